This is an optimization exercise on Yosys and OpenROAD, whose aim is small area, not a production implementation. Where RTL was checked, it was by simulation tests only, not by an equivalence proof against the original. The runs stand in the order in which they began. Some may have run side by side, so a run need not build on the results above it, and the first need not be the original design. Some runs may be left out. An edit can pass the tests and still lose a function that they never use. The RTL of runs 2 to 4 was laid out without a check of its function. No driver is modelled on the clock port, so clocking that relies on it looks cheaper here than on a real chip. Power figures rest on the tool's default switching activity, not on a simulated workload.

`design/flow/design.v`:
```
`timescale 1ns / 1ps
module instruction_decode(input wire[31:0] instruction, output wire[1:0] opcode, output wire[3:0] fcode, output wire[4:0] rs, output wire[4:0] rt, output wire[15:0] imm, output wire[15:0] sh, output wire[25:0] j);
		assign opcode = instruction[31:30];
		assign fcode = instruction[29:26];
		assign rs = instruction[25:21];
		assign rt = instruction[20:16];
		assign imm = instruction[15:0];
		assign sh = instruction[15:0];
		assign j = instruction[25:0];
endmodule
`timescale 1ns / 1ps
module control_unit(input wire clk, input wire rst, input wire[1:0] opcode, input wire[3:0] fcode, 
output reg[5:0] alu_control, 
output reg branch, regWrite, memWrite, const_src, memRead, regData, reg2PC, regWriteSelect );
always@(opcode or fcode or rst)
begin	
	if(rst)
	begin
		alu_control <= 0;
		branch <= 0;
		regWrite <= 0;
		memWrite <= 0;
		memRead <= 0;
		regData <= 0;
		reg2PC <= 0;
		regWriteSelect <= 0;
		const_src <= 0;
	end
	else begin
		alu_control <= 0;
		branch <= 0;
		regWrite <= 0;
		memWrite <= 0;
		memRead <= 0;
		regData <= 0;
		reg2PC <= 0;
		regWriteSelect <= 0;
		const_src <= 0;
		case(opcode)
			2'd0: begin
						case(fcode)
							4'd0: begin
										alu_control <= 6'd0;
										branch <= 0;
										regWrite <= 1;
										memWrite <= 0;
										memRead <= 1;
										const_src <= 0;
										regData <= 0;
										reg2PC <= 0;
										regWriteSelect <= 0;	
									end
							4'd1: begin
										alu_control <= 6'd0;
										branch <= 0;
										regWrite <= 0;
										memWrite <= 1;
										memRead <= 0;
										const_src <= 0;
										regData <= 0;
										reg2PC <= 0;
										regWriteSelect <= 0;	
									end
							default: begin
										end
						endcase	
					end
			2'd1: begin
						case(fcode)
							4'd0: begin
										alu_control <= 6'b010000;
										branch <= 0;
										regWrite <= 1;
										memWrite <= 0;
										memRead <= 0;
										const_src <= 0;
										regData <= 1;
										reg2PC <= 0;
										regWriteSelect <= 0;	
									end
							4'd1: begin
										alu_control <= 6'b010001;
										branch <= 0;
										regWrite <= 1;
										memWrite <= 0;
										memRead <= 0;
										const_src <= 0;
										regData <= 1;
										reg2PC <= 0;
										regWriteSelect <= 0;	
									end
							4'd2: begin
										alu_control <= 6'b010010;
										branch <= 0;
										regWrite <= 1;
										memWrite <= 0;
										memRead <= 0;
										const_src <= 0;
										regData <= 1;
										reg2PC <= 0;
										regWriteSelect <= 0;	
									end
							4'd3: begin
										alu_control <= 6'b010011;
										branch <= 0;
										regWrite <= 1;
										memWrite <= 0;
										memRead <= 0;
										const_src <= 0;
										regData <= 1;
										reg2PC <= 0;
										regWriteSelect <= 0;	
									end
							4'd4: begin
										alu_control <= 6'b010100;
										branch <= 0;
										regWrite <= 1;
										memWrite <= 0;
										memRead <= 0;
										const_src <= 0;
										regData <= 1;
										reg2PC <= 0;
										regWriteSelect <= 0;	
									end
							4'd5: begin
										alu_control <= 6'b010101;
										branch <= 0;
										regWrite <= 1;
										memWrite <= 0;
										memRead <= 0;
										const_src <= 0;
										regData <= 1;
										reg2PC <= 0;
										regWriteSelect <= 0;	
									end
							4'd6: begin
										alu_control <= 6'b010110;
										branch <= 0;
										regWrite <= 1;
										memWrite <= 0;
										memRead <= 0;
										const_src <= 0;
										regData <= 1;
										reg2PC <= 0;
										regWriteSelect <= 0;	
									end
							4'd7: begin
										alu_control <= 6'b010111;
										branch <= 0;
										regWrite <= 1;
										memWrite <= 0;
										memRead <= 0;
										const_src <= 0;
										regData <= 1;
										reg2PC <= 0;
										regWriteSelect <= 0;	
									end
							4'd8: begin
										alu_control <= 6'b011000;
										branch <= 0;
										regWrite <= 1;
										memWrite <= 0;
										memRead <= 0;
										const_src <= 0;
										regData <= 1;
										reg2PC <= 0;
										regWriteSelect <= 0;	
									end	
							default: begin
										end
						endcase
					end
			2'd2: begin
						case(fcode)
							4'd0: begin
											alu_control <= 6'b100000;
											branch <= 0;
											regWrite <= 1;
											memWrite <= 0;
											const_src <= 0;
											memRead <= 0;
											regData <= 1;
											reg2PC <= 0;
											regWriteSelect <= 0;	
										end
							4'd1: begin
											alu_control <= 6'b100001;
											branch <= 0;
											regWrite <= 1;
											memWrite <= 0;
											const_src <= 0;
											memRead <= 0;
											regData <= 1;
											reg2PC <= 0;
											regWriteSelect <= 0;	
										end
							4'd2: begin
											alu_control <= 6'b100010;
											branch <= 0;
											regWrite <= 1;
											memWrite <= 0;
											const_src <= 1;
											memRead <= 0;
											regData <= 1;
											reg2PC <= 0;
											regWriteSelect <= 0;	
										end
							4'd3: begin
											alu_control <= 6'b100011;
											branch <= 0;
											regWrite <= 1;
											memWrite <= 0;
											const_src <= 1;
											memRead <= 0;
											regData <= 1;
											reg2PC <= 0;
											regWriteSelect <= 0;	
										end
							4'd4: begin
											alu_control <= 6'b100100;
											branch <= 0;
											regWrite <= 1;
											memWrite <= 0;
											const_src <= 1;
											memRead <= 0;
											regData <= 1;
											reg2PC <= 0;
											regWriteSelect <= 0;	
										end
							default: begin
										end
						endcase
					end
			2'd3: begin
						case(fcode)
							4'd0: begin
											alu_control <= 6'b110000;
											branch <= 1;
											regWrite <= 0;
											memWrite <= 0;
											const_src <= 0;
											memRead <= 0;
											regData <= 0;
											reg2PC <= 1;
											regWriteSelect <= 0;	
										end
							4'd1: begin
											alu_control <= 6'b110001;
											branch <= 1;
											regWrite <= 0;
											memWrite <= 0;
											const_src <= 0;
											memRead <= 0;
											regData <= 0;
											reg2PC <= 0;
											regWriteSelect <= 0;	
										end
							4'd2: begin
											alu_control <= 6'b110010;
											branch <= 1;
											regWrite <= 0;
											memWrite <= 0;
											const_src <= 0;
											memRead <= 0;
											regData <= 0;
											reg2PC <= 0;
											regWriteSelect <= 0;	
										end
							4'd3: begin
											alu_control <= 6'b110011;
											branch <= 1;
											regWrite <= 0;
											memWrite <= 0;
											memRead <= 0;
											const_src <= 0;
											regData <= 0;
											reg2PC <= 0;
											regWriteSelect <= 0;	
										end
							4'd4: begin
											alu_control <= 6'b110100;
											branch <= 1;
											regWrite <= 0;
											memWrite <= 0;
											memRead <= 0;
											const_src <= 0;
											regData <= 0;
											reg2PC <= 0;
											regWriteSelect <= 0;	
										end
							4'd5: begin
											alu_control <= 6'b110101;
											branch <= 1;
											regWrite <= 0;
											memWrite <= 0;
											memRead <= 0;
											const_src <= 0;
											regData <= 0;
											reg2PC <= 0;
											regWriteSelect <= 0;	
										end
							4'd6: begin
											alu_control <= 6'b110110;
											branch <= 1;
											regWrite <= 0;
											memWrite <= 0;
											memRead <= 0;
											const_src <= 0;
											regData <= 0;
											reg2PC <= 0;
											regWriteSelect <= 0;	
										end
							4'd7: begin
											alu_control <= 6'b110111;
											branch <= 1;
											regWrite <= 0;
											memWrite <= 0;
											memRead <= 0;
											const_src <= 0;
											regData <= 0;
											reg2PC <= 0;
											regWriteSelect <= 0;	
										end
							4'd8: begin
											alu_control <= 6'b111000;
											branch <= 1;
											regWrite <= 0;
											memWrite <= 0;
											memRead <= 0;
											const_src <= 0;
											regData <= 0;
											reg2PC <= 0;
											regWriteSelect <= 0;	
										end
							4'd9: begin
											alu_control <= 6'b111001;
											branch <= 1;
											regWrite <= 0;
											memWrite <= 0;
											memRead <= 0;
											const_src <= 0;
											regData <= 0;
											reg2PC <= 0;
											regWriteSelect <= 0;	
										end
							4'd10: begin
											alu_control <= 6'b111010;
											branch <= 1;
											regWrite <= 0;
											memWrite <= 0;
											memRead <= 0;
											const_src <= 0;
											regData <= 0;
											reg2PC <= 0;
											regWriteSelect <= 0;	
										end
							4'd11: begin
											alu_control <= 6'b111011;
											branch <= 1;
											regWrite <= 1;
											memWrite <= 0;
											memRead <= 0;
											const_src <= 0;
											regData <= 0;
											reg2PC <= 1;
											regWriteSelect <= 0;	
										end
							default: begin
										end
						endcase
					end
			default: begin
						end
		endcase
	end
end
endmodule
`timescale 1ns / 1ps
module branch(input wire clk, input wire rst, input wire[1:0] opcode, input wire[3:0] fcode, input wire[25:0] offset_in, input wire[31:0] reg_val, input wire z_flag, input wire c_flag, input wire s_flag, input wire o_flag, output reg[25:0] offset_out, output reg branch );
	wire z_flag_c, c_flag_c, o_flag_c, s_flag_c;
	d_flip_flop z_flag_ff(clk, rst, z_flag, z_flag_c),
				 c_flag_ff(clk, rst, c_flag, c_flag_c),
				 s_flag_ff(clk, rst, s_flag, s_flag_c),
				 o_flag_ff(clk, rst, o_flag, o_flag_c);
	always @(opcode or fcode or reg_val or offset_in or z_flag_c or c_flag_c or s_flag_c or o_flag_c or rst)
	begin
		if (rst) begin
			offset_out = 0;
			branch = 0;
		end
		else begin
			if (opcode == 2'b11) begin
				branch = 1;
				case(fcode)
					4'b0010: begin  
									offset_out = offset_in;
								end
					4'b0001: begin  
									offset_out = reg_val[25:0];
								end
					4'b0011: begin  
									if (z_flag_c) offset_out = offset_in;
									else begin
										branch = 0;
										offset_out = 0;
									end
								end
					4'b0100: begin  
									if (!z_flag_c) offset_out = offset_in;
									else begin
										branch = 0;
										offset_out = 0;
									end
								end
					4'b0101: begin  
									if (c_flag_c) offset_out = offset_in;
									else begin
										branch = 0;
										offset_out = 0;
									end
								end
					4'b0110: begin  
									if (!c_flag_c) offset_out = offset_in;
									else begin
										branch = 0;
										offset_out = 0;
									end
								end
					4'b0111: begin  
									if (s_flag_c) offset_out = offset_in;
									else begin
										branch = 0;
										offset_out = 0;
									end
								end
					4'b1000: begin  
									if (!s_flag_c) offset_out = offset_in;
									else begin
										branch = 0;
										offset_out = 0;
									end
								end
					4'b1001: begin  
									if (o_flag_c) offset_out = offset_in;
									else begin
										branch = 0;
										offset_out = 0;
									end
								end
					4'b1010: begin  
									if (!o_flag_c) offset_out = offset_in;
									else begin
										branch = 0;
										offset_out = 0;
									end
								end
					4'b1011: begin  
									offset_out = offset_in;
								end
					4'b0000: begin  
									offset_out = reg_val[25:0];
								end
					default: begin
									branch = 0;
									offset_out = 0;
								end
					endcase
			end
			else begin 
				offset_out = 0;
				branch = 0;
			end
		end
	end
endmodule
`timescale 1ns / 1ps
module d_flip_flop(input wire clk, input wire rst, input wire in, output reg out);
	always @(posedge clk or posedge rst)
	begin
		if(rst)
			out <= 0;
		else
			out <= in;
	end
endmodule
`timescale 1ns / 1ps
module Mux_32b_2x1(input wire [31:0] a, input wire [31:0] b, input wire select, output reg[31:0] out);
	always @(*)
	begin 
		if(select)
			out = b;
		else out = a;
	end
endmodule
`timescale 1ns / 1ps
module Mux_5b_2x1(input wire [4:0] a, input wire [4:0] b, input wire select, output reg[4:0] out);
	always @(*)
		begin 
			if(select)
				out = b;
			else out = a;
		end
endmodule
`timescale 1ns / 1ps
module register_bank(input wire clk,input wire rst,input wire regWriteEnable, input wire [4:0] regAddr_write, input wire [31:0] regWriteData, input wire [4:0] regAddr_1, output wire [31:0] regReadData_1,input wire [4:0] regAddr_2, output wire [31:0] regReadData_2, input wire flag);
	reg [31:0] regArray [31:0];
	integer i; 
	always @ (posedge clk or posedge rst )
	begin
		if(rst)
		begin
			for(i=0;i<32;i=i+1) 
				regArray[i] <= 32'd0;
		end
		else
		begin
			if(regWriteEnable) 
			begin
				regArray[regAddr_write] <= regWriteData;
			end
		end
	end
	assign regReadData_1 = regArray[regAddr_1];  
	assign regReadData_2 = flag?regArray[regAddr_2]:32'd0;  
endmodule
`timescale 1ns / 1ps
module alu(input wire[31:0] a, input wire[31:0] b, input wire[15:0] imm, input wire[5:0] control, output reg[31:0] res, output reg[31:0] res_mult, output reg c_flag, output reg z_flag, output reg s_flag, output reg o_flag);
	wire [31:0] multu_l, multu_u, mult_l, mult_u, addi;
	wire [31:0] addn, shift, shif_i;
	wire cn, ci;
	always@(a or b or imm or control)
	begin
		c_flag = 0;  
		z_flag = 0;  
		s_flag = 0;  
		o_flag = 0;  
		res_mult = 32'd0;
		case(control)
			6'b010000: res = a & b;
			6'b010001: res = a ^ b;
			6'b010010: begin
							{c_flag,res} = a+b;
						  end 
			6'b010011: begin
							res = a * b;  
						  end
			6'b010100: begin
							res = a * b;  
						  end
			6'b010101: res = ~b + 1;
			6'b010110: res = a>>b;
			6'b010111: res = a<<b;
			6'b011000: res = $signed(a)>>>b;
			6'b100000: begin
							{c_flag,res} = a+imm;
						  end
			6'b100001: res = ~imm + 1;
			6'b100010: res = a>>imm;
			6'b100011: res = a<<imm;
			6'b100100: res = $signed(a)>>>imm; 
			6'b000000: res = a+imm;
			6'b110000: res = a;
			6'b110001: res = b;
			default: res = 32'd0;
		endcase
		if(res==32'd0) begin
			z_flag = 1;  
		end
		s_flag = res[31];  
		o_flag = c_flag^(res[31]^(a[31]^b[31]));  
	end
endmodule
`timescale 1ns / 1ps
module l_s_memory( input wire clk, input wire rst, input wire [9:0] addr, input wire [31:0] data_in, input wire MemRead, MemWrite, 
	output wire [31:0] data_out,
	output wire [9:0] mem_addr, output wire [31:0] mem_wdata, output wire mem_we, output wire mem_re, input wire [31:0] mem_rdata);
	wire ena;
	wire [9:0] address;
	assign ena = (MemRead)? 1'b1 : MemWrite;
	assign address = (ena)? addr : 10'd0;
	assign mem_addr = address;
	assign mem_wdata = data_in;
	assign mem_we = MemWrite;
	assign mem_re = MemRead;
	assign data_out = mem_rdata;
endmodule
`timescale 1ns / 1ps
module data_path( input wire clk, input wire rst, input wire regWriteEnable, input wire[4:0] regAddr_1, input wire[4:0] regAddr_2,  input wire [15:0] shift_amount,
					  input wire [31:0] npc, input wire reg_to_pc, input wire regWrite_select,
					  input wire MemRead, input wire MemWrite, input wire [5:0] alu_control, input wire const_src, input wire reg_data,
					  input wire [15:0] imm, output wire [31:0] alu_result, alu_result_mult, output wire zero_flag, output wire carry_flag,
					  output wire sign_flag, output wire overflow_flag,
					  output wire [9:0] dmem_addr, output wire [31:0] dmem_wdata, output wire dmem_we, output wire dmem_re, input wire [31:0] dmem_rdata);
	wire[31:0] memDataOut; 
	wire[31:0] alu_result_temp, alu_result_temp_mult;  
	wire[31:0] regWriteData, regReadData_1, regReadData_2;  
	wire[31:0] regWriteData_temp;    
		l_s_memory l_s_mem(.clk(clk), .rst(rst),.addr(alu_result_temp[9:0]),.data_in(regReadData_2),.MemRead(MemRead),
						.MemWrite(MemWrite),.data_out(memDataOut),
						.mem_addr(dmem_addr),.mem_wdata(dmem_wdata),.mem_we(dmem_we),.mem_re(dmem_re),.mem_rdata(dmem_rdata));  
	Mux_32b_2x1 reg_input(.a(memDataOut),.b(alu_result_temp),.select(reg_data),.out(regWriteData_temp));
	Mux_32b_2x1 regBank_pc_input(.a(regWriteData_temp),.b(npc),.select(reg_to_pc),.out(regWriteData));   
	wire [4:0] reg_Addr_1_final;  
	Mux_5b_2x1 regBank_addr_input (.a(regAddr_1),.b(5'b11111),.select(reg_to_pc),.out(reg_Addr_1_final));  
	wire [4:0] regWriteAddr;
	Mux_5b_2x1 regWriteAddr_select (.a(reg_Addr_1_final),.b(regAddr_2),.select(regWrite_select),.out(regWriteAddr));
	register_bank Reg_Bank(.clk(clk),.rst(rst),.regWriteEnable(regWriteEnable),.regWriteData(regWriteData), .regAddr_write(regWriteAddr),
					 .regAddr_1(reg_Addr_1_final),.regAddr_2(regAddr_2),.regReadData_1(regReadData_1),.regReadData_2(regReadData_2), .flag(1'b1));
	wire [31:0] alu_input_3, alu_const_input;
	Mux_32b_2x1 alu_input_imm (.a({{16{imm[15]}},imm}),.b({16'b0,shift_amount}),.select(const_src),.out(alu_input_3)); 
	alu ALU(.a(regReadData_1),.b(regReadData_2),.imm(alu_input_3[15:0]),.control(alu_control),.res(alu_result_temp),.res_mult(alu_result_temp_mult),.z_flag(zero_flag),
				.c_flag(carry_flag),.s_flag(sign_flag),.o_flag(overflow_flag));
	assign alu_result = alu_result_temp;
	assign alu_result_mult = alu_result_temp_mult;	
endmodule
`timescale 1ns / 1ps
module kgp_risc( input wire clk, input wire rst,
	output wire [31:0] imem_addr, input wire [31:0] imem_data,
	output wire [9:0] dmem_addr, output wire [31:0] dmem_wdata, output wire dmem_we, output wire dmem_re, input wire [31:0] dmem_rdata );
	wire [31:0] pc;
	wire [31:0] instruction;
	wire [31:0] alu_result, alu_result_mult;
	wire[25:0] jump_offset;
	assign imem_addr = pc;
	assign instruction = imem_data;
	wire [1:0] opcode; 
	wire [4:0] reg_addr_1, reg_addr_2; 
	wire [3:0] fcode; 
	wire [15:0] imm, shift_amount; 
	wire [25:0] offset; 
	wire [5:0] alu_control;  
	wire Branch, regWrite, MemWrite,MemRead,const_src,reg_data,reg_to_pc,regWrite_select;  
	wire zero_flag, carry_flag, sign_flag, overflow_flag;  
	instruction_decode ID(.instruction(instruction),.opcode(opcode), .rs(reg_addr_1),.rt(reg_addr_2),.sh(shift_amount),
									.fcode(fcode),.imm(imm),.j(offset));  
	control_unit CU (.opcode(opcode),.fcode(fcode),.clk(clk),.rst(rst),.alu_control(alu_control),
					 .branch(Branch),.regWrite(regWrite),.memRead(MemRead),.memWrite(MemWrite),.regWriteSelect(regWrite_select),
					 .const_src(const_src),.regData(reg_data),.reg2PC(reg_to_pc));
	wire branch_success;  
	branch BL(.clk(clk),.rst(rst),.opcode(opcode),.fcode(fcode),.offset_in(offset),.reg_val(alu_result),.z_flag(zero_flag),
				  .c_flag(carry_flag),.o_flag(overflow_flag),.s_flag(sign_flag),.branch(branch_success),.offset_out(jump_offset));  
	data_path DP (.clk(clk),.rst(rst),.regWriteEnable(regWrite),.regAddr_1(reg_addr_1),.regAddr_2(reg_addr_2),.shift_amount(shift_amount), 
					 .npc(pc),.reg_to_pc(reg_to_pc), .regWrite_select(regWrite_select),
					 .MemRead(MemRead),.MemWrite(MemWrite),.alu_control(alu_control),.const_src(const_src),.reg_data(reg_data),
					 .imm(imm),.alu_result(alu_result),.alu_result_mult(alu_result_mult),.zero_flag(zero_flag),.carry_flag(carry_flag),
					 .sign_flag(sign_flag),.overflow_flag(overflow_flag),
					 .dmem_addr(dmem_addr),.dmem_wdata(dmem_wdata),.dmem_we(dmem_we),.dmem_re(dmem_re),.dmem_rdata(dmem_rdata)); 
	PC_next PCN(.clk(clk),.rst(rst),.offset(jump_offset),.branch(branch_success),.pc(pc));
endmodule
`timescale 1ns / 1ps
`default_nettype none
module PC_next(input wire clk,input wire [25:0] offset,input wire branch, output reg [31:0] pc,input wire rst);
	wire [31:0] pc_next, pc_non_jump, pc_jump;
	always @(posedge clk or posedge rst)
	begin
		if(rst)
		begin
			pc <= 32'd0; 		 
		end
		else
			pc <= pc_next; 	 
	end
	assign pc_non_jump = pc + 32'd4; 								 
	assign pc_jump = pc + 32'd4 + {{6{offset[25]}},offset}; 	 
	assign pc_next = (branch)? pc_jump: pc_non_jump; 			 
endmodule
```
`design/flow/run.sh`:
```
#!/bin/bash
# synth_recipe.tcl (not shown) runs the flow's synth.tcl, then flattens the netlist and writes it again
# the make line also repeats each setting of config.mk as NAME=value (left out here)
make -C /OpenROAD-flow-scripts/flow DESIGN_CONFIG=/design/flow/config.mk WORK_HOME=/design/flow/orfs CLKGATE_MAP_FILE= SYNTH_SCRIPT=/design/flow/synth_recipe.tcl finish
```
`design/flow/config.mk`:
```
export PLATFORM = sky130hd
export DESIGN_NAME = kgp_risc
export DESIGN_NICKNAME = kgp_risc
export VERILOG_FILES = /design/flow/design.v
export SDC_FILE = /design/flow/constraint.sdc
export NUM_CORES = 4
export LEC_CHECK = 0
export CAP_MARGIN = 20
export CORE_MARGIN = 2
export CORE_UTILIZATION = 30
export SLEW_MARGIN = 20
```
`design/flow/constraint.sdc`:
```
create_clock -name core_clock -period 25.0 [get_ports {clk}]
set_input_delay 5.0000 -clock core_clock [delete_from_list [all_inputs] [get_ports {clk}]]
set_output_delay 5.0000 -clock core_clock [all_outputs]
set_load 0.01 [all_outputs]
```
==> impl_metrics.ini, run 1 <==
[grt]
grt_pass1_vias = 85930
grt_max_degree = 163
grt_usage = 0.3622
grt_overflow = 0
antenna_found_initial = 63
grt_pass1_wl_um = 726800

[hold_path]
hold_path_class = flip-flop to flip-flop

[worst_setup_path]
slowest_delay_ns = 0.97
cp_common_cell = fa_1
endpoint_kind = output pin
worstSetupPathType = input port to output pin
required_ns = 20.00
cp_slowest_cell = a2111oi_0
worstSetupStartpointType = input port
cpLargestDelayFamily = adder cells
critPathArrivalTime_ns = 16.44
cp_max_fo = 31
worstPathBufferInverterCount = 8

[synth]
synthFlopType = dfrtp_1
synth_common_cells = 1704 x nand2_1, 1242 x o21ai_0, 1060 x dfrtp_1, 685 x nand3_1, 654 x clkbuf_1
synth_edf_count = 0
synth_fa_ha_area_frac = 0.1271
synth_cells = 10489
synth_cell_types = 114
postSynth.asyncResetShare = 1.000
synthesis.area_um2 = 85220
yosysSeqAreaShare = 0.3113
synth_xor_area_frac = 0.01973
synth_area_leaders = dfrtp_1 31%, fa_1 9.7%, nand2_1 7.5%, o21ai_0 7.3%, nand3_1 4.0%
ys_warn_count = 9
synth_top_area_frac = 0.3113
synth.largest_area_cell = dfrtp_1
yosys.area_share.simple = 0.2231
synth_compound_area_frac = 0.2068
synth_most_common_cell = nand2_1
synth_area_per_cell_um2 = 8.124
synth_top_family_by_area = simple AND/OR/NAND/NOR gates
synth_seq_cells = 1060
synth_mux_area_frac = 0.04064

[timing]
period_minus_slack_ns = 21.44
setup_tns_ns = 0
clock.fmax_mhz = 46.64
finalHoldViolations = 0
finalClockSkew_ns = 0.1256
maxSlewHeadroom = 0.1226
worst_pin_slew_ns = 1.316
slew_viol_final = 0
hold_ws_ns = 0.4875
fin_crit_sh = 0.8577
setup_viol = 0
grt_setup_unrepaired = no

[clock_network]
clock_latency_ns = 0.90
cts_resized = 0
numCtsBuffers = 113
cts_tree = yes
clockRootBuffer = clkbuf_16
ctsHoldBuffers = 0
cts_buffer_depth = 3
cts_sinks = 1060
path_clk_slew_ns = 0.07
cts_setup_buffers = 0
cts-htree-levels = 3

[final_layout]
drive_gt1_frac = 0.09387
area.growth.synth_to_final_pct = 12.64
fin_util = 0.3400
final_nets = 10941
design_area_um2 = 95990

[power]
switching_share = 0.4026
peakVddDrop_mv = 0.06216
powerDensity_nw_per_um2 = 57.90
clkPwrFrac = 0.329
pwr-share-comb = 0.299
pwr-share-seq = 0.372
p_switching_mw = 2.238
leakagePower_nw = 41.11
power_mw = 5.558
p_int_mw = 3.320

[placed_design]
gp_congestion = 1.101
placedInstanceArea_um2 = 91720
io_buffers = 141
dp_hpwl_um = 374900

[detailed_routing]
drt-total-wl_um = 535300
drt_iter0_markers = 15078
ant_nets = 0
drc_errors = 0
viasPerCell = 6.491
dr.pass1.iters = 13
vias = 91828
wl_per_cell_um = 37.84

[floorplan]
die_area_um2 = 288300
die_y_um = 537.0
core_um2 = 282300
rows = 195
die_x_um = 537.0
start_util = 0.3019
ioPinCount = 142

[status]
status = finished clean

[job]
drv_cap = 0
## power by group through the flow
stage	Clock (mW)	Combinational, mW	Sequential, mW
3_3_place_gp	0	1.57	2.08
3_5_place_dp	0	1.57	2.08
2_1_floorplan	0	0.893	1.98
5_1_grt	1.90	1.72	2.07
4_1_cts	1.83	1.58	2.05
6_report	1.83	1.66	2.07
## layer usage
metal / global-route usage / vias up / wire [um]
met5: 0.005921 / - / 482
met4: 0.2888 / 44 / 53200
met3: 0.1555 / 2562 / 73610
met2: 0.5026 / 7880 / 213100
met1: 0.4342 / 44717 / 194900
li1: - / 36625 / -
## path summary, 6_finish.rpt
check,endpoint,slack [ns],startpoint,cells past startpoint
setup reg to reg,PCN.pc[31]$_DFF_PP0_,10.61,DP.Reg_Bank.regArray[28][5]$_DFFE_PP0P_,53
max in group asynchronous,DP.Reg_Bank.regArray[16][17]$_DFFE_PP0P_,16.13,rst,6
hold / removal,DP.Reg_Bank.regArray[11][19]$_DFFE_PP0P_,0.49,DP.Reg_Bank.regArray[11][19]$_DFFE_PP0P_,2
setup / recovery,dmem_addr[9],3.56,imem_data[27],32
min in group asynchronous,PCN.pc[2]$_DFF_PP0_,4.90,rst,2
hold reg to reg,DP.Reg_Bank.regArray[11][19]$_DFFE_PP0P_,0.49,DP.Reg_Bank.regArray[11][19]$_DFFE_PP0P_,2
## cell type report
type | instances | area, um^2
Antenna cell | 50 | 125.1
Fill cell | 29870 | 186300
Multi-Input combinational cell | 7940 | 53800
Clock buffer | 147 | 3127
Sequential cell | 1060 | 26530
Timing Repair Buffer | 575 | 4815
Tap cell | 3743 | 4683
Clock inverter | 67 | 783.3
Inverter | 566 | 2131
## layout by cell type (no fill, tap or decap), types with 80 or more instances in the layout
cell	count
nor2_1	504
xnor2_1	138
nand3_1	678
nor3_1	203
a22o_1	80
clkbuf_16	114
ha_1	208
a21oi_1	254
dfrtp_1	1060
and3_1	175
fa_1	411
a211oi_1	107
buf_4	424
nand2_1	1677
and2_1	172
inv_1	556
clkdlybuf4s50_1	131
a22oi_1	254
nand4_1	184
o21ai_0	1231
mux2i_1	256
## worst reg2reg max path, delay by kind of cell, from the launching register on
family          cells  cell delay (ns)
compound gates     21             4.59
buf+inv             6             0.95
simple gates       12             3.38
flops               1             0.48
xor+xnor            3             0.62
fa+ha+maj          11             4.34
## logic make-up after synthesis
family | Yosys count
xor+xnor | 192
simple gates | 4049
mux | 325
flops | 1060
fa+ha+maj | 619
buf+inv | 1489
compound gates | 2755
## per-stage QoR
stage | instances | worst slack (ns)
finish | 14148 | 3.558
global route | 14105 | 3.430
CTS | 14088 | 3.819
detailed placement | 13874 | 3.841
global placement | 13873 | 3.937
floorplan | 10489 | -4.163
## state kept, by name, summed over array words and instances (netlist names)
register,count
DP.Reg_Bank.regArray,1024
PCN.pc,32
BL.c_flag_ff.out,1
BL.o_flag_ff.out,1
BL.s_flag_ff.out,1
BL.z_flag_ff.out,1
==> run 2: changes to the inputs <==
==> design/flow/design.v (replaced) <==
`timescale 1ns / 1ps
module mul32(input wire [31:0] a, input wire [31:0] b, output wire [31:0] p);
	wire bo0 = b[0] ^ 1'b0;
	wire bt0 = (b[1] & ~b[0] & ~1'b0) | (~b[1] & b[0] & 1'b0);
	wire bn0 = b[1];
	wire m_0; mbpp pm_0(.one(bo0), .two(bt0), .neg(bn0), .x(a[0]), .y(1'b0), .p(m_0));
	wire m_1; mbpp pm_1(.one(bo0), .two(bt0), .neg(bn0), .x(a[1]), .y(a[0]), .p(m_1));
	wire m_2; mbpp pm_2(.one(bo0), .two(bt0), .neg(bn0), .x(a[2]), .y(a[1]), .p(m_2));
	wire m_3; mbpp pm_3(.one(bo0), .two(bt0), .neg(bn0), .x(a[3]), .y(a[2]), .p(m_3));
	wire m_4; mbpp pm_4(.one(bo0), .two(bt0), .neg(bn0), .x(a[4]), .y(a[3]), .p(m_4));
	wire m_5; mbpp pm_5(.one(bo0), .two(bt0), .neg(bn0), .x(a[5]), .y(a[4]), .p(m_5));
	wire m_6; mbpp pm_6(.one(bo0), .two(bt0), .neg(bn0), .x(a[6]), .y(a[5]), .p(m_6));
	wire m_7; mbpp pm_7(.one(bo0), .two(bt0), .neg(bn0), .x(a[7]), .y(a[6]), .p(m_7));
	wire m_8; mbpp pm_8(.one(bo0), .two(bt0), .neg(bn0), .x(a[8]), .y(a[7]), .p(m_8));
	wire m_9; mbpp pm_9(.one(bo0), .two(bt0), .neg(bn0), .x(a[9]), .y(a[8]), .p(m_9));
	wire m_10; mbpp pm_10(.one(bo0), .two(bt0), .neg(bn0), .x(a[10]), .y(a[9]), .p(m_10));
	wire m_11; mbpp pm_11(.one(bo0), .two(bt0), .neg(bn0), .x(a[11]), .y(a[10]), .p(m_11));
	wire m_12; mbpp pm_12(.one(bo0), .two(bt0), .neg(bn0), .x(a[12]), .y(a[11]), .p(m_12));
	wire m_13; mbpp pm_13(.one(bo0), .two(bt0), .neg(bn0), .x(a[13]), .y(a[12]), .p(m_13));
	wire m_14; mbpp pm_14(.one(bo0), .two(bt0), .neg(bn0), .x(a[14]), .y(a[13]), .p(m_14));
	wire m_15; mbpp pm_15(.one(bo0), .two(bt0), .neg(bn0), .x(a[15]), .y(a[14]), .p(m_15));
	wire m_16; mbpp pm_16(.one(bo0), .two(bt0), .neg(bn0), .x(a[16]), .y(a[15]), .p(m_16));
	wire m_17; mbpp pm_17(.one(bo0), .two(bt0), .neg(bn0), .x(a[17]), .y(a[16]), .p(m_17));
	wire m_18; mbpp pm_18(.one(bo0), .two(bt0), .neg(bn0), .x(a[18]), .y(a[17]), .p(m_18));
	wire m_19; mbpp pm_19(.one(bo0), .two(bt0), .neg(bn0), .x(a[19]), .y(a[18]), .p(m_19));
	wire m_20; mbpp pm_20(.one(bo0), .two(bt0), .neg(bn0), .x(a[20]), .y(a[19]), .p(m_20));
	wire m_21; mbpp pm_21(.one(bo0), .two(bt0), .neg(bn0), .x(a[21]), .y(a[20]), .p(m_21));
	wire m_22; mbpp pm_22(.one(bo0), .two(bt0), .neg(bn0), .x(a[22]), .y(a[21]), .p(m_22));
	wire m_23; mbpp pm_23(.one(bo0), .two(bt0), .neg(bn0), .x(a[23]), .y(a[22]), .p(m_23));
	wire m_24; mbpp pm_24(.one(bo0), .two(bt0), .neg(bn0), .x(a[24]), .y(a[23]), .p(m_24));
	wire m_25; mbpp pm_25(.one(bo0), .two(bt0), .neg(bn0), .x(a[25]), .y(a[24]), .p(m_25));
	wire m_26; mbpp pm_26(.one(bo0), .two(bt0), .neg(bn0), .x(a[26]), .y(a[25]), .p(m_26));
	wire m_27; mbpp pm_27(.one(bo0), .two(bt0), .neg(bn0), .x(a[27]), .y(a[26]), .p(m_27));
	wire m_28; mbpp pm_28(.one(bo0), .two(bt0), .neg(bn0), .x(a[28]), .y(a[27]), .p(m_28));
	wire m_29; mbpp pm_29(.one(bo0), .two(bt0), .neg(bn0), .x(a[29]), .y(a[28]), .p(m_29));
	wire m_30; mbpp pm_30(.one(bo0), .two(bt0), .neg(bn0), .x(a[30]), .y(a[29]), .p(m_30));
	wire m_31; mbpp pm_31(.one(bo0), .two(bt0), .neg(bn0), .x(a[31]), .y(a[30]), .p(m_31));
	wire bo1 = b[2] ^ b[1];
	wire bt1 = (b[3] & ~b[2] & ~b[1]) | (~b[3] & b[2] & b[1]);
	wire bn1 = b[3];
	wire m_32; mbpp pm_32(.one(bo1), .two(bt1), .neg(bn1), .x(a[0]), .y(1'b0), .p(m_32));
	wire m_33; mbpp pm_33(.one(bo1), .two(bt1), .neg(bn1), .x(a[1]), .y(a[0]), .p(m_33));
	wire m_34; mbpp pm_34(.one(bo1), .two(bt1), .neg(bn1), .x(a[2]), .y(a[1]), .p(m_34));
	wire m_35; mbpp pm_35(.one(bo1), .two(bt1), .neg(bn1), .x(a[3]), .y(a[2]), .p(m_35));
	wire m_36; mbpp pm_36(.one(bo1), .two(bt1), .neg(bn1), .x(a[4]), .y(a[3]), .p(m_36));
	wire m_37; mbpp pm_37(.one(bo1), .two(bt1), .neg(bn1), .x(a[5]), .y(a[4]), .p(m_37));
	wire m_38; mbpp pm_38(.one(bo1), .two(bt1), .neg(bn1), .x(a[6]), .y(a[5]), .p(m_38));
	wire m_39; mbpp pm_39(.one(bo1), .two(bt1), .neg(bn1), .x(a[7]), .y(a[6]), .p(m_39));
	wire m_40; mbpp pm_40(.one(bo1), .two(bt1), .neg(bn1), .x(a[8]), .y(a[7]), .p(m_40));
	wire m_41; mbpp pm_41(.one(bo1), .two(bt1), .neg(bn1), .x(a[9]), .y(a[8]), .p(m_41));
	wire m_42; mbpp pm_42(.one(bo1), .two(bt1), .neg(bn1), .x(a[10]), .y(a[9]), .p(m_42));
	wire m_43; mbpp pm_43(.one(bo1), .two(bt1), .neg(bn1), .x(a[11]), .y(a[10]), .p(m_43));
	wire m_44; mbpp pm_44(.one(bo1), .two(bt1), .neg(bn1), .x(a[12]), .y(a[11]), .p(m_44));
	wire m_45; mbpp pm_45(.one(bo1), .two(bt1), .neg(bn1), .x(a[13]), .y(a[12]), .p(m_45));
	wire m_46; mbpp pm_46(.one(bo1), .two(bt1), .neg(bn1), .x(a[14]), .y(a[13]), .p(m_46));
	wire m_47; mbpp pm_47(.one(bo1), .two(bt1), .neg(bn1), .x(a[15]), .y(a[14]), .p(m_47));
	wire m_48; mbpp pm_48(.one(bo1), .two(bt1), .neg(bn1), .x(a[16]), .y(a[15]), .p(m_48));
	wire m_49; mbpp pm_49(.one(bo1), .two(bt1), .neg(bn1), .x(a[17]), .y(a[16]), .p(m_49));
	wire m_50; mbpp pm_50(.one(bo1), .two(bt1), .neg(bn1), .x(a[18]), .y(a[17]), .p(m_50));
	wire m_51; mbpp pm_51(.one(bo1), .two(bt1), .neg(bn1), .x(a[19]), .y(a[18]), .p(m_51));
	wire m_52; mbpp pm_52(.one(bo1), .two(bt1), .neg(bn1), .x(a[20]), .y(a[19]), .p(m_52));
	wire m_53; mbpp pm_53(.one(bo1), .two(bt1), .neg(bn1), .x(a[21]), .y(a[20]), .p(m_53));
	wire m_54; mbpp pm_54(.one(bo1), .two(bt1), .neg(bn1), .x(a[22]), .y(a[21]), .p(m_54));
	wire m_55; mbpp pm_55(.one(bo1), .two(bt1), .neg(bn1), .x(a[23]), .y(a[22]), .p(m_55));
	wire m_56; mbpp pm_56(.one(bo1), .two(bt1), .neg(bn1), .x(a[24]), .y(a[23]), .p(m_56));
	wire m_57; mbpp pm_57(.one(bo1), .two(bt1), .neg(bn1), .x(a[25]), .y(a[24]), .p(m_57));
	wire m_58; mbpp pm_58(.one(bo1), .two(bt1), .neg(bn1), .x(a[26]), .y(a[25]), .p(m_58));
	wire m_59; mbpp pm_59(.one(bo1), .two(bt1), .neg(bn1), .x(a[27]), .y(a[26]), .p(m_59));
	wire m_60; mbpp pm_60(.one(bo1), .two(bt1), .neg(bn1), .x(a[28]), .y(a[27]), .p(m_60));
	wire m_61; mbpp pm_61(.one(bo1), .two(bt1), .neg(bn1), .x(a[29]), .y(a[28]), .p(m_61));
	wire bo2 = b[4] ^ b[3];
	wire bt2 = (b[5] & ~b[4] & ~b[3]) | (~b[5] & b[4] & b[3]);
	wire bn2 = b[5];
	wire m_62; mbpp pm_62(.one(bo2), .two(bt2), .neg(bn2), .x(a[0]), .y(1'b0), .p(m_62));
	wire m_63; mbpp pm_63(.one(bo2), .two(bt2), .neg(bn2), .x(a[1]), .y(a[0]), .p(m_63));
	wire m_64; mbpp pm_64(.one(bo2), .two(bt2), .neg(bn2), .x(a[2]), .y(a[1]), .p(m_64));
	wire m_65; mbpp pm_65(.one(bo2), .two(bt2), .neg(bn2), .x(a[3]), .y(a[2]), .p(m_65));
	wire m_66; mbpp pm_66(.one(bo2), .two(bt2), .neg(bn2), .x(a[4]), .y(a[3]), .p(m_66));
	wire m_67; mbpp pm_67(.one(bo2), .two(bt2), .neg(bn2), .x(a[5]), .y(a[4]), .p(m_67));
	wire m_68; mbpp pm_68(.one(bo2), .two(bt2), .neg(bn2), .x(a[6]), .y(a[5]), .p(m_68));
	wire m_69; mbpp pm_69(.one(bo2), .two(bt2), .neg(bn2), .x(a[7]), .y(a[6]), .p(m_69));
	wire m_70; mbpp pm_70(.one(bo2), .two(bt2), .neg(bn2), .x(a[8]), .y(a[7]), .p(m_70));
	wire m_71; mbpp pm_71(.one(bo2), .two(bt2), .neg(bn2), .x(a[9]), .y(a[8]), .p(m_71));
	wire m_72; mbpp pm_72(.one(bo2), .two(bt2), .neg(bn2), .x(a[10]), .y(a[9]), .p(m_72));
	wire m_73; mbpp pm_73(.one(bo2), .two(bt2), .neg(bn2), .x(a[11]), .y(a[10]), .p(m_73));
	wire m_74; mbpp pm_74(.one(bo2), .two(bt2), .neg(bn2), .x(a[12]), .y(a[11]), .p(m_74));
	wire m_75; mbpp pm_75(.one(bo2), .two(bt2), .neg(bn2), .x(a[13]), .y(a[12]), .p(m_75));
	wire m_76; mbpp pm_76(.one(bo2), .two(bt2), .neg(bn2), .x(a[14]), .y(a[13]), .p(m_76));
	wire m_77; mbpp pm_77(.one(bo2), .two(bt2), .neg(bn2), .x(a[15]), .y(a[14]), .p(m_77));
	wire m_78; mbpp pm_78(.one(bo2), .two(bt2), .neg(bn2), .x(a[16]), .y(a[15]), .p(m_78));
	wire m_79; mbpp pm_79(.one(bo2), .two(bt2), .neg(bn2), .x(a[17]), .y(a[16]), .p(m_79));
	wire m_80; mbpp pm_80(.one(bo2), .two(bt2), .neg(bn2), .x(a[18]), .y(a[17]), .p(m_80));
	wire m_81; mbpp pm_81(.one(bo2), .two(bt2), .neg(bn2), .x(a[19]), .y(a[18]), .p(m_81));
	wire m_82; mbpp pm_82(.one(bo2), .two(bt2), .neg(bn2), .x(a[20]), .y(a[19]), .p(m_82));
	wire m_83; mbpp pm_83(.one(bo2), .two(bt2), .neg(bn2), .x(a[21]), .y(a[20]), .p(m_83));
	wire m_84; mbpp pm_84(.one(bo2), .two(bt2), .neg(bn2), .x(a[22]), .y(a[21]), .p(m_84));
	wire m_85; mbpp pm_85(.one(bo2), .two(bt2), .neg(bn2), .x(a[23]), .y(a[22]), .p(m_85));
	wire m_86; mbpp pm_86(.one(bo2), .two(bt2), .neg(bn2), .x(a[24]), .y(a[23]), .p(m_86));
	wire m_87; mbpp pm_87(.one(bo2), .two(bt2), .neg(bn2), .x(a[25]), .y(a[24]), .p(m_87));
	wire m_88; mbpp pm_88(.one(bo2), .two(bt2), .neg(bn2), .x(a[26]), .y(a[25]), .p(m_88));
	wire m_89; mbpp pm_89(.one(bo2), .two(bt2), .neg(bn2), .x(a[27]), .y(a[26]), .p(m_89));
	wire bo3 = b[6] ^ b[5];
	wire bt3 = (b[7] & ~b[6] & ~b[5]) | (~b[7] & b[6] & b[5]);
	wire bn3 = b[7];
	wire m_90; mbpp pm_90(.one(bo3), .two(bt3), .neg(bn3), .x(a[0]), .y(1'b0), .p(m_90));
	wire m_91; mbpp pm_91(.one(bo3), .two(bt3), .neg(bn3), .x(a[1]), .y(a[0]), .p(m_91));
	wire m_92; mbpp pm_92(.one(bo3), .two(bt3), .neg(bn3), .x(a[2]), .y(a[1]), .p(m_92));
	wire m_93; mbpp pm_93(.one(bo3), .two(bt3), .neg(bn3), .x(a[3]), .y(a[2]), .p(m_93));
	wire m_94; mbpp pm_94(.one(bo3), .two(bt3), .neg(bn3), .x(a[4]), .y(a[3]), .p(m_94));
	wire m_95; mbpp pm_95(.one(bo3), .two(bt3), .neg(bn3), .x(a[5]), .y(a[4]), .p(m_95));
	wire m_96; mbpp pm_96(.one(bo3), .two(bt3), .neg(bn3), .x(a[6]), .y(a[5]), .p(m_96));
	wire m_97; mbpp pm_97(.one(bo3), .two(bt3), .neg(bn3), .x(a[7]), .y(a[6]), .p(m_97));
	wire m_98; mbpp pm_98(.one(bo3), .two(bt3), .neg(bn3), .x(a[8]), .y(a[7]), .p(m_98));
	wire m_99; mbpp pm_99(.one(bo3), .two(bt3), .neg(bn3), .x(a[9]), .y(a[8]), .p(m_99));
	wire m_100; mbpp pm_100(.one(bo3), .two(bt3), .neg(bn3), .x(a[10]), .y(a[9]), .p(m_100));
	wire m_101; mbpp pm_101(.one(bo3), .two(bt3), .neg(bn3), .x(a[11]), .y(a[10]), .p(m_101));
	wire m_102; mbpp pm_102(.one(bo3), .two(bt3), .neg(bn3), .x(a[12]), .y(a[11]), .p(m_102));
	wire m_103; mbpp pm_103(.one(bo3), .two(bt3), .neg(bn3), .x(a[13]), .y(a[12]), .p(m_103));
	wire m_104; mbpp pm_104(.one(bo3), .two(bt3), .neg(bn3), .x(a[14]), .y(a[13]), .p(m_104));
	wire m_105; mbpp pm_105(.one(bo3), .two(bt3), .neg(bn3), .x(a[15]), .y(a[14]), .p(m_105));
	wire m_106; mbpp pm_106(.one(bo3), .two(bt3), .neg(bn3), .x(a[16]), .y(a[15]), .p(m_106));
	wire m_107; mbpp pm_107(.one(bo3), .two(bt3), .neg(bn3), .x(a[17]), .y(a[16]), .p(m_107));
	wire m_108; mbpp pm_108(.one(bo3), .two(bt3), .neg(bn3), .x(a[18]), .y(a[17]), .p(m_108));
	wire m_109; mbpp pm_109(.one(bo3), .two(bt3), .neg(bn3), .x(a[19]), .y(a[18]), .p(m_109));
	wire m_110; mbpp pm_110(.one(bo3), .two(bt3), .neg(bn3), .x(a[20]), .y(a[19]), .p(m_110));
	wire m_111; mbpp pm_111(.one(bo3), .two(bt3), .neg(bn3), .x(a[21]), .y(a[20]), .p(m_111));
	wire m_112; mbpp pm_112(.one(bo3), .two(bt3), .neg(bn3), .x(a[22]), .y(a[21]), .p(m_112));
	wire m_113; mbpp pm_113(.one(bo3), .two(bt3), .neg(bn3), .x(a[23]), .y(a[22]), .p(m_113));
	wire m_114; mbpp pm_114(.one(bo3), .two(bt3), .neg(bn3), .x(a[24]), .y(a[23]), .p(m_114));
	wire m_115; mbpp pm_115(.one(bo3), .two(bt3), .neg(bn3), .x(a[25]), .y(a[24]), .p(m_115));
	wire bo4 = b[8] ^ b[7];
	wire bt4 = (b[9] & ~b[8] & ~b[7]) | (~b[9] & b[8] & b[7]);
	wire bn4 = b[9];
	wire m_116; mbpp pm_116(.one(bo4), .two(bt4), .neg(bn4), .x(a[0]), .y(1'b0), .p(m_116));
	wire m_117; mbpp pm_117(.one(bo4), .two(bt4), .neg(bn4), .x(a[1]), .y(a[0]), .p(m_117));
	wire m_118; mbpp pm_118(.one(bo4), .two(bt4), .neg(bn4), .x(a[2]), .y(a[1]), .p(m_118));
	wire m_119; mbpp pm_119(.one(bo4), .two(bt4), .neg(bn4), .x(a[3]), .y(a[2]), .p(m_119));
	wire m_120; mbpp pm_120(.one(bo4), .two(bt4), .neg(bn4), .x(a[4]), .y(a[3]), .p(m_120));
	wire m_121; mbpp pm_121(.one(bo4), .two(bt4), .neg(bn4), .x(a[5]), .y(a[4]), .p(m_121));
	wire m_122; mbpp pm_122(.one(bo4), .two(bt4), .neg(bn4), .x(a[6]), .y(a[5]), .p(m_122));
	wire m_123; mbpp pm_123(.one(bo4), .two(bt4), .neg(bn4), .x(a[7]), .y(a[6]), .p(m_123));
	wire m_124; mbpp pm_124(.one(bo4), .two(bt4), .neg(bn4), .x(a[8]), .y(a[7]), .p(m_124));
	wire m_125; mbpp pm_125(.one(bo4), .two(bt4), .neg(bn4), .x(a[9]), .y(a[8]), .p(m_125));
	wire m_126; mbpp pm_126(.one(bo4), .two(bt4), .neg(bn4), .x(a[10]), .y(a[9]), .p(m_126));
	wire m_127; mbpp pm_127(.one(bo4), .two(bt4), .neg(bn4), .x(a[11]), .y(a[10]), .p(m_127));
	wire m_128; mbpp pm_128(.one(bo4), .two(bt4), .neg(bn4), .x(a[12]), .y(a[11]), .p(m_128));
	wire m_129; mbpp pm_129(.one(bo4), .two(bt4), .neg(bn4), .x(a[13]), .y(a[12]), .p(m_129));
	wire m_130; mbpp pm_130(.one(bo4), .two(bt4), .neg(bn4), .x(a[14]), .y(a[13]), .p(m_130));
	wire m_131; mbpp pm_131(.one(bo4), .two(bt4), .neg(bn4), .x(a[15]), .y(a[14]), .p(m_131));
	wire m_132; mbpp pm_132(.one(bo4), .two(bt4), .neg(bn4), .x(a[16]), .y(a[15]), .p(m_132));
	wire m_133; mbpp pm_133(.one(bo4), .two(bt4), .neg(bn4), .x(a[17]), .y(a[16]), .p(m_133));
	wire m_134; mbpp pm_134(.one(bo4), .two(bt4), .neg(bn4), .x(a[18]), .y(a[17]), .p(m_134));
	wire m_135; mbpp pm_135(.one(bo4), .two(bt4), .neg(bn4), .x(a[19]), .y(a[18]), .p(m_135));
	wire m_136; mbpp pm_136(.one(bo4), .two(bt4), .neg(bn4), .x(a[20]), .y(a[19]), .p(m_136));
	wire m_137; mbpp pm_137(.one(bo4), .two(bt4), .neg(bn4), .x(a[21]), .y(a[20]), .p(m_137));
	wire m_138; mbpp pm_138(.one(bo4), .two(bt4), .neg(bn4), .x(a[22]), .y(a[21]), .p(m_138));
	wire m_139; mbpp pm_139(.one(bo4), .two(bt4), .neg(bn4), .x(a[23]), .y(a[22]), .p(m_139));
	wire bo5 = b[10] ^ b[9];
	wire bt5 = (b[11] & ~b[10] & ~b[9]) | (~b[11] & b[10] & b[9]);
	wire bn5 = b[11];
	wire m_140; mbpp pm_140(.one(bo5), .two(bt5), .neg(bn5), .x(a[0]), .y(1'b0), .p(m_140));
	wire m_141; mbpp pm_141(.one(bo5), .two(bt5), .neg(bn5), .x(a[1]), .y(a[0]), .p(m_141));
	wire m_142; mbpp pm_142(.one(bo5), .two(bt5), .neg(bn5), .x(a[2]), .y(a[1]), .p(m_142));
	wire m_143; mbpp pm_143(.one(bo5), .two(bt5), .neg(bn5), .x(a[3]), .y(a[2]), .p(m_143));
	wire m_144; mbpp pm_144(.one(bo5), .two(bt5), .neg(bn5), .x(a[4]), .y(a[3]), .p(m_144));
	wire m_145; mbpp pm_145(.one(bo5), .two(bt5), .neg(bn5), .x(a[5]), .y(a[4]), .p(m_145));
	wire m_146; mbpp pm_146(.one(bo5), .two(bt5), .neg(bn5), .x(a[6]), .y(a[5]), .p(m_146));
	wire m_147; mbpp pm_147(.one(bo5), .two(bt5), .neg(bn5), .x(a[7]), .y(a[6]), .p(m_147));
	wire m_148; mbpp pm_148(.one(bo5), .two(bt5), .neg(bn5), .x(a[8]), .y(a[7]), .p(m_148));
	wire m_149; mbpp pm_149(.one(bo5), .two(bt5), .neg(bn5), .x(a[9]), .y(a[8]), .p(m_149));
	wire m_150; mbpp pm_150(.one(bo5), .two(bt5), .neg(bn5), .x(a[10]), .y(a[9]), .p(m_150));
	wire m_151; mbpp pm_151(.one(bo5), .two(bt5), .neg(bn5), .x(a[11]), .y(a[10]), .p(m_151));
	wire m_152; mbpp pm_152(.one(bo5), .two(bt5), .neg(bn5), .x(a[12]), .y(a[11]), .p(m_152));
	wire m_153; mbpp pm_153(.one(bo5), .two(bt5), .neg(bn5), .x(a[13]), .y(a[12]), .p(m_153));
	wire m_154; mbpp pm_154(.one(bo5), .two(bt5), .neg(bn5), .x(a[14]), .y(a[13]), .p(m_154));
	wire m_155; mbpp pm_155(.one(bo5), .two(bt5), .neg(bn5), .x(a[15]), .y(a[14]), .p(m_155));
	wire m_156; mbpp pm_156(.one(bo5), .two(bt5), .neg(bn5), .x(a[16]), .y(a[15]), .p(m_156));
	wire m_157; mbpp pm_157(.one(bo5), .two(bt5), .neg(bn5), .x(a[17]), .y(a[16]), .p(m_157));
	wire m_158; mbpp pm_158(.one(bo5), .two(bt5), .neg(bn5), .x(a[18]), .y(a[17]), .p(m_158));
	wire m_159; mbpp pm_159(.one(bo5), .two(bt5), .neg(bn5), .x(a[19]), .y(a[18]), .p(m_159));
	wire m_160; mbpp pm_160(.one(bo5), .two(bt5), .neg(bn5), .x(a[20]), .y(a[19]), .p(m_160));
	wire m_161; mbpp pm_161(.one(bo5), .two(bt5), .neg(bn5), .x(a[21]), .y(a[20]), .p(m_161));
	wire bo6 = b[12] ^ b[11];
	wire bt6 = (b[13] & ~b[12] & ~b[11]) | (~b[13] & b[12] & b[11]);
	wire bn6 = b[13];
	wire m_162; mbpp pm_162(.one(bo6), .two(bt6), .neg(bn6), .x(a[0]), .y(1'b0), .p(m_162));
	wire m_163; mbpp pm_163(.one(bo6), .two(bt6), .neg(bn6), .x(a[1]), .y(a[0]), .p(m_163));
	wire m_164; mbpp pm_164(.one(bo6), .two(bt6), .neg(bn6), .x(a[2]), .y(a[1]), .p(m_164));
	wire m_165; mbpp pm_165(.one(bo6), .two(bt6), .neg(bn6), .x(a[3]), .y(a[2]), .p(m_165));
	wire m_166; mbpp pm_166(.one(bo6), .two(bt6), .neg(bn6), .x(a[4]), .y(a[3]), .p(m_166));
	wire m_167; mbpp pm_167(.one(bo6), .two(bt6), .neg(bn6), .x(a[5]), .y(a[4]), .p(m_167));
	wire m_168; mbpp pm_168(.one(bo6), .two(bt6), .neg(bn6), .x(a[6]), .y(a[5]), .p(m_168));
	wire m_169; mbpp pm_169(.one(bo6), .two(bt6), .neg(bn6), .x(a[7]), .y(a[6]), .p(m_169));
	wire m_170; mbpp pm_170(.one(bo6), .two(bt6), .neg(bn6), .x(a[8]), .y(a[7]), .p(m_170));
	wire m_171; mbpp pm_171(.one(bo6), .two(bt6), .neg(bn6), .x(a[9]), .y(a[8]), .p(m_171));
	wire m_172; mbpp pm_172(.one(bo6), .two(bt6), .neg(bn6), .x(a[10]), .y(a[9]), .p(m_172));
	wire m_173; mbpp pm_173(.one(bo6), .two(bt6), .neg(bn6), .x(a[11]), .y(a[10]), .p(m_173));
	wire m_174; mbpp pm_174(.one(bo6), .two(bt6), .neg(bn6), .x(a[12]), .y(a[11]), .p(m_174));
	wire m_175; mbpp pm_175(.one(bo6), .two(bt6), .neg(bn6), .x(a[13]), .y(a[12]), .p(m_175));
	wire m_176; mbpp pm_176(.one(bo6), .two(bt6), .neg(bn6), .x(a[14]), .y(a[13]), .p(m_176));
	wire m_177; mbpp pm_177(.one(bo6), .two(bt6), .neg(bn6), .x(a[15]), .y(a[14]), .p(m_177));
	wire m_178; mbpp pm_178(.one(bo6), .two(bt6), .neg(bn6), .x(a[16]), .y(a[15]), .p(m_178));
	wire m_179; mbpp pm_179(.one(bo6), .two(bt6), .neg(bn6), .x(a[17]), .y(a[16]), .p(m_179));
	wire m_180; mbpp pm_180(.one(bo6), .two(bt6), .neg(bn6), .x(a[18]), .y(a[17]), .p(m_180));
	wire m_181; mbpp pm_181(.one(bo6), .two(bt6), .neg(bn6), .x(a[19]), .y(a[18]), .p(m_181));
	wire bo7 = b[14] ^ b[13];
	wire bt7 = (b[15] & ~b[14] & ~b[13]) | (~b[15] & b[14] & b[13]);
	wire bn7 = b[15];
	wire m_182; mbpp pm_182(.one(bo7), .two(bt7), .neg(bn7), .x(a[0]), .y(1'b0), .p(m_182));
	wire m_183; mbpp pm_183(.one(bo7), .two(bt7), .neg(bn7), .x(a[1]), .y(a[0]), .p(m_183));
	wire m_184; mbpp pm_184(.one(bo7), .two(bt7), .neg(bn7), .x(a[2]), .y(a[1]), .p(m_184));
	wire m_185; mbpp pm_185(.one(bo7), .two(bt7), .neg(bn7), .x(a[3]), .y(a[2]), .p(m_185));
	wire m_186; mbpp pm_186(.one(bo7), .two(bt7), .neg(bn7), .x(a[4]), .y(a[3]), .p(m_186));
	wire m_187; mbpp pm_187(.one(bo7), .two(bt7), .neg(bn7), .x(a[5]), .y(a[4]), .p(m_187));
	wire m_188; mbpp pm_188(.one(bo7), .two(bt7), .neg(bn7), .x(a[6]), .y(a[5]), .p(m_188));
	wire m_189; mbpp pm_189(.one(bo7), .two(bt7), .neg(bn7), .x(a[7]), .y(a[6]), .p(m_189));
	wire m_190; mbpp pm_190(.one(bo7), .two(bt7), .neg(bn7), .x(a[8]), .y(a[7]), .p(m_190));
	wire m_191; mbpp pm_191(.one(bo7), .two(bt7), .neg(bn7), .x(a[9]), .y(a[8]), .p(m_191));
	wire m_192; mbpp pm_192(.one(bo7), .two(bt7), .neg(bn7), .x(a[10]), .y(a[9]), .p(m_192));
	wire m_193; mbpp pm_193(.one(bo7), .two(bt7), .neg(bn7), .x(a[11]), .y(a[10]), .p(m_193));
	wire m_194; mbpp pm_194(.one(bo7), .two(bt7), .neg(bn7), .x(a[12]), .y(a[11]), .p(m_194));
	wire m_195; mbpp pm_195(.one(bo7), .two(bt7), .neg(bn7), .x(a[13]), .y(a[12]), .p(m_195));
	wire m_196; mbpp pm_196(.one(bo7), .two(bt7), .neg(bn7), .x(a[14]), .y(a[13]), .p(m_196));
	wire m_197; mbpp pm_197(.one(bo7), .two(bt7), .neg(bn7), .x(a[15]), .y(a[14]), .p(m_197));
	wire m_198; mbpp pm_198(.one(bo7), .two(bt7), .neg(bn7), .x(a[16]), .y(a[15]), .p(m_198));
	wire m_199; mbpp pm_199(.one(bo7), .two(bt7), .neg(bn7), .x(a[17]), .y(a[16]), .p(m_199));
	wire bo8 = b[16] ^ b[15];
	wire bt8 = (b[17] & ~b[16] & ~b[15]) | (~b[17] & b[16] & b[15]);
	wire bn8 = b[17];
	wire m_200; mbpp pm_200(.one(bo8), .two(bt8), .neg(bn8), .x(a[0]), .y(1'b0), .p(m_200));
	wire m_201; mbpp pm_201(.one(bo8), .two(bt8), .neg(bn8), .x(a[1]), .y(a[0]), .p(m_201));
	wire m_202; mbpp pm_202(.one(bo8), .two(bt8), .neg(bn8), .x(a[2]), .y(a[1]), .p(m_202));
	wire m_203; mbpp pm_203(.one(bo8), .two(bt8), .neg(bn8), .x(a[3]), .y(a[2]), .p(m_203));
	wire m_204; mbpp pm_204(.one(bo8), .two(bt8), .neg(bn8), .x(a[4]), .y(a[3]), .p(m_204));
	wire m_205; mbpp pm_205(.one(bo8), .two(bt8), .neg(bn8), .x(a[5]), .y(a[4]), .p(m_205));
	wire m_206; mbpp pm_206(.one(bo8), .two(bt8), .neg(bn8), .x(a[6]), .y(a[5]), .p(m_206));
	wire m_207; mbpp pm_207(.one(bo8), .two(bt8), .neg(bn8), .x(a[7]), .y(a[6]), .p(m_207));
	wire m_208; mbpp pm_208(.one(bo8), .two(bt8), .neg(bn8), .x(a[8]), .y(a[7]), .p(m_208));
	wire m_209; mbpp pm_209(.one(bo8), .two(bt8), .neg(bn8), .x(a[9]), .y(a[8]), .p(m_209));
	wire m_210; mbpp pm_210(.one(bo8), .two(bt8), .neg(bn8), .x(a[10]), .y(a[9]), .p(m_210));
	wire m_211; mbpp pm_211(.one(bo8), .two(bt8), .neg(bn8), .x(a[11]), .y(a[10]), .p(m_211));
	wire m_212; mbpp pm_212(.one(bo8), .two(bt8), .neg(bn8), .x(a[12]), .y(a[11]), .p(m_212));
	wire m_213; mbpp pm_213(.one(bo8), .two(bt8), .neg(bn8), .x(a[13]), .y(a[12]), .p(m_213));
	wire m_214; mbpp pm_214(.one(bo8), .two(bt8), .neg(bn8), .x(a[14]), .y(a[13]), .p(m_214));
	wire m_215; mbpp pm_215(.one(bo8), .two(bt8), .neg(bn8), .x(a[15]), .y(a[14]), .p(m_215));
	wire bo9 = b[18] ^ b[17];
	wire bt9 = (b[19] & ~b[18] & ~b[17]) | (~b[19] & b[18] & b[17]);
	wire bn9 = b[19];
	wire m_216; mbpp pm_216(.one(bo9), .two(bt9), .neg(bn9), .x(a[0]), .y(1'b0), .p(m_216));
	wire m_217; mbpp pm_217(.one(bo9), .two(bt9), .neg(bn9), .x(a[1]), .y(a[0]), .p(m_217));
	wire m_218; mbpp pm_218(.one(bo9), .two(bt9), .neg(bn9), .x(a[2]), .y(a[1]), .p(m_218));
	wire m_219; mbpp pm_219(.one(bo9), .two(bt9), .neg(bn9), .x(a[3]), .y(a[2]), .p(m_219));
	wire m_220; mbpp pm_220(.one(bo9), .two(bt9), .neg(bn9), .x(a[4]), .y(a[3]), .p(m_220));
	wire m_221; mbpp pm_221(.one(bo9), .two(bt9), .neg(bn9), .x(a[5]), .y(a[4]), .p(m_221));
	wire m_222; mbpp pm_222(.one(bo9), .two(bt9), .neg(bn9), .x(a[6]), .y(a[5]), .p(m_222));
	wire m_223; mbpp pm_223(.one(bo9), .two(bt9), .neg(bn9), .x(a[7]), .y(a[6]), .p(m_223));
	wire m_224; mbpp pm_224(.one(bo9), .two(bt9), .neg(bn9), .x(a[8]), .y(a[7]), .p(m_224));
	wire m_225; mbpp pm_225(.one(bo9), .two(bt9), .neg(bn9), .x(a[9]), .y(a[8]), .p(m_225));
	wire m_226; mbpp pm_226(.one(bo9), .two(bt9), .neg(bn9), .x(a[10]), .y(a[9]), .p(m_226));
	wire m_227; mbpp pm_227(.one(bo9), .two(bt9), .neg(bn9), .x(a[11]), .y(a[10]), .p(m_227));
	wire m_228; mbpp pm_228(.one(bo9), .two(bt9), .neg(bn9), .x(a[12]), .y(a[11]), .p(m_228));
	wire m_229; mbpp pm_229(.one(bo9), .two(bt9), .neg(bn9), .x(a[13]), .y(a[12]), .p(m_229));
	wire bo10 = b[20] ^ b[19];
	wire bt10 = (b[21] & ~b[20] & ~b[19]) | (~b[21] & b[20] & b[19]);
	wire bn10 = b[21];
	wire m_230; mbpp pm_230(.one(bo10), .two(bt10), .neg(bn10), .x(a[0]), .y(1'b0), .p(m_230));
	wire m_231; mbpp pm_231(.one(bo10), .two(bt10), .neg(bn10), .x(a[1]), .y(a[0]), .p(m_231));
	wire m_232; mbpp pm_232(.one(bo10), .two(bt10), .neg(bn10), .x(a[2]), .y(a[1]), .p(m_232));
	wire m_233; mbpp pm_233(.one(bo10), .two(bt10), .neg(bn10), .x(a[3]), .y(a[2]), .p(m_233));
	wire m_234; mbpp pm_234(.one(bo10), .two(bt10), .neg(bn10), .x(a[4]), .y(a[3]), .p(m_234));
	wire m_235; mbpp pm_235(.one(bo10), .two(bt10), .neg(bn10), .x(a[5]), .y(a[4]), .p(m_235));
	wire m_236; mbpp pm_236(.one(bo10), .two(bt10), .neg(bn10), .x(a[6]), .y(a[5]), .p(m_236));
	wire m_237; mbpp pm_237(.one(bo10), .two(bt10), .neg(bn10), .x(a[7]), .y(a[6]), .p(m_237));
	wire m_238; mbpp pm_238(.one(bo10), .two(bt10), .neg(bn10), .x(a[8]), .y(a[7]), .p(m_238));
	wire m_239; mbpp pm_239(.one(bo10), .two(bt10), .neg(bn10), .x(a[9]), .y(a[8]), .p(m_239));
	wire m_240; mbpp pm_240(.one(bo10), .two(bt10), .neg(bn10), .x(a[10]), .y(a[9]), .p(m_240));
	wire m_241; mbpp pm_241(.one(bo10), .two(bt10), .neg(bn10), .x(a[11]), .y(a[10]), .p(m_241));
	wire bo11 = b[22] ^ b[21];
	wire bt11 = (b[23] & ~b[22] & ~b[21]) | (~b[23] & b[22] & b[21]);
	wire bn11 = b[23];
	wire m_242; mbpp pm_242(.one(bo11), .two(bt11), .neg(bn11), .x(a[0]), .y(1'b0), .p(m_242));
	wire m_243; mbpp pm_243(.one(bo11), .two(bt11), .neg(bn11), .x(a[1]), .y(a[0]), .p(m_243));
	wire m_244; mbpp pm_244(.one(bo11), .two(bt11), .neg(bn11), .x(a[2]), .y(a[1]), .p(m_244));
	wire m_245; mbpp pm_245(.one(bo11), .two(bt11), .neg(bn11), .x(a[3]), .y(a[2]), .p(m_245));
	wire m_246; mbpp pm_246(.one(bo11), .two(bt11), .neg(bn11), .x(a[4]), .y(a[3]), .p(m_246));
	wire m_247; mbpp pm_247(.one(bo11), .two(bt11), .neg(bn11), .x(a[5]), .y(a[4]), .p(m_247));
	wire m_248; mbpp pm_248(.one(bo11), .two(bt11), .neg(bn11), .x(a[6]), .y(a[5]), .p(m_248));
	wire m_249; mbpp pm_249(.one(bo11), .two(bt11), .neg(bn11), .x(a[7]), .y(a[6]), .p(m_249));
	wire m_250; mbpp pm_250(.one(bo11), .two(bt11), .neg(bn11), .x(a[8]), .y(a[7]), .p(m_250));
	wire m_251; mbpp pm_251(.one(bo11), .two(bt11), .neg(bn11), .x(a[9]), .y(a[8]), .p(m_251));
	wire bo12 = b[24] ^ b[23];
	wire bt12 = (b[25] & ~b[24] & ~b[23]) | (~b[25] & b[24] & b[23]);
	wire bn12 = b[25];
	wire m_252; mbpp pm_252(.one(bo12), .two(bt12), .neg(bn12), .x(a[0]), .y(1'b0), .p(m_252));
	wire m_253; mbpp pm_253(.one(bo12), .two(bt12), .neg(bn12), .x(a[1]), .y(a[0]), .p(m_253));
	wire m_254; mbpp pm_254(.one(bo12), .two(bt12), .neg(bn12), .x(a[2]), .y(a[1]), .p(m_254));
	wire m_255; mbpp pm_255(.one(bo12), .two(bt12), .neg(bn12), .x(a[3]), .y(a[2]), .p(m_255));
	wire m_256; mbpp pm_256(.one(bo12), .two(bt12), .neg(bn12), .x(a[4]), .y(a[3]), .p(m_256));
	wire m_257; mbpp pm_257(.one(bo12), .two(bt12), .neg(bn12), .x(a[5]), .y(a[4]), .p(m_257));
	wire m_258; mbpp pm_258(.one(bo12), .two(bt12), .neg(bn12), .x(a[6]), .y(a[5]), .p(m_258));
	wire m_259; mbpp pm_259(.one(bo12), .two(bt12), .neg(bn12), .x(a[7]), .y(a[6]), .p(m_259));
	wire bo13 = b[26] ^ b[25];
	wire bt13 = (b[27] & ~b[26] & ~b[25]) | (~b[27] & b[26] & b[25]);
	wire bn13 = b[27];
	wire m_260; mbpp pm_260(.one(bo13), .two(bt13), .neg(bn13), .x(a[0]), .y(1'b0), .p(m_260));
	wire m_261; mbpp pm_261(.one(bo13), .two(bt13), .neg(bn13), .x(a[1]), .y(a[0]), .p(m_261));
	wire m_262; mbpp pm_262(.one(bo13), .two(bt13), .neg(bn13), .x(a[2]), .y(a[1]), .p(m_262));
	wire m_263; mbpp pm_263(.one(bo13), .two(bt13), .neg(bn13), .x(a[3]), .y(a[2]), .p(m_263));
	wire m_264; mbpp pm_264(.one(bo13), .two(bt13), .neg(bn13), .x(a[4]), .y(a[3]), .p(m_264));
	wire m_265; mbpp pm_265(.one(bo13), .two(bt13), .neg(bn13), .x(a[5]), .y(a[4]), .p(m_265));
	wire bo14 = b[28] ^ b[27];
	wire bt14 = (b[29] & ~b[28] & ~b[27]) | (~b[29] & b[28] & b[27]);
	wire bn14 = b[29];
	wire m_266; mbpp pm_266(.one(bo14), .two(bt14), .neg(bn14), .x(a[0]), .y(1'b0), .p(m_266));
	wire m_267; mbpp pm_267(.one(bo14), .two(bt14), .neg(bn14), .x(a[1]), .y(a[0]), .p(m_267));
	wire m_268; mbpp pm_268(.one(bo14), .two(bt14), .neg(bn14), .x(a[2]), .y(a[1]), .p(m_268));
	wire m_269; mbpp pm_269(.one(bo14), .two(bt14), .neg(bn14), .x(a[3]), .y(a[2]), .p(m_269));
	wire bo15 = b[30] ^ b[29];
	wire bt15 = (b[31] & ~b[30] & ~b[29]) | (~b[31] & b[30] & b[29]);
	wire bn15 = b[31];
	wire m_270; mbpp pm_270(.one(bo15), .two(bt15), .neg(bn15), .x(a[0]), .y(1'b0), .p(m_270));
	wire m_271; mbpp pm_271(.one(bo15), .two(bt15), .neg(bn15), .x(a[1]), .y(a[0]), .p(m_271));
	wire m_272, m_273; mha hm_272(.x(bn0), .y(m_0), .s(m_272), .c(m_273));
	wire m_274, m_275; mha hm_274(.x(m_1), .y(m_273), .s(m_274), .c(m_275));
	wire m_276, m_277; mfa fm_276(.x(bn1), .y(m_2), .z(m_32), .s(m_276), .c(m_277));
	wire m_278, m_279; mha hm_278(.x(m_276), .y(m_275), .s(m_278), .c(m_279));
	wire m_280, m_281; mfa fm_280(.x(m_3), .y(m_33), .z(m_277), .s(m_280), .c(m_281));
	wire m_282, m_283; mha hm_282(.x(m_279), .y(m_280), .s(m_282), .c(m_283));
	wire m_284, m_285; mfa fm_284(.x(bn2), .y(m_4), .z(m_34), .s(m_284), .c(m_285));
	wire m_286, m_287; mfa fm_286(.x(m_62), .y(m_284), .z(m_281), .s(m_286), .c(m_287));
	wire m_288, m_289; mha hm_288(.x(m_283), .y(m_286), .s(m_288), .c(m_289));
	wire m_290, m_291; mfa fm_290(.x(m_5), .y(m_35), .z(m_63), .s(m_290), .c(m_291));
	wire m_292, m_293; mfa fm_292(.x(m_285), .y(m_290), .z(m_287), .s(m_292), .c(m_293));
	wire m_294, m_295; mha hm_294(.x(m_289), .y(m_292), .s(m_294), .c(m_295));
	wire m_296, m_297; mfa fm_296(.x(bn3), .y(m_6), .z(m_36), .s(m_296), .c(m_297));
	wire m_298, m_299; mfa fm_298(.x(m_64), .y(m_90), .z(m_291), .s(m_298), .c(m_299));
	wire m_300, m_301; mfa fm_300(.x(m_296), .y(m_298), .z(m_293), .s(m_300), .c(m_301));
	wire m_302, m_303; mha hm_302(.x(m_295), .y(m_300), .s(m_302), .c(m_303));
	wire m_304, m_305; mfa fm_304(.x(m_7), .y(m_37), .z(m_65), .s(m_304), .c(m_305));
	wire m_306, m_307; mfa fm_306(.x(m_91), .y(m_297), .z(m_304), .s(m_306), .c(m_307));
	wire m_308, m_309; mfa fm_308(.x(m_299), .y(m_306), .z(m_301), .s(m_308), .c(m_309));
	wire m_310, m_311; mha hm_310(.x(m_303), .y(m_308), .s(m_310), .c(m_311));
	wire m_312, m_313; mfa fm_312(.x(bn4), .y(m_8), .z(m_38), .s(m_312), .c(m_313));
	wire m_314, m_315; mfa fm_314(.x(m_66), .y(m_92), .z(m_116), .s(m_314), .c(m_315));
	wire m_316, m_317; mfa fm_316(.x(m_305), .y(m_312), .z(m_314), .s(m_316), .c(m_317));
	wire m_318, m_319; mfa fm_318(.x(m_307), .y(m_316), .z(m_309), .s(m_318), .c(m_319));
	wire m_320, m_321; mha hm_320(.x(m_311), .y(m_318), .s(m_320), .c(m_321));
	wire m_322, m_323; mfa fm_322(.x(m_9), .y(m_39), .z(m_67), .s(m_322), .c(m_323));
	wire m_324, m_325; mfa fm_324(.x(m_93), .y(m_117), .z(m_313), .s(m_324), .c(m_325));
	wire m_326, m_327; mfa fm_326(.x(m_315), .y(m_322), .z(m_317), .s(m_326), .c(m_327));
	wire m_328, m_329; mfa fm_328(.x(m_324), .y(m_326), .z(m_319), .s(m_328), .c(m_329));
	wire m_330, m_331; mha hm_330(.x(m_321), .y(m_328), .s(m_330), .c(m_331));
	wire m_332, m_333; mfa fm_332(.x(bn5), .y(m_10), .z(m_40), .s(m_332), .c(m_333));
	wire m_334, m_335; mfa fm_334(.x(m_68), .y(m_94), .z(m_118), .s(m_334), .c(m_335));
	wire m_336, m_337; mfa fm_336(.x(m_140), .y(m_323), .z(m_332), .s(m_336), .c(m_337));
	wire m_338, m_339; mfa fm_338(.x(m_334), .y(m_325), .z(m_336), .s(m_338), .c(m_339));
	wire m_340, m_341; mfa fm_340(.x(m_327), .y(m_338), .z(m_329), .s(m_340), .c(m_341));
	wire m_342, m_343; mha hm_342(.x(m_331), .y(m_340), .s(m_342), .c(m_343));
	wire m_344, m_345; mfa fm_344(.x(m_11), .y(m_41), .z(m_69), .s(m_344), .c(m_345));
	wire m_346, m_347; mfa fm_346(.x(m_95), .y(m_119), .z(m_141), .s(m_346), .c(m_347));
	wire m_348, m_349; mfa fm_348(.x(m_333), .y(m_335), .z(m_344), .s(m_348), .c(m_349));
	wire m_350, m_351; mfa fm_350(.x(m_346), .y(m_337), .z(m_348), .s(m_350), .c(m_351));
	wire m_352, m_353; mfa fm_352(.x(m_339), .y(m_350), .z(m_341), .s(m_352), .c(m_353));
	wire m_354, m_355; mha hm_354(.x(m_343), .y(m_352), .s(m_354), .c(m_355));
	wire m_356, m_357; mfa fm_356(.x(bn6), .y(m_12), .z(m_42), .s(m_356), .c(m_357));
	wire m_358, m_359; mfa fm_358(.x(m_70), .y(m_96), .z(m_120), .s(m_358), .c(m_359));
	wire m_360, m_361; mfa fm_360(.x(m_142), .y(m_162), .z(m_345), .s(m_360), .c(m_361));
	wire m_362, m_363; mfa fm_362(.x(m_347), .y(m_356), .z(m_358), .s(m_362), .c(m_363));
	wire m_364, m_365; mfa fm_364(.x(m_349), .y(m_360), .z(m_362), .s(m_364), .c(m_365));
	wire m_366, m_367; mfa fm_366(.x(m_351), .y(m_364), .z(m_353), .s(m_366), .c(m_367));
	wire m_368, m_369; mha hm_368(.x(m_355), .y(m_366), .s(m_368), .c(m_369));
	wire m_370, m_371; mfa fm_370(.x(m_13), .y(m_43), .z(m_71), .s(m_370), .c(m_371));
	wire m_372, m_373; mfa fm_372(.x(m_97), .y(m_121), .z(m_143), .s(m_372), .c(m_373));
	wire m_374, m_375; mfa fm_374(.x(m_163), .y(m_357), .z(m_359), .s(m_374), .c(m_375));
	wire m_376, m_377; mfa fm_376(.x(m_370), .y(m_372), .z(m_361), .s(m_376), .c(m_377));
	wire m_378, m_379; mfa fm_378(.x(m_363), .y(m_374), .z(m_365), .s(m_378), .c(m_379));
	wire m_380, m_381; mfa fm_380(.x(m_376), .y(m_378), .z(m_367), .s(m_380), .c(m_381));
	wire m_382, m_383; mha hm_382(.x(m_369), .y(m_380), .s(m_382), .c(m_383));
	wire m_384, m_385; mfa fm_384(.x(bn7), .y(m_14), .z(m_44), .s(m_384), .c(m_385));
	wire m_386, m_387; mfa fm_386(.x(m_72), .y(m_98), .z(m_122), .s(m_386), .c(m_387));
	wire m_388, m_389; mfa fm_388(.x(m_144), .y(m_164), .z(m_182), .s(m_388), .c(m_389));
	wire m_390, m_391; mfa fm_390(.x(m_371), .y(m_373), .z(m_384), .s(m_390), .c(m_391));
	wire m_392, m_393; mfa fm_392(.x(m_386), .y(m_388), .z(m_375), .s(m_392), .c(m_393));
	wire m_394, m_395; mfa fm_394(.x(m_390), .y(m_377), .z(m_392), .s(m_394), .c(m_395));
	wire m_396, m_397; mfa fm_396(.x(m_379), .y(m_394), .z(m_381), .s(m_396), .c(m_397));
	wire m_398, m_399; mha hm_398(.x(m_383), .y(m_396), .s(m_398), .c(m_399));
	wire m_400, m_401; mfa fm_400(.x(m_15), .y(m_45), .z(m_73), .s(m_400), .c(m_401));
	wire m_402, m_403; mfa fm_402(.x(m_99), .y(m_123), .z(m_145), .s(m_402), .c(m_403));
	wire m_404, m_405; mfa fm_404(.x(m_165), .y(m_183), .z(m_385), .s(m_404), .c(m_405));
	wire m_406, m_407; mfa fm_406(.x(m_387), .y(m_389), .z(m_400), .s(m_406), .c(m_407));
	wire m_408, m_409; mfa fm_408(.x(m_402), .y(m_391), .z(m_404), .s(m_408), .c(m_409));
	wire m_410, m_411; mfa fm_410(.x(m_406), .y(m_393), .z(m_408), .s(m_410), .c(m_411));
	wire m_412, m_413; mfa fm_412(.x(m_395), .y(m_410), .z(m_397), .s(m_412), .c(m_413));
	wire m_414, m_415; mha hm_414(.x(m_399), .y(m_412), .s(m_414), .c(m_415));
	wire m_416, m_417; mfa fm_416(.x(bn8), .y(m_16), .z(m_46), .s(m_416), .c(m_417));
	wire m_418, m_419; mfa fm_418(.x(m_74), .y(m_100), .z(m_124), .s(m_418), .c(m_419));
	wire m_420, m_421; mfa fm_420(.x(m_146), .y(m_166), .z(m_184), .s(m_420), .c(m_421));
	wire m_422, m_423; mfa fm_422(.x(m_200), .y(m_401), .z(m_403), .s(m_422), .c(m_423));
	wire m_424, m_425; mfa fm_424(.x(m_416), .y(m_418), .z(m_420), .s(m_424), .c(m_425));
	wire m_426, m_427; mfa fm_426(.x(m_405), .y(m_407), .z(m_422), .s(m_426), .c(m_427));
	wire m_428, m_429; mfa fm_428(.x(m_424), .y(m_409), .z(m_426), .s(m_428), .c(m_429));
	wire m_430, m_431; mfa fm_430(.x(m_411), .y(m_428), .z(m_413), .s(m_430), .c(m_431));
	wire m_432, m_433; mha hm_432(.x(m_415), .y(m_430), .s(m_432), .c(m_433));
	wire m_434, m_435; mfa fm_434(.x(m_17), .y(m_47), .z(m_75), .s(m_434), .c(m_435));
	wire m_436, m_437; mfa fm_436(.x(m_101), .y(m_125), .z(m_147), .s(m_436), .c(m_437));
	wire m_438, m_439; mfa fm_438(.x(m_167), .y(m_185), .z(m_201), .s(m_438), .c(m_439));
	wire m_440, m_441; mfa fm_440(.x(m_417), .y(m_419), .z(m_421), .s(m_440), .c(m_441));
	wire m_442, m_443; mfa fm_442(.x(m_434), .y(m_436), .z(m_438), .s(m_442), .c(m_443));
	wire m_444, m_445; mfa fm_444(.x(m_423), .y(m_425), .z(m_440), .s(m_444), .c(m_445));
	wire m_446, m_447; mfa fm_446(.x(m_442), .y(m_427), .z(m_444), .s(m_446), .c(m_447));
	wire m_448, m_449; mfa fm_448(.x(m_429), .y(m_446), .z(m_431), .s(m_448), .c(m_449));
	wire m_450, m_451; mha hm_450(.x(m_433), .y(m_448), .s(m_450), .c(m_451));
	wire m_452, m_453; mfa fm_452(.x(bn9), .y(m_18), .z(m_48), .s(m_452), .c(m_453));
	wire m_454, m_455; mfa fm_454(.x(m_76), .y(m_102), .z(m_126), .s(m_454), .c(m_455));
	wire m_456, m_457; mfa fm_456(.x(m_148), .y(m_168), .z(m_186), .s(m_456), .c(m_457));
	wire m_458, m_459; mfa fm_458(.x(m_202), .y(m_216), .z(m_435), .s(m_458), .c(m_459));
	wire m_460, m_461; mfa fm_460(.x(m_437), .y(m_439), .z(m_452), .s(m_460), .c(m_461));
	wire m_462, m_463; mfa fm_462(.x(m_454), .y(m_456), .z(m_441), .s(m_462), .c(m_463));
	wire m_464, m_465; mfa fm_464(.x(m_443), .y(m_458), .z(m_460), .s(m_464), .c(m_465));
	wire m_466, m_467; mfa fm_466(.x(m_445), .y(m_462), .z(m_464), .s(m_466), .c(m_467));
	wire m_468, m_469; mfa fm_468(.x(m_447), .y(m_466), .z(m_449), .s(m_468), .c(m_469));
	wire m_470, m_471; mha hm_470(.x(m_451), .y(m_468), .s(m_470), .c(m_471));
	wire m_472, m_473; mfa fm_472(.x(m_19), .y(m_49), .z(m_77), .s(m_472), .c(m_473));
	wire m_474, m_475; mfa fm_474(.x(m_103), .y(m_127), .z(m_149), .s(m_474), .c(m_475));
	wire m_476, m_477; mfa fm_476(.x(m_169), .y(m_187), .z(m_203), .s(m_476), .c(m_477));
	wire m_478, m_479; mfa fm_478(.x(m_217), .y(m_453), .z(m_455), .s(m_478), .c(m_479));
	wire m_480, m_481; mfa fm_480(.x(m_457), .y(m_472), .z(m_474), .s(m_480), .c(m_481));
	wire m_482, m_483; mfa fm_482(.x(m_476), .y(m_459), .z(m_461), .s(m_482), .c(m_483));
	wire m_484, m_485; mfa fm_484(.x(m_478), .y(m_480), .z(m_463), .s(m_484), .c(m_485));
	wire m_486, m_487; mfa fm_486(.x(m_465), .y(m_482), .z(m_467), .s(m_486), .c(m_487));
	wire m_488, m_489; mfa fm_488(.x(m_484), .y(m_486), .z(m_469), .s(m_488), .c(m_489));
	wire m_490, m_491; mha hm_490(.x(m_471), .y(m_488), .s(m_490), .c(m_491));
	wire m_492, m_493; mfa fm_492(.x(bn10), .y(m_20), .z(m_50), .s(m_492), .c(m_493));
	wire m_494, m_495; mfa fm_494(.x(m_78), .y(m_104), .z(m_128), .s(m_494), .c(m_495));
	wire m_496, m_497; mfa fm_496(.x(m_150), .y(m_170), .z(m_188), .s(m_496), .c(m_497));
	wire m_498, m_499; mfa fm_498(.x(m_204), .y(m_218), .z(m_230), .s(m_498), .c(m_499));
	wire m_500, m_501; mfa fm_500(.x(m_473), .y(m_475), .z(m_477), .s(m_500), .c(m_501));
	wire m_502, m_503; mfa fm_502(.x(m_492), .y(m_494), .z(m_496), .s(m_502), .c(m_503));
	wire m_504, m_505; mfa fm_504(.x(m_498), .y(m_479), .z(m_481), .s(m_504), .c(m_505));
	wire m_506, m_507; mfa fm_506(.x(m_500), .y(m_502), .z(m_483), .s(m_506), .c(m_507));
	wire m_508, m_509; mfa fm_508(.x(m_504), .y(m_485), .z(m_506), .s(m_508), .c(m_509));
	wire m_510, m_511; mfa fm_510(.x(m_487), .y(m_508), .z(m_489), .s(m_510), .c(m_511));
	wire m_512, m_513; mha hm_512(.x(m_491), .y(m_510), .s(m_512), .c(m_513));
	wire m_514, m_515; mfa fm_514(.x(m_21), .y(m_51), .z(m_79), .s(m_514), .c(m_515));
	wire m_516, m_517; mfa fm_516(.x(m_105), .y(m_129), .z(m_151), .s(m_516), .c(m_517));
	wire m_518, m_519; mfa fm_518(.x(m_171), .y(m_189), .z(m_205), .s(m_518), .c(m_519));
	wire m_520, m_521; mfa fm_520(.x(m_219), .y(m_231), .z(m_493), .s(m_520), .c(m_521));
	wire m_522, m_523; mfa fm_522(.x(m_495), .y(m_497), .z(m_499), .s(m_522), .c(m_523));
	wire m_524, m_525; mfa fm_524(.x(m_514), .y(m_516), .z(m_518), .s(m_524), .c(m_525));
	wire m_526, m_527; mfa fm_526(.x(m_501), .y(m_503), .z(m_520), .s(m_526), .c(m_527));
	wire m_528, m_529; mfa fm_528(.x(m_522), .y(m_524), .z(m_505), .s(m_528), .c(m_529));
	wire m_530, m_531; mfa fm_530(.x(m_526), .y(m_507), .z(m_528), .s(m_530), .c(m_531));
	wire m_532, m_533; mfa fm_532(.x(m_509), .y(m_530), .z(m_511), .s(m_532), .c(m_533));
	wire m_534, m_535; mha hm_534(.x(m_513), .y(m_532), .s(m_534), .c(m_535));
	wire m_536, m_537; mfa fm_536(.x(bn11), .y(m_22), .z(m_52), .s(m_536), .c(m_537));
	wire m_538, m_539; mfa fm_538(.x(m_80), .y(m_106), .z(m_130), .s(m_538), .c(m_539));
	wire m_540, m_541; mfa fm_540(.x(m_152), .y(m_172), .z(m_190), .s(m_540), .c(m_541));
	wire m_542, m_543; mfa fm_542(.x(m_206), .y(m_220), .z(m_232), .s(m_542), .c(m_543));
	wire m_544, m_545; mfa fm_544(.x(m_242), .y(m_515), .z(m_517), .s(m_544), .c(m_545));
	wire m_546, m_547; mfa fm_546(.x(m_519), .y(m_536), .z(m_538), .s(m_546), .c(m_547));
	wire m_548, m_549; mfa fm_548(.x(m_540), .y(m_542), .z(m_521), .s(m_548), .c(m_549));
	wire m_550, m_551; mfa fm_550(.x(m_523), .y(m_525), .z(m_544), .s(m_550), .c(m_551));
	wire m_552, m_553; mfa fm_552(.x(m_546), .y(m_527), .z(m_548), .s(m_552), .c(m_553));
	wire m_554, m_555; mfa fm_554(.x(m_550), .y(m_529), .z(m_552), .s(m_554), .c(m_555));
	wire m_556, m_557; mfa fm_556(.x(m_531), .y(m_554), .z(m_533), .s(m_556), .c(m_557));
	wire m_558, m_559; mha hm_558(.x(m_535), .y(m_556), .s(m_558), .c(m_559));
	wire m_560, m_561; mfa fm_560(.x(m_23), .y(m_53), .z(m_81), .s(m_560), .c(m_561));
	wire m_562, m_563; mfa fm_562(.x(m_107), .y(m_131), .z(m_153), .s(m_562), .c(m_563));
	wire m_564, m_565; mfa fm_564(.x(m_173), .y(m_191), .z(m_207), .s(m_564), .c(m_565));
	wire m_566, m_567; mfa fm_566(.x(m_221), .y(m_233), .z(m_243), .s(m_566), .c(m_567));
	wire m_568, m_569; mfa fm_568(.x(m_537), .y(m_539), .z(m_541), .s(m_568), .c(m_569));
	wire m_570, m_571; mfa fm_570(.x(m_543), .y(m_560), .z(m_562), .s(m_570), .c(m_571));
	wire m_572, m_573; mfa fm_572(.x(m_564), .y(m_566), .z(m_545), .s(m_572), .c(m_573));
	wire m_574, m_575; mfa fm_574(.x(m_547), .y(m_568), .z(m_570), .s(m_574), .c(m_575));
	wire m_576, m_577; mfa fm_576(.x(m_549), .y(m_551), .z(m_572), .s(m_576), .c(m_577));
	wire m_578, m_579; mfa fm_578(.x(m_574), .y(m_553), .z(m_576), .s(m_578), .c(m_579));
	wire m_580, m_581; mfa fm_580(.x(m_555), .y(m_578), .z(m_557), .s(m_580), .c(m_581));
	wire m_582, m_583; mha hm_582(.x(m_559), .y(m_580), .s(m_582), .c(m_583));
	wire m_584, m_585; mfa fm_584(.x(bn12), .y(m_24), .z(m_54), .s(m_584), .c(m_585));
	wire m_586, m_587; mfa fm_586(.x(m_82), .y(m_108), .z(m_132), .s(m_586), .c(m_587));
	wire m_588, m_589; mfa fm_588(.x(m_154), .y(m_174), .z(m_192), .s(m_588), .c(m_589));
	wire m_590, m_591; mfa fm_590(.x(m_208), .y(m_222), .z(m_234), .s(m_590), .c(m_591));
	wire m_592, m_593; mfa fm_592(.x(m_244), .y(m_252), .z(m_561), .s(m_592), .c(m_593));
	wire m_594, m_595; mfa fm_594(.x(m_563), .y(m_565), .z(m_567), .s(m_594), .c(m_595));
	wire m_596, m_597; mfa fm_596(.x(m_584), .y(m_586), .z(m_588), .s(m_596), .c(m_597));
	wire m_598, m_599; mfa fm_598(.x(m_590), .y(m_569), .z(m_571), .s(m_598), .c(m_599));
	wire m_600, m_601; mfa fm_600(.x(m_592), .y(m_594), .z(m_596), .s(m_600), .c(m_601));
	wire m_602, m_603; mfa fm_602(.x(m_573), .y(m_575), .z(m_598), .s(m_602), .c(m_603));
	wire m_604, m_605; mfa fm_604(.x(m_600), .y(m_577), .z(m_602), .s(m_604), .c(m_605));
	wire m_606, m_607; mfa fm_606(.x(m_579), .y(m_604), .z(m_581), .s(m_606), .c(m_607));
	wire m_608, m_609; mha hm_608(.x(m_583), .y(m_606), .s(m_608), .c(m_609));
	wire m_610, m_611; mfa fm_610(.x(m_25), .y(m_55), .z(m_83), .s(m_610), .c(m_611));
	wire m_612, m_613; mfa fm_612(.x(m_109), .y(m_133), .z(m_155), .s(m_612), .c(m_613));
	wire m_614, m_615; mfa fm_614(.x(m_175), .y(m_193), .z(m_209), .s(m_614), .c(m_615));
	wire m_616, m_617; mfa fm_616(.x(m_223), .y(m_235), .z(m_245), .s(m_616), .c(m_617));
	wire m_618, m_619; mfa fm_618(.x(m_253), .y(m_585), .z(m_587), .s(m_618), .c(m_619));
	wire m_620, m_621; mfa fm_620(.x(m_589), .y(m_591), .z(m_610), .s(m_620), .c(m_621));
	wire m_622, m_623; mfa fm_622(.x(m_612), .y(m_614), .z(m_616), .s(m_622), .c(m_623));
	wire m_624, m_625; mfa fm_624(.x(m_593), .y(m_595), .z(m_597), .s(m_624), .c(m_625));
	wire m_626, m_627; mfa fm_626(.x(m_618), .y(m_620), .z(m_622), .s(m_626), .c(m_627));
	wire m_628, m_629; mfa fm_628(.x(m_599), .y(m_601), .z(m_624), .s(m_628), .c(m_629));
	wire m_630, m_631; mfa fm_630(.x(m_626), .y(m_603), .z(m_628), .s(m_630), .c(m_631));
	wire m_632, m_633; mfa fm_632(.x(m_605), .y(m_630), .z(m_607), .s(m_632), .c(m_633));
	wire m_634, m_635; mha hm_634(.x(m_609), .y(m_632), .s(m_634), .c(m_635));
	wire m_636, m_637; mfa fm_636(.x(bn13), .y(m_26), .z(m_56), .s(m_636), .c(m_637));
	wire m_638, m_639; mfa fm_638(.x(m_84), .y(m_110), .z(m_134), .s(m_638), .c(m_639));
	wire m_640, m_641; mfa fm_640(.x(m_156), .y(m_176), .z(m_194), .s(m_640), .c(m_641));
	wire m_642, m_643; mfa fm_642(.x(m_210), .y(m_224), .z(m_236), .s(m_642), .c(m_643));
	wire m_644, m_645; mfa fm_644(.x(m_246), .y(m_254), .z(m_260), .s(m_644), .c(m_645));
	wire m_646, m_647; mfa fm_646(.x(m_611), .y(m_613), .z(m_615), .s(m_646), .c(m_647));
	wire m_648, m_649; mfa fm_648(.x(m_617), .y(m_636), .z(m_638), .s(m_648), .c(m_649));
	wire m_650, m_651; mfa fm_650(.x(m_640), .y(m_642), .z(m_644), .s(m_650), .c(m_651));
	wire m_652, m_653; mfa fm_652(.x(m_619), .y(m_621), .z(m_623), .s(m_652), .c(m_653));
	wire m_654, m_655; mfa fm_654(.x(m_646), .y(m_648), .z(m_650), .s(m_654), .c(m_655));
	wire m_656, m_657; mfa fm_656(.x(m_625), .y(m_627), .z(m_652), .s(m_656), .c(m_657));
	wire m_658, m_659; mfa fm_658(.x(m_654), .y(m_629), .z(m_656), .s(m_658), .c(m_659));
	wire m_660, m_661; mfa fm_660(.x(m_631), .y(m_658), .z(m_633), .s(m_660), .c(m_661));
	wire m_662, m_663; mha hm_662(.x(m_635), .y(m_660), .s(m_662), .c(m_663));
	wire m_664, m_665; mfa fm_664(.x(m_27), .y(m_57), .z(m_85), .s(m_664), .c(m_665));
	wire m_666, m_667; mfa fm_666(.x(m_111), .y(m_135), .z(m_157), .s(m_666), .c(m_667));
	wire m_668, m_669; mfa fm_668(.x(m_177), .y(m_195), .z(m_211), .s(m_668), .c(m_669));
	wire m_670, m_671; mfa fm_670(.x(m_225), .y(m_237), .z(m_247), .s(m_670), .c(m_671));
	wire m_672, m_673; mfa fm_672(.x(m_255), .y(m_261), .z(m_637), .s(m_672), .c(m_673));
	wire m_674, m_675; mfa fm_674(.x(m_639), .y(m_641), .z(m_643), .s(m_674), .c(m_675));
	wire m_676, m_677; mfa fm_676(.x(m_645), .y(m_664), .z(m_666), .s(m_676), .c(m_677));
	wire m_678, m_679; mfa fm_678(.x(m_668), .y(m_670), .z(m_647), .s(m_678), .c(m_679));
	wire m_680, m_681; mfa fm_680(.x(m_649), .y(m_651), .z(m_672), .s(m_680), .c(m_681));
	wire m_682, m_683; mfa fm_682(.x(m_674), .y(m_676), .z(m_653), .s(m_682), .c(m_683));
	wire m_684, m_685; mfa fm_684(.x(m_655), .y(m_678), .z(m_680), .s(m_684), .c(m_685));
	wire m_686, m_687; mfa fm_686(.x(m_657), .y(m_682), .z(m_684), .s(m_686), .c(m_687));
	wire m_688, m_689; mfa fm_688(.x(m_659), .y(m_686), .z(m_661), .s(m_688), .c(m_689));
	wire m_690, m_691; mha hm_690(.x(m_663), .y(m_688), .s(m_690), .c(m_691));
	wire m_692, m_693; mfa fm_692(.x(bn14), .y(m_28), .z(m_58), .s(m_692), .c(m_693));
	wire m_694, m_695; mfa fm_694(.x(m_86), .y(m_112), .z(m_136), .s(m_694), .c(m_695));
	wire m_696, m_697; mfa fm_696(.x(m_158), .y(m_178), .z(m_196), .s(m_696), .c(m_697));
	wire m_698, m_699; mfa fm_698(.x(m_212), .y(m_226), .z(m_238), .s(m_698), .c(m_699));
	wire m_700, m_701; mfa fm_700(.x(m_248), .y(m_256), .z(m_262), .s(m_700), .c(m_701));
	wire m_702, m_703; mfa fm_702(.x(m_266), .y(m_665), .z(m_667), .s(m_702), .c(m_703));
	wire m_704, m_705; mfa fm_704(.x(m_669), .y(m_671), .z(m_692), .s(m_704), .c(m_705));
	wire m_706, m_707; mfa fm_706(.x(m_694), .y(m_696), .z(m_698), .s(m_706), .c(m_707));
	wire m_708, m_709; mfa fm_708(.x(m_700), .y(m_673), .z(m_675), .s(m_708), .c(m_709));
	wire m_710, m_711; mfa fm_710(.x(m_677), .y(m_702), .z(m_704), .s(m_710), .c(m_711));
	wire m_712, m_713; mfa fm_712(.x(m_706), .y(m_679), .z(m_681), .s(m_712), .c(m_713));
	wire m_714, m_715; mfa fm_714(.x(m_708), .y(m_710), .z(m_683), .s(m_714), .c(m_715));
	wire m_716, m_717; mfa fm_716(.x(m_685), .y(m_712), .z(m_687), .s(m_716), .c(m_717));
	wire m_718, m_719; mfa fm_718(.x(m_714), .y(m_716), .z(m_689), .s(m_718), .c(m_719));
	wire m_720, m_721; mha hm_720(.x(m_691), .y(m_718), .s(m_720), .c(m_721));
	wire m_722, m_723; mfa fm_722(.x(m_29), .y(m_59), .z(m_87), .s(m_722), .c(m_723));
	wire m_724, m_725; mfa fm_724(.x(m_113), .y(m_137), .z(m_159), .s(m_724), .c(m_725));
	wire m_726, m_727; mfa fm_726(.x(m_179), .y(m_197), .z(m_213), .s(m_726), .c(m_727));
	wire m_728, m_729; mfa fm_728(.x(m_227), .y(m_239), .z(m_249), .s(m_728), .c(m_729));
	wire m_730, m_731; mfa fm_730(.x(m_257), .y(m_263), .z(m_267), .s(m_730), .c(m_731));
	wire m_732, m_733; mfa fm_732(.x(m_693), .y(m_695), .z(m_697), .s(m_732), .c(m_733));
	wire m_734, m_735; mfa fm_734(.x(m_699), .y(m_701), .z(m_722), .s(m_734), .c(m_735));
	wire m_736, m_737; mfa fm_736(.x(m_724), .y(m_726), .z(m_728), .s(m_736), .c(m_737));
	wire m_738, m_739; mfa fm_738(.x(m_730), .y(m_703), .z(m_705), .s(m_738), .c(m_739));
	wire m_740, m_741; mfa fm_740(.x(m_707), .y(m_732), .z(m_734), .s(m_740), .c(m_741));
	wire m_742, m_743; mfa fm_742(.x(m_736), .y(m_709), .z(m_711), .s(m_742), .c(m_743));
	wire m_744, m_745; mfa fm_744(.x(m_738), .y(m_740), .z(m_713), .s(m_744), .c(m_745));
	wire m_746, m_747; mfa fm_746(.x(m_742), .y(m_715), .z(m_744), .s(m_746), .c(m_747));
	wire m_748, m_749; mfa fm_748(.x(m_717), .y(m_746), .z(m_719), .s(m_748), .c(m_749));
	wire m_750, m_751; mha hm_750(.x(m_721), .y(m_748), .s(m_750), .c(m_751));
	wire m_752, m_753; mfa fm_752(.x(bn15), .y(m_30), .z(m_60), .s(m_752), .c(m_753));
	wire m_754, m_755; mfa fm_754(.x(m_88), .y(m_114), .z(m_138), .s(m_754), .c(m_755));
	wire m_756, m_757; mfa fm_756(.x(m_160), .y(m_180), .z(m_198), .s(m_756), .c(m_757));
	wire m_758, m_759; mfa fm_758(.x(m_214), .y(m_228), .z(m_240), .s(m_758), .c(m_759));
	wire m_760, m_761; mfa fm_760(.x(m_250), .y(m_258), .z(m_264), .s(m_760), .c(m_761));
	wire m_762, m_763; mfa fm_762(.x(m_268), .y(m_270), .z(m_723), .s(m_762), .c(m_763));
	wire m_764, m_765; mfa fm_764(.x(m_725), .y(m_727), .z(m_729), .s(m_764), .c(m_765));
	wire m_766, m_767; mfa fm_766(.x(m_731), .y(m_752), .z(m_754), .s(m_766), .c(m_767));
	wire m_768, m_769; mfa fm_768(.x(m_756), .y(m_758), .z(m_760), .s(m_768), .c(m_769));
	wire m_770, m_771; mfa fm_770(.x(m_733), .y(m_735), .z(m_737), .s(m_770), .c(m_771));
	wire m_772, m_773; mfa fm_772(.x(m_762), .y(m_764), .z(m_766), .s(m_772), .c(m_773));
	wire m_774, m_775; mfa fm_774(.x(m_768), .y(m_739), .z(m_741), .s(m_774), .c(m_775));
	wire m_776, m_777; mfa fm_776(.x(m_770), .y(m_772), .z(m_743), .s(m_776), .c(m_777));
	wire m_778, m_779; mfa fm_778(.x(m_774), .y(m_745), .z(m_776), .s(m_778), .c(m_779));
	wire m_780, m_781; mfa fm_780(.x(m_747), .y(m_778), .z(m_749), .s(m_780), .c(m_781));
	wire m_782, m_783; mha hm_782(.x(m_751), .y(m_780), .s(m_782), .c(m_783));
	wire m_784 = m_31 ^ m_61;
	wire m_785 = m_89 ^ m_115;
	wire m_786 = m_139 ^ m_161;
	wire m_787 = m_181 ^ m_199;
	wire m_788 = m_215 ^ m_229;
	wire m_789 = m_241 ^ m_251;
	wire m_790 = m_259 ^ m_265;
	wire m_791 = m_269 ^ m_271;
	wire m_792 = m_784 ^ m_785;
	wire m_793 = m_786 ^ m_787;
	wire m_794 = m_788 ^ m_789;
	wire m_795 = m_790 ^ m_791;
	wire m_796 = m_753 ^ m_755;
	wire m_797 = m_757 ^ m_759;
	wire m_798 = m_761 ^ m_792;
	wire m_799 = m_793 ^ m_794;
	wire m_800 = m_795 ^ m_796;
	wire m_801 = m_797 ^ m_798;
	wire m_802 = m_799 ^ m_763;
	wire m_803 = m_765 ^ m_767;
	wire m_804 = m_769 ^ m_800;
	wire m_805 = m_801 ^ m_802;
	wire m_806 = m_803 ^ m_804;
	wire m_807 = m_771 ^ m_773;
	wire m_808 = m_805 ^ m_806;
	wire m_809 = m_807 ^ m_808;
	wire m_810 = m_775 ^ m_809;
	wire m_811 = m_810 ^ m_777;
	wire m_812 = m_811 ^ m_779;
	wire m_813 = m_812 ^ m_781;
	wire m_814 = m_813 ^ m_783;
	assign p = {m_814, m_782, m_750, m_720, m_690, m_662, m_634, m_608, m_582, m_558, m_534, m_512, m_490, m_470, m_450, m_432, m_414, m_398, m_382, m_368, m_354, m_342, m_330, m_320, m_310, m_302, m_294, m_288, m_282, m_278, m_274, m_272};
endmodule
`timescale 1ns / 1ps
module kgp_risc( input wire clk, input wire rst,
	output wire [31:0] imem_addr, input wire [31:0] imem_data,
	output wire [9:0] dmem_addr, output wire [31:0] dmem_wdata, output wire dmem_we, output wire dmem_re, input wire [31:0] dmem_rdata );
	wire [1:0]  op  = imem_data[31:30];
	wire [3:0]  fc  = imem_data[29:26];
	wire [4:0]  rs  = imem_data[25:21];
	wire [4:0]  rt  = imem_data[20:16];
	wire [15:0] imm = imem_data[15:0];
	wire [25:0] off = imem_data[25:0];
	wire op0 = (op == 2'd0), op1 = (op == 2'd1), op2 = (op == 2'd2), op3 = (op == 2'd3);
	wire is_ld  = op0 & (fc == 4'd0);
	wire is_st  = op0 & (fc == 4'd1);
	wire r_and  = op1 & (fc == 4'd0);
	wire r_xor  = op1 & (fc == 4'd1);
	wire r_add  = op1 & (fc == 4'd2);
	wire r_mul  = op1 & ((fc == 4'd3) | (fc == 4'd4));
	wire r_neg  = op1 & (fc == 4'd5);
	wire r_srl  = op1 & (fc == 4'd6);
	wire r_sll  = op1 & (fc == 4'd7);
	wire r_sra  = op1 & (fc == 4'd8);
	wire i_add  = op2 & (fc == 4'd0);
	wire i_neg  = op2 & (fc == 4'd1);
	wire i_srl  = op2 & (fc == 4'd2);
	wire i_sll  = op2 & (fc == 4'd3);
	wire i_sra  = op2 & (fc == 4'd4);
	wire b_ret  = op3 & (fc == 4'd0);
	wire b_reg  = op3 & (fc == 4'd1);
	wire b_call = op3 & (fc == 4'd11);
	wire b_zero = op3 & (fc >= 4'd2) & (fc <= 4'd11);
	wire r_ok   = op1 & (fc <= 4'd8);
	wire i_ok   = op2 & (fc <= 4'd4);
	wire rpc    = b_ret | b_call;
	wire s_shift = r_srl | r_sll | r_sra | i_srl | i_sll | i_sra;
	wire s_add   = ~(r_and | r_xor | r_mul | s_shift | b_ret | b_reg | b_zero);
	reg [31:0] pc;
	reg zf, cf, sf, vf;
	reg [31:0] vld;                
	wire [4:0] a1 = rpc ? 5'd31 : rs;
	wire we = (is_ld | r_ok | i_ok | b_call) & ~rst;
	wire [31:0] wd;
	wire [31:0] sel1 = (32'd1 << a1) & vld;
	wire [31:0] sel2 = (32'd1 << rt) & vld;
	wire [31:0] wsel = (32'd1 << a1) & {32{we}};
	wire [31:0] col [0:31];        
	genvar g, i;
	generate for (g = 0; g < 32; g = g + 1) begin : R
		reg [31:0] r;
		wire [31:0] nx;
		wire en = wsel[g];
		wire enn = ~wsel[g];
		for (i = 0; i < 32; i = i + 1) begin : B
			wmux u (.en(en), .enn(enn), .d(wd[i]), .q(r[i]), .y(nx[i]));
			assign col[i][g] = r[i];
		end
		always @(posedge clk) r <= nx;
	end endgenerate
	wire [31:0] a, b;
	generate for (i = 0; i < 32; i = i + 1) begin : RD
		rdbit u1 (.s(sel1), .d(col[i]), .y(a[i]));
		rdbit u2 (.s(sel2), .d(col[i]), .y(b[i]));
	end endgenerate
	wire neg = r_neg | i_neg;
	wire [31:0] opnd = (r_add | r_neg) ? b : {16'd0, imm};
	wire [31:0] sum;
	wire cout;
	add32 ADD (.a(a & {32{~neg}}), .b(opnd ^ {32{neg}}), .ci(neg), .s(sum), .co(cout));
	wire [31:0] samt = op1 ? b : {16'd0, imm};
	wire big = |samt[31:5];
	wire left = r_sll | i_sll;
	wire fill = (r_sra | i_sra) & a[31];
	wire [31:0] shres;
	shifter SH (.a(a), .n(samt[4:0]), .big(big), .left(left), .fill(fill), .y(shres));
	wire [31:0] prod;
	mul32 MUL (.a(a), .b(b), .p(prod));
	wire [31:0] res = ({32{r_and}} & (a & b)) | ({32{r_xor}} & (a ^ b)) | ({32{r_mul}} & prod)
	                | ({32{s_shift}} & shres) | ({32{b_ret}} & a) | ({32{b_reg}} & b)
	                | ({32{s_add}} & sum);
	wire c_n = (r_add | i_add) & cout;
	wire z_n = ~|res;
	wire s_n = res[31];
	wire v_n = c_n ^ res[31] ^ a[31] ^ b[31];
	wire take = op3 & ( (fc == 4'd0) | (fc == 4'd1) | (fc == 4'd2) | (fc == 4'd11)
	                  | ((fc == 4'd3) & zf) | ((fc == 4'd4) & ~zf)
	                  | ((fc == 4'd5) & cf) | ((fc == 4'd6) & ~cf)
	                  | ((fc == 4'd7) & sf) | ((fc == 4'd8) & ~sf)
	                  | ((fc == 4'd9) & vf) | ((fc == 4'd10) & ~vf) );
	wire [25:0] x = (b_ret | b_reg) ? res[25:0] : off;
	wire [31:0] pcn;
	pcnext PCN (.pc(pc), .y({{6{x[25]}}, x} & {32{take}}), .n(pcn));
	assign wd = b_call ? pc : (is_ld ? dmem_rdata : res);
	always @(posedge clk or posedge rst) begin
		if (rst) begin
			pc <= 32'd0;
			zf <= 1'b0; cf <= 1'b0; sf <= 1'b0; vf <= 1'b0;
			vld <= 32'd0;
		end else begin
			pc <= pcn;
			zf <= z_n; cf <= c_n; sf <= s_n; vf <= v_n;
			vld <= vld | wsel;
		end
	end
	assign imem_addr  = pc;
	assign dmem_re    = is_ld & ~rst;
	assign dmem_we    = is_st & ~rst;
	assign dmem_addr  = (is_ld | is_st) ? sum[9:0] : 10'd0;
	assign dmem_wdata = b;
endmodule
module wmux(input wire en, input wire enn, input wire d, input wire q, output wire y);
	assign y = (en & d) | (enn & q);
endmodule
module rdbit(input wire [31:0] s, input wire [31:0] d, output wire y);
	assign y = |(s & d);
endmodule
module mfa(input wire x, input wire y, input wire z, output wire s, output wire c);
	assign s = x ^ y ^ z;
	assign c = (x & y) | (x & z) | (y & z);
endmodule
module mha(input wire x, input wire y, output wire s, output wire c);
	assign s = x ^ y;
	assign c = x & y;
endmodule
module mbpp(input wire one, input wire two, input wire neg, input wire x, input wire y, output wire p);
	assign p = ((one & x) | (two & y)) ^ neg;
endmodule
module add32(input wire [31:0] a, input wire [31:0] b, input wire ci, output wire [31:0] s, output wire co);
	wire [32:0] c;
	assign c[0] = ci;
	genvar k;
	generate for (k = 0; k < 32; k = k + 1) begin : F
		mfa u (.x(a[k]), .y(b[k]), .z(c[k]), .s(s[k]), .c(c[k+1]));
	end endgenerate
	assign co = c[32];
endmodule
module pcnext(input wire [31:0] pc, input wire [31:0] y, output wire [31:0] n);
	wire [31:0] p4;
	wire [32:2] ic;
	assign p4[1:0] = pc[1:0];
	assign p4[2] = ~pc[2];
	assign ic[3] = pc[2];
	genvar k;
	generate for (k = 3; k < 32; k = k + 1) begin : I
		mha u (.x(pc[k]), .y(ic[k]), .s(p4[k]), .c(ic[k+1]));
	end endgenerate
	wire [32:0] c;
	assign c[0] = 1'b0;
	generate for (k = 0; k < 32; k = k + 1) begin : F
		mfa u (.x(p4[k]), .y(y[k]), .z(c[k]), .s(n[k]), .c(c[k+1]));
	end endgenerate
endmodule
module shifter(input wire [31:0] a, input wire [4:0] n, input wire big, input wire left, input wire fill, output wire [31:0] y);
	wire [31:0] arev, sin, sr, srrev;
	genvar k;
	generate for (k = 0; k < 32; k = k + 1) begin : REV
		assign arev[k] = a[31-k];
		assign srrev[k] = sr[31-k];
	end endgenerate
	assign sin = left ? arev : a;
	wire [32:0] sx = $signed({fill, sin}) >>> n;
	assign sr = big ? {32{fill}} : sx[31:0];
	assign y = left ? srrev : sr;
endmodule
--- a/design/flow/config.mk
+++ b/design/flow/config.mk
@@ -7,5 +7,7 @@
 export LEC_CHECK = 0
 export CAP_MARGIN = 20
 export CORE_MARGIN = 2
-export CORE_UTILIZATION = 30
+export CORE_UTILIZATION = 45
 export SLEW_MARGIN = 20
+export SYNTH_HIERARCHICAL = 1
+export SYNTH_MINIMUM_KEEP_SIZE = 0
==> run 2 against run 1 <==
Compared with the run above: maximum frequency shrank 13%; cell area is 19% lower; core utilization rose by 21 points; clock power is essentially flat; first-iteration DRC count is 42% lower; total power shrank 20%.
==> impl_metrics.ini, run 2 <==
[power]
powerDensity_nw_per_um2 = 57.01
power_mw = 4.431
peakVddDrop_mv = 0.05809
leakagePower_nw = 30.51

[timing]
finalClockSkew_ns = 0.08382
clock.fmax_mhz = 40.58
period_minus_slack_ns = 24.64
setup_ws_ns = 0.3595
finalHoldViolations = 0
worst_pin_slew_ns = 1.172
maxSlewHeadroom = 0.2170
setup_viol = 0
fin_crit_sh = 0.9856
grt_setup_unrepaired = no
slew_viol_final = 0

[synth]
synth_top_area_frac = 0.3207
synth_common_cells = 1024 x a22o_1, 1024 x dfxtp_1, 960 x a22oi_1, 337 x a22oi_2, 334 x xnor2_1
yosysSeqAreaShare = 0.3473
ys_warn_count = 7
synth_area_leaders = dfxtp_1 32%, a22o_1 14%, a22oi_1 11%, fa_1 9.1%, a22oi_2 6.6%
synth_cell_types = 83
synth.largest_area_cell = dfxtp_1
synth_edf_count = 0
synthFlopType = dfxtp_1
synth_cells = 5738
postSynth.asyncResetShare = 0.06227
synth_seq_cells = 1092
synth_area_per_cell_um2 = 11.14
synthesis.area_um2 = 63920

[worst_setup_path]
critPathArrivalTime_ns = 25.23
worstSetupStartpointType = input port
required_ns = 25.59
cp_slowest_cell = or4_4
endpoint_kind = flip-flop
cp_common_cell = fa_1
cp_max_fo = 10
worstSetupPathType = input port to flip-flop
slowest_delay_ns = 0.72

[status]
status = finished clean

[final_layout]
drive_gt1_frac = 0.2159
regMostFlops = R.r
area.growth.synth_to_final_pct = 21.58
reg_top3 = R.r x1024, pc x32, vld x32
largest_reg_flops = 1024
final_nets = 6987
layout_common_cells = 1024 x dfxtp_1, 1024 x a22o_1, 960 x a22oi_1
nFillCells = 12339

[floorplan]
die_x_um = 380.9
die_y_um = 380.9
ioPinCount = 142
die_area_um2 = 145100
core_um2 = 141200
start_util = 0.4526
rows = 138

[placed_design]
dp_hpwl_um = 218800
pre_cts_ws_ns = -0.3359
gp_congestion = 1.062
io_buffers = 141

[detailed_routing]
vias = 62297
drt-total-wl_um = 321100
wl_per_cell_um = 37.51
dr.pass1.iters = 8
ant_nets = 0
drt_iter0_markers = 8795
viasPerCell = 7.278
drc_errors = 0

[clock_network]
clock_latency_ns = 0.80
numCtsBuffers = 115
clockRootBuffer = clkbuf_16
cts_sinks = 1092
cts_setup_buffers = 0
cts_buffer_depth = 3
cts_tree = yes
path_clk_slew_ns = 0.06
cts-htree-levels = 3

[grt]
grt_max_degree = 65
grt_overflow = 0
grt_pass1_vias = 59535
grt_usage = 0.4288
antenna_found_initial = 35
grt_pass1_wl_um = 454700

[hold_path]
hold_path_class = flip-flop to flip-flop

[job]
drv_cap = 0
## run 2: per-stage QoR
stage                 util  instance area [um^2]  setup TNS (ns)  instances  hold WS (ns)
detailed placement  0.5201                 73460         -0.3359       8310        0.4520
global placement    0.5200                 73440         -0.4659       8309        0.4466
global route        0.5497                 77640               0       8530        0.4921
floorplan                -                 63990               0       5753        0.4332
CTS                 0.5490                 77540               0       8525        0.4657
finish              0.5502                 77720               0       8560        0.4656
## run 2: where the power goes
part	total, mW	switching (mW)	internal, mW
clock network	1.86	0.790	1.07
logic	0.596	0.353	0.243
registers	1.97	0.119	1.85
## run 2: modules after synthesis (local to each module, per instance), excerpt
module | times used | cells inside
wmux | 1024 | 1
rdbit | 64 | 21
shifter | 1 | 395
mul32 | 1 | 126
mfa | 289 | 1
kgp_risc | 1 | 1954
mbpp | 272 | 2
pcnext | 1 | 2
mha | 60 | 1
## run 2: metal layers
layer | GRT usage | vias to the layer above | wire, um
li1 | - | 25375 | -
met1 | 0.5605 | 31277 | 123000
met5 | 0.001984 | - | 338
met2 | 0.6118 | 4635 | 132200
met3 | 0.1366 | 988 | 41360
met4 | 0.2658 | 22 | 24150
## run 2: repair_timing
item                                    CTS  global route
hold buffers                              0             0
gates resized for setup                   0             4
endpoints found under the setup margin    0             1
## run 2: critical path, delay by kind of cell
kind | cells | cell delay [ns]
AO/OA/AOI/OAI | 4 | 0.83
adder cells (fa/ha/maj) | 32 | 13.99
buffers and inverters | 3 | 0.86
multiplexers | 2 | 1.08
AND/OR/NAND/NOR | 12 | 3.45
## run 2: cell families (layout without fill, tap and decap cells)
logic type                 after synthesis  in the layout  synth area share
other                                    2             49         0.0001175
and+or+nand+nor                        931            931           0.08117
adders and majority gates              381            381            0.1085
AOI/OAI and AO/OA                     2547           2547            0.3464
buffers and inverters                  180           1065           0.01583
xor gates and xnor gates               354            354           0.04850
DFF                                   1092           1092            0.3473
muxes                                  251            251           0.05216
## run 2: cell type report
cell class                      count  area, um^2  share of cell area
Inverter                           32       121.4            0.001562
Multi-Input combinational cell   4481       41190              0.5300
Antenna cell                       32       80.08            0.001030
Tap cell                         1890        2365             0.03043
Timing Repair Buffer              818        7680             0.09882
Clock buffer                      148        3152             0.04056
Sequential cell                  1092       22200              0.2857
Clock inverter                     67       927.1             0.01193
## run 2: path summary, 6_finish.rpt
path / endpoint / depth (start not counted) / start / slack, ns
max: pc[31]$_DFF_PP0_ / 53 / imem_data[27] / 0.36
min: vld[7]$_DFF_PP0_ / 1 / vld[7]$_DFF_PP0_ / 0.47
max reg2reg: pc[31]$_DFF_PP0_ / 51 / vld[5]$_DFF_PP0_ / 5.67
min reg2reg: vld[7]$_DFF_PP0_ / 1 / vld[7]$_DFF_PP0_ / 0.47
max in group asynchronous: pc[31]$_DFF_PP0_ / 3 / rst / 18.86
min in group asynchronous: vld[0]$_DFF_PP0_ / 2 / rst / 5.11
==> run 3: changes to the inputs <==
==> design/flow/design.v (replaced) <==
`timescale 1ns / 1ps
module mul32(input wire [31:0] a, input wire [31:0] b, output wire [31:0] p);
	wire bo0 = b[0] ^ 1'b0;
	wire bt0 = (b[1] & ~b[0] & ~1'b0) | (~b[1] & b[0] & 1'b0);
	wire bn0 = b[1] & ~(b[0] & 1'b0);
	wire x0_0; xr ux0_0(.a(a[0]), .b(bn0), .y(x0_0));
	wire x0_1; xr ux0_1(.a(a[1]), .b(bn0), .y(x0_1));
	wire x0_2; xr ux0_2(.a(a[2]), .b(bn0), .y(x0_2));
	wire x0_3; xr ux0_3(.a(a[3]), .b(bn0), .y(x0_3));
	wire x0_4; xr ux0_4(.a(a[4]), .b(bn0), .y(x0_4));
	wire x0_5; xr ux0_5(.a(a[5]), .b(bn0), .y(x0_5));
	wire x0_6; xr ux0_6(.a(a[6]), .b(bn0), .y(x0_6));
	wire x0_7; xr ux0_7(.a(a[7]), .b(bn0), .y(x0_7));
	wire x0_8; xr ux0_8(.a(a[8]), .b(bn0), .y(x0_8));
	wire x0_9; xr ux0_9(.a(a[9]), .b(bn0), .y(x0_9));
	wire x0_10; xr ux0_10(.a(a[10]), .b(bn0), .y(x0_10));
	wire x0_11; xr ux0_11(.a(a[11]), .b(bn0), .y(x0_11));
	wire x0_12; xr ux0_12(.a(a[12]), .b(bn0), .y(x0_12));
	wire x0_13; xr ux0_13(.a(a[13]), .b(bn0), .y(x0_13));
	wire x0_14; xr ux0_14(.a(a[14]), .b(bn0), .y(x0_14));
	wire x0_15; xr ux0_15(.a(a[15]), .b(bn0), .y(x0_15));
	wire x0_16; xr ux0_16(.a(a[16]), .b(bn0), .y(x0_16));
	wire x0_17; xr ux0_17(.a(a[17]), .b(bn0), .y(x0_17));
	wire x0_18; xr ux0_18(.a(a[18]), .b(bn0), .y(x0_18));
	wire x0_19; xr ux0_19(.a(a[19]), .b(bn0), .y(x0_19));
	wire x0_20; xr ux0_20(.a(a[20]), .b(bn0), .y(x0_20));
	wire x0_21; xr ux0_21(.a(a[21]), .b(bn0), .y(x0_21));
	wire x0_22; xr ux0_22(.a(a[22]), .b(bn0), .y(x0_22));
	wire x0_23; xr ux0_23(.a(a[23]), .b(bn0), .y(x0_23));
	wire x0_24; xr ux0_24(.a(a[24]), .b(bn0), .y(x0_24));
	wire x0_25; xr ux0_25(.a(a[25]), .b(bn0), .y(x0_25));
	wire x0_26; xr ux0_26(.a(a[26]), .b(bn0), .y(x0_26));
	wire x0_27; xr ux0_27(.a(a[27]), .b(bn0), .y(x0_27));
	wire x0_28; xr ux0_28(.a(a[28]), .b(bn0), .y(x0_28));
	wire x0_29; xr ux0_29(.a(a[29]), .b(bn0), .y(x0_29));
	wire x0_30; xr ux0_30(.a(a[30]), .b(bn0), .y(x0_30));
	wire x0_31; xr ux0_31(.a(a[31]), .b(bn0), .y(x0_31));
	wire m_1; ao22 pm_1(.a(bo0), .b(x0_0), .c(bt0), .d(bn0), .y(m_1));
	wire m_2; ao22 pm_2(.a(bo0), .b(x0_1), .c(bt0), .d(x0_0), .y(m_2));
	wire m_3; ao22 pm_3(.a(bo0), .b(x0_2), .c(bt0), .d(x0_1), .y(m_3));
	wire m_4; ao22 pm_4(.a(bo0), .b(x0_3), .c(bt0), .d(x0_2), .y(m_4));
	wire m_5; ao22 pm_5(.a(bo0), .b(x0_4), .c(bt0), .d(x0_3), .y(m_5));
	wire m_6; ao22 pm_6(.a(bo0), .b(x0_5), .c(bt0), .d(x0_4), .y(m_6));
	wire m_7; ao22 pm_7(.a(bo0), .b(x0_6), .c(bt0), .d(x0_5), .y(m_7));
	wire m_8; ao22 pm_8(.a(bo0), .b(x0_7), .c(bt0), .d(x0_6), .y(m_8));
	wire m_9; ao22 pm_9(.a(bo0), .b(x0_8), .c(bt0), .d(x0_7), .y(m_9));
	wire m_10; ao22 pm_10(.a(bo0), .b(x0_9), .c(bt0), .d(x0_8), .y(m_10));
	wire m_11; ao22 pm_11(.a(bo0), .b(x0_10), .c(bt0), .d(x0_9), .y(m_11));
	wire m_12; ao22 pm_12(.a(bo0), .b(x0_11), .c(bt0), .d(x0_10), .y(m_12));
	wire m_13; ao22 pm_13(.a(bo0), .b(x0_12), .c(bt0), .d(x0_11), .y(m_13));
	wire m_14; ao22 pm_14(.a(bo0), .b(x0_13), .c(bt0), .d(x0_12), .y(m_14));
	wire m_15; ao22 pm_15(.a(bo0), .b(x0_14), .c(bt0), .d(x0_13), .y(m_15));
	wire m_16; ao22 pm_16(.a(bo0), .b(x0_15), .c(bt0), .d(x0_14), .y(m_16));
	wire m_17; ao22 pm_17(.a(bo0), .b(x0_16), .c(bt0), .d(x0_15), .y(m_17));
	wire m_18; ao22 pm_18(.a(bo0), .b(x0_17), .c(bt0), .d(x0_16), .y(m_18));
	wire m_19; ao22 pm_19(.a(bo0), .b(x0_18), .c(bt0), .d(x0_17), .y(m_19));
	wire m_20; ao22 pm_20(.a(bo0), .b(x0_19), .c(bt0), .d(x0_18), .y(m_20));
	wire m_21; ao22 pm_21(.a(bo0), .b(x0_20), .c(bt0), .d(x0_19), .y(m_21));
	wire m_22; ao22 pm_22(.a(bo0), .b(x0_21), .c(bt0), .d(x0_20), .y(m_22));
	wire m_23; ao22 pm_23(.a(bo0), .b(x0_22), .c(bt0), .d(x0_21), .y(m_23));
	wire m_24; ao22 pm_24(.a(bo0), .b(x0_23), .c(bt0), .d(x0_22), .y(m_24));
	wire m_25; ao22 pm_25(.a(bo0), .b(x0_24), .c(bt0), .d(x0_23), .y(m_25));
	wire m_26; ao22 pm_26(.a(bo0), .b(x0_25), .c(bt0), .d(x0_24), .y(m_26));
	wire m_27; ao22 pm_27(.a(bo0), .b(x0_26), .c(bt0), .d(x0_25), .y(m_27));
	wire m_28; ao22 pm_28(.a(bo0), .b(x0_27), .c(bt0), .d(x0_26), .y(m_28));
	wire m_29; ao22 pm_29(.a(bo0), .b(x0_28), .c(bt0), .d(x0_27), .y(m_29));
	wire m_30; ao22 pm_30(.a(bo0), .b(x0_29), .c(bt0), .d(x0_28), .y(m_30));
	wire m_31; ao22 pm_31(.a(bo0), .b(x0_30), .c(bt0), .d(x0_29), .y(m_31));
	wire m_32; ao22 pm_32(.a(bo0), .b(x0_31), .c(bt0), .d(x0_30), .y(m_32));
	wire bo1 = b[2] ^ b[1];
	wire bt1 = (b[3] & ~b[2] & ~b[1]) | (~b[3] & b[2] & b[1]);
	wire bn1 = b[3] & ~(b[2] & b[1]);
	wire x1_0; xr ux1_0(.a(a[0]), .b(bn1), .y(x1_0));
	wire x1_1; xr ux1_1(.a(a[1]), .b(bn1), .y(x1_1));
	wire x1_2; xr ux1_2(.a(a[2]), .b(bn1), .y(x1_2));
	wire x1_3; xr ux1_3(.a(a[3]), .b(bn1), .y(x1_3));
	wire x1_4; xr ux1_4(.a(a[4]), .b(bn1), .y(x1_4));
	wire x1_5; xr ux1_5(.a(a[5]), .b(bn1), .y(x1_5));
	wire x1_6; xr ux1_6(.a(a[6]), .b(bn1), .y(x1_6));
	wire x1_7; xr ux1_7(.a(a[7]), .b(bn1), .y(x1_7));
	wire x1_8; xr ux1_8(.a(a[8]), .b(bn1), .y(x1_8));
	wire x1_9; xr ux1_9(.a(a[9]), .b(bn1), .y(x1_9));
	wire x1_10; xr ux1_10(.a(a[10]), .b(bn1), .y(x1_10));
	wire x1_11; xr ux1_11(.a(a[11]), .b(bn1), .y(x1_11));
	wire x1_12; xr ux1_12(.a(a[12]), .b(bn1), .y(x1_12));
	wire x1_13; xr ux1_13(.a(a[13]), .b(bn1), .y(x1_13));
	wire x1_14; xr ux1_14(.a(a[14]), .b(bn1), .y(x1_14));
	wire x1_15; xr ux1_15(.a(a[15]), .b(bn1), .y(x1_15));
	wire x1_16; xr ux1_16(.a(a[16]), .b(bn1), .y(x1_16));
	wire x1_17; xr ux1_17(.a(a[17]), .b(bn1), .y(x1_17));
	wire x1_18; xr ux1_18(.a(a[18]), .b(bn1), .y(x1_18));
	wire x1_19; xr ux1_19(.a(a[19]), .b(bn1), .y(x1_19));
	wire x1_20; xr ux1_20(.a(a[20]), .b(bn1), .y(x1_20));
	wire x1_21; xr ux1_21(.a(a[21]), .b(bn1), .y(x1_21));
	wire x1_22; xr ux1_22(.a(a[22]), .b(bn1), .y(x1_22));
	wire x1_23; xr ux1_23(.a(a[23]), .b(bn1), .y(x1_23));
	wire x1_24; xr ux1_24(.a(a[24]), .b(bn1), .y(x1_24));
	wire x1_25; xr ux1_25(.a(a[25]), .b(bn1), .y(x1_25));
	wire x1_26; xr ux1_26(.a(a[26]), .b(bn1), .y(x1_26));
	wire x1_27; xr ux1_27(.a(a[27]), .b(bn1), .y(x1_27));
	wire x1_28; xr ux1_28(.a(a[28]), .b(bn1), .y(x1_28));
	wire x1_29; xr ux1_29(.a(a[29]), .b(bn1), .y(x1_29));
	wire m_33; ao22 pm_33(.a(bo1), .b(x1_0), .c(bt1), .d(bn1), .y(m_33));
	wire m_34; ao22 pm_34(.a(bo1), .b(x1_1), .c(bt1), .d(x1_0), .y(m_34));
	wire m_35; ao22 pm_35(.a(bo1), .b(x1_2), .c(bt1), .d(x1_1), .y(m_35));
	wire m_36; ao22 pm_36(.a(bo1), .b(x1_3), .c(bt1), .d(x1_2), .y(m_36));
	wire m_37; ao22 pm_37(.a(bo1), .b(x1_4), .c(bt1), .d(x1_3), .y(m_37));
	wire m_38; ao22 pm_38(.a(bo1), .b(x1_5), .c(bt1), .d(x1_4), .y(m_38));
	wire m_39; ao22 pm_39(.a(bo1), .b(x1_6), .c(bt1), .d(x1_5), .y(m_39));
	wire m_40; ao22 pm_40(.a(bo1), .b(x1_7), .c(bt1), .d(x1_6), .y(m_40));
	wire m_41; ao22 pm_41(.a(bo1), .b(x1_8), .c(bt1), .d(x1_7), .y(m_41));
	wire m_42; ao22 pm_42(.a(bo1), .b(x1_9), .c(bt1), .d(x1_8), .y(m_42));
	wire m_43; ao22 pm_43(.a(bo1), .b(x1_10), .c(bt1), .d(x1_9), .y(m_43));
	wire m_44; ao22 pm_44(.a(bo1), .b(x1_11), .c(bt1), .d(x1_10), .y(m_44));
	wire m_45; ao22 pm_45(.a(bo1), .b(x1_12), .c(bt1), .d(x1_11), .y(m_45));
	wire m_46; ao22 pm_46(.a(bo1), .b(x1_13), .c(bt1), .d(x1_12), .y(m_46));
	wire m_47; ao22 pm_47(.a(bo1), .b(x1_14), .c(bt1), .d(x1_13), .y(m_47));
	wire m_48; ao22 pm_48(.a(bo1), .b(x1_15), .c(bt1), .d(x1_14), .y(m_48));
	wire m_49; ao22 pm_49(.a(bo1), .b(x1_16), .c(bt1), .d(x1_15), .y(m_49));
	wire m_50; ao22 pm_50(.a(bo1), .b(x1_17), .c(bt1), .d(x1_16), .y(m_50));
	wire m_51; ao22 pm_51(.a(bo1), .b(x1_18), .c(bt1), .d(x1_17), .y(m_51));
	wire m_52; ao22 pm_52(.a(bo1), .b(x1_19), .c(bt1), .d(x1_18), .y(m_52));
	wire m_53; ao22 pm_53(.a(bo1), .b(x1_20), .c(bt1), .d(x1_19), .y(m_53));
	wire m_54; ao22 pm_54(.a(bo1), .b(x1_21), .c(bt1), .d(x1_20), .y(m_54));
	wire m_55; ao22 pm_55(.a(bo1), .b(x1_22), .c(bt1), .d(x1_21), .y(m_55));
	wire m_56; ao22 pm_56(.a(bo1), .b(x1_23), .c(bt1), .d(x1_22), .y(m_56));
	wire m_57; ao22 pm_57(.a(bo1), .b(x1_24), .c(bt1), .d(x1_23), .y(m_57));
	wire m_58; ao22 pm_58(.a(bo1), .b(x1_25), .c(bt1), .d(x1_24), .y(m_58));
	wire m_59; ao22 pm_59(.a(bo1), .b(x1_26), .c(bt1), .d(x1_25), .y(m_59));
	wire m_60; ao22 pm_60(.a(bo1), .b(x1_27), .c(bt1), .d(x1_26), .y(m_60));
	wire m_61; ao22 pm_61(.a(bo1), .b(x1_28), .c(bt1), .d(x1_27), .y(m_61));
	wire m_62; ao22 pm_62(.a(bo1), .b(x1_29), .c(bt1), .d(x1_28), .y(m_62));
	wire bo2 = b[4] ^ b[3];
	wire bt2 = (b[5] & ~b[4] & ~b[3]) | (~b[5] & b[4] & b[3]);
	wire bn2 = b[5] & ~(b[4] & b[3]);
	wire x2_0; xr ux2_0(.a(a[0]), .b(bn2), .y(x2_0));
	wire x2_1; xr ux2_1(.a(a[1]), .b(bn2), .y(x2_1));
	wire x2_2; xr ux2_2(.a(a[2]), .b(bn2), .y(x2_2));
	wire x2_3; xr ux2_3(.a(a[3]), .b(bn2), .y(x2_3));
	wire x2_4; xr ux2_4(.a(a[4]), .b(bn2), .y(x2_4));
	wire x2_5; xr ux2_5(.a(a[5]), .b(bn2), .y(x2_5));
	wire x2_6; xr ux2_6(.a(a[6]), .b(bn2), .y(x2_6));
	wire x2_7; xr ux2_7(.a(a[7]), .b(bn2), .y(x2_7));
	wire x2_8; xr ux2_8(.a(a[8]), .b(bn2), .y(x2_8));
	wire x2_9; xr ux2_9(.a(a[9]), .b(bn2), .y(x2_9));
	wire x2_10; xr ux2_10(.a(a[10]), .b(bn2), .y(x2_10));
	wire x2_11; xr ux2_11(.a(a[11]), .b(bn2), .y(x2_11));
	wire x2_12; xr ux2_12(.a(a[12]), .b(bn2), .y(x2_12));
	wire x2_13; xr ux2_13(.a(a[13]), .b(bn2), .y(x2_13));
	wire x2_14; xr ux2_14(.a(a[14]), .b(bn2), .y(x2_14));
	wire x2_15; xr ux2_15(.a(a[15]), .b(bn2), .y(x2_15));
	wire x2_16; xr ux2_16(.a(a[16]), .b(bn2), .y(x2_16));
	wire x2_17; xr ux2_17(.a(a[17]), .b(bn2), .y(x2_17));
	wire x2_18; xr ux2_18(.a(a[18]), .b(bn2), .y(x2_18));
	wire x2_19; xr ux2_19(.a(a[19]), .b(bn2), .y(x2_19));
	wire x2_20; xr ux2_20(.a(a[20]), .b(bn2), .y(x2_20));
	wire x2_21; xr ux2_21(.a(a[21]), .b(bn2), .y(x2_21));
	wire x2_22; xr ux2_22(.a(a[22]), .b(bn2), .y(x2_22));
	wire x2_23; xr ux2_23(.a(a[23]), .b(bn2), .y(x2_23));
	wire x2_24; xr ux2_24(.a(a[24]), .b(bn2), .y(x2_24));
	wire x2_25; xr ux2_25(.a(a[25]), .b(bn2), .y(x2_25));
	wire x2_26; xr ux2_26(.a(a[26]), .b(bn2), .y(x2_26));
	wire x2_27; xr ux2_27(.a(a[27]), .b(bn2), .y(x2_27));
	wire m_63; ao22 pm_63(.a(bo2), .b(x2_0), .c(bt2), .d(bn2), .y(m_63));
	wire m_64; ao22 pm_64(.a(bo2), .b(x2_1), .c(bt2), .d(x2_0), .y(m_64));
	wire m_65; ao22 pm_65(.a(bo2), .b(x2_2), .c(bt2), .d(x2_1), .y(m_65));
	wire m_66; ao22 pm_66(.a(bo2), .b(x2_3), .c(bt2), .d(x2_2), .y(m_66));
	wire m_67; ao22 pm_67(.a(bo2), .b(x2_4), .c(bt2), .d(x2_3), .y(m_67));
	wire m_68; ao22 pm_68(.a(bo2), .b(x2_5), .c(bt2), .d(x2_4), .y(m_68));
	wire m_69; ao22 pm_69(.a(bo2), .b(x2_6), .c(bt2), .d(x2_5), .y(m_69));
	wire m_70; ao22 pm_70(.a(bo2), .b(x2_7), .c(bt2), .d(x2_6), .y(m_70));
	wire m_71; ao22 pm_71(.a(bo2), .b(x2_8), .c(bt2), .d(x2_7), .y(m_71));
	wire m_72; ao22 pm_72(.a(bo2), .b(x2_9), .c(bt2), .d(x2_8), .y(m_72));
	wire m_73; ao22 pm_73(.a(bo2), .b(x2_10), .c(bt2), .d(x2_9), .y(m_73));
	wire m_74; ao22 pm_74(.a(bo2), .b(x2_11), .c(bt2), .d(x2_10), .y(m_74));
	wire m_75; ao22 pm_75(.a(bo2), .b(x2_12), .c(bt2), .d(x2_11), .y(m_75));
	wire m_76; ao22 pm_76(.a(bo2), .b(x2_13), .c(bt2), .d(x2_12), .y(m_76));
	wire m_77; ao22 pm_77(.a(bo2), .b(x2_14), .c(bt2), .d(x2_13), .y(m_77));
	wire m_78; ao22 pm_78(.a(bo2), .b(x2_15), .c(bt2), .d(x2_14), .y(m_78));
	wire m_79; ao22 pm_79(.a(bo2), .b(x2_16), .c(bt2), .d(x2_15), .y(m_79));
	wire m_80; ao22 pm_80(.a(bo2), .b(x2_17), .c(bt2), .d(x2_16), .y(m_80));
	wire m_81; ao22 pm_81(.a(bo2), .b(x2_18), .c(bt2), .d(x2_17), .y(m_81));
	wire m_82; ao22 pm_82(.a(bo2), .b(x2_19), .c(bt2), .d(x2_18), .y(m_82));
	wire m_83; ao22 pm_83(.a(bo2), .b(x2_20), .c(bt2), .d(x2_19), .y(m_83));
	wire m_84; ao22 pm_84(.a(bo2), .b(x2_21), .c(bt2), .d(x2_20), .y(m_84));
	wire m_85; ao22 pm_85(.a(bo2), .b(x2_22), .c(bt2), .d(x2_21), .y(m_85));
	wire m_86; ao22 pm_86(.a(bo2), .b(x2_23), .c(bt2), .d(x2_22), .y(m_86));
	wire m_87; ao22 pm_87(.a(bo2), .b(x2_24), .c(bt2), .d(x2_23), .y(m_87));
	wire m_88; ao22 pm_88(.a(bo2), .b(x2_25), .c(bt2), .d(x2_24), .y(m_88));
	wire m_89; ao22 pm_89(.a(bo2), .b(x2_26), .c(bt2), .d(x2_25), .y(m_89));
	wire m_90; ao22 pm_90(.a(bo2), .b(x2_27), .c(bt2), .d(x2_26), .y(m_90));
	wire bo3 = b[6] ^ b[5];
	wire bt3 = (b[7] & ~b[6] & ~b[5]) | (~b[7] & b[6] & b[5]);
	wire bn3 = b[7] & ~(b[6] & b[5]);
	wire x3_0; xr ux3_0(.a(a[0]), .b(bn3), .y(x3_0));
	wire x3_1; xr ux3_1(.a(a[1]), .b(bn3), .y(x3_1));
	wire x3_2; xr ux3_2(.a(a[2]), .b(bn3), .y(x3_2));
	wire x3_3; xr ux3_3(.a(a[3]), .b(bn3), .y(x3_3));
	wire x3_4; xr ux3_4(.a(a[4]), .b(bn3), .y(x3_4));
	wire x3_5; xr ux3_5(.a(a[5]), .b(bn3), .y(x3_5));
	wire x3_6; xr ux3_6(.a(a[6]), .b(bn3), .y(x3_6));
	wire x3_7; xr ux3_7(.a(a[7]), .b(bn3), .y(x3_7));
	wire x3_8; xr ux3_8(.a(a[8]), .b(bn3), .y(x3_8));
	wire x3_9; xr ux3_9(.a(a[9]), .b(bn3), .y(x3_9));
	wire x3_10; xr ux3_10(.a(a[10]), .b(bn3), .y(x3_10));
	wire x3_11; xr ux3_11(.a(a[11]), .b(bn3), .y(x3_11));
	wire x3_12; xr ux3_12(.a(a[12]), .b(bn3), .y(x3_12));
	wire x3_13; xr ux3_13(.a(a[13]), .b(bn3), .y(x3_13));
	wire x3_14; xr ux3_14(.a(a[14]), .b(bn3), .y(x3_14));
	wire x3_15; xr ux3_15(.a(a[15]), .b(bn3), .y(x3_15));
	wire x3_16; xr ux3_16(.a(a[16]), .b(bn3), .y(x3_16));
	wire x3_17; xr ux3_17(.a(a[17]), .b(bn3), .y(x3_17));
	wire x3_18; xr ux3_18(.a(a[18]), .b(bn3), .y(x3_18));
	wire x3_19; xr ux3_19(.a(a[19]), .b(bn3), .y(x3_19));
	wire x3_20; xr ux3_20(.a(a[20]), .b(bn3), .y(x3_20));
	wire x3_21; xr ux3_21(.a(a[21]), .b(bn3), .y(x3_21));
	wire x3_22; xr ux3_22(.a(a[22]), .b(bn3), .y(x3_22));
	wire x3_23; xr ux3_23(.a(a[23]), .b(bn3), .y(x3_23));
	wire x3_24; xr ux3_24(.a(a[24]), .b(bn3), .y(x3_24));
	wire x3_25; xr ux3_25(.a(a[25]), .b(bn3), .y(x3_25));
	wire m_91; ao22 pm_91(.a(bo3), .b(x3_0), .c(bt3), .d(bn3), .y(m_91));
	wire m_92; ao22 pm_92(.a(bo3), .b(x3_1), .c(bt3), .d(x3_0), .y(m_92));
	wire m_93; ao22 pm_93(.a(bo3), .b(x3_2), .c(bt3), .d(x3_1), .y(m_93));
	wire m_94; ao22 pm_94(.a(bo3), .b(x3_3), .c(bt3), .d(x3_2), .y(m_94));
	wire m_95; ao22 pm_95(.a(bo3), .b(x3_4), .c(bt3), .d(x3_3), .y(m_95));
	wire m_96; ao22 pm_96(.a(bo3), .b(x3_5), .c(bt3), .d(x3_4), .y(m_96));
	wire m_97; ao22 pm_97(.a(bo3), .b(x3_6), .c(bt3), .d(x3_5), .y(m_97));
	wire m_98; ao22 pm_98(.a(bo3), .b(x3_7), .c(bt3), .d(x3_6), .y(m_98));
	wire m_99; ao22 pm_99(.a(bo3), .b(x3_8), .c(bt3), .d(x3_7), .y(m_99));
	wire m_100; ao22 pm_100(.a(bo3), .b(x3_9), .c(bt3), .d(x3_8), .y(m_100));
	wire m_101; ao22 pm_101(.a(bo3), .b(x3_10), .c(bt3), .d(x3_9), .y(m_101));
	wire m_102; ao22 pm_102(.a(bo3), .b(x3_11), .c(bt3), .d(x3_10), .y(m_102));
	wire m_103; ao22 pm_103(.a(bo3), .b(x3_12), .c(bt3), .d(x3_11), .y(m_103));
	wire m_104; ao22 pm_104(.a(bo3), .b(x3_13), .c(bt3), .d(x3_12), .y(m_104));
	wire m_105; ao22 pm_105(.a(bo3), .b(x3_14), .c(bt3), .d(x3_13), .y(m_105));
	wire m_106; ao22 pm_106(.a(bo3), .b(x3_15), .c(bt3), .d(x3_14), .y(m_106));
	wire m_107; ao22 pm_107(.a(bo3), .b(x3_16), .c(bt3), .d(x3_15), .y(m_107));
	wire m_108; ao22 pm_108(.a(bo3), .b(x3_17), .c(bt3), .d(x3_16), .y(m_108));
	wire m_109; ao22 pm_109(.a(bo3), .b(x3_18), .c(bt3), .d(x3_17), .y(m_109));
	wire m_110; ao22 pm_110(.a(bo3), .b(x3_19), .c(bt3), .d(x3_18), .y(m_110));
	wire m_111; ao22 pm_111(.a(bo3), .b(x3_20), .c(bt3), .d(x3_19), .y(m_111));
	wire m_112; ao22 pm_112(.a(bo3), .b(x3_21), .c(bt3), .d(x3_20), .y(m_112));
	wire m_113; ao22 pm_113(.a(bo3), .b(x3_22), .c(bt3), .d(x3_21), .y(m_113));
	wire m_114; ao22 pm_114(.a(bo3), .b(x3_23), .c(bt3), .d(x3_22), .y(m_114));
	wire m_115; ao22 pm_115(.a(bo3), .b(x3_24), .c(bt3), .d(x3_23), .y(m_115));
	wire m_116; ao22 pm_116(.a(bo3), .b(x3_25), .c(bt3), .d(x3_24), .y(m_116));
	wire bo4 = b[8] ^ b[7];
	wire bt4 = (b[9] & ~b[8] & ~b[7]) | (~b[9] & b[8] & b[7]);
	wire bn4 = b[9] & ~(b[8] & b[7]);
	wire x4_0; xr ux4_0(.a(a[0]), .b(bn4), .y(x4_0));
	wire x4_1; xr ux4_1(.a(a[1]), .b(bn4), .y(x4_1));
	wire x4_2; xr ux4_2(.a(a[2]), .b(bn4), .y(x4_2));
	wire x4_3; xr ux4_3(.a(a[3]), .b(bn4), .y(x4_3));
	wire x4_4; xr ux4_4(.a(a[4]), .b(bn4), .y(x4_4));
	wire x4_5; xr ux4_5(.a(a[5]), .b(bn4), .y(x4_5));
	wire x4_6; xr ux4_6(.a(a[6]), .b(bn4), .y(x4_6));
	wire x4_7; xr ux4_7(.a(a[7]), .b(bn4), .y(x4_7));
	wire x4_8; xr ux4_8(.a(a[8]), .b(bn4), .y(x4_8));
	wire x4_9; xr ux4_9(.a(a[9]), .b(bn4), .y(x4_9));
	wire x4_10; xr ux4_10(.a(a[10]), .b(bn4), .y(x4_10));
	wire x4_11; xr ux4_11(.a(a[11]), .b(bn4), .y(x4_11));
	wire x4_12; xr ux4_12(.a(a[12]), .b(bn4), .y(x4_12));
	wire x4_13; xr ux4_13(.a(a[13]), .b(bn4), .y(x4_13));
	wire x4_14; xr ux4_14(.a(a[14]), .b(bn4), .y(x4_14));
	wire x4_15; xr ux4_15(.a(a[15]), .b(bn4), .y(x4_15));
	wire x4_16; xr ux4_16(.a(a[16]), .b(bn4), .y(x4_16));
	wire x4_17; xr ux4_17(.a(a[17]), .b(bn4), .y(x4_17));
	wire x4_18; xr ux4_18(.a(a[18]), .b(bn4), .y(x4_18));
	wire x4_19; xr ux4_19(.a(a[19]), .b(bn4), .y(x4_19));
	wire x4_20; xr ux4_20(.a(a[20]), .b(bn4), .y(x4_20));
	wire x4_21; xr ux4_21(.a(a[21]), .b(bn4), .y(x4_21));
	wire x4_22; xr ux4_22(.a(a[22]), .b(bn4), .y(x4_22));
	wire x4_23; xr ux4_23(.a(a[23]), .b(bn4), .y(x4_23));
	wire m_117; ao22 pm_117(.a(bo4), .b(x4_0), .c(bt4), .d(bn4), .y(m_117));
	wire m_118; ao22 pm_118(.a(bo4), .b(x4_1), .c(bt4), .d(x4_0), .y(m_118));
	wire m_119; ao22 pm_119(.a(bo4), .b(x4_2), .c(bt4), .d(x4_1), .y(m_119));
	wire m_120; ao22 pm_120(.a(bo4), .b(x4_3), .c(bt4), .d(x4_2), .y(m_120));
	wire m_121; ao22 pm_121(.a(bo4), .b(x4_4), .c(bt4), .d(x4_3), .y(m_121));
	wire m_122; ao22 pm_122(.a(bo4), .b(x4_5), .c(bt4), .d(x4_4), .y(m_122));
	wire m_123; ao22 pm_123(.a(bo4), .b(x4_6), .c(bt4), .d(x4_5), .y(m_123));
	wire m_124; ao22 pm_124(.a(bo4), .b(x4_7), .c(bt4), .d(x4_6), .y(m_124));
	wire m_125; ao22 pm_125(.a(bo4), .b(x4_8), .c(bt4), .d(x4_7), .y(m_125));
	wire m_126; ao22 pm_126(.a(bo4), .b(x4_9), .c(bt4), .d(x4_8), .y(m_126));
	wire m_127; ao22 pm_127(.a(bo4), .b(x4_10), .c(bt4), .d(x4_9), .y(m_127));
	wire m_128; ao22 pm_128(.a(bo4), .b(x4_11), .c(bt4), .d(x4_10), .y(m_128));
	wire m_129; ao22 pm_129(.a(bo4), .b(x4_12), .c(bt4), .d(x4_11), .y(m_129));
	wire m_130; ao22 pm_130(.a(bo4), .b(x4_13), .c(bt4), .d(x4_12), .y(m_130));
	wire m_131; ao22 pm_131(.a(bo4), .b(x4_14), .c(bt4), .d(x4_13), .y(m_131));
	wire m_132; ao22 pm_132(.a(bo4), .b(x4_15), .c(bt4), .d(x4_14), .y(m_132));
	wire m_133; ao22 pm_133(.a(bo4), .b(x4_16), .c(bt4), .d(x4_15), .y(m_133));
	wire m_134; ao22 pm_134(.a(bo4), .b(x4_17), .c(bt4), .d(x4_16), .y(m_134));
	wire m_135; ao22 pm_135(.a(bo4), .b(x4_18), .c(bt4), .d(x4_17), .y(m_135));
	wire m_136; ao22 pm_136(.a(bo4), .b(x4_19), .c(bt4), .d(x4_18), .y(m_136));
	wire m_137; ao22 pm_137(.a(bo4), .b(x4_20), .c(bt4), .d(x4_19), .y(m_137));
	wire m_138; ao22 pm_138(.a(bo4), .b(x4_21), .c(bt4), .d(x4_20), .y(m_138));
	wire m_139; ao22 pm_139(.a(bo4), .b(x4_22), .c(bt4), .d(x4_21), .y(m_139));
	wire m_140; ao22 pm_140(.a(bo4), .b(x4_23), .c(bt4), .d(x4_22), .y(m_140));
	wire bo5 = b[10] ^ b[9];
	wire bt5 = (b[11] & ~b[10] & ~b[9]) | (~b[11] & b[10] & b[9]);
	wire bn5 = b[11] & ~(b[10] & b[9]);
	wire x5_0; xr ux5_0(.a(a[0]), .b(bn5), .y(x5_0));
	wire x5_1; xr ux5_1(.a(a[1]), .b(bn5), .y(x5_1));
	wire x5_2; xr ux5_2(.a(a[2]), .b(bn5), .y(x5_2));
	wire x5_3; xr ux5_3(.a(a[3]), .b(bn5), .y(x5_3));
	wire x5_4; xr ux5_4(.a(a[4]), .b(bn5), .y(x5_4));
	wire x5_5; xr ux5_5(.a(a[5]), .b(bn5), .y(x5_5));
	wire x5_6; xr ux5_6(.a(a[6]), .b(bn5), .y(x5_6));
	wire x5_7; xr ux5_7(.a(a[7]), .b(bn5), .y(x5_7));
	wire x5_8; xr ux5_8(.a(a[8]), .b(bn5), .y(x5_8));
	wire x5_9; xr ux5_9(.a(a[9]), .b(bn5), .y(x5_9));
	wire x5_10; xr ux5_10(.a(a[10]), .b(bn5), .y(x5_10));
	wire x5_11; xr ux5_11(.a(a[11]), .b(bn5), .y(x5_11));
	wire x5_12; xr ux5_12(.a(a[12]), .b(bn5), .y(x5_12));
	wire x5_13; xr ux5_13(.a(a[13]), .b(bn5), .y(x5_13));
	wire x5_14; xr ux5_14(.a(a[14]), .b(bn5), .y(x5_14));
	wire x5_15; xr ux5_15(.a(a[15]), .b(bn5), .y(x5_15));
	wire x5_16; xr ux5_16(.a(a[16]), .b(bn5), .y(x5_16));
	wire x5_17; xr ux5_17(.a(a[17]), .b(bn5), .y(x5_17));
	wire x5_18; xr ux5_18(.a(a[18]), .b(bn5), .y(x5_18));
	wire x5_19; xr ux5_19(.a(a[19]), .b(bn5), .y(x5_19));
	wire x5_20; xr ux5_20(.a(a[20]), .b(bn5), .y(x5_20));
	wire x5_21; xr ux5_21(.a(a[21]), .b(bn5), .y(x5_21));
	wire m_141; ao22 pm_141(.a(bo5), .b(x5_0), .c(bt5), .d(bn5), .y(m_141));
	wire m_142; ao22 pm_142(.a(bo5), .b(x5_1), .c(bt5), .d(x5_0), .y(m_142));
	wire m_143; ao22 pm_143(.a(bo5), .b(x5_2), .c(bt5), .d(x5_1), .y(m_143));
	wire m_144; ao22 pm_144(.a(bo5), .b(x5_3), .c(bt5), .d(x5_2), .y(m_144));
	wire m_145; ao22 pm_145(.a(bo5), .b(x5_4), .c(bt5), .d(x5_3), .y(m_145));
	wire m_146; ao22 pm_146(.a(bo5), .b(x5_5), .c(bt5), .d(x5_4), .y(m_146));
	wire m_147; ao22 pm_147(.a(bo5), .b(x5_6), .c(bt5), .d(x5_5), .y(m_147));
	wire m_148; ao22 pm_148(.a(bo5), .b(x5_7), .c(bt5), .d(x5_6), .y(m_148));
	wire m_149; ao22 pm_149(.a(bo5), .b(x5_8), .c(bt5), .d(x5_7), .y(m_149));
	wire m_150; ao22 pm_150(.a(bo5), .b(x5_9), .c(bt5), .d(x5_8), .y(m_150));
	wire m_151; ao22 pm_151(.a(bo5), .b(x5_10), .c(bt5), .d(x5_9), .y(m_151));
	wire m_152; ao22 pm_152(.a(bo5), .b(x5_11), .c(bt5), .d(x5_10), .y(m_152));
	wire m_153; ao22 pm_153(.a(bo5), .b(x5_12), .c(bt5), .d(x5_11), .y(m_153));
	wire m_154; ao22 pm_154(.a(bo5), .b(x5_13), .c(bt5), .d(x5_12), .y(m_154));
	wire m_155; ao22 pm_155(.a(bo5), .b(x5_14), .c(bt5), .d(x5_13), .y(m_155));
	wire m_156; ao22 pm_156(.a(bo5), .b(x5_15), .c(bt5), .d(x5_14), .y(m_156));
	wire m_157; ao22 pm_157(.a(bo5), .b(x5_16), .c(bt5), .d(x5_15), .y(m_157));
	wire m_158; ao22 pm_158(.a(bo5), .b(x5_17), .c(bt5), .d(x5_16), .y(m_158));
	wire m_159; ao22 pm_159(.a(bo5), .b(x5_18), .c(bt5), .d(x5_17), .y(m_159));
	wire m_160; ao22 pm_160(.a(bo5), .b(x5_19), .c(bt5), .d(x5_18), .y(m_160));
	wire m_161; ao22 pm_161(.a(bo5), .b(x5_20), .c(bt5), .d(x5_19), .y(m_161));
	wire m_162; ao22 pm_162(.a(bo5), .b(x5_21), .c(bt5), .d(x5_20), .y(m_162));
	wire bo6 = b[12] ^ b[11];
	wire bt6 = (b[13] & ~b[12] & ~b[11]) | (~b[13] & b[12] & b[11]);
	wire bn6 = b[13] & ~(b[12] & b[11]);
	wire x6_0; xr ux6_0(.a(a[0]), .b(bn6), .y(x6_0));
	wire x6_1; xr ux6_1(.a(a[1]), .b(bn6), .y(x6_1));
	wire x6_2; xr ux6_2(.a(a[2]), .b(bn6), .y(x6_2));
	wire x6_3; xr ux6_3(.a(a[3]), .b(bn6), .y(x6_3));
	wire x6_4; xr ux6_4(.a(a[4]), .b(bn6), .y(x6_4));
	wire x6_5; xr ux6_5(.a(a[5]), .b(bn6), .y(x6_5));
	wire x6_6; xr ux6_6(.a(a[6]), .b(bn6), .y(x6_6));
	wire x6_7; xr ux6_7(.a(a[7]), .b(bn6), .y(x6_7));
	wire x6_8; xr ux6_8(.a(a[8]), .b(bn6), .y(x6_8));
	wire x6_9; xr ux6_9(.a(a[9]), .b(bn6), .y(x6_9));
	wire x6_10; xr ux6_10(.a(a[10]), .b(bn6), .y(x6_10));
	wire x6_11; xr ux6_11(.a(a[11]), .b(bn6), .y(x6_11));
	wire x6_12; xr ux6_12(.a(a[12]), .b(bn6), .y(x6_12));
	wire x6_13; xr ux6_13(.a(a[13]), .b(bn6), .y(x6_13));
	wire x6_14; xr ux6_14(.a(a[14]), .b(bn6), .y(x6_14));
	wire x6_15; xr ux6_15(.a(a[15]), .b(bn6), .y(x6_15));
	wire x6_16; xr ux6_16(.a(a[16]), .b(bn6), .y(x6_16));
	wire x6_17; xr ux6_17(.a(a[17]), .b(bn6), .y(x6_17));
	wire x6_18; xr ux6_18(.a(a[18]), .b(bn6), .y(x6_18));
	wire x6_19; xr ux6_19(.a(a[19]), .b(bn6), .y(x6_19));
	wire m_163; ao22 pm_163(.a(bo6), .b(x6_0), .c(bt6), .d(bn6), .y(m_163));
	wire m_164; ao22 pm_164(.a(bo6), .b(x6_1), .c(bt6), .d(x6_0), .y(m_164));
	wire m_165; ao22 pm_165(.a(bo6), .b(x6_2), .c(bt6), .d(x6_1), .y(m_165));
	wire m_166; ao22 pm_166(.a(bo6), .b(x6_3), .c(bt6), .d(x6_2), .y(m_166));
	wire m_167; ao22 pm_167(.a(bo6), .b(x6_4), .c(bt6), .d(x6_3), .y(m_167));
	wire m_168; ao22 pm_168(.a(bo6), .b(x6_5), .c(bt6), .d(x6_4), .y(m_168));
	wire m_169; ao22 pm_169(.a(bo6), .b(x6_6), .c(bt6), .d(x6_5), .y(m_169));
	wire m_170; ao22 pm_170(.a(bo6), .b(x6_7), .c(bt6), .d(x6_6), .y(m_170));
	wire m_171; ao22 pm_171(.a(bo6), .b(x6_8), .c(bt6), .d(x6_7), .y(m_171));
	wire m_172; ao22 pm_172(.a(bo6), .b(x6_9), .c(bt6), .d(x6_8), .y(m_172));
	wire m_173; ao22 pm_173(.a(bo6), .b(x6_10), .c(bt6), .d(x6_9), .y(m_173));
	wire m_174; ao22 pm_174(.a(bo6), .b(x6_11), .c(bt6), .d(x6_10), .y(m_174));
	wire m_175; ao22 pm_175(.a(bo6), .b(x6_12), .c(bt6), .d(x6_11), .y(m_175));
	wire m_176; ao22 pm_176(.a(bo6), .b(x6_13), .c(bt6), .d(x6_12), .y(m_176));
	wire m_177; ao22 pm_177(.a(bo6), .b(x6_14), .c(bt6), .d(x6_13), .y(m_177));
	wire m_178; ao22 pm_178(.a(bo6), .b(x6_15), .c(bt6), .d(x6_14), .y(m_178));
	wire m_179; ao22 pm_179(.a(bo6), .b(x6_16), .c(bt6), .d(x6_15), .y(m_179));
	wire m_180; ao22 pm_180(.a(bo6), .b(x6_17), .c(bt6), .d(x6_16), .y(m_180));
	wire m_181; ao22 pm_181(.a(bo6), .b(x6_18), .c(bt6), .d(x6_17), .y(m_181));
	wire m_182; ao22 pm_182(.a(bo6), .b(x6_19), .c(bt6), .d(x6_18), .y(m_182));
	wire bo7 = b[14] ^ b[13];
	wire bt7 = (b[15] & ~b[14] & ~b[13]) | (~b[15] & b[14] & b[13]);
	wire bn7 = b[15] & ~(b[14] & b[13]);
	wire x7_0; xr ux7_0(.a(a[0]), .b(bn7), .y(x7_0));
	wire x7_1; xr ux7_1(.a(a[1]), .b(bn7), .y(x7_1));
	wire x7_2; xr ux7_2(.a(a[2]), .b(bn7), .y(x7_2));
	wire x7_3; xr ux7_3(.a(a[3]), .b(bn7), .y(x7_3));
	wire x7_4; xr ux7_4(.a(a[4]), .b(bn7), .y(x7_4));
	wire x7_5; xr ux7_5(.a(a[5]), .b(bn7), .y(x7_5));
	wire x7_6; xr ux7_6(.a(a[6]), .b(bn7), .y(x7_6));
	wire x7_7; xr ux7_7(.a(a[7]), .b(bn7), .y(x7_7));
	wire x7_8; xr ux7_8(.a(a[8]), .b(bn7), .y(x7_8));
	wire x7_9; xr ux7_9(.a(a[9]), .b(bn7), .y(x7_9));
	wire x7_10; xr ux7_10(.a(a[10]), .b(bn7), .y(x7_10));
	wire x7_11; xr ux7_11(.a(a[11]), .b(bn7), .y(x7_11));
	wire x7_12; xr ux7_12(.a(a[12]), .b(bn7), .y(x7_12));
	wire x7_13; xr ux7_13(.a(a[13]), .b(bn7), .y(x7_13));
	wire x7_14; xr ux7_14(.a(a[14]), .b(bn7), .y(x7_14));
	wire x7_15; xr ux7_15(.a(a[15]), .b(bn7), .y(x7_15));
	wire x7_16; xr ux7_16(.a(a[16]), .b(bn7), .y(x7_16));
	wire x7_17; xr ux7_17(.a(a[17]), .b(bn7), .y(x7_17));
	wire m_183; ao22 pm_183(.a(bo7), .b(x7_0), .c(bt7), .d(bn7), .y(m_183));
	wire m_184; ao22 pm_184(.a(bo7), .b(x7_1), .c(bt7), .d(x7_0), .y(m_184));
	wire m_185; ao22 pm_185(.a(bo7), .b(x7_2), .c(bt7), .d(x7_1), .y(m_185));
	wire m_186; ao22 pm_186(.a(bo7), .b(x7_3), .c(bt7), .d(x7_2), .y(m_186));
	wire m_187; ao22 pm_187(.a(bo7), .b(x7_4), .c(bt7), .d(x7_3), .y(m_187));
	wire m_188; ao22 pm_188(.a(bo7), .b(x7_5), .c(bt7), .d(x7_4), .y(m_188));
	wire m_189; ao22 pm_189(.a(bo7), .b(x7_6), .c(bt7), .d(x7_5), .y(m_189));
	wire m_190; ao22 pm_190(.a(bo7), .b(x7_7), .c(bt7), .d(x7_6), .y(m_190));
	wire m_191; ao22 pm_191(.a(bo7), .b(x7_8), .c(bt7), .d(x7_7), .y(m_191));
	wire m_192; ao22 pm_192(.a(bo7), .b(x7_9), .c(bt7), .d(x7_8), .y(m_192));
	wire m_193; ao22 pm_193(.a(bo7), .b(x7_10), .c(bt7), .d(x7_9), .y(m_193));
	wire m_194; ao22 pm_194(.a(bo7), .b(x7_11), .c(bt7), .d(x7_10), .y(m_194));
	wire m_195; ao22 pm_195(.a(bo7), .b(x7_12), .c(bt7), .d(x7_11), .y(m_195));
	wire m_196; ao22 pm_196(.a(bo7), .b(x7_13), .c(bt7), .d(x7_12), .y(m_196));
	wire m_197; ao22 pm_197(.a(bo7), .b(x7_14), .c(bt7), .d(x7_13), .y(m_197));
	wire m_198; ao22 pm_198(.a(bo7), .b(x7_15), .c(bt7), .d(x7_14), .y(m_198));
	wire m_199; ao22 pm_199(.a(bo7), .b(x7_16), .c(bt7), .d(x7_15), .y(m_199));
	wire m_200; ao22 pm_200(.a(bo7), .b(x7_17), .c(bt7), .d(x7_16), .y(m_200));
	wire bo8 = b[16] ^ b[15];
	wire bt8 = (b[17] & ~b[16] & ~b[15]) | (~b[17] & b[16] & b[15]);
	wire bn8 = b[17] & ~(b[16] & b[15]);
	wire x8_0; xr ux8_0(.a(a[0]), .b(bn8), .y(x8_0));
	wire x8_1; xr ux8_1(.a(a[1]), .b(bn8), .y(x8_1));
	wire x8_2; xr ux8_2(.a(a[2]), .b(bn8), .y(x8_2));
	wire x8_3; xr ux8_3(.a(a[3]), .b(bn8), .y(x8_3));
	wire x8_4; xr ux8_4(.a(a[4]), .b(bn8), .y(x8_4));
	wire x8_5; xr ux8_5(.a(a[5]), .b(bn8), .y(x8_5));
	wire x8_6; xr ux8_6(.a(a[6]), .b(bn8), .y(x8_6));
	wire x8_7; xr ux8_7(.a(a[7]), .b(bn8), .y(x8_7));
	wire x8_8; xr ux8_8(.a(a[8]), .b(bn8), .y(x8_8));
	wire x8_9; xr ux8_9(.a(a[9]), .b(bn8), .y(x8_9));
	wire x8_10; xr ux8_10(.a(a[10]), .b(bn8), .y(x8_10));
	wire x8_11; xr ux8_11(.a(a[11]), .b(bn8), .y(x8_11));
	wire x8_12; xr ux8_12(.a(a[12]), .b(bn8), .y(x8_12));
	wire x8_13; xr ux8_13(.a(a[13]), .b(bn8), .y(x8_13));
	wire x8_14; xr ux8_14(.a(a[14]), .b(bn8), .y(x8_14));
	wire x8_15; xr ux8_15(.a(a[15]), .b(bn8), .y(x8_15));
	wire m_201; ao22 pm_201(.a(bo8), .b(x8_0), .c(bt8), .d(bn8), .y(m_201));
	wire m_202; ao22 pm_202(.a(bo8), .b(x8_1), .c(bt8), .d(x8_0), .y(m_202));
	wire m_203; ao22 pm_203(.a(bo8), .b(x8_2), .c(bt8), .d(x8_1), .y(m_203));
	wire m_204; ao22 pm_204(.a(bo8), .b(x8_3), .c(bt8), .d(x8_2), .y(m_204));
	wire m_205; ao22 pm_205(.a(bo8), .b(x8_4), .c(bt8), .d(x8_3), .y(m_205));
	wire m_206; ao22 pm_206(.a(bo8), .b(x8_5), .c(bt8), .d(x8_4), .y(m_206));
	wire m_207; ao22 pm_207(.a(bo8), .b(x8_6), .c(bt8), .d(x8_5), .y(m_207));
	wire m_208; ao22 pm_208(.a(bo8), .b(x8_7), .c(bt8), .d(x8_6), .y(m_208));
	wire m_209; ao22 pm_209(.a(bo8), .b(x8_8), .c(bt8), .d(x8_7), .y(m_209));
	wire m_210; ao22 pm_210(.a(bo8), .b(x8_9), .c(bt8), .d(x8_8), .y(m_210));
	wire m_211; ao22 pm_211(.a(bo8), .b(x8_10), .c(bt8), .d(x8_9), .y(m_211));
	wire m_212; ao22 pm_212(.a(bo8), .b(x8_11), .c(bt8), .d(x8_10), .y(m_212));
	wire m_213; ao22 pm_213(.a(bo8), .b(x8_12), .c(bt8), .d(x8_11), .y(m_213));
	wire m_214; ao22 pm_214(.a(bo8), .b(x8_13), .c(bt8), .d(x8_12), .y(m_214));
	wire m_215; ao22 pm_215(.a(bo8), .b(x8_14), .c(bt8), .d(x8_13), .y(m_215));
	wire m_216; ao22 pm_216(.a(bo8), .b(x8_15), .c(bt8), .d(x8_14), .y(m_216));
	wire bo9 = b[18] ^ b[17];
	wire bt9 = (b[19] & ~b[18] & ~b[17]) | (~b[19] & b[18] & b[17]);
	wire bn9 = b[19] & ~(b[18] & b[17]);
	wire x9_0; xr ux9_0(.a(a[0]), .b(bn9), .y(x9_0));
	wire x9_1; xr ux9_1(.a(a[1]), .b(bn9), .y(x9_1));
	wire x9_2; xr ux9_2(.a(a[2]), .b(bn9), .y(x9_2));
	wire x9_3; xr ux9_3(.a(a[3]), .b(bn9), .y(x9_3));
	wire x9_4; xr ux9_4(.a(a[4]), .b(bn9), .y(x9_4));
	wire x9_5; xr ux9_5(.a(a[5]), .b(bn9), .y(x9_5));
	wire x9_6; xr ux9_6(.a(a[6]), .b(bn9), .y(x9_6));
	wire x9_7; xr ux9_7(.a(a[7]), .b(bn9), .y(x9_7));
	wire x9_8; xr ux9_8(.a(a[8]), .b(bn9), .y(x9_8));
	wire x9_9; xr ux9_9(.a(a[9]), .b(bn9), .y(x9_9));
	wire x9_10; xr ux9_10(.a(a[10]), .b(bn9), .y(x9_10));
	wire x9_11; xr ux9_11(.a(a[11]), .b(bn9), .y(x9_11));
	wire x9_12; xr ux9_12(.a(a[12]), .b(bn9), .y(x9_12));
	wire x9_13; xr ux9_13(.a(a[13]), .b(bn9), .y(x9_13));
	wire m_217; ao22 pm_217(.a(bo9), .b(x9_0), .c(bt9), .d(bn9), .y(m_217));
	wire m_218; ao22 pm_218(.a(bo9), .b(x9_1), .c(bt9), .d(x9_0), .y(m_218));
	wire m_219; ao22 pm_219(.a(bo9), .b(x9_2), .c(bt9), .d(x9_1), .y(m_219));
	wire m_220; ao22 pm_220(.a(bo9), .b(x9_3), .c(bt9), .d(x9_2), .y(m_220));
	wire m_221; ao22 pm_221(.a(bo9), .b(x9_4), .c(bt9), .d(x9_3), .y(m_221));
	wire m_222; ao22 pm_222(.a(bo9), .b(x9_5), .c(bt9), .d(x9_4), .y(m_222));
	wire m_223; ao22 pm_223(.a(bo9), .b(x9_6), .c(bt9), .d(x9_5), .y(m_223));
	wire m_224; ao22 pm_224(.a(bo9), .b(x9_7), .c(bt9), .d(x9_6), .y(m_224));
	wire m_225; ao22 pm_225(.a(bo9), .b(x9_8), .c(bt9), .d(x9_7), .y(m_225));
	wire m_226; ao22 pm_226(.a(bo9), .b(x9_9), .c(bt9), .d(x9_8), .y(m_226));
	wire m_227; ao22 pm_227(.a(bo9), .b(x9_10), .c(bt9), .d(x9_9), .y(m_227));
	wire m_228; ao22 pm_228(.a(bo9), .b(x9_11), .c(bt9), .d(x9_10), .y(m_228));
	wire m_229; ao22 pm_229(.a(bo9), .b(x9_12), .c(bt9), .d(x9_11), .y(m_229));
	wire m_230; ao22 pm_230(.a(bo9), .b(x9_13), .c(bt9), .d(x9_12), .y(m_230));
	wire bo10 = b[20] ^ b[19];
	wire bt10 = (b[21] & ~b[20] & ~b[19]) | (~b[21] & b[20] & b[19]);
	wire bn10 = b[21] & ~(b[20] & b[19]);
	wire x10_0; xr ux10_0(.a(a[0]), .b(bn10), .y(x10_0));
	wire x10_1; xr ux10_1(.a(a[1]), .b(bn10), .y(x10_1));
	wire x10_2; xr ux10_2(.a(a[2]), .b(bn10), .y(x10_2));
	wire x10_3; xr ux10_3(.a(a[3]), .b(bn10), .y(x10_3));
	wire x10_4; xr ux10_4(.a(a[4]), .b(bn10), .y(x10_4));
	wire x10_5; xr ux10_5(.a(a[5]), .b(bn10), .y(x10_5));
	wire x10_6; xr ux10_6(.a(a[6]), .b(bn10), .y(x10_6));
	wire x10_7; xr ux10_7(.a(a[7]), .b(bn10), .y(x10_7));
	wire x10_8; xr ux10_8(.a(a[8]), .b(bn10), .y(x10_8));
	wire x10_9; xr ux10_9(.a(a[9]), .b(bn10), .y(x10_9));
	wire x10_10; xr ux10_10(.a(a[10]), .b(bn10), .y(x10_10));
	wire x10_11; xr ux10_11(.a(a[11]), .b(bn10), .y(x10_11));
	wire m_231; ao22 pm_231(.a(bo10), .b(x10_0), .c(bt10), .d(bn10), .y(m_231));
	wire m_232; ao22 pm_232(.a(bo10), .b(x10_1), .c(bt10), .d(x10_0), .y(m_232));
	wire m_233; ao22 pm_233(.a(bo10), .b(x10_2), .c(bt10), .d(x10_1), .y(m_233));
	wire m_234; ao22 pm_234(.a(bo10), .b(x10_3), .c(bt10), .d(x10_2), .y(m_234));
	wire m_235; ao22 pm_235(.a(bo10), .b(x10_4), .c(bt10), .d(x10_3), .y(m_235));
	wire m_236; ao22 pm_236(.a(bo10), .b(x10_5), .c(bt10), .d(x10_4), .y(m_236));
	wire m_237; ao22 pm_237(.a(bo10), .b(x10_6), .c(bt10), .d(x10_5), .y(m_237));
	wire m_238; ao22 pm_238(.a(bo10), .b(x10_7), .c(bt10), .d(x10_6), .y(m_238));
	wire m_239; ao22 pm_239(.a(bo10), .b(x10_8), .c(bt10), .d(x10_7), .y(m_239));
	wire m_240; ao22 pm_240(.a(bo10), .b(x10_9), .c(bt10), .d(x10_8), .y(m_240));
	wire m_241; ao22 pm_241(.a(bo10), .b(x10_10), .c(bt10), .d(x10_9), .y(m_241));
	wire m_242; ao22 pm_242(.a(bo10), .b(x10_11), .c(bt10), .d(x10_10), .y(m_242));
	wire bo11 = b[22] ^ b[21];
	wire bt11 = (b[23] & ~b[22] & ~b[21]) | (~b[23] & b[22] & b[21]);
	wire bn11 = b[23] & ~(b[22] & b[21]);
	wire x11_0; xr ux11_0(.a(a[0]), .b(bn11), .y(x11_0));
	wire x11_1; xr ux11_1(.a(a[1]), .b(bn11), .y(x11_1));
	wire x11_2; xr ux11_2(.a(a[2]), .b(bn11), .y(x11_2));
	wire x11_3; xr ux11_3(.a(a[3]), .b(bn11), .y(x11_3));
	wire x11_4; xr ux11_4(.a(a[4]), .b(bn11), .y(x11_4));
	wire x11_5; xr ux11_5(.a(a[5]), .b(bn11), .y(x11_5));
	wire x11_6; xr ux11_6(.a(a[6]), .b(bn11), .y(x11_6));
	wire x11_7; xr ux11_7(.a(a[7]), .b(bn11), .y(x11_7));
	wire x11_8; xr ux11_8(.a(a[8]), .b(bn11), .y(x11_8));
	wire x11_9; xr ux11_9(.a(a[9]), .b(bn11), .y(x11_9));
	wire m_243; ao22 pm_243(.a(bo11), .b(x11_0), .c(bt11), .d(bn11), .y(m_243));
	wire m_244; ao22 pm_244(.a(bo11), .b(x11_1), .c(bt11), .d(x11_0), .y(m_244));
	wire m_245; ao22 pm_245(.a(bo11), .b(x11_2), .c(bt11), .d(x11_1), .y(m_245));
	wire m_246; ao22 pm_246(.a(bo11), .b(x11_3), .c(bt11), .d(x11_2), .y(m_246));
	wire m_247; ao22 pm_247(.a(bo11), .b(x11_4), .c(bt11), .d(x11_3), .y(m_247));
	wire m_248; ao22 pm_248(.a(bo11), .b(x11_5), .c(bt11), .d(x11_4), .y(m_248));
	wire m_249; ao22 pm_249(.a(bo11), .b(x11_6), .c(bt11), .d(x11_5), .y(m_249));
	wire m_250; ao22 pm_250(.a(bo11), .b(x11_7), .c(bt11), .d(x11_6), .y(m_250));
	wire m_251; ao22 pm_251(.a(bo11), .b(x11_8), .c(bt11), .d(x11_7), .y(m_251));
	wire m_252; ao22 pm_252(.a(bo11), .b(x11_9), .c(bt11), .d(x11_8), .y(m_252));
	wire bo12 = b[24] ^ b[23];
	wire bt12 = (b[25] & ~b[24] & ~b[23]) | (~b[25] & b[24] & b[23]);
	wire bn12 = b[25] & ~(b[24] & b[23]);
	wire x12_0; xr ux12_0(.a(a[0]), .b(bn12), .y(x12_0));
	wire x12_1; xr ux12_1(.a(a[1]), .b(bn12), .y(x12_1));
	wire x12_2; xr ux12_2(.a(a[2]), .b(bn12), .y(x12_2));
	wire x12_3; xr ux12_3(.a(a[3]), .b(bn12), .y(x12_3));
	wire x12_4; xr ux12_4(.a(a[4]), .b(bn12), .y(x12_4));
	wire x12_5; xr ux12_5(.a(a[5]), .b(bn12), .y(x12_5));
	wire x12_6; xr ux12_6(.a(a[6]), .b(bn12), .y(x12_6));
	wire x12_7; xr ux12_7(.a(a[7]), .b(bn12), .y(x12_7));
	wire m_253; ao22 pm_253(.a(bo12), .b(x12_0), .c(bt12), .d(bn12), .y(m_253));
	wire m_254; ao22 pm_254(.a(bo12), .b(x12_1), .c(bt12), .d(x12_0), .y(m_254));
	wire m_255; ao22 pm_255(.a(bo12), .b(x12_2), .c(bt12), .d(x12_1), .y(m_255));
	wire m_256; ao22 pm_256(.a(bo12), .b(x12_3), .c(bt12), .d(x12_2), .y(m_256));
	wire m_257; ao22 pm_257(.a(bo12), .b(x12_4), .c(bt12), .d(x12_3), .y(m_257));
	wire m_258; ao22 pm_258(.a(bo12), .b(x12_5), .c(bt12), .d(x12_4), .y(m_258));
	wire m_259; ao22 pm_259(.a(bo12), .b(x12_6), .c(bt12), .d(x12_5), .y(m_259));
	wire m_260; ao22 pm_260(.a(bo12), .b(x12_7), .c(bt12), .d(x12_6), .y(m_260));
	wire bo13 = b[26] ^ b[25];
	wire bt13 = (b[27] & ~b[26] & ~b[25]) | (~b[27] & b[26] & b[25]);
	wire bn13 = b[27] & ~(b[26] & b[25]);
	wire x13_0; xr ux13_0(.a(a[0]), .b(bn13), .y(x13_0));
	wire x13_1; xr ux13_1(.a(a[1]), .b(bn13), .y(x13_1));
	wire x13_2; xr ux13_2(.a(a[2]), .b(bn13), .y(x13_2));
	wire x13_3; xr ux13_3(.a(a[3]), .b(bn13), .y(x13_3));
	wire x13_4; xr ux13_4(.a(a[4]), .b(bn13), .y(x13_4));
	wire x13_5; xr ux13_5(.a(a[5]), .b(bn13), .y(x13_5));
	wire m_261; ao22 pm_261(.a(bo13), .b(x13_0), .c(bt13), .d(bn13), .y(m_261));
	wire m_262; ao22 pm_262(.a(bo13), .b(x13_1), .c(bt13), .d(x13_0), .y(m_262));
	wire m_263; ao22 pm_263(.a(bo13), .b(x13_2), .c(bt13), .d(x13_1), .y(m_263));
	wire m_264; ao22 pm_264(.a(bo13), .b(x13_3), .c(bt13), .d(x13_2), .y(m_264));
	wire m_265; ao22 pm_265(.a(bo13), .b(x13_4), .c(bt13), .d(x13_3), .y(m_265));
	wire m_266; ao22 pm_266(.a(bo13), .b(x13_5), .c(bt13), .d(x13_4), .y(m_266));
	wire bo14 = b[28] ^ b[27];
	wire bt14 = (b[29] & ~b[28] & ~b[27]) | (~b[29] & b[28] & b[27]);
	wire bn14 = b[29] & ~(b[28] & b[27]);
	wire x14_0; xr ux14_0(.a(a[0]), .b(bn14), .y(x14_0));
	wire x14_1; xr ux14_1(.a(a[1]), .b(bn14), .y(x14_1));
	wire x14_2; xr ux14_2(.a(a[2]), .b(bn14), .y(x14_2));
	wire x14_3; xr ux14_3(.a(a[3]), .b(bn14), .y(x14_3));
	wire m_267; ao22 pm_267(.a(bo14), .b(x14_0), .c(bt14), .d(bn14), .y(m_267));
	wire m_268; ao22 pm_268(.a(bo14), .b(x14_1), .c(bt14), .d(x14_0), .y(m_268));
	wire m_269; ao22 pm_269(.a(bo14), .b(x14_2), .c(bt14), .d(x14_1), .y(m_269));
	wire m_270; ao22 pm_270(.a(bo14), .b(x14_3), .c(bt14), .d(x14_2), .y(m_270));
	wire bo15 = b[30] ^ b[29];
	wire bt15 = (b[31] & ~b[30] & ~b[29]) | (~b[31] & b[30] & b[29]);
	wire bn15 = b[31] & ~(b[30] & b[29]);
	wire x15_0; xr ux15_0(.a(a[0]), .b(bn15), .y(x15_0));
	wire x15_1; xr ux15_1(.a(a[1]), .b(bn15), .y(x15_1));
	wire m_271; ao22 pm_271(.a(bo15), .b(x15_0), .c(bt15), .d(bn15), .y(m_271));
	wire m_272; ao22 pm_272(.a(bo15), .b(x15_1), .c(bt15), .d(x15_0), .y(m_272));
	wire m_273, m_274; mha hm_273(.x(m_25), .y(m_55), .s(m_273), .c(m_274));
	wire m_275, m_276; mha hm_275(.x(m_26), .y(m_56), .s(m_275), .c(m_276));
	wire m_277, m_278; mfa fm_277(.x(m_27), .y(m_57), .z(m_85), .s(m_277), .c(m_278));
	wire m_279, m_280; mha hm_279(.x(m_111), .y(m_135), .s(m_279), .c(m_280));
	wire m_281, m_282; mfa fm_281(.x(m_28), .y(m_58), .z(m_86), .s(m_281), .c(m_282));
	wire m_283, m_284; mha hm_283(.x(m_112), .y(m_136), .s(m_283), .c(m_284));
	wire m_285, m_286; mfa fm_285(.x(m_29), .y(m_59), .z(m_87), .s(m_285), .c(m_286));
	wire m_287, m_288; mfa fm_287(.x(m_113), .y(m_137), .z(m_159), .s(m_287), .c(m_288));
	wire m_289, m_290; mha hm_289(.x(m_179), .y(m_197), .s(m_289), .c(m_290));
	wire m_291, m_292; mfa fm_291(.x(m_30), .y(m_60), .z(m_88), .s(m_291), .c(m_292));
	wire m_293, m_294; mfa fm_293(.x(m_114), .y(m_138), .z(m_160), .s(m_293), .c(m_294));
	wire m_295, m_296; mha hm_295(.x(m_180), .y(m_198), .s(m_295), .c(m_296));
	wire m_297, m_298; mfa fm_297(.x(m_31), .y(m_61), .z(m_89), .s(m_297), .c(m_298));
	wire m_299, m_300; mfa fm_299(.x(m_115), .y(m_139), .z(m_161), .s(m_299), .c(m_300));
	wire m_301, m_302; mfa fm_301(.x(m_181), .y(m_199), .z(m_215), .s(m_301), .c(m_302));
	wire m_303, m_304; mha hm_303(.x(m_229), .y(m_241), .s(m_303), .c(m_304));
	wire m_305 = m_32 ^ m_62;
	wire m_306 = m_90 ^ m_116;
	wire m_307 = m_140 ^ m_162;
	wire m_308 = m_182 ^ m_200;
	wire m_309 = m_216 ^ m_230;
	wire m_310 = m_242 ^ m_252;
	wire m_311 = m_260 ^ m_266;
	wire m_312, m_313; mha hm_312(.x(m_17), .y(m_47), .s(m_312), .c(m_313));
	wire m_314, m_315; mha hm_314(.x(m_18), .y(m_48), .s(m_314), .c(m_315));
	wire m_316, m_317; mfa fm_316(.x(m_19), .y(m_49), .z(m_77), .s(m_316), .c(m_317));
	wire m_318, m_319; mha hm_318(.x(m_103), .y(m_127), .s(m_318), .c(m_319));
	wire m_320, m_321; mfa fm_320(.x(m_20), .y(m_50), .z(m_78), .s(m_320), .c(m_321));
	wire m_322, m_323; mha hm_322(.x(m_104), .y(m_128), .s(m_322), .c(m_323));
	wire m_324, m_325; mfa fm_324(.x(m_21), .y(m_51), .z(m_79), .s(m_324), .c(m_325));
	wire m_326, m_327; mfa fm_326(.x(m_105), .y(m_129), .z(m_151), .s(m_326), .c(m_327));
	wire m_328, m_329; mha hm_328(.x(m_171), .y(m_189), .s(m_328), .c(m_329));
	wire m_330, m_331; mfa fm_330(.x(m_22), .y(m_52), .z(m_80), .s(m_330), .c(m_331));
	wire m_332, m_333; mfa fm_332(.x(m_106), .y(m_130), .z(m_152), .s(m_332), .c(m_333));
	wire m_334, m_335; mha hm_334(.x(m_172), .y(m_190), .s(m_334), .c(m_335));
	wire m_336, m_337; mfa fm_336(.x(m_23), .y(m_53), .z(m_81), .s(m_336), .c(m_337));
	wire m_338, m_339; mfa fm_338(.x(m_107), .y(m_131), .z(m_153), .s(m_338), .c(m_339));
	wire m_340, m_341; mfa fm_340(.x(m_173), .y(m_191), .z(m_207), .s(m_340), .c(m_341));
	wire m_342, m_343; mha hm_342(.x(m_221), .y(m_233), .s(m_342), .c(m_343));
	wire m_344, m_345; mfa fm_344(.x(m_24), .y(m_54), .z(m_82), .s(m_344), .c(m_345));
	wire m_346, m_347; mfa fm_346(.x(m_108), .y(m_132), .z(m_154), .s(m_346), .c(m_347));
	wire m_348, m_349; mfa fm_348(.x(m_174), .y(m_192), .z(m_208), .s(m_348), .c(m_349));
	wire m_350, m_351; mha hm_350(.x(m_222), .y(m_234), .s(m_350), .c(m_351));
	wire m_352, m_353; mfa fm_352(.x(m_273), .y(m_83), .z(m_109), .s(m_352), .c(m_353));
	wire m_354, m_355; mfa fm_354(.x(m_133), .y(m_155), .z(m_175), .s(m_354), .c(m_355));
	wire m_356, m_357; mfa fm_356(.x(m_193), .y(m_209), .z(m_223), .s(m_356), .c(m_357));
	wire m_358, m_359; mfa fm_358(.x(m_235), .y(m_245), .z(m_253), .s(m_358), .c(m_359));
	wire m_360, m_361; mfa fm_360(.x(m_274), .y(m_275), .z(m_84), .s(m_360), .c(m_361));
	wire m_362, m_363; mfa fm_362(.x(m_110), .y(m_134), .z(m_156), .s(m_362), .c(m_363));
	wire m_364, m_365; mfa fm_364(.x(m_176), .y(m_194), .z(m_210), .s(m_364), .c(m_365));
	wire m_366, m_367; mfa fm_366(.x(m_224), .y(m_236), .z(m_246), .s(m_366), .c(m_367));
	wire m_368, m_369; mfa fm_368(.x(m_276), .y(m_277), .z(m_279), .s(m_368), .c(m_369));
	wire m_370, m_371; mfa fm_370(.x(m_157), .y(m_177), .z(m_195), .s(m_370), .c(m_371));
	wire m_372, m_373; mfa fm_372(.x(m_211), .y(m_225), .z(m_237), .s(m_372), .c(m_373));
	wire m_374, m_375; mfa fm_374(.x(m_247), .y(m_255), .z(m_261), .s(m_374), .c(m_375));
	wire m_376, m_377; mfa fm_376(.x(m_278), .y(m_280), .z(m_281), .s(m_376), .c(m_377));
	wire m_378, m_379; mfa fm_378(.x(m_283), .y(m_158), .z(m_178), .s(m_378), .c(m_379));
	wire m_380, m_381; mfa fm_380(.x(m_196), .y(m_212), .z(m_226), .s(m_380), .c(m_381));
	wire m_382, m_383; mfa fm_382(.x(m_238), .y(m_248), .z(m_256), .s(m_382), .c(m_383));
	wire m_384, m_385; mfa fm_384(.x(m_282), .y(m_284), .z(m_285), .s(m_384), .c(m_385));
	wire m_386, m_387; mfa fm_386(.x(m_287), .y(m_289), .z(m_213), .s(m_386), .c(m_387));
	wire m_388, m_389; mfa fm_388(.x(m_227), .y(m_239), .z(m_249), .s(m_388), .c(m_389));
	wire m_390, m_391; mfa fm_390(.x(m_257), .y(m_263), .z(m_267), .s(m_390), .c(m_391));
	wire m_392, m_393; mfa fm_392(.x(m_286), .y(m_288), .z(m_290), .s(m_392), .c(m_393));
	wire m_394, m_395; mfa fm_394(.x(m_291), .y(m_293), .z(m_295), .s(m_394), .c(m_395));
	wire m_396, m_397; mfa fm_396(.x(m_214), .y(m_228), .z(m_240), .s(m_396), .c(m_397));
	wire m_398, m_399; mfa fm_398(.x(m_250), .y(m_258), .z(m_264), .s(m_398), .c(m_399));
	wire m_400, m_401; mfa fm_400(.x(m_292), .y(m_294), .z(m_296), .s(m_400), .c(m_401));
	wire m_402, m_403; mfa fm_402(.x(m_297), .y(m_299), .z(m_301), .s(m_402), .c(m_403));
	wire m_404, m_405; mfa fm_404(.x(m_303), .y(m_251), .z(m_259), .s(m_404), .c(m_405));
	wire m_406, m_407; mfa fm_406(.x(m_265), .y(m_269), .z(m_271), .s(m_406), .c(m_407));
	wire m_408 = m_298 ^ m_300;
	wire m_409 = m_302 ^ m_304;
	wire m_410 = m_305 ^ m_306;
	wire m_411 = m_307 ^ m_308;
	wire m_412 = m_309 ^ m_310;
	wire m_413 = m_311 ^ m_270;
	wire m_414, m_415; mha hm_414(.x(m_11), .y(m_41), .s(m_414), .c(m_415));
	wire m_416, m_417; mha hm_416(.x(m_12), .y(m_42), .s(m_416), .c(m_417));
	wire m_418, m_419; mfa fm_418(.x(m_13), .y(m_43), .z(m_71), .s(m_418), .c(m_419));
	wire m_420, m_421; mha hm_420(.x(m_97), .y(m_121), .s(m_420), .c(m_421));
	wire m_422, m_423; mfa fm_422(.x(m_14), .y(m_44), .z(m_72), .s(m_422), .c(m_423));
	wire m_424, m_425; mha hm_424(.x(m_98), .y(m_122), .s(m_424), .c(m_425));
	wire m_426, m_427; mfa fm_426(.x(m_15), .y(m_45), .z(m_73), .s(m_426), .c(m_427));
	wire m_428, m_429; mfa fm_428(.x(m_99), .y(m_123), .z(m_145), .s(m_428), .c(m_429));
	wire m_430, m_431; mha hm_430(.x(m_165), .y(m_183), .s(m_430), .c(m_431));
	wire m_432, m_433; mfa fm_432(.x(m_16), .y(m_46), .z(m_74), .s(m_432), .c(m_433));
	wire m_434, m_435; mfa fm_434(.x(m_100), .y(m_124), .z(m_146), .s(m_434), .c(m_435));
	wire m_436, m_437; mha hm_436(.x(m_166), .y(m_184), .s(m_436), .c(m_437));
	wire m_438, m_439; mfa fm_438(.x(m_312), .y(m_75), .z(m_101), .s(m_438), .c(m_439));
	wire m_440, m_441; mfa fm_440(.x(m_125), .y(m_147), .z(m_167), .s(m_440), .c(m_441));
	wire m_442, m_443; mfa fm_442(.x(m_185), .y(m_201), .z(bn8), .s(m_442), .c(m_443));
	wire m_444, m_445; mfa fm_444(.x(m_313), .y(m_314), .z(m_76), .s(m_444), .c(m_445));
	wire m_446, m_447; mfa fm_446(.x(m_102), .y(m_126), .z(m_148), .s(m_446), .c(m_447));
	wire m_448, m_449; mfa fm_448(.x(m_168), .y(m_186), .z(m_202), .s(m_448), .c(m_449));
	wire m_450, m_451; mfa fm_450(.x(m_315), .y(m_316), .z(m_318), .s(m_450), .c(m_451));
	wire m_452, m_453; mfa fm_452(.x(m_149), .y(m_169), .z(m_187), .s(m_452), .c(m_453));
	wire m_454, m_455; mfa fm_454(.x(m_203), .y(m_217), .z(bn9), .s(m_454), .c(m_455));
	wire m_456, m_457; mfa fm_456(.x(m_317), .y(m_319), .z(m_320), .s(m_456), .c(m_457));
	wire m_458, m_459; mfa fm_458(.x(m_322), .y(m_150), .z(m_170), .s(m_458), .c(m_459));
	wire m_460, m_461; mfa fm_460(.x(m_188), .y(m_204), .z(m_218), .s(m_460), .c(m_461));
	wire m_462, m_463; mfa fm_462(.x(m_321), .y(m_323), .z(m_324), .s(m_462), .c(m_463));
	wire m_464, m_465; mfa fm_464(.x(m_326), .y(m_328), .z(m_205), .s(m_464), .c(m_465));
	wire m_466, m_467; mfa fm_466(.x(m_219), .y(m_231), .z(bn10), .s(m_466), .c(m_467));
	wire m_468, m_469; mfa fm_468(.x(m_325), .y(m_327), .z(m_329), .s(m_468), .c(m_469));
	wire m_470, m_471; mfa fm_470(.x(m_330), .y(m_332), .z(m_334), .s(m_470), .c(m_471));
	wire m_472, m_473; mfa fm_472(.x(m_206), .y(m_220), .z(m_232), .s(m_472), .c(m_473));
	wire m_474, m_475; mfa fm_474(.x(m_331), .y(m_333), .z(m_335), .s(m_474), .c(m_475));
	wire m_476, m_477; mfa fm_476(.x(m_336), .y(m_338), .z(m_340), .s(m_476), .c(m_477));
	wire m_478, m_479; mfa fm_478(.x(m_342), .y(m_243), .z(bn11), .s(m_478), .c(m_479));
	wire m_480, m_481; mfa fm_480(.x(m_337), .y(m_339), .z(m_341), .s(m_480), .c(m_481));
	wire m_482, m_483; mfa fm_482(.x(m_343), .y(m_344), .z(m_346), .s(m_482), .c(m_483));
	wire m_484, m_485; mfa fm_484(.x(m_348), .y(m_350), .z(m_244), .s(m_484), .c(m_485));
	wire m_486, m_487; mfa fm_486(.x(m_345), .y(m_347), .z(m_349), .s(m_486), .c(m_487));
	wire m_488, m_489; mfa fm_488(.x(m_351), .y(m_352), .z(m_354), .s(m_488), .c(m_489));
	wire m_490, m_491; mfa fm_490(.x(m_356), .y(m_358), .z(bn12), .s(m_490), .c(m_491));
	wire m_492, m_493; mfa fm_492(.x(m_353), .y(m_355), .z(m_357), .s(m_492), .c(m_493));
	wire m_494, m_495; mfa fm_494(.x(m_359), .y(m_360), .z(m_362), .s(m_494), .c(m_495));
	wire m_496, m_497; mfa fm_496(.x(m_364), .y(m_366), .z(m_254), .s(m_496), .c(m_497));
	wire m_498, m_499; mfa fm_498(.x(m_361), .y(m_363), .z(m_365), .s(m_498), .c(m_499));
	wire m_500, m_501; mfa fm_500(.x(m_367), .y(m_368), .z(m_370), .s(m_500), .c(m_501));
	wire m_502, m_503; mfa fm_502(.x(m_372), .y(m_374), .z(bn13), .s(m_502), .c(m_503));
	wire m_504, m_505; mfa fm_504(.x(m_369), .y(m_371), .z(m_373), .s(m_504), .c(m_505));
	wire m_506, m_507; mfa fm_506(.x(m_375), .y(m_376), .z(m_378), .s(m_506), .c(m_507));
	wire m_508, m_509; mfa fm_508(.x(m_380), .y(m_382), .z(m_262), .s(m_508), .c(m_509));
	wire m_510, m_511; mfa fm_510(.x(m_377), .y(m_379), .z(m_381), .s(m_510), .c(m_511));
	wire m_512, m_513; mfa fm_512(.x(m_383), .y(m_384), .z(m_386), .s(m_512), .c(m_513));
	wire m_514, m_515; mfa fm_514(.x(m_388), .y(m_390), .z(bn14), .s(m_514), .c(m_515));
	wire m_516, m_517; mfa fm_516(.x(m_385), .y(m_387), .z(m_389), .s(m_516), .c(m_517));
	wire m_518, m_519; mfa fm_518(.x(m_391), .y(m_392), .z(m_394), .s(m_518), .c(m_519));
	wire m_520, m_521; mfa fm_520(.x(m_396), .y(m_398), .z(m_268), .s(m_520), .c(m_521));
	wire m_522, m_523; mfa fm_522(.x(m_393), .y(m_395), .z(m_397), .s(m_522), .c(m_523));
	wire m_524, m_525; mfa fm_524(.x(m_399), .y(m_400), .z(m_402), .s(m_524), .c(m_525));
	wire m_526, m_527; mfa fm_526(.x(m_404), .y(m_406), .z(bn15), .s(m_526), .c(m_527));
	wire m_528 = m_401 ^ m_403;
	wire m_529 = m_405 ^ m_407;
	wire m_530 = m_408 ^ m_409;
	wire m_531 = m_410 ^ m_411;
	wire m_532 = m_412 ^ m_413;
	wire m_533, m_534; mha hm_533(.x(m_7), .y(m_37), .s(m_533), .c(m_534));
	wire m_535, m_536; mha hm_535(.x(m_8), .y(m_38), .s(m_535), .c(m_536));
	wire m_537, m_538; mfa fm_537(.x(m_9), .y(m_39), .z(m_67), .s(m_537), .c(m_538));
	wire m_539, m_540; mha hm_539(.x(m_93), .y(m_117), .s(m_539), .c(m_540));
	wire m_541, m_542; mfa fm_541(.x(m_10), .y(m_40), .z(m_68), .s(m_541), .c(m_542));
	wire m_543, m_544; mha hm_543(.x(m_94), .y(m_118), .s(m_543), .c(m_544));
	wire m_545, m_546; mfa fm_545(.x(m_414), .y(m_69), .z(m_95), .s(m_545), .c(m_546));
	wire m_547, m_548; mfa fm_547(.x(m_119), .y(m_141), .z(bn5), .s(m_547), .c(m_548));
	wire m_549, m_550; mfa fm_549(.x(m_415), .y(m_416), .z(m_70), .s(m_549), .c(m_550));
	wire m_551, m_552; mfa fm_551(.x(m_96), .y(m_120), .z(m_142), .s(m_551), .c(m_552));
	wire m_553, m_554; mfa fm_553(.x(m_417), .y(m_418), .z(m_420), .s(m_553), .c(m_554));
	wire m_555, m_556; mfa fm_555(.x(m_143), .y(m_163), .z(bn6), .s(m_555), .c(m_556));
	wire m_557, m_558; mfa fm_557(.x(m_419), .y(m_421), .z(m_422), .s(m_557), .c(m_558));
	wire m_559, m_560; mfa fm_559(.x(m_424), .y(m_144), .z(m_164), .s(m_559), .c(m_560));
	wire m_561, m_562; mfa fm_561(.x(m_423), .y(m_425), .z(m_426), .s(m_561), .c(m_562));
	wire m_563, m_564; mfa fm_563(.x(m_428), .y(m_430), .z(bn7), .s(m_563), .c(m_564));
	wire m_565, m_566; mfa fm_565(.x(m_427), .y(m_429), .z(m_431), .s(m_565), .c(m_566));
	wire m_567, m_568; mfa fm_567(.x(m_432), .y(m_434), .z(m_436), .s(m_567), .c(m_568));
	wire m_569, m_570; mfa fm_569(.x(m_433), .y(m_435), .z(m_437), .s(m_569), .c(m_570));
	wire m_571, m_572; mfa fm_571(.x(m_438), .y(m_440), .z(m_442), .s(m_571), .c(m_572));
	wire m_573, m_574; mfa fm_573(.x(m_439), .y(m_441), .z(m_443), .s(m_573), .c(m_574));
	wire m_575, m_576; mfa fm_575(.x(m_444), .y(m_446), .z(m_448), .s(m_575), .c(m_576));
	wire m_577, m_578; mfa fm_577(.x(m_445), .y(m_447), .z(m_449), .s(m_577), .c(m_578));
	wire m_579, m_580; mfa fm_579(.x(m_450), .y(m_452), .z(m_454), .s(m_579), .c(m_580));
	wire m_581, m_582; mfa fm_581(.x(m_451), .y(m_453), .z(m_455), .s(m_581), .c(m_582));
	wire m_583, m_584; mfa fm_583(.x(m_456), .y(m_458), .z(m_460), .s(m_583), .c(m_584));
	wire m_585, m_586; mfa fm_585(.x(m_457), .y(m_459), .z(m_461), .s(m_585), .c(m_586));
	wire m_587, m_588; mfa fm_587(.x(m_462), .y(m_464), .z(m_466), .s(m_587), .c(m_588));
	wire m_589, m_590; mfa fm_589(.x(m_463), .y(m_465), .z(m_467), .s(m_589), .c(m_590));
	wire m_591, m_592; mfa fm_591(.x(m_468), .y(m_470), .z(m_472), .s(m_591), .c(m_592));
	wire m_593, m_594; mfa fm_593(.x(m_469), .y(m_471), .z(m_473), .s(m_593), .c(m_594));
	wire m_595, m_596; mfa fm_595(.x(m_474), .y(m_476), .z(m_478), .s(m_595), .c(m_596));
	wire m_597, m_598; mfa fm_597(.x(m_475), .y(m_477), .z(m_479), .s(m_597), .c(m_598));
	wire m_599, m_600; mfa fm_599(.x(m_480), .y(m_482), .z(m_484), .s(m_599), .c(m_600));
	wire m_601, m_602; mfa fm_601(.x(m_481), .y(m_483), .z(m_485), .s(m_601), .c(m_602));
	wire m_603, m_604; mfa fm_603(.x(m_486), .y(m_488), .z(m_490), .s(m_603), .c(m_604));
	wire m_605, m_606; mfa fm_605(.x(m_487), .y(m_489), .z(m_491), .s(m_605), .c(m_606));
	wire m_607, m_608; mfa fm_607(.x(m_492), .y(m_494), .z(m_496), .s(m_607), .c(m_608));
	wire m_609, m_610; mfa fm_609(.x(m_493), .y(m_495), .z(m_497), .s(m_609), .c(m_610));
	wire m_611, m_612; mfa fm_611(.x(m_498), .y(m_500), .z(m_502), .s(m_611), .c(m_612));
	wire m_613, m_614; mfa fm_613(.x(m_499), .y(m_501), .z(m_503), .s(m_613), .c(m_614));
	wire m_615, m_616; mfa fm_615(.x(m_504), .y(m_506), .z(m_508), .s(m_615), .c(m_616));
	wire m_617, m_618; mfa fm_617(.x(m_505), .y(m_507), .z(m_509), .s(m_617), .c(m_618));
	wire m_619, m_620; mfa fm_619(.x(m_510), .y(m_512), .z(m_514), .s(m_619), .c(m_620));
	wire m_621, m_622; mfa fm_621(.x(m_511), .y(m_513), .z(m_515), .s(m_621), .c(m_622));
	wire m_623, m_624; mfa fm_623(.x(m_516), .y(m_518), .z(m_520), .s(m_623), .c(m_624));
	wire m_625, m_626; mfa fm_625(.x(m_517), .y(m_519), .z(m_521), .s(m_625), .c(m_626));
	wire m_627, m_628; mfa fm_627(.x(m_522), .y(m_524), .z(m_526), .s(m_627), .c(m_628));
	wire m_629 = m_523 ^ m_525;
	wire m_630 = m_527 ^ m_528;
	wire m_631 = m_529 ^ m_530;
	wire m_632 = m_531 ^ m_532;
	wire m_633, m_634; mha hm_633(.x(m_5), .y(m_35), .s(m_633), .c(m_634));
	wire m_635, m_636; mha hm_635(.x(m_6), .y(m_36), .s(m_635), .c(m_636));
	wire m_637, m_638; mfa fm_637(.x(m_533), .y(m_65), .z(m_91), .s(m_637), .c(m_638));
	wire m_639, m_640; mfa fm_639(.x(m_534), .y(m_535), .z(m_66), .s(m_639), .c(m_640));
	wire m_641, m_642; mfa fm_641(.x(m_536), .y(m_537), .z(m_539), .s(m_641), .c(m_642));
	wire m_643, m_644; mfa fm_643(.x(m_538), .y(m_540), .z(m_541), .s(m_643), .c(m_644));
	wire m_645, m_646; mfa fm_645(.x(m_542), .y(m_544), .z(m_545), .s(m_645), .c(m_646));
	wire m_647, m_648; mfa fm_647(.x(m_546), .y(m_548), .z(m_549), .s(m_647), .c(m_648));
	wire m_649, m_650; mfa fm_649(.x(m_550), .y(m_552), .z(m_553), .s(m_649), .c(m_650));
	wire m_651, m_652; mfa fm_651(.x(m_554), .y(m_556), .z(m_557), .s(m_651), .c(m_652));
	wire m_653, m_654; mfa fm_653(.x(m_558), .y(m_560), .z(m_561), .s(m_653), .c(m_654));
	wire m_655, m_656; mfa fm_655(.x(m_562), .y(m_564), .z(m_565), .s(m_655), .c(m_656));
	wire m_657, m_658; mfa fm_657(.x(m_566), .y(m_568), .z(m_569), .s(m_657), .c(m_658));
	wire m_659, m_660; mfa fm_659(.x(m_570), .y(m_572), .z(m_573), .s(m_659), .c(m_660));
	wire m_661, m_662; mfa fm_661(.x(m_574), .y(m_576), .z(m_577), .s(m_661), .c(m_662));
	wire m_663, m_664; mfa fm_663(.x(m_578), .y(m_580), .z(m_581), .s(m_663), .c(m_664));
	wire m_665, m_666; mfa fm_665(.x(m_582), .y(m_584), .z(m_585), .s(m_665), .c(m_666));
	wire m_667, m_668; mfa fm_667(.x(m_586), .y(m_588), .z(m_589), .s(m_667), .c(m_668));
	wire m_669, m_670; mfa fm_669(.x(m_590), .y(m_592), .z(m_593), .s(m_669), .c(m_670));
	wire m_671, m_672; mfa fm_671(.x(m_594), .y(m_596), .z(m_597), .s(m_671), .c(m_672));
	wire m_673, m_674; mfa fm_673(.x(m_598), .y(m_600), .z(m_601), .s(m_673), .c(m_674));
	wire m_675, m_676; mfa fm_675(.x(m_602), .y(m_604), .z(m_605), .s(m_675), .c(m_676));
	wire m_677, m_678; mfa fm_677(.x(m_606), .y(m_608), .z(m_609), .s(m_677), .c(m_678));
	wire m_679, m_680; mfa fm_679(.x(m_610), .y(m_612), .z(m_613), .s(m_679), .c(m_680));
	wire m_681, m_682; mfa fm_681(.x(m_614), .y(m_616), .z(m_617), .s(m_681), .c(m_682));
	wire m_683, m_684; mfa fm_683(.x(m_618), .y(m_620), .z(m_621), .s(m_683), .c(m_684));
	wire m_685, m_686; mfa fm_685(.x(m_622), .y(m_624), .z(m_625), .s(m_685), .c(m_686));
	wire m_687 = m_626 ^ m_628;
	wire m_688 = m_629 ^ m_630;
	wire m_689 = m_631 ^ m_632;
	wire m_690, m_691; mha hm_690(.x(m_3), .y(m_33), .s(m_690), .c(m_691));
	wire m_692, m_693; mha hm_692(.x(m_4), .y(m_34), .s(m_692), .c(m_693));
	wire m_694, m_695; mfa fm_694(.x(m_633), .y(m_63), .z(bn2), .s(m_694), .c(m_695));
	wire m_696, m_697; mfa fm_696(.x(m_634), .y(m_635), .z(m_64), .s(m_696), .c(m_697));
	wire m_698, m_699; mfa fm_698(.x(m_636), .y(m_637), .z(bn3), .s(m_698), .c(m_699));
	wire m_700, m_701; mfa fm_700(.x(m_638), .y(m_639), .z(m_92), .s(m_700), .c(m_701));
	wire m_702, m_703; mfa fm_702(.x(m_640), .y(m_641), .z(bn4), .s(m_702), .c(m_703));
	wire m_704, m_705; mfa fm_704(.x(m_642), .y(m_643), .z(m_543), .s(m_704), .c(m_705));
	wire m_706, m_707; mfa fm_706(.x(m_644), .y(m_645), .z(m_547), .s(m_706), .c(m_707));
	wire m_708, m_709; mfa fm_708(.x(m_646), .y(m_647), .z(m_551), .s(m_708), .c(m_709));
	wire m_710, m_711; mfa fm_710(.x(m_648), .y(m_649), .z(m_555), .s(m_710), .c(m_711));
	wire m_712, m_713; mfa fm_712(.x(m_650), .y(m_651), .z(m_559), .s(m_712), .c(m_713));
	wire m_714, m_715; mfa fm_714(.x(m_652), .y(m_653), .z(m_563), .s(m_714), .c(m_715));
	wire m_716, m_717; mfa fm_716(.x(m_654), .y(m_655), .z(m_567), .s(m_716), .c(m_717));
	wire m_718, m_719; mfa fm_718(.x(m_656), .y(m_657), .z(m_571), .s(m_718), .c(m_719));
	wire m_720, m_721; mfa fm_720(.x(m_658), .y(m_659), .z(m_575), .s(m_720), .c(m_721));
	wire m_722, m_723; mfa fm_722(.x(m_660), .y(m_661), .z(m_579), .s(m_722), .c(m_723));
	wire m_724, m_725; mfa fm_724(.x(m_662), .y(m_663), .z(m_583), .s(m_724), .c(m_725));
	wire m_726, m_727; mfa fm_726(.x(m_664), .y(m_665), .z(m_587), .s(m_726), .c(m_727));
	wire m_728, m_729; mfa fm_728(.x(m_666), .y(m_667), .z(m_591), .s(m_728), .c(m_729));
	wire m_730, m_731; mfa fm_730(.x(m_668), .y(m_669), .z(m_595), .s(m_730), .c(m_731));
	wire m_732, m_733; mfa fm_732(.x(m_670), .y(m_671), .z(m_599), .s(m_732), .c(m_733));
	wire m_734, m_735; mfa fm_734(.x(m_672), .y(m_673), .z(m_603), .s(m_734), .c(m_735));
	wire m_736, m_737; mfa fm_736(.x(m_674), .y(m_675), .z(m_607), .s(m_736), .c(m_737));
	wire m_738, m_739; mfa fm_738(.x(m_676), .y(m_677), .z(m_611), .s(m_738), .c(m_739));
	wire m_740, m_741; mfa fm_740(.x(m_678), .y(m_679), .z(m_615), .s(m_740), .c(m_741));
	wire m_742, m_743; mfa fm_742(.x(m_680), .y(m_681), .z(m_619), .s(m_742), .c(m_743));
	wire m_744, m_745; mfa fm_744(.x(m_682), .y(m_683), .z(m_623), .s(m_744), .c(m_745));
	wire m_746, m_747; mfa fm_746(.x(m_684), .y(m_685), .z(m_627), .s(m_746), .c(m_747));
	wire m_748 = m_686 ^ m_687;
	wire m_749 = m_688 ^ m_689;
	wire m_750 = m_747 ^ m_748;
	wire m_751 = m_749 ^ m_272;
	wire m_752 = m_750 ^ m_751;
	wire m_753, m_754; mha hm_753(.x(m_1), .y(bn0), .s(m_753), .c(m_754));
	wire m_755, m_756; rce rm_755(.a(m_2), .b(1'b0), .c(m_754), .s(m_755), .cn(m_756));
	wire m_757, m_758; rco rm_757(.a(m_690), .b(bn1), .cn(m_756), .s(m_757), .c(m_758));
	wire m_759, m_760; rce rm_759(.a(m_691), .b(m_692), .c(m_758), .s(m_759), .cn(m_760));
	wire m_761, m_762; rco rm_761(.a(m_693), .b(m_694), .cn(m_760), .s(m_761), .c(m_762));
	wire m_763, m_764; rce rm_763(.a(m_695), .b(m_696), .c(m_762), .s(m_763), .cn(m_764));
	wire m_765, m_766; rco rm_765(.a(m_697), .b(m_698), .cn(m_764), .s(m_765), .c(m_766));
	wire m_767, m_768; rce rm_767(.a(m_699), .b(m_700), .c(m_766), .s(m_767), .cn(m_768));
	wire m_769, m_770; rco rm_769(.a(m_701), .b(m_702), .cn(m_768), .s(m_769), .c(m_770));
	wire m_771, m_772; rce rm_771(.a(m_703), .b(m_704), .c(m_770), .s(m_771), .cn(m_772));
	wire m_773, m_774; rco rm_773(.a(m_705), .b(m_706), .cn(m_772), .s(m_773), .c(m_774));
	wire m_775, m_776; rce rm_775(.a(m_707), .b(m_708), .c(m_774), .s(m_775), .cn(m_776));
	wire m_777, m_778; rco rm_777(.a(m_709), .b(m_710), .cn(m_776), .s(m_777), .c(m_778));
	wire m_779, m_780; rce rm_779(.a(m_711), .b(m_712), .c(m_778), .s(m_779), .cn(m_780));
	wire m_781, m_782; rco rm_781(.a(m_713), .b(m_714), .cn(m_780), .s(m_781), .c(m_782));
	wire m_783, m_784; rce rm_783(.a(m_715), .b(m_716), .c(m_782), .s(m_783), .cn(m_784));
	wire m_785, m_786; rco rm_785(.a(m_717), .b(m_718), .cn(m_784), .s(m_785), .c(m_786));
	wire m_787, m_788; rce rm_787(.a(m_719), .b(m_720), .c(m_786), .s(m_787), .cn(m_788));
	wire m_789, m_790; rco rm_789(.a(m_721), .b(m_722), .cn(m_788), .s(m_789), .c(m_790));
	wire m_791, m_792; rce rm_791(.a(m_723), .b(m_724), .c(m_790), .s(m_791), .cn(m_792));
	wire m_793, m_794; rco rm_793(.a(m_725), .b(m_726), .cn(m_792), .s(m_793), .c(m_794));
	wire m_795, m_796; rce rm_795(.a(m_727), .b(m_728), .c(m_794), .s(m_795), .cn(m_796));
	wire m_797, m_798; rco rm_797(.a(m_729), .b(m_730), .cn(m_796), .s(m_797), .c(m_798));
	wire m_799, m_800; rce rm_799(.a(m_731), .b(m_732), .c(m_798), .s(m_799), .cn(m_800));
	wire m_801, m_802; rco rm_801(.a(m_733), .b(m_734), .cn(m_800), .s(m_801), .c(m_802));
	wire m_803, m_804; rce rm_803(.a(m_735), .b(m_736), .c(m_802), .s(m_803), .cn(m_804));
	wire m_805, m_806; rco rm_805(.a(m_737), .b(m_738), .cn(m_804), .s(m_805), .c(m_806));
	wire m_807, m_808; rce rm_807(.a(m_739), .b(m_740), .c(m_806), .s(m_807), .cn(m_808));
	wire m_809, m_810; rco rm_809(.a(m_741), .b(m_742), .cn(m_808), .s(m_809), .c(m_810));
	wire m_811, m_812; rce rm_811(.a(m_743), .b(m_744), .c(m_810), .s(m_811), .cn(m_812));
	wire m_813, m_814; rco rm_813(.a(m_745), .b(m_746), .cn(m_812), .s(m_813), .c(m_814));
	wire m_815 = m_752 ^ m_814;
	assign p = {m_815, m_813, m_811, m_809, m_807, m_805, m_803, m_801, m_799, m_797, m_795, m_793, m_791, m_789, m_787, m_785, m_783, m_781, m_779, m_777, m_775, m_773, m_771, m_769, m_767, m_765, m_763, m_761, m_759, m_757, m_755, m_753};
endmodule
`timescale 1ns / 1ps
module kgp_risc( input wire clk, input wire rst,
	output wire [31:0] imem_addr, input wire [31:0] imem_data,
	output wire [9:0] dmem_addr, output wire [31:0] dmem_wdata, output wire dmem_we, output wire dmem_re, input wire [31:0] dmem_rdata );
	wire [1:0]  op  = imem_data[31:30];
	wire [3:0]  fc  = imem_data[29:26];
	wire [4:0]  rs  = imem_data[25:21];
	wire [4:0]  rt  = imem_data[20:16];
	wire [15:0] imm = imem_data[15:0];
	wire [25:0] off = imem_data[25:0];
	wire op0 = (op == 2'd0), op1 = (op == 2'd1), op2 = (op == 2'd2), op3 = (op == 2'd3);
	wire is_ld  = op0 & (fc == 4'd0);
	wire is_st  = op0 & (fc == 4'd1);
	wire r_and  = op1 & (fc == 4'd0);
	wire r_xor  = op1 & (fc == 4'd1);
	wire r_add  = op1 & (fc == 4'd2);
	wire r_mul  = op1 & ((fc == 4'd3) | (fc == 4'd4));
	wire r_neg  = op1 & (fc == 4'd5);
	wire r_srl  = op1 & (fc == 4'd6);
	wire r_sll  = op1 & (fc == 4'd7);
	wire r_sra  = op1 & (fc == 4'd8);
	wire i_add  = op2 & (fc == 4'd0);
	wire i_neg  = op2 & (fc == 4'd1);
	wire i_srl  = op2 & (fc == 4'd2);
	wire i_sll  = op2 & (fc == 4'd3);
	wire i_sra  = op2 & (fc == 4'd4);
	wire b_ret  = op3 & (fc == 4'd0);
	wire b_reg  = op3 & (fc == 4'd1);
	wire b_call = op3 & (fc == 4'd11);
	wire b_zero = op3 & (fc >= 4'd2) & (fc <= 4'd11);
	wire r_ok   = op1 & (fc <= 4'd8);
	wire i_ok   = op2 & (fc <= 4'd4);
	wire rpc    = b_ret | b_call;
	wire s_shift = r_srl | r_sll | r_sra | i_srl | i_sll | i_sra;
	wire s_add   = ~(r_and | r_xor | r_mul | s_shift | b_ret | b_reg | b_zero);
	reg [31:0] pc;
	reg zf, cf, sf, vf;
	reg [31:0] vld;                
	wire [4:0] a1 = rpc ? 5'd31 : rs;
	wire we = (is_ld | r_ok | i_ok | b_call) & ~rst;
	wire [31:0] wd;
	wire [31:0] sel1 = (32'd1 << a1) & vld;
	wire [31:0] sel2 = (32'd1 << rt) & vld;
	wire [31:0] wsel = (32'd1 << a1) & {32{we}};
	wire [31:0] col [0:31];        
	genvar g, i;
	generate for (g = 0; g < 32; g = g + 1) begin : R
		reg [31:0] r;
		wire [31:0] nx;
		wire en = wsel[g];
		wire enn = ~wsel[g];
		for (i = 0; i < 32; i = i + 1) begin : B
			wmux u (.en(en), .enn(enn), .d(wd[i]), .q(r[i]), .y(nx[i]));
			assign col[i][g] = r[i];
		end
		always @(posedge clk) r <= nx;
	end endgenerate
	wire [31:0] a, b;
	generate for (i = 0; i < 32; i = i + 1) begin : RD
		rdbit u1 (.s(sel1), .d(col[i]), .y(a[i]));
		rdbit u2 (.s(sel2), .d(col[i]), .y(b[i]));
	end endgenerate
	wire neg = r_neg | i_neg;
	wire [31:0] opnd = (r_add | r_neg) ? b : {16'd0, imm};
	wire [31:0] sum;
	wire cout;
	add32 ADD (.a(a & {32{~neg}}), .b(opnd ^ {32{neg}}), .ci(neg), .s(sum), .co(cout));
	wire [31:0] samt = op1 ? b : {16'd0, imm};
	wire big = |samt[31:5];
	wire left = r_sll | i_sll;
	wire fill = (r_sra | i_sra) & a[31];
	wire [31:0] shres;
	shifter SH (.a(a), .n(samt[4:0]), .big(big), .left(left), .fill(fill), .y(shres));
	wire [31:0] prod;
	mul32 MUL (.a(a), .b(b), .p(prod));
	wire [31:0] res = ({32{r_and}} & (a & b)) | ({32{r_xor}} & (a ^ b)) | ({32{r_mul}} & prod)
	                | ({32{s_shift}} & shres) | ({32{b_ret}} & a) | ({32{b_reg}} & b)
	                | ({32{s_add}} & sum);
	wire c_n = (r_add | i_add) & cout;
	wire z_n = ~|res;
	wire s_n = res[31];
	wire v_n = c_n ^ res[31] ^ a[31] ^ b[31];
	wire take = op3 & ( (fc == 4'd0) | (fc == 4'd1) | (fc == 4'd2) | (fc == 4'd11)
	                  | ((fc == 4'd3) & zf) | ((fc == 4'd4) & ~zf)
	                  | ((fc == 4'd5) & cf) | ((fc == 4'd6) & ~cf)
	                  | ((fc == 4'd7) & sf) | ((fc == 4'd8) & ~sf)
	                  | ((fc == 4'd9) & vf) | ((fc == 4'd10) & ~vf) );
	wire [25:0] x = b_ret ? a[25:0] : (b_reg ? b[25:0] : off);
	wire [31:0] pcn;
	pcnext PCN (.pc(pc), .y({{6{x[25]}}, x} & {32{take}}), .n(pcn));
	assign wd = b_call ? pc : (is_ld ? dmem_rdata : res);
	always @(posedge clk or posedge rst) begin
		if (rst) begin
			pc <= 32'd0;
			zf <= 1'b0; cf <= 1'b0; sf <= 1'b0; vf <= 1'b0;
			vld <= 32'd0;
		end else begin
			pc <= pcn;
			zf <= z_n; cf <= c_n; sf <= s_n; vf <= v_n;
			vld <= vld | wsel;
		end
	end
	assign imem_addr  = pc;
	assign dmem_re    = is_ld & ~rst;
	assign dmem_we    = is_st & ~rst;
	assign dmem_addr  = (is_ld | is_st) ? sum[9:0] : 10'd0;
	assign dmem_wdata = b;
endmodule
module wmux(input wire en, input wire enn, input wire d, input wire q, output wire y);
	assign y = (en & d) | (enn & q);
endmodule
module ao22(input wire a, input wire b, input wire c, input wire d, output wire y);
	assign y = (a & b) | (c & d);
endmodule
module ao3(input wire s0, input wire d0, input wire s1, input wire d1, input wire s2, input wire d2, output wire y);
	assign y = ~((s0 & d0) | (s1 & d1) | (s2 & d2));
endmodule
module xr(input wire a, input wire b, output wire y);
	assign y = a ^ b;
endmodule
module xn(input wire a, input wire b, output wire y);
	assign y = ~(a ^ b);
endmodule
module nd(input wire a, input wire b, output wire y);
	assign y = ~(a & b);
endmodule
module cge(input wire a, input wire b, input wire p, input wire c, output wire cn);
	assign cn = ~((a & b) | (p & c));
endmodule
module cgo(input wire nab, input wire pn, input wire cn, output wire c);
	assign c = ~(nab & (pn | cn));
endmodule
module mxi(input wire s, input wire a, input wire b, output wire y);
	assign y = ~(s ? b : a);
endmodule
module mfa(input wire x, input wire y, input wire z, output wire s, output wire c);
	assign s = x ^ y ^ z;
	assign c = (x & y) | (x & z) | (y & z);
endmodule
module mha(input wire x, input wire y, output wire s, output wire c);
	assign s = x ^ y;
	assign c = x & y;
endmodule
module rdbit(input wire [31:0] s, input wire [31:0] d, output wire y);
	wire [9:0] t;
	wire u;
	genvar k;
	generate for (k = 0; k < 10; k = k + 1) begin : A
		ao3 u (.s0(s[3*k]), .d0(d[3*k]), .s1(s[3*k+1]), .d1(d[3*k+1]), .s2(s[3*k+2]), .d2(d[3*k+2]), .y(t[k]));
	end endgenerate
	ao22 u10 (.a(s[30]), .b(d[30]), .c(s[31]), .d(d[31]), .y(u));
	assign y = ~&t | u;
endmodule
module rce(input wire a, input wire b, input wire c, output wire s, output wire cn);
	wire p;
	xr u0 (.a(a), .b(b), .y(p));
	xr u1 (.a(p), .b(c), .y(s));
	cge u2 (.a(a), .b(b), .p(p), .c(c), .cn(cn));
endmodule
module rco(input wire a, input wire b, input wire cn, output wire s, output wire c);
	wire pn, nab;
	xn u0 (.a(a), .b(b), .y(pn));
	xr u1 (.a(pn), .b(cn), .y(s));
	nd u2 (.a(a), .b(b), .y(nab));
	cgo u3 (.nab(nab), .pn(pn), .cn(cn), .c(c));
endmodule
module add32(input wire [31:0] a, input wire [31:0] b, input wire ci, output wire [31:0] s, output wire co);
	wire [32:0] c;                 
	assign c[0] = ci;
	genvar k;
	generate for (k = 0; k < 32; k = k + 2) begin : F
		rce u0 (.a(a[k]), .b(b[k]), .c(c[k]), .s(s[k]), .cn(c[k+1]));
		rco u1 (.a(a[k+1]), .b(b[k+1]), .cn(c[k+1]), .s(s[k+1]), .c(c[k+2]));
	end endgenerate
	assign co = c[32];
endmodule
module pcnext(input wire [31:0] pc, input wire [31:0] y, output wire [31:0] n);
	wire [31:0] p4;
	wire [32:2] ic;
	assign p4[1:0] = pc[1:0];
	assign p4[2] = ~pc[2];
	assign ic[3] = pc[2];
	genvar k;
	generate for (k = 3; k < 32; k = k + 1) begin : I
		mha u (.x(pc[k]), .y(ic[k]), .s(p4[k]), .c(ic[k+1]));
	end endgenerate
	wire co;
	add32 A (.a(p4), .b(y), .ci(1'b0), .s(n), .co(co));
endmodule
module shifter(input wire [31:0] a, input wire [4:0] n, input wire big, input wire left, input wire fill, output wire [31:0] y);
	wire [31:0] s0, s1, s2, s3, s4, s5, s6;
	wire fn = ~fill;
	genvar k;
	generate for (k = 0; k < 32; k = k + 1) begin : S
		mxi r0 (.s(left), .a(a[k]), .b(a[31-k]), .y(s0[k]));                                
		mxi r1 (.s(n[0]), .a(s0[k]), .b(k + 1  < 32 ? s0[k+1]  : fn), .y(s1[k]));         
		mxi r2 (.s(n[1]), .a(s1[k]), .b(k + 2  < 32 ? s1[k+2]  : fill), .y(s2[k]));       
		mxi r3 (.s(n[2]), .a(s2[k]), .b(k + 4  < 32 ? s2[k+4]  : fn), .y(s3[k]));         
		mxi r4 (.s(n[3]), .a(s3[k]), .b(k + 8  < 32 ? s3[k+8]  : fill), .y(s4[k]));       
		mxi r5 (.s(n[4]), .a(s4[k]), .b(k + 16 < 32 ? s4[k+16] : fn), .y(s5[k]));         
		mxi r6 (.s(big), .a(s5[k]), .b(fill), .y(s6[k]));                                  
		mxi r7 (.s(left), .a(s6[k]), .b(s6[31-k]), .y(y[k]));                              
	end endgenerate
endmodule
==> run 3 against run 2 <==
Compared with the run above: clock skew shrank 0.0070 ns; combinational power shrank 13%; sequential cell count is the same; critical endpoint is now R[5].r[31]$_DFF_P_; core utilization shrank 2.9 points; critical path depth is the same; still clean on timing, DRC and antenna; cell area shrank 9.3%; sequential share of layout area grew 2.9 points; non-clock buffer count shrank 437; cell count shrank 9.7%; count of clock-buffer cells in the layout grew 14; worst hold slack gained 0.014 ns; highest routed layer unchanged.
==> impl_metrics.ini, run 3 <==
[worst_setup_path]
reg2reg_from = vld[9]$_DFF_PP0_
r2r_end = R[5].r[31]$_DFF_P_
endpoint_kind = flip-flop
worst_r2r_path_depth = 51
critPathArrivalTime_ns = 18.95
worstSetupStartpointType = input port
cp_slowest_cell = clkdlybuf4s50_1
cp_max_fo = 32
worstSetupPathType = input port to flip-flop
required_ns = 25.63
r2r_slack_ns = 12.28
cp_common_cell = o21ai_1
slowest_delay_ns = 0.88

[power]
powerDensity_nw_per_um2 = 61.59
p_int_mw = 3.149
peakVddDrop_mv = 0.09689
switching_share = 0.2743
pwr-share-comb = 0.119
pwr-share-seq = 0.450
p_switching_mw = 1.190
leakagePower_nw = 30.28
clkPwrFrac = 0.431

[final_layout]
final_nets = 6204
area.growth.synth_to_final_pct = 15.19
fin_util = 0.5214
drive_gt1_frac = 0.09943
regMostFlops = R.r
final_common_cell = a22o_1
reg_top3 = R.r x1024, pc x32, vld x32
largest_reg_flops = 1024
nFillCells = 12108
layout_common_cells = 1360 x a22o_1, 1024 x dfxtp_1, 640 x a222oi_1

[clock_network]
cts_tree = yes
path_clk_slew_ns = 0.07
cts_sinks = 1092
cts_resized = 0
cts-htree-levels = 3
clockRootBuffer = clkbuf_16
ctsHoldBuffers = 0
numCtsBuffers = 112
clock_latency_ns = 0.80
cts_buffer_depth = 3
cts_setup_buffers = 0

[floorplan]
ioPinCount = 142
rows = 135
die_y_um = 372.7
die_x_um = 372.7
core_um2 = 135100
die_area_um2 = 138900
start_util = 0.4526

[timing]
worst_pin_slew_ns = 1.135
period_minus_slack_ns = 18.32
finalHoldViolations = 0
grt_setup_unrepaired = no
fin_crit_sh = 0.7328
clock.fmax_mhz = 54.58
maxSlewHeadroom = 0.2432
finalClockSkew_ns = 0.07685
slew_viol_final = 0
setup_tns_ns = 0
setup_viol = 0

[detailed_routing]
wl_per_cell_um = 37.73
drc_errors = 0
viasPerCell = 7.641
vias = 59032
dr.pass1.iters = 14
drt_iter0_markers = 11016
drt-total-wl_um = 291500
ant_nets = 0

[grt]
antenna_found_initial = 34
grt_usage = 0.4023
grt_pass1_vias = 56553
grt_max_degree = 65
grt_pass1_wl_um = 414000
grt_overflow = 0

[hold_path]
hold_end = vld[29]$_DFF_PP0_
min-delay-start = vld[29]$_DFF_PP0_
min_path_cells = 1
hold_path_class = flip-flop to flip-flop

[job]
drv_cap = 0

[synth]
synthesis.area_um2 = 61160
synth_area_per_cell_um2 = 11.25
ys_warn_count = 7
synth_cells = 5439

[placed_design]
gp_congestion = 0.9970
dp_hpwl_um = 185200
io_buffers = 141

[status]
status = finished clean
==> run 3: worst max path at each step <==
stage	from	end	slack [ns]
CTS	imem_data[27]	R[22].r[31]$_DFF_P_	7.03
detailed placement	imem_data[27]	R[16].r[31]$_DFF_P_	6.32
floorplan	imem_data[18]	R[1].r[31]$_DFF_P_	7.08
finish	imem_data[27]	R[5].r[31]$_DFF_P_	6.68
global route	imem_data[27]	R[5].r[31]$_DFF_P_	5.92
global placement	imem_data[27]	R[16].r[31]$_DFF_P_	6.45
==> run 3: final cells by class <==
type                            instances  area [um^2]  share of cell area
Antenna cell                           11        27.53           0.0003907
Clock buffer                          162         3302             0.04687
Tap cell                             1781         2228             0.03163
Clock inverter                         50        805.8             0.01144
Inverter                               25        95.09            0.001350
Multi-Input combinational cell       4224        38570              0.5475
Sequential cell                      1092        22200              0.3151
Timing Repair Buffer                  381         3223             0.04575
==> run 3: metrics by stage <==
step / setup slack, ns / cells / power [mW] / hold WS (ns) / area [um^2]
floorplan: 7.084 / 5441 / 2.261 / 0.4332 / 61170
global placement: 6.448 / 7502 / 2.476 / 0.4490 / 66290
detailed placement: 6.322 / 7502 / 2.485 / 0.4647 / 66290
CTS: 7.032 / 7714 / 4.322 / 0.4798 / 70400
global route: 5.925 / 7719 / 4.450 / 0.5040 / 70440
finish: 6.679 / 7726 / 4.339 / 0.4797 / 70450
==> run 3: worst max-delay path: cells and delay by family <==
kind            cells  cell delay [ns]
buf+inv             3             1.59
simple gates        8             3.35
fa+ha+maj           3             1.32
compound gates     31             6.22
mux                 1             0.16
xor+xnor            7             1.18
==> run 3: power by group through the flow <==
stage	Combinational, mW	Sequential (mW)	Clock [mW]
2_1_floorplan	0.299	1.96	0
3_3_place_gp	0.494	1.98	0
3_5_place_dp	0.503	1.98	0
4_1_cts	0.505	1.95	1.87
5_1_grt	0.545	1.96	1.94
6_report	0.517	1.95	1.87
==> run 3: layer usage <==
metal,part of all wire,global-route usage
met1,0.37,0.5173
met2,0.41,0.5739
met3,0.14,0.1229
met4,0.082,0.2794
met5,0.00063,0
==> run 4: changes to the inputs <==
--- a/design/flow/config.mk
+++ b/design/flow/config.mk
@@ -7,7 +7,8 @@
 export LEC_CHECK = 0
 export CAP_MARGIN = 20
 export CORE_MARGIN = 2
-export CORE_UTILIZATION = 45
+export CORE_UTILIZATION = 60
+export PLACE_DENSITY = 0.7
 export SLEW_MARGIN = 20
 export SYNTH_HIERARCHICAL = 1
 export SYNTH_MINIMUM_KEEP_SIZE = 0
==> run 4 against run 3 <==
Compared with the run above: die area decreased by 25%; sequential power is essentially flat; sequential share of layout area up 0.36 points.
==> impl_metrics.ini, run 4 <==
[detailed_routing]
drt-total-wl_um = 279100
viasPerCell = 8.201
wl_met2_um = 112600
wl_per_cell_um = 38.10
drc_errors = 0
vias = 60065
wl_met3_um = 44210
drt_iter0_markers = 13479
routed.top_layer = met5
ant_nets = 0
dr.pass1.iters = 17
wl_met1_um = 94650

[hold_path]
hold_end = vld[29]$_DFF_PP0_
min_path_cells = 1
min-delay-start = vld[29]$_DFF_PP0_
hold_path_class = flip-flop to flip-flop

[power]
leakagePower_nw = 30.20
peakVddDrop_mv = 0.06686
powerDensity_nw_per_um2 = 60.73

[clock_network]
clockRootBuffer = clkbuf_16
cts_tree = yes
cts_resized = 0
cts_sinks = 1092
path_clk_slew_ns = 0.07
cts-htree-levels = 3
clock_latency_ns = 0.72
ctsHoldBuffers = 0
cts_buffer_depth = 3
cts_setup_buffers = 0
numCtsBuffers = 109

[timing]
grt_setup_unrepaired = no
worst_pin_slew_ns = 1.180
period_minus_slack_ns = 18.12
slew_viol_final = 0
clock.fmax_mhz = 55.20
hold_ws_ns = 0.4745
setup_tns_ns = 0
finalHoldViolations = 0
finalClockSkew_ns = 0.05158
maxSlewHeadroom = 0.2134
setup_viol = 0
fin_crit_sh = 0.7247

[grt]
grt_overflow = 0
antenna_found_initial = 33
grt_pass1_wl_um = 397700
grt_max_degree = 56
grt_usage = 0.5173
grt_pass1_vias = 56433

[final_layout]
final_nets = 6206
final_common_cell = a22o_1
largest_reg_flops = 1024
drive_gt1_frac = 0.08993
design_area_um2 = 69660
reg_top3 = R.r x1024, pc x32, vld x32
area.growth.synth_to_final_pct = 13.89
fin_util = 0.6866
layout_common_cells = 1360 x a22o_1, 1024 x dfxtp_1, 640 x a222oi_1
regMostFlops = R.r

[worst_setup_path]
endpoint_kind = flip-flop
cp_max_fo = 32
cp_slowest_cell = clkdlybuf4s50_1
worst_r2r_path_depth = 49
critPathArrivalTime_ns = 18.71
worstSetupPathType = input port to flip-flop
worstSetupStartpointType = input port
reg2reg_from = vld[12]$_DFF_PP0_
required_ns = 25.59
slowest_delay_ns = 0.73
r2r_end = R[3].r[31]$_DFF_P_
r2r_slack_ns = 12.27

[floorplan]
start_util = 0.6029
core_um2 = 101400
ioPinCount = 142
die_area_um2 = 104500
die_x_um = 323.3
die_y_um = 323.3
rows = 117

[placed_design]
placedInstanceArea_um2 = 65730
io_buffers = 141
gp_congestion = 1.015
dp_hpwl_um = 174700

[synth]
synth_area_per_cell_um2 = 11.25
synthesis.area_um2 = 61160
synth_cells = 5439
ys_warn_count = 7

[job]
drv_cap = 0

[status]
status = finished clean
==> run 4: area by class of cell <==
cell class,count,area (um^2)
multi-input combinational,4224,38460
fill,7893,31790
sequential,1092,22200
timing repair buffer,386,3268
clock buffer,156,3248
tap,1368,1712
clock inverter,44,600.6
inverter,25,93.84
antenna,29,72.57
==> run 4: routing by layer <==
metal | global-route usage | up-vias
met3 | 0.2122 | 1505
met4 | 0.3967 | 28
met2 | 0.7317 | 5556
met1 | 0.6221 | 28923
met5 | 0.01389 | -
li1 | - | 24053
==> run 4: power by group <==
part / total [mW] / internal [mW] / leakage (nW) / switching [mW]
clock network: 1.77 / 1.03 / 1.91 / 0.738
registers: 1.95 / 1.85 / 9.14 / 0.0973
logic: 0.518 / 0.211 / 19.2 / 0.307
total: 4.23 / 3.09 / 30.2 / 1.14
==> run 4: how the worst max path moves through the flow <==
stage                  startpoint                   to  slack, ns  depth (start not counted)
finish              imem_data[27]   R[3].r[31]$_DFF_P_       6.88                         53
global route        imem_data[27]   R[2].r[31]$_DFF_P_       6.22                         55
CTS                 imem_data[27]   R[3].r[31]$_DFF_P_       7.32                         53
detailed placement  imem_data[27]   R[3].r[31]$_DFF_P_       6.61                         53
global placement    imem_data[27]  R[25].r[31]$_DFF_P_       6.77                         53
floorplan           imem_data[18]   R[1].r[31]$_DFF_P_       7.08                         50
==> run 4: critical path: cells and delay by family <==
| family | cells | cell delay (ns) |
|---|---|---|
| AOI/OAI and AO/OA | 30 | 6.42 |
| adders and majority gates | 3 | 1.43 |
| buffers and inverters | 4 | 1.54 |
| muxes | 1 | 0.15 |
| and+or+nand+nor | 8 | 2.65 |
| xor gates and xnor gates | 7 | 1.36 |
==> run 4: metrics by stage <==
stage / cells / setup slack (ns) / total power, mW
6_report: 7324 / 6.884 / 4.231
5_1_grt: 7304 / 6.222 / 4.322
2_1_floorplan: 5441 / 7.084 / 2.261
3_5_place_dp: 7095 / 6.612 / 2.477
4_1_cts: 7295 / 7.320 / 4.196
3_3_place_gp: 7094 / 6.774 / 2.464
==> run 5: changes to the inputs <==
--- a/design/flow/design.v
+++ b/design/flow/design.v
@@ -952,12 +952,14 @@
 	wire big = |samt[31:5];
 	wire left = r_sll | i_sll;
 	wire fill = (r_sra | i_sra) & a[31];
-	wire [31:0] shres;
-	shifter SH (.a(a), .n(samt[4:0]), .big(big), .left(left), .fill(fill), .y(shres));
+	wire [31:0] shn;
+	shifter SH (.a(a), .n(samt[4:0]), .left(left), .fill(fill), .yn(shn));
+	wire sh_in = s_shift & ~big;           
+	wire sh_all = s_shift & big & fill;    
 	wire [31:0] prod;
 	mul32 MUL (.a(a), .b(b), .p(prod));
 	wire [31:0] res = ({32{r_and}} & (a & b)) | ({32{r_xor}} & (a ^ b)) | ({32{r_mul}} & prod)
-	                | ({32{s_shift}} & shres) | ({32{b_ret}} & a) | ({32{b_reg}} & b)
+	                | ({32{sh_in}} & ~shn) | {32{sh_all}} | ({32{b_ret}} & a) | ({32{b_reg}} & b)
 	                | ({32{s_add}} & sum);
 	wire c_n = (r_add | i_add) & cout;
 	wire z_n = ~|res;
@@ -1070,8 +1072,8 @@
 	wire co;
 	add32 A (.a(p4), .b(y), .ci(1'b0), .s(n), .co(co));
 endmodule
-module shifter(input wire [31:0] a, input wire [4:0] n, input wire big, input wire left, input wire fill, output wire [31:0] y);
-	wire [31:0] s0, s1, s2, s3, s4, s5, s6;
+module shifter(input wire [31:0] a, input wire [4:0] n, input wire left, input wire fill, output wire [31:0] yn);
+	wire [31:0] s0, s1, s2, s3, s4, s5;
 	wire fn = ~fill;
 	genvar k;
 	generate for (k = 0; k < 32; k = k + 1) begin : S
@@ -1081,7 +1083,6 @@
 		mxi r3 (.s(n[2]), .a(s2[k]), .b(k + 4  < 32 ? s2[k+4]  : fn), .y(s3[k]));         
 		mxi r4 (.s(n[3]), .a(s3[k]), .b(k + 8  < 32 ? s3[k+8]  : fill), .y(s4[k]));       
 		mxi r5 (.s(n[4]), .a(s4[k]), .b(k + 16 < 32 ? s4[k+16] : fn), .y(s5[k]));         
-		mxi r6 (.s(big), .a(s5[k]), .b(fill), .y(s6[k]));                                  
-		mxi r7 (.s(left), .a(s6[k]), .b(s6[31-k]), .y(y[k]));                              
+		mxi r6 (.s(left), .a(s5[k]), .b(s5[31-k]), .y(yn[k]));                             
 	end endgenerate
 endmodule
==> run 5 against run 4 <==
Compared with the run above: total power down 0.75%; register-to-register slack worse by 0.33 ns; critical path depth increased by 4; sequential cell count stayed put; worst setup slack worse by 0.76 ns; area after synthesis decreased by 0.65%; die area is 0.64% lower; cell area decreased by 0.34%; clock power decreased by 3%; global-route usage shrank 0.085 points.
==> impl_metrics.ini, run 5 <==
[grt]
grt_max_degree = 70
grt_pass1_wl_um = 396100
grt_usage = 0.5164
grt_pass1_vias = 57204
grt_overflow = 0
antenna_found_initial = 33

[floorplan]
start_util = 0.6059
die_area_um2 = 103800
rows = 116
die_y_um = 322.2
ioPinCount = 142
core_um2 = 100300
die_x_um = 322.2

[detailed_routing]
viasPerCell = 8.219
ant_nets = 0
wl_per_cell_um = 38.05
vias = 60287
drt_iter0_markers = 13831
drc_errors = 0
drt-total-wl_um = 279100
dr.pass1.iters = 17

[final_layout]
regMostFlops = R.r
reg_top3 = R.r x1024, pc x32, vld x32
final_nets = 6245
final_common_cell = a22o_1
largest_reg_flops = 1024
drive_gt1_frac = 0.09172
final-instance-count-excl-fill = 7335
nFillCells = 7683
layout_common_cells = 1368 x a22o_1, 1024 x dfxtp_1, 641 x a222oi_1
fin_util = 0.6922
area.growth.synth_to_final_pct = 14.25

[timing]
period_minus_slack_ns = 18.87
finalClockSkew_ns = 0.05248
clock.fmax_mhz = 52.99
finalHoldViolations = 0
setup_ws_ns = 6.127
fin_crit_sh = 0.7549
worst_pin_slew_ns = 1.234
slew_viol_final = 0
setup_viol = 0
setup_tns_ns = 0
maxSlewHeadroom = 0.1774
grt_setup_unrepaired = no

[clock_network]
path_clk_slew_ns = 0.06
clockRootBuffer = clkbuf_16
numCtsBuffers = 108
cts_sinks = 1092
cts_resized = 0
cts_buffer_depth = 3
cts_tree = yes
ctsHoldBuffers = 0
cts-htree-levels = 3
cts_setup_buffers = 0
clock_latency_ns = 0.74

[placed_design]
pre_cts_ws_ns = 6.249
dp_cells = 7121
dp_hpwl_um = 175400
io_buffers = 141
gp_congestion = 1.034

[synth]
ys_warn_count = 7
synthesis.area_um2 = 60770
synth_area_per_cell_um2 = 11.10
synth_cells = 5475

[worst_setup_path]
required_ns = 25.63
worstSetupPathType = input port to flip-flop
worstSetupStartpointType = input port
cp_max_fo = 32
slowest_delay_ns = 0.91
worstPathBufferInverterCount = 5
endpoint_kind = flip-flop
critPathArrivalTime_ns = 19.51
cp_slowest_cell = or4_1
cp_common_cell = o21ai_1
cpLargestDelayFamily = compound AO/OA/AOI/OAI gates

[hold_path]
hold_path_class = flip-flop to flip-flop

[power]
powerDensity_nw_per_um2 = 60.48
power_mw = 4.199
peakVddDrop_mv = 0.06648
leakagePower_nw = 29.70

[job]
drv_cap = 0

[status]
status = finished clean
run 5: cell count changes in the layout (fill, tap and decap cells not counted), sizes merged, moves of 19 or more:
cell	before	now
mux2i	338	274
a221o	64	2
nor2	61	110
and2	56	8
o21ai	66	100
nor2b	25	58
nor3	51	20
o2111ai	0	28
mux2	37	15
a221oi	1	20
run 5: worst reg2reg max path: cells and delay by family (launching register included):
kind                       cells  cell delay (ns)
DFF                            1             0.42
AOI/OAI and AO/OA             33             6.27
adders and majority gates      4             1.77
and+or+nand+nor                4             1.58
xor gates and xnor gates       7             1.79
buffers and inverters          3             1.19
run 5: cell type report:
class | count | area [um^2] | share of cell area
clock inverters | 31 | 464.2 | 0.006686
inverters | 41 | 155.1 | 0.002235
multi-input cells | 4244 | 38250 | 0.5510
diodes | 14 | 35.03 | 0.0005046
flip-flops and latches | 1092 | 22200 | 0.3198
well taps | 1357 | 1698 | 0.02446
clock buffers | 166 | 3233 | 0.04657
repair buffers | 390 | 3388 | 0.04880
run 5: worst paths after layout:
path / start / endpoint / slack, ns / cells past startpoint
min in group asynchronous: rst / pc[17]$_DFF_PP0_ / 5.06 / 3
worst min register to register: vld[31]$_DFF_PP0_ / vld[31]$_DFF_PP0_ / 0.48 / 1
max in group asynchronous: rst / vld[7]$_DFF_PP0_ / 19.18 / 3
worst max register to register: vld[18]$_DFF_PP0_ / R[22].r[31]$_DFF_P_ / 11.94 / 51
worst max-delay path: imem_data[27] / R[22].r[31]$_DFF_P_ / 6.13 / 57
worst min-delay path: vld[31]$_DFF_PP0_ / vld[31]$_DFF_PP0_ / 0.48 / 1
run 5: through the flow:
stage | hold slack (ns) | area (um^2)
CTS | 0.4802 | 69310
global placement | 0.4562 | 65530
detailed placement | 0.4627 | 65610
global route | 0.5042 | 69400
finish | 0.4841 | 69430
floorplan | 0.4393 | 60770
run 5: power breakdown:
group	switching, mW	total, mW	internal, mW
clock	0.736	1.72	0.984
combinational	0.310	0.526	0.215
sequential	0.101	1.95	1.85
run 5: routing by layer:
layer	global-route usage	wire length, um	vias up
met5	0.01528	525	-
met4	0.4164	28620	36
met3	0.2115	45470	1578
met2	0.7309	111000	5712
met1	0.6139	93530	28840
li1	-	-	24121
==> run 6: changes to the inputs <==
==> design/flow/flow/run.sh (new file) <==
#!/bin/bash
# Own layout flow: the standard ORFS flow (standard.sh, unchanged synthesis), with
#  - port buffers of the smallest buffer cell (every port still gets its own buffer),
#  - an area-recovery pass after CTS (repair_timing -recover_power: downsizes cells that
#    have setup slack to spare), followed by the standard legalisation and checks.
# Each tool's output goes to a log file in this folder and ORFS's own logs under orfs/logs.
set -euo pipefail
W=$PWD
bash standard.sh \
  "BUFFER_PORTS_ARGS=-buffer_cell sky130_fd_sc_hd__buf_1" \
  "POST_CTS_TCL=$W/flow/recover.tcl" \
  finish > "$W/standard_finish.log" 2>&1
==> design/flow/flow/recover.tcl (new file) <==
# Area recovery after CTS: downsize cells on paths with setup slack to spare,
# keeping a margin for routing; then legalise the placement again.
log_cmd estimate_parasitics -placement
log_cmd repair_timing -recover_power 100 -setup_margin 2.0
log_cmd repair_timing -setup -hold
set result [catch { detailed_placement } msg]
if { $result != 0 } {
  error "Detailed placement failed after area recovery: $msg"
}
check_placement -verbose
report_design_area
==> design/flow/standard.sh (new file) <==
#!/bin/bash
# synth_recipe.tcl (not shown) runs the flow's synth.tcl, then flattens the netlist and writes it again
# the make line also repeats each setting of config.mk as NAME=value (left out here)
make -C /OpenROAD-flow-scripts/flow DESIGN_CONFIG=/design/flow/config.mk WORK_HOME=/design/flow/orfs CLKGATE_MAP_FILE= SYNTH_SCRIPT=/design/flow/synth_recipe.tcl "${@:-finish}"
--- a/design/flow/config.mk
+++ b/design/flow/config.mk
@@ -7,8 +7,10 @@
 export LEC_CHECK = 0
 export CAP_MARGIN = 20
 export CORE_MARGIN = 2
-export CORE_UTILIZATION = 60
-export PLACE_DENSITY = 0.7
+export CORE_UTILIZATION = 50
+export CTS_CLUSTER_DIAMETER = 100
+export CTS_CLUSTER_SIZE = 30
+export PLACE_DENSITY = 0.65
 export SLEW_MARGIN = 20
 export SYNTH_HIERARCHICAL = 1
 export SYNTH_MINIMUM_KEEP_SIZE = 0
removed: design/flow/run.sh
==> run 6 against run 5 <==
Compared with the run above: area after synthesis is the same; synthesized cell count unchanged; core utilization down 13 points; first-iteration DRC count decreased by 15%; die area increased by 20%; critical path depth is the same; worst setup slack gained 0.52 ns; still clean; largest cell class unchanged; clock skew up 0.037 ns.
==> impl_metrics.ini, run 6 <==
[final_layout]
final_nets = 6236
drive_gt1_frac = 0.08566
nFillCells = 10551
multi_input_area_um2 = 38250
final_common_cell = a22o_1
reg_top3 = R.r x1024, pc x32, vld x32
largest_reg_flops = 1024
layout_common_cells = 1368 x a22o_1, 1024 x dfxtp_1, 641 x a222oi_1
design_area_um2 = 67550
area.growth.synth_to_final_pct = 11.17
regMostFlops = R.r
regArea_um2 = 22200

[floorplan]
ioPinCount = 142
rows = 127
start_util = 0.5052
die_y_um = 352.6
die_area_um2 = 124300
core_um2 = 120300
die_x_um = 352.6

[synth]
ys_warn_count = 7
synth_area_per_cell_um2 = 11.10
synthesis.area_um2 = 60770
synth_cells = 5475

[worst_setup_path]
worstSetupPathType = input port to flip-flop
r2r_end = R[25].r[31]$_DFF_P_
critPathArrivalTime_ns = 18.97
crit_end = R[25].r[31]$_DFF_P_
required_ns = 25.61
cp_common_cell = o21ai_1
r2r_slack_ns = 11.95
reg2reg_from = vld[22]$_DFF_PP0_
slowest_delay_ns = 0.72
cp_max_fo = 32
worst_r2r_path_depth = 51
worstSetupStartpointType = input port
endpoint_kind = flip-flop
crit_start = imem_data[27]
cp_slowest_cell = buf_1

[job]
drv_cap = 0

[clock_network]
cts_sinks = 1092
path_clk_slew_ns = 0.12
cts_tree = yes
clock_latency_ns = 0.74

[detailed_routing]
wl_per_cell_um = 38.58
vias = 59898
viasPerCell = 7.981
drt-total-wl_um = 289600
dr.pass1.iters = 17
ant_nets = 0
drt_iter0_markers = 11771
drc_errors = 0

[timing]
setup_tns_ns = 0
clock.fmax_mhz = 54.48
finalClockSkew_ns = 0.08988
worst_pin_slew_ns = 1.344
period_minus_slack_ns = 18.35
grt_setup_unrepaired = no
maxSlewHeadroom = 0.1041
slew_viol_final = 0
setup_viol = 0
finalHoldViolations = 0
fin_crit_sh = 0.7342
setup_ws_ns = 6.645

[grt]
grt_pass1_wl_um = 408900
grt_overflow = 0
grt_usage = 0.4440
antenna_found_initial = 16
grt_pass1_vias = 56803
grt_max_degree = 69

[placed_design]
gp_congestion = 1.044
pre_cts_ws_ns = 6.571
io_buffers = 141
placedInstanceArea_um2 = 65010
dp_hpwl_um = 179900

[power]
leakagePower_nw = 28.66
peakVddDrop_mv = 0.06048
powerDensity_nw_per_um2 = 50.46

[status]
status = finished clean

[hold_path]
hold_path_class = flip-flop to flip-flop
==> run 6: how the worst min path moves through the flow <==
stage,from,slack [ns],cells past startpoint,to
floorplan,vld[0]$_DFF_PP0_,0.44,1,vld[0]$_DFF_PP0_
global placement,vld[22]$_DFF_PP0_,0.46,1,vld[22]$_DFF_PP0_
detailed placement,vld[25]$_DFF_PP0_,0.46,1,vld[25]$_DFF_PP0_
global route,vld[25]$_DFF_PP0_,0.50,1,vld[25]$_DFF_PP0_
finish,vld[19]$_DFF_PP0_,0.50,1,vld[19]$_DFF_PP0_
==> run 6: through the flow <==
stage	hold WS, ns	instances	total power [mW]	util
floorplan	0.4393	5477	2.264	-
global placement	0.4591	7371	2.437	0.5404
detailed placement	0.4612	7371	2.448	0.5404
global route	0.5012	7500	3.498	0.5615
finish	0.4989	7505	3.409	0.5616
==> run 6: power by group <==
part           switching [mW]  internal, mW
Clock                   0.607         0.353
Sequential              0.104          1.85
Combinational           0.309         0.184
==> run 6: worst max-delay path: cells and delay by family <==
family	cells	cell delay (ns)
buffers and inverters	5	2.05
XOR/XNOR	7	1.27
AND/OR/NAND/NOR	9	2.94
AO/OA/AOI/OAI	33	6.35
adder cells (fa/ha/maj)	3	1.29
==> run 6: routing by layer <==
metal  global-route usage  wire (um)  up-vias
met5             0.005769        286        -
met4               0.3327      26570       18
met3               0.1695      45050     1282
met2               0.6243     115700     5423
met1               0.5482     101900    29163
li1                     -          -    24012
==> run 6: area by class of cell <==
class | instances | share of cell area
clock inverter | 11 | 0.002649
antenna | 9 | 0.0003334
tap | 1612 | 0.02986
clock buffer | 52 | 0.01735
sequential | 1092 | 0.3286
timing repair buffer | 444 | 0.05268
inverter | 41 | 0.002297
multi-input combinational | 4244 | 0.5662
==> run 7: changes to the inputs <==
==> design/flow/run.sh (new file) <==
#!/bin/bash
# synth_recipe.tcl (not shown) runs the flow's synth.tcl, then flattens the netlist and writes it again
# the make line also repeats each setting of config.mk as NAME=value (left out here)
make -C /OpenROAD-flow-scripts/flow DESIGN_CONFIG=/design/flow/config.mk WORK_HOME=/design/flow/orfs CLKGATE_MAP_FILE= SYNTH_SCRIPT=/design/flow/synth_recipe.tcl finish
removed: design/flow/flow/run.sh
removed: design/flow/flow/recover.tcl
removed: design/flow/standard.sh
==> run 7 against run 6 <==
Compared with the run above: maximum frequency down 2.7%; register-to-register slack better by 0.40 ns; cell area down 0.40%; sequential cell count unchanged; via count down 2.2%; clock power down 1%; sequential share of layout area up 0.13 points; sequential power about the same; wire length down 2.0%.
==> impl_metrics.ini, run 7 <==
[detailed_routing]
ant_nets = 0
dr.pass1.iters = 13
wl_per_cell_um = 38.10
drc_errors = 0
drt-total-wl_um = 283800
vias = 58575
viasPerCell = 7.866
drt_iter0_markers = 11185

[clock_network]
cts_resized = 0
clockRootBuffer = clkbuf_16
cts_buffer_depth = 3
ctsHoldBuffers = 0
path_clk_slew_ns = 0.12
cts-htree-levels = 2
cts_setup_buffers = 0
cts_tree = yes
clock_latency_ns = 0.71
cts_sinks = 1092
numCtsBuffers = 44

[grt]
grt_pass1_vias = 56544
grt_max_degree = 69
grt_overflow = 0
grt_pass1_wl_um = 403000
grt_usage = 0.4351
antenna_found_initial = 12

[timing]
setup_viol = 0
finalClockSkew_ns = 0.04883
maxSlewHeadroom = 0.2270
grt_setup_unrepaired = no
setup_tns_ns = 0
clock.fmax_mhz = 53.03
slew_viol_final = 0
setup_ws_ns = 6.144
period_minus_slack_ns = 18.86
fin_crit_sh = 0.7542
finalHoldViolations = 0
hold_ws_ns = 0.4908
worst_pin_slew_ns = 1.155

[floorplan]
core_um2 = 120300
die_area_um2 = 124300
start_util = 0.5052
die_y_um = 352.6
die_x_um = 352.6
ioPinCount = 142
rows = 127

[final_layout]
largest_reg_flops = 1024
reg_top3 = R.r x1024, pc x32, vld x32
regMostFlops = R.r
regArea_um2 = 22200
layout_common_cells = 1368 x a22o_1, 1024 x dfxtp_1, 641 x a222oi_1
final_common_cell = a22o_1
design_area_um2 = 67290
final_nets = 6183
fin_util = 0.5594
multi_input_area_um2 = 38270
drive_gt1_frac = 0.07636
area.growth.synth_to_final_pct = 10.73
final-instance-count-excl-fill = 7447
nFillCells = 10502

[worst_setup_path]
cp_slowest_cell = clkdlybuf4s50_1
worstSetupPathType = input port to flip-flop
slowest_delay_ns = 0.85
endpoint_kind = flip-flop
worst_r2r_path_depth = 49
required_ns = 25.66
r2r_end = R[3].r[31]$_DFF_P_
r2r_slack_ns = 12.35
critPathArrivalTime_ns = 19.52
cp_common_cell = o21ai_1
reg2reg_from = vld[12]$_DFF_PP0_
worstSetupStartpointType = input port
cp_max_fo = 35

[power]
power_mw = 3.420
peakVddDrop_mv = 0.05273
leakagePower_nw = 28.49
powerDensity_nw_per_um2 = 50.82

[job]
drv_cap = 0

[synth]
synth_area_per_cell_um2 = 11.10
synthesis.area_um2 = 60770
synth_cells = 5475
ys_warn_count = 7

[hold_path]
hold_path_class = flip-flop to flip-flop
min-delay-start = vld[14]$_DFF_PP0_
min_path_cells = 1
hold_end = vld[14]$_DFF_PP0_

[placed_design]
gp_congestion = 1.058
io_buffers = 141
dp_cells = 7379
pre_cts_ws_ns = 5.920
placedInstanceArea_um2 = 65910
dp_hpwl_um = 181200

[status]
status = finished clean
-- run 7: area by class of cell --
cell class                      instances  share of cell area
Antenna cell                            7           0.0002603
Clock buffer                           50             0.01701
Timing Repair Buffer                  392             0.04950
Inverter                               41            0.002306
Tap cell                             1612             0.02998
Multi-Input combinational cell       4244              0.5687
Sequential cell                      1092              0.3300
Clock inverter                          9            0.002250
-- run 7: layer usage --
layer	share of wire	wire [um]	vias up	GRT usage
met3	0.14	38950	1146	0.1404
met5	0.00081	230	-	0
li1	-	-	23886	-
met4	0.088	24910	10	0.3150
met1	0.36	102100	28798	0.5363
met2	0.41	117600	4735	0.6379
-- run 7: where the power goes --
group	switching [mW]	total (mW)	internal [mW]	leakage (nW)
registers	0.105	1.96	1.85	9.14
clock network	0.594	0.946	0.352	0.628
logic	0.305	0.517	0.212	18.7
total	1.00	3.42	2.42	28.5
-- run 7: critical path, delay by kind of cell --
kind | cells | cell delay, ns
AOI/OAI and AO/OA | 33 | 5.88
buffers and inverters | 5 | 2.42
xor gates and xnor gates | 7 | 1.59
adders and majority gates | 3 | 1.31
and+or+nand+nor | 9 | 3.16
-- run 7: how the worst max path moves through the flow --
stage	from	endpoint	slack [ns]	depth (start not counted)
after floorplan	imem_data[20]	R[24].r[31]$_DFF_P_	7.18	51
after global placement	imem_data[31]	R[2].r[31]$_DFF_P_	6.10	57
after detailed placement	imem_data[31]	R[3].r[31]$_DFF_P_	5.92	57
after CTS	imem_data[31]	R[3].r[31]$_DFF_P_	6.60	57
after global routing	imem_data[31]	R[30].r[31]$_DFF_P_	5.52	57
final	imem_data[31]	R[3].r[31]$_DFF_P_	6.14	57
==> run 8: changes to the inputs <==
==> design/flow/config.mk (replaced) <==
export PLATFORM = sky130hd
export DESIGN_NAME = kgp_risc
export DESIGN_NICKNAME = kgp_risc
export VERILOG_FILES = /design/flow/design.v
export SDC_FILE = /design/flow/constraint.sdc
export NUM_CORES = 4
export LEC_CHECK = 0
export CAP_MARGIN = 5
export CORE_MARGIN = 2
export CORE_UTILIZATION = 50
export CTS_CLUSTER_DIAMETER = 90
export CTS_CLUSTER_SIZE = 24
export PLACE_DENSITY = 0.65
export SLEW_MARGIN = 5
export SYNTH_HIERARCHICAL = 1
export SYNTH_MINIMUM_KEEP_SIZE = 0
==> run 8 against run 7 <==
Compared with the run above: sequential share of layout area shrank 0.055 points; count of clock-buffer cells in the layout grew 9; combinational power is essentially flat; sequential power is essentially flat; maximum frequency is essentially flat; wire length shrank 0.13%; register-to-register slack is essentially flat; area after synthesis is the same; die area is the same; total power grew 1.7%; largest cell class unchanged.
==> impl_metrics.ini, run 8 <==
[grt]
grt_pass1_wl_um = 402900
antenna_found_initial = 7
grt_usage = 0.4352
grt_pass1_vias = 56415
grt_overflow = 0
grt_max_degree = 69

[clock_network]
cts_resized = 0
cts_sinks = 1092
cts-htree-levels = 2
path_clk_slew_ns = 0.10
cts_setup_buffers = 0
clockRootBuffer = clkbuf_16
ctsHoldBuffers = 0
numCtsBuffers = 53
cts_tree = yes
clock_latency_ns = 0.73
cts_buffer_depth = 3

[timing]
maxSlewHeadroom = 0.1648
period_minus_slack_ns = 18.86
setup_tns_ns = 0
fin_crit_sh = 0.7542
worst_pin_slew_ns = 1.248
finalHoldViolations = 0
finalClockSkew_ns = 0.04429
grt_setup_unrepaired = no
clock.fmax_mhz = 53.03
slew_viol_final = 0
setup_viol = 0

[floorplan]
die_y_um = 352.6
rows = 127
ioPinCount = 142
die_x_um = 352.6
die_area_um2 = 124300
start_util = 0.5052
core_um2 = 120300

[worst_setup_path]
slowest_delay_ns = 0.88
crit_start = imem_data[31]
critPathArrivalTime_ns = 19.52
worstSetupStartpointType = input port
required_ns = 25.66
endpoint_kind = flip-flop
r2r_slack_ns = 12.35
reg2reg_from = vld[12]$_DFF_PP0_
cp_slowest_cell = clkdlybuf4s50_1
worstSetupPathType = input port to flip-flop
cp_common_cell = o21ai_1
cp_max_fo = 35

[power]
powerDensity_nw_per_um2 = 51.59
leakagePower_nw = 28.55
peakVddDrop_mv = 0.05542
power_mw = 3.477

[detailed_routing]
viasPerCell = 7.863
drc_errors = 0
drt-total-wl_um = 283400
ant_nets = 0
vias = 58581
wl_per_cell_um = 38.04
drt_iter0_markers = 11253
dr.pass1.iters = 17

[final_layout]
largest_reg_flops = 1024
fin_util = 0.5603
regMostFlops = R.r
area.growth.synth_to_final_pct = 10.92
reg_top3 = R.r x1024, pc x32, vld x32
layout_common_cells = 1368 x a22o_1, 1024 x dfxtp_1, 641 x a222oi_1
nFillCells = 10516
drive_gt1_frac = 0.07663
final_common_cell = a22o_1
final_nets = 6190
design_area_um2 = 67400

[hold_path]
min-delay-start = vld[9]$_DFF_PP0_
hold_path_class = flip-flop to flip-flop

[synth]
synth_area_per_cell_um2 = 11.10
synth_cells = 5475
synthesis.area_um2 = 60770
ys_warn_count = 7

[status]
status = finished clean

[placed_design]
placedInstanceArea_um2 = 65900
gp_congestion = 1.058
dp_hpwl_um = 181200
io_buffers = 141

[job]
drv_cap = 0
run 8: where the power goes:
group          total (mW)  switching [mW]  internal (mW)
combinational       0.515           0.305          0.210
sequential           1.96           0.105           1.85
clock                1.01           0.608          0.399
run 8: area by class of cell:
cell class,count,area [um^2],share of cell area
Multi-Input combinational cell,4244,38250,0.5676
Sequential cell,1092,22200,0.3294
Timing Repair Buffer,390,3276,0.04860
Tap cell,1612,2017,0.02993
Clock buffer,59,1370,0.02033
Inverter,41,155.1,0.002302
Clock inverter,7,112.6,0.001671
Antenna cell,5,12.51,0.0001856
run 8: path summary, 6_finish.rpt:
check	end	depth (start not counted)
setup / recovery	R[25].r[31]$_DFF_P_	57
hold / removal	vld[9]$_DFF_PP0_	1
setup reg to reg	R[25].r[31]$_DFF_P_	49
hold reg to reg	vld[9]$_DFF_PP0_	1
max in group asynchronous	vld[0]$_DFF_PP0_	3
min in group asynchronous	vf$_DFF_PP0_	3
run 8: per-stage QoR:
stage	worst slack, ns	hold slack [ns]	instances
after floorplan	7.175	0.4393	5477
after global placement	6.099	0.4551	7379
after detailed placement	5.953	0.4630	7379
after CTS	6.648	0.4867	7445
after global routing	5.557	0.5094	7447
final	6.144	0.4897	7450
run 8: worst max-delay path: cells and delay by family:
family          cells  cell delay (ns)
compound gates     33             5.85
fa+ha+maj           3             1.31
simple gates        9             3.17
buf+inv             5             2.46
xor+xnor            7             1.58
run 8: routing by layer:
layer / GRT usage / up-vias / wire, um
li1: - / 23915 / -
met1: 0.5370 / 28870 / 101300
met2: 0.6387 / 4663 / 117700
met3: 0.1348 / 1127 / 39200
met4: 0.3193 / 6 / 25050
met5: 0.01038 / - / 207
==> run 9: changes to the inputs <==
--- a/design/flow/design.v
+++ b/design/flow/design.v
@@ -944,21 +944,24 @@
 		rdbit u2 (.s(sel2), .d(col[i]), .y(b[i]));
 	end endgenerate
 	wire neg = r_neg | i_neg;
-	wire [31:0] opnd = (r_add | r_neg) ? b : {16'd0, imm};
-	wire [31:0] sum;
+	wire [31:0] opnd = r_ok ? b : {16'd0, imm};
+	wire [31:0] sum, pp;
 	wire cout;
-	add32 ADD (.a(a & {32{~neg}}), .b(opnd ^ {32{neg}}), .ci(neg), .s(sum), .co(cout));
+	add32 ADD (.a(a & {32{~neg}}), .b(opnd ^ {32{neg}}), .ci(neg), .s(sum), .co(cout), .pp(pp));
+	wire [31:0] axb = pp ^ 32'haaaaaaaa;
 	wire [31:0] samt = op1 ? b : {16'd0, imm};
 	wire big = |samt[31:5];
 	wire left = r_sll | i_sll;
+	wire right = r_srl | r_sra | i_srl | i_sra;
 	wire fill = (r_sra | i_sra) & a[31];
 	wire [31:0] shn;
-	shifter SH (.a(a), .n(samt[4:0]), .left(left), .fill(fill), .yn(shn));
-	wire sh_in = s_shift & ~big;           
-	wire sh_all = s_shift & big & fill;    
+	shifter SH (.a(a), .n(samt[4:0]), .fill(fill), .yn(shn));
+	wire sh_in = right & ~big;             
+	wire sh_all = right & big & fill;      
+	wire [31:0] mb = ({32{r_mul}} & b) | ((32'd1 << samt[4:0]) & {32{left & ~big}});
 	wire [31:0] prod;
-	mul32 MUL (.a(a), .b(b), .p(prod));
-	wire [31:0] res = ({32{r_and}} & (a & b)) | ({32{r_xor}} & (a ^ b)) | ({32{r_mul}} & prod)
+	mul32 MUL (.a(a), .b(mb), .p(prod));
+	wire [31:0] res = ({32{r_and}} & a & ~axb) | ({32{r_xor}} & axb) | ({32{r_mul | left}} & prod)
 	                | ({32{sh_in}} & ~shn) | {32{sh_all}} | ({32{b_ret}} & a) | ({32{b_reg}} & b)
 	                | ({32{s_add}} & sum);
 	wire c_n = (r_add | i_add) & cout;
@@ -1036,29 +1039,42 @@
 	ao22 u10 (.a(s[30]), .b(d[30]), .c(s[31]), .d(d[31]), .y(u));
 	assign y = ~&t | u;
 endmodule
-module rce(input wire a, input wire b, input wire c, output wire s, output wire cn);
-	wire p;
+module rce(input wire a, input wire b, input wire c, output wire s, output wire cn, output wire p);
 	xr u0 (.a(a), .b(b), .y(p));
 	xr u1 (.a(p), .b(c), .y(s));
 	cge u2 (.a(a), .b(b), .p(p), .c(c), .cn(cn));
 endmodule
-module rco(input wire a, input wire b, input wire cn, output wire s, output wire c);
-	wire pn, nab;
+module rco(input wire a, input wire b, input wire cn, output wire s, output wire c, output wire pn);
+	wire nab;
 	xn u0 (.a(a), .b(b), .y(pn));
 	xr u1 (.a(pn), .b(cn), .y(s));
 	nd u2 (.a(a), .b(b), .y(nab));
 	cgo u3 (.nab(nab), .pn(pn), .cn(cn), .c(c));
 endmodule
-module add32(input wire [31:0] a, input wire [31:0] b, input wire ci, output wire [31:0] s, output wire co);
+module add32(input wire [31:0] a, input wire [31:0] b, input wire ci, output wire [31:0] s, output wire co,
+	output wire [31:0] pp);        
 	wire [32:0] c;                 
 	assign c[0] = ci;
 	genvar k;
 	generate for (k = 0; k < 32; k = k + 2) begin : F
-		rce u0 (.a(a[k]), .b(b[k]), .c(c[k]), .s(s[k]), .cn(c[k+1]));
-		rco u1 (.a(a[k+1]), .b(b[k+1]), .cn(c[k+1]), .s(s[k+1]), .c(c[k+2]));
+		rce u0 (.a(a[k]), .b(b[k]), .c(c[k]), .s(s[k]), .cn(c[k+1]), .p(pp[k]));
+		rco u1 (.a(a[k+1]), .b(b[k+1]), .cn(c[k+1]), .s(s[k+1]), .c(c[k+2]), .pn(pp[k+1]));
 	end endgenerate
 	assign co = c[32];
 endmodule
+module addpc(input wire [31:0] a, input wire [31:0] b, output wire [31:0] s);
+	wire [32:1] c;                 
+	wire [31:16] pp;
+	genvar k;
+	mha u0 (.x(a[0]), .y(b[0]), .s(s[0]), .c(c[1]));
+	generate for (k = 1; k < 16; k = k + 1) begin : L
+		mfa u (.x(a[k]), .y(b[k]), .z(c[k]), .s(s[k]), .c(c[k+1]));
+	end endgenerate
+	generate for (k = 16; k < 32; k = k + 2) begin : F
+		rce u0 (.a(a[k]), .b(b[k]), .c(c[k]), .s(s[k]), .cn(c[k+1]), .p(pp[k]));
+		rco u1 (.a(a[k+1]), .b(b[k+1]), .cn(c[k+1]), .s(s[k+1]), .c(c[k+2]), .pn(pp[k+1]));
+	end endgenerate
+endmodule
 module pcnext(input wire [31:0] pc, input wire [31:0] y, output wire [31:0] n);
 	wire [31:0] p4;
 	wire [32:2] ic;
@@ -1069,20 +1085,17 @@
 	generate for (k = 3; k < 32; k = k + 1) begin : I
 		mha u (.x(pc[k]), .y(ic[k]), .s(p4[k]), .c(ic[k+1]));
 	end endgenerate
-	wire co;
-	add32 A (.a(p4), .b(y), .ci(1'b0), .s(n), .co(co));
+	addpc A (.a(p4), .b(y), .s(n));
 endmodule
-module shifter(input wire [31:0] a, input wire [4:0] n, input wire left, input wire fill, output wire [31:0] yn);
-	wire [31:0] s0, s1, s2, s3, s4, s5;
+module shifter(input wire [31:0] a, input wire [4:0] n, input wire fill, output wire [31:0] yn);
+	wire [31:0] s1, s2, s3, s4;
 	wire fn = ~fill;
 	genvar k;
 	generate for (k = 0; k < 32; k = k + 1) begin : S
-		mxi r0 (.s(left), .a(a[k]), .b(a[31-k]), .y(s0[k]));                                
-		mxi r1 (.s(n[0]), .a(s0[k]), .b(k + 1  < 32 ? s0[k+1]  : fn), .y(s1[k]));         
-		mxi r2 (.s(n[1]), .a(s1[k]), .b(k + 2  < 32 ? s1[k+2]  : fill), .y(s2[k]));       
-		mxi r3 (.s(n[2]), .a(s2[k]), .b(k + 4  < 32 ? s2[k+4]  : fn), .y(s3[k]));         
-		mxi r4 (.s(n[3]), .a(s3[k]), .b(k + 8  < 32 ? s3[k+8]  : fill), .y(s4[k]));       
-		mxi r5 (.s(n[4]), .a(s4[k]), .b(k + 16 < 32 ? s4[k+16] : fn), .y(s5[k]));         
-		mxi r6 (.s(left), .a(s5[k]), .b(s5[31-k]), .y(yn[k]));                             
+		mxi r1 (.s(n[0]), .a(a[k]),  .b(k + 1  < 32 ? a[k+1]   : fill), .y(s1[k]));      
+		mxi r2 (.s(n[1]), .a(s1[k]), .b(k + 2  < 32 ? s1[k+2]  : fn), .y(s2[k]));        
+		mxi r3 (.s(n[2]), .a(s2[k]), .b(k + 4  < 32 ? s2[k+4]  : fill), .y(s3[k]));      
+		mxi r4 (.s(n[3]), .a(s3[k]), .b(k + 8  < 32 ? s3[k+8]  : fn), .y(s4[k]));        
+		mxi r5 (.s(n[4]), .a(s4[k]), .b(k + 16 < 32 ? s4[k+16] : fill), .y(yn[k]));     
 	end endgenerate
 endmodule
==> run 9 against run 8 <==
Compared with the run above: maximum frequency is 10% lower; worst setup slack got worse by 2.2 ns; wire length grew 2.4%; sequential share of layout area is 0.42 points higher; core utilization shrank 0.33 points; sequential power barely moved; die area decreased by 1.2%; non-clock buffer count shrank 4; now fails the layout checks on capacitance limit, slew limit; worst hold slack improved by 0.0095 ns; via count is 1.0% higher; global-route usage up 1.7 points; count of clock-buffer cells in the layout is 6 higher; largest cell class unchanged; critical endpoint is now R[19].r[31]$_DFF_P_.
==> impl_metrics.ini, run 9 <==
[status]
status = failed layout checks
so_faults = capacitance limit, slew limit

[clock_network]
path_clk_slew_ns = 0.10
cts-htree-levels = 2
ctsHoldBuffers = 0
cts_setup_buffers = 0
cts_tree = yes
cts_sinks = 1092
cts_resized = 0
cts_buffer_depth = 3
clock_latency_ns = 0.72
numCtsBuffers = 53
clockRootBuffer = clkbuf_16

[placed_design]
io_buffers = 141
dp_cells = 7339
dp_hpwl_um = 190200
gp_congestion = 1.044
pre_cts_ws_ns = 4.122

[detailed_routing]
drc_errors = 0
drt_iter0_markers = 14035
drt-total-wl_um = 290200
viasPerCell = 7.960
ant_nets = 0
dr.pass1.iters = 15
vias = 59169
wl_per_cell_um = 39.05

[timing]
maxSlewHeadroom = -0.02534
finalHoldViolations = 0
period_minus_slack_ns = 21.02
finalClockSkew_ns = 0.04350
clock.fmax_mhz = 47.58
hold_ws_ns = 0.4992
slew_viol_final = 10
setup_tns_ns = 0
setup_ws_ns = 3.983
fin_crit_sh = 0.8407
worst_pin_slew_ns = 1.531
grt_setup_unrepaired = no
setup_viol = 0

[synth]
synthesis.area_um2 = 60020
synth_cells = 5454
ys_warn_count = 7
synth_area_per_cell_um2 = 11.00

[hold_path]
min_path_cells = 1
hold_path_class = flip-flop to flip-flop

[power]
power_mw = 3.446
peakVddDrop_mv = 0.06009
powerDensity_nw_per_um2 = 51.78
clkPwrFrac = 0.295
p_switching_uw = 997.3
pwr-share-seq = 0.570
p_int_mw = 2.449
pwr-share-comb = 0.135
leakagePower_nw = 28.29
switching_share = 0.2894

[worst_setup_path]
slowest_delay_ns = 1.01
cp_common_cell = o21ai_1
cp_slowest_cell = nor2b_4
worstSetupPathType = input port to flip-flop
cp_max_fo = 33
worstSetupStartpointType = input port
endpoint_kind = flip-flop
critPathArrivalTime_ns = 21.68
worst_r2r_path_depth = 55
required_ns = 25.66

[final_layout]
regMostFlops = R.r
largest_reg_flops = 1024
reg_top3 = R.r x1024, pc x32, vld x32
final_nets = 6135
final-instance-count-excl-fill = 7433
drive_gt1_frac = 0.07309
layout_common_cells = 1377 x a22o_1, 1024 x dfxtp_1, 641 x a222oi_1
nFillCells = 10455
multi_input_area_um2 = 37280
final_common_cell = a22o_1
regArea_um2 = 22200
area.growth.synth_to_final_pct = 10.89

[grt]
grt_usage = 0.4526
grt_pass1_vias = 54850
antenna_found_initial = 36
grt_overflow = 0
grt_max_degree = 67
grt_pass1_wl_um = 406500

[floorplan]
start_util = 0.5023
rows = 127
die_area_um2 = 122800
die_x_um = 350.5
core_um2 = 119500
die_y_um = 350.5
ioPinCount = 142

[job]
drv_cap = 2
[run 9: layout make-up]
type / instances / area share
Multi-Input combinational cell: 4187 / 0.5602
Sequential cell: 1092 / 0.3336
Timing Repair Buffer: 386 / 0.04884
Tap cell: 1612 / 0.03031
Clock buffer: 65 / 0.02107
Inverter: 63 / 0.003572
Clock inverter: 8 / 0.001692
Antenna cell: 20 / 0.0007520
[run 9: critical path: cells and delay by family]
kind / cells / cell delay, ns
AND/OR/NAND/NOR: 11 / 5.01
AO/OA/AOI/OAI: 32 / 6.97
multiplexers: 1 / 0.17
adder cells (fa/ha/maj): 3 / 1.30
buffers and inverters: 3 / 1.38
XOR/XNOR: 7 / 1.73
[run 9: worst paths after layout]
check / slack (ns) / start / end
max in group asynchronous: 18.71 / rst / pc[5]$_DFF_PP0_
min in group asynchronous: 5.12 / rst / vld[2]$_DFF_PP0_
max reg2reg: 9.02 / vld[2]$_DFF_PP0_ / R[19].r[31]$_DFF_P_
min reg2reg: 0.50 / vld[25]$_DFF_PP0_ / vld[25]$_DFF_PP0_
max: 3.98 / imem_data[18] / R[19].r[31]$_DFF_P_
min: 0.50 / vld[25]$_DFF_PP0_ / vld[25]$_DFF_PP0_
[run 9: stage by stage]
stage | area (um^2) | util
after floorplan | 60020 | -
after global placement | 64970 | 0.5437
after detailed placement | 64970 | 0.5437
after CTS | 66490 | 0.5564
after global routing | 66510 | 0.5566
final | 66550 | 0.5570
[run 9: metal layers]
layer  GRT usage  wire, um  up-vias
met5   0.0003925       214        -
li1            -         -    23777
met4      0.2800     22650       30
met1      0.5925    106600    28806
met3      0.2015     51010     1173
met2      0.6016    109800     5383
[run 9: power groups by stage]
stage          Combinational [mW]  Clock [mW]  Sequential [mW]
2_1_floorplan               0.245           0             1.97
3_3_place_gp                0.441           0             2.00
3_5_place_dp                0.450           0             2.00
4_1_cts                     0.450        1.00             1.96
5_1_grt                     0.488        1.06             1.97
6_report                    0.465        1.02             1.96
==> run 10: changes to the inputs <==
==> design/flow/flow/run.sh (new file) <==
#!/bin/bash
# Own layout flow: the standard ORFS flow (standard.sh, with the unchanged standard
# synthesis and every step as standard), except that port buffering uses buf_2 cells
# (BUFFER_PORTS_ARGS) instead of ORFS's default choice; every input and output port still
# gets its own buffer.
# make's full output goes to standard_finish.log here; ORFS keeps each step's log in orfs/logs.
set -euo pipefail
W=$PWD
bash standard.sh \
  "BUFFER_PORTS_ARGS=-buffer_cell sky130_fd_sc_hd__buf_2" \
  finish > "$W/standard_finish.log" 2>&1
==> design/flow/standard.sh (new file) <==
#!/bin/bash
# synth_recipe.tcl (not shown) runs the flow's synth.tcl, then flattens the netlist and writes it again
# the make line also repeats each setting of config.mk as NAME=value (left out here)
make -C /OpenROAD-flow-scripts/flow DESIGN_CONFIG=/design/flow/config.mk WORK_HOME=/design/flow/orfs CLKGATE_MAP_FILE= SYNTH_SCRIPT=/design/flow/synth_recipe.tcl "${@:-finish}"
--- a/design/flow/config.mk
+++ b/design/flow/config.mk
@@ -5,12 +5,12 @@
 export SDC_FILE = /design/flow/constraint.sdc
 export NUM_CORES = 4
 export LEC_CHECK = 0
-export CAP_MARGIN = 5
+export CAP_MARGIN = 20
 export CORE_MARGIN = 2
 export CORE_UTILIZATION = 50
 export CTS_CLUSTER_DIAMETER = 90
 export CTS_CLUSTER_SIZE = 24
 export PLACE_DENSITY = 0.65
-export SLEW_MARGIN = 5
+export SLEW_MARGIN = 20
 export SYNTH_HIERARCHICAL = 1
 export SYNTH_MINIMUM_KEEP_SIZE = 0
removed: design/flow/run.sh
==> run 10 against run 9 <==
Compared with the run above: the run now finishes clean; global-route usage shrank 0.12 points; combinational power decreased by 6.7%; largest power group unchanged; largest cell class unchanged; sequential power barely moved; non-clock buffer count fell by 3; worst setup slack improved by 1.0 ns.
==> impl_metrics.ini, run 10 <==
[timing]
hold_ws_ns = 0.4880
worst_pin_slew_ns = 1.287
period_minus_slack_ns = 19.99
clock.fmax_mhz = 50.02
slew_viol_final = 0
setup_tns_ns = 0
maxSlewHeadroom = 0.1412
fin_crit_sh = 0.7997
finalHoldViolations = 0
grt_setup_unrepaired = no
setup_viol = 0
finalClockSkew_ns = 0.06738

[power]
leakagePower_nw = 28.39
switching_share = 0.2923
clkPwrFrac = 0.299
p_int_mw = 2.416
powerDensity_nw_per_um2 = 51.88
pwr-share-comb = 0.127
pwr-share-seq = 0.574
p_switching_uw = 998.0
peakVddDrop_mv = 0.05806

[grt]
grt_usage = 0.4514
grt_overflow = 0
antenna_found_initial = 42
grt_max_degree = 69
grt_pass1_wl_um = 405500
grt_pass1_vias = 54617

[clock_network]
clockRootBuffer = clkbuf_16
clock_latency_ns = 0.76
cts_buffer_depth = 3
numCtsBuffers = 53
cts_tree = yes
cts-htree-levels = 2
cts_sinks = 1092
cts_setup_buffers = 0
ctsHoldBuffers = 0
path_clk_slew_ns = 0.11
cts_resized = 0

[final_layout]
reg_top3 = R.r x1024, pc x32, vld x32
nFillCells = 10457
regArea_um2 = 22200
drive_gt1_frac = 0.09641
regMostFlops = R.r
largest_reg_flops = 1024
layout_common_cells = 1377 x a22o_1, 1024 x dfxtp_1, 641 x a222oi_1
final_common_cell = a22o_1
final-instance-count-excl-fill = 7425
area.growth.synth_to_final_pct = 9.639
final_nets = 6132
multi_input_area_um2 = 37270

[hold_path]
hold_path_class = flip-flop to flip-flop

[status]
status = finished clean

[placed_design]
io_buffers = 141
dp_hpwl_um = 188200
dp_cells = 7337
gp_congestion = 1.063

[synth]
synthesis.area_um2 = 60020
ys_warn_count = 7
synth_area_per_cell_um2 = 11.00
synth_cells = 5454

[job]
drv_cap = 0

[floorplan]
ioPinCount = 142
rows = 127
core_um2 = 119500
die_y_um = 350.5
die_area_um2 = 122800
start_util = 0.5023
die_x_um = 350.5

[detailed_routing]
wl_per_cell_um = 38.99
dr.pass1.iters = 13
drt_iter0_markers = 13703
vias = 59071
drc_errors = 0
ant_nets = 0
drt-total-wl_um = 289500
viasPerCell = 7.956

[worst_setup_path]
cp_max_fo = 32
critPathArrivalTime_ns = 20.59
worstSetupStartpointType = input port
slowest_delay_ns = 0.86
cp_slowest_cell = or3_1
endpoint_kind = flip-flop
cp_common_cell = o21ai_1
worstSetupPathType = input port to flip-flop
required_ns = 25.60
-- run 10: final cells by class --
class,instances,area share
clock buffers,64,0.02111
well taps,1612,0.03065
repair buffers,383,0.03839
flip-flops and latches,1092,0.3374
inverters,63,0.003613
diodes,15,0.0005704
multi-input cells,4187,0.5663
clock inverters,9,0.001996
-- run 10: power groups by stage --
stage | clock network [mW] | logic (mW) | registers, mW
after floorplan | 0 | 0.245 | 1.97
after global placement | 0 | 0.409 | 1.99
after detailed placement | 0 | 0.418 | 1.99
after CTS | 1.01 | 0.419 | 1.95
after global routing | 1.07 | 0.455 | 1.97
final | 1.02 | 0.434 | 1.96
-- run 10: routing by layer --
metal,vias to the layer above,GRT usage,part of all wire
met2,5335,0.6009,0.38
met4,34,0.2678,0.074
li1,23809,-,-
met3,1124,0.1952,0.17
met1,28769,0.5977,0.37
met5,-,0.01099,0.0014
-- run 10: worst max-delay path: cells and delay by family --
kind	cells	cell delay, ns
adder cells (fa/ha/maj)	2	0.78
XOR/XNOR	7	1.16
buffers and inverters	4	1.19
AND/OR/NAND/NOR	11	4.24
multiplexers	1	0.27
AO/OA/AOI/OAI	34	7.88
-- run 10: path summary, 6_finish.rpt --
| check | endpoint | startpoint | cells after the start | slack [ns] |
|---|---|---|---|---|
| max in group asynchronous | pc[11]$_DFF_PP0_ | rst | 3 | 19.79 |
| max reg2reg | R[16].r[31]$_DFF_P_ | vld[2]$_DFF_PP0_ | 57 | 9.40 |
| max | R[16].r[31]$_DFF_P_ | imem_data[16] | 59 | 5.01 |
| min in group asynchronous | vld[24]$_DFF_PP0_ | rst | 3 | 4.61 |
| min reg2reg | vld[29]$_DFF_PP0_ | vld[29]$_DFF_PP0_ | 1 | 0.49 |
| min | vld[29]$_DFF_PP0_ | vld[29]$_DFF_PP0_ | 1 | 0.49 |
-- run 10: through the flow --
step           instance area [um^2]  utilization  worst slack (ns)  power, mW
2_1_floorplan                 60020            -             2.701      2.216
3_3_place_gp                  64240       0.5376             4.897      2.403
3_5_place_dp                  64240       0.5376             4.953      2.410
4_1_cts                       65760       0.5503             5.594      3.382
5_1_grt                       65780       0.5505             4.494      3.497
6_report                      65810       0.5507             5.008      3.414
==> run 11: changes to the inputs <==
==> design/flow/flow/run.sh (replaced) <==
#!/bin/bash
# Own layout flow: the standard ORFS flow (standard.sh, with the unchanged standard
# synthesis and every step as standard), except that
#  - port buffering uses buf_2 cells (BUFFER_PORTS_ARGS) instead of ORFS's default choice;
#    every input and output port still gets its own buffer;
#  - clock tree synthesis runs with the same sink clustering as config.mk asks for, but
#    without dummy load cells (CTS_ARGS).
# make's full output goes to standard_finish.log here; ORFS keeps each step's log in orfs/logs.
set -euo pipefail
W=$PWD
bash standard.sh \
  "BUFFER_PORTS_ARGS=-buffer_cell sky130_fd_sc_hd__buf_2" \
  "CTS_ARGS=-sink_clustering_enable -repair_clock_nets -sink_clustering_size 24 -sink_clustering_max_diameter 90 -dont_use_dummy_load" \
  finish > "$W/standard_finish.log" 2>&1
--- a/design/flow/config.mk
+++ b/design/flow/config.mk
@@ -7,10 +7,10 @@
 export LEC_CHECK = 0
 export CAP_MARGIN = 20
 export CORE_MARGIN = 2
-export CORE_UTILIZATION = 50
+export CORE_UTILIZATION = 55
 export CTS_CLUSTER_DIAMETER = 90
 export CTS_CLUSTER_SIZE = 24
-export PLACE_DENSITY = 0.65
+export PLACE_DENSITY = 0.7
 export SLEW_MARGIN = 20
 export SYNTH_HIERARCHICAL = 1
 export SYNTH_MINIMUM_KEEP_SIZE = 0
==> run 11 against run 10 <==
Compared with the run above: combinational power increased by 0.9%; area after synthesis unchanged; sequential power is essentially flat; clock power shrank 6%; die area shrank 9.0%; critical endpoint is now R[26].r[31]$_DFF_P_; largest power group unchanged.
==> impl_metrics.ini, run 11 <==
[status]
status = finished clean

[detailed_routing]
viasPerCell = 8.247
vias = 59635
wl_per_cell_um = 40.51
drt_iter0_markers = 13259
ant_nets = 0
drt-total-wl_um = 292900
dr.pass1.iters = 15
drc_errors = 0

[floorplan]
start_util = 0.5529
die_x_um = 334.3
ioPinCount = 142
die_area_um2 = 111800
rows = 121
die_y_um = 334.3
core_um2 = 108600

[clock_network]
path_clk_slew_ns = 0.11
clock_latency_ns = 0.74
cts_buffer_depth = 3
clockRootBuffer = clkbuf_16
cts_resized = 0
ctsHoldBuffers = 0
cts_setup_buffers = 0
numCtsBuffers = 54
cts_tree = yes
cts_sinks = 1092
cts-htree-levels = 2

[worst_setup_path]
r2r_slack_ns = 8.62
reg2reg_from = vld[5]$_DFF_PP0_
worst_r2r_path_depth = 55
slowest_delay_ns = 1.03
endpoint_kind = flip-flop
cp_slowest_cell = nor2b_4
r2r_end = R[26].r[31]$_DFF_P_
required_ns = 25.56
worstSetupStartpointType = input port
crit_end = R[26].r[31]$_DFF_P_
cp_common_cell = o21ai_1
worstSetupPathType = input port to flip-flop
critPathArrivalTime_ns = 21.50
cp_max_fo = 33
crit_start = imem_data[16]

[timing]
finalHoldViolations = 0
setup_tns_ns = 0
setup_ws_ns = 4.060
maxSlewHeadroom = 0.1696
grt_setup_unrepaired = no
setup_viol = 0
fin_crit_sh = 0.8376
clock.fmax_mhz = 47.76
worst_pin_slew_ns = 1.244
finalClockSkew_ns = 0.1313
slew_viol_final = 0
period_minus_slack_ns = 20.94

[job]
drv_cap = 0

[grt]
grt_usage = 0.5018
grt_pass1_wl_um = 409000
grt_max_degree = 67
grt_overflow = 0
antenna_found_initial = 36
grt_pass1_vias = 55705

[power]
leakagePower_nw = 28.44
powerDensity_nw_per_um2 = 51.40
power_mw = 3.369
peakVddDrop_mv = 0.06115

[final_layout]
drive_gt1_frac = 0.09638
regMostFlops = R.r
largest_reg_flops = 1024
area.growth.synth_to_final_pct = 9.204
reg_top3 = R.r x1024, pc x32, vld x32
layout_common_cells = 1377 x a22o_1, 1024 x dfxtp_1, 641 x a222oi_1
design_area_um2 = 65540
final_nets = 6154
final_common_cell = a22o_1

[placed_design]
placedInstanceArea_um2 = 64140
dp_hpwl_um = 188500
gp_congestion = 1.063
io_buffers = 141
pre_cts_ws_ns = 4.174

[synth]
synth_area_per_cell_um2 = 11.00
synth_cells = 5454
synthesis.area_um2 = 60020
ys_warn_count = 7

[hold_path]
hold_path_class = flip-flop to flip-flop
run 11: worst min-delay path by stage:
stage | start | to | slack [ns] | cells past startpoint
after floorplan | vld[0]$_DFF_PP0_ | vld[0]$_DFF_PP0_ | 0.44 | 1
after global placement | vld[27]$_DFF_PP0_ | vld[27]$_DFF_PP0_ | 0.46 | 1
after detailed placement | vld[2]$_DFF_PP0_ | vld[2]$_DFF_PP0_ | 0.47 | 1
after CTS | vld[14]$_DFF_PP0_ | vld[14]$_DFF_PP0_ | 0.49 | 1
after global routing | vld[3]$_DFF_PP0_ | vld[3]$_DFF_PP0_ | 0.51 | 1
final | vld[2]$_DFF_PP0_ | vld[2]$_DFF_PP0_ | 0.50 | 1
run 11: per-layer routing:
metal	GRT usage	vias up	routed length (um)
met2	0.6671	5613	110800
met5	0	-	274
met3	0.2603	1281	54570
li1	-	23787	-
met4	0.3183	42	23550
met1	0.6314	28912	103800
run 11: critical path, delay by kind of cell:
kind	cells	cell delay, ns
adders and majority gates	3	1.29
xor gates and xnor gates	7	1.29
muxes	1	0.27
AOI/OAI and AO/OA	32	7.60
and+or+nand+nor	11	5.09
buffers and inverters	3	0.88
run 11: layout make-up:
cell class	count	area, um^2
sequential	1092	22200
clock buffer	54	1351
tap	1414	1769
timing repair buffer	404	2680
multi-input combinational	4187	37260
antenna	17	42.54
inverter	63	237.7
fill	9224	43010
run 11: where the power goes:
group          switching (mW)  total, mW  internal, mW
registers               0.114       1.97          1.85
clock network           0.579      0.963         0.384
logic                   0.279      0.438         0.159
run 11: per-stage QoR:
step           std cells  hold WS [ns]    util
2_1_floorplan       5455        0.4403       -
5_1_grt             7217        0.5102  0.6035
3_3_place_gp        7160        0.4600  0.5908
4_1_cts             7214        0.4924  0.6033
3_5_place_dp        7160        0.4651  0.5908
6_report            7231        0.4951  0.6038
==> run 12: changes to the inputs <==
--- a/design/flow/config.mk
+++ b/design/flow/config.mk
@@ -7,10 +7,10 @@
 export LEC_CHECK = 0
 export CAP_MARGIN = 20
 export CORE_MARGIN = 2
-export CORE_UTILIZATION = 55
+export CORE_UTILIZATION = 50
 export CTS_CLUSTER_DIAMETER = 90
 export CTS_CLUSTER_SIZE = 24
-export PLACE_DENSITY = 0.7
+export PLACE_DENSITY = 0.65
 export SLEW_MARGIN = 20
 export SYNTH_HIERARCHICAL = 1
 export SYNTH_MINIMUM_KEEP_SIZE = 0
==> run 12 against run 11 <==
Compared with the run above: still clean on timing, DRC and antenna; via count shrank 0.89%; area after synthesis is the same; worst setup slack gained 0.86 ns; maximum frequency grew 4.3%; count of clock-buffer cells in the layout shrank 1; critical path depth grew 2; global-route usage shrank 5.1 points; cell area grew 0.12%; core utilization shrank 5.5 points.
==> impl_metrics.ini, run 12 <==
[power]
peakVddDrop_mv = 0.05860
leakagePower_nw = 28.31
power_mw = 3.358
powerDensity_nw_per_um2 = 51.16

[final_layout]
drive_gt1_frac = 0.09502
design_area_um2 = 65620
largest_reg_flops = 1024
final-instance-count-excl-fill = 7409
layout_common_cells = 1377 x a22o_1, 1024 x dfxtp_1, 641 x a222oi_1
reg_top3 = R.r x1024, pc x32, vld x32
final_common_cell = a22o_1
final_nets = 6132
regMostFlops = R.r
area.growth.synth_to_final_pct = 9.333

[floorplan]
core_um2 = 119500
die_area_um2 = 122800
start_util = 0.5023
rows = 127
ioPinCount = 142
die_x_um = 350.5
die_y_um = 350.5

[worst_setup_path]
worst_r2r_path_depth = 57
slowest_delay_ns = 0.85
cp_max_fo = 32
required_ns = 25.54
worstSetupPathType = input port to flip-flop
cp_slowest_cell = or3_1
cp_common_cell = o21ai_1
endpoint_kind = flip-flop
worstSetupStartpointType = input port
critPathArrivalTime_ns = 20.63

[clock_network]
cts-htree-levels = 2
clockRootBuffer = clkbuf_16
cts_tree = yes
clock_latency_ns = 0.75
cts_buffer_depth = 3
ctsHoldBuffers = 0
cts_setup_buffers = 0
path_clk_slew_ns = 0.11
numCtsBuffers = 53
cts_resized = 0
cts_sinks = 1092

[timing]
finalClockSkew_ns = 0.1374
period_minus_slack_ns = 20.08
grt_setup_unrepaired = no
hold_ws_ns = 0.4892
worst_pin_slew_ns = 1.269
finalHoldViolations = 0
setup_viol = 0
maxSlewHeadroom = 0.1541
slew_viol_final = 0
fin_crit_sh = 0.8033
clock.fmax_mhz = 49.79
setup_tns_ns = 0

[hold_path]
hold_path_class = flip-flop to flip-flop
min_path_cells = 1

[placed_design]
dp_hpwl_um = 188200
dp_cells = 7337
io_buffers = 141
gp_congestion = 1.063
placedInstanceArea_um2 = 64240

[grt]
grt_overflow = 0
grt_max_degree = 69
grt_usage = 0.4507
grt_pass1_vias = 54684
antenna_found_initial = 37
grt_pass1_wl_um = 404600

[synth]
synth_cells = 5454
synth_area_per_cell_um2 = 11.00
ys_warn_count = 7
synthesis.area_um2 = 60020

[detailed_routing]
viasPerCell = 7.977
dr.pass1.iters = 13
drc_errors = 0
ant_nets = 0
drt_iter0_markers = 13765
vias = 59103
wl_per_cell_um = 39.02
drt-total-wl_um = 289100

[job]
drv_cap = 0

[status]
status = finished clean
run 12: changes by cell type in the layout (fill, tap and decap cells not counted), sizes merged:
cell,previous run,this run
clkbuf,54,53
clkinv,2,1
buf,404,383
diode,17,19
inv,61,62
run 12: path summary, 6_finish.rpt:
check | startpoint | to | slack (ns)
setup / recovery | imem_data[16] | R[16].r[31]$_DFF_P_ | 4.92
hold / removal | vld[29]$_DFF_PP0_ | vld[29]$_DFF_PP0_ | 0.49
setup reg to reg | vld[2]$_DFF_PP0_ | R[16].r[31]$_DFF_P_ | 9.39
hold reg to reg | vld[29]$_DFF_PP0_ | vld[29]$_DFF_PP0_ | 0.49
max in group asynchronous | rst | pc[12]$_DFF_PP0_ | 19.70
min in group asynchronous | rst | vld[24]$_DFF_PP0_ | 4.62
run 12: critical path: cells and delay by family:
| family | cells | cell delay (ns) |
|---|---|---|
| mux | 1 | 0.27 |
| compound gates | 34 | 7.90 |
| simple gates | 11 | 4.28 |
| xor+xnor | 7 | 1.15 |
| buf+inv | 4 | 1.16 |
| fa+ha+maj | 2 | 0.78 |
run 12: routing by layer:
layer | share of wire | global-route usage | vias to the layer above | routed length, um
met4 | 0.077 | 0.2805 | 28 | 22270
met3 | 0.17 | 0.1927 | 1093 | 50340
met5 | 0.0013 | 0.01099 | - | 371
li1 | - | - | 23787 | -
met1 | 0.37 | 0.5953 | 28870 | 106800
met2 | 0.38 | 0.5974 | 5325 | 109400
run 12: metrics by stage:
step | util | worst slack, ns
detailed placement | 0.5376 | 4.953
global route | 0.5489 | 4.397
CTS | 0.5487 | 5.554
finish | 0.5492 | 4.917
global placement | 0.5376 | 4.897
floorplan | - | 2.701
run 12: power breakdown:
group	switching (mW)	internal, mW
registers	0.106	1.85
logic	0.274	0.159
clock network	0.586	0.378
total	0.966	2.39
run 12: final cells by class:
cell class              instances  area [um^2]
well taps                    1612         2017
fillers                     10471        53870
diodes                         19        47.55
flip-flops and latches       1092        22200
inverters                      63        237.7
clock buffers                  53         1326
repair buffers                383         2526
multi-input cells            4187        37270
==> run 13: changes to the inputs <==
--- a/design/flow/design.v
+++ b/design/flow/design.v
@@ -1012,6 +1012,12 @@
 module nd(input wire a, input wire b, output wire y);
 	assign y = ~(a & b);
 endmodule
+module nd4(input wire a, input wire b, input wire c, input wire d, output wire y);
+	assign y = ~(a & b & c & d);
+endmodule
+module or4(input wire a, input wire b, input wire c, input wire d, output wire y);
+	assign y = a | b | c | d;
+endmodule
 module cge(input wire a, input wire b, input wire p, input wire c, output wire cn);
 	assign cn = ~((a & b) | (p & c));
 endmodule
@@ -1036,8 +1042,12 @@
 	generate for (k = 0; k < 10; k = k + 1) begin : A
 		ao3 u (.s0(s[3*k]), .d0(d[3*k]), .s1(s[3*k+1]), .d1(d[3*k+1]), .s2(s[3*k+2]), .d2(d[3*k+2]), .y(t[k]));
 	end endgenerate
+	wire [2:0] w;
 	ao22 u10 (.a(s[30]), .b(d[30]), .c(s[31]), .d(d[31]), .y(u));
-	assign y = ~&t | u;
+	nd4 n0 (.a(t[0]), .b(t[1]), .c(t[2]), .d(t[3]), .y(w[0]));
+	nd4 n1 (.a(t[4]), .b(t[5]), .c(t[6]), .d(t[7]), .y(w[1]));
+	nd n2 (.a(t[8]), .b(t[9]), .y(w[2]));
+	or4 o (.a(w[0]), .b(w[1]), .c(w[2]), .d(u), .y(y));
 endmodule
 module rce(input wire a, input wire b, input wire c, output wire s, output wire cn, output wire p);
 	xr u0 (.a(a), .b(b), .y(p));
==> run 13 against run 12 <==
Compared with the run above: still clean on timing, DRC and antenna; clock power is 0.9% higher; count of clock-buffer cells in the layout up 1; sequential cell count is the same; cell count is 0.24% higher; synthesized cell count stayed put; critical path type unchanged; largest power group unchanged.
==> impl_metrics.ini, run 13 <==
[final_layout]
drive_gt1_frac = 0.09589
reg_top3 = R.r x1024, pc x32, vld x32
area.growth.synth_to_final_pct = 9.711
regMostFlops = R.r
layout_common_cells = 1377 x a22o_1, 1024 x dfxtp_1, 641 x a222oi_1
final_common_cell = a22o_1
final_nets = 6163
final-instance-count-excl-fill = 7427
largest_reg_flops = 1024

[detailed_routing]
vias = 59268
wl_per_cell_um = 38.73
drt_iter0_markers = 13654
drc_errors = 0
ant_nets = 0
viasPerCell = 7.980
drt-total-wl_um = 287600
dr.pass1.iters = 15

[worst_setup_path]
r2r_slack_ns = 9.07
critPathArrivalTime_ns = 21.17
slowest_delay_ns = 1.01
endpoint_kind = flip-flop
reg2reg_from = vld[0]$_DFF_PP0_
cpLargestDelayFamily = compound AO/OA/AOI/OAI gates
cp_common_cell = o21ai_1
worstSetupStartpointType = input port
worst_r2r_path_depth = 55
r2r_end = R[5].r[31]$_DFF_P_
cp_slowest_cell = nor2b_4
worstPathBufferInverterCount = 3
required_ns = 25.66
cp_max_fo = 33
worstSetupPathType = input port to flip-flop

[clock_network]
cts_resized = 0
clockRootBuffer = clkbuf_16
cts_tree = yes
cts-htree-levels = 2
numCtsBuffers = 54
ctsHoldBuffers = 0
cts_setup_buffers = 0
clock_latency_ns = 0.74
cts_buffer_depth = 3
path_clk_slew_ns = 0.10
cts_sinks = 1092

[synth]
synthesis.area_um2 = 59860
synth_area_per_cell_um2 = 10.98
synth_cells = 5454
ys_warn_count = 7

[power]
p_switching_uw = 963.6
pwr-share-seq = 0.584
leakagePower_nw = 28.68
p_int_mw = 2.397
powerDensity_nw_per_um2 = 51.18
pwr-share-comb = 0.127
clkPwrFrac = 0.289
switching_share = 0.2867
peakVddDrop_mv = 0.05840

[placed_design]
dp_hpwl_um = 188500
io_buffers = 141
gp_congestion = 1.038
dp_cells = 7355

[floorplan]
core_um2 = 118400
die_area_um2 = 122500
die_x_um = 350.0
rows = 126
start_util = 0.5056
die_y_um = 350.0
ioPinCount = 142

[hold_path]
min_path_cells = 1
min-delay-start = vld[2]$_DFF_PP0_
hold_end = vld[2]$_DFF_PP0_
hold_path_class = flip-flop to flip-flop

[grt]
grt_max_degree = 65
grt_usage = 0.4507
grt_overflow = 0
antenna_found_initial = 29
grt_pass1_vias = 55865
grt_pass1_wl_um = 404100

[timing]
fin_crit_sh = 0.8206
clock.fmax_mhz = 48.74
period_minus_slack_ns = 20.52
worst_pin_slew_ns = 1.188
grt_setup_unrepaired = no
maxSlewHeadroom = 0.1994
finalHoldViolations = 0
finalClockSkew_ns = 0.1166
setup_tns_ns = 0
setup_viol = 0
slew_viol_final = 0

[job]
drv_cap = 0

[status]
status = finished clean
[run 13: cell count changes in the layout (fill, tap and decap cells not counted), moves of 2 or more]
cell,before,now
nand2_1,258,324
nand3b_1,76,12
or3_1,67,3
or4_1,2,66
buf_4,241,272
and3_1,44,67
and3_2,24,1
o21ai_1,46,42
o21ai_0,72,75
nand2_2,13,11
nor2b_2,7,5
nor2b_4,3,5
[run 13: layout make-up]
class,instances,area (um^2)
repair buffers,413,2748
inverters,63,237.7
flip-flops and latches,1092,22200
fillers,10485,52720
clock buffers,54,1351
diodes,18,45.04
well taps,1600,2002
multi-input cells,4187,37090
[run 13: routing by layer]
layer,vias up,global-route usage,routed length [um]
met4,24,0.2942,23650
met3,1217,0.1855,48720
met5,-,0,153
met2,5463,0.6141,110600
met1,28756,0.5813,104500
li1,23808,-,-
[run 13: through the flow]
stage / worst slack (ns) / total power, mW / instance area (um^2) / hold WS, ns / util
after floorplan: 2.521 / 2.216 / 59860 / 0.4403 / -
after global placement: 4.645 / 2.396 / 64270 / 0.4611 / 0.5428
after detailed placement: 4.472 / 2.405 / 64270 / 0.4660 / 0.5429
after CTS: 5.157 / 3.329 / 65630 / 0.4897 / 0.5543
after global routing: 3.889 / 3.447 / 65640 / 0.5069 / 0.5544
final: 4.484 / 3.361 / 65670 / 0.4947 / 0.5547
[run 13: worst max path at each step]
stage | from | cells after the start | endpoint | slack (ns)
after detailed placement | imem_data[16] | 55 | R[5].r[31]$_DFF_P_ | 4.47
final | imem_data[16] | 57 | R[5].r[31]$_DFF_P_ | 4.48
after global placement | imem_data[16] | 57 | R[11].r[31]$_DFF_P_ | 4.65
after floorplan | imem_data[19] | 55 | R[0].r[31]$_DFF_P_ | 2.52
after global routing | imem_data[16] | 57 | R[10].r[31]$_DFF_P_ | 3.89
after CTS | imem_data[16] | 55 | R[17].r[31]$_DFF_P_ | 5.16
[run 13: power by group through the flow]
stage	Clock, mW	Sequential, mW	Combinational, mW
final	0.973	1.96	0.426
after global routing	1.02	1.97	0.451
after CTS	0.962	1.96	0.411
after detailed placement	0	1.99	0.411
after global placement	0	1.99	0.402
after floorplan	0	1.97	0.245
==> run 14: changes to the inputs <==
--- a/design/flow/flow/run.sh
+++ b/design/flow/flow/run.sh
@@ -10,5 +10,5 @@
 W=$PWD
 bash standard.sh \
   "BUFFER_PORTS_ARGS=-buffer_cell sky130_fd_sc_hd__buf_2" \
-  "CTS_ARGS=-sink_clustering_enable -repair_clock_nets -sink_clustering_size 24 -sink_clustering_max_diameter 90 -dont_use_dummy_load" \
+  "CTS_ARGS=-sink_clustering_enable -repair_clock_nets -sink_clustering_size 27 -sink_clustering_max_diameter 95 -dont_use_dummy_load" \
   finish > "$W/standard_finish.log" 2>&1
--- a/design/flow/config.mk
+++ b/design/flow/config.mk
@@ -8,8 +8,8 @@
 export CAP_MARGIN = 20
 export CORE_MARGIN = 2
 export CORE_UTILIZATION = 50
-export CTS_CLUSTER_DIAMETER = 90
-export CTS_CLUSTER_SIZE = 24
+export CTS_CLUSTER_DIAMETER = 95
+export CTS_CLUSTER_SIZE = 27
 export PLACE_DENSITY = 0.65
 export SLEW_MARGIN = 20
 export SYNTH_HIERARCHICAL = 1
==> run 14 against run 13 <==
Compared with the run above: still clean on timing, DRC and antenna; worst setup slack hardly changed; critical path depth is 1 lower; total power is 1.2% lower; global-route usage is 0.060 points lower; area after synthesis stayed put; highest routed layer unchanged.
==> impl_metrics.ini, run 14 <==
[synth]
synth_area_per_cell_um2 = 10.98
ys_warn_count = 7
synth_cells = 5454
synthesis.area_um2 = 59860

[power]
peakVddDrop_mv = 0.05540
leakagePower_nw = 28.62
power_mw = 3.320
powerDensity_nw_per_um2 = 50.64

[final_layout]
layout_common_cells = 1377 x a22o_1, 1024 x dfxtp_1, 641 x a222oi_1
fin_util = 0.5536
largest_reg_flops = 1024
area.growth.synth_to_final_pct = 9.498
final_common_cell = a22o_1
nFillCells = 10508
multi_input_area_um2 = 37090
final_nets = 6158
reg_top3 = R.r x1024, pc x32, vld x32
regArea_um2 = 22200
design_area_um2 = 65550
regMostFlops = R.r
drive_gt1_frac = 0.09511

[detailed_routing]
drt_iter0_markers = 12902
wl_per_cell_um = 38.69
dr.pass1.iters = 15
vias = 59323
viasPerCell = 7.994
drt-total-wl_um = 287100
drc_errors = 0
ant_nets = 0

[grt]
antenna_found_initial = 34
grt_overflow = 0
grt_pass1_vias = 55826
grt_pass1_wl_um = 403400
grt_usage = 0.4501
grt_max_degree = 65

[worst_setup_path]
worstSetupPathType = input port to flip-flop
cp_max_fo = 33
cp_common_cell = o21ai_1
worstSetupStartpointType = input port
required_ns = 25.63
critPathArrivalTime_ns = 21.15
endpoint_kind = flip-flop
slowest_delay_ns = 1.00
cp_slowest_cell = nor2b_4

[job]
drv_cap = 0

[clock_network]
cts_buffer_depth = 3
clock_latency_ns = 0.75
clockRootBuffer = clkbuf_16
numCtsBuffers = 49
cts_tree = yes
cts-htree-levels = 2
cts_setup_buffers = 0
cts_sinks = 1092
cts_resized = 0
ctsHoldBuffers = 0
path_clk_slew_ns = 0.10

[timing]
finalHoldViolations = 0
setup_viol = 0
period_minus_slack_ns = 20.52
maxSlewHeadroom = 0.2221
hold_ws_ns = 0.4931
finalClockSkew_ns = 0.1482
clock.fmax_mhz = 48.74
setup_tns_ns = 0
fin_crit_sh = 0.8206
worst_pin_slew_ns = 1.155
grt_setup_unrepaired = no
slew_viol_final = 0

[floorplan]
ioPinCount = 142
die_x_um = 350.0
die_y_um = 350.0
die_area_um2 = 122500
rows = 126
core_um2 = 118400
start_util = 0.5056

[status]
status = finished clean

[placed_design]
io_buffers = 141
dp_hpwl_um = 188500
gp_congestion = 1.038
placedInstanceArea_um2 = 64270

[hold_path]
hold_path_class = flip-flop to flip-flop
==> run 14: stage by stage <==
step	setup WS [ns]	cells
after global routing	3.841	7409
after CTS	5.139	7404
after global placement	4.645	7355
after floorplan	2.521	5455
after detailed placement	4.472	7355
final	4.484	7421
==> run 14: area by class of cell <==
type / count / area share
well taps: 1600 / 0.03054
inverters: 63 / 0.003627
flip-flops and latches: 1092 / 0.3387
clock buffers: 49 / 0.01871
multi-input cells: 4187 / 0.5658
diodes: 17 / 0.0006490
repair buffers: 413 / 0.04192
==> run 14: worst paths after layout <==
kind                                   startpoint                 end  slack (ns)  cells after the start
worst max-delay path                imem_data[16]  R[5].r[31]$_DFF_P_        4.48                     56
worst min-delay path            vld[15]$_DFF_PP0_   vld[15]$_DFF_PP0_        0.49                      1
worst max register to register  vld[18]$_DFF_PP0_  R[5].r[31]$_DFF_P_        9.10                     55
worst min register to register  vld[15]$_DFF_PP0_   vld[15]$_DFF_PP0_        0.49                      1
max in group asynchronous                     rst   vld[23]$_DFF_PP0_       19.32                      3
min in group asynchronous                     rst    pc[16]$_DFF_PP0_        4.55                      2
==> run 14: critical path: cells and delay by family <==
kind,cells,cell delay [ns]
buffers and inverters,2,0.62
xor gates and xnor gates,7,1.49
AOI/OAI and AO/OA,32,6.93
adders and majority gates,3,1.33
and+or+nand+nor,11,5.55
muxes,1,0.14
==> run 14: power by group <==
part	total, mW	leakage, nW	switching (mW)	internal, mW
registers	1.96	9.14	0.108	1.85
clock network	0.931	0.604	0.580	0.351
logic	0.426	18.9	0.267	0.159
total	3.32	28.6	0.955	2.36
==> run 14: per-layer routing <==
layer,vias to the layer above,global-route usage,share of wire
met5,-,0.001570,0.00069
met4,28,0.3072,0.084
met3,1229,0.1843,0.17
met2,5561,0.6089,0.39
li1,23795,-,-
met1,28710,0.5795,0.36

[port drivers added, routing unchanged]
Ports are ideal in the flow. The routed layouts listed here were re-timed in OpenROAD. Step 1 (the two cells are an assumption about what drives the block):
set clk [get_ports {clk}]
set_driving_cell -lib_cell sky130_fd_sc_hd__clkbuf_16 $clk
set_driving_cell -lib_cell sky130_fd_sc_hd__buf_2 [delete_from_list [all_inputs] $clk]
Step 2 times the ports against the registers' clock, not the clock port: input delays grow and output delays shrink by t, the midpoint of the rising clock arrivals with the driver on. Slacks: ideal ports / drivers / drivers and shift; pairs: ideal ports / drivers.
run | shift t [ns] | slack for setup (ns) | worst setup path after step 2 | clock arrival spread, ns | pins driven straight from the clock port
run 1 | 0.919 | 3.558 / 3.439 / 3.439 | input to output | 0.125 / 0.125 | 1
run 2 | 0.830 | 0.360 / 0.405 / -0.425 | input to register | 0.084 / 0.084 | 1
run 3 | 0.851 | 6.679 / 6.737 / 5.887 | input to register | 0.077 / 0.077 | 1
run 4 | 0.776 | 6.884 / 6.901 / 6.125 | input to register | 0.052 / 0.052 | 1
run 5 | 0.786 | 6.127 / 6.173 / 5.388 | input to register | 0.052 / 0.053 | 1
run 6 | 0.773 | 6.645 / 6.693 / 5.920 | input to register | 0.090 / 0.090 | 1
run 7 | 0.765 | 6.144 / 6.183 / 5.418 | input to register | 0.049 / 0.048 | 1
run 8 | 0.792 | 6.144 / 6.182 / 5.390 | input to register | 0.045 / 0.045 | 1
run 9 | 0.770 | 3.983 / 4.017 / 3.248 | input to register | 0.044 / 0.043 | 1
run 10 | 0.789 | 5.008 / 5.033 / 4.244 | input to register | 0.067 / 0.068 | 1
run 11 | 0.739 | 4.060 / 4.104 / 3.365 | input to register | 0.132 / 0.132 | 1
run 12 | 0.744 | 4.917 / 4.943 / 4.200 | input to register | 0.137 / 0.137 | 1
run 13 | 0.752 | 4.484 / 4.533 / 3.781 | input to register | 0.116 / 0.116 | 1
run 14 | 0.771 | 4.484 / 4.554 / 3.782 | input to register | 0.149 / 0.149 | 1
With both steps, setup timing fails in run 2, where it was met with ideal ports. For run 3, which loses most, drivers alone change the setup slack by +0.058 ns; drivers and shift together by -0.792 ns.
